What follows belongs to an exercise in optimizing a design on an open flow for small area and a short achievable clock period; a production flow would make more cautious choices. At most, simulation tests tie the RTL to the original design; equivalence was not proved. The runs stand in the order in which they began. Some may have run side by side, so a run need not build on the results above it, and the first need not be the original design. Some runs may be left out. An edit can pass the tests and still lose a function that they never use. For runs 2 to 9, 13 to 15, 19, 21 to 25, 28, 31, 32, 35 and 38, only the layout was checked, not whether the RTL still works. No activity file was given, so power comes from the tool's default toggle rates.

===== flow/design.v =====
module matmul(A,B,y,clk);    
    input logic [31:0] A;
    input logic [31:0] B;
    output logic [31:0] y;
	 input logic clk;
    logic [7:0] A1 [0:1][0:1];
    logic [7:0] B1 [0:1][0:1];
    logic [7:0] y1 [0:1][0:1]; 
    integer i,j,k;
    always @(posedge clk)  
    begin
        {A1[0][0],A1[0][1],A1[1][0],A1[1][1]} = A;
        {B1[0][0],B1[0][1],B1[1][0],B1[1][1]} = B;
        i = 0;
        j = 0;
        k = 0;
        {y1[0][0],y1[0][1],y1[1][0],y1[1][1]} = 32'd0; 
        for(i=0;i < 2;i=i+1)
            for(j=0;j < 2;j=j+1)
                for(k=0;k < 2;k=k+1)
                    y1[i][j] = y1[i][j] + (A1[i][k] * B1[k][j]);
        y = {y1[0][0],y1[0][1],y1[1][0],y1[1][1]};            
    end 
endmodule

===== flow/config.mk =====
export PLATFORM = sky130hd
export DESIGN_NAME = matmul
export DESIGN_NICKNAME = matmul
export VERILOG_FILES = /design/flow/design.v
export SDC_FILE = /design/flow/constraint.sdc
export NUM_CORES = 4
export LEC_CHECK = 0
export CAP_MARGIN = 20
export CORE_MARGIN = 2
export CORE_UTILIZATION = 40
export SLEW_MARGIN = 20

===== flow/run.sh =====
#!/bin/bash
# synth_recipe.tcl (not shown) runs the flow's synth.tcl, then flattens the netlist and writes it again
# the make line also repeats each setting of config.mk as NAME=value (left out here)
make -C /OpenROAD-flow-scripts/flow DESIGN_CONFIG=/design/flow/config.mk WORK_HOME=/design/flow/orfs CLKGATE_MAP_FILE= SYNTH_SCRIPT=/design/flow/synth_recipe.tcl finish

===== flow/constraint.sdc =====
create_clock -name core_clock -period 10.0 [get_ports {clk}]
set_input_delay 2.0000 -clock core_clock [delete_from_list [all_inputs] [get_ports {clk}]]
set_output_delay 2.0000 -clock core_clock [all_outputs]
set_load 0.01 [all_outputs]

==> results of run 1 <==
==> cell type report <==
type / count / area [sq um]
tap: 275 / 344
clock buffer: 7 / 153
sequential: 32 / 641
inverter: 180 / 676
fill: 2118 / 11100
timing repair buffer: 97 / 968
multi-input combinational: 696 / 7060
==> metal layers <==
layer | routed length, um | up-vias | part of all wire
li1 | - | 2930 | -
met3 | 1170 | 18 | 0.055
met1 | 9420 | 3082 | 0.44
met5 | 13 | - | 0.00061
met2 | 10400 | 136 | 0.49
met4 | 292 | 2 | 0.014
==> tightest hold or removal path: stages <==
cell and delay (ns):
sky130_fd_sc_hd__clkdlybuf4s50_1 0.46, sky130_fd_sc_hd__buf_4 0.24, sky130_fd_sc_hd__and2_1 0.16, sky130_fd_sc_hd__ha_1 0.11
==> cell families (layout without fill, tap and decap cells) <==
family,Yosys count,after routing,synth area share
AOI/OAI and AO/OA,20,20,0.0141
xor gates and xnor gates,116,116,0.145
adders and majority gates,264,264,0.497
buffers and inverters,214,284,0.0948
DFF,32,32,0.0753
and+or+nand+nor,296,296,0.173
==> cells in the mapped netlist <==
library cell,n
sky130_fd_sc_hd__nand2_1,143
sky130_fd_sc_hd__a21oi_1,12
sky130_fd_sc_hd__o21bai_1,4
sky130_fd_sc_hd__and2_1,145
sky130_fd_sc_hd__xor2_1,21
sky130_fd_sc_hd__inv_1,180
sky130_fd_sc_hd__nor2_1,8
sky130_fd_sc_hd__clkbuf_1,31
sky130_fd_sc_hd__fa_1,124
sky130_fd_sc_hd__clkbuf_2,2
sky130_fd_sc_hd__xnor2_1,79
sky130_fd_sc_hd__dfxtp_1,32
sky130_fd_sc_hd__a21o_1,4
sky130_fd_sc_hd__xnor3_1,16
sky130_fd_sc_hd__ha_1,140
sky130_fd_sc_hd__buf_2,1
==> how the worst min path moves through the flow <==
stage | endpoint | slack, ns | depth (start not counted)
floorplan | y[16] | 2.23 | 2
global placement | y[8] | 2.74 | 1
detailed placement | y[9] | 2.74 | 1
CTS | y[16] | 2.69 | 4
global route | y[16] | 2.71 | 4
finish | y[16] | 2.71 | 4
==> power by group <==
part / total (mW) / internal [mW] / switching [mW]
Sequential: 0.221 / 0.205 / 0.0159
Clock: 0.168 / 0.105 / 0.0633
Combinational: 1.54 / 0.847 / 0.697
Total: 1.93 / 1.16 / 0.776
==> run summary, run 1 <==
Worst Min Path Start=B[16]; Initial Utilization=0.406; final antenna-violating net count=0; post-detailed-placement half-perimeter wirelength=17,600 um; initial detailed-routing violation count=approximately 350; placement-stage worst setup slack=roughly 2.7 ns; fin. max-slew vios=0; final standard cell area without fillers=9850 sq um; GR Util All Layers=0.204; Worst Max-Slew Pin Slew=about 0.73 ns; detailed-router iteration count before antenna repair=4; quantity of I/O buffers inserted on ports=96; CTS clk-pin slew, worst paths=around 0.060 ns; nature of the critical path endpoint=register; Crit. path cell count=15; endpoint of the most critical setup path=y[15]; Finished Core Util=0.470; die area=around 22,000 sq um; Yosys warning count=4; Distinct cells, synth=16; slowest cell on the critical path=sky130_fd_sc_hd__clkdlybuf4s50_1; shortest clock period the worst path allows after layout=about 7.0 ns; DRC viols=0; global-route met1 utilization=0.276; maximum number of pins on one net before global-route repair=17; Yosys reg bits=32; Top delay family on crit path=adder cells; clock tree buffer depth=2; final weighted congestion in routability-driven placement=a little over 0.8; number of vias per cell after detailed routing=approximately 4.8; Maximum Capacitance Violations=0; Worst EP required=just over 10 ns; Post-CTS Setup Inserts=0; maximum frequency from static timing analysis=144 MHz; TritonCTS clock tree=yes; antenna diode count=0; Cell Count Post-Placement=approximately 1,300; cells taking the most area after synthesis=sky130_fd_sc_hd__fa_1, sky130_fd_sc_hd__ha_1, sky130_fd_sc_hd__and2_1; number of gates given a new drive strength after cts=0; net total in the final layout=roughly 1,300; maximum ir drop on the vdd rail=~95 uV; worst min-delay path class=in -> reg; width of the die=around 150 um; fraction of the yosys area taken by sequential cells=0.0753; met2 usage=0.348; via count of the first global-routing pass=about 6,500; minimum setup slack in the final design=3.04 ns; Leak=approximately 4.8 nW; setup total negative slack=0 ns; layout cells sized above 1=0.00791; std cell rows=53; CORE AREA=approximately 21,000 sq um; CTS Buf Count=5; cell type with the highest occurrence count on the critical path=sky130_fd_sc_hd__fa_1; cell area reported after detailed placement=about 9700 sq um; element type at the critical path start=input port; met3 track demand over resource=0.0259; most frequent cells in the layout=sky130_fd_sc_hd__inv_1, sky130_fd_sc_hd__and2_1, sky130_fd_sc_hd__nand2_1; number of antenna violations at the first check in global routing=1; Final Non-Filler Cells=about 1,300; wire length of the first global-routing pass=approximately 35,000 um; Top Ports=97; Hold-fix buffers, CTS=0; area growth from synthesis to layout=15.7%; Hold Worst Slack=2.71 ns; routed wire length per instance=approximately 17 um; cell at the root of the clock tree=sky130_fd_sc_hd__clkbuf_16; overall power after layout=1.93 mW; tightest slew margin relative to the limit=0.511; Post-Synthesis Cell Area=~8500 sq um; RSZ-0062 raised after global routing=no; Most Crowded Layer GR=met2; Die Y=between 100 and 150 um; synthesized area divided by synthesized cell count=around 9 sq um; type of the worst setup path=in -> reg; timing startpoint of the critical path=B[25]; CP cell instances=clkdlybuf4s50_1 -> nand2_1 -> fa_1 -> fa_1 -> fa_1 -> inv_1 -> fa_1 -> fa_1 -> inv_1 -> fa_1 -> xor2_1 -> xnor2_1 -> xnor2_1 -> xnor3_1 -> xnor3_1; crit-path max FO=14; number of setup violations in the final report=0; area fraction of the dominant cell type after synthesis=0.292; number of flip-flops in the largest register=32; final number of hold-violating endpoints=0; GR Overflow Total=0; cell accounting for the most synthesized area=sky130_fd_sc_hd__fa_1; final worst-path cycle share=0.696; Post-Route WL=approximately 21,000 um; Synth Net Count=1,271; power per unit of standard cell area=around 200 nW/um^2; Critical Path Max Stage Delay=between 0.8 and 0.9 ns; Via Count=roughly 6,200; result of the run=complete, no violations; htree depth=2; Buf/Inv on CP=3; Critical Path AT=between 7 and 8 ns; total number of clock tree sinks=32; post-synthesis cell count=around 940; most common cell after layout, fill and taps aside=sky130_fd_sc_hd__inv_1
==> inputs of run 2 (changes only) <==
==> flow/design.v (replaced) <==
module matmul_fa (input logic a, input logic b, input logic c, output logic s, output logic co);
  assign s = a ^ b ^ c;
  assign co = (a & b) | (a & c) | (b & c);
endmodule
module matmul_ha (input logic a, input logic b, output logic s, output logic co);
  assign s = a ^ b;
  assign co = a & b;
endmodule
module matmul_dot2 (input logic [7:0] a0, input logic [7:0] b0,
                    input logic [7:0] a1, input logic [7:0] b1,
                    output logic [7:0] y);
  wire n1 = ~(a0[0] & b0[0]);
  wire n2 = ~(a0[0] & b0[1]);
  wire n3 = ~(a0[0] & b0[2]);
  wire n4 = ~(a0[0] & b0[3]);
  wire n5 = ~(a0[0] & b0[4]);
  wire n6 = ~(a0[0] & b0[5]);
  wire n7 = ~(a0[0] & b0[6]);
  wire n8 = a0[0] & b0[7];
  wire n9 = ~(a0[1] & b0[0]);
  wire n10 = ~(a0[1] & b0[1]);
  wire n11 = ~(a0[1] & b0[2]);
  wire n12 = ~(a0[1] & b0[3]);
  wire n13 = ~(a0[1] & b0[4]);
  wire n14 = ~(a0[1] & b0[5]);
  wire n15 = a0[1] & b0[6];
  wire n16 = ~(a0[2] & b0[0]);
  wire n17 = ~(a0[2] & b0[1]);
  wire n18 = ~(a0[2] & b0[2]);
  wire n19 = ~(a0[2] & b0[3]);
  wire n20 = ~(a0[2] & b0[4]);
  wire n21 = a0[2] & b0[5];
  wire n22 = ~(a0[3] & b0[0]);
  wire n23 = ~(a0[3] & b0[1]);
  wire n24 = ~(a0[3] & b0[2]);
  wire n25 = ~(a0[3] & b0[3]);
  wire n26 = a0[3] & b0[4];
  wire n27 = ~(a0[4] & b0[0]);
  wire n28 = ~(a0[4] & b0[1]);
  wire n29 = ~(a0[4] & b0[2]);
  wire n30 = a0[4] & b0[3];
  wire n31 = ~(a0[5] & b0[0]);
  wire n32 = ~(a0[5] & b0[1]);
  wire n33 = a0[5] & b0[2];
  wire n34 = ~(a0[6] & b0[0]);
  wire n35 = a0[6] & b0[1];
  wire n36 = a0[7] & b0[0];
  wire n37 = ~(a1[0] & b1[0]);
  wire n38 = ~(a1[0] & b1[1]);
  wire n39 = ~(a1[0] & b1[2]);
  wire n40 = ~(a1[0] & b1[3]);
  wire n41 = ~(a1[0] & b1[4]);
  wire n42 = ~(a1[0] & b1[5]);
  wire n43 = ~(a1[0] & b1[6]);
  wire n44 = a1[0] & b1[7];
  wire n45 = ~(a1[1] & b1[0]);
  wire n46 = ~(a1[1] & b1[1]);
  wire n47 = ~(a1[1] & b1[2]);
  wire n48 = ~(a1[1] & b1[3]);
  wire n49 = ~(a1[1] & b1[4]);
  wire n50 = ~(a1[1] & b1[5]);
  wire n51 = a1[1] & b1[6];
  wire n52 = ~(a1[2] & b1[0]);
  wire n53 = ~(a1[2] & b1[1]);
  wire n54 = ~(a1[2] & b1[2]);
  wire n55 = ~(a1[2] & b1[3]);
  wire n56 = ~(a1[2] & b1[4]);
  wire n57 = a1[2] & b1[5];
  wire n58 = ~(a1[3] & b1[0]);
  wire n59 = ~(a1[3] & b1[1]);
  wire n60 = ~(a1[3] & b1[2]);
  wire n61 = ~(a1[3] & b1[3]);
  wire n62 = a1[3] & b1[4];
  wire n63 = ~(a1[4] & b1[0]);
  wire n64 = ~(a1[4] & b1[1]);
  wire n65 = ~(a1[4] & b1[2]);
  wire n66 = a1[4] & b1[3];
  wire n67 = ~(a1[5] & b1[0]);
  wire n68 = ~(a1[5] & b1[1]);
  wire n69 = a1[5] & b1[2];
  wire n70 = ~(a1[6] & b1[0]);
  wire n71 = a1[6] & b1[1];
  wire n72 = a1[7] & b1[0];
  wire n73 = n1 ^ n37;
  wire n74 = n1 | n37;
  wire n75, n76;
  matmul_fa fn75 (.a(n2), .b(n9), .c(n38), .s(n75), .co(n76));
  wire n77, n78;
  matmul_fa fn77 (.a(n45), .b(n74), .c(n75), .s(n77), .co(n78));
  wire n79, n80;
  matmul_fa fn79 (.a(n3), .b(n10), .c(n16), .s(n79), .co(n80));
  wire n81, n82;
  matmul_fa fn81 (.a(n39), .b(n46), .c(n52), .s(n81), .co(n82));
  wire n83, n84;
  matmul_fa fn83 (.a(n76), .b(n79), .c(n81), .s(n83), .co(n84));
  wire n85 = n78 ^ n83;
  wire n86 = n78 | n83;
  wire n87, n88;
  matmul_fa fn87 (.a(n4), .b(n11), .c(n17), .s(n87), .co(n88));
  wire n89, n90;
  matmul_fa fn89 (.a(n22), .b(n40), .c(n47), .s(n89), .co(n90));
  wire n91, n92;
  matmul_fa fn91 (.a(n53), .b(n58), .c(n80), .s(n91), .co(n92));
  wire n93, n94;
  matmul_fa fn93 (.a(n82), .b(n87), .c(n89), .s(n93), .co(n94));
  wire n95, n96;
  matmul_fa fn95 (.a(n84), .b(n91), .c(n93), .s(n95), .co(n96));
  wire n97 = n86 ^ n95;
  wire n98 = n86 | n95;
  wire n99, n100;
  matmul_fa fn99 (.a(n5), .b(n12), .c(n18), .s(n99), .co(n100));
  wire n101, n102;
  matmul_fa fn101 (.a(n23), .b(n27), .c(n41), .s(n101), .co(n102));
  wire n103, n104;
  matmul_fa fn103 (.a(n48), .b(n54), .c(n59), .s(n103), .co(n104));
  wire n105, n106;
  matmul_fa fn105 (.a(n63), .b(n88), .c(n90), .s(n105), .co(n106));
  wire n107, n108;
  matmul_fa fn107 (.a(n99), .b(n101), .c(n103), .s(n107), .co(n108));
  wire n109, n110;
  matmul_fa fn109 (.a(n92), .b(n94), .c(n105), .s(n109), .co(n110));
  wire n111, n112;
  matmul_fa fn111 (.a(n107), .b(n96), .c(n109), .s(n111), .co(n112));
  wire n113 = n98 ^ n111;
  wire n114 = n98 | n111;
  wire n115, n116;
  matmul_fa fn115 (.a(n6), .b(n13), .c(n19), .s(n115), .co(n116));
  wire n117, n118;
  matmul_fa fn117 (.a(n24), .b(n28), .c(n31), .s(n117), .co(n118));
  wire n119, n120;
  matmul_fa fn119 (.a(n42), .b(n49), .c(n55), .s(n119), .co(n120));
  wire n121, n122;
  matmul_fa fn121 (.a(n60), .b(n64), .c(n67), .s(n121), .co(n122));
  wire n123, n124;
  matmul_fa fn123 (.a(n100), .b(n102), .c(n104), .s(n123), .co(n124));
  wire n125, n126;
  matmul_fa fn125 (.a(n115), .b(n117), .c(n119), .s(n125), .co(n126));
  wire n127, n128;
  matmul_fa fn127 (.a(n121), .b(n106), .c(n108), .s(n127), .co(n128));
  wire n129, n130;
  matmul_fa fn129 (.a(n123), .b(n125), .c(n110), .s(n129), .co(n130));
  wire n131, n132;
  matmul_fa fn131 (.a(n127), .b(n112), .c(n129), .s(n131), .co(n132));
  wire n133 = n114 ^ n131;
  wire n134 = n114 | n131;
  wire n135, n136;
  matmul_fa fn135 (.a(n7), .b(n14), .c(n20), .s(n135), .co(n136));
  wire n137, n138;
  matmul_fa fn137 (.a(n25), .b(n29), .c(n32), .s(n137), .co(n138));
  wire n139, n140;
  matmul_fa fn139 (.a(n34), .b(n43), .c(n50), .s(n139), .co(n140));
  wire n141, n142;
  matmul_fa fn141 (.a(n56), .b(n61), .c(n65), .s(n141), .co(n142));
  wire n143, n144;
  matmul_fa fn143 (.a(n68), .b(n70), .c(n116), .s(n143), .co(n144));
  wire n145, n146;
  matmul_fa fn145 (.a(n118), .b(n120), .c(n122), .s(n145), .co(n146));
  wire n147, n148;
  matmul_fa fn147 (.a(n135), .b(n137), .c(n139), .s(n147), .co(n148));
  wire n149, n150;
  matmul_fa fn149 (.a(n141), .b(n124), .c(n126), .s(n149), .co(n150));
  wire n151, n152;
  matmul_fa fn151 (.a(n143), .b(n145), .c(n147), .s(n151), .co(n152));
  wire n153, n154;
  matmul_fa fn153 (.a(n128), .b(n149), .c(n151), .s(n153), .co(n154));
  wire n155, n156;
  matmul_fa fn155 (.a(n130), .b(n153), .c(n132), .s(n155), .co(n156));
  wire n157 = n134 ^ n155;
  wire n158 = n134 | n155;
  wire n159 = n8 ^ n15;
  wire n160 = n21 ^ n26;
  wire n161 = n30 ^ n33;
  wire n162 = n35 ^ n36;
  wire n163 = n44 ^ n51;
  wire n164 = n57 ^ n62;
  wire n165 = n66 ^ n69;
  wire n166 = n71 ^ n72;
  wire n167 = n159 ^ n160;
  wire n168 = n161 ^ n162;
  wire n169 = n163 ^ n164;
  wire n170 = n165 ^ n166;
  wire n171 = n136 ^ n138;
  wire n172 = n140 ^ n142;
  wire n173 = n167 ^ n168;
  wire n174 = n169 ^ n170;
  wire n175 = n171 ^ n172;
  wire n176 = n173 ^ n174;
  wire n177 = n144 ^ n146;
  wire n178 = n148 ^ n175;
  wire n179 = n176 ^ n177;
  wire n180 = n178 ^ n150;
  wire n181 = n179 ^ n152;
  wire n182 = n180 ^ n181;
  wire n183 = n154 ^ n182;
  wire n184 = n183 ^ n156;
  wire n185 = n184 ^ n158;
  assign y = {n185, n157, n133, n113, n97, n85, ~n77, n73};
endmodule
module matmul(A,B,y,clk);
    input logic [31:0] A;
    input logic [31:0] B;
    output logic [31:0] y;
    input logic clk;
    logic [7:0] y00, y01, y10, y11;
    matmul_dot2 u00 (.a0(A[31:24]), .b0(B[31:24]), .a1(A[23:16]), .b1(B[15:8]), .y(y00));
    matmul_dot2 u01 (.a0(A[31:24]), .b0(B[23:16]), .a1(A[23:16]), .b1(B[7:0]),  .y(y01));
    matmul_dot2 u10 (.a0(A[15:8]),  .b0(B[31:24]), .a1(A[7:0]),   .b1(B[15:8]), .y(y10));
    matmul_dot2 u11 (.a0(A[15:8]),  .b0(B[23:16]), .a1(A[7:0]),   .b1(B[7:0]),  .y(y11));
    always_ff @(posedge clk)
        y <= {y00, y01, y10, y11};
endmodule
--- a/flow/config.mk
+++ b/flow/config.mk
@@ -11 +11,3 @@
 export SLEW_MARGIN = 20
+export SYNTH_HIERARCHICAL = 1
+export SYNTH_MINIMUM_KEEP_SIZE = 0
==> run 2 against run 1 <==
- routed wire length down 18%
- clock power down 9.5%
- first-iteration DRC count up 2.6%
- via count down 22%
- critical path type unchanged
- core utilization up 1.0 points
- critical endpoint unchanged
- final cell count down 26%
- final area down 23%
- worst hold slack worse by 0.027 ns
==> run summary, run 2 <==
RSZ-0062 raised after global routing=no; Synth Net Count=893; met3 track demand over resource=0.0357; number of flip-flops in the largest register=32; number of vias per cell after detailed routing=5.05; wire length of the first global-routing pass=between 20,000 and 30,000 um; area fraction of the dominant cell type after synthesis=0.465; Post-CTS Setup Inserts=0; area growth from synthesis to layout=18.3%; maximum frequency from static timing analysis=around 140 MHz; CTS Buf Count=5; Hold-fix buffers, CTS=0; Distinct cells, synth=13; crit-path max FO=16; Top Ports=97; fraction of the yosys area taken by sequential cells=0.100; Via Count=between 4,000 and 5,000; met2 usage=0.381; via count of the first global-routing pass=~5,300; post-detailed-placement half-perimeter wirelength=13,400 um; die area=~17,000 sq um; total number of clock tree sinks=32; Post-Synthesis Cell Area=between 6000 and 7000 sq um; nature of the critical path endpoint=register; net total in the final layout=a little under 1,000; GR Overflow Total=0; number of antenna violations at the first check in global routing=0; Initial Utilization=0.406; final antenna-violating net count=0; GR Util All Layers=0.221; dominant synthesized flop cell=sky130_fd_sc_hd__dfxtp_1; antenna diode count=0; detailed-router iteration count before antenna repair=5; htree depth=2; power per unit of standard cell area=194 nW/um^2; most instantiated library cell after synthesis=sky130_fd_sc_hd__nand2_1; Finished Core Util=0.480; Leak=2.89 nW; initial detailed-routing violation count=roughly 360; CORE AREA=between 15,000 and 20,000 sq um; post-synthesis cell count=between 600 and 700; final number of hold-violating endpoints=0; TritonCTS clock tree=yes; final weighted congestion in routability-driven placement=around 0.87; clock tree buffer depth=2; number of gates given a new drive strength after cts=0; number of enable-type register cells in the synthesized netlist=0; most frequent cells in the layout=sky130_fd_sc_hd__nand2_1, sky130_fd_sc_hd__fa_1, sky130_fd_sc_hd__clkdlybuf4s50_1; Most Crowded Layer GR=met2; shortest clock period the worst path allows after layout=just over 7 ns; Worst Max-Slew Pin Slew=about 0.74 ns; Yosys warning count=7; Post-Route WL=approximately 17,000 um; cells taking the most area after synthesis=sky130_fd_sc_hd__fa_1, sky130_fd_sc_hd__nand2_1, sky130_fd_sc_hd__dfxtp_1; most common cell after layout, fill and taps aside=sky130_fd_sc_hd__nand2_1; CTS clk-pin slew, worst paths=around 0.060 ns; tightest slew margin relative to the limit=0.503; quantity of I/O buffers inserted on ports=96; fin. max-slew vios=0; global-route met1 utilization=0.292; synthesized area divided by synthesized cell count=slightly below 10 sq um; layout cells sized above 1=0.0327; Critical Path AT=between 7 and 8 ns; Die Y=between 100 and 150 um; std cell rows=46; DRC viols=0; cell at the root of the clock tree=sky130_fd_sc_hd__clkbuf_16; element type at the critical path start=input port; width of the die=roughly 130 um; number of fill cells in the layout=about 1,500; number of setup violations in the final report=0; cell accounting for the most synthesized area=sky130_fd_sc_hd__fa_1; Maximum Capacitance Violations=0; Worst EP required=~10 ns; worst min-delay path class=in -> reg; maximum number of pins on one net before global-route repair=17; final worst-path cycle share=0.708; proportion of synthesized flip-flops having asynchronous set or reset=0; leading post-synthesis cells by instance count=sky130_fd_sc_hd__nand2_1, sky130_fd_sc_hd__fa_1, sky130_fd_sc_hd__xnor2_1; routed wire length per instance=between 15 and 20 um; type of the worst setup path=in -> reg; maximum ir drop on the vdd rail=roughly 89 uV; result of the run=complete, no violations; Yosys reg bits=32; setup total negative slack=0 ns
==> run 2: area by class of cell <==
| type | count | area (sq um) | share of cell area |
|---|---|---|---|
| well taps | 216 | 270 | 0.0358 |
| clock inverters | 1 | 5.00 | 0.000663 |
| inverters | 32 | 120 | 0.0159 |
| flip-flops and latches | 32 | 641 | 0.0849 |
| clock buffers | 6 | 129 | 0.0171 |
| multi-input cells | 564 | 5410 | 0.716 |
| repair buffers | 98 | 976 | 0.129 |
==> run 2: cells by family after synthesis <==
| logic type | synth area share |
|---|---|
| AND/OR/NAND/NOR | 0.175 |
| XOR/XNOR | 0.161 |
| adder cells (fa/ha/maj) | 0.512 |
| flip-flops | 0.100 |
| buffers and inverters | 0.0518 |
==> run 2: path summary, 6_finish.rpt <==
kind / startpoint / to / cells after the start
setup / recovery: B[24] / y[15] / 15
hold / removal: B[8] / y[9] / 5
==> run 2: Yosys stat by module (local to each module, per instance) <==
module	cell area (sq um)	cells
matmul_dot2	693	119
matmul	641	32
matmul_fa	20.0	1
==> run 2: metal layers <==
layer / wire (um) / part of all wire / vias up
met5: 0 / 0 / -
met4: 262 / 0.015 / 0
met3: 1540 / 0.088 / 22
met2: 8870 / 0.51 / 226
met1: 6820 / 0.39 / 2459
li1: - / - / 2089
==> run 2: power breakdown <==
part           switching [mW]  internal (mW)  leakage (nW)  total (mW)
registers              0.0141          0.199         0.270       0.213
logic                   0.490          0.611          2.56        1.10
clock network          0.0617         0.0906        0.0667       0.152
==> run 2: metrics by stage <==
stage	power [mW]	std cells	setup WS [ns]	hold slack, ns	cell area, sq um
after floorplan	1.25	656	3.82	2.30	6380
after global placement	1.30	942	2.72	2.74	7410
after detailed placement	1.33	942	2.64	2.73	7410
after CTS	1.49	949	2.94	2.67	7550
after global routing	1.62	949	2.70	2.72	7550
final	1.47	949	2.92	2.68	7550
==> run 2: critical path: stages <==
cell and delay [ns]:
sky130_fd_sc_hd__clkdlybuf4s50_1 0.95, sky130_fd_sc_hd__nand2_1 0.19, sky130_fd_sc_hd__fa_1 0.61, sky130_fd_sc_hd__fa_1 0.44, sky130_fd_sc_hd__fa_1 0.41, sky130_fd_sc_hd__fa_1 0.44
sky130_fd_sc_hd__fa_1 0.42, sky130_fd_sc_hd__fa_1 0.49, sky130_fd_sc_hd__inv_1 0.05, sky130_fd_sc_hd__ha_1 0.21, sky130_fd_sc_hd__xnor2_1 0.14, sky130_fd_sc_hd__xnor2_1 0.19
sky130_fd_sc_hd__xnor2_1 0.15, sky130_fd_sc_hd__xnor2_1 0.14, sky130_fd_sc_hd__xnor3_1 0.40
==> inputs of run 3 (changes only) <==
==> flow/flow/run.sh (new file) <==
#!/bin/bash
set -e
cp standard.sh standard.sh.txt 2>/dev/null || true
export BUFFER_PORTS_ARGS="-buffer_cell sky130_fd_sc_hd__buf_1"
bash standard.sh > standard.log 2>&1
==> flow/standard.sh (new file) <==
#!/bin/bash
# synth_recipe.tcl (not shown) runs the flow's synth.tcl, then flattens the netlist and writes it again
# the make line also repeats each setting of config.mk as NAME=value (left out here)
make -C /OpenROAD-flow-scripts/flow DESIGN_CONFIG=/design/flow/config.mk WORK_HOME=/design/flow/orfs CLKGATE_MAP_FILE= SYNTH_SCRIPT=/design/flow/synth_recipe.tcl "${@:-finish}"
removed: flow/run.sh
==> run 3 against run 2 <==
- still clean
- synthesized area did not move
- power decreased by 5.8%
- die area did not move
- critical path depth stayed put
- first-iteration DRC count grew 19%
- clock-buffer cell count rose by 1
- flip-flop and latch count did not move
- routed wire length is 4.2% lower
- sequential power is essentially flat
- critical path type unchanged
- critical endpoint is now y[31]
- largest cell class unchanged
- largest power group unchanged
- highest routed layer unchanged
==> run summary, run 3 <==
slowest cell on the critical path=sky130_fd_sc_hd__buf_1; detailed-router iteration count before antenna repair=5; area fraction of the dominant cell type after synthesis=0.465; Worst Max-Slew Pin Slew=~0.89 ns; final worst-path cycle share=0.671; number of vias per cell after detailed routing=between 5 and 6; maximum frequency from static timing analysis=between 100 and 150 MHz; cell at the root of the clock tree=sky130_fd_sc_hd__clkbuf_16; via count of the first global-routing pass=around 4,900; Post-Synthesis Cell Area=6380 sq um; cells taking the most area after synthesis=sky130_fd_sc_hd__fa_1, sky130_fd_sc_hd__nand2_1, sky130_fd_sc_hd__dfxtp_1; fraction of power consumed by sequential logic=0.154; switching part of the total=0.403; number of antenna violations at the first check in global routing=0; shortest clock period the worst path allows after layout=between 6 and 7 ns; setup total negative slack=0 ns; net total in the final layout=between 900 and 1,000; final number of hold-violating endpoints=0; final weighted congestion in routability-driven placement=approximately 0.83; dominant synthesized flop cell=sky130_fd_sc_hd__dfxtp_1; most instantiated library cell after synthesis=sky130_fd_sc_hd__nand2_1; Hold-fix buffers, CTS=0; Combinational Power Share=0.726; synthesized area divided by synthesized cell count=roughly 9.7 sq um; Post-CTS Setup Inserts=0; Leak=2.66 nW; leading post-synthesis cells by instance count=sky130_fd_sc_hd__nand2_1, sky130_fd_sc_hd__fa_1, sky130_fd_sc_hd__xnor2_1; post-synthesis cell count=656; Clk pwr share=0.121; number of cells on the worst hold path=4; Critical Path AT=between 6 and 7 ns; cell internal power dissipation=between 800 and 900 uW; RSZ-0062 raised after global routing=no; switching power=between 500 and 600 uW; number of gates given a new drive strength after cts=0; tightest slew margin relative to the limit=0.405; htree depth=2; most frequent cells in the layout=sky130_fd_sc_hd__nand2_1, sky130_fd_sc_hd__fa_1, sky130_fd_sc_hd__buf_1; cell type with the highest occurrence count on the critical path=sky130_fd_sc_hd__fa_1; Via Count=about 4,800; power per unit of standard cell area=between 150 and 200 nW/um^2; antenna diode count=0; Synth Net Count=roughly 890; number of flip-flops in the largest register=32; proportion of synthesized flip-flops having asynchronous set or reset=0; result of the run=complete, no violations; CTS Buf Count=5; cell accounting for the most synthesized area=sky130_fd_sc_hd__fa_1; Die Y=130 um; CORE AREA=15,700 sq um; std cell rows=46; initial detailed-routing violation count=423; Distinct cells, synth=13; area growth from synthesis to layout=9.69%; Initial Utilization=0.406; CTS clk-pin slew, worst paths=approximately 0.050 ns; Worst EP required=10.17 ns; maximum ir drop on the vdd rail=about 96 uV; element type at the critical path start=input port; worst min-delay path class=in -> reg; wire length of the first global-routing pass=26,500 um; DRC viols=0; Cell Count Post-Placement=946; number of enable-type register cells in the synthesized netlist=0; post-detailed-placement half-perimeter wirelength=13,000 um; die area=~17,000 sq um; layout cells sized above 1=0.0393; Top Ports=just under 100; Maximum Capacitance Violations=0; GR Util All Layers=0.209; nature of the critical path endpoint=register; Critical Path Max Stage Delay=approximately 0.6 ns; clock tree buffer depth=2; CP cell instances=buf_1 -> nand2_1 -> fa_1 -> fa_1 -> fa_1 -> fa_1 -> fa_1 -> fa_1 -> inv_1 -> ha_1 -> xnor2_1 -> xnor2_1 -> xnor2_1 -> xnor2_1 -> xnor3_1; total number of clock tree sinks=32; number of setup violations in the final report=0; quantity of I/O buffers inserted on ports=96; Post-Route WL=16,800 um; routed wire length per instance=roughly 18 um; fin. max-slew vios=0; most common cell after layout, fill and taps aside=sky130_fd_sc_hd__nand2_1; type of the worst setup path=in -> reg; final antenna-violating net count=0; TritonCTS clock tree=yes; crit-path max FO=16; fraction of the yosys area taken by sequential cells=0.100; Yosys warning count=7; Final Non-Filler Cells=between 900 and 1,000; width of the die=130 um; maximum number of pins on one net before global-route repair=17; GR Overflow Total=0; Yosys reg bits=32
[run 3: cell counts after synthesis]
Identical to the previous run, type by type.
[run 3: cell families (layout without fill, tap and decap cells)]
kind of cell | count (synthesis) | after routing | share of synthesized area
XOR/XNOR | 104 | 104 | 0.161
adder cells (fa/ha/maj) | 172 | 172 | 0.512
buffers and inverters | 60 | 141 | 0.0518
flip-flops | 32 | 32 | 0.100
AND/OR/NAND/NOR | 288 | 288 | 0.175
[run 3: power groups by stage]
stage	clock, mW	combinational (mW)	sequential [mW]
2_1_floorplan	0	1.00	0.246
3_3_place_gp	0	1.00	0.216
3_5_place_dp	0	1.02	0.215
4_1_cts	0.173	1.03	0.213
5_1_grt	0.176	1.15	0.218
6_report	0.167	1.00	0.212
[run 3: modules after synthesis, one instance, submodules excluded]
module | flip-flops and latches | copies in the design
matmul_dot2 | 0 | 4
matmul | 32 | 1
matmul_fa | 0 | 148
[run 3: layer usage]
metal	track usage	routed length (um)	up-vias
li1	-	-	2099
met1	0.294	7110	2443
met2	0.343	8170	216
met3	0.0324	1250	14
met4	0.0512	224	0
met5	0	0	-
[run 3: final timing paths]
check     to   from  slack, ns
max    y[31]  A[24]       3.29
min    y[16]   B[0]       2.31
[run 3: layout make-up]
type,instances,area (sq um)
sequential,32,641
tap,216,270
fill,1570,8720
inverter,32,120
timing repair buffer,102,405
clock buffer,7,153
multi-input combinational,564,5410
[run 3: metrics by stage]
step	hold slack [ns]	util	total power, mW	cell area [sq um]	setup WS [ns]
finish	2.31	0.445	1.38	6990	3.29
global route	2.33	0.445	1.54	6990	3.02
CTS	2.31	0.445	1.41	6990	3.31
detailed placement	2.38	0.435	1.24	6840	3.01
global placement	2.39	0.435	1.22	6840	3.01
floorplan	2.30	-	1.25	6380	3.82
[run 3: critical path, delay by kind of cell]
family	cells	cell delay, ns
buffers and inverters	2	0.65
xor gates and xnor gates	5	1.03
adders and majority gates	7	2.98
and+or+nand+nor	1	0.20
==> inputs of run 4 (changes only) <==
==> flow/flow/run.sh (replaced) <==
#!/bin/bash
# The standard layout (standard.sh), except that buffer_ports uses
# sky130_fd_sc_hd__buf_1 for the port buffers instead of the delay-buffer cell it picks by default.
set -e
export BUFFER_PORTS_ARGS="-buffer_cell sky130_fd_sc_hd__buf_1"
bash standard.sh > standard.log 2>&1
--- a/flow/config.mk
+++ b/flow/config.mk
@@ -10,2 +10,3 @@
 export CORE_UTILIZATION = 40
+export SETUP_SLACK_MARGIN = 1.5
 export SLEW_MARGIN = 20
==> run 4 against run 3 <==
- largest power group unchanged
- via count stayed put
- synthesized area did not move
- sequential share of layout area is the same
- clock power barely moved
- power is the same
- synthesized cell count stayed put
- final cell count stayed put
==> run summary, run 4 <==
result of the run=complete, no violations; net total in the final layout=974; clock tree buffer depth=2; element type at the critical path start=input port; Distinct cells, synth=13; number of vias per cell after detailed routing=about 5.0; Critical Path Max Stage Delay=about 0.61 ns; maximum number of pins on one net before global-route repair=17; most common cell after layout, fill and taps aside=sky130_fd_sc_hd__nand2_1; leading post-synthesis cells by instance count=sky130_fd_sc_hd__nand2_1, sky130_fd_sc_hd__fa_1, sky130_fd_sc_hd__xnor2_1; post-synthesis cell count=roughly 660; detailed-router iteration count before antenna repair=5; cell at the root of the clock tree=sky130_fd_sc_hd__clkbuf_16; area growth from synthesis to layout=9.69%; Finished Core Util=0.445; final weighted congestion in routability-driven placement=0.834; CTS Buf Count=5; met2 wire len=around 8200 um; GR Util All Layers=0.209; number of gates given a new drive strength after cts=0; initial detailed-routing violation count=roughly 420; CTS clk-pin slew, worst paths=~0.050 ns; number of flip-flops in the largest register=32; RSZ-0062 raised after global routing=no; routed wire length per instance=~18 um; Yosys reg bits=32; Leak=around 2.7 nW; Post-CTS Setup Inserts=0; tightest slew margin relative to the limit=0.405; setup total negative slack=0 ns; cells taking the most area after synthesis=sky130_fd_sc_hd__fa_1, sky130_fd_sc_hd__nand2_1, sky130_fd_sc_hd__dfxtp_1; quantity of I/O buffers inserted on ports=96; Yosys warning count=7; crit-path max FO=16; proportion of synthesized flip-flops having asynchronous set or reset=0; power per unit of standard cell area=~200 nW/um^2; maximum ir drop on the vdd rail=roughly 96 uV; total number of clock tree sinks=32; CORE AREA=roughly 16,000 sq um; fin. max-slew vios=0; Maximum Capacitance Violations=0; Synth Net Count=about 890; via count of the first global-routing pass=~4,900; TritonCTS clock tree=yes; number of antenna violations at the first check in global routing=0; dominant synthesized flop cell=sky130_fd_sc_hd__dfxtp_1; most instantiated library cell after synthesis=sky130_fd_sc_hd__nand2_1; final number of hold-violating endpoints=0; number of cells on the worst hold path=4; Post-Route WL=16,800 um; Post-Synthesis Cell Area=6380 sq um; Critical Path AT=a little under 7 ns; number of setup violations in the final report=0; uppermost layer routed=met4; htree depth=2; nature of the critical path endpoint=register; slowest cell on the critical path=sky130_fd_sc_hd__buf_1; antenna diode count=0; Via Count=about 4,800; number of enable-type register cells in the synthesized netlist=0; Top Ports=97; die area=approximately 17,000 sq um; synthesized area divided by synthesized cell count=roughly 9.7 sq um; worst min-delay path class=in -> reg; Die Y=approximately 130 um; type of the worst setup path=in -> reg; Initial Utilization=0.406; post-detailed-placement half-perimeter wirelength=about 13,000 um; endpoint with the worst hold slack=y[16]; maximum frequency from static timing analysis=149 MHz; fraction of the yosys area taken by sequential cells=0.100; layout cells sized above 1=0.0393; width of the die=about 130 um; DRC viols=0; final antenna-violating net count=0; shortest clock period the worst path allows after layout=around 6.7 ns; cell accounting for the most synthesized area=sky130_fd_sc_hd__fa_1; CP cell instances=buf_1 -> nand2_1 -> fa_1 -> fa_1 -> fa_1 -> fa_1 -> fa_1 -> fa_1 -> inv_1 -> ha_1 -> xnor2_1 -> xnor2_1 -> xnor2_1 -> xnor2_1 -> xnor3_1; total length of routed met3 wires=~1300 um; area fraction of the dominant cell type after synthesis=0.465; std cell rows=46; Hold-fix buffers, CTS=0; wire length of the first global-routing pass=between 20,000 and 30,000 um; final worst-path cycle share=0.671; timing startpoint of the critical path=A[24]; Worst Min Path Start=B[0]; Worst Max-Slew Pin Slew=approximately 0.9 ns; Worst EP required=10.17 ns; GR Overflow Total=0; most frequent cells in the layout=sky130_fd_sc_hd__nand2_1, sky130_fd_sc_hd__fa_1, sky130_fd_sc_hd__buf_1; cell type with the highest occurrence count on the critical path=sky130_fd_sc_hd__fa_1; DRT met1 WL=~7100 um
## run 4: cell counts after synthesis
Identical to the previous run, type by type.
## run 4: cell families (layout without fill, tap and decap cells)
group / count (synthesis) / in the layout / share of synthesized area
flip-flops: 32 / 32 / 0.100
AND/OR/NAND/NOR: 288 / 288 / 0.175
adder cells (fa/ha/maj): 172 / 172 / 0.512
buffers and inverters: 60 / 141 / 0.0518
XOR/XNOR: 104 / 104 / 0.161
## run 4: critical path: cells and delay by family
kind / cells / cell delay [ns]
xor gates and xnor gates: 5 / 1.03
adders and majority gates: 7 / 2.98
buffers and inverters: 2 / 0.65
and+or+nand+nor: 1 / 0.20
## run 4: Yosys stat by module (local to each module, per instance)
| module | flops+latches | cell area [sq um] |
|---|---|---|
| matmul_dot2 | 0 | 693 |
| matmul | 32 | 641 |
| matmul_fa | 0 | 20.0 |
## run 4: stage by stage
step           hold WS [ns]  instances  power, mW  instance area, sq um  setup WS, ns
6_report               2.31        953       1.38                  6990          3.29
5_1_grt                2.33        953       1.54                  6990          3.02
4_1_cts                2.31        953       1.41                  6990          3.31
3_5_place_dp           2.38        946       1.24                  6840          3.01
3_3_place_gp           2.39        946       1.22                  6840          3.01
2_1_floorplan          2.30        656       1.25                  6380          3.82
## run 4: worst max path at each step
stage,to,slack [ns]
floorplan,y[15],3.82
global placement,y[23],3.01
detailed placement,y[23],3.01
CTS,y[31],3.31
global route,y[7],3.02
finish,y[31],3.29
## run 4: layout make-up
class	instances	area [sq um]
clock buffer	7	153
multi-input combinational	564	5410
fill	1570	8720
tap	216	270
timing repair buffer	102	405
inverter	32	120
sequential	32	641
## run 4: routing by layer
metal / track usage / up-vias
met2: 0.343 / 216
li1: - / 2099
met1: 0.294 / 2443
met3: 0.0324 / 14
met5: 0 / -
met4: 0.0512 / 0
## run 4: power by group
group          leakage [nW]  total (mW)  internal, mW  switching, mW
logic                  2.31        1.00         0.521          0.481
clock network        0.0760       0.167         0.105         0.0624
registers             0.270       0.212         0.199         0.0134
==> inputs of run 5 (changes only) <==
--- a/flow/config.mk
+++ b/flow/config.mk
@@ -10,3 +10,3 @@
 export CORE_UTILIZATION = 40
-export SETUP_SLACK_MARGIN = 1.5
+export SETUP_SLACK_MARGIN = 3.5
 export SLEW_MARGIN = 20
==> run 5 against run 4 <==
- core utilization is 0.60 points higher
- synthesized cell count stayed put
- clock-buffer cell count stayed put
- setup slack better by 0.44 ns
- final area is 1.3% higher
- first-iteration DRC count is 6.1% higher
- combinational power hardly changed
- still clean
- largest power group unchanged
- global-route usage hardly changed
- synthesized area stayed put
- largest cell class unchanged
- routed wire length is 0.60% higher
- worst hold slack worse by 0.049 ns
==> run summary, run 5 <==
result of the run=complete, no violations; quantity of I/O buffers inserted on ports=between 90 and 100; Via Count=around 4,800; Cell Count Post-Placement=946; placement-stage worst setup slack=between 3 and 4 ns; shortest clock period the worst path allows after layout=6.27 ns; cells taking the most area after synthesis=sky130_fd_sc_hd__fa_1, sky130_fd_sc_hd__nand2_1, sky130_fd_sc_hd__dfxtp_1; Initial Utilization=0.406; most instantiated library cell after synthesis=sky130_fd_sc_hd__nand2_1; antenna diode count=0; global-route met1 utilization=0.294; die area=roughly 17,000 sq um; cell type with the highest occurrence count on the critical path=sky130_fd_sc_hd__fa_1; Post-Synthesis Cell Area=6380 sq um; maximum frequency from static timing analysis=159 MHz; Yosys reg bits=32; met2 usage=0.343; layout cells sized above 1=0.0757; number of flip-flops in the largest register=32; Post-Route WL=between 15,000 and 20,000 um; crit-path max FO=14; post-detailed-placement half-perimeter wirelength=13,000 um; final antenna-violating net count=0; fraction of power consumed by sequential logic=0.153; worst min-delay path class=in -> reg; cell at the root of the clock tree=sky130_fd_sc_hd__clkbuf_16; CTS Buf Count=5; type of the worst setup path=in -> reg; number of vias per cell after detailed routing=about 5.0; GR Overflow Total=0; minimum setup slack in the final design=~3.7 ns; clock tree buffer depth=2; proportion of synthesized flip-flops having asynchronous set or reset=0; element type at the critical path start=input port; most frequent cells in the layout=sky130_fd_sc_hd__nand2_1, sky130_fd_sc_hd__fa_1, sky130_fd_sc_hd__xnor2_1, sky130_fd_sc_hd__buf_1; CORE AREA=15,700 sq um; cell accounting for the most synthesized area=sky130_fd_sc_hd__fa_1; fraction of the yosys area taken by sequential cells=0.100; Leak=~2.8 nW; CTS clk-pin slew, worst paths=~0.060 ns; maximum number of pins on one net before global-route repair=17; routed wire length per instance=roughly 18 um; Most Crowded Layer GR=met2; area growth from synthesis to layout=11.2%; Top Ports=97; setup total negative slack=0 ns; Clk pwr share=0.120; DRC viols=0; cell internal power dissipation=about 830 uW; Distinct cells, synth=13; final number of hold-violating endpoints=0; Synth Net Count=893; leading post-synthesis cells by instance count=sky130_fd_sc_hd__nand2_1, sky130_fd_sc_hd__fa_1, sky130_fd_sc_hd__xnor2_1; Die Y=about 130 um; most common cell after layout, fill and taps aside=sky130_fd_sc_hd__nand2_1; RSZ-0062 raised after global routing=no; area fraction of the dominant cell type after synthesis=0.465; total number of clock tree sinks=32; initial detailed-routing violation count=449; maximum ir drop on the vdd rail=just under 100 uV; dominant synthesized flop cell=sky130_fd_sc_hd__dfxtp_1; synthesized area divided by synthesized cell count=between 9 and 10 sq um; tightest slew margin relative to the limit=0.579; Combinational Power Share=0.727; fin. max-slew vios=0; Hold-fix buffers, CTS=0; Critical Path Max Stage Delay=~0.52 ns; std cell rows=46; TritonCTS clock tree=yes; number of setup violations in the final report=0; Worst Max-Slew Pin Slew=0.631 ns; width of the die=~130 um; via count of the first global-routing pass=just under 5,000; final weighted congestion in routability-driven placement=roughly 0.83; CP cell instances=buf_2 -> nand2_1 -> fa_1 -> fa_1 -> fa_1 -> fa_1 -> fa_1 -> fa_1 -> inv_1 -> ha_1 -> xnor2_1 -> xnor2_1 -> xnor2_1 -> xnor2_1 -> xnor3_1; number of antenna violations at the first check in global routing=0; Final Non-Filler Cells=between 900 and 1,000; number of enable-type register cells in the synthesized netlist=0; met3 track demand over resource=0.0324; switching part of the total=0.403; Maximum Capacitance Violations=0; power per unit of standard cell area=approximately 200 nW/um^2; GR Util All Layers=0.209; final worst-path cycle share=0.627; Critical Path AT=about 6.5 ns; wire length of the first global-routing pass=between 20,000 and 30,000 um; detailed-router iteration count before antenna repair=5; nature of the critical path endpoint=register; overall power after layout=1.39 mW; post-synthesis cell count=between 600 and 700; htree depth=2; Yosys warning count=7; net total in the final layout=between 900 and 1,000; switching power=roughly 560 uW; slowest cell on the critical path=sky130_fd_sc_hd__fa_1; Worst EP required=10.18 ns
==> run 5: layer usage <==
layer	share of wire	up-vias
li1	-	2104
met1	0.41	2459
met2	0.49	215
met3	0.081	14
met4	0.013	0
met5	0	-
==> run 5: power by group through the flow <==
stage | sequential, mW | clock (mW) | combinational [mW]
after global placement | 0.216 | 0 | 1.00
after CTS | 0.213 | 0.173 | 1.03
after detailed placement | 0.215 | 0 | 1.02
final | 0.212 | 0.166 | 1.01
after floorplan | 0.246 | 0 | 1.00
after global routing | 0.218 | 0.176 | 1.15
==> run 5: critical path, delay by kind of cell <==
family	cells	cell delay, ns
fa+ha+maj	7	2.91
xor+xnor	5	1.04
buf+inv	2	0.34
simple gates	1	0.15
==> run 5: layout make-up <==
cell class                 instances  area (sq um)
sequential                        32           641
multi-input combinational        564          5410
clock buffer                       7           153
inverter                          32           120
timing repair buffer             105           499
tap                              216           270
fill                            1559          8620
==> run 5: modules after synthesis, one instance, submodules excluded <==
| module | cell area, sq um | cells inside | copies in the design |
|---|---|---|---|
| matmul_fa | 20.0 | 1 | 148 |
| matmul_dot2 | 693 | 119 | 4 |
| matmul | 641 | 32 | 1 |
==> run 5: timing repair <==
action | CTS | global route
buffers inserted | 0 | 3
gates resized for setup | 16 | 27
gates cloned | 0 | 0
endpoints found under the setup margin | 4 | 4
hold endpoints to repair | 0 | 0
==> run 5: kinds of logic after synthesis <==
logic type                 after synthesis  synth area share
and+or+nand+nor                        288             0.175
DFF                                     32             0.100
xor gates and xnor gates               104             0.161
adders and majority gates              172             0.512
buffers and inverters                   60            0.0518
==> run 5: per-stage QoR <==
| stage | hold WS, ns | util | cell area, sq um |
|---|---|---|---|
| floorplan | 2.30 | - | 6380 |
| global placement | 2.39 | 0.435 | 6840 |
| detailed placement | 2.38 | 0.435 | 6840 |
| CTS | 2.29 | 0.447 | 7020 |
| global route | 2.28 | 0.451 | 7090 |
| finish | 2.26 | 0.451 | 7090 |
==> run 5: final timing paths <==
path,to,cells after the start,start
setup / recovery,y[23],15,A[17]
hold / removal,y[8],3,A[0]
==> inputs of run 6 (changes only) <==
--- a/flow/config.mk
+++ b/flow/config.mk
@@ -10,3 +10,3 @@
 export CORE_UTILIZATION = 40
-export SETUP_SLACK_MARGIN = 3.5
+export SETUP_SLACK_MARGIN = 5
 export SLEW_MARGIN = 20
==> run 6 against run 5 <==
- largest power group unchanged
- setup slack improved by 0.48 ns
- synthesized area unchanged
- critical path depth is 1 higher
- global-route usage grew 1.6 points
- routed wire length up 6.5%
- final cell count down 0.21%
- flip-flop and latch count is the same
- synthesized cell count stayed put
- die area stayed put
- first-iteration DRC count is 22% lower
- sequential share of layout area down 0.68 points
- still clean on timing, DRC and antenna
==> run summary, run 6 <==
GR Util All Layers=0.225; layout cells sized above 1=0.199; tightest slew margin relative to the limit=0.727; post-synthesis cell count=656; Clk pwr share=0.116; number of antenna violations at the first check in global routing=1; cell area reported after detailed placement=7060 sq um; shortest clock period the worst path allows after layout=around 5.8 ns; Top Ports=just under 100; endpoint with the worst hold slack=y[16]; wire length of the first global-routing pass=between 20,000 and 30,000 um; number of fill cells in the layout=about 1,500; detailed-router iteration count before antenna repair=5; final worst-path cycle share=0.579; number of cells on the worst hold path=3; proportion of synthesized flip-flops having asynchronous set or reset=0; Post-Route WL=roughly 18,000 um; synthesized area divided by synthesized cell count=just under 10 sq um; Via Count=between 4,000 and 5,000; result of the run=complete, no violations; element type at the critical path start=input port; power per unit of standard cell area=185 nW/um^2; clock tree buffer depth=2; setup total negative slack=0 ns; maximum number of pins on one net before global-route repair=17; Worst Max-Slew Pin Slew=0.410 ns; most instantiated library cell after synthesis=sky130_fd_sc_hd__nand2_1; TritonCTS clock tree=yes; Distinct cells, synth=13; cell accounting for the most synthesized area=sky130_fd_sc_hd__fa_1; net total in the final layout=between 900 and 1,000; CORE AREA=between 15,000 and 20,000 sq um; die area=roughly 17,000 sq um; dominant synthesized flop cell=sky130_fd_sc_hd__dfxtp_1; switching part of the total=0.429; maximum frequency from static timing analysis=173 MHz; number of vias per cell after detailed routing=between 5 and 6; final number of hold-violating endpoints=0; Worst Min Path Start=A[16]; fraction of the yosys area taken by sequential cells=0.100; leading post-synthesis cells by instance count=sky130_fd_sc_hd__nand2_1, sky130_fd_sc_hd__fa_1, sky130_fd_sc_hd__xnor2_1; Critical Path Max Stage Delay=between 0.5 and 0.6 ns; Post-Synthesis Cell Area=approximately 6400 sq um; cells taking the most area after synthesis=sky130_fd_sc_hd__fa_1, sky130_fd_sc_hd__nand2_1, sky130_fd_sc_hd__dfxtp_1; routed wire length per instance=~19 um; quantity of I/O buffers inserted on ports=between 90 and 100; post-detailed-placement half-perimeter wirelength=around 14,000 um; Hold-fix buffers, CTS=0; Die Y=130 um; number of enable-type register cells in the synthesized netlist=0; most frequent cells in the layout=sky130_fd_sc_hd__nand2_1, sky130_fd_sc_hd__fa_1, sky130_fd_sc_hd__xnor2_1; fin. max-slew vios=0; htree depth=2; width of the die=about 130 um; initial detailed-routing violation count=349; type of the worst setup path=in -> reg; Combinational Power Share=0.733; fraction of power consumed by sequential logic=0.151; minimum setup slack in the final design=approximately 4.2 ns; final standard cell area without fillers=~7700 sq um; cell at the root of the clock tree=sky130_fd_sc_hd__clkbuf_16; Yosys reg bits=32; std cell rows=46; Worst EP required=about 10 ns; DRC viols=0; slowest cell on the critical path=sky130_fd_sc_hd__fa_1; area fraction of the dominant cell type after synthesis=0.465; via count of the first global-routing pass=~5,500; most common cell after layout, fill and taps aside=sky130_fd_sc_hd__nand2_1; Leak=~3 nW; Finished Core Util=0.488; Critical Path AT=between 5 and 6 ns; final weighted congestion in routability-driven placement=roughly 0.84; number of flip-flops in the largest register=32; switching power=just over 600 uW; crit-path max FO=7; maximum ir drop on the vdd rail=between 70 and 80 uV; total number of clock tree sinks=32; GR Overflow Total=0; Buf/Inv on CP=4; final antenna-violating net count=0; CTS Buf Count=5; Maximum Capacitance Violations=0; Initial Utilization=0.406; CP cell instances=buf_6 -> buf_12 -> buf_6 -> nand2_1 -> fa_1 -> fa_1 -> fa_1 -> fa_1 -> fa_1 -> inv_2 -> ha_4 -> xnor2_2 -> xnor2_1 -> xnor2_1 -> xnor2_1 -> xnor3_1; Yosys warning count=7; Synth Net Count=between 800 and 900; nature of the critical path endpoint=register; Top delay family on crit path=adder cells; worst min-delay path class=in -> reg; Hold Worst Slack=approximately 2.1 ns; placement-stage worst setup slack=between 3 and 4 ns; number of setup violations in the final report=0; area growth from synthesis to layout=20.3%; antenna diode count=0; CTS clk-pin slew, worst paths=~0.060 ns; RSZ-0062 raised after global routing=yes; cell internal power dissipation=between 800 and 900 uW; cell type with the highest occurrence count on the critical path=sky130_fd_sc_hd__fa_1
[run 6: cell count changes in the layout (fill, tap and decap cells not counted), moves of 12 or more]
cell,delta
sky130_fd_sc_hd__nand2_1,-16
sky130_fd_sc_hd__nand2_2,+12
sky130_fd_sc_hd__buf_12,+12
sky130_fd_sc_hd__fa_1,-40
sky130_fd_sc_hd__fa_2,+40
sky130_fd_sc_hd__buf_1,-26
[run 6: cell type report]
class	instances	area, sq um	area share
clock buffers	8	146	0.0191
flip-flops and latches	32	641	0.0835
inverters	32	120	0.0157
multi-input cells	564	5690	0.742
repair buffers	102	803	0.105
well taps	216	270	0.0352
[run 6: logic make-up after synthesis]
group                      count (synthesis)  synth area share
xor gates and xnor gates                 104             0.161
DFF                                       32             0.100
and+or+nand+nor                          288             0.175
adders and majority gates                172             0.512
buffers and inverters                     60            0.0518
[run 6: tightest hold or removal path, stage by stage]
cell and delay, ns:
sky130_fd_sc_hd__buf_12 0.13, sky130_fd_sc_hd__and2_1 0.14, sky130_fd_sc_hd__ha_1 0.13
[run 6: metrics by stage]
step                      cells  power, mW
after detailed placement    942       1.25
after floorplan             656       1.30
final                       954       1.42
after global routing        954       1.60
after CTS                   954       1.44
after global placement      942       1.23
[run 6: modules after synthesis, one instance, submodules excluded]
module / times used / flops+latches / cells / area (sq um)
matmul: 1 / 32 / 32 / 641
matmul_dot2: 4 / 0 / 119 / 693
matmul_fa: 148 / 0 / 1 / 20.0
[run 6: power groups by stage]
stage | clock network [mW] | registers [mW] | logic, mW
5_1_grt | 0.177 | 0.220 | 1.20
6_report | 0.165 | 0.214 | 1.04
3_3_place_gp | 0 | 0.217 | 1.01
4_1_cts | 0.171 | 0.215 | 1.06
3_5_place_dp | 0 | 0.217 | 1.03
2_1_floorplan | 0 | 0.246 | 1.05
[run 6: layer usage]
metal,part of all wire,up-vias,GRT usage
li1,-,2105,-
met1,0.42,2490,0.296
met2,0.50,199,0.386
met3,0.063,34,0.0349
met4,0.024,2,0.0702
met5,0.00072,-,0
[run 6: worst max path at each step]
stage | endpoint | start | slack, ns | cells past startpoint
3_5_place_dp | y[31] | A[17] | 3.18 | 15
6_report | y[7] | A[1] | 4.21 | 16
3_3_place_gp | y[23] | A[17] | 3.28 | 15
2_1_floorplan | y[15] | A[1] | 4.13 | 15
5_1_grt | y[15] | A[1] | 4.10 | 16
4_1_cts | y[31] | A[17] | 4.18 | 15
[run 6: what timing repair did]
| item | 4_1_cts | 5_1_grt |
|---|---|---|
| buffers inserted | 4 | 0 |
| resized for setup | 140 | 44 |
| endpoints found under the setup margin | 14 | 7 |
| pin swaps | 30 | 22 |
==> inputs of run 7 (changes only) <==
==> flow/design.v (replaced) <==
module matmul_fa (input logic a, input logic b, input logic c, output logic s, output logic co);
  assign s = a ^ b ^ c;
  assign co = (a & b) | (a & c) | (b & c);
endmodule
module matmul_dot2 (input logic [7:0] a0, input logic [7:0] b0,
                    input logic [7:0] a1, input logic [7:0] b1,
                    output logic [7:0] y);
  wire n1 = ~(a0[0] & b0[0]);
  wire n2 = ~(a1[0] & b1[0]);
  wire n3 = n1 ^ n2;
  wire n4 = ~(a0[0] & b0[0] & a1[0] & b1[0]);
  wire n5 = ~(a0[0] & b0[1]);
  wire n6 = ~(a0[1] & b0[0]);
  wire n7 = ~(a1[0] & b1[1]);
  wire n8 = ~(a1[1] & b1[0]);
  wire n9, n10;
  matmul_fa un9 (.a(n4), .b(n5), .c(n6), .s(n9), .co(n10));
  wire n11, n12;
  matmul_fa un11 (.a(n7), .b(n8), .c(n9), .s(n11), .co(n12));
  wire n13 = ~n11;
  wire n14 = ~(a0[0] & b0[2]);
  wire n15 = ~(a0[1] & b0[1]);
  wire n16 = ~(n14 ^ n15);
  wire n17 = ~(a0[0] & b0[2] & a0[1] & b0[1]);
  wire n18 = ~(a0[2] & b0[0]);
  wire n19 = ~(a1[0] & b1[2]);
  wire n20 = ~(a1[1] & b1[1]);
  wire n21 = ~(a1[2] & b1[0]);
  wire n22, n23;
  matmul_fa un22 (.a(n18), .b(n19), .c(n20), .s(n22), .co(n23));
  wire n24, n25;
  matmul_fa un24 (.a(n21), .b(n16), .c(n10), .s(n24), .co(n25));
  wire n26, n27;
  matmul_fa un26 (.a(n22), .b(n24), .c(n12), .s(n26), .co(n27));
  wire n28 = ~n26;
  wire n29 = ~(a0[0] & b0[3]);
  wire n30 = ~(a0[1] & b0[2]);
  wire n31 = ~(n29 ^ n30);
  wire n32 = ~(a0[0] & b0[3] & a0[1] & b0[2]);
  wire n33 = ~(a0[2] & b0[1]);
  wire n34 = ~(a0[3] & b0[0]);
  wire n35 = ~(a1[0] & b1[3]);
  wire n36 = ~(a1[1] & b1[2]);
  wire n37 = ~(a1[2] & b1[1]);
  wire n38 = ~(a1[3] & b1[0]);
  wire n39, n40;
  matmul_fa un39 (.a(n17), .b(n33), .c(n34), .s(n39), .co(n40));
  wire n41, n42;
  matmul_fa un41 (.a(n35), .b(n36), .c(n37), .s(n41), .co(n42));
  wire n43, n44;
  matmul_fa un43 (.a(n38), .b(n31), .c(n23), .s(n43), .co(n44));
  wire n45, n46;
  matmul_fa un45 (.a(n39), .b(n41), .c(n25), .s(n45), .co(n46));
  wire n47, n48;
  matmul_fa un47 (.a(n43), .b(n45), .c(n27), .s(n47), .co(n48));
  wire n49 = ~n47;
  wire n50 = ~(a0[0] & b0[4]);
  wire n51 = ~(a0[1] & b0[3]);
  wire n52 = ~(n50 ^ n51);
  wire n53 = ~(a0[0] & b0[4] & a0[1] & b0[3]);
  wire n54 = ~(a0[2] & b0[2]);
  wire n55 = ~(a0[3] & b0[1]);
  wire n56 = ~(a0[4] & b0[0]);
  wire n57 = ~(a1[0] & b1[4]);
  wire n58 = ~(a1[1] & b1[3]);
  wire n59 = ~(a1[2] & b1[2]);
  wire n60 = ~(a1[3] & b1[1]);
  wire n61 = ~(a1[4] & b1[0]);
  wire n62, n63;
  matmul_fa un62 (.a(n32), .b(n54), .c(n55), .s(n62), .co(n63));
  wire n64, n65;
  matmul_fa un64 (.a(n56), .b(n57), .c(n58), .s(n64), .co(n65));
  wire n66, n67;
  matmul_fa un66 (.a(n59), .b(n60), .c(n61), .s(n66), .co(n67));
  wire n68, n69;
  matmul_fa un68 (.a(n52), .b(n40), .c(n42), .s(n68), .co(n69));
  wire n70, n71;
  matmul_fa un70 (.a(n62), .b(n64), .c(n66), .s(n70), .co(n71));
  wire n72, n73;
  matmul_fa un72 (.a(n44), .b(n68), .c(n70), .s(n72), .co(n73));
  wire n74, n75;
  matmul_fa un74 (.a(n46), .b(n72), .c(n48), .s(n74), .co(n75));
  wire n76 = ~n74;
  wire n77 = ~(a0[0] & b0[5]);
  wire n78 = ~(a0[1] & b0[4]);
  wire n79 = ~(n77 ^ n78);
  wire n80 = ~(a0[0] & b0[5] & a0[1] & b0[4]);
  wire n81 = ~(a0[2] & b0[3]);
  wire n82 = ~(a0[3] & b0[2]);
  wire n83 = ~(a0[4] & b0[1]);
  wire n84 = ~(a0[5] & b0[0]);
  wire n85 = ~(a1[0] & b1[5]);
  wire n86 = ~(a1[1] & b1[4]);
  wire n87 = ~(a1[2] & b1[3]);
  wire n88 = ~(a1[3] & b1[2]);
  wire n89 = ~(a1[4] & b1[1]);
  wire n90 = ~(a1[5] & b1[0]);
  wire n91, n92;
  matmul_fa un91 (.a(n53), .b(n81), .c(n82), .s(n91), .co(n92));
  wire n93, n94;
  matmul_fa un93 (.a(n83), .b(n84), .c(n85), .s(n93), .co(n94));
  wire n95, n96;
  matmul_fa un95 (.a(n86), .b(n87), .c(n88), .s(n95), .co(n96));
  wire n97, n98;
  matmul_fa un97 (.a(n89), .b(n90), .c(n79), .s(n97), .co(n98));
  wire n99, n100;
  matmul_fa un99 (.a(n63), .b(n65), .c(n67), .s(n99), .co(n100));
  wire n101, n102;
  matmul_fa un101 (.a(n91), .b(n93), .c(n95), .s(n101), .co(n102));
  wire n103, n104;
  matmul_fa un103 (.a(n97), .b(n69), .c(n71), .s(n103), .co(n104));
  wire n105, n106;
  matmul_fa un105 (.a(n99), .b(n101), .c(n103), .s(n105), .co(n106));
  wire n107, n108;
  matmul_fa un107 (.a(n73), .b(n105), .c(n75), .s(n107), .co(n108));
  wire n109 = ~n107;
  wire n110 = ~(a0[0] & b0[6]);
  wire n111 = ~(a0[1] & b0[5]);
  wire n112 = ~(n110 ^ n111);
  wire n113 = ~(a0[0] & b0[6] & a0[1] & b0[5]);
  wire n114 = ~(a0[2] & b0[4]);
  wire n115 = ~(a0[3] & b0[3]);
  wire n116 = ~(a0[4] & b0[2]);
  wire n117 = ~(a0[5] & b0[1]);
  wire n118 = ~(a0[6] & b0[0]);
  wire n119 = ~(a1[0] & b1[6]);
  wire n120 = ~(a1[1] & b1[5]);
  wire n121 = ~(a1[2] & b1[4]);
  wire n122 = ~(a1[3] & b1[3]);
  wire n123 = ~(a1[4] & b1[2]);
  wire n124 = ~(a1[5] & b1[1]);
  wire n125 = ~(a1[6] & b1[0]);
  wire n126, n127;
  matmul_fa un126 (.a(n80), .b(n114), .c(n115), .s(n126), .co(n127));
  wire n128, n129;
  matmul_fa un128 (.a(n116), .b(n117), .c(n118), .s(n128), .co(n129));
  wire n130, n131;
  matmul_fa un130 (.a(n119), .b(n120), .c(n121), .s(n130), .co(n131));
  wire n132, n133;
  matmul_fa un132 (.a(n122), .b(n123), .c(n124), .s(n132), .co(n133));
  wire n134, n135;
  matmul_fa un134 (.a(n125), .b(n112), .c(n92), .s(n134), .co(n135));
  wire n136, n137;
  matmul_fa un136 (.a(n94), .b(n96), .c(n126), .s(n136), .co(n137));
  wire n138, n139;
  matmul_fa un138 (.a(n128), .b(n130), .c(n132), .s(n138), .co(n139));
  wire n140, n141;
  matmul_fa un140 (.a(n98), .b(n100), .c(n134), .s(n140), .co(n141));
  wire n142, n143;
  matmul_fa un142 (.a(n102), .b(n136), .c(n138), .s(n142), .co(n143));
  wire n144, n145;
  matmul_fa un144 (.a(n104), .b(n140), .c(n142), .s(n144), .co(n145));
  wire n146, n147;
  matmul_fa un146 (.a(n106), .b(n144), .c(n108), .s(n146), .co(n147));
  wire n148 = ~n146;
  wire n149 = a0[0] & b0[7];
  wire n150 = a0[1] & b0[6];
  wire n151 = a0[2] & b0[5];
  wire n152 = a0[3] & b0[4];
  wire n153 = a0[4] & b0[3];
  wire n154 = a0[5] & b0[2];
  wire n155 = a0[6] & b0[1];
  wire n156 = a0[7] & b0[0];
  wire n157 = a1[0] & b1[7];
  wire n158 = a1[1] & b1[6];
  wire n159 = a1[2] & b1[5];
  wire n160 = a1[3] & b1[4];
  wire n161 = a1[4] & b1[3];
  wire n162 = a1[5] & b1[2];
  wire n163 = a1[6] & b1[1];
  wire n164 = a1[7] & b1[0];
  wire n165 = n113 ^ n149;
  wire n166 = n150 ^ n151;
  wire n167 = n152 ^ n153;
  wire n168 = n154 ^ n155;
  wire n169 = n156 ^ n157;
  wire n170 = n158 ^ n159;
  wire n171 = n160 ^ n161;
  wire n172 = n162 ^ n163;
  wire n173 = n164 ^ n165;
  wire n174 = n166 ^ n167;
  wire n175 = n168 ^ n169;
  wire n176 = n170 ^ n171;
  wire n177 = n172 ^ n173;
  wire n178 = n174 ^ n175;
  wire n179 = n176 ^ n127;
  wire n180 = n129 ^ n131;
  wire n181 = n133 ^ n177;
  wire n182 = n178 ^ n179;
  wire n183 = n180 ^ n181;
  wire n184 = n182 ^ n135;
  wire n185 = n137 ^ n139;
  wire n186 = n183 ^ n184;
  wire n187 = n185 ^ n186;
  wire n188 = n141 ^ n187;
  wire n189 = n143 ^ n188;
  wire n190 = n189 ^ n145;
  wire n191 = n190 ^ n147;
  assign y = {n191, n148, n109, n76, n49, n28, n13, n3};
endmodule
module matmul(A,B,y,clk);
    input logic [31:0] A;
    input logic [31:0] B;
    output logic [31:0] y;
    input logic clk;
    logic [7:0] y00, y01, y10, y11;
    matmul_dot2 u00 (.a0(A[31:24]), .b0(B[31:24]), .a1(A[23:16]), .b1(B[15:8]), .y(y00));
    matmul_dot2 u01 (.a0(A[31:24]), .b0(B[23:16]), .a1(A[23:16]), .b1(B[7:0]),  .y(y01));
    matmul_dot2 u10 (.a0(A[15:8]),  .b0(B[31:24]), .a1(A[7:0]),   .b1(B[15:8]), .y(y10));
    matmul_dot2 u11 (.a0(A[15:8]),  .b0(B[23:16]), .a1(A[7:0]),   .b1(B[7:0]),  .y(y11));
    always_ff @(posedge clk)
        y <= {y00, y01, y10, y11};
endmodule
==> run 7 against run 6 <==
- core utilization grew 0.69 points
- flip-flop and latch count is the same
- critical path depth shrank 1
- highest routed layer is now met4
- largest power group unchanged
==> run summary, run 7 <==
die area=about 17,000 sq um; TritonCTS clock tree=yes; maximum ir drop on the vdd rail=between 100 and 150 uV; crit-path max FO=5; cell type with the highest occurrence count on the critical path=sky130_fd_sc_hd__fa_2; maximum frequency from static timing analysis=173 MHz; CORE AREA=15,900 sq um; overall power after layout=roughly 1.4 mW; quantity of I/O buffers inserted on ports=between 90 and 100; GR Util All Layers=0.240; Leak=between 2 and 3 nW; maximum number of pins on one net before global-route repair=19; Critical Path Max Stage Delay=0.60 ns; Yosys reg bits=32; cell at the root of the clock tree=sky130_fd_sc_hd__clkbuf_16; Cell Count Post-Placement=960; synthesized area divided by synthesized cell count=9.29 sq um; Hold-fix buffers, CTS=0; width of the die=131 um; post-synthesis cell count=700; element type at the critical path start=input port; Critical Path AT=around 5.9 ns; type of the worst setup path=in -> reg; dominant synthesized flop cell=sky130_fd_sc_hd__dfxtp_1; detailed-router iteration count before antenna repair=6; worst min-delay path class=in -> reg; Worst EP required=roughly 10 ns; CTS clk-pin slew, worst paths=0.05 ns; setup total negative slack=0 ns; via count of the first global-routing pass=between 5,000 and 6,000; layout cells sized above 1=0.196; Top delay family on crit path=adder cells; shortest clock period the worst path allows after layout=a little under 6 ns; Initial Utilization=0.409; antenna diode count=0; Synth Net Count=a little over 900; area fraction of the dominant cell type after synthesis=0.456; final number of hold-violating endpoints=0; Post-Route WL=19,800 um; met3 track demand over resource=0.0544; number of flip-flops in the largest register=32; proportion of synthesized flip-flops having asynchronous set or reset=0; Buf/Inv on CP=3; cell internal power dissipation=~850 uW; tightest slew margin relative to the limit=0.724; Yosys warning count=7; routed wire length per instance=about 20 um; Distinct cells, synth=13; cell accounting for the most synthesized area=sky130_fd_sc_hd__fa_1; leading post-synthesis cells by instance count=sky130_fd_sc_hd__nand2_1, sky130_fd_sc_hd__fa_1, sky130_fd_sc_hd__xnor2_1; CP cell instances=buf_1 -> buf_6 -> buf_4 -> nand2_1 -> fa_1 -> fa_2 -> fa_1 -> fa_2 -> fa_2 -> fa_2 -> xor2_1 -> xnor2_1 -> xnor2_2 -> xnor3_1 -> xnor3_1; result of the run=complete, no violations; GR Overflow Total=0; fin. max-slew vios=0; most common cell after layout, fill and taps aside=sky130_fd_sc_hd__nand2_1; htree depth=2; cells taking the most area after synthesis=sky130_fd_sc_hd__fa_1, sky130_fd_sc_hd__nand2_1, sky130_fd_sc_hd__xnor2_1; Maximum Capacitance Violations=0; switching power=590 uW; slowest cell on the critical path=sky130_fd_sc_hd__fa_2; Clk pwr share=0.113; DRC viols=0; most instantiated library cell after synthesis=sky130_fd_sc_hd__nand2_1; number of vias per cell after detailed routing=between 5 and 6; final worst-path cycle share=0.577; switching part of the total=0.410; Top Ports=between 90 and 100; most frequent cells in the layout=sky130_fd_sc_hd__nand2_1, sky130_fd_sc_hd__fa_1, sky130_fd_sc_hd__xnor2_1; final weighted congestion in routability-driven placement=0.837; clock tree buffer depth=2; Combinational Power Share=0.739; Worst Max-Slew Pin Slew=0.414 ns; number of antenna violations at the first check in global routing=0; power per unit of standard cell area=approximately 180 nW/um^2; area growth from synthesis to layout=20.9%; nature of the critical path endpoint=register; Most Crowded Layer GR=met2; wire length of the first global-routing pass=between 30,000 and 40,000 um; net total in the final layout=roughly 1,000; initial detailed-routing violation count=approximately 420; post-detailed-placement half-perimeter wirelength=approximately 13,000 um; total number of clock tree sinks=32; fraction of power consumed by sequential logic=0.148; global-route met1 utilization=0.321; Via Count=about 5,300; number of fill cells in the layout=between 1,500 and 2,000; std cell rows=46; Die Y=131 um; CTS Buf Count=5; RSZ-0062 raised after global routing=yes; Final Non-Filler Cells=around 1,000; final antenna-violating net count=0; number of enable-type register cells in the synthesized netlist=0; number of setup violations in the final report=0; fraction of the yosys area taken by sequential cells=0.0985; Post-Synthesis Cell Area=about 6500 sq um; met2 usage=0.388
==> run 7: cell count changes after synthesis, sizes merged <==
cell / delta
nand4: +20
xor2: +4
xnor3: +4
nand3: +4
nand2: +8
clkbuf: +20
ha: -24
xnor2: +12
inv: -8
and2: -8
buf: +12
==> run 7: logic make-up after synthesis <==
kind of cell / share of synthesized area
xor gates and xnor gates: 0.189
adders and majority gates: 0.456
buffers and inverters: 0.0685
DFF: 0.0985
and+or+nand+nor: 0.189
==> run 7: timing repair <==
| item | CTS | global route |
|---|---|---|
| setup buffers | 29 | 0 |
| cloned | 9 | 0 |
| gates resized for setup | 112 | 20 |
| endpoints found under the setup margin | 12 | 8 |
| pin swaps | 28 | 17 |
==> run 7: cell type report <==
class,instances,area (sq um),area share
multi-input combinational,584,5600,0.712
timing repair buffer,142,1120,0.142
sequential,32,641,0.0815
tap,216,270,0.0344
clock buffer,8,146,0.0186
inverter,24,90.1,0.0115
==> run 7: routing by layer <==
layer,routed length [um],vias up
li1,-,2247
met1,8080,2685
met2,9390,297
met3,1860,36
met4,465,0
met5,0,-
==> run 7: through the flow <==
stage               worst slack [ns]  hold slack (ns)  cell area (sq um)  utilization
finish                          4.23             2.05               7860        0.495
global route                    4.07             2.06               7860        0.495
CTS                             4.19             2.04               7790        0.491
detailed placement              3.23             2.39               6960        0.438
global placement                3.31             2.39               6960        0.438
floorplan                       4.00             2.28               6940            -
==> run 7: worst paths after layout <==
path | start | endpoint | slack, ns | cells after the start
setup / recovery | B[8] | y[15] | 4.23 | 15
hold / removal | A[16] | y[16] | 2.05 | 3
==> run 7: power groups by stage <==
stage / registers (mW) / logic (mW) / clock network (mW)
floorplan: 0.247 / 1.02 / 0
global placement: 0.218 / 1.00 / 0
detailed placement: 0.215 / 1.02 / 0
CTS: 0.213 / 1.07 / 0.172
global route: 0.217 / 1.19 / 0.175
finish: 0.212 / 1.06 / 0.162
==> run 7: per-module statistics from Yosys, one instance, submodules excluded <==
module / copies in the design / flops+latches
matmul: 1 / 32
matmul_fa: 148 / 0
matmul_dot2: 4 / 0
==> inputs of run 8 (changes only) <==
==> flow/design.v: back to that of run 2 <==
--- a/flow/config.mk
+++ b/flow/config.mk
@@ -9,4 +9,5 @@
 export CORE_MARGIN = 2
-export CORE_UTILIZATION = 40
-export SETUP_SLACK_MARGIN = 5
+export CORE_UTILIZATION = 70
+export PLACE_DENSITY = 0.8
+export SETUP_SLACK_MARGIN = 3.5
 export SLEW_MARGIN = 20
==> run 8 against run 7 <==
- final cell count is 16% lower
- sequential share of layout area up 1.2 points
- setup slack got worse by 0.60 ns
- power is 3.7% lower
- critical path depth is 1 higher
- fmax decreased by 9.5%
- largest cell class unchanged
- global-route usage increased by 12 points
- still clean
==> run summary, run 8 <==
result of the run=complete, no violations; element type at the critical path start=input port; number of enable-type register cells in the synthesized netlist=0; layout cells sized above 1=0.0759; initial detailed-routing violation count=around 450; synthesized area divided by synthesized cell count=slightly below 10 sq um; GR Overflow Total=0; maximum number of pins on one net before global-route repair=17; cell at the root of the clock tree=sky130_fd_sc_hd__clkbuf_8; endpoint with the worst hold slack=y[8]; Die Y=around 99 um; Post-Synthesis Cell Area=roughly 6400 sq um; Top Ports=slightly below 100; post-detailed-placement half-perimeter wirelength=between 10,000 and 15,000 um; most frequent cells in the layout=sky130_fd_sc_hd__nand2_1, sky130_fd_sc_hd__fa_1, sky130_fd_sc_hd__xnor2_1; TritonCTS clock tree=yes; Distinct cells, synth=13; area fraction of the dominant cell type after synthesis=0.465; met2 usage=0.574; Worst Min Path Start=A[0]; Combinational Power Share=0.762; Hold-fix buffers, CTS=0; global-route met1 utilization=0.480; cells taking the most area after synthesis=sky130_fd_sc_hd__fa_1, sky130_fd_sc_hd__nand2_1, sky130_fd_sc_hd__dfxtp_1; number of setup violations in the final report=0; htree depth=2; total number of clock tree sinks=32; final weighted congestion in routability-driven placement=roughly 0.95; number of cells on the worst hold path=3; most common cell after layout, fill and taps aside=sky130_fd_sc_hd__nand2_1; Synth Net Count=between 800 and 900; cell accounting for the most synthesized area=sky130_fd_sc_hd__fa_1; Most Crowded Layer GR=met2; cell internal power dissipation=795 uW; fraction of the yosys area taken by sequential cells=0.100; power per unit of standard cell area=approximately 200 nW/um^2; Critical Path AT=6.56 ns; quantity of I/O buffers inserted on ports=96; proportion of synthesized flip-flops having asynchronous set or reset=0; antenna diode count=0; overall power after layout=~1.4 mW; worst min-delay path class=in -> reg; Worst EP required=10.19 ns; final worst-path cycle share=0.637; area growth from synthesis to layout=7.95%; Clk pwr share=0.085; shortest clock period the worst path allows after layout=roughly 6.4 ns; final antenna-violating net count=0; number of vias per cell after detailed routing=between 5 and 6; CTS Buf Count=5; die area=around 9900 sq um; switching part of the total=0.426; Leak=2.72 nW; met3 track demand over resource=0.0949; fraction of power consumed by sequential logic=0.153; leading post-synthesis cells by instance count=sky130_fd_sc_hd__nand2_1, sky130_fd_sc_hd__fa_1, sky130_fd_sc_hd__xnor2_1; Post-Route WL=between 15,000 and 20,000 um; setup total negative slack=0 ns; routed wire length per instance=roughly 20 um; net total in the final layout=975; Worst Max-Slew Pin Slew=about 0.64 ns; CTS clk-pin slew, worst paths=0.09 ns; Hold Worst Slack=2.22 ns; tightest slew margin relative to the limit=0.572; Via Count=between 5,000 and 6,000; clock tree buffer depth=2; most instantiated library cell after synthesis=sky130_fd_sc_hd__nand2_1; Maximum Capacitance Violations=0; width of the die=roughly 99 um; post-synthesis cell count=656; Initial Utilization=0.728; GR Util All Layers=0.365; detailed-router iteration count before antenna repair=5; Yosys warning count=7; CORE AREA=between 8000 and 9000 sq um; maximum frequency from static timing analysis=around 160 MHz; DRC viols=0; nature of the critical path endpoint=register; via count of the first global-routing pass=around 5,700; wire length of the first global-routing pass=27,300 um; dominant synthesized flop cell=sky130_fd_sc_hd__dfxtp_1; final number of hold-violating endpoints=0; RSZ-0062 raised after global routing=yes; maximum ir drop on the vdd rail=roughly 210 uV; type of the worst setup path=in -> reg; crit-path max FO=16; fin. max-slew vios=0; number of antenna violations at the first check in global routing=0; Yosys reg bits=32; switching power=590 uW; number of flip-flops in the largest register=32; std cell rows=34
[run 8: cell types whose count changed in the layout (fill, tap and decap cells not counted), sizes merged]
cell    change
buf        -38
ha         +24
nand4      -20
xnor2      -12
and2        +8
inv         +8
nand2       -8
bufbuf      -4
nand3       -4
xnor3       -4
xor2        -4
clkbuf      +2
[run 8: logic make-up (layout without fill, tap and decap cells)]
family / after synthesis / count (layout) / share of synthesized area
AND/OR/NAND/NOR: 288 / 288 / 0.175
adder cells (fa/ha/maj): 172 / 172 / 0.512
XOR/XNOR: 104 / 104 / 0.161
flip-flops: 32 / 32 / 0.100
buffers and inverters: 60 / 142 / 0.0518
[run 8: critical path: stages]
cell	delay, ns
sky130_fd_sc_hd__buf_1	0.08
sky130_fd_sc_hd__buf_6	0.20
sky130_fd_sc_hd__nand2_1	0.11
sky130_fd_sc_hd__fa_1	0.51
sky130_fd_sc_hd__fa_1	0.44
sky130_fd_sc_hd__fa_1	0.44
sky130_fd_sc_hd__fa_1	0.49
sky130_fd_sc_hd__fa_1	0.39
sky130_fd_sc_hd__fa_1	0.50
sky130_fd_sc_hd__inv_1	0.05
sky130_fd_sc_hd__ha_1	0.24
sky130_fd_sc_hd__xnor2_1	0.19
sky130_fd_sc_hd__xnor2_1	0.17
sky130_fd_sc_hd__xnor2_1	0.18
sky130_fd_sc_hd__xnor2_1	0.16
sky130_fd_sc_hd__xnor3_1	0.40
[run 8: power by group through the flow]
stage / Combinational, mW / Sequential (mW) / Clock [mW]
after floorplan: 1.00 / 0.246 / 0
after global routing: 1.17 / 0.217 / 0.122
after CTS: 1.05 / 0.212 / 0.121
after detailed placement: 1.03 / 0.215 / 0
after global placement: 0.978 / 0.213 / 0
final: 1.06 / 0.212 / 0.118
[run 8: metal layers]
| metal | vias up | share of wire |
|---|---|---|
| met4 | 0 | 0.047 |
| met3 | 83 | 0.15 |
| met1 | 2422 | 0.35 |
| li1 | 2103 | - |
| met5 | - | 0 |
| met2 | 443 | 0.45 |
[run 8: per-stage QoR]
| stage | area (sq um) | std cells | setup WS [ns] | utilization |
|---|---|---|---|---|
| 6_report | 6880 | 846 | 3.63 | 0.785 |
| 3_3_place_gp | 6700 | 837 | 3.00 | 0.764 |
| 2_1_floorplan | 6380 | 656 | 3.82 | - |
| 3_5_place_dp | 6700 | 837 | 2.91 | 0.764 |
| 4_1_cts | 6830 | 844 | 3.48 | 0.780 |
| 5_1_grt | 6880 | 846 | 3.46 | 0.785 |
[run 8: modules after synthesis (local to each module, per instance)]
module | cell area [sq um] | flops+latches
matmul_dot2 | 693 | 0
matmul | 641 | 32
matmul_fa | 20.0 | 0
[run 8: layout make-up]
| cell class | count | area [sq um] |
|---|---|---|
| tap | 108 | 135 |
| clock buffer | 7 | 96.3 |
| inverter | 32 | 120 |
| fill | 592 | 1880 |
| multi-input combinational | 564 | 5410 |
| timing repair buffer | 103 | 485 |
| sequential | 32 | 641 |
[run 8: worst max path at each step]
stage | startpoint | endpoint | slack (ns) | depth (start not counted)
finish | A[8] | y[7] | 3.63 | 16
global route | A[8] | y[7] | 3.46 | 16
CTS | B[3] | y[7] | 3.48 | 15
detailed placement | B[16] | y[7] | 2.91 | 15
global placement | B[16] | y[7] | 3.00 | 15
floorplan | B[27] | y[15] | 3.82 | 15
[run 8: timing repair]
item / in CTS / in global routing
buffers inserted: 0 / 2
setup endpoints to repair: 4 / 4
pin swaps: 0 / 1
gates resized for setup: 25 / 21
==> inputs of run 9 (changes only) <==
==> flow/design.v: back to that of run 7 <==
--- a/flow/config.mk
+++ b/flow/config.mk
@@ -9,4 +9,3 @@
 export CORE_MARGIN = 2
-export CORE_UTILIZATION = 70
-export PLACE_DENSITY = 0.8
+export CORE_UTILIZATION = 40
 export SETUP_SLACK_MARGIN = 3.5
==> run 9 against run 8 <==
- clock-buffer cell count unchanged
- final cell count is 17% higher
- via count down 0.93%
- non-clock buffer count rose by 24
- clock power up about 70%
- die area is 75% higher
- flip-flop and latch count is the same
- critical endpoint unchanged
==> run summary, run 9 <==
endpoint with the worst hold slack=y[16]; synthesized area divided by synthesized cell count=~9.3 sq um; Worst EP required=between 10 and 15 ns; clock tree buffer depth=2; multiplexer share of the synthesized area=0; Maximum Capacitance Violations=0; Top Ports=97; wire length of the first global-routing pass=29,000 um; cell at the root of the clock tree=sky130_fd_sc_hd__clkbuf_16; post-synthesis cell count=700; Critical Path AT=approximately 6.5 ns; initial detailed-routing violation count=between 300 and 400; layout cells sized above 1=0.0955; final number of hold-violating endpoints=0; timing startpoint of the critical path=B[16]; maximum ir drop on the vdd rail=approximately 150 uV; final antenna-violating net count=0; result of the run=complete, no violations; Yosys reg bits=32; number of vias per cell after detailed routing=5.05; Cell Count Post-Placement=around 960; width of the die=around 130 um; most common cell after layout, fill and taps aside=sky130_fd_sc_hd__nand2_1; fraction of the yosys area taken by sequential cells=0.0985; shortest clock period the worst path allows after layout=~6.4 ns; Leak=2.74 nW; number of antenna violations at the first check in global routing=0; power per unit of standard cell area=~210 nW/um^2; xor-xnor portion of the synthesized cell area=0.189; fraction of power consumed by sequential logic=0.141; Die Y=about 130 um; Combinational Power Share=0.726; routed wire length per instance=about 18 um; Via Count=roughly 5,000; maximum frequency from static timing analysis=~160 MHz; area share of and/or/nand/nor cells after synthesis=0.189; Synth Net Count=~910; cell accounting for the most synthesized area=sky130_fd_sc_hd__fa_1; total number of clock tree sinks=32; CTS Buf Count=5; area fraction of the dominant cell type after synthesis=0.456; Initial Utilization=0.409; Worst Min Path Start=B[16]; DRC viols=0; std cell rows=46; Hold Worst Slack=between 2 and 2.5 ns; tightest slew margin relative to the limit=0.533; leading post-synthesis cells by instance count=sky130_fd_sc_hd__nand2_1, sky130_fd_sc_hd__fa_1, sky130_fd_sc_hd__xnor2_1; Final Non-Filler Cells=approximately 990; CORE AREA=15,900 sq um; TritonCTS clock tree=yes; area of the multi-input gates=about 5500 sq um; Critical Path Max Stage Delay=about 0.48 ns; detailed-router iteration count before antenna repair=5; combinational family with the most area after synthesis=adder cells; Yosys warning count=7; number of enable-type register cells in the synthesized netlist=0; setup total negative slack=0 ns; number of setup violations in the final report=0; overall power after layout=about 1.5 mW; RSZ-0062 raised after global routing=yes; area growth from synthesis to layout=13.2%; Clk pwr share=0.132; maximum number of pins on one net before global-route repair=27; cells taking the most area after synthesis=sky130_fd_sc_hd__fa_1, sky130_fd_sc_hd__nand2_1, sky130_fd_sc_hd__xnor2_1; CTS clk-pin slew, worst paths=0.06 ns; Worst Max-Slew Pin Slew=0.700 ns; type of the worst setup path=in -> reg; slowest cell on the critical path=sky130_fd_sc_hd__fa_1; number of flip-flops in the largest register=32; most instantiated library cell after synthesis=sky130_fd_sc_hd__nand2_1; nature of the critical path endpoint=register; quantity of I/O buffers inserted on ports=96; via count of the first global-routing pass=approximately 5,500; post-synthesis compound-gate area fraction=0; most frequent cells in the layout=sky130_fd_sc_hd__nand2_1, sky130_fd_sc_hd__fa_1, sky130_fd_sc_hd__xnor2_1; worst min-delay path class=in -> reg; Distinct cells, synth=13; switching part of the total=0.384; Post-Synthesis Cell Area=6500 sq um; crit-path max FO=11; number of cells on the worst hold path=3; GR Overflow Total=0; Finished Core Util=0.463; dominant synthesized flop cell=sky130_fd_sc_hd__dfxtp_1; die area=between 15,000 and 20,000 sq um; cell internal power dissipation=a little over 900 uW; number of fill cells in the layout=between 1,500 and 2,000; GR Util All Layers=0.215; antenna diode count=0; sequential cell area=around 640 sq um; CP cell instances=clkbuf_4 -> buf_8 -> nand4_1 -> fa_2 -> fa_1 -> fa_1 -> fa_1 -> fa_1 -> fa_1 -> fa_1 -> xor2_2 -> xnor2_2 -> xnor2_2 -> xnor3_1 -> xnor3_1; final worst-path cycle share=0.636; adder and majority gate portion of the synthesized area=0.456; switching power=about 600 uW; proportion of synthesized flip-flops having asynchronous set or reset=0; Hold-fix buffers, CTS=0; final weighted congestion in routability-driven placement=between 0.8 and 0.9; htree depth=2; net total in the final layout=approximately 990; post-detailed-placement half-perimeter wirelength=13,400 um; Post-Route WL=between 15,000 and 20,000 um; fin. max-slew vios=0; element type at the critical path start=input port; cell type with the highest occurrence count on the critical path=sky130_fd_sc_hd__fa_1
## run 9: changes by cell type after synthesis, sizes merged, moves of 12 or more
| cell | previous run | this run |
|---|---|---|
| buf | 28 | 40 |
| clkbuf | 0 | 20 |
| ha | 24 | 0 |
| nand4 | 0 | 20 |
| xnor2 | 80 | 92 |
## run 9: power by group through the flow
stage                     Clock, mW  Combinational [mW]  Sequential (mW)
after CTS                     0.206                1.09            0.216
after global placement            0                1.06            0.220
after floorplan                   0                1.08            0.247
after global routing          0.211                1.23            0.219
final                         0.201                1.10            0.215
after detailed placement          0                1.08            0.218
## run 9: logic make-up (layout without fill, tap and decap cells)
kind of cell | after synthesis | after routing
AND/OR/NAND/NOR | 312 | 312
flip-flops | 32 | 32
buffers and inverters | 84 | 159
adder cells (fa/ha/maj) | 148 | 148
XOR/XNOR | 124 | 124
## run 9: routing by layer
layer / GRT usage / share of wire
met5: 0 / 0
met4: 0.0652 / 0.017
met3: 0.0417 / 0.056
met2: 0.365 / 0.51
met1: 0.279 / 0.42
## run 9: stage by stage
stage                     setup WS, ns  cell area, sq um
after global routing              3.46              7360
after CTS                         3.51              7090
after floorplan                   3.51              6560
after global placement            2.93              6880
after detailed placement          2.86              6880
final                             3.64              7360
## run 9: critical path, delay by kind of cell
kind | cells | cell delay (ns)
xor gates and xnor gates | 5 | 1.15
adders and majority gates | 7 | 2.90
buffers and inverters | 2 | 0.34
and+or+nand+nor | 1 | 0.13
## run 9: per-module statistics from Yosys, one instance, submodules excluded
module,cells inside,flip-flops and latches
matmul_dot2,130,0
matmul,32,32
matmul_fa,1,0
## run 9: final cells by class
cell class,count,share of cell area
Multi-Input combinational cell,584,0.742
Timing Repair Buffer,127,0.0972
Sequential cell,32,0.0870
Inverter,24,0.0122
Clock buffer,7,0.0207
Tap cell,216,0.0367
Clock inverter,1,0.00408
## run 9: how the worst max path moves through the flow
| stage | endpoint | slack (ns) | cells past startpoint |
|---|---|---|---|
| floorplan | y[15] | 3.51 | 15 |
| global placement | y[7] | 2.93 | 14 |
| detailed placement | y[7] | 2.86 | 14 |
| CTS | y[23] | 3.51 | 15 |
| global route | y[15] | 3.46 | 15 |
| finish | y[7] | 3.64 | 15 |
## run 9: repair_timing
item | CTS | global route
pin swaps | 2 | 5
setup endpoints to repair | 4 | 4
buffers inserted | 0 | 18
cloned | 0 | 1
gates resized for setup | 25 | 26
==> inputs of run 10 (changes only) <==
--- a/flow/design.v
+++ b/flow/design.v
@@ -1 +1,4 @@
+module matmul_xor (input logic a, input logic b, output logic y);
+  assign y = a ^ b;
+endmodule
 module matmul_fa (input logic a, input logic b, input logic c, output logic s, output logic co);
@@ -155,45 +158,72 @@
   wire n148 = ~n146;
-  wire n149 = a0[0] & b0[7];
-  wire n150 = a0[1] & b0[6];
-  wire n151 = a0[2] & b0[5];
-  wire n152 = a0[3] & b0[4];
-  wire n153 = a0[4] & b0[3];
-  wire n154 = a0[5] & b0[2];
-  wire n155 = a0[6] & b0[1];
-  wire n156 = a0[7] & b0[0];
-  wire n157 = a1[0] & b1[7];
-  wire n158 = a1[1] & b1[6];
-  wire n159 = a1[2] & b1[5];
-  wire n160 = a1[3] & b1[4];
-  wire n161 = a1[4] & b1[3];
-  wire n162 = a1[5] & b1[2];
-  wire n163 = a1[6] & b1[1];
-  wire n164 = a1[7] & b1[0];
-  wire n165 = n113 ^ n149;
-  wire n166 = n150 ^ n151;
-  wire n167 = n152 ^ n153;
-  wire n168 = n154 ^ n155;
-  wire n169 = n156 ^ n157;
-  wire n170 = n158 ^ n159;
-  wire n171 = n160 ^ n161;
-  wire n172 = n162 ^ n163;
-  wire n173 = n164 ^ n165;
-  wire n174 = n166 ^ n167;
-  wire n175 = n168 ^ n169;
-  wire n176 = n170 ^ n171;
-  wire n177 = n172 ^ n173;
-  wire n178 = n174 ^ n175;
-  wire n179 = n176 ^ n127;
-  wire n180 = n129 ^ n131;
-  wire n181 = n133 ^ n177;
-  wire n182 = n178 ^ n179;
-  wire n183 = n180 ^ n181;
-  wire n184 = n182 ^ n135;
-  wire n185 = n137 ^ n139;
-  wire n186 = n183 ^ n184;
-  wire n187 = n185 ^ n186;
-  wire n188 = n141 ^ n187;
-  wire n189 = n143 ^ n188;
-  wire n190 = n189 ^ n145;
-  wire n191 = n190 ^ n147;
+  wire n149 = ~(a0[0] & b0[7]);
+  wire n150 = ~(a0[1] & b0[6]);
+  wire n151 = ~(a0[2] & b0[5]);
+  wire n152 = ~(a0[3] & b0[4]);
+  wire n153 = ~(a0[4] & b0[3]);
+  wire n154 = ~(a0[5] & b0[2]);
+  wire n155 = ~(a0[6] & b0[1]);
+  wire n156 = ~(a0[7] & b0[0]);
+  wire n157 = ~(a1[0] & b1[7]);
+  wire n158 = ~(a1[1] & b1[6]);
+  wire n159 = ~(a1[2] & b1[5]);
+  wire n160 = ~(a1[3] & b1[4]);
+  wire n161 = ~(a1[4] & b1[3]);
+  wire n162 = ~(a1[5] & b1[2]);
+  wire n163 = ~(a1[6] & b1[1]);
+  wire n164 = ~(a1[7] & b1[0]);
+  wire n165;
+  matmul_xor un165 (.a(n113), .b(n149), .y(n165));
+  wire n166;
+  matmul_xor un166 (.a(n150), .b(n151), .y(n166));
+  wire n167;
+  matmul_xor un167 (.a(n152), .b(n153), .y(n167));
+  wire n168;
+  matmul_xor un168 (.a(n154), .b(n155), .y(n168));
+  wire n169;
+  matmul_xor un169 (.a(n156), .b(n157), .y(n169));
+  wire n170;
+  matmul_xor un170 (.a(n158), .b(n159), .y(n170));
+  wire n171;
+  matmul_xor un171 (.a(n160), .b(n161), .y(n171));
+  wire n172;
+  matmul_xor un172 (.a(n162), .b(n163), .y(n172));
+  wire n173;
+  matmul_xor un173 (.a(n164), .b(n165), .y(n173));
+  wire n174;
+  matmul_xor un174 (.a(n166), .b(n167), .y(n174));
+  wire n175;
+  matmul_xor un175 (.a(n168), .b(n169), .y(n175));
+  wire n176;
+  matmul_xor un176 (.a(n170), .b(n171), .y(n176));
+  wire n177;
+  matmul_xor un177 (.a(n172), .b(n173), .y(n177));
+  wire n178;
+  matmul_xor un178 (.a(n174), .b(n175), .y(n178));
+  wire n179;
+  matmul_xor un179 (.a(n176), .b(n127), .y(n179));
+  wire n180;
+  matmul_xor un180 (.a(n129), .b(n131), .y(n180));
+  wire n181;
+  matmul_xor un181 (.a(n133), .b(n177), .y(n181));
+  wire n182;
+  matmul_xor un182 (.a(n178), .b(n179), .y(n182));
+  wire n183;
+  matmul_xor un183 (.a(n180), .b(n181), .y(n183));
+  wire n184;
+  matmul_xor un184 (.a(n182), .b(n135), .y(n184));
+  wire n185;
+  matmul_xor un185 (.a(n137), .b(n139), .y(n185));
+  wire n186;
+  matmul_xor un186 (.a(n183), .b(n184), .y(n186));
+  wire n187;
+  matmul_xor un187 (.a(n185), .b(n186), .y(n187));
+  wire n188;
+  matmul_xor un188 (.a(n141), .b(n187), .y(n188));
+  wire n189;
+  matmul_xor un189 (.a(n143), .b(n188), .y(n189));
+  wire n190;
+  matmul_xor un190 (.a(n189), .b(n145), .y(n190));
+  wire n191;
+  matmul_xor un191 (.a(n190), .b(n147), .y(n191));
   assign y = {n191, n148, n109, n76, n49, n28, n13, n3};
==> run 10 against run 9 <==
- synthesized area down 0.77%
- final area decreased by 6.6%
- first-iteration DRC count down 15%
- die area fell by 0.74%
- combinational power fell by 27%
- clock power fell by about 30%
- power decreased by 24%
- largest power group unchanged
==> run summary, run 10 <==
Top Ports=just under 100; maximum ir drop on the vdd rail=between 80 and 90 uV; GR Overflow Total=0; fraction of the yosys area taken by sequential cells=0.0993; wire length of the first global-routing pass=around 26,000 um; total number of clock tree sinks=32; dominant synthesized flop cell=sky130_fd_sc_hd__dfxtp_1; power per unit of standard cell area=between 150 and 200 nW/um^2; Post-CTS Setup Inserts=0; cells taking the most area after synthesis=sky130_fd_sc_hd__fa_1, sky130_fd_sc_hd__nand2_1, sky130_fd_sc_hd__xor2_1; nature of the critical path endpoint=register; most instantiated library cell after synthesis=sky130_fd_sc_hd__nand2_1; TritonCTS clock tree=yes; final antenna-violating net count=0; type of the worst setup path=in -> reg; cell type with the highest occurrence count on the critical path=sky130_fd_sc_hd__fa_1; fin. max-slew vios=0; Yosys warning count=7; via count of the first global-routing pass=around 5,100; Critical Path Max Stage Delay=roughly 0.70 ns; most common cell after layout, fill and taps aside=sky130_fd_sc_hd__nand2_1; std cell rows=46; CORE AREA=roughly 16,000 sq um; clock tree buffer depth=2; Synth Net Count=921; number of enable-type register cells in the synthesized netlist=0; final number of hold-violating endpoints=0; quantity of I/O buffers inserted on ports=96; synthesized area divided by synthesized cell count=between 9 and 10 sq um; Critical Path AT=6.11 ns; cell at the root of the clock tree=sky130_fd_sc_hd__clkbuf_16; number of flip-flops in the largest register=32; die area=between 15,000 and 20,000 sq um; area fraction of the dominant cell type after synthesis=0.459; GR Util All Layers=0.204; area growth from synthesis to layout=6.59%; number of vias per cell after detailed routing=about 5; placement-stage worst setup slack=3.77 ns; number of gates given a new drive strength after cts=0; slowest cell on the critical path=sky130_fd_sc_hd__buf_1; minimum setup slack in the final design=just over 4 ns; Post-Synthesis Cell Area=~6500 sq um; number of antenna violations at the first check in global routing=0; cell area reported after detailed placement=just under 7000 sq um; result of the run=complete, no violations; most frequent cells in the layout=sky130_fd_sc_hd__nand2_1, sky130_fd_sc_hd__fa_1, sky130_fd_sc_hd__xor2_1; leading post-synthesis cells by instance count=sky130_fd_sc_hd__nand2_1, sky130_fd_sc_hd__fa_1, sky130_fd_sc_hd__xor2_1; number of fill cells in the layout=roughly 1,600; post-detailed-placement half-perimeter wirelength=about 13,000 um; layout cells sized above 1=0.0172; antenna diode count=0; CP cell instances=buf_1 -> nand4_1 -> fa_1 -> fa_1 -> fa_1 -> fa_1 -> fa_1 -> fa_1 -> fa_1 -> xor2_1; Leak=about 2.5 nW; net total in the final layout=972; CTS Buf Count=5; Worst EP required=10.16 ns; Via Count=between 4,000 and 5,000; Distinct cells, synth=11; tightest slew margin relative to the limit=0.353; final standard cell area without fillers=around 6900 sq um; crit-path max FO=20; Worst Max-Slew Pin Slew=0.970 ns; RSZ-0062 raised after global routing=no; Die Y=131 um; Initial Utilization=0.408; met3 track demand over resource=0.0297; Hold-fix buffers, CTS=0; global-route met1 utilization=0.280; Cell Count Post-Placement=between 900 and 1,000; detailed-router iteration count before antenna repair=6; final worst-path cycle share=0.595; cell accounting for the most synthesized area=sky130_fd_sc_hd__fa_1; proportion of synthesized flip-flops having asynchronous set or reset=0; Buf/Inv on CP=1; setup total negative slack=0 ns; Maximum Capacitance Violations=0; Finished Core Util=0.434; final weighted congestion in routability-driven placement=around 0.82; number of setup violations in the final report=0; met2 usage=0.342; DRC viols=0; worst min-delay path class=in -> reg; htree depth=2; routed wire length per instance=16.6 um; post-synthesis cell count=708; element type at the critical path start=input port; Most Crowded Layer GR=met2; CTS clk-pin slew, worst paths=~0.050 ns; maximum frequency from static timing analysis=~170 MHz; Final Non-Filler Cells=between 900 and 1,000; width of the die=approximately 130 um; Top delay family on crit path=adder cells; Yosys reg bits=32; maximum number of pins on one net before global-route repair=21; initial detailed-routing violation count=a little under 300; shortest clock period the worst path allows after layout=5.95 ns; Post-Route WL=about 16,000 um
==> run 10: cell count changes after synthesis, moves of 8 or more <==
| cell | delta |
|---|---|
| sky130_fd_sc_hd__buf_2 | +16 |
| sky130_fd_sc_hd__clkbuf_1 | -20 |
| sky130_fd_sc_hd__nand3_1 | +16 |
| sky130_fd_sc_hd__nand4_1 | -16 |
| sky130_fd_sc_hd__xnor2_1 | -68 |
| sky130_fd_sc_hd__xnor3_1 | -8 |
| sky130_fd_sc_hd__xor2_1 | +88 |
==> run 10: final cells by class <==
cell class	instances	area, sq um	area share
Clock buffer	5	125	0.0182
Timing Repair Buffer	100	390	0.0568
Multi-Input combinational cell	596	5360	0.779
Tap cell	216	270	0.0393
Sequential cell	32	641	0.0932
Inverter	24	90.1	0.0131
==> run 10: path summary, 6_finish.rpt <==
path	start	end	slack (ns)	depth (start not counted)
worst min-delay path	A[24]	y[16]	2.19	4
worst max-delay path	A[8]	y[15]	4.05	10
==> run 10: report_power, final <==
| group | leakage (nW) | internal, mW | switching [mW] | total, mW |
|---|---|---|---|---|
| sequential | 0.270 | 0.200 | 0.0120 | 0.212 |
| combinational | 2.17 | 0.353 | 0.450 | 0.803 |
| clock | 0.0616 | 0.0877 | 0.0529 | 0.141 |
| total | 2.50 | 0.641 | 0.514 | 1.16 |
==> run 10: per-module statistics from Yosys (local to each module, per instance) <==
module       area (sq um)  flip-flops and latches  cells inside
matmul_dot2           475                       0           105
matmul_xor           8.76                       0             1
matmul_fa            20.0                       0             1
matmul                641                      32            32
==> run 10: through the flow <==
step | hold WS [ns] | total power [mW]
2_1_floorplan | 2.30 | 1.09
3_3_place_gp | 2.39 | 1.02
3_5_place_dp | 2.38 | 1.04
4_1_cts | 2.18 | 1.18
5_1_grt | 2.21 | 1.31
6_report | 2.19 | 1.16
==> run 10: layer usage <==
layer,part of all wire,routed length (um)
met2,0.50,8010
met1,0.42,6860
met4,0.013,214
met5,0,0
met3,0.066,1070
==> run 10: logic make-up (layout without fill, tap and decap cells) <==
kind of cell             after synthesis  count (layout)  share of synthesized area
buffers and inverters                 80             129                     0.0698
adder cells (fa/ha/maj)              148             148                      0.459
AND/OR/NAND/NOR                      316             316                      0.192
flip-flops                            32              32                     0.0993
XOR/XNOR                             132             132                      0.179
==> run 10: worst min-delay path, cell delays in order <==
cell,delay [ns]
sky130_fd_sc_hd__buf_1,0.07
sky130_fd_sc_hd__buf_4,0.20
sky130_fd_sc_hd__nand2_1,0.09
sky130_fd_sc_hd__xor2_1,0.06
==> inputs of run 11 (changes only) <==
--- a/flow/config.mk
+++ b/flow/config.mk
@@ -10,3 +10,3 @@
 export CORE_UTILIZATION = 40
-export SETUP_SLACK_MARGIN = 3.5
+export SETUP_SLACK_MARGIN = 5
 export SLEW_MARGIN = 20
==> run 11 against run 10 <==
- first-iteration DRC count down 14%
- via count up 2.3%
- sequential power barely moved
- synthesized area unchanged
- routed wire length rose by 7.7%
==> run summary, run 11 <==
Initial Utilization=0.408; Maximum Capacitance Violations=0; area growth from synthesis to layout=13.8%; final weighted congestion in routability-driven placement=0.812; CTS Buf Count=5; Worst EP required=approximately 10 ns; GR Overflow Total=0; CORE AREA=about 16,000 sq um; switching power=around 530 uW; quantity of I/O buffers inserted on ports=96; final worst-path cycle share=0.500; number of setup violations in the final report=0; number of vias per cell after detailed routing=between 4 and 5; nature of the critical path endpoint=register; switching part of the total=0.442; final number of hold-violating endpoints=0; Critical Path AT=between 5 and 6 ns; final antenna-violating net count=0; crit-path max FO=8; Synth Net Count=921; post-detailed-placement half-perimeter wirelength=between 10,000 and 15,000 um; Yosys reg bits=32; xor-xnor portion of the synthesized cell area=0.179; Post-Synthesis Cell Area=6450 sq um; post-synthesis compound-gate area fraction=0; DRC viols=0; proportion of synthesized flip-flops having asynchronous set or reset=0; most frequent cells in the layout=sky130_fd_sc_hd__nand2_1, sky130_fd_sc_hd__xor2_1, sky130_fd_sc_hd__fa_1; Top Ports=97; synthesized area divided by synthesized cell count=9.11 sq um; number of enable-type register cells in the synthesized netlist=0; GR Util All Layers=0.219; area fraction of the dominant cell type after synthesis=0.459; element type at the critical path start=input port; cell accounting for the most synthesized area=sky130_fd_sc_hd__fa_1; Worst Max-Slew Pin Slew=between 0.3 and 0.4 ns; number of antenna violations at the first check in global routing=0; TritonCTS clock tree=yes; Die Y=131 um; Post-Route WL=17,400 um; via count of the first global-routing pass=5,425; most instantiated library cell after synthesis=sky130_fd_sc_hd__nand2_1; total number of clock tree sinks=32; Yosys warning count=7; area share of and/or/nand/nor cells after synthesis=0.192; maximum number of pins on one net before global-route repair=21; Combinational Power Share=0.706; die area=approximately 17,000 sq um; power per unit of standard cell area=164 nW/um^2; cells taking the most area after synthesis=sky130_fd_sc_hd__fa_1, sky130_fd_sc_hd__nand2_1, sky130_fd_sc_hd__xor2_1; post-synthesis cell count=about 700; Distinct cells, synth=11; fraction of power consumed by sequential logic=0.177; combinational family with the most area after synthesis=adder cells; routed wire length per instance=between 15 and 20 um; type of the worst setup path=in -> reg; maximum ir drop on the vdd rail=around 87 uV; most common cell after layout, fill and taps aside=sky130_fd_sc_hd__nand2_1; layout cells sized above 1=0.157; shortest clock period the worst path allows after layout=~5.0 ns; Clk pwr share=0.117; final standard cell area without fillers=7340 sq um; std cell rows=46; initial detailed-routing violation count=between 200 and 250; fin. max-slew vios=0; fraction of the yosys area taken by sequential cells=0.0993; worst min-delay path class=in -> reg; number of fill cells in the layout=approximately 1,500; Leak=approximately 2.7 nW; width of the die=about 130 um; cell at the root of the clock tree=sky130_fd_sc_hd__clkbuf_16; cell area reported after detailed placement=a little under 7000 sq um; cell internal power dissipation=about 670 uW; Hold Worst Slack=~2.0 ns; htree depth=2; dominant synthesized flop cell=sky130_fd_sc_hd__dfxtp_1; detailed-router iteration count before antenna repair=5; Via Count=4,959; maximum frequency from static timing analysis=between 200 and 250 MHz; tightest slew margin relative to the limit=0.752; CTS clk-pin slew, worst paths=~0.05 ns; wire length of the first global-routing pass=28,400 um; adder and majority gate portion of the synthesized area=0.459; result of the run=complete, no violations; leading post-synthesis cells by instance count=sky130_fd_sc_hd__nand2_1, sky130_fd_sc_hd__fa_1, sky130_fd_sc_hd__xor2_1; multiplexer share of the synthesized area=0; RSZ-0062 raised after global routing=yes; number of flip-flops in the largest register=32; antenna diode count=0; net total in the final layout=993; clock tree buffer depth=2; setup total negative slack=0 ns
run 11: cell counts after synthesis:
Identical to the previous run, type by type.
run 11: logic make-up after synthesis:
group / Yosys count
DFF: 32
and+or+nand+nor: 316
buffers and inverters: 80
xor gates and xnor gates: 132
adders and majority gates: 148
run 11: worst paths after layout:
kind | startpoint | endpoint | slack, ns | depth (start not counted)
hold / removal | A[24] | y[24] | 2.04 | 3
setup / recovery | B[0] | y[7] | 5.00 | 11
run 11: timing repair:
item,in CTS,in global routing
hold buffers,0,0
pin swaps,1,5
gates cloned,2,0
setup endpoints to repair,12,8
buffers inserted,16,2
resized for setup,84,11
endpoints found under the hold margin,0,0
run 11: power groups by stage:
stage          Sequential [mW]  Combinational [mW]  Clock, mW
2_1_floorplan            0.247               0.870          0
3_3_place_gp             0.217               0.830          0
3_5_place_dp             0.217               0.851          0
4_1_cts                  0.214               0.869      0.147
5_1_grt                  0.220               0.982      0.152
6_report                 0.212               0.849      0.141
run 11: modules after synthesis (local to each module, per instance):
| module | flops+latches | times used | area [sq um] | cells inside |
|---|---|---|---|---|
| matmul | 32 | 1 | 641 | 32 |
| matmul_dot2 | 0 | 4 | 475 | 105 |
| matmul_xor | 0 | 108 | 8.76 | 1 |
| matmul_fa | 0 | 148 | 20.0 | 1 |
run 11: layout make-up:
class                      count  area (sq um)  area share
inverter                      24          90.1      0.0123
multi-input combinational    596          5490       0.749
tap                          216           270      0.0368
clock buffer                   5           125      0.0171
timing repair buffer         121           719      0.0980
sequential                    32           641      0.0873
run 11: through the flow:
step | instances | total power [mW] | utilization | setup slack (ns)
after floorplan | 708 | 1.12 | - | 4.81
after global placement | 969 | 1.05 | 0.435 | 4.09
after detailed placement | 969 | 1.07 | 0.435 | 4.03
after CTS | 992 | 1.23 | 0.460 | 4.98
after global routing | 994 | 1.35 | 0.464 | 4.89
final | 994 | 1.20 | 0.464 | 5.00
run 11: routing by layer:
layer	up-vias	global-route usage	wire length, um
li1	2217	-	-
met1	2529	0.285	7100
met2	196	0.383	8750
met3	17	0.0362	1300
met4	0	0.0513	239
met5	-	0	0
run 11: critical path: stages:
cell,delay [ns]
sky130_fd_sc_hd__buf_1,0.09
sky130_fd_sc_hd__buf_6,0.15
sky130_fd_sc_hd__nand4_1,0.12
sky130_fd_sc_hd__fa_2,0.37
sky130_fd_sc_hd__fa_2,0.35
sky130_fd_sc_hd__fa_1,0.47
sky130_fd_sc_hd__fa_2,0.36
sky130_fd_sc_hd__fa_2,0.37
sky130_fd_sc_hd__fa_2,0.34
sky130_fd_sc_hd__fa_1,0.38
sky130_fd_sc_hd__xor2_1,0.16
==> inputs of run 12 (changes only) <==
--- a/flow/flow/run.sh
+++ b/flow/flow/run.sh
@@ -5,2 +5,2 @@
 export BUFFER_PORTS_ARGS="-buffer_cell sky130_fd_sc_hd__buf_1"
-bash standard.sh > standard.log 2>&1
+bash standard.sh SETUP_SLACK_MARGIN=6.5 finish > standard.log 2>&1
--- a/flow/config.mk
+++ b/flow/config.mk
@@ -10,3 +10,2 @@
 export CORE_UTILIZATION = 40
-export SETUP_SLACK_MARGIN = 5
 export SLEW_MARGIN = 20
==> run 12 against run 11 <==
- flip-flop and latch count unchanged
- synthesized area unchanged
- setup slack got worse by 0.026 ns
- fmax decreased by 0.51%
- first-iteration DRC count increased by 43%
- still clean
- worst hold slack got worse by 0.0041 ns
- core utilization increased by 1.3 points
- sequential share of layout area decreased by 0.23 points
- die area unchanged
- routed wire length increased by 3.5%
- sequential power about the same
- highest routed layer unchanged
==> run summary, run 12 <==
Critical Path Max Stage Delay=approximately 0.53 ns; maximum number of pins on one net before global-route repair=21; initial detailed-routing violation count=356; net total in the final layout=about 1,000; post-detailed-placement half-perimeter wirelength=between 10,000 and 15,000 um; most instantiated library cell after synthesis=sky130_fd_sc_hd__nand2_1; Post-Route WL=18,000 um; antenna diode count=0; wire length of the first global-routing pass=approximately 28,000 um; maximum frequency from static timing analysis=around 200 MHz; fraction of power consumed by sequential logic=0.169; CORE AREA=15,800 sq um; post-synthesis cell count=between 700 and 800; Synth Net Count=roughly 920; Post-Synthesis Cell Area=about 6500 sq um; setup total negative slack=0 ns; clock tree buffer depth=2; switching power=around 550 uW; Yosys warning count=7; leading post-synthesis cells by instance count=sky130_fd_sc_hd__nand2_1, sky130_fd_sc_hd__fa_1, sky130_fd_sc_hd__xor2_1; Hold-fix buffers, CTS=0; GR Util All Layers=0.224; layout cells sized above 1=0.179; CP cell instances=buf_1 -> buf_6 -> nand4_1 -> fa_2 -> fa_2 -> fa_2 -> fa_2 -> fa_2 -> fa_2 -> fa_2 -> inv_1; Initial Utilization=0.408; power per unit of standard cell area=roughly 170 nW/um^2; synthesized area divided by synthesized cell count=approximately 9.1 sq um; CTS Buf Count=5; RSZ-0062 raised after global routing=yes; number of flip-flops in the largest register=32; std cell rows=between 40 and 50; Worst EP required=around 10 ns; cell internal power dissipation=between 700 and 800 uW; final number of hold-violating endpoints=0; Die Y=roughly 130 um; dominant synthesized flop cell=sky130_fd_sc_hd__dfxtp_1; number of vias per cell after detailed routing=approximately 5.0; number of enable-type register cells in the synthesized netlist=0; worst min-delay path class=in -> reg; most common cell after layout, fill and taps aside=sky130_fd_sc_hd__nand2_1; crit-path max FO=7; switching part of the total=0.440; Hold Worst Slack=2.03 ns; number of setup violations in the final report=0; final antenna-violating net count=0; fraction of the yosys area taken by sequential cells=0.0993; Clk pwr share=0.127; shortest clock period the worst path allows after layout=slightly above 5 ns; tightest slew margin relative to the limit=0.740; area growth from synthesis to layout=16.9%; detailed-router iteration count before antenna repair=7; TritonCTS clock tree=yes; Leak=2.84 nW; slowest cell on the critical path=sky130_fd_sc_hd__fa_2; routed wire length per instance=about 18 um; cell accounting for the most synthesized area=sky130_fd_sc_hd__fa_1; Distinct cells, synth=11; htree depth=2; width of the die=approximately 130 um; cell at the root of the clock tree=sky130_fd_sc_hd__clkbuf_16; fin. max-slew vios=0; type of the worst setup path=in -> reg; most frequent cells in the layout=sky130_fd_sc_hd__nand2_1, sky130_fd_sc_hd__xor2_1, sky130_fd_sc_hd__fa_1; via count of the first global-routing pass=5,312; number of cells on the worst hold path=3; total number of clock tree sinks=32; Combinational Power Share=0.705; die area=around 17,000 sq um; maximum ir drop on the vdd rail=slightly below 100 uV; Yosys reg bits=32; area fraction of the dominant cell type after synthesis=0.459; CTS clk-pin slew, worst paths=~0.050 ns; final worst-path cycle share=0.503; proportion of synthesized flip-flops having asynchronous set or reset=0; DRC viols=0; nature of the critical path endpoint=register; element type at the critical path start=input port; result of the run=complete, no violations; cells taking the most area after synthesis=sky130_fd_sc_hd__fa_1, sky130_fd_sc_hd__nand2_1, sky130_fd_sc_hd__xor2_1; quantity of I/O buffers inserted on ports=96; number of antenna violations at the first check in global routing=0; Critical Path AT=5.22 ns; cell type with the highest occurrence count on the critical path=sky130_fd_sc_hd__fa_2; Worst Max-Slew Pin Slew=roughly 0.4 ns; Top Ports=between 90 and 100; GR Overflow Total=0; Via Count=slightly above 5,000; final weighted congestion in routability-driven placement=0.810; Maximum Capacitance Violations=0
## run 12: layout make-up
cell class              instances  area, sq um
well taps                     216          270
inverters                      24         90.1
clock buffers                   8          146
repair buffers                128          881
multi-input cells             596         5510
fillers                      1561         8290
flip-flops and latches         32          641
## run 12: cell families after synthesis
family        share of synthesized area
xor+xnor                          0.179
fa+ha+maj                         0.459
buf+inv                          0.0698
flops                            0.0993
simple gates                      0.192
## run 12: stage by stage
step                      area (sq um)  worst slack, ns  utilization  total power, mW  std cells
after floorplan                   6750             4.82            -             1.12        708
after global placement            6890             4.07        0.435             1.05        968
after detailed placement          6890             4.01        0.435             1.07        968
after CTS                         7450             4.99        0.471             1.27        999
after global routing              7540             4.90        0.476             1.40       1004
final                             7540             4.97        0.476             1.25       1004
## run 12: critical path, delay by kind of cell
family | cells | cell delay [ns]
buffers and inverters | 3 | 0.27
AND/OR/NAND/NOR | 1 | 0.14
adder cells (fa/ha/maj) | 7 | 2.81
## run 12: power by group through the flow
stage / registers, mW / logic [mW] / clock network [mW]
floorplan: 0.247 / 0.871 / 0
global placement: 0.215 / 0.834 / 0
detailed placement: 0.215 / 0.856 / 0
CTS: 0.212 / 0.891 / 0.163
global route: 0.218 / 1.02 / 0.169
finish: 0.211 / 0.884 / 0.159
## run 12: per-layer routing
metal / vias to the layer above / GRT usage / part of all wire
met4: 0 / 0.0738 / 0.024
met5: - / 0 / 0
met2: 186 / 0.370 / 0.49
met1: 2598 / 0.295 / 0.42
met3: 29 / 0.0448 / 0.068
li1: 2233 / - / -
## run 12: worst paths after layout
kind	startpoint	to	slack (ns)
setup / recovery	B[0]	y[6]	4.97
hold / removal	A[24]	y[24]	2.03
## run 12: what timing repair did
action | in CTS | in global routing
pin swaps | 24 | 12
cloned | 2 | 1
buffers inserted | 21 | 4
endpoints found under the setup margin | 28 | 24
gates resized for setup | 124 | 8
## run 12: per-module statistics from Yosys, one instance, submodules excluded
module	flops+latches	cells inside	area (sq um)	copies in the design
matmul	32	32	641	1
matmul_dot2	0	105	475	4
matmul_fa	0	1	20.0	148
matmul_xor	0	1	8.76	108
==> inputs of run 13 (changes only) <==
==> flow/design.v (replaced) <==
module matmul_fa (input logic a, input logic b, input logic c, output logic s, output logic co);
  assign s = a ^ b ^ c;
  assign co = (a & b) | (a & c) | (b & c);
endmodule
module matmul_xor (input logic a, input logic b, output logic y);
  assign y = a ^ b;
endmodule
module matmul_xnor (input logic a, input logic b, output logic y);
  assign y = ~(a ^ b);
endmodule
module matmul_or (input logic a, input logic b, output logic y);
  assign y = a | b;
endmodule
module matmul_and (input logic a, input logic b, output logic y);
  assign y = a & b;
endmodule
module matmul_nand (input logic a, input logic b, output logic y);
  assign y = ~(a & b);
endmodule
module matmul_nor (input logic a, input logic b, output logic y);
  assign y = ~(a | b);
endmodule
module matmul_aoi (input logic a1, input logic a2, input logic b1, output logic y);
  assign y = ~((a1 & a2) | b1);
endmodule
module matmul_oai (input logic a1, input logic a2, input logic b1, output logic y);
  assign y = ~((a1 | a2) & b1);
endmodule
module matmul_dot2 (input logic [7:0] a0, input logic [7:0] b0,
                    input logic [7:0] a1, input logic [7:0] b1,
                    output logic [7:0] y);
  wire n1 = ~(a0[0] & b0[0]);
  wire n2 = ~(a1[0] & b1[0]);
  wire n3 = ~(a0[0] & b0[1]);
  wire n4 = ~(a0[1] & b0[0]);
  wire n5 = ~(a1[0] & b1[1]);
  wire n6 = ~(a1[1] & b1[0]);
  wire n7, n8;
  matmul_fa un7 (.a(n3), .b(n4), .c(n5), .s(n7), .co(n8));
  wire n9 = ~(a0[0] & b0[2]);
  wire n10 = ~(a0[1] & b0[1]);
  wire n11 = ~(a0[2] & b0[0]);
  wire n12 = ~(a1[0] & b1[2]);
  wire n13 = ~(a1[1] & b1[1]);
  wire n14 = ~(a1[2] & b1[0]);
  wire n15, n16;
  matmul_fa un15 (.a(n9), .b(n10), .c(n11), .s(n15), .co(n16));
  wire n17, n18;
  matmul_fa un17 (.a(n12), .b(n13), .c(n14), .s(n17), .co(n18));
  wire n19;
  matmul_xnor un19 (.a(n8), .b(n15), .y(n19));
  wire n20;
  matmul_or un20 (.a(n8), .b(n15), .y(n20));
  wire n21 = ~(a0[0] & b0[3]);
  wire n22 = ~(a0[1] & b0[2]);
  wire n23 = ~(a0[2] & b0[1]);
  wire n24 = ~(a0[3] & b0[0]);
  wire n25 = ~(a1[0] & b1[3]);
  wire n26 = ~(a1[1] & b1[2]);
  wire n27 = ~(a1[2] & b1[1]);
  wire n28 = ~(a1[3] & b1[0]);
  wire n29, n30;
  matmul_fa un29 (.a(n21), .b(n22), .c(n23), .s(n29), .co(n30));
  wire n31, n32;
  matmul_fa un31 (.a(n24), .b(n25), .c(n26), .s(n31), .co(n32));
  wire n33, n34;
  matmul_fa un33 (.a(n27), .b(n28), .c(n16), .s(n33), .co(n34));
  wire n35, n36;
  matmul_fa un35 (.a(n18), .b(n29), .c(n31), .s(n35), .co(n36));
  wire n37;
  matmul_xnor un37 (.a(n20), .b(n33), .y(n37));
  wire n38;
  matmul_or un38 (.a(n20), .b(n33), .y(n38));
  wire n39 = ~(a0[0] & b0[4]);
  wire n40 = ~(a0[1] & b0[3]);
  wire n41 = ~(a0[2] & b0[2]);
  wire n42 = ~(a0[3] & b0[1]);
  wire n43 = ~(a0[4] & b0[0]);
  wire n44 = ~(a1[0] & b1[4]);
  wire n45 = ~(a1[1] & b1[3]);
  wire n46 = ~(a1[2] & b1[2]);
  wire n47 = ~(a1[3] & b1[1]);
  wire n48 = ~(a1[4] & b1[0]);
  wire n49, n50;
  matmul_fa un49 (.a(n39), .b(n40), .c(n41), .s(n49), .co(n50));
  wire n51, n52;
  matmul_fa un51 (.a(n42), .b(n43), .c(n44), .s(n51), .co(n52));
  wire n53, n54;
  matmul_fa un53 (.a(n45), .b(n46), .c(n47), .s(n53), .co(n54));
  wire n55, n56;
  matmul_fa un55 (.a(n48), .b(n30), .c(n32), .s(n55), .co(n56));
  wire n57, n58;
  matmul_fa un57 (.a(n49), .b(n51), .c(n53), .s(n57), .co(n58));
  wire n59, n60;
  matmul_fa un59 (.a(n34), .b(n55), .c(n36), .s(n59), .co(n60));
  wire n61;
  matmul_xnor un61 (.a(n57), .b(n38), .y(n61));
  wire n62;
  matmul_or un62 (.a(n57), .b(n38), .y(n62));
  wire n63 = ~(a0[0] & b0[5]);
  wire n64 = ~(a0[1] & b0[4]);
  wire n65 = ~(a0[2] & b0[3]);
  wire n66 = ~(a0[3] & b0[2]);
  wire n67 = ~(a0[4] & b0[1]);
  wire n68 = ~(a0[5] & b0[0]);
  wire n69 = ~(a1[0] & b1[5]);
  wire n70 = ~(a1[1] & b1[4]);
  wire n71 = ~(a1[2] & b1[3]);
  wire n72 = ~(a1[3] & b1[2]);
  wire n73 = ~(a1[4] & b1[1]);
  wire n74 = ~(a1[5] & b1[0]);
  wire n75, n76;
  matmul_fa un75 (.a(n63), .b(n64), .c(n65), .s(n75), .co(n76));
  wire n77, n78;
  matmul_fa un77 (.a(n66), .b(n67), .c(n68), .s(n77), .co(n78));
  wire n79, n80;
  matmul_fa un79 (.a(n69), .b(n70), .c(n71), .s(n79), .co(n80));
  wire n81, n82;
  matmul_fa un81 (.a(n72), .b(n73), .c(n74), .s(n81), .co(n82));
  wire n83, n84;
  matmul_fa un83 (.a(n50), .b(n52), .c(n54), .s(n83), .co(n84));
  wire n85, n86;
  matmul_fa un85 (.a(n75), .b(n77), .c(n79), .s(n85), .co(n86));
  wire n87, n88;
  matmul_fa un87 (.a(n81), .b(n56), .c(n58), .s(n87), .co(n88));
  wire n89, n90;
  matmul_fa un89 (.a(n83), .b(n85), .c(n60), .s(n89), .co(n90));
  wire n91;
  matmul_xnor un91 (.a(n62), .b(n87), .y(n91));
  wire n92;
  matmul_or un92 (.a(n62), .b(n87), .y(n92));
  wire n93 = ~(a0[0] & b0[6]);
  wire n94 = ~(a0[1] & b0[5]);
  wire n95 = ~(a0[2] & b0[4]);
  wire n96 = ~(a0[3] & b0[3]);
  wire n97 = ~(a0[4] & b0[2]);
  wire n98 = ~(a0[5] & b0[1]);
  wire n99 = ~(a0[6] & b0[0]);
  wire n100 = ~(a1[0] & b1[6]);
  wire n101 = ~(a1[1] & b1[5]);
  wire n102 = ~(a1[2] & b1[4]);
  wire n103 = ~(a1[3] & b1[3]);
  wire n104 = ~(a1[4] & b1[2]);
  wire n105 = ~(a1[5] & b1[1]);
  wire n106 = ~(a1[6] & b1[0]);
  wire n107, n108;
  matmul_fa un107 (.a(n93), .b(n94), .c(n95), .s(n107), .co(n108));
  wire n109, n110;
  matmul_fa un109 (.a(n96), .b(n97), .c(n98), .s(n109), .co(n110));
  wire n111, n112;
  matmul_fa un111 (.a(n99), .b(n100), .c(n101), .s(n111), .co(n112));
  wire n113, n114;
  matmul_fa un113 (.a(n102), .b(n103), .c(n104), .s(n113), .co(n114));
  wire n115, n116;
  matmul_fa un115 (.a(n105), .b(n106), .c(n76), .s(n115), .co(n116));
  wire n117, n118;
  matmul_fa un117 (.a(n78), .b(n80), .c(n82), .s(n117), .co(n118));
  wire n119, n120;
  matmul_fa un119 (.a(n107), .b(n109), .c(n111), .s(n119), .co(n120));
  wire n121, n122;
  matmul_fa un121 (.a(n113), .b(n84), .c(n115), .s(n121), .co(n122));
  wire n123, n124;
  matmul_fa un123 (.a(n86), .b(n117), .c(n119), .s(n123), .co(n124));
  wire n125, n126;
  matmul_fa un125 (.a(n88), .b(n121), .c(n123), .s(n125), .co(n126));
  wire n127;
  matmul_xnor un127 (.a(n92), .b(n90), .y(n127));
  wire n128;
  matmul_or un128 (.a(n92), .b(n90), .y(n128));
  wire n129 = ~(a0[0] & b0[7]);
  wire n130 = ~(a0[1] & b0[6]);
  wire n131 = ~(a0[2] & b0[5]);
  wire n132 = ~(a0[3] & b0[4]);
  wire n133 = ~(a0[4] & b0[3]);
  wire n134 = ~(a0[5] & b0[2]);
  wire n135 = ~(a0[6] & b0[1]);
  wire n136 = ~(a0[7] & b0[0]);
  wire n137 = ~(a1[0] & b1[7]);
  wire n138 = ~(a1[1] & b1[6]);
  wire n139 = ~(a1[2] & b1[5]);
  wire n140 = ~(a1[3] & b1[4]);
  wire n141 = ~(a1[4] & b1[3]);
  wire n142 = ~(a1[5] & b1[2]);
  wire n143 = ~(a1[6] & b1[1]);
  wire n144 = ~(a1[7] & b1[0]);
  wire n145;
  matmul_xor un145 (.a(n129), .b(n130), .y(n145));
  wire n146;
  matmul_xor un146 (.a(n131), .b(n132), .y(n146));
  wire n147;
  matmul_xor un147 (.a(n133), .b(n134), .y(n147));
  wire n148;
  matmul_xor un148 (.a(n135), .b(n136), .y(n148));
  wire n149;
  matmul_xor un149 (.a(n137), .b(n138), .y(n149));
  wire n150;
  matmul_xor un150 (.a(n139), .b(n140), .y(n150));
  wire n151;
  matmul_xor un151 (.a(n141), .b(n142), .y(n151));
  wire n152;
  matmul_xor un152 (.a(n143), .b(n144), .y(n152));
  wire n153;
  matmul_xor un153 (.a(n145), .b(n146), .y(n153));
  wire n154;
  matmul_xor un154 (.a(n147), .b(n148), .y(n154));
  wire n155;
  matmul_xor un155 (.a(n149), .b(n150), .y(n155));
  wire n156;
  matmul_xor un156 (.a(n151), .b(n152), .y(n156));
  wire n157;
  matmul_xor un157 (.a(n153), .b(n154), .y(n157));
  wire n158;
  matmul_xor un158 (.a(n155), .b(n156), .y(n158));
  wire n159;
  matmul_xor un159 (.a(n108), .b(n110), .y(n159));
  wire n160;
  matmul_xor un160 (.a(n112), .b(n114), .y(n160));
  wire n161;
  matmul_xor un161 (.a(n157), .b(n158), .y(n161));
  wire n162;
  matmul_xor un162 (.a(n159), .b(n160), .y(n162));
  wire n163;
  matmul_xor un163 (.a(n161), .b(n162), .y(n163));
  wire n164;
  matmul_xor un164 (.a(n116), .b(n118), .y(n164));
  wire n165;
  matmul_xor un165 (.a(n120), .b(n163), .y(n165));
  wire n166;
  matmul_xor un166 (.a(n164), .b(n165), .y(n166));
  wire n167;
  matmul_xor un167 (.a(n122), .b(n166), .y(n167));
  wire n168;
  matmul_xor un168 (.a(n124), .b(n167), .y(n168));
  wire n169;
  matmul_xor un169 (.a(n168), .b(n126), .y(n169));
  wire n170;
  matmul_xor un170 (.a(n128), .b(n169), .y(n170));
  wire n171;
  matmul_xor un171 (.a(n1), .b(n2), .y(n171));
  wire n172;
  matmul_or un172 (.a(n1), .b(n2), .y(n172));
  wire n173, n174;
  matmul_fa un173 (.a(n6), .b(n7), .c(n172), .s(n173), .co(n174));
  wire n175 = ~n173;
  wire n176, n177;
  matmul_fa un176 (.a(n17), .b(n19), .c(n174), .s(n176), .co(n177));
  wire n178 = ~n176;
  wire n179, n180;
  matmul_fa un179 (.a(n35), .b(n37), .c(n177), .s(n179), .co(n180));
  wire n181 = ~n179;
  wire n182;
  matmul_xor un182 (.a(n61), .b(n59), .y(n182));
  wire n183;
  matmul_and un183 (.a(n61), .b(n59), .y(n183));
  wire n184;
  matmul_or un184 (.a(n61), .b(n59), .y(n184));
  wire n185;
  matmul_oai un185 (.a1(n183), .a2(n180), .b1(n184), .y(n185));
  wire n186;
  matmul_xor un186 (.a(n182), .b(n180), .y(n186));
  wire n187 = ~n186;
  wire n188;
  matmul_xor un188 (.a(n91), .b(n89), .y(n188));
  wire n189;
  matmul_nand un189 (.a(n91), .b(n89), .y(n189));
  wire n190;
  matmul_nor un190 (.a(n91), .b(n89), .y(n190));
  wire n191;
  matmul_aoi un191 (.a1(n189), .a2(n185), .b1(n190), .y(n191));
  wire n192;
  matmul_xor un192 (.a(n188), .b(n185), .y(n192));
  wire n193;
  matmul_xor un193 (.a(n127), .b(n125), .y(n193));
  wire n194;
  matmul_and un194 (.a(n127), .b(n125), .y(n194));
  wire n195;
  matmul_or un195 (.a(n127), .b(n125), .y(n195));
  wire n196;
  matmul_oai un196 (.a1(n194), .a2(n191), .b1(n195), .y(n196));
  wire n197;
  matmul_xor un197 (.a(n193), .b(n191), .y(n197));
  wire n198 = ~n197;
  wire n199;
  matmul_xor un199 (.a(n170), .b(n196), .y(n199));
  wire n200 = ~n199;
  assign y = {n200, n198, n192, n187, n181, n178, n175, n171};
endmodule
module matmul(A,B,y,clk);
    input logic [31:0] A;
    input logic [31:0] B;
    output logic [31:0] y;
    input logic clk;
    logic [7:0] y00, y01, y10, y11;
    matmul_dot2 u00 (.a0(A[31:24]), .b0(B[31:24]), .a1(A[23:16]), .b1(B[15:8]), .y(y00));
    matmul_dot2 u01 (.a0(A[31:24]), .b0(B[23:16]), .a1(A[23:16]), .b1(B[7:0]),  .y(y01));
    matmul_dot2 u10 (.a0(A[15:8]),  .b0(B[31:24]), .a1(A[7:0]),   .b1(B[15:8]), .y(y10));
    matmul_dot2 u11 (.a0(A[15:8]),  .b0(B[23:16]), .a1(A[7:0]),   .b1(B[7:0]),  .y(y11));
    always_ff @(posedge clk)
        y <= {y00, y01, y10, y11};
endmodule
--- a/flow/flow/run.sh
+++ b/flow/flow/run.sh
@@ -5,2 +5,2 @@
 export BUFFER_PORTS_ARGS="-buffer_cell sky130_fd_sc_hd__buf_1"
-bash standard.sh SETUP_SLACK_MARGIN=6.5 finish > standard.log 2>&1
+bash standard.sh  finish > standard.log 2>&1
--- a/flow/config.mk
+++ b/flow/config.mk
@@ -10,2 +10,3 @@
 export CORE_UTILIZATION = 40
+export SETUP_SLACK_MARGIN = 5
 export SLEW_MARGIN = 20
==> run 13 against run 12 <==
- critical path depth down 1
- clock power down 3%
- worst hold slack better by 0.14 ns
- still clean on timing, DRC and antenna
- power up 8.9%
- critical endpoint is now y[31]
- clock-buffer cell count down 3
- sequential power up 3%
- combinational power up 12%
- routed wire length down 4.3%
- sequential share of layout area up 0.54 points
- core utilization down 3.3 points
- setup slack better by 0.19 ns
- largest cell class unchanged
==> run summary, run 13 <==
proportion of synthesized flip-flops having asynchronous set or reset=0; Initial Utilization=0.411; layout cells sized above 1=0.0625; DRC viols=0; clock tree buffer depth=2; Worst Max-Slew Pin Slew=0.466 ns; Yosys reg bits=32; placement-stage worst setup slack=4.47 ns; CP cell instances=clkdlybuf4s15_2 -> nand2_1 -> fa_1 -> fa_1 -> fa_1 -> fa_1 -> or2_1 -> o21ai_1 -> xor2_1 -> inv_1; Crit. path cell count=10; crit-path max FO=16; leading post-synthesis cells by instance count=sky130_fd_sc_hd__nand2_1, sky130_fd_sc_hd__fa_1, sky130_fd_sc_hd__xor2_1; Cell Count Post-Placement=1,008; combinational family with the most area after synthesis=adder cells; Critical Path AT=5.03 ns; die area=~17,000 sq um; fin. max-slew vios=0; Via Count=roughly 5,000; adder and majority gate portion of the synthesized area=0.414; net total in the final layout=~1,000; number of antenna violations at the first check in global routing=0; number of enable-type register cells in the synthesized netlist=0; final weighted congestion in routability-driven placement=0.854; area fraction of the dominant cell type after synthesis=0.414; Leak=2.71 nW; initial detailed-routing violation count=around 260; Final Non-Filler Cells=between 1,000 and 1,500; htree depth=2; post-synthesis compound-gate area fraction=0.0114; synthesized area divided by synthesized cell count=8.84 sq um; final antenna-violating net count=0; detailed-router iteration count before antenna repair=4; xor-xnor portion of the synthesized cell area=0.208; area share of and/or/nand/nor cells after synthesis=0.207; maximum ir drop on the vdd rail=~87 uV; element type at the critical path start=input port; Buf/Inv on CP=2; via count of the first global-routing pass=roughly 5,300; cell at the root of the clock tree=sky130_fd_sc_hd__clkbuf_16; wire length of the first global-routing pass=roughly 28,000 um; nature of the critical path endpoint=register; Yosys warning count=7; GR Overflow Total=0; number of flip-flops in the largest register=32; Die Y=roughly 130 um; multiplexer share of the synthesized area=0; setup total negative slack=0 ns; fraction of the yosys area taken by sequential cells=0.0974; result of the run=complete, no violations; Maximum Capacitance Violations=0; post-synthesis cell count=~740; final number of hold-violating endpoints=0; Hold-fix buffers, CTS=0; number of setup violations in the final report=0; final worst-path cycle share=0.484; number of vias per cell after detailed routing=between 4 and 5; Synth Net Count=around 950; total number of clock tree sinks=32; maximum frequency from static timing analysis=207 MHz; cell type with the highest occurrence count on the critical path=sky130_fd_sc_hd__fa_1; Post-CTS Setup Inserts=0; Critical Path Max Stage Delay=between 0.5 and 0.6 ns; routed wire length per instance=16.9 um; number of cells on the worst hold path=3; slowest cell on the critical path=sky130_fd_sc_hd__fa_1; TritonCTS clock tree=yes; Finished Core Util=0.443; worst min-delay path class=in -> reg; minimum setup slack in the final design=around 5.2 ns; area growth from synthesis to layout=7.76%; post-detailed-placement half-perimeter wirelength=between 10,000 and 15,000 um; tightest slew margin relative to the limit=0.689; antenna diode count=0; width of the die=between 100 and 150 um; Top delay family on crit path=adder cells; Post-Synthesis Cell Area=roughly 6600 sq um; most common cell after layout, fill and taps aside=sky130_fd_sc_hd__nand2_1; number of fill cells in the layout=roughly 1,700; quantity of I/O buffers inserted on ports=96; Distinct cells, synth=13; cells taking the most area after synthesis=sky130_fd_sc_hd__fa_1, sky130_fd_sc_hd__xor2_1, sky130_fd_sc_hd__nand2_1; Worst EP required=between 10 and 15 ns; overall power after layout=1.37 mW; GR Util All Layers=0.206; cell accounting for the most synthesized area=sky130_fd_sc_hd__fa_1; CORE AREA=approximately 16,000 sq um; CTS Buf Count=5; RSZ-0062 raised after global routing=no; Top Ports=97; type of the worst setup path=in -> reg; power per unit of standard cell area=~190 nW/um^2; shortest clock period the worst path allows after layout=between 4 and 5 ns; most instantiated library cell after synthesis=sky130_fd_sc_hd__nand2_1; CTS clk-pin slew, worst paths=0.06 ns; most frequent cells in the layout=sky130_fd_sc_hd__nand2_1, sky130_fd_sc_hd__fa_1, sky130_fd_sc_hd__xor2_1; Post-Route WL=between 15,000 and 20,000 um; dominant synthesized flop cell=sky130_fd_sc_hd__dfxtp_1; std cell rows=46; maximum number of pins on one net before global-route repair=17
## run 13: routing by layer
layer,GRT usage,wire [um],vias to the layer above
met5,0,0,-
met4,0.0675,375,0
met3,0.0281,924,27
met2,0.346,8550,182
met1,0.276,7370,2541
li1,-,-,2288
## run 13: layout make-up
| type | instances | area, sq um | share of cell area |
|---|---|---|---|
| Clock buffer | 5 | 125 | 0.0177 |
| Clock inverter | 3 | 18.8 | 0.00265 |
| Inverter | 24 | 90.1 | 0.0127 |
| Multi-Input combinational cell | 640 | 5530 | 0.780 |
| Sequential cell | 32 | 641 | 0.0904 |
| Tap cell | 216 | 270 | 0.0381 |
| Timing Repair Buffer | 96 | 417 | 0.0588 |
## run 13: final timing paths
path                 to  start  slack, ns
hold / removal    y[16]  A[24]       2.17
setup / recovery  y[31]   B[8]       5.16
## run 13: cells by family (layout without fill, tap and decap cells)
family          count (synthesis)  count (layout)
compound gates                 12              12
fa+ha+maj                     136             136
buf+inv                        72             128
simple gates                  336             336
xor+xnor                      156             156
flops                          32              32
## run 13: metrics by stage
step           area, sq um  hold slack (ns)
3_3_place_gp          6890             2.39
5_1_grt               7090             2.20
2_1_floorplan         6580             2.30
4_1_cts               7080             2.16
3_5_place_dp          6890             2.38
6_report              7090             2.17
## run 13: where the power goes
part	internal (mW)	total [mW]	switching [mW]
combinational	0.438	0.993	0.555
clock	0.0917	0.155	0.0629
sequential	0.200	0.218	0.0181
## run 13: worst min-delay path, cell delays in order
cell and delay, ns:
sky130_fd_sc_hd__buf_2 0.21, sky130_fd_sc_hd__nand2_1 0.13, sky130_fd_sc_hd__xor2_1 0.07
## run 13: modules after synthesis (local to each module, per instance), excerpt
module	cell area (sq um)	flip-flops and latches	cells
matmul_oai	5.00	0	1
matmul_nor	3.75	0	1
matmul_or	6.26	0	1
matmul_dot2	373	0	90
matmul_xor	8.76	0	1
matmul_and	6.26	0	1
matmul_xnor	8.76	0	1
## run 13: timing repair
| item | 4_1_cts | 5_1_grt |
|---|---|---|
| gates resized for setup | 24 | 25 |
| gates cloned | 0 | 0 |
| endpoints found under the setup margin | 9 | 8 |
==> inputs of run 14 (changes only) <==
--- a/flow/design.v
+++ b/flow/design.v
@@ -247,41 +247,47 @@
   wire n178 = ~n176;
-  wire n179, n180;
-  matmul_fa un179 (.a(n35), .b(n37), .c(n177), .s(n179), .co(n180));
-  wire n181 = ~n179;
+  wire n179;
+  matmul_xor un179 (.a(n35), .b(n37), .y(n179));
+  wire n180;
+  matmul_and un180 (.a(n35), .b(n37), .y(n180));
+  wire n181;
+  matmul_or un181 (.a(n35), .b(n37), .y(n181));
   wire n182;
-  matmul_xor un182 (.a(n61), .b(n59), .y(n182));
+  matmul_oai un182 (.a1(n180), .a2(n177), .b1(n181), .y(n182));
   wire n183;
-  matmul_and un183 (.a(n61), .b(n59), .y(n183));
-  wire n184;
-  matmul_or un184 (.a(n61), .b(n59), .y(n184));
+  matmul_xor un183 (.a(n179), .b(n177), .y(n183));
+  wire n184 = ~n183;
   wire n185;
-  matmul_oai un185 (.a1(n183), .a2(n180), .b1(n184), .y(n185));
+  matmul_xor un185 (.a(n61), .b(n59), .y(n185));
   wire n186;
-  matmul_xor un186 (.a(n182), .b(n180), .y(n186));
-  wire n187 = ~n186;
+  matmul_nand un186 (.a(n61), .b(n59), .y(n186));
+  wire n187;
+  matmul_nor un187 (.a(n61), .b(n59), .y(n187));
   wire n188;
-  matmul_xor un188 (.a(n91), .b(n89), .y(n188));
+  matmul_aoi un188 (.a1(n186), .a2(n182), .b1(n187), .y(n188));
   wire n189;
-  matmul_nand un189 (.a(n91), .b(n89), .y(n189));
+  matmul_xor un189 (.a(n185), .b(n182), .y(n189));
   wire n190;
-  matmul_nor un190 (.a(n91), .b(n89), .y(n190));
+  matmul_xor un190 (.a(n91), .b(n89), .y(n190));
   wire n191;
-  matmul_aoi un191 (.a1(n189), .a2(n185), .b1(n190), .y(n191));
+  matmul_and un191 (.a(n91), .b(n89), .y(n191));
   wire n192;
-  matmul_xor un192 (.a(n188), .b(n185), .y(n192));
+  matmul_or un192 (.a(n91), .b(n89), .y(n192));
   wire n193;
-  matmul_xor un193 (.a(n127), .b(n125), .y(n193));
+  matmul_oai un193 (.a1(n191), .a2(n188), .b1(n192), .y(n193));
   wire n194;
-  matmul_and un194 (.a(n127), .b(n125), .y(n194));
-  wire n195;
-  matmul_or un195 (.a(n127), .b(n125), .y(n195));
+  matmul_xor un194 (.a(n190), .b(n188), .y(n194));
+  wire n195 = ~n194;
   wire n196;
-  matmul_oai un196 (.a1(n194), .a2(n191), .b1(n195), .y(n196));
+  matmul_xor un196 (.a(n127), .b(n125), .y(n196));
   wire n197;
-  matmul_xor un197 (.a(n193), .b(n191), .y(n197));
-  wire n198 = ~n197;
+  matmul_nand un197 (.a(n127), .b(n125), .y(n197));
+  wire n198;
+  matmul_nor un198 (.a(n127), .b(n125), .y(n198));
   wire n199;
-  matmul_xor un199 (.a(n170), .b(n196), .y(n199));
-  wire n200 = ~n199;
-  assign y = {n200, n198, n192, n187, n181, n178, n175, n171};
+  matmul_aoi un199 (.a1(n197), .a2(n193), .b1(n198), .y(n199));
+  wire n200;
+  matmul_xor un200 (.a(n196), .b(n193), .y(n200));
+  wire n201;
+  matmul_xor un201 (.a(n170), .b(n199), .y(n201));
+  assign y = {n201, n200, n195, n189, n184, n178, n175, n171};
 endmodule
==> run 14 against run 13 <==
- final area is 0.65% higher
- sequential share of layout area is 0.059 points lower
- core utilization is 0.29 points higher
- power is 1.7% higher
- still clean
- worst hold slack better by 0.0061 ns
- routed wire length is 2.7% lower
- highest routed layer unchanged
- synthesized area is 0.38% higher
- non-clock buffer count stayed put
- combinational power is 0.8% lower
- clock-buffer cell count is 2 higher
==> run summary, run 14 <==
result of the run=complete, no violations; htree depth=2; Via Count=about 4,900; crit-path max FO=8; global-route met1 utilization=0.271; Post-CTS Setup Inserts=0; CORE AREA=~16,000 sq um; Distinct cells, synth=13; met3 track demand over resource=0.0234; Leak=2.69 nW; Post-Synthesis Cell Area=~6600 sq um; routed wire length per instance=16.4 um; antenna diode count=0; fin. max-slew vios=0; area growth from synthesis to layout=8.06%; post-synthesis cell count=752; cell area reported after detailed placement=just under 7000 sq um; via count of the first global-routing pass=around 5,000; type of the worst setup path=in -> reg; number of antenna violations at the first check in global routing=0; final standard cell area without fillers=approximately 7100 sq um; final weighted congestion in routability-driven placement=around 0.8; number of flip-flops in the largest register=32; cell at the root of the clock tree=sky130_fd_sc_hd__clkbuf_16; number of cells on the worst hold path=3; maximum frequency from static timing analysis=approximately 210 MHz; fraction of the yosys area taken by sequential cells=0.0970; Synth Net Count=949; final number of hold-violating endpoints=0; overall power after layout=around 1.4 mW; synthesized area divided by synthesized cell count=~9 sq um; net total in the final layout=1,004; worst min-delay path class=in -> reg; Worst Min Path Start=A[0]; dominant synthesized flop cell=sky130_fd_sc_hd__dfxtp_1; Worst Max-Slew Pin Slew=0.560 ns; proportion of synthesized flip-flops having asynchronous set or reset=0; wire length of the first global-routing pass=approximately 27,000 um; Top Ports=between 90 and 100; met2 usage=0.333; Post-Route WL=approximately 17,000 um; cells taking the most area after synthesis=sky130_fd_sc_hd__fa_1, sky130_fd_sc_hd__xor2_1, sky130_fd_sc_hd__nand2_1; CTS Buf Count=5; clock tree buffer depth=2; Most Crowded Layer GR=met2; element type at the critical path start=input port; tightest slew margin relative to the limit=0.627; most common cell after layout, fill and taps aside=sky130_fd_sc_hd__nand2_1; layout cells sized above 1=0.0582; leading post-synthesis cells by instance count=sky130_fd_sc_hd__nand2_1, sky130_fd_sc_hd__xor2_1, sky130_fd_sc_hd__fa_1; endpoint with the worst hold slack=y[8]; cell accounting for the most synthesized area=sky130_fd_sc_hd__fa_1; setup total negative slack=0 ns; std cell rows=46; CTS clk-pin slew, worst paths=0.06 ns; quantity of I/O buffers inserted on ports=96; post-detailed-placement half-perimeter wirelength=approximately 13,000 um; TritonCTS clock tree=yes; DRC viols=0; final worst-path cycle share=0.483; initial detailed-routing violation count=about 340; maximum number of pins on one net before global-route repair=17; final antenna-violating net count=0; nature of the critical path endpoint=register; GR Util All Layers=0.197; total number of clock tree sinks=32; Critical Path AT=about 5.0 ns; number of setup violations in the final report=0; GR Overflow Total=0; Initial Utilization=0.413; maximum ir drop on the vdd rail=89.9 uV; die area=17,500 sq um; Maximum Capacitance Violations=0; Yosys reg bits=32; Die Y=between 100 and 150 um; width of the die=between 100 and 150 um; most frequent cells in the layout=sky130_fd_sc_hd__nand2_1, sky130_fd_sc_hd__xor2_1, sky130_fd_sc_hd__fa_1; detailed-router iteration count before antenna repair=4; RSZ-0062 raised after global routing=no; shortest clock period the worst path allows after layout=~4.8 ns; Worst EP required=between 10 and 15 ns; area fraction of the dominant cell type after synthesis=0.400; number of enable-type register cells in the synthesized netlist=0; power per unit of standard cell area=around 190 nW/um^2; number of vias per cell after detailed routing=between 4 and 5; most instantiated library cell after synthesis=sky130_fd_sc_hd__nand2_1; Yosys warning count=7
==> run 14: cell types whose count changed after synthesis <==
cell / change
sky130_fd_sc_hd__nand2_1: +4
sky130_fd_sc_hd__fa_1: -4
sky130_fd_sc_hd__inv_1: -8
sky130_fd_sc_hd__xor2_1: +8
sky130_fd_sc_hd__nor2_1: +4
sky130_fd_sc_hd__a21oi_2: +4
==> run 14: power by group <==
group          internal [mW]  switching [mW]  total, mW
logic                  0.432           0.553      0.985
clock network          0.131          0.0581      0.189
registers              0.199          0.0151      0.214
total                  0.762           0.626       1.39
==> run 14: through the flow <==
stage | util | instances | setup slack, ns | hold slack, ns
global placement | 0.432 | 1016 | 4.54 | 2.39
detailed placement | 0.432 | 1016 | 4.48 | 2.39
global route | 0.446 | 1024 | 5.01 | 2.22
CTS | 0.446 | 1024 | 4.99 | 2.17
floorplan | - | 752 | 5.15 | 2.30
finish | 0.446 | 1024 | 5.17 | 2.18
==> run 14: critical path: stages <==
cell,delay [ns]
sky130_fd_sc_hd__buf_1,0.40
sky130_fd_sc_hd__nand2_1,0.15
sky130_fd_sc_hd__fa_1,0.52
sky130_fd_sc_hd__fa_1,0.56
sky130_fd_sc_hd__fa_1,0.44
sky130_fd_sc_hd__fa_1,0.56
sky130_fd_sc_hd__nand2_1,0.10
sky130_fd_sc_hd__a21oi_2,0.17
sky130_fd_sc_hd__xor2_1,0.14
==> run 14: per-layer routing <==
metal	up-vias	wire (um)
met5	-	0
met4	0	184
met3	14	825
met2	150	8360
met1	2461	7390
li1	2321	-
==> run 14: worst max-delay path by stage <==
stage | slack, ns | start | cells past startpoint | to
6_report | 5.17 | A[12] | 9 | y[7]
5_1_grt | 5.01 | A[3] | 13 | y[15]
4_1_cts | 4.99 | B[9] | 10 | y[31]
3_5_place_dp | 4.48 | B[24] | 10 | y[31]
3_3_place_gp | 4.54 | A[8] | 10 | y[7]
2_1_floorplan | 5.15 | A[8] | 11 | y[15]
==> run 14: logic make-up (layout without fill, tap and decap cells) <==
group,Yosys count,count (layout),synth area share
and+or+nand+nor,344,344,0.211
DFF,32,32,0.0970
AOI/OAI and AO/OA,16,16,0.0167
xor gates and xnor gates,164,164,0.218
adders and majority gates,132,132,0.400
buffers and inverters,64,120,0.0576
==> run 14: modules after synthesis, one instance, submodules excluded <==
module	area (sq um)	times used
matmul_or	6.26	32
matmul	641	1
matmul_nand	3.75	8
matmul_aoi	8.76	8
matmul_dot2	365	4
matmul_xor	8.76	144
matmul_oai	5.00	8
matmul_and	6.26	8
matmul_nor	3.75	8
matmul_xnor	8.76	20
matmul_fa	20.0	132
==> run 14: final cells by class <==
cell class              instances  area, sq um
clock inverters                 1         30.0
clock buffers                   7          153
inverters                      16         60.1
well taps                     216          270
flip-flops and latches         32          641
multi-input cells             656         5580
fillers                      1688         8870
repair buffers                 96          399
==> run 14: timing repair <==
action / CTS / global route
gates resized for setup: 20 / 17
setup endpoints to repair: 9 / 9
gates cloned: 0 / 0
hold buffers: 0 / 0
==> inputs of run 15 (changes only) <==
==> flow/design.v: back to that of run 13 <==
--- a/flow/flow/run.sh
+++ b/flow/flow/run.sh
@@ -5,2 +5,2 @@
 export BUFFER_PORTS_ARGS="-buffer_cell sky130_fd_sc_hd__buf_1"
-bash standard.sh  finish > standard.log 2>&1
+bash standard.sh SETUP_SLACK_MARGIN=6.5 finish > standard.log 2>&1
--- a/flow/config.mk
+++ b/flow/config.mk
@@ -10,3 +10,2 @@
 export CORE_UTILIZATION = 40
-export SETUP_SLACK_MARGIN = 5
 export SLEW_MARGIN = 20
==> run 15 against run 14 <==
- via count increased by 5.7%
- critical path type unchanged
- fmax increased by 1.4%
- still clean on timing, DRC and antenna
- critical endpoint is now y[23]
- flip-flop and latch count stayed put
==> run summary, run 15 <==
adder and majority gate portion of the synthesized area=0.414; overall power after layout=1.55 mW; combinational family with the most area after synthesis=adder cells; xor-xnor portion of the synthesized cell area=0.208; worst min-delay path class=in -> reg; Initial Utilization=0.411; Die Y=~130 um; GR Overflow Total=0; Synth Net Count=945; Critical Path AT=4.93 ns; Leak=3.40 nW; RSZ-0062 raised after global routing=yes; initial detailed-routing violation count=approximately 320; number of flip-flops in the largest register=32; slowest cell on the critical path=sky130_fd_sc_hd__fa_1; DRC viols=0; dominant synthesized flop cell=sky130_fd_sc_hd__dfxtp_1; minimum setup slack in the final design=around 5.2 ns; power per unit of standard cell area=~180 nW/um^2; number of antenna violations at the first check in global routing=0; post-detailed-placement half-perimeter wirelength=13,300 um; number of enable-type register cells in the synthesized netlist=0; sequential cell area=about 640 sq um; number of setup violations in the final report=0; cell accounting for the most synthesized area=sky130_fd_sc_hd__fa_1; most frequent cells in the layout=sky130_fd_sc_hd__nand2_1, sky130_fd_sc_hd__xor2_1, sky130_fd_sc_hd__fa_1; fin. max-slew vios=0; die area=17,500 sq um; via count of the first global-routing pass=around 6,000; Critical Path Max Stage Delay=~0.44 ns; net total in the final layout=about 1,100; crit-path max FO=8; Hold-fix buffers, CTS=0; most common cell after layout, fill and taps aside=sky130_fd_sc_hd__nand2_1; Yosys warning count=7; synthesized area divided by synthesized cell count=about 9 sq um; Final Non-Filler Cells=~1,100; layout cells sized above 1=0.285; most instantiated library cell after synthesis=sky130_fd_sc_hd__nand2_1; Top delay family on crit path=adder cells; setup total negative slack=0 ns; total number of clock tree sinks=32; clock tree buffer depth=2; Top Ports=between 90 and 100; number of fill cells in the layout=about 1,500; cell type with the highest occurrence count on the critical path=sky130_fd_sc_hd__fa_2; Buf/Inv on CP=5; post-synthesis cell count=about 740; area growth from synthesis to layout=32.1%; area fraction of the dominant cell type after synthesis=0.414; Distinct cells, synth=13; placement-stage worst setup slack=4.33 ns; std cell rows=46; Cell Count Post-Placement=about 1,000; antenna diode count=0; Worst EP required=a little over 10 ns; number of vias per cell after detailed routing=roughly 4.9; maximum ir drop on the vdd rail=124 uV; nature of the critical path endpoint=register; cells taking the most area after synthesis=sky130_fd_sc_hd__fa_1, sky130_fd_sc_hd__xor2_1, sky130_fd_sc_hd__nand2_1; routed wire length per instance=between 15 and 20 um; wire length of the first global-routing pass=31,200 um; GR Util All Layers=0.227; leading post-synthesis cells by instance count=sky130_fd_sc_hd__nand2_1, sky130_fd_sc_hd__fa_1, sky130_fd_sc_hd__xor2_1; multiplexer share of the synthesized area=0; post-synthesis compound-gate area fraction=0.0114; width of the die=around 130 um; Finished Core Util=0.543; Yosys reg bits=32; detailed-router iteration count before antenna repair=5; Via Count=about 5,200; proportion of synthesized flip-flops having asynchronous set or reset=0; TritonCTS clock tree=yes; CTS clk-pin slew, worst paths=about 0.050 ns; area share of and/or/nand/nor cells after synthesis=0.207; final antenna-violating net count=0; cell at the root of the clock tree=sky130_fd_sc_hd__clkbuf_16; Worst Max-Slew Pin Slew=approximately 0.40 ns; element type at the critical path start=input port; Post-Synthesis Cell Area=between 6000 and 7000 sq um; Post-Route WL=just under 20,000 um; fraction of the yosys area taken by sequential cells=0.0974; final worst-path cycle share=0.476; result of the run=complete, no violations; CP cell instances=buf_6 -> buf_8 -> buf_4 -> buf_4 -> nand2_2 -> fa_2 -> fa_2 -> fa_2 -> fa_1 -> xnor2_1 -> and2_1 -> o21ai_1 -> xor2_1 -> inv_1; maximum number of pins on one net before global-route repair=17; shortest clock period the worst path allows after layout=about 4.8 ns; type of the worst setup path=in -> reg; final number of hold-violating endpoints=0; CTS Buf Count=5; maximum frequency from static timing analysis=210 MHz; area of the multi-input gates=roughly 6000 sq um; htree depth=2; CORE AREA=about 16,000 sq um; quantity of I/O buffers inserted on ports=96; Maximum Capacitance Violations=0; final weighted congestion in routability-driven placement=a little over 0.8; tightest slew margin relative to the limit=0.733
-- run 15: final timing paths --
path	from	end	slack, ns	cells past startpoint
worst max-delay path	B[0]	y[23]	5.24	14
worst min-delay path	A[16]	y[16]	2.04	3
-- run 15: logic make-up (layout without fill, tap and decap cells) --
logic type / Yosys count / after routing
xor gates and xnor gates: 156 / 156
DFF: 32 / 32
and+or+nand+nor: 336 / 336
adders and majority gates: 136 / 136
buffers and inverters: 72 / 180
AOI/OAI and AO/OA: 12 / 12
-- run 15: metal layers --
metal / share of wire / wire length, um / track usage / up-vias
li1: - / - / - / 2392
met4: 0.020 / 385 / 0.0597 / 0
met3: 0.065 / 1250 / 0.0319 / 25
met1: 0.42 / 8180 / 0.303 / 2613
met2: 0.49 / 9440 / 0.390 / 199
met5: 0 / 0 / 0 / -
-- run 15: worst min-delay path: cells and delay by family --
family                 cells  cell delay [ns]
buffers and inverters      1             0.12
XOR/XNOR                   1             0.07
AND/OR/NAND/NOR            1             0.08
-- run 15: Yosys stat by module, one instance, submodules excluded --
module / cells / copies in the design / area [sq um]
matmul_xnor: 1 / 20 / 8.76
matmul_nor: 1 / 4 / 3.75
matmul_or: 1 / 32 / 6.26
matmul_nand: 1 / 4 / 3.75
matmul_dot2: 90 / 4 / 373
matmul_xor: 1 / 136 / 8.76
matmul_aoi: 1 / 4 / 8.76
matmul_oai: 1 / 8 / 5.00
matmul_fa: 1 / 136 / 20.0
matmul: 32 / 1 / 641
matmul_and: 1 / 8 / 6.26
-- run 15: through the flow --
stage               hold slack (ns)  area, sq um
finish                         2.04         8690
global route                   2.04         8690
CTS                            2.03         8300
detailed placement             2.39         7010
global placement               2.39         7010
floorplan                      2.30         6790
-- run 15: power by group --
part	leakage (nW)	internal, mW	switching (mW)
registers	0.270	0.199	0.0154
clock network	0.0736	0.0916	0.0585
logic	3.05	0.553	0.634
total	3.40	0.844	0.708
-- run 15: area by class of cell --
cell class	count	share of cell area
clock buffers	5	0.0144
clock inverters	3	0.00216
inverters	24	0.0104
multi-input cells	640	0.687
flip-flops and latches	32	0.0737
well taps	216	0.0311
repair buffers	148	0.181
-- run 15: repair_timing --
action | 4_1_cts | 5_1_grt
setup endpoints to repair | 28 | 24
pin swaps | 89 | 79
resized for setup | 268 | 72
gates cloned | 4 | 0
buffers inserted | 32 | 14
==> inputs of run 16 (changes only) <==
--- a/flow/design.v
+++ b/flow/design.v
@@ -259,29 +259,26 @@
   wire n186;
-  matmul_xor un186 (.a(n182), .b(n180), .y(n186));
-  wire n187 = ~n186;
+  matmul_xnor un186 (.a(n182), .b(n180), .y(n186));
+  wire n187;
+  matmul_xor un187 (.a(n91), .b(n89), .y(n187));
   wire n188;
-  matmul_xor un188 (.a(n91), .b(n89), .y(n188));
+  matmul_nand un188 (.a(n91), .b(n89), .y(n188));
   wire n189;
-  matmul_nand un189 (.a(n91), .b(n89), .y(n189));
+  matmul_nor un189 (.a(n91), .b(n89), .y(n189));
   wire n190;
-  matmul_nor un190 (.a(n91), .b(n89), .y(n190));
+  matmul_aoi un190 (.a1(n188), .a2(n185), .b1(n189), .y(n190));
   wire n191;
-  matmul_aoi un191 (.a1(n189), .a2(n185), .b1(n190), .y(n191));
+  matmul_xor un191 (.a(n187), .b(n185), .y(n191));
   wire n192;
-  matmul_xor un192 (.a(n188), .b(n185), .y(n192));
+  matmul_xor un192 (.a(n127), .b(n125), .y(n192));
   wire n193;
-  matmul_xor un193 (.a(n127), .b(n125), .y(n193));
+  matmul_and un193 (.a(n127), .b(n125), .y(n193));
   wire n194;
-  matmul_and un194 (.a(n127), .b(n125), .y(n194));
+  matmul_or un194 (.a(n127), .b(n125), .y(n194));
   wire n195;
-  matmul_or un195 (.a(n127), .b(n125), .y(n195));
+  matmul_oai un195 (.a1(n193), .a2(n190), .b1(n194), .y(n195));
   wire n196;
-  matmul_oai un196 (.a1(n194), .a2(n191), .b1(n195), .y(n196));
+  matmul_xnor un196 (.a(n192), .b(n190), .y(n196));
   wire n197;
-  matmul_xor un197 (.a(n193), .b(n191), .y(n197));
-  wire n198 = ~n197;
-  wire n199;
-  matmul_xor un199 (.a(n170), .b(n196), .y(n199));
-  wire n200 = ~n199;
-  assign y = {n200, n198, n192, n187, n181, n178, n175, n171};
+  matmul_xnor un197 (.a(n170), .b(n195), .y(n197));
+  assign y = {n197, n196, n191, n186, n181, n178, n175, n171};
 endmodule
--- a/flow/flow/run.sh
+++ b/flow/flow/run.sh
@@ -5,2 +5,2 @@
 export BUFFER_PORTS_ARGS="-buffer_cell sky130_fd_sc_hd__buf_1"
-bash standard.sh SETUP_SLACK_MARGIN=6.5 finish > standard.log 2>&1
+bash standard.sh  finish > standard.log 2>&1
--- a/flow/config.mk
+++ b/flow/config.mk
@@ -10,2 +10,3 @@
 export CORE_UTILIZATION = 40
+export SETUP_SLACK_MARGIN = 4.5
 export SLEW_MARGIN = 20
==> run 16 against run 15 <==
- worst hold slack improved by 0.36 ns
- synthesized area fell by 0.68%
- clock-buffer cell count rose by 2
- combinational power fell by 18%
==> run summary, run 16 <==
leading post-synthesis cells by instance count=sky130_fd_sc_hd__nand2_1, sky130_fd_sc_hd__fa_1, sky130_fd_sc_hd__xor2_1; fin. max-slew vios=0; final weighted congestion in routability-driven placement=~0.8; die area=17,400 sq um; htree depth=2; GR Overflow Total=0; DRC viols=0; Post-Route WL=16,900 um; nature of the critical path endpoint=register; Die Y=approximately 130 um; Top Ports=between 90 and 100; detailed-router iteration count before antenna repair=4; Hold-fix buffers, CTS=0; maximum number of pins on one net before global-route repair=17; Yosys warning count=7; number of cells on the worst hold path=3; number of vias per cell after detailed routing=about 4.9; timing startpoint of the critical path=A[8]; proportion of synthesized flip-flops having asynchronous set or reset=0; wire length of the first global-routing pass=between 20,000 and 30,000 um; initial detailed-routing violation count=between 200 and 300; TritonCTS clock tree=yes; width of the die=around 130 um; Post-Synthesis Cell Area=6530 sq um; via count of the first global-routing pass=~5,200; cell accounting for the most synthesized area=sky130_fd_sc_hd__fa_1; most frequent cells in the layout=sky130_fd_sc_hd__nand2_1, sky130_fd_sc_hd__fa_1, sky130_fd_sc_hd__xor2_1; most common cell after layout, fill and taps aside=sky130_fd_sc_hd__nand2_1; std cell rows=46; area of the multi-input gates=approximately 5500 sq um; area growth from synthesis to layout=7.55%; most instantiated library cell after synthesis=sky130_fd_sc_hd__nand2_1; number of enable-type register cells in the synthesized netlist=0; CORE AREA=approximately 16,000 sq um; worst min-delay path class=in -> reg; number of setup violations in the final report=0; shortest clock period the worst path allows after layout=5.17 ns; number of fill cells in the layout=between 1,500 and 2,000; setup total negative slack=0 ns; maximum ir drop on the vdd rail=about 85 uV; Yosys reg bits=32; area fraction of the dominant cell type after synthesis=0.417; Worst Max-Slew Pin Slew=about 0.9 ns; fraction of the yosys area taken by sequential cells=0.0981; post-synthesis cell count=732; crit-path max FO=16; Combinational Power Share=0.706; Finished Core Util=0.441; Clk pwr share=0.139; CTS clk-pin slew, worst paths=approximately 0.050 ns; final worst-path cycle share=0.517; endpoint of the most critical setup path=y[7]; clock tree buffer depth=2; Worst EP required=between 10 and 15 ns; quantity of I/O buffers inserted on ports=96; switching power=between 600 and 700 uW; cell at the root of the clock tree=sky130_fd_sc_hd__clkbuf_16; number of flip-flops in the largest register=32; Post-CTS Setup Inserts=0; net total in the final layout=988; Via Count=about 5,000; tightest slew margin relative to the limit=0.395; switching part of the total=0.435; final number of hold-violating endpoints=0; number of gates given a new drive strength after cts=0; sequential cell area=roughly 640 sq um; number of antenna violations at the first check in global routing=0; Initial Utilization=0.410; result of the run=complete, no violations; cells taking the most area after synthesis=sky130_fd_sc_hd__fa_1, sky130_fd_sc_hd__nand2_1, sky130_fd_sc_hd__xor2_1; Leak=between 2 and 3 nW; Critical Path AT=5.39 ns; fraction of power consumed by sequential logic=0.155; layout cells sized above 1=0.0152; Maximum Capacitance Violations=0; GR Util All Layers=0.206; type of the worst setup path=in -> reg; power per unit of standard cell area=197 nW/um^2; Worst Min Path Start=B[16]; final antenna-violating net count=0; maximum frequency from static timing analysis=just under 200 MHz; cell internal power dissipation=approximately 780 uW; Synth Net Count=slightly above 900; element type at the critical path start=input port; antenna diode count=0; Distinct cells, synth=13; RSZ-0062 raised after global routing=no; synthesized area divided by synthesized cell count=approximately 8.9 sq um; dominant synthesized flop cell=sky130_fd_sc_hd__dfxtp_1; total number of clock tree sinks=32; post-detailed-placement half-perimeter wirelength=13,300 um; routed wire length per instance=approximately 17 um; CTS Buf Count=5
## run 16: metrics by stage
stage               power, mW  cells  cell area (sq um)  hold slack (ns)  worst slack, ns
floorplan                1.25    732               6530             2.30             5.20
global placement         1.19    996               6840             2.39             4.54
detailed placement       1.20    996               6840             2.39             4.53
CTS                      1.40   1004               7020             2.38             4.83
global route             1.53   1004               7020             2.45             4.66
finish                   1.38   1004               7020             2.40             4.83
## run 16: worst min path at each step
| stage | endpoint | slack (ns) |
|---|---|---|
| 2_1_floorplan | y[0] | 2.30 |
| 3_3_place_gp | y[9] | 2.39 |
| 3_5_place_dp | y[18] | 2.39 |
| 4_1_cts | y[8] | 2.38 |
| 5_1_grt | y[16] | 2.45 |
| 6_report | y[0] | 2.40 |
## run 16: cell type report
class / count / area share
Multi-Input combinational cell: 640 / 0.787
Sequential cell: 32 / 0.0912
Timing Repair Buffer: 96 / 0.0513
Tap cell: 216 / 0.0385
Clock buffer: 7 / 0.0217
Inverter: 12 / 0.00641
Clock inverter: 1 / 0.00428
## run 16: critical path: stages
cell and delay [ns]:
sky130_fd_sc_hd__buf_1 0.65, sky130_fd_sc_hd__nand2_1 0.20, sky130_fd_sc_hd__fa_1 0.57, sky130_fd_sc_hd__fa_1 0.48, sky130_fd_sc_hd__fa_1 0.57, sky130_fd_sc_hd__fa_1 0.45
sky130_fd_sc_hd__or2_1 0.24, sky130_fd_sc_hd__o21ai_1 0.09, sky130_fd_sc_hd__xnor2_1 0.13
## run 16: power by group through the flow
stage                     registers, mW  logic [mW]  clock network (mW)
final                             0.215       0.977               0.193
after CTS                         0.215       0.988               0.199
after global placement            0.218       0.973                   0
after detailed placement          0.218       0.985                   0
after floorplan                   0.246        1.00                   0
after global routing              0.220        1.10               0.204
## run 16: kinds of logic (layout without fill, tap and decap cells)
kind of cell	Yosys count	count (layout)	share of synthesized area
buf+inv	60	116	0.0559
simple gates	336	336	0.208
fa+ha+maj	136	136	0.417
xor+xnor	156	156	0.209
flops	32	32	0.0981
compound gates	12	12	0.0115
## run 16: Yosys stat by module (local to each module, per instance), a selection
module | flops+latches | cells | copies in the design | cell area [sq um]
matmul_and | 0 | 1 | 8 | 6.26
matmul_aoi | 0 | 1 | 4 | 8.76
matmul_dot2 | 0 | 87 | 4 | 362
matmul_fa | 0 | 1 | 136 | 20.0
matmul_nand | 0 | 1 | 4 | 3.75
matmul_nor | 0 | 1 | 4 | 3.75
matmul_oai | 0 | 1 | 8 | 5.00
matmul_xnor | 0 | 1 | 32 | 8.76
matmul_xor | 0 | 1 | 124 | 8.76
## run 16: per-layer routing
layer  wire length, um  track usage  vias to the layer above
met5                 0            0                        -
met4               284       0.0628                        0
met3              1010       0.0373                       18
met2              8360        0.350                      182
met1              7250        0.267                     2496
li1                  -            -                     2264
==> inputs of run 17 (changes only) <==
--- a/flow/config.mk
+++ b/flow/config.mk
@@ -10,3 +10,3 @@
 export CORE_UTILIZATION = 40
-export SETUP_SLACK_MARGIN = 4.5
+export SETUP_SLACK_MARGIN = 5
 export SLEW_MARGIN = 20
==> run 17 against run 16 <==
- fmax grew 6.9%
- critical path depth is the same
- largest cell class unchanged
- global-route usage is essentially flat
- power is essentially flat
- via count grew 0.99%
- flip-flop and latch count is the same
==> run summary, run 17 <==
shortest clock period the worst path allows after layout=~4.8 ns; cell area reported after detailed placement=6840 sq um; most frequent cells in the layout=sky130_fd_sc_hd__nand2_1, sky130_fd_sc_hd__fa_1, sky130_fd_sc_hd__xor2_1; most instantiated library cell after synthesis=sky130_fd_sc_hd__nand2_1; tightest slew margin relative to the limit=0.574; nature of the critical path endpoint=register; quantity of I/O buffers inserted on ports=between 90 and 100; setup total negative slack=0 ns; crit-path max FO=16; most common cell after layout, fill and taps aside=sky130_fd_sc_hd__nand2_1; Critical Path AT=about 5.0 ns; htree depth=2; number of fill cells in the layout=approximately 1,600; fraction of the yosys area taken by sequential cells=0.0981; number of enable-type register cells in the synthesized netlist=0; overall power after layout=1.39 mW; fin. max-slew vios=0; Synth Net Count=933; worst min-delay path class=in -> reg; antenna diode count=0; wire length of the first global-routing pass=between 20,000 and 30,000 um; Die Y=132 um; final number of hold-violating endpoints=0; Leak=~2.6 nW; placement-stage worst setup slack=approximately 4.5 ns; element type at the critical path start=input port; Buf/Inv on CP=1; Hold Worst Slack=2.18 ns; number of antenna violations at the first check in global routing=0; std cell rows=46; via count of the first global-routing pass=around 5,300; cell type with the highest occurrence count on the critical path=sky130_fd_sc_hd__fa_1; cell accounting for the most synthesized area=sky130_fd_sc_hd__fa_1; area growth from synthesis to layout=8.31%; Post-Synthesis Cell Area=around 6500 sq um; Initial Utilization=0.410; Worst Min Path Start=A[8]; layout cells sized above 1=0.0533; Maximum Capacitance Violations=0; final worst-path cycle share=0.484; Worst Max-Slew Pin Slew=between 0.6 and 0.7 ns; DRC viols=0; CTS clk-pin slew, worst paths=~0.05 ns; dominant synthesized flop cell=sky130_fd_sc_hd__dfxtp_1; RSZ-0062 raised after global routing=yes; CP cell instances=clkdlybuf4s15_2 -> nand2_1 -> fa_1 -> fa_1 -> fa_1 -> fa_1 -> or2_1 -> o21ai_1 -> xnor2_1; area fraction of the dominant cell type after synthesis=0.417; clock tree buffer depth=2; Distinct cells, synth=13; type of the worst setup path=in -> reg; endpoint with the worst hold slack=y[8]; GR Util All Layers=0.206; number of flip-flops in the largest register=32; Worst EP required=10.18 ns; net total in the final layout=between 900 and 1,000; maximum number of pins on one net before global-route repair=17; result of the run=complete, no violations; maximum ir drop on the vdd rail=84.6 uV; total number of clock tree sinks=32; Yosys reg bits=32; final standard cell area without fillers=7070 sq um; CORE AREA=15,900 sq um; minimum setup slack in the final design=about 5.2 ns; detailed-router iteration count before antenna repair=4; leading post-synthesis cells by instance count=sky130_fd_sc_hd__nand2_1, sky130_fd_sc_hd__fa_1, sky130_fd_sc_hd__xor2_1; number of vias per cell after detailed routing=4.99; width of the die=between 100 and 150 um; post-synthesis cell count=732; Post-Route WL=17,000 um; CTS Buf Count=5; Yosys warning count=7; power per unit of standard cell area=between 150 and 200 nW/um^2; number of cells on the worst hold path=3; Top delay family on crit path=adder cells; cells taking the most area after synthesis=sky130_fd_sc_hd__fa_1, sky130_fd_sc_hd__nand2_1, sky130_fd_sc_hd__xor2_1; final weighted congestion in routability-driven placement=~0.82; Top Ports=between 90 and 100; Cell Count Post-Placement=~1,000; initial detailed-routing violation count=approximately 290; post-detailed-placement half-perimeter wirelength=about 13,000 um; Critical Path Max Stage Delay=0.57 ns; synthesized area divided by synthesized cell count=just under 9 sq um; cell at the root of the clock tree=sky130_fd_sc_hd__clkbuf_16; Finished Core Util=0.444; slowest cell on the critical path=sky130_fd_sc_hd__fa_1; Hold-fix buffers, CTS=0; TritonCTS clock tree=yes; Via Count=5,009; routed wire length per instance=16.9 um; maximum frequency from static timing analysis=about 210 MHz; proportion of synthesized flip-flops having asynchronous set or reset=0; Final Non-Filler Cells=between 1,000 and 1,500; Post-CTS Setup Inserts=0; GR Overflow Total=0; number of setup violations in the final report=0; die area=17,400 sq um; final antenna-violating net count=0
[run 17: cell type report]
class	count	area [sq um]	share of cell area
clock buffer	7	153	0.0216
clock inverter	1	30.0	0.00424
inverter	12	45.0	0.00637
multi-input combinational	640	5530	0.781
sequential	32	641	0.0906
tap	216	270	0.0382
timing repair buffer	96	410	0.0580
[run 17: logic make-up after synthesis]
kind of cell	Yosys count	synth area share
flip-flops	32	0.0981
AO/OA/AOI/OAI	12	0.0115
XOR/XNOR	156	0.209
AND/OR/NAND/NOR	336	0.208
buffers and inverters	60	0.0559
adder cells (fa/ha/maj)	136	0.417
[run 17: timing repair]
| action | 4_1_cts | 5_1_grt |
|---|---|---|
| pin swaps | 0 | 0 |
| resized for setup | 11 | 30 |
| setup endpoints to repair | 8 | 8 |
[run 17: worst max path at each step]
stage / from / endpoint / slack, ns / depth (start not counted)
2_1_floorplan: A[8] / y[15] / 5.20 / 10
5_1_grt: A[24] / y[23] / 4.99 / 10
4_1_cts: B[1] / y[23] / 5.01 / 9
6_report: A[24] / y[23] / 5.16 / 9
3_5_place_dp: A[8] / y[7] / 4.53 / 9
3_3_place_gp: A[8] / y[7] / 4.54 / 9
[run 17: power breakdown]
part / internal, mW / total (mW) / switching (mW)
sequential: 0.199 / 0.214 / 0.0153
clock: 0.131 / 0.192 / 0.0613
combinational: 0.454 / 0.978 / 0.525
[run 17: per-module statistics from Yosys (local to each module, per instance)]
module	cells inside	flops+latches
matmul_dot2	87	0
matmul_oai	1	0
matmul_aoi	1	0
matmul_xor	1	0
matmul_xnor	1	0
matmul	32	32
matmul_and	1	0
matmul_or	1	0
matmul_fa	1	0
matmul_nor	1	0
matmul_nand	1	0
[run 17: worst min-delay path: cells and delay by family]
kind / cells / cell delay, ns
buffers and inverters: 1 / 0.22
and+or+nand+nor: 1 / 0.13
xor gates and xnor gates: 1 / 0.06
[run 17: layer usage]
metal,vias to the layer above,GRT usage,part of all wire
li1,2265,-,-
met1,2547,0.267,0.42
met2,177,0.352,0.50
met3,20,0.0373,0.063
met4,0,0.0628,0.017
met5,-,0,0
==> inputs of run 18 (changes only) <==
--- a/flow/flow/run.sh
+++ b/flow/flow/run.sh
@@ -5,2 +5,2 @@
 export BUFFER_PORTS_ARGS="-buffer_cell sky130_fd_sc_hd__buf_1"
-bash standard.sh  finish > standard.log 2>&1
+bash standard.sh SETUP_SLACK_MARGIN=5.5 finish > standard.log 2>&1
--- a/flow/config.mk
+++ b/flow/config.mk
@@ -10,3 +10,2 @@
 export CORE_UTILIZATION = 40
-export SETUP_SLACK_MARGIN = 5
 export SLEW_MARGIN = 20
==> run 18 against run 17 <==
- clock-buffer cell count shrank 1
- core utilization rose by 6.6 points
- power rose by 4.8%
- sequential share of layout area decreased by 1.2 points
- die area unchanged
- routed wire length increased by 9.8%
- non-clock buffer count up 20
- synthesized cell count unchanged
- first-iteration DRC count rose by 34%
- final cell count grew 2.0%
- combinational power increased by 9%
- sequential power fell by 2%
- largest power group unchanged
==> run summary, run 18 <==
result of the run=complete, no violations; timing startpoint of the critical path=A[10]; number of setup violations in the final report=0; Combinational Power Share=0.734; antenna diode count=0; proportion of synthesized flip-flops having asynchronous set or reset=0; Leak=roughly 3 nW; maximum frequency from static timing analysis=about 220 MHz; minimum setup slack in the final design=5.40 ns; post-synthesis cell count=~730; DRC viols=0; number of antenna violations at the first check in global routing=0; dominant synthesized flop cell=sky130_fd_sc_hd__dfxtp_1; Worst Max-Slew Pin Slew=0.314 ns; area fraction of the dominant cell type after synthesis=0.417; slowest cell on the critical path=sky130_fd_sc_hd__fa_1; Final Non-Filler Cells=~1,000; cell type with the highest occurrence count on the critical path=sky130_fd_sc_hd__fa_1; Top Ports=97; final standard cell area without fillers=~8100 sq um; layout cells sized above 1=0.199; Post-Synthesis Cell Area=between 6000 and 7000 sq um; final antenna-violating net count=0; setup total negative slack=0 ns; fraction of power consumed by sequential logic=0.145; fin. max-slew vios=0; maximum number of pins on one net before global-route repair=17; net total in the final layout=1,008; cell area reported after detailed placement=between 6000 and 7000 sq um; number of enable-type register cells in the synthesized netlist=0; die area=17,400 sq um; final number of hold-violating endpoints=0; RSZ-0062 raised after global routing=yes; Yosys reg bits=32; switching power=624 uW; CTS Buf Count=5; power per unit of standard cell area=179 nW/um^2; post-detailed-placement half-perimeter wirelength=roughly 13,000 um; wire length of the first global-routing pass=~29,000 um; Worst Min Path Start=A[16]; Die Y=132 um; fraction of the yosys area taken by sequential cells=0.0981; Via Count=approximately 5,200; number of vias per cell after detailed routing=roughly 5.1; Critical Path AT=about 4.8 ns; final worst-path cycle share=0.460; maximum ir drop on the vdd rail=roughly 120 uV; placement-stage worst setup slack=between 4 and 5 ns; shortest clock period the worst path allows after layout=approximately 4.6 ns; worst min-delay path class=in -> reg; Crit. path cell count=11; area growth from synthesis to layout=24.5%; Finished Core Util=0.510; clock tree buffer depth=2; GR Overflow Total=0; Worst EP required=~10 ns; number of flip-flops in the largest register=32; Clk pwr share=0.121; switching part of the total=0.430; TritonCTS clock tree=yes; cell internal power dissipation=~830 uW; type of the worst setup path=in -> reg; Post-Route WL=approximately 19,000 um; tightest slew margin relative to the limit=0.789; via count of the first global-routing pass=around 5,600; Hold Worst Slack=approximately 2.1 ns; CORE AREA=15,900 sq um; Critical Path Max Stage Delay=between 0.5 and 0.6 ns; quantity of I/O buffers inserted on ports=96; std cell rows=46; cell at the root of the clock tree=sky130_fd_sc_hd__clkbuf_16; cells taking the most area after synthesis=sky130_fd_sc_hd__fa_1, sky130_fd_sc_hd__nand2_1, sky130_fd_sc_hd__xor2_1; Top delay family on crit path=adder cells; CP cell instances=buf_1 -> buf_6 -> buf_4 -> nand2_1 -> fa_1 -> fa_1 -> fa_1 -> fa_2 -> or2_1 -> o21ai_1 -> xnor2_1; Synth Net Count=around 930; detailed-router iteration count before antenna repair=4; most instantiated library cell after synthesis=sky130_fd_sc_hd__nand2_1; synthesized area divided by synthesized cell count=about 9 sq um; overall power after layout=between 1 and 1.5 mW; width of the die=132 um; Buf/Inv on CP=3; Distinct cells, synth=13; Cell Count Post-Placement=997; Initial Utilization=0.410; nature of the critical path endpoint=register; htree depth=2; Maximum Capacitance Violations=0; most common cell after layout, fill and taps aside=sky130_fd_sc_hd__nand2_1; cell accounting for the most synthesized area=sky130_fd_sc_hd__fa_1; CTS clk-pin slew, worst paths=about 0.05 ns; number of cells on the worst hold path=3; leading post-synthesis cells by instance count=sky130_fd_sc_hd__nand2_1, sky130_fd_sc_hd__fa_1, sky130_fd_sc_hd__xor2_1; initial detailed-routing violation count=around 390; routed wire length per instance=about 18 um; Hold-fix buffers, CTS=0; final weighted congestion in routability-driven placement=0.839; element type at the critical path start=input port; total number of clock tree sinks=32; most frequent cells in the layout=sky130_fd_sc_hd__nand2_1, sky130_fd_sc_hd__xor2_1, sky130_fd_sc_hd__fa_1; crit-path max FO=6; Yosys warning count=7; GR Util All Layers=0.211
## run 18: cells by family after synthesis
group | share of synthesized area
and+or+nand+nor | 0.208
xor gates and xnor gates | 0.209
adders and majority gates | 0.417
buffers and inverters | 0.0559
DFF | 0.0981
AOI/OAI and AO/OA | 0.0115
## run 18: worst paths after layout
check / endpoint / slack (ns)
worst max-delay path: y[15] / 5.40
worst min-delay path: y[16] / 2.06
## run 18: layout make-up
cell class | count | area [sq um]
Clock inverter | 2 | 35.0
Clock buffer | 6 | 129
Multi-Input combinational cell | 640 | 5830
Tap cell | 216 | 270
Fill cell | 1518 | 7810
Inverter | 12 | 45.0
Sequential cell | 32 | 641
Timing Repair Buffer | 116 | 1180
## run 18: timing repair
item,4_1_cts,5_1_grt
resized for setup,156,131
buffers inserted,3,10
setup endpoints to repair,20,9
pin swaps,28,85
gates cloned,0,6
## run 18: power groups by stage
| stage | registers [mW] | logic (mW) | clock network (mW) |
|---|---|---|---|
| 4_1_cts | 0.211 | 1.02 | 0.181 |
| 3_3_place_gp | 0.214 | 0.976 | 0 |
| 3_5_place_dp | 0.214 | 0.995 | 0 |
| 6_report | 0.210 | 1.07 | 0.176 |
| 2_1_floorplan | 0.246 | 1.01 | 0 |
| 5_1_grt | 0.216 | 1.19 | 0.189 |
## run 18: layer usage
layer	vias up	share of wire	track usage	routed length (um)
li1	2305	-	-	-
met1	2632	0.40	0.265	7460
met2	206	0.51	0.367	9600
met3	32	0.059	0.0319	1100
met4	0	0.027	0.0797	505
met5	-	0	0	0
## run 18: Yosys stat by module, one instance, submodules excluded
module       area, sq um  cells inside  flops+latches
matmul_aoi          8.76             1              0
matmul_or           6.26             1              0
matmul_and          6.26             1              0
matmul_xnor         8.76             1              0
matmul_nand         3.75             1              0
matmul               641            32             32
matmul_dot2          362            87              0
matmul_fa           20.0             1              0
matmul_nor          3.75             1              0
matmul_oai          5.00             1              0
matmul_xor          8.76             1              0
## Run 19: large edit since run 18, in outline
flow/design.v: 297 -> 324 lines; modules unchanged: 10
  matmul_maj: new, 3 lines
  matmul_dot2: edited, 256 -> 280 lines, not shown
==> module matmul_maj as of run 19 <==
module matmul_maj (input logic a, input logic b, input logic c, output logic y);
  assign y = (a & b) | (a & c) | (b & c);
endmodule
--- a/flow/flow/run.sh
+++ b/flow/flow/run.sh
@@ -5,2 +5,2 @@
 export BUFFER_PORTS_ARGS="-buffer_cell sky130_fd_sc_hd__buf_1"
-bash standard.sh SETUP_SLACK_MARGIN=5.5 finish > standard.log 2>&1
+bash standard.sh  finish > standard.log 2>&1
--- a/flow/config.mk
+++ b/flow/config.mk
@@ -10,2 +10,3 @@
 export CORE_UTILIZATION = 40
+export SETUP_SLACK_MARGIN = 5
 export SLEW_MARGIN = 20
==> run 19 against run 18 <==
- still clean on timing, DRC and antenna
- synthesized area rose by 3.2%
- global-route usage down 1.1 points
- combinational power hardly changed
- flip-flop and latch count is the same
==> run summary, run 19 <==
result of the run=complete, no violations; DRC viols=0; endpoint of the most critical setup path=y[23]; element type at the critical path start=input port; number of setup violations in the final report=0; crit-path max FO=16; total number of clock tree sinks=32; Crit. path cell count=13; number of antenna violations at the first check in global routing=0; width of the die=~130 um; most common cell after layout, fill and taps aside=sky130_fd_sc_hd__nand2_1; die area=around 18,000 sq um; Hold-fix buffers, CTS=0; fraction of power consumed by sequential logic=0.149; cell area reported after detailed placement=7060 sq um; Worst EP required=10.21 ns; Critical Path Max Stage Delay=about 0.46 ns; power per unit of standard cell area=approximately 200 nW/um^2; switching part of the total=0.452; Yosys reg bits=32; post-synthesis cell count=780; final standard cell area without fillers=just over 7000 sq um; most frequent cells in the layout=sky130_fd_sc_hd__nand2_1, sky130_fd_sc_hd__xor2_1, sky130_fd_sc_hd__fa_1; fraction of the yosys area taken by sequential cells=0.0950; Clk pwr share=0.104; via count of the first global-routing pass=5,310; Maximum Capacitance Violations=0; std cell rows=47; tightest slew margin relative to the limit=0.584; synthesized area divided by synthesized cell count=just under 9 sq um; Leak=2.70 nW; setup total negative slack=0 ns; net total in the final layout=just over 1,000; Top delay family on crit path=XOR/XNOR gates; sequential cell area=approximately 640 sq um; Worst Max-Slew Pin Slew=0.624 ns; number of vias per cell after detailed routing=between 4 and 5; most instantiated library cell after synthesis=sky130_fd_sc_hd__nand2_1; maximum ir drop on the vdd rail=approximately 94 uV; layout cells sized above 1=0.0789; area of the multi-input gates=roughly 5700 sq um; switching power=between 600 and 700 uW; Yosys warning count=7; Distinct cells, synth=14; Critical Path AT=~5 ns; wire length of the first global-routing pass=roughly 28,000 um; number of flip-flops in the largest register=32; leading post-synthesis cells by instance count=sky130_fd_sc_hd__nand2_1, sky130_fd_sc_hd__xor2_1, sky130_fd_sc_hd__fa_1; GR Util All Layers=0.199; Synth Net Count=around 960; area fraction of the dominant cell type after synthesis=0.333; maximum number of pins on one net before global-route repair=17; detailed-router iteration count before antenna repair=5; area growth from synthesis to layout=7.89%; cell accounting for the most synthesized area=sky130_fd_sc_hd__fa_1; RSZ-0062 raised after global routing=yes; dominant synthesized flop cell=sky130_fd_sc_hd__dfxtp_1; Buf/Inv on CP=1; GR Overflow Total=0; clock tree buffer depth=2; Finished Core Util=0.440; CP cell instances=clkdlybuf4s18_2 -> nand2_1 -> fa_1 -> xor2_1 -> xor2_1 -> xor2_1 -> xor2_1 -> xor2_1 -> xor2_1 -> xor2_1 -> xor2_1 -> xor2_1 -> xnor2_1; post-detailed-placement half-perimeter wirelength=roughly 13,000 um; Via Count=approximately 5,200; cell at the root of the clock tree=sky130_fd_sc_hd__clkbuf_16; Post-Synthesis Cell Area=6740 sq um; number of fill cells in the layout=1,657; shortest clock period the worst path allows after layout=4.87 ns; TritonCTS clock tree=yes; final antenna-violating net count=0; cell internal power dissipation=784 uW; quantity of I/O buffers inserted on ports=96; final number of hold-violating endpoints=0; antenna diode count=0; maximum frequency from static timing analysis=around 210 MHz; CORE AREA=between 15,000 and 20,000 sq um; cells taking the most area after synthesis=sky130_fd_sc_hd__fa_1, sky130_fd_sc_hd__xor2_1, sky130_fd_sc_hd__nand2_1; proportion of synthesized flip-flops having asynchronous set or reset=0; number of enable-type register cells in the synthesized netlist=0; timing startpoint of the critical path=B[16]; worst min-delay path class=in -> reg; initial detailed-routing violation count=375; Post-Route WL=between 15,000 and 20,000 um; CTS Buf Count=5; Die Y=roughly 130 um; type of the worst setup path=in -> reg; cell type with the highest occurrence count on the critical path=sky130_fd_sc_hd__xor2_1; final worst-path cycle share=0.487; final weighted congestion in routability-driven placement=approximately 0.9; slowest cell on the critical path=sky130_fd_sc_hd__clkdlybuf4s18_2; fin. max-slew vios=0; htree depth=2; CTS clk-pin slew, worst paths=around 0.050 ns; routed wire length per instance=approximately 17 um; Initial Utilization=0.408; nature of the critical path endpoint=register; Top Ports=between 90 and 100; Combinational Power Share=0.747
-- run 19: how the worst min path moves through the flow --
| stage | cells past startpoint | slack [ns] | endpoint | startpoint |
|---|---|---|---|---|
| 6_report | 3 | 2.24 | y[24] | B[24] |
| 5_1_grt | 4 | 2.25 | y[0] | B[0] |
| 3_5_place_dp | 1 | 2.39 | y[6] | y[6] |
| 3_3_place_gp | 1 | 2.39 | y[5] | y[5] |
| 2_1_floorplan | 0 | 2.30 | y[0] | y[0] |
| 4_1_cts | 4 | 2.23 | y[16] | B[0] |
-- run 19: kinds of logic after synthesis --
logic type | after synthesis | share of synthesized area
flops | 32 | 0.0950
xor+xnor | 204 | 0.265
buf+inv | 60 | 0.0542
simple gates | 336 | 0.202
compound gates | 12 | 0.0111
fa+ha+maj | 136 | 0.373
-- run 19: cell type report --
type	instances	share of cell area
multi-input combinational	688	0.789
timing repair buffer	97	0.0592
clock buffer	8	0.0201
inverter	12	0.00619
sequential	32	0.0881
tap	220	0.0378
-- run 19: routing by layer --
metal,up-vias,wire [um],track usage
li1,2439,-,-
met2,236,7940,0.313
met5,-,0,0
met3,19,1490,0.0291
met1,2534,7980,0.290
met4,0,210,0.0532
-- run 19: power by group through the flow --
stage	Clock, mW	Combinational, mW	Sequential, mW
2_1_floorplan	0	1.08	0.247
3_3_place_gp	0	1.06	0.217
3_5_place_dp	0	1.07	0.217
4_1_cts	0.154	1.08	0.215
5_1_grt	0.159	1.19	0.218
6_report	0.149	1.07	0.213
-- run 19: modules after synthesis (local to each module, per instance), a selection --
module       flops+latches  cells inside  cell area, sq um
matmul                  32            32               641
matmul_dot2              0            87               362
matmul_maj               0             1              11.3
matmul_xnor              0             1              8.76
matmul_aoi               0             1              8.76
matmul_nand              0             1              3.75
-- run 19: through the flow --
| step | setup WS, ns | hold WS (ns) | instances | power, mW |
|---|---|---|---|---|
| global route | 4.96 | 2.25 | 1057 | 1.57 |
| detailed placement | 4.57 | 2.39 | 1049 | 1.29 |
| CTS | 4.99 | 2.23 | 1057 | 1.45 |
| finish | 5.13 | 2.24 | 1057 | 1.43 |
| floorplan | 5.36 | 2.30 | 780 | 1.33 |
| global placement | 4.56 | 2.39 | 1049 | 1.27 |
-- run 19: timing repair --
item | in CTS | in global routing
setup endpoints to repair | 5 | 8
cloned | 0 | 0
setup buffers | 0 | 0
gates resized for setup | 13 | 33
==> inputs of run 20 (changes only) <==
==> flow/design.v: back to that of run 16 <==
--- a/flow/config.mk
+++ b/flow/config.mk
@@ -10,2 +10,3 @@
 export CORE_UTILIZATION = 40
+export CTS_BUF_LIST = sky130_fd_sc_hd__clkbuf_8
 export SETUP_SLACK_MARGIN = 5
==> run 20 against run 19 <==
- still clean on timing, DRC and antenna
- core utilization about the same
- worst hold slack got worse by 0.060 ns
- critical path depth down 4
- via count shrank 3.8%
- routed wire length shrank 4.0%
- highest routed layer unchanged
- setup slack worse by 0.0049 ns
- final cell count fell by 5.0%
- fmax about the same
- clock-buffer cell count down 1
- die area down 3.0%
- non-clock buffer count fell by 1
==> run summary, run 20 <==
most instantiated library cell after synthesis=sky130_fd_sc_hd__nand2_1; area fraction of the dominant cell type after synthesis=0.417; maximum frequency from static timing analysis=between 200 and 250 MHz; nature of the critical path endpoint=register; Maximum Capacitance Violations=0; power per unit of standard cell area=190 nW/um^2; number of cells on the worst hold path=3; CTS Buf Count=5; area growth from synthesis to layout=7.47%; Worst EP required=10.24 ns; Distinct cells, synth=13; width of the die=132 um; maximum number of pins on one net before global-route repair=17; Top Ports=97; number of enable-type register cells in the synthesized netlist=0; slowest cell on the critical path=sky130_fd_sc_hd__fa_1; setup total negative slack=0 ns; quantity of I/O buffers inserted on ports=96; CORE AREA=15,900 sq um; DRC viols=0; number of flip-flops in the largest register=32; Hold Worst Slack=roughly 2.2 ns; layout cells sized above 1=0.0482; worst min-delay path class=in -> reg; number of vias per cell after detailed routing=about 5; GR Util All Layers=0.206; final number of hold-violating endpoints=0; Yosys warning count=7; most common cell after layout, fill and taps aside=sky130_fd_sc_hd__nand2_1; most frequent cells in the layout=sky130_fd_sc_hd__nand2_1, sky130_fd_sc_hd__fa_1, sky130_fd_sc_hd__xor2_1; std cell rows=between 40 and 50; Worst Max-Slew Pin Slew=about 0.63 ns; number of setup violations in the final report=0; leading post-synthesis cells by instance count=sky130_fd_sc_hd__nand2_1, sky130_fd_sc_hd__fa_1, sky130_fd_sc_hd__xor2_1; result of the run=complete, no violations; htree depth=2; Yosys reg bits=32; post-synthesis cell count=between 700 and 800; tightest slew margin relative to the limit=0.582; placement-stage worst setup slack=around 4.5 ns; Post-Route WL=approximately 17,000 um; Synth Net Count=933; Crit. path cell count=9; dominant synthesized flop cell=sky130_fd_sc_hd__dfxtp_1; net total in the final layout=988; Hold-fix buffers, CTS=0; cell type with the highest occurrence count on the critical path=sky130_fd_sc_hd__fa_1; cell accounting for the most synthesized area=sky130_fd_sc_hd__fa_1; die area=around 17,000 sq um; Via Count=slightly above 5,000; routed wire length per instance=about 17 um; fraction of the yosys area taken by sequential cells=0.0981; via count of the first global-routing pass=around 5,300; Top delay family on crit path=adder cells; total number of clock tree sinks=32; proportion of synthesized flip-flops having asynchronous set or reset=0; CP cell instances=clkdlybuf4s15_2 -> nand2_1 -> fa_1 -> fa_1 -> fa_1 -> fa_1 -> or2_1 -> o21ai_1 -> xnor2_1; synthesized area divided by synthesized cell count=~8.9 sq um; CTS clk-pin slew, worst paths=roughly 0.07 ns; initial detailed-routing violation count=~260; fin. max-slew vios=0; detailed-router iteration count before antenna repair=5; element type at the critical path start=input port; cells taking the most area after synthesis=sky130_fd_sc_hd__fa_1, sky130_fd_sc_hd__nand2_1, sky130_fd_sc_hd__xor2_1; final worst-path cycle share=0.488; Critical Path Max Stage Delay=approximately 0.56 ns; Die Y=132 um; antenna diode count=0; clock tree buffer depth=2; Initial Utilization=0.410; maximum ir drop on the vdd rail=~81 uV; TritonCTS clock tree=yes; shortest clock period the worst path allows after layout=between 4 and 5 ns; cell at the root of the clock tree=sky130_fd_sc_hd__clkbuf_8; number of antenna violations at the first check in global routing=0; Leak=approximately 2.6 nW; type of the worst setup path=in -> reg; final antenna-violating net count=0; post-detailed-placement half-perimeter wirelength=approximately 13,000 um; RSZ-0062 raised after global routing=yes; Buf/Inv on CP=1; final weighted congestion in routability-driven placement=0.819; wire length of the first global-routing pass=~28,000 um; GR Overflow Total=0; number of fill cells in the layout=roughly 1,600; crit-path max FO=16; Post-Synthesis Cell Area=around 6500 sq um; Critical Path AT=just over 5 ns; minimum setup slack in the final design=roughly 5.1 ns
==> run 20: cell types whose count changed in the layout (fill, tap and decap cells not counted), sizes merged <==
cell | previous run | this run
buf | 69 | 72
bufinv | 0 | 1
clkbuf | 32 | 28
clkdlybuf4s18 | 1 | 0
fa | 112 | 136
maj3 | 24 | 0
xor2 | 172 | 124
==> run 20: power breakdown <==
part	switching, mW	internal, mW
combinational	0.524	0.453
clock	0.0570	0.0880
sequential	0.0154	0.199
total	0.597	0.740
==> run 20: kinds of logic after synthesis <==
group                      share of synthesized area
buffers and inverters                         0.0559
xor gates and xnor gates                       0.209
AOI/OAI and AO/OA                             0.0115
and+or+nand+nor                                0.208
DFF                                           0.0981
adders and majority gates                      0.417
==> run 20: per-module statistics from Yosys, one instance, submodules excluded, a selection <==
module / cell area, sq um / flip-flops and latches / copies in the design / cells
matmul_nor: 3.75 / 0 / 4 / 1
matmul_xor: 8.76 / 0 / 124 / 1
matmul_and: 6.26 / 0 / 8 / 1
matmul_aoi: 8.76 / 0 / 4 / 1
matmul_or: 6.26 / 0 / 32 / 1
matmul_oai: 5.00 / 0 / 8 / 1
==> run 20: repair_timing <==
action,CTS,global route
resized for setup,8,28
setup buffers,0,0
setup endpoints to repair,5,10
==> run 20: through the flow <==
stage	cells	power, mW	instance area (sq um)	utilization
3_5_place_dp	996	1.20	6840	0.429
4_1_cts	1004	1.35	6990	0.439
5_1_grt	1004	1.48	7020	0.440
6_report	1004	1.34	7020	0.440
3_3_place_gp	996	1.19	6840	0.429
2_1_floorplan	732	1.25	6530	-
==> run 20: path summary, 6_finish.rpt <==
path / startpoint / end / slack (ns)
setup / recovery: A[8] / y[7] / 5.12
hold / removal: B[16] / y[0] / 2.18
==> run 20: metal layers <==
layer  routed length [um]  GRT usage
met5                    0          0
met2                 8350      0.349
met4                  353     0.0676
met1                 7150      0.269
met3                 1070     0.0350
==> run 20: final cells by class <==
type,count,area [sq um],share of cell area
Clock buffer,7,96.3,0.0137
Sequential cell,32,641,0.0913
Clock inverter,1,30.0,0.00428
Tap cell,216,270,0.0385
Timing Repair Buffer,96,412,0.0586
Multi-Input combinational cell,640,5530,0.787
Inverter,12,45.0,0.00642
==> run 20: tightest hold or removal path, delay by kind of cell <==
family        cells  cell delay, ns
buf+inv           1            0.22
simple gates      1            0.14
xor+xnor          1            0.07
==> inputs of run 21 (changes only) <==
==> flow/design.v: back to that of run 19 <==
--- a/flow/flow/run.sh
+++ b/flow/flow/run.sh
@@ -5,2 +5,2 @@
 export BUFFER_PORTS_ARGS="-buffer_cell sky130_fd_sc_hd__buf_1"
-bash standard.sh  finish > standard.log 2>&1
+bash standard.sh SETUP_SLACK_MARGIN=5.4 finish > standard.log 2>&1
--- a/flow/config.mk
+++ b/flow/config.mk
@@ -10,4 +10,2 @@
 export CORE_UTILIZATION = 40
-export CTS_BUF_LIST = sky130_fd_sc_hd__clkbuf_8
-export SETUP_SLACK_MARGIN = 5
 export SLEW_MARGIN = 20
==> run 21 against run 20 <==
- highest routed layer unchanged
- power up 9.6%
- synthesized area increased by 3.2%
- still clean
- clock-buffer cell count fell by 1
==> run summary, run 21 <==
result of the run=complete, no violations; worst min-delay path class=in -> reg; Initial Utilization=0.408; Yosys warning count=7; final antenna-violating net count=0; number of flip-flops in the largest register=32; type of the worst setup path=in -> reg; GR Overflow Total=0; Hold-fix buffers, CTS=0; number of vias per cell after detailed routing=about 5; htree depth=2; synthesized area divided by synthesized cell count=between 8 and 9 sq um; CTS Buf Count=5; met3 track demand over resource=0.0299; cell accounting for the most synthesized area=sky130_fd_sc_hd__fa_1; post-synthesis cell count=between 700 and 800; tightest slew margin relative to the limit=0.778; fin. max-slew vios=0; initial detailed-routing violation count=about 260; die area=~18,000 sq um; std cell rows=47; proportion of synthesized flip-flops having asynchronous set or reset=0; nature of the critical path endpoint=register; clock tree buffer depth=2; sequential cell area=roughly 640 sq um; shortest clock period the worst path allows after layout=4.48 ns; crit-path max FO=14; element type at the critical path start=input port; maximum number of pins on one net before global-route repair=17; placement-stage worst setup slack=around 4.7 ns; width of the die=~130 um; TritonCTS clock tree=yes; most instantiated library cell after synthesis=sky130_fd_sc_hd__nand2_1; met2 usage=0.357; most frequent cells in the layout=sky130_fd_sc_hd__nand2_1, sky130_fd_sc_hd__xor2_1, sky130_fd_sc_hd__fa_1; detailed-router iteration count before antenna repair=5; final worst-path cycle share=0.448; Post-Route WL=18,100 um; post-detailed-placement half-perimeter wirelength=~14,000 um; total number of clock tree sinks=32; CTS clk-pin slew, worst paths=about 0.06 ns; final weighted congestion in routability-driven placement=~0.86; leading post-synthesis cells by instance count=sky130_fd_sc_hd__nand2_1, sky130_fd_sc_hd__xor2_1, sky130_fd_sc_hd__fa_1; fraction of the yosys area taken by sequential cells=0.0950; layout cells sized above 1=0.139; Maximum Capacitance Violations=0; maximum frequency from static timing analysis=about 220 MHz; area fraction of the dominant cell type after synthesis=0.333; Post-Synthesis Cell Area=6740 sq um; most common cell after layout, fill and taps aside=sky130_fd_sc_hd__nand2_1; setup total negative slack=0 ns; net total in the final layout=a little over 1,000; Worst Max-Slew Pin Slew=around 0.33 ns; via count of the first global-routing pass=around 5,400; number of enable-type register cells in the synthesized netlist=0; Critical Path AT=4.67 ns; number of setup violations in the final report=0; routed wire length per instance=between 15 and 20 um; Yosys reg bits=32; power per unit of standard cell area=between 150 and 200 nW/um^2; CORE AREA=about 17,000 sq um; Worst EP required=around 10 ns; Most Crowded Layer GR=met2; number of fill cells in the layout=around 1,700; cell at the root of the clock tree=sky130_fd_sc_hd__clkbuf_16; wire length of the first global-routing pass=between 20,000 and 30,000 um; RSZ-0062 raised after global routing=yes; Via Count=about 5,300; Die Y=~130 um; Top Ports=a little under 100; final number of hold-violating endpoints=0; area of the multi-input gates=just under 6000 sq um; number of antenna violations at the first check in global routing=0; Synth Net Count=between 900 and 1,000; minimum setup slack in the final design=5.52 ns; DRC viols=0; Hold Worst Slack=around 2.1 ns; cells taking the most area after synthesis=sky130_fd_sc_hd__fa_1, sky130_fd_sc_hd__xor2_1, sky130_fd_sc_hd__nand2_1; dominant synthesized flop cell=sky130_fd_sc_hd__dfxtp_1; maximum ir drop on the vdd rail=about 80 uV; global-route met1 utilization=0.267; GR Util All Layers=0.205; Distinct cells, synth=14; antenna diode count=0; area growth from synthesis to layout=12.4%; Leak=~2.9 nW; quantity of I/O buffers inserted on ports=96
[run 21: final cells by class]
cell class,count,area share
Clock inverter,2,0.00132
Timing Repair Buffer,104,0.0845
Inverter,12,0.00594
Multi-Input combinational cell,688,0.769
Sequential cell,32,0.0845
Tap cell,220,0.0363
Clock buffer,6,0.0183
[run 21: worst paths after layout]
path / start / end / depth (start not counted)
worst max-delay path: B[17] / y[23] / 10
worst min-delay path: A[0] / y[8] / 3
[run 21: kinds of logic (layout without fill, tap and decap cells)]
logic type / count (synthesis) / after routing / synth area share
simple gates: 336 / 336 / 0.202
xor+xnor: 204 / 204 / 0.265
fa+ha+maj: 136 / 136 / 0.373
buf+inv: 60 / 124 / 0.0542
flops: 32 / 32 / 0.0950
compound gates: 12 / 12 / 0.0111
[run 21: per-stage QoR]
stage	total power, mW	area, sq um	util	cells
CTS	1.46	7320	0.443	1058
detailed placement	1.30	7130	0.431	1050
finish	1.47	7580	0.459	1064
global placement	1.28	7130	0.431	1050
global route	1.60	7580	0.459	1064
floorplan	1.34	6800	-	780
[run 21: Yosys stat by module (local to each module, per instance)]
module	area (sq um)	flip-flops and latches	copies in the design	cells inside
matmul_xnor	8.76	0	32	1
matmul_xor	8.76	0	172	1
matmul_dot2	362	0	4	87
matmul_and	6.26	0	8	1
matmul_maj	11.3	0	24	1
matmul_nand	3.75	0	4	1
matmul_oai	5.00	0	8	1
matmul_nor	3.75	0	4	1
matmul_or	6.26	0	32	1
matmul	641	32	1	32
matmul_fa	20.0	0	112	1
matmul_aoi	8.76	0	4	1
[run 21: repair_timing]
| action | 4_1_cts | 5_1_grt |
|---|---|---|
| buffers inserted | 0 | 5 |
| pin swaps | 0 | 38 |
| gates cloned | 0 | 1 |
| endpoints found under the setup margin | 12 | 8 |
| resized for setup | 52 | 106 |
[run 21: routing by layer]
metal / wire length [um] / up-vias / part of all wire
met1: 7620 / 2679 / 0.42
met3: 1060 / 16 / 0.059
met2: 9140 / 187 / 0.51
met4: 235 / 0 / 0.013
met5: 0 / - / 0
li1: - / 2452 / -
[run 21: worst max-delay path: stages]
cell	delay, ns
sky130_fd_sc_hd__clkbuf_4	0.24
sky130_fd_sc_hd__nand2_1	0.11
sky130_fd_sc_hd__fa_1	0.51
sky130_fd_sc_hd__fa_1	0.42
sky130_fd_sc_hd__fa_1	0.43
sky130_fd_sc_hd__maj3_2	0.36
sky130_fd_sc_hd__o21ai_2	0.20
sky130_fd_sc_hd__a21oi_2	0.10
sky130_fd_sc_hd__o21ai_1	0.20
sky130_fd_sc_hd__xnor2_1	0.09
[run 21: power by group]
group	total [mW]	internal, mW	leakage [nW]	switching, mW
combinational	1.09	0.507	2.53	0.582
clock	0.160	0.0982	0.0766	0.0620
sequential	0.216	0.199	0.270	0.0170
total	1.47	0.805	2.88	0.661
==> inputs of run 22 (changes only) <==
==> flow/flow/run.sh (replaced) <==
#!/bin/bash
# The standard layout (standard.sh), except that buffer_ports uses
# sky130_fd_sc_hd__buf_2 for the port buffers instead of the delay-buffer cell it picks by default.
set -e
export BUFFER_PORTS_ARGS="-buffer_cell sky130_fd_sc_hd__buf_2"
bash standard.sh  finish > standard.log 2>&1
==> run 22 against run 21 <==
- final area down 3.3%
- non-clock buffer count down 8
- final cell count down 0.85%
- critical endpoint is now y[15]
- highest routed layer unchanged
==> run summary, run 22 <==
width of the die=134 um; initial detailed-routing violation count=358; leading post-synthesis cells by instance count=sky130_fd_sc_hd__nand2_1, sky130_fd_sc_hd__xor2_1, sky130_fd_sc_hd__fa_1; Maximum Capacitance Violations=0; area fraction of the dominant cell type after synthesis=0.333; die area=17,900 sq um; most instantiated library cell after synthesis=sky130_fd_sc_hd__nand2_1; RSZ-0062 raised after global routing=no; Post-Synthesis Cell Area=slightly below 7000 sq um; Via Count=5,171; Cell Count Post-Placement=between 1,000 and 1,500; power per unit of standard cell area=between 150 and 200 nW/um^2; quantity of I/O buffers inserted on ports=96; total number of clock tree sinks=32; detailed-router iteration count before antenna repair=5; number of setup violations in the final report=0; Hold-fix buffers, CTS=0; CORE AREA=approximately 17,000 sq um; Finished Core Util=0.444; CTS clk-pin slew, worst paths=roughly 0.050 ns; fin. max-slew vios=0; cell at the root of the clock tree=sky130_fd_sc_hd__clkbuf_16; maximum ir drop on the vdd rail=91.7 uV; GR Overflow Total=0; Post-CTS Setup Inserts=0; Synth Net Count=957; std cell rows=47; type of the worst setup path=in -> reg; TritonCTS clock tree=yes; routed wire length per instance=between 15 and 20 um; result of the run=complete, no violations; number of enable-type register cells in the synthesized netlist=0; htree depth=2; net total in the final layout=1,012; final antenna-violating net count=0; dominant synthesized flop cell=sky130_fd_sc_hd__dfxtp_1; Leak=2.87 nW; maximum frequency from static timing analysis=around 210 MHz; Worst EP required=between 10 and 15 ns; setup total negative slack=0 ns; maximum number of pins on one net before global-route repair=17; Post-Route WL=roughly 17,000 um; final worst-path cycle share=0.471; Final Non-Filler Cells=1,055; most common cell after layout, fill and taps aside=sky130_fd_sc_hd__nand2_1; element type at the critical path start=input port; Yosys reg bits=32; via count of the first global-routing pass=~5,300; cell accounting for the most synthesized area=sky130_fd_sc_hd__fa_1; nature of the critical path endpoint=register; number of vias per cell after detailed routing=4.90; number of antenna violations at the first check in global routing=0; area growth from synthesis to layout=8.72%; post-synthesis cell count=between 700 and 800; crit-path max FO=16; synthesized area divided by synthesized cell count=between 8 and 9 sq um; wire length of the first global-routing pass=between 20,000 and 30,000 um; Yosys warning count=7; DRC viols=0; Critical Path AT=4.87 ns; fraction of the yosys area taken by sequential cells=0.0950; shortest clock period the worst path allows after layout=4.71 ns; most frequent cells in the layout=sky130_fd_sc_hd__nand2_1, sky130_fd_sc_hd__xor2_1, sky130_fd_sc_hd__fa_1; Distinct cells, synth=14; GR Util All Layers=0.201; antenna diode count=0; Die Y=roughly 130 um; final weighted congestion in routability-driven placement=0.874; worst min-delay path class=in -> reg; Top Ports=a little under 100; post-detailed-placement half-perimeter wirelength=roughly 13,000 um; layout cells sized above 1=0.157; proportion of synthesized flip-flops having asynchronous set or reset=0; CTS Buf Count=5; number of flip-flops in the largest register=32; final number of hold-violating endpoints=0; number of gates given a new drive strength after cts=0; Worst Max-Slew Pin Slew=roughly 0.40 ns; cells taking the most area after synthesis=sky130_fd_sc_hd__fa_1, sky130_fd_sc_hd__xor2_1, sky130_fd_sc_hd__nand2_1; tightest slew margin relative to the limit=0.730; clock tree buffer depth=2; Initial Utilization=0.408
run 22: final cells by class:
type	count	area [sq um]
timing repair buffer	96	480
multi-input combinational	688	5740
inverter	12	45.0
tap	220	275
clock buffer	7	153
sequential	32	641
fill	1672	9200
run 22: per-module statistics from Yosys (local to each module, per instance):
module	flops+latches	cells	copies in the design	area, sq um
matmul_nor	0	1	4	3.75
matmul_xnor	0	1	32	8.76
matmul_and	0	1	8	6.26
matmul_oai	0	1	8	5.00
matmul_fa	0	1	112	20.0
matmul_dot2	0	87	4	362
matmul_maj	0	1	24	11.3
matmul	32	32	1	641
matmul_aoi	0	1	4	8.76
matmul_xor	0	1	172	8.76
matmul_nand	0	1	4	3.75
matmul_or	0	1	32	6.26
run 22: path summary, 6_finish.rpt:
| check | startpoint | end | slack [ns] | cells past startpoint |
|---|---|---|---|---|
| max | A[8] | y[15] | 5.29 | 10 |
| min | A[0] | y[0] | 2.20 | 3 |
run 22: logic make-up after synthesis:
kind of cell             after synthesis  synth area share
AO/OA/AOI/OAI                         12            0.0111
AND/OR/NAND/NOR                      336             0.202
flip-flops                            32            0.0950
adder cells (fa/ha/maj)              136             0.373
XOR/XNOR                             204             0.265
buffers and inverters                 60            0.0542
run 22: metrics by stage:
| step | cell area, sq um | total power, mW | setup slack (ns) | hold slack [ns] |
|---|---|---|---|---|
| 2_1_floorplan | 6740 | 1.33 | 5.36 | 2.30 |
| 3_3_place_gp | 7180 | 1.29 | 5.08 | 2.39 |
| 3_5_place_dp | 7180 | 1.31 | 5.04 | 2.39 |
| 4_1_cts | 7330 | 1.46 | 5.33 | 2.19 |
| 5_1_grt | 7330 | 1.59 | 5.10 | 2.22 |
| 6_report | 7330 | 1.45 | 5.29 | 2.20 |
run 22: per-layer routing:
metal  GRT usage  vias to the layer above  wire length (um)
met3      0.0238                       16              1230
li1            -                     2434                 -
met2       0.306                      201              7700
met5           0                        -                 0
met4      0.0443                        0               198
met1       0.308                     2520              8330
run 22: power breakdown:
part / switching, mW / total (mW) / internal (mW)
clock network: 0.0518 / 0.156 / 0.104
logic: 0.579 / 1.08 / 0.501
registers: 0.0126 / 0.212 / 0.199
run 22: critical path, stage by stage:
cell and delay [ns]:
sky130_fd_sc_hd__buf_2 0.33, sky130_fd_sc_hd__nand2_1 0.16, sky130_fd_sc_hd__fa_1 0.52, sky130_fd_sc_hd__fa_1 0.42
sky130_fd_sc_hd__fa_1 0.42, sky130_fd_sc_hd__maj3_2 0.34, sky130_fd_sc_hd__o21ai_1 0.25, sky130_fd_sc_hd__a21oi_2 0.11
sky130_fd_sc_hd__o21ai_1 0.21, sky130_fd_sc_hd__xnor2_1 0.10
==> inputs of run 23 (changes only) <==
==> flow/flow/run.sh (replaced) <==
#!/bin/bash
# The standard layout (standard.sh) with two changes to the port buffers:
# buffer_ports uses sky130_fd_sc_hd__buf_4 for them instead of the delay-buffer cell it picks by
# default, and after global placement flow/outbuf.tcl sets the output ports'
# buffers to buf_1 (they only drive the pin load).
set -e
export BUFFER_PORTS_ARGS="-buffer_cell sky130_fd_sc_hd__buf_4"
export POST_GLOBAL_PLACE_TCL="$(pwd)/flow/outbuf.tcl"
bash standard.sh  finish > standard.log 2>&1
==> flow/flow/outbuf.tcl (new file) <==
# Output ports only drive their pin load: their port buffers get the smallest
# buffer cell (the input ports keep the cell buffer_ports used).
set outbuf sky130_fd_sc_hd__buf_1
set n 0
foreach port [all_outputs] {
  set net [get_nets [get_full_name $port]]
  foreach pin [get_pins -of_objects $net -filter "direction == output"] {
    set inst [get_cells -of_objects $pin]
    set cell [get_property [get_property $inst liberty_cell] name]
    if {[string match "sky130_fd_sc_hd__buf_*" $cell] && $cell ne $outbuf} {
      replace_cell $inst $outbuf
      incr n
    }
  }
}
puts "outbuf.tcl: $n output port buffers set to $outbuf"
==> run 23 against run 22 <==
- sequential power about the same
- clock power barely moved
- synthesized cell count stayed put
- via count grew 0.58%
- critical endpoint is now y[23]
- final area increased by 1.6%
- sequential share of layout area down 0.14 points
- die area is the same
- clock-buffer cell count unchanged
- worst hold slack got worse by 0.066 ns
- global-route usage shrank 0.13 points
==> run summary, run 23 <==
result of the run=complete, no violations; post-synthesis cell count=780; post-detailed-placement half-perimeter wirelength=~13,000 um; Top delay family on crit path=simple AND/OR/NAND/NOR gates; tightest slew margin relative to the limit=0.790; cell type with the highest occurrence count on the critical path=sky130_fd_sc_hd__or2_1; leading post-synthesis cells by instance count=sky130_fd_sc_hd__nand2_1, sky130_fd_sc_hd__xor2_1, sky130_fd_sc_hd__fa_1; Finished Core Util=0.451; setup total negative slack=0 ns; cells taking the most area after synthesis=sky130_fd_sc_hd__fa_1, sky130_fd_sc_hd__xor2_1, sky130_fd_sc_hd__nand2_1; antenna diode count=0; Crit. path cell count=11; Critical Path AT=roughly 4.7 ns; most common cell after layout, fill and taps aside=sky130_fd_sc_hd__nand2_1; Critical Path Max Stage Delay=0.48 ns; global-route met1 utilization=0.302; Buf/Inv on CP=1; Leak=about 2.8 nW; CP cell instances=buf_4 -> nand2_1 -> fa_1 -> fa_1 -> or2_1 -> or2_1 -> or2_1 -> xnor2_1 -> and2_1 -> o21ai_1 -> xnor2_1; final antenna-violating net count=0; area growth from synthesis to layout=10.5%; Post-Synthesis Cell Area=about 6700 sq um; Worst EP required=10.17 ns; initial detailed-routing violation count=300; Most Crowded Layer GR=met2; Via Count=between 5,000 and 6,000; most frequent cells in the layout=sky130_fd_sc_hd__nand2_1, sky130_fd_sc_hd__xor2_1, sky130_fd_sc_hd__fa_1; die area=around 18,000 sq um; final number of hold-violating endpoints=0; cell accounting for the most synthesized area=sky130_fd_sc_hd__fa_1; via count of the first global-routing pass=approximately 5,200; TritonCTS clock tree=yes; Post-Route WL=about 18,000 um; clock tree buffer depth=2; final worst-path cycle share=0.452; Initial Utilization=0.408; maximum frequency from static timing analysis=between 200 and 250 MHz; GR Overflow Total=0; most instantiated library cell after synthesis=sky130_fd_sc_hd__nand2_1; Hold-fix buffers, CTS=0; Hold Worst Slack=2.13 ns; Post-CTS Setup Inserts=0; routed wire length per instance=between 15 and 20 um; CTS clk-pin slew, worst paths=0.06 ns; cell area reported after detailed placement=approximately 7300 sq um; area fraction of the dominant cell type after synthesis=0.333; Synth Net Count=~960; maximum ir drop on the vdd rail=76.7 uV; std cell rows=between 40 and 50; net total in the final layout=1,012; total number of clock tree sinks=32; wire length of the first global-routing pass=28,100 um; final standard cell area without fillers=around 7400 sq um; type of the worst setup path=in -> reg; Yosys reg bits=32; Die Y=134 um; number of vias per cell after detailed routing=4.93; number of enable-type register cells in the synthesized netlist=0; Worst Max-Slew Pin Slew=about 0.31 ns; slowest cell on the critical path=sky130_fd_sc_hd__fa_1; CORE AREA=roughly 17,000 sq um; width of the die=134 um; cell at the root of the clock tree=sky130_fd_sc_hd__clkbuf_16; synthesized area divided by synthesized cell count=8.64 sq um; Top Ports=97; number of gates given a new drive strength after cts=0; number of fill cells in the layout=1,663; element type at the critical path start=input port; timing startpoint of the critical path=A[24]; layout cells sized above 1=0.119; nature of the critical path endpoint=register; endpoint of the most critical setup path=y[23]; met2 usage=0.307; Distinct cells, synth=14; number of antenna violations at the first check in global routing=0; number of flip-flops in the largest register=32; quantity of I/O buffers inserted on ports=96; worst min-delay path class=in -> reg; Maximum Capacitance Violations=0; Yosys warning count=7; detailed-router iteration count before antenna repair=5; fin. max-slew vios=0; CTS Buf Count=5; shortest clock period the worst path allows after layout=4.52 ns; htree depth=2; met3 track demand over resource=0.0291; Final Non-Filler Cells=1,055; RSZ-0062 raised after global routing=no; crit-path max FO=16; Cell Count Post-Placement=1,048; DRC viols=0; proportion of synthesized flip-flops having asynchronous set or reset=0; maximum number of pins on one net before global-route repair=17; fraction of the yosys area taken by sequential cells=0.0950; number of setup violations in the final report=0; dominant synthesized flop cell=sky130_fd_sc_hd__dfxtp_1; power per unit of standard cell area=roughly 190 nW/um^2; GR Util All Layers=0.200
[run 23: worst min-delay path by stage]
stage / start / to / slack [ns] / cells past startpoint
2_1_floorplan: y[0] / y[0] / 2.30 / 0
3_5_place_dp: y[30] / y[30] / 2.39 / 1
5_1_grt: A[0] / y[0] / 2.14 / 3
6_report: A[0] / y[0] / 2.13 / 3
3_3_place_gp: y[30] / y[30] / 2.39 / 1
4_1_cts: A[0] / y[0] / 2.12 / 3
[run 23: tightest hold or removal path: stages]
cell and delay [ns]:
sky130_fd_sc_hd__buf_4 0.19, sky130_fd_sc_hd__nand2_1 0.11, sky130_fd_sc_hd__xor2_1 0.07
[run 23: metrics by stage]
stage | setup WS (ns) | power (mW)
6_report | 5.48 | 1.44
5_1_grt | 5.28 | 1.59
4_1_cts | 5.49 | 1.46
3_5_place_dp | 5.20 | 1.30
3_3_place_gp | 5.20 | 1.33
2_1_floorplan | 5.36 | 1.33
[run 23: area by class of cell]
class / count / area (sq um) / area share
multi-input cells: 688 / 5740 / 0.770
flip-flops and latches: 32 / 641 / 0.0860
repair buffers: 96 / 601 / 0.0806
well taps: 220 / 275 / 0.0369
clock buffers: 7 / 153 / 0.0205
inverters: 12 / 45.0 / 0.00605
[run 23: routing by layer]
layer / share of wire / up-vias / wire [um]
met5: 0 / - / 0
met4: 0.0091 / 0 / 160
met3: 0.072 / 17 / 1260
met2: 0.44 / 210 / 7820
met1: 0.48 / 2540 / 8410
li1: - / 2434 / -
[run 23: per-module statistics from Yosys, one instance, submodules excluded]
| module | area, sq um | times used | cells inside |
|---|---|---|---|
| matmul_fa | 20.0 | 112 | 1 |
| matmul_or | 6.26 | 32 | 1 |
| matmul_nand | 3.75 | 4 | 1 |
| matmul_nor | 3.75 | 4 | 1 |
| matmul_aoi | 8.76 | 4 | 1 |
| matmul_oai | 5.00 | 8 | 1 |
| matmul | 641 | 1 | 32 |
| matmul_maj | 11.3 | 24 | 1 |
| matmul_dot2 | 362 | 4 | 87 |
| matmul_xor | 8.76 | 172 | 1 |
| matmul_and | 6.26 | 8 | 1 |
| matmul_xnor | 8.76 | 32 | 1 |
[run 23: cell families after synthesis]
kind of cell / share of synthesized area
simple gates: 0.202
xor+xnor: 0.265
fa+ha+maj: 0.373
buf+inv: 0.0542
flops: 0.0950
compound gates: 0.0111
[run 23: where the power goes]
group          switching [mW]  total (mW)  internal, mW
Sequential             0.0148       0.214         0.199
Combinational           0.578        1.07         0.495
Clock                  0.0518       0.156         0.104
==> inputs of run 24 (changes only) <==
==> flow/flow/run.sh (replaced) <==
#!/bin/bash
# The standard layout (standard.sh) with two changes to the port buffers:
# buffer_ports uses sky130_fd_sc_hd__buf_2 for them instead of the delay-buffer cell it picks by
# default, and after global placement flow/outbuf.tcl sets the output ports'
# buffers to buf_1 (they only drive the pin load).
set -e
export BUFFER_PORTS_ARGS="-buffer_cell sky130_fd_sc_hd__buf_2"
export POST_GLOBAL_PLACE_TCL="$(pwd)/flow/outbuf.tcl"
bash standard.sh  finish > standard.log 2>&1
==> run 24 against run 23 <==
- setup slack lost 0.18 ns
- non-clock buffer count is the same
- combinational power is essentially flat
- synthesized area is the same
- largest power group unchanged
==> run summary, run 24 <==
routed wire length per instance=roughly 17 um; total number of clock tree sinks=32; Leak=roughly 2.8 nW; Initial Utilization=0.408; wire length of the first global-routing pass=around 29,000 um; detailed-router iteration count before antenna repair=5; Post-CTS Setup Inserts=0; uppermost layer routed=met4; Buf/Inv on CP=1; Via Count=between 5,000 and 6,000; element type at the critical path start=input port; layout cells sized above 1=0.119; Die Y=134 um; minimum setup slack in the final design=5.30 ns; leading post-synthesis cells by instance count=sky130_fd_sc_hd__nand2_1, sky130_fd_sc_hd__xor2_1, sky130_fd_sc_hd__fa_1; net total in the final layout=just over 1,000; cells taking the most area after synthesis=sky130_fd_sc_hd__fa_1, sky130_fd_sc_hd__xor2_1, sky130_fd_sc_hd__nand2_1; cell type with the highest occurrence count on the critical path=sky130_fd_sc_hd__or2_1; proportion of synthesized flip-flops having asynchronous set or reset=0; initial detailed-routing violation count=301; area growth from synthesis to layout=8.13%; Critical Path Max Stage Delay=0.48 ns; number of vias per cell after detailed routing=~4.9; Top delay family on crit path=simple AND/OR/NAND/NOR gates; Final Non-Filler Cells=about 1,100; area fraction of the dominant cell type after synthesis=0.333; CORE AREA=16,500 sq um; GR Overflow Total=0; synthesized area divided by synthesized cell count=approximately 8.6 sq um; cell accounting for the most synthesized area=sky130_fd_sc_hd__fa_1; antenna diode count=0; placement-stage worst setup slack=about 5 ns; number of gates given a new drive strength after cts=0; power per unit of standard cell area=around 200 nW/um^2; Distinct cells, synth=14; most common cell after layout, fill and taps aside=sky130_fd_sc_hd__nand2_1; final standard cell area without fillers=roughly 7300 sq um; Cell Count Post-Placement=around 1,000; TritonCTS clock tree=yes; final worst-path cycle share=0.470; final number of hold-violating endpoints=0; number of flip-flops in the largest register=32; Worst Max-Slew Pin Slew=between 0.4 and 0.5 ns; Yosys reg bits=32; DRT met1 WL=8360 um; std cell rows=47; CP cell instances=buf_2 -> nand2_1 -> fa_1 -> fa_1 -> or2_1 -> or2_1 -> or2_1 -> xnor2_1 -> and2_1 -> o21ai_1 -> xnor2_1; most frequent cells in the layout=sky130_fd_sc_hd__nand2_1, sky130_fd_sc_hd__xor2_1, sky130_fd_sc_hd__fa_1; Maximum Capacitance Violations=0; met2 wire len=7670 um; RSZ-0062 raised after global routing=no; Critical Path AT=~5 ns; type of the worst setup path=in -> reg; post-detailed-placement half-perimeter wirelength=about 13,000 um; total length of routed met3 wires=between 1000 and 1500 um; fraction of the yosys area taken by sequential cells=0.0950; die area=approximately 18,000 sq um; dominant synthesized flop cell=sky130_fd_sc_hd__dfxtp_1; number of setup violations in the final report=0; worst min-delay path class=in -> reg; CTS clk-pin slew, worst paths=0.05 ns; number of enable-type register cells in the synthesized netlist=0; Yosys warning count=7; Top Ports=97; maximum ir drop on the vdd rail=94.9 uV; shortest clock period the worst path allows after layout=between 4 and 5 ns; overall power after layout=approximately 1.4 mW; final antenna-violating net count=0; post-synthesis cell count=approximately 800; Post-Synthesis Cell Area=around 6700 sq um; most instantiated library cell after synthesis=sky130_fd_sc_hd__nand2_1; tightest slew margin relative to the limit=0.733; maximum number of pins on one net before global-route repair=17; cell area reported after detailed placement=a little over 7000 sq um; Finished Core Util=0.441; number of antenna violations at the first check in global routing=0; result of the run=complete, no violations; GR Util All Layers=0.202; width of the die=134 um; Synth Net Count=~960; quantity of I/O buffers inserted on ports=96; fin. max-slew vios=0; cell at the root of the clock tree=sky130_fd_sc_hd__clkbuf_16; clock tree buffer depth=2; setup total negative slack=0 ns; crit-path max FO=16; Hold-fix buffers, CTS=0; Post-Route WL=17,500 um; CTS Buf Count=5; nature of the critical path endpoint=register; htree depth=2; via count of the first global-routing pass=roughly 5,300; Hold Worst Slack=approximately 2.2 ns; slowest cell on the critical path=sky130_fd_sc_hd__fa_1; Worst EP required=around 10 ns; maximum frequency from static timing analysis=~210 MHz; DRC viols=0
[run 24: cell counts after synthesis]
Identical to the previous run, type by type.
[run 24: worst paths after layout]
path	from	slack, ns	end	cells after the start
max	A[24]	5.30	y[23]	11
min	A[16]	2.20	y[24]	3
[run 24: worst min-delay path: stages]
cell                      delay (ns)
sky130_fd_sc_hd__buf_2          0.22
sky130_fd_sc_hd__nand2_1        0.13
sky130_fd_sc_hd__xor2_1         0.07
[run 24: layout make-up]
type | instances | area, sq um
multi-input cells | 688 | 5740
clock buffers | 7 | 153
flip-flops and latches | 32 | 641
well taps | 220 | 275
inverters | 12 | 45.0
fillers | 1672 | 9240
repair buffers | 96 | 440
[run 24: cell families (layout without fill, tap and decap cells)]
| logic type | Yosys count | in the layout | share of synthesized area |
|---|---|---|---|
| AOI/OAI and AO/OA | 12 | 12 | 0.0111 |
| and+or+nand+nor | 336 | 336 | 0.202 |
| DFF | 32 | 32 | 0.0950 |
| xor gates and xnor gates | 204 | 204 | 0.265 |
| buffers and inverters | 60 | 115 | 0.0542 |
| adders and majority gates | 136 | 136 | 0.373 |
[run 24: report_power, final]
group	switching (mW)	internal, mW	leakage (nW)
sequential	0.0142	0.199	0.270
combinational	0.583	0.487	2.43
clock	0.0520	0.104	0.0760
[run 24: modules after synthesis (local to each module, per instance), a selection]
| module | cells inside | cell area [sq um] |
|---|---|---|
| matmul_maj | 1 | 11.3 |
| matmul | 32 | 641 |
| matmul_aoi | 1 | 8.76 |
| matmul_dot2 | 87 | 362 |
| matmul_oai | 1 | 5.00 |
| matmul_xnor | 1 | 8.76 |
| matmul_nand | 1 | 3.75 |
| matmul_nor | 1 | 3.75 |
| matmul_or | 1 | 6.26 |
| matmul_fa | 1 | 20.0 |
| matmul_and | 1 | 6.26 |
[run 24: metal layers]
| layer | global-route usage | vias to the layer above |
|---|---|---|
| met2 | 0.306 | 210 |
| li1 | - | 2432 |
| met3 | 0.0197 | 15 |
| met4 | 0.0479 | 0 |
| met5 | 0 | - |
| met1 | 0.311 | 2538 |
## Run 25: large edit since run 24, in outline
flow/design.v: 324 -> 337 lines; modules unchanged: 11
  matmul_nand4: new, 3 lines
  matmul_dot2: edited, 280 -> 290 lines, not shown
==> module matmul_nand4 as of run 25 <==
module matmul_nand4 (input logic a, input logic b, input logic c, input logic d, output logic y);
  assign y = ~(a & b & c & d);
endmodule
==> flow/flow/run.sh (replaced) <==
#!/bin/bash
# The standard layout (standard.sh) with two changes to the port buffers:
# buffer_ports uses sky130_fd_sc_hd__buf_4 for them instead of the delay-buffer cell it picks by
# default, and after global placement flow/outbuf.tcl sets the output ports'
# buffers to buf_1 (they only drive the pin load).
set -e
export BUFFER_PORTS_ARGS="-buffer_cell sky130_fd_sc_hd__buf_4"
export POST_GLOBAL_PLACE_TCL="$(pwd)/flow/outbuf.tcl"
bash standard.sh  finish > standard.log 2>&1
==> run 25 against run 24 <==
- setup slack better by 0.27 ns
- first-iteration DRC count down 8.6%
- routed wire length down 0.45%
- critical endpoint is now y[15]
- highest routed layer unchanged
==> run summary, run 25 <==
Worst EP required=between 10 and 15 ns; fraction of the yosys area taken by sequential cells=0.0942; Die Y=134 um; most frequent cells in the layout=sky130_fd_sc_hd__nand2_1, sky130_fd_sc_hd__xor2_1, sky130_fd_sc_hd__fa_1; nature of the critical path endpoint=register; fin. max-slew vios=0; post-synthesis cell count=roughly 800; GR Util All Layers=0.200; maximum number of pins on one net before global-route repair=25; power per unit of standard cell area=190 nW/um^2; clock tree buffer depth=2; switching power=645 uW; Top Ports=97; dominant synthesized flop cell=sky130_fd_sc_hd__dfxtp_1; cell at the root of the clock tree=sky130_fd_sc_hd__clkbuf_16; die area=around 18,000 sq um; TritonCTS clock tree=yes; Yosys warning count=7; Post-CTS Setup Inserts=0; maximum frequency from static timing analysis=approximately 230 MHz; number of antenna violations at the first check in global routing=0; initial detailed-routing violation count=roughly 280; number of gates given a new drive strength after cts=0; tightest slew margin relative to the limit=0.737; most common cell after layout, fill and taps aside=sky130_fd_sc_hd__nand2_1; via count of the first global-routing pass=between 5,000 and 6,000; Leak=between 2 and 3 nW; std cell rows=47; setup total negative slack=0 ns; number of setup violations in the final report=0; post-detailed-placement half-perimeter wirelength=about 14,000 um; Yosys reg bits=32; total number of clock tree sinks=32; CP cell instances=buf_4 -> nand2_1 -> fa_1 -> fa_1 -> xor2_1 -> or2_1 -> o21ai_1 -> a21oi_2 -> o21ai_1 -> a21oi_2 -> xor2_1; crit-path max FO=24; GR Overflow Total=0; maximum ir drop on the vdd rail=between 70 and 80 uV; placement-stage worst setup slack=around 5.3 ns; Distinct cells, synth=15; Via Count=5,338; layout cells sized above 1=0.127; number of fill cells in the layout=~1,700; final worst-path cycle share=0.443; area fraction of the dominant cell type after synthesis=0.306; htree depth=2; CTS clk-pin slew, worst paths=around 0.060 ns; number of vias per cell after detailed routing=approximately 5.0; cell accounting for the most synthesized area=sky130_fd_sc_hd__fa_1; DRC viols=0; net total in the final layout=roughly 1,000; cells taking the most area after synthesis=sky130_fd_sc_hd__fa_1, sky130_fd_sc_hd__xor2_1, sky130_fd_sc_hd__nand2_1; type of the worst setup path=in -> reg; number of enable-type register cells in the synthesized netlist=0; final antenna-violating net count=0; Post-Synthesis Cell Area=6800 sq um; Combinational Power Share=0.717; Worst Max-Slew Pin Slew=~0.39 ns; worst min-delay path class=in -> reg; width of the die=between 100 and 150 um; Critical Path AT=between 4 and 5 ns; synthesized area divided by synthesized cell count=~8.5 sq um; proportion of synthesized flip-flops having asynchronous set or reset=0; minimum setup slack in the final design=between 5 and 6 ns; slowest cell on the critical path=sky130_fd_sc_hd__fa_1; most instantiated library cell after synthesis=sky130_fd_sc_hd__nand2_1; quantity of I/O buffers inserted on ports=between 90 and 100; result of the run=complete, no violations; Initial Utilization=0.410; number of cells on the worst hold path=3; Clk pwr share=0.133; cell internal power dissipation=786 uW; area growth from synthesis to layout=10.9%; Maximum Capacitance Violations=0; Post-Route WL=between 15,000 and 20,000 um; antenna diode count=0; CTS Buf Count=5; endpoint with the worst hold slack=y[0]; Critical Path Max Stage Delay=0.52 ns; detailed-router iteration count before antenna repair=5; number of flip-flops in the largest register=32; fraction of power consumed by sequential logic=0.150; Hold-fix buffers, CTS=0; Worst Min Path Start=A[0]; leading post-synthesis cells by instance count=sky130_fd_sc_hd__nand2_1, sky130_fd_sc_hd__xor2_1, sky130_fd_sc_hd__fa_1; Synth Net Count=between 900 and 1,000; RSZ-0062 raised after global routing=no; wire length of the first global-routing pass=about 28,000 um; CORE AREA=approximately 17,000 sq um; switching part of the total=0.451; shortest clock period the worst path allows after layout=~4.4 ns; routed wire length per instance=between 15 and 20 um; final number of hold-violating endpoints=0; element type at the critical path start=input port
-- run 25: cell types whose count changed after synthesis --
cell,change
sky130_fd_sc_hd__a21oi_2,+4
sky130_fd_sc_hd__fa_1,-8
sky130_fd_sc_hd__inv_1,-8
sky130_fd_sc_hd__maj3_2,+4
sky130_fd_sc_hd__nand2_1,+4
sky130_fd_sc_hd__nand4_1,+16
sky130_fd_sc_hd__nor2_1,+4
sky130_fd_sc_hd__or2_1,-16
sky130_fd_sc_hd__xnor2_1,-8
sky130_fd_sc_hd__xor2_1,+24
-- run 25: cells by family (layout without fill, tap and decap cells) --
kind of cell / after synthesis / in the layout / share of synthesized area
AOI/OAI and AO/OA: 16 / 16 / 0.0162
adders and majority gates: 132 / 132 / 0.352
and+or+nand+nor: 344 / 344 / 0.205
DFF: 32 / 32 / 0.0942
buffers and inverters: 52 / 108 / 0.0493
xor gates and xnor gates: 220 / 220 / 0.283
-- run 25: per-module statistics from Yosys, one instance, submodules excluded --
module,flip-flops and latches,cells inside
matmul,32,32
matmul_dot2,0,85
matmul_fa,0,1
matmul_maj,0,1
matmul_aoi,0,1
matmul_xnor,0,1
matmul_xor,0,1
matmul_and,0,1
matmul_nand4,0,1
matmul_or,0,1
matmul_oai,0,1
matmul_nand,0,1
matmul_nor,0,1
-- run 25: power groups by stage --
stage          clock (mW)  sequential [mW]  combinational, mW
6_report            0.190            0.215               1.03
5_1_grt             0.201            0.218               1.15
4_1_cts             0.197            0.216               1.04
3_5_place_dp            0            0.218               1.04
3_3_place_gp            0            0.219               1.06
2_1_floorplan           0            0.247               1.04
-- run 25: per-layer routing --
layer / vias up / wire [um] / global-route usage
met2: 173 / 8450 / 0.340
met1: 2616 / 7750 / 0.266
li1: 2534 / - / -
met4: 0 / 224 / 0.0515
met3: 15 / 980 / 0.0302
met5: - / 0 / 0
-- run 25: area by class of cell --
cell class / count / area [sq um] / area share
clock buffers: 7 / 153 / 0.0202
repair buffers: 96 / 601 / 0.0797
well taps: 220 / 275 / 0.0365
clock inverters: 1 / 30.0 / 0.00398
flip-flops and latches: 32 / 641 / 0.0850
multi-input cells: 712 / 5830 / 0.773
inverters: 4 / 15.0 / 0.00199
-- run 25: worst max-delay path by stage --
stage                     cells after the start     to  start  slack [ns]
final                                        11  y[15]   A[8]        5.57
after global routing                         11  y[23]  A[24]        5.37
after CTS                                    11  y[15]   A[8]        5.58
after detailed placement                     11  y[15]   A[8]        5.26
after global placement                       11  y[15]   A[8]        5.28
after floorplan                              12  y[15]   A[8]        5.52
-- run 25: through the flow --
stage / util / cells / hold slack, ns / power, mW / instance area (sq um)
final: 0.455 / 1072 / 2.12 / 1.43 / 7540
after global routing: 0.455 / 1072 / 2.14 / 1.57 / 7540
after CTS: 0.455 / 1072 / 2.11 / 1.45 / 7540
after detailed placement: 0.444 / 1064 / 2.39 / 1.26 / 7360
after global placement: 0.451 / 1064 / 2.39 / 1.28 / 7480
after floorplan: - / 796 / 2.30 / 1.29 / 6800
-- run 25: critical path, delay by kind of cell --
family | cells | cell delay (ns)
AO/OA/AOI/OAI | 4 | 0.63
AND/OR/NAND/NOR | 2 | 0.35
adder cells (fa/ha/maj) | 2 | 0.99
XOR/XNOR | 2 | 0.38
buffers and inverters | 1 | 0.24
==> inputs of run 26 (changes only) <==
==> flow/design.v (replaced) <==
module matmul_fa (input logic a, input logic b, input logic c, output logic s, output logic co);
  assign s = a ^ b ^ c;
  assign co = (a & b) | (a & c) | (b & c);
endmodule
module matmul_and (input logic a, input logic b, output logic y);
  assign y = a & b;
endmodule
module matmul_aoi (input logic a1, input logic a2, input logic b1, output logic y);
  assign y = ~((a1 & a2) | b1);
endmodule
module matmul_maj (input logic a, input logic b, input logic c, output logic y);
  assign y = (a & b) | (a & c) | (b & c);
endmodule
module matmul_nand (input logic a, input logic b, output logic y);
  assign y = ~(a & b);
endmodule
module matmul_nor (input logic a, input logic b, output logic y);
  assign y = ~(a | b);
endmodule
module matmul_oai (input logic a1, input logic a2, input logic b1, output logic y);
  assign y = ~((a1 | a2) & b1);
endmodule
module matmul_or (input logic a, input logic b, output logic y);
  assign y = a | b;
endmodule
module matmul_xnor (input logic a, input logic b, output logic y);
  assign y = ~(a ^ b);
endmodule
module matmul_xor (input logic a, input logic b, output logic y);
  assign y = a ^ b;
endmodule
module matmul_dot2 (input logic [7:0] a0, input logic [7:0] b0,
                    input logic [7:0] a1, input logic [7:0] b1,
                    output logic [7:0] y);
  wire n1 = ~(a0[0] & b0[0]);
  wire n2 = ~(a1[0] & b1[0]);
  wire n3 = ~(a0[0] & b0[1]);
  wire n4 = ~(a0[1] & b0[0]);
  wire n5 = ~(a1[0] & b1[1]);
  wire n6 = ~(a1[1] & b1[0]);
  wire n7, n8;
  matmul_fa un7 (.a(n3), .b(n4), .c(n5), .s(n7), .co(n8));
  wire n9 = ~(a0[0] & b0[2]);
  wire n10 = ~(a0[1] & b0[1]);
  wire n11 = ~(a0[2] & b0[0]);
  wire n12 = ~(a1[0] & b1[2]);
  wire n13 = ~(a1[1] & b1[1]);
  wire n14 = ~(a1[2] & b1[0]);
  wire n15, n16;
  matmul_fa un15 (.a(n9), .b(n10), .c(n11), .s(n15), .co(n16));
  wire n17, n18;
  matmul_fa un17 (.a(n12), .b(n13), .c(n14), .s(n17), .co(n18));
  wire n19;
  matmul_xnor un19 (.a(n8), .b(n15), .y(n19));
  wire n20;
  matmul_or un20 (.a(n8), .b(n15), .y(n20));
  wire n21 = ~(a0[0] & b0[3]);
  wire n22 = ~(a0[1] & b0[2]);
  wire n23 = ~(a0[2] & b0[1]);
  wire n24 = ~(a0[3] & b0[0]);
  wire n25 = ~(a1[0] & b1[3]);
  wire n26 = ~(a1[1] & b1[2]);
  wire n27 = ~(a1[2] & b1[1]);
  wire n28 = ~(a1[3] & b1[0]);
  wire n29, n30;
  matmul_fa un29 (.a(n21), .b(n22), .c(n23), .s(n29), .co(n30));
  wire n31, n32;
  matmul_fa un31 (.a(n24), .b(n25), .c(n26), .s(n31), .co(n32));
  wire n33, n34;
  matmul_fa un33 (.a(n27), .b(n28), .c(n16), .s(n33), .co(n34));
  wire n35, n36;
  matmul_fa un35 (.a(n18), .b(n29), .c(n31), .s(n35), .co(n36));
  wire n37;
  matmul_xnor un37 (.a(n20), .b(n33), .y(n37));
  wire n38;
  matmul_or un38 (.a(n20), .b(n33), .y(n38));
  wire n39 = ~(a0[0] & b0[4]);
  wire n40 = ~(a0[1] & b0[3]);
  wire n41 = ~(a0[2] & b0[2]);
  wire n42 = ~(a0[3] & b0[1]);
  wire n43 = ~(a0[4] & b0[0]);
  wire n44 = ~(a1[0] & b1[4]);
  wire n45 = ~(a1[1] & b1[3]);
  wire n46 = ~(a1[2] & b1[2]);
  wire n47 = ~(a1[3] & b1[1]);
  wire n48 = ~(a1[4] & b1[0]);
  wire n49, n50;
  matmul_fa un49 (.a(n39), .b(n40), .c(n41), .s(n49), .co(n50));
  wire n51, n52;
  matmul_fa un51 (.a(n42), .b(n43), .c(n44), .s(n51), .co(n52));
  wire n53, n54;
  matmul_fa un53 (.a(n45), .b(n46), .c(n47), .s(n53), .co(n54));
  wire n55, n56;
  matmul_fa un55 (.a(n48), .b(n30), .c(n32), .s(n55), .co(n56));
  wire n57, n58;
  matmul_fa un57 (.a(n49), .b(n51), .c(n53), .s(n57), .co(n58));
  wire n59, n60;
  matmul_fa un59 (.a(n34), .b(n55), .c(n36), .s(n59), .co(n60));
  wire n61;
  matmul_xnor un61 (.a(n57), .b(n38), .y(n61));
  wire n62;
  matmul_or un62 (.a(n57), .b(n38), .y(n62));
  wire n63 = ~(a0[0] & b0[5]);
  wire n64 = ~(a0[1] & b0[4]);
  wire n65 = ~(a0[2] & b0[3]);
  wire n66 = ~(a0[3] & b0[2]);
  wire n67 = ~(a0[4] & b0[1]);
  wire n68 = ~(a0[5] & b0[0]);
  wire n69 = ~(a1[0] & b1[5]);
  wire n70 = ~(a1[1] & b1[4]);
  wire n71 = ~(a1[2] & b1[3]);
  wire n72 = ~(a1[3] & b1[2]);
  wire n73 = ~(a1[4] & b1[1]);
  wire n74 = ~(a1[5] & b1[0]);
  wire n75, n76;
  matmul_fa un75 (.a(n63), .b(n64), .c(n65), .s(n75), .co(n76));
  wire n77, n78;
  matmul_fa un77 (.a(n66), .b(n67), .c(n68), .s(n77), .co(n78));
  wire n79, n80;
  matmul_fa un79 (.a(n69), .b(n70), .c(n71), .s(n79), .co(n80));
  wire n81, n82;
  matmul_fa un81 (.a(n72), .b(n73), .c(n74), .s(n81), .co(n82));
  wire n83, n84;
  matmul_fa un83 (.a(n50), .b(n52), .c(n54), .s(n83), .co(n84));
  wire n85, n86;
  matmul_fa un85 (.a(n75), .b(n77), .c(n79), .s(n85), .co(n86));
  wire n87, n88;
  matmul_fa un87 (.a(n81), .b(n56), .c(n58), .s(n87), .co(n88));
  wire n89;
  matmul_xor un89 (.a(n83), .b(n85), .y(n89));
  wire n90;
  matmul_xor un90 (.a(n89), .b(n60), .y(n90));
  wire n91;
  matmul_maj un91 (.a(n83), .b(n85), .c(n60), .y(n91));
  wire n92;
  matmul_xnor un92 (.a(n62), .b(n87), .y(n92));
  wire n93;
  matmul_or un93 (.a(n62), .b(n87), .y(n93));
  wire n94 = ~(a0[0] & b0[6]);
  wire n95 = ~(a0[1] & b0[5]);
  wire n96 = ~(a0[2] & b0[4]);
  wire n97 = ~(a0[3] & b0[3]);
  wire n98 = ~(a0[4] & b0[2]);
  wire n99 = ~(a0[5] & b0[1]);
  wire n100 = ~(a0[6] & b0[0]);
  wire n101 = ~(a1[0] & b1[6]);
  wire n102 = ~(a1[1] & b1[5]);
  wire n103 = ~(a1[2] & b1[4]);
  wire n104 = ~(a1[3] & b1[3]);
  wire n105 = ~(a1[4] & b1[2]);
  wire n106 = ~(a1[5] & b1[1]);
  wire n107 = ~(a1[6] & b1[0]);
  wire n108, n109;
  matmul_fa un108 (.a(n94), .b(n95), .c(n96), .s(n108), .co(n109));
  wire n110, n111;
  matmul_fa un110 (.a(n97), .b(n98), .c(n99), .s(n110), .co(n111));
  wire n112, n113;
  matmul_fa un112 (.a(n100), .b(n101), .c(n102), .s(n112), .co(n113));
  wire n114, n115;
  matmul_fa un114 (.a(n103), .b(n104), .c(n105), .s(n114), .co(n115));
  wire n116, n117;
  matmul_fa un116 (.a(n106), .b(n107), .c(n76), .s(n116), .co(n117));
  wire n118, n119;
  matmul_fa un118 (.a(n78), .b(n80), .c(n82), .s(n118), .co(n119));
  wire n120, n121;
  matmul_fa un120 (.a(n108), .b(n110), .c(n112), .s(n120), .co(n121));
  wire n122, n123;
  matmul_fa un122 (.a(n114), .b(n84), .c(n116), .s(n122), .co(n123));
  wire n124;
  matmul_xor un124 (.a(n86), .b(n118), .y(n124));
  wire n125;
  matmul_xor un125 (.a(n124), .b(n120), .y(n125));
  wire n126;
  matmul_maj un126 (.a(n86), .b(n118), .c(n120), .y(n126));
  wire n127;
  matmul_xor un127 (.a(n125), .b(n88), .y(n127));
  wire n128;
  matmul_xor un128 (.a(n127), .b(n122), .y(n128));
  wire n129;
  matmul_maj un129 (.a(n125), .b(n88), .c(n122), .y(n129));
  wire n130;
  matmul_xnor un130 (.a(n93), .b(n91), .y(n130));
  wire n131;
  matmul_or un131 (.a(n93), .b(n91), .y(n131));
  wire n132 = ~(a0[0] & b0[7]);
  wire n133 = ~(a0[1] & b0[6]);
  wire n134 = ~(a0[2] & b0[5]);
  wire n135 = ~(a0[3] & b0[4]);
  wire n136 = ~(a0[4] & b0[3]);
  wire n137 = ~(a0[5] & b0[2]);
  wire n138 = ~(a0[6] & b0[1]);
  wire n139 = ~(a0[7] & b0[0]);
  wire n140 = ~(a1[0] & b1[7]);
  wire n141 = ~(a1[1] & b1[6]);
  wire n142 = ~(a1[2] & b1[5]);
  wire n143 = ~(a1[3] & b1[4]);
  wire n144 = ~(a1[4] & b1[3]);
  wire n145 = ~(a1[5] & b1[2]);
  wire n146 = ~(a1[6] & b1[1]);
  wire n147 = ~(a1[7] & b1[0]);
  wire n148;
  matmul_xor un148 (.a(n132), .b(n133), .y(n148));
  wire n149;
  matmul_xor un149 (.a(n134), .b(n135), .y(n149));
  wire n150;
  matmul_xor un150 (.a(n136), .b(n137), .y(n150));
  wire n151;
  matmul_xor un151 (.a(n138), .b(n139), .y(n151));
  wire n152;
  matmul_xor un152 (.a(n140), .b(n141), .y(n152));
  wire n153;
  matmul_xor un153 (.a(n142), .b(n143), .y(n153));
  wire n154;
  matmul_xor un154 (.a(n144), .b(n145), .y(n154));
  wire n155;
  matmul_xor un155 (.a(n146), .b(n147), .y(n155));
  wire n156;
  matmul_xor un156 (.a(n148), .b(n149), .y(n156));
  wire n157;
  matmul_xor un157 (.a(n150), .b(n151), .y(n157));
  wire n158;
  matmul_xor un158 (.a(n152), .b(n153), .y(n158));
  wire n159;
  matmul_xor un159 (.a(n154), .b(n155), .y(n159));
  wire n160;
  matmul_xor un160 (.a(n156), .b(n157), .y(n160));
  wire n161;
  matmul_xor un161 (.a(n158), .b(n159), .y(n161));
  wire n162;
  matmul_xor un162 (.a(n109), .b(n111), .y(n162));
  wire n163;
  matmul_xor un163 (.a(n113), .b(n115), .y(n163));
  wire n164;
  matmul_xor un164 (.a(n160), .b(n161), .y(n164));
  wire n165;
  matmul_xor un165 (.a(n162), .b(n163), .y(n165));
  wire n166;
  matmul_xor un166 (.a(n164), .b(n165), .y(n166));
  wire n167;
  matmul_xor un167 (.a(n117), .b(n119), .y(n167));
  wire n168;
  matmul_xor un168 (.a(n121), .b(n166), .y(n168));
  wire n169;
  matmul_xor un169 (.a(n167), .b(n168), .y(n169));
  wire n170;
  matmul_xor un170 (.a(n123), .b(n126), .y(n170));
  wire n171;
  matmul_xor un171 (.a(n169), .b(n170), .y(n171));
  wire n172;
  matmul_xor un172 (.a(n129), .b(n171), .y(n172));
  wire n173;
  matmul_xor un173 (.a(n131), .b(n172), .y(n173));
  wire n174;
  matmul_xor un174 (.a(n1), .b(n2), .y(n174));
  wire n175;
  matmul_or un175 (.a(n1), .b(n2), .y(n175));
  wire n176, n177;
  matmul_fa un176 (.a(n6), .b(n7), .c(n175), .s(n176), .co(n177));
  wire n178 = ~n176;
  wire n179, n180;
  matmul_fa un179 (.a(n17), .b(n19), .c(n177), .s(n179), .co(n180));
  wire n181 = ~n179;
  wire n182;
  matmul_xor un182 (.a(n35), .b(n37), .y(n182));
  wire n183;
  matmul_xor un183 (.a(n182), .b(n180), .y(n183));
  wire n184;
  matmul_maj un184 (.a(n35), .b(n37), .c(n180), .y(n184));
  wire n185 = ~n183;
  wire n186;
  matmul_xor un186 (.a(n61), .b(n59), .y(n186));
  wire n187;
  matmul_and un187 (.a(n61), .b(n59), .y(n187));
  wire n188;
  matmul_or un188 (.a(n61), .b(n59), .y(n188));
  wire n189;
  matmul_xnor un189 (.a(n186), .b(n184), .y(n189));
  wire n190;
  matmul_oai un190 (.a1(n187), .a2(n184), .b1(n188), .y(n190));
  wire n191;
  matmul_xor un191 (.a(n90), .b(n92), .y(n191));
  wire n192;
  matmul_nand un192 (.a(n90), .b(n92), .y(n192));
  wire n193;
  matmul_nor un193 (.a(n90), .b(n92), .y(n193));
  wire n194;
  matmul_xor un194 (.a(n191), .b(n190), .y(n194));
  wire n195;
  matmul_aoi un195 (.a1(n192), .a2(n190), .b1(n193), .y(n195));
  wire n196;
  matmul_xor un196 (.a(n128), .b(n130), .y(n196));
  wire n197;
  matmul_and un197 (.a(n128), .b(n130), .y(n197));
  wire n198;
  matmul_or un198 (.a(n128), .b(n130), .y(n198));
  wire n199;
  matmul_xnor un199 (.a(n196), .b(n195), .y(n199));
  wire n200;
  matmul_oai un200 (.a1(n197), .a2(n195), .b1(n198), .y(n200));
  wire n201;
  matmul_xnor un201 (.a(n173), .b(n200), .y(n201));
  assign y = {n201, n199, n194, n189, n185, n181, n178, n174};
endmodule
module matmul(A,B,y,clk);
    input logic [31:0] A;
    input logic [31:0] B;
    output logic [31:0] y;
    input logic clk;
    logic [7:0] y00, y01, y10, y11;
    matmul_dot2 u00 (.a0(A[31:24]), .b0(B[31:24]), .a1(A[23:16]), .b1(B[15:8]), .y(y00));
    matmul_dot2 u01 (.a0(A[31:24]), .b0(B[23:16]), .a1(A[23:16]), .b1(B[7:0]),  .y(y01));
    matmul_dot2 u10 (.a0(A[15:8]),  .b0(B[31:24]), .a1(A[7:0]),   .b1(B[15:8]), .y(y10));
    matmul_dot2 u11 (.a0(A[15:8]),  .b0(B[23:16]), .a1(A[7:0]),   .b1(B[7:0]),  .y(y11));
    always_ff @(posedge clk)
        y <= {y00, y01, y10, y11};
endmodule
==> run 26 against run 25 <==
- worst hold slack worse by 0.018 ns
- power fell by 4.4%
- synthesized cell count shrank 4.0%
- highest routed layer unchanged
- sequential power down 2%
- clock-buffer cell count decreased by 2
- final cell count decreased by 3.3%
- fmax is 1.7% lower
==> run summary, run 26 <==
result of the run=complete, no violations; Via Count=slightly above 5,000; Maximum Capacitance Violations=0; number of fill cells in the layout=1,694; cells taking the most area after synthesis=sky130_fd_sc_hd__fa_1, sky130_fd_sc_hd__xor2_1, sky130_fd_sc_hd__nand2_1; number of gates given a new drive strength after cts=0; final antenna-violating net count=0; endpoint with the worst hold slack=y[0]; most instantiated library cell after synthesis=sky130_fd_sc_hd__nand2_1; Worst Min Path Start=A[8]; element type at the critical path start=input port; Synth Net Count=~950; setup total negative slack=0 ns; proportion of synthesized flip-flops having asynchronous set or reset=0; multiplexer share of the synthesized area=0; DRC viols=0; post-detailed-placement half-perimeter wirelength=around 13,000 um; die area=between 15,000 and 20,000 sq um; adder and majority gate portion of the synthesized area=0.387; fin. max-slew vios=0; nature of the critical path endpoint=register; leading post-synthesis cells by instance count=sky130_fd_sc_hd__nand2_1, sky130_fd_sc_hd__xor2_1, sky130_fd_sc_hd__fa_1; Post-Route WL=between 15,000 and 20,000 um; shortest clock period the worst path allows after layout=roughly 4.5 ns; number of antenna violations at the first check in global routing=0; dominant synthesized flop cell=sky130_fd_sc_hd__dfxtp_1; total number of clock tree sinks=32; number of enable-type register cells in the synthesized netlist=0; area growth from synthesis to layout=10.2%; Critical Path AT=about 4.7 ns; number of cells on the worst hold path=3; maximum ir drop on the vdd rail=85.1 uV; type of the worst setup path=in -> reg; CTS clk-pin slew, worst paths=about 0.04 ns; GR Util All Layers=0.198; area fraction of the dominant cell type after synthesis=0.360; TritonCTS clock tree=yes; most common cell after layout, fill and taps aside=sky130_fd_sc_hd__nand2_1; final standard cell area without fillers=between 7000 and 8000 sq um; net total in the final layout=1,004; detailed-router iteration count before antenna repair=4; maximum number of pins on one net before global-route repair=17; antenna diode count=0; std cell rows=47; minimum setup slack in the final design=approximately 5.5 ns; initial detailed-routing violation count=between 300 and 400; post-synthesis cell count=between 700 and 800; post-synthesis compound-gate area fraction=0.0113; quantity of I/O buffers inserted on ports=96; worst min-delay path class=in -> reg; number of setup violations in the final report=0; number of vias per cell after detailed routing=4.85; Distinct cells, synth=14; clock tree buffer depth=2; crit-path max FO=16; synthesized area divided by synthesized cell count=8.73 sq um; CORE AREA=between 15,000 and 20,000 sq um; Yosys reg bits=32; width of the die=133 um; fraction of the yosys area taken by sequential cells=0.0960; xor-xnor portion of the synthesized cell area=0.247; maximum frequency from static timing analysis=222 MHz; Leak=~2.8 nW; Yosys warning count=7; overall power after layout=approximately 1.4 mW; number of flip-flops in the largest register=32; Post-CTS Setup Inserts=0; power per unit of standard cell area=186 nW/um^2; tightest slew margin relative to the limit=0.807; wire length of the first global-routing pass=27,300 um; Worst Max-Slew Pin Slew=between 0.2 and 0.3 ns; Worst EP required=about 10 ns; cell at the root of the clock tree=sky130_fd_sc_hd__clkbuf_16; via count of the first global-routing pass=around 5,200; Hold-fix buffers, CTS=0; Initial Utilization=0.405; RSZ-0062 raised after global routing=no; layout cells sized above 1=0.109; combinational family with the most area after synthesis=adder cells; cell area reported after detailed placement=between 7000 and 8000 sq um; cell accounting for the most synthesized area=sky130_fd_sc_hd__fa_1; Die Y=about 130 um; routed wire length per instance=16.0 um; GR Overflow Total=0; CTS Buf Count=5; final number of hold-violating endpoints=0; placement-stage worst setup slack=5.20 ns; most frequent cells in the layout=sky130_fd_sc_hd__nand2_1, sky130_fd_sc_hd__xor2_1, sky130_fd_sc_hd__fa_1; final worst-path cycle share=0.451; Top Ports=between 90 and 100; area share of and/or/nand/nor cells after synthesis=0.204; Post-Synthesis Cell Area=6670 sq um; timing startpoint of the critical path=B[24]; htree depth=2
==> run 26: changes by cell type after synthesis, moves of 8 or more <==
cell / before / now
sky130_fd_sc_hd__or2_1: 16 / 32
sky130_fd_sc_hd__maj3_2: 28 / 16
sky130_fd_sc_hd__xor2_1: 196 / 156
sky130_fd_sc_hd__fa_1: 104 / 120
sky130_fd_sc_hd__inv_1: 4 / 12
sky130_fd_sc_hd__nand4_1: 16 / 0
sky130_fd_sc_hd__xnor2_1: 24 / 32
==> run 26: stage by stage <==
stage | util | hold slack [ns] | std cells
final | 0.447 | 2.10 | 1037
after global routing | 0.447 | 2.11 | 1037
after CTS | 0.447 | 2.09 | 1037
after detailed placement | 0.439 | 2.39 | 1032
after global placement | 0.446 | 2.39 | 1032
after floorplan | - | 2.30 | 764
==> run 26: where the power goes <==
group / switching [mW] / internal [mW]
logic: 0.544 / 0.477
clock network: 0.0500 / 0.0873
registers: 0.0116 / 0.199
total: 0.605 / 0.764
==> run 26: logic make-up after synthesis <==
group	Yosys count
and+or+nand+nor	336
xor gates and xnor gates	188
adders and majority gates	136
buffers and inverters	60
DFF	32
AOI/OAI and AO/OA	12
==> run 26: worst max path at each step <==
stage                       end  slack, ns  cells after the start
final                     y[15]       5.49                     10
after global placement    y[31]       5.24                     10
after floorplan           y[15]       5.30                     11
after global routing      y[15]       5.31                     10
after detailed placement  y[23]       5.20                     10
after CTS                 y[23]       5.50                     10
==> run 26: critical path, stage by stage <==
cell and delay (ns):
sky130_fd_sc_hd__buf_4 0.21, sky130_fd_sc_hd__nand2_1 0.12, sky130_fd_sc_hd__fa_1 0.45, sky130_fd_sc_hd__fa_1 0.48, sky130_fd_sc_hd__fa_1 0.45, sky130_fd_sc_hd__maj3_2 0.34
sky130_fd_sc_hd__xnor2_1 0.25, sky130_fd_sc_hd__and2_1 0.17, sky130_fd_sc_hd__o21ai_1 0.07, sky130_fd_sc_hd__xnor2_1 0.12
==> run 26: area by class of cell <==
cell class / count / area (sq um) / area share
multi-input cells: 672 / 5670 / 0.771
repair buffers: 96 / 601 / 0.0817
well taps: 220 / 275 / 0.0374
flip-flops and latches: 32 / 641 / 0.0871
inverters: 12 / 45.0 / 0.00613
clock buffers: 5 / 125 / 0.0170
==> run 26: per-module statistics from Yosys (local to each module, per instance) <==
module	cells	copies in the design	area, sq um
matmul_nor	1	4	3.75
matmul_xor	1	156	8.76
matmul_xnor	1	32	8.76
matmul	32	1	641
matmul_nand	1	4	3.75
matmul_fa	1	120	20.0
matmul_and	1	8	6.26
matmul_maj	1	16	11.3
matmul_aoi	1	4	8.76
matmul_dot2	87	4	362
matmul_oai	1	8	5.00
matmul_or	1	32	6.26
==> run 26: routing by layer <==
| metal | up-vias | track usage | wire [um] |
|---|---|---|---|
| met5 | - | 0 | 0 |
| met4 | 0 | 0.0626 | 368 |
| met3 | 28 | 0.0346 | 1260 |
| met2 | 178 | 0.321 | 7870 |
| met1 | 2455 | 0.272 | 7100 |
| li1 | 2371 | - | - |
==> inputs of run 27 (changes only) <==
==> flow/flow/run.sh (replaced) <==
#!/bin/bash
# The standard layout (standard.sh) with two changes:
# - buffer_ports gives every port a sky130_fd_sc_hd__buf_6 buffer instead of the delay-buffer
#   cell it picks by default;
# - after global placement, flow/size2.tcl sets each cell that is not near-critical to the smallest drive strength
#   of its family that keeps the worst setup slack, and
#   gives the output ports buf_1 buffers.
# Each tool's full output is in the ORFS logs under orfs/logs; make's output
# is in standard.log.
set -e
export BUFFER_PORTS_ARGS="-buffer_cell sky130_fd_sc_hd__buf_6"
export POST_GLOBAL_PLACE_TCL="$(pwd)/flow/size2.tcl"
bash standard.sh  finish > standard.log 2>&1
==> flow/flow/size2.tcl (new file) <==
set outbuf sky130_fd_sc_hd__buf_1
set n 0
foreach port [all_outputs] {
  set net [get_nets [get_full_name $port]]
  foreach pin [get_pins -of_objects $net -filter "direction == output"] {
    set inst [get_cells -of_objects $pin]
    set cell [get_property [get_property $inst liberty_cell] name]
    if {[string match "sky130_fd_sc_hd__buf_*" $cell] && $cell ne $outbuf} {
      replace_cell $inst $outbuf
      incr n
    }
  }
}
puts "size2.tcl: $n output port buffers set to $outbuf"
estimate_parasitics -placement

proc total_area {} {
  set a 0.0
  foreach i [[ord::get_db_block] getInsts] {
    set m [$i getMaster]
    if {[$m getType] eq "CORE"} { set a [expr {$a + [$m getWidth] * [$m getHeight] / 1e6}] }
  }
  return $a
}
puts [format "size2.tcl: start area %.1f wns %.3f" [total_area] [worst_slack -max]]
if {[info exists ::env(SIZE_MARGIN)] && $::env(SIZE_MARGIN) ne ""} {
  repair_timing -setup -setup_margin $::env(SIZE_MARGIN) -skip_last_gasp -verbose
  estimate_parasitics -placement
  puts [format "size2.tcl: after repair_timing area %.1f wns %.3f" [total_area] [worst_slack -max]]
}

set dont_use [expr {[info exists ::env(DONT_USE_CELLS)] ? $::env(DONT_USE_CELLS) : {}}]
array set fam {}
array set carea {}
foreach lc [get_lib_cells sky130_fd_sc_hd__*] {
  set name [get_name $lc]
  if {[lsearch -exact $dont_use $name] >= 0} continue
  if {![regexp {^(sky130_fd_sc_hd__[a-z0-9]+)_([0-9]+)$} $name -> base size]} continue
  set m [[ord::get_db] findMaster $name]
  if {$m eq "NULL"} continue
  set carea($name) [expr {[$m getWidth] * [$m getHeight] / 1e6}]
  lappend fam($base) $name
}
set skip_re {^sky130_fd_sc_hd__(dfxtp|dfxbp|dfrtp|tapvpwrvgnd|fill|decap|conb)}
set W [worst_slack -max]
set changed 0
foreach inst [get_cells *] {
  set lc [get_property $inst liberty_cell]
  if {$lc eq "" || $lc eq "NULL"} continue
  set cell [get_name $lc]
  if {[regexp $skip_re $cell]} continue
  if {![regexp {^(sky130_fd_sc_hd__[a-z0-9]+)_([0-9]+)$} $cell -> base size]} continue
  if {![info exists fam($base)]} continue
  set smaller {}
  foreach alt $fam($base) {
    if {$carea($alt) < $carea($cell) - 1e-6} { lappend smaller [list $carea($alt) $alt] }
  }
  if {![llength $smaller]} continue
  set s 1e9
  foreach pin [get_pins -of_objects $inst -filter "direction == output"] {
    set ps [get_property $pin slack_max]
    if {$ps ne "" && $ps < $s} { set s $ps }
  }
  if {$s < $W + 0.02} continue
  foreach pair [lsort -real -index 0 $smaller] {
    set alt [lindex $pair 1]
    replace_cell $inst $alt
    estimate_parasitics -placement
    if {[worst_slack -max] >= $W - 0.0005} { incr changed; set cell {}; break }
  }
  if {$cell ne {}} {
    replace_cell $inst $cell
    estimate_parasitics -placement
  }
}
puts [format "size2.tcl: downsized %d cells, area %.1f wns %.3f" $changed [total_area] [worst_slack -max]]
removed: flow/flow/outbuf.tcl
==> run 27 against run 26 <==
- synthesized cell count unchanged
- via count is 1.3% lower
- still clean on timing, DRC and antenna
- critical path depth unchanged
- combinational power hardly changed
- critical endpoint is now y[7]
==> run summary, run 27 <==
number of enable-type register cells in the synthesized netlist=0; tightest slew margin relative to the limit=0.803; maximum ir drop on the vdd rail=approximately 65 uV; Via Count=roughly 5,000; std cell rows=47; clock tree buffer depth=2; Yosys reg bits=32; Synth Net Count=949; detailed-router iteration count before antenna repair=4; Finished Core Util=0.443; Hold-fix buffers, CTS=0; power per unit of standard cell area=186 nW/um^2; shortest clock period the worst path allows after layout=between 4 and 5 ns; RSZ-0062 raised after global routing=no; Most Crowded Layer GR=met2; Distinct cells, synth=14; post-detailed-placement half-perimeter wirelength=about 13,000 um; width of the die=133 um; cell accounting for the most synthesized area=sky130_fd_sc_hd__fa_1; area of the multi-input gates=approximately 5700 sq um; fin. max-slew vios=0; nature of the critical path endpoint=register; post-synthesis cell count=764; Worst EP required=10.17 ns; most common cell after layout, fill and taps aside=sky130_fd_sc_hd__nand2_1; type of the worst setup path=in -> reg; Initial Utilization=0.405; htree depth=2; total number of clock tree sinks=32; result of the run=complete, no violations; final number of hold-violating endpoints=0; element type at the critical path start=input port; number of vias per cell after detailed routing=4.78; area fraction of the dominant cell type after synthesis=0.360; Post-Synthesis Cell Area=around 6700 sq um; quantity of I/O buffers inserted on ports=96; Post-CTS Setup Inserts=0; DRC viols=0; final worst-path cycle share=0.447; die area=17,700 sq um; layout cells sized above 1=0.0845; sequential cell area=641 sq um; met3 track demand over resource=0.0312; Hold Worst Slack=between 2 and 2.5 ns; Leak=~2.7 nW; number of setup violations in the final report=0; routed wire length per instance=roughly 16 um; overall power after layout=about 1.4 mW; leading post-synthesis cells by instance count=sky130_fd_sc_hd__nand2_1, sky130_fd_sc_hd__xor2_1, sky130_fd_sc_hd__fa_1; cell at the root of the clock tree=sky130_fd_sc_hd__clkbuf_16; area growth from synthesis to layout=9.36%; via count of the first global-routing pass=5,141; cells taking the most area after synthesis=sky130_fd_sc_hd__fa_1, sky130_fd_sc_hd__xor2_1, sky130_fd_sc_hd__nand2_1; synthesized area divided by synthesized cell count=8.73 sq um; setup total negative slack=0 ns; GR Overflow Total=0; Yosys warning count=7; number of gates given a new drive strength after cts=0; CTS clk-pin slew, worst paths=~0.040 ns; fraction of the yosys area taken by sequential cells=0.0960; crit-path max FO=14; most frequent cells in the layout=sky130_fd_sc_hd__nand2_1, sky130_fd_sc_hd__xor2_1, sky130_fd_sc_hd__fa_1; initial detailed-routing violation count=232; Worst Max-Slew Pin Slew=roughly 0.29 ns; Top Ports=97; TritonCTS clock tree=yes; global-route met1 utilization=0.275; GR Util All Layers=0.196; worst min-delay path class=in -> reg; CTS Buf Count=5; number of fill cells in the layout=between 1,500 and 2,000; maximum number of pins on one net before global-route repair=17; Post-Route WL=16,600 um; proportion of synthesized flip-flops having asynchronous set or reset=0; number of antenna violations at the first check in global routing=0; final antenna-violating net count=0; number of flip-flops in the largest register=32; Die Y=133 um; CORE AREA=16,500 sq um; maximum frequency from static timing analysis=around 220 MHz; Critical Path AT=approximately 4.6 ns; most instantiated library cell after synthesis=sky130_fd_sc_hd__nand2_1; net total in the final layout=around 1,000; met2 usage=0.325; Maximum Capacitance Violations=0; dominant synthesized flop cell=sky130_fd_sc_hd__dfxtp_1; wire length of the first global-routing pass=about 27,000 um
-- run 27: cell type report --
class / instances / share of cell area
inverter: 12 / 0.00617
tap: 220 / 0.0377
timing repair buffer: 96 / 0.0758
clock buffer: 5 / 0.0171
sequential: 32 / 0.0878
multi-input combinational: 672 / 0.775
antenna: 1 / 0.000343
-- run 27: through the flow --
| stage | cells | setup slack [ns] | instance area (sq um) |
|---|---|---|---|
| 2_1_floorplan | 764 | 5.30 | 6670 |
| 3_3_place_gp | 1032 | 5.30 | 7710 |
| 3_5_place_dp | 1032 | 5.24 | 7170 |
| 4_1_cts | 1037 | 5.54 | 7290 |
| 5_1_grt | 1037 | 5.34 | 7290 |
| 6_report | 1038 | 5.53 | 7300 |
-- run 27: logic make-up after synthesis --
logic type                 count (synthesis)  synth area share
buffers and inverters                     60            0.0548
DFF                                       32            0.0960
adders and majority gates                136             0.387
AOI/OAI and AO/OA                         12            0.0113
and+or+nand+nor                          336             0.204
xor gates and xnor gates                 188             0.247
-- run 27: layer usage --
layer | wire length, um | vias to the layer above
li1 | - | 2371
met1 | 7470 | 2430
met2 | 7840 | 155
met3 | 1150 | 10
met4 | 146 | 0
met5 | 0 | -
-- run 27: per-module statistics from Yosys, one instance, submodules excluded, excerpt --
module | cells inside | area [sq um]
matmul_maj | 1 | 11.3
matmul | 32 | 641
matmul_nand | 1 | 3.75
matmul_fa | 1 | 20.0
matmul_oai | 1 | 5.00
matmul_or | 1 | 6.26
matmul_nor | 1 | 3.75
-- run 27: where the power goes --
group | internal, mW | total [mW] | switching (mW)
logic | 0.470 | 1.01 | 0.542
clock network | 0.0874 | 0.137 | 0.0499
registers | 0.199 | 0.211 | 0.0122
total | 0.756 | 1.36 | 0.604
-- run 27: final timing paths --
kind | from | end | cells past startpoint
max | A[9] | y[7] | 10
min | A[8] | y[8] | 3
-- run 27: worst max-delay path, cell delays in order --
cell and delay (ns):
sky130_fd_sc_hd__buf_4 0.20, sky130_fd_sc_hd__nand2_1 0.11, sky130_fd_sc_hd__fa_1 0.44, sky130_fd_sc_hd__fa_1 0.49, sky130_fd_sc_hd__fa_1 0.46, sky130_fd_sc_hd__maj3_2 0.34
sky130_fd_sc_hd__xnor2_1 0.24, sky130_fd_sc_hd__and2_1 0.16, sky130_fd_sc_hd__o21ai_1 0.06, sky130_fd_sc_hd__xnor2_1 0.12
==> inputs of run 28 (changes only) <==
==> flow/design.v: back to that of run 25 <==
==> run 28 against run 27 <==
- fmax increased by 0.46%
- global-route usage grew 0.51 points
- final area up 0.48%
- critical path depth unchanged
- combinational power is essentially flat
- synthesized area grew 2.0%
- synthesized cell count increased by 4.2%
- clock-buffer cell count is the same
- sequential share of layout area about the same
- flip-flop and latch count did not move
- via count increased by 7.0%
- highest routed layer unchanged
==> run summary, run 28 <==
Top delay family on crit path=adder cells; dominant synthesized flop cell=sky130_fd_sc_hd__dfxtp_1; type of the worst setup path=in -> reg; CORE AREA=around 17,000 sq um; cell accounting for the most synthesized area=sky130_fd_sc_hd__fa_1; leading post-synthesis cells by instance count=sky130_fd_sc_hd__nand2_1, sky130_fd_sc_hd__xor2_1, sky130_fd_sc_hd__fa_1; Cell Count Post-Placement=about 1,100; cells taking the most area after synthesis=sky130_fd_sc_hd__fa_1, sky130_fd_sc_hd__xor2_1, sky130_fd_sc_hd__nand2_1; number of flip-flops in the largest register=32; overall power after layout=roughly 1.4 mW; Synth Net Count=965; Buf/Inv on CP=1; synthesized area divided by synthesized cell count=8.54 sq um; Hold-fix buffers, CTS=0; DRT met1 WL=between 7000 and 8000 um; routed wire length per instance=approximately 16 um; CP cell instances=buf_2 -> nand2_1 -> fa_1 -> fa_1 -> xor2_1 -> xor2_1 -> and2_1 -> o21ai_1 -> a21oi_2 -> xor2_1; Worst Max-Slew Pin Slew=between 0.5 and 0.6 ns; antenna diode count=0; Post-CTS Setup Inserts=0; nature of the critical path endpoint=register; total length of routed met3 wires=roughly 980 um; number of setup violations in the final report=0; wire length of the first global-routing pass=roughly 28,000 um; Post-Route WL=approximately 17,000 um; Initial Utilization=0.410; std cell rows=47; number of gates given a new drive strength after cts=0; fraction of the yosys area taken by sequential cells=0.0942; final antenna-violating net count=0; clock tree buffer depth=2; met2 wire len=8220 um; detailed-router iteration count before antenna repair=5; area growth from synthesis to layout=7.78%; cell at the root of the clock tree=sky130_fd_sc_hd__clkbuf_16; GR Overflow Total=0; number of vias per cell after detailed routing=4.96; result of the run=complete, no violations; number of enable-type register cells in the synthesized netlist=0; Worst Min Path Start=A[24]; Worst EP required=between 10 and 15 ns; net total in the final layout=1,020; total number of clock tree sinks=32; shortest clock period the worst path allows after layout=about 4.4 ns; CTS clk-pin slew, worst paths=0.06 ns; Top Ports=97; element type at the critical path start=input port; Leak=2.72 nW; Distinct cells, synth=15; Final Non-Filler Cells=1,072; most common cell after layout, fill and taps aside=sky130_fd_sc_hd__nand2_1; CTS Buf Count=5; endpoint with the worst hold slack=y[16]; GR Util All Layers=0.201; Post-Synthesis Cell Area=approximately 7000 sq um; area fraction of the dominant cell type after synthesis=0.306; post-synthesis cell count=796; Via Count=roughly 5,300; via count of the first global-routing pass=~5,400; fin. max-slew vios=0; post-detailed-placement half-perimeter wirelength=between 10,000 and 15,000 um; width of the die=~130 um; Critical Path Max Stage Delay=0.60 ns; final number of hold-violating endpoints=0; Yosys warning count=7; tightest slew margin relative to the limit=0.654; cell type with the highest occurrence count on the critical path=sky130_fd_sc_hd__xor2_1; most instantiated library cell after synthesis=sky130_fd_sc_hd__nand2_1; Critical Path AT=~4.7 ns; crit-path max FO=14; most frequent cells in the layout=sky130_fd_sc_hd__nand2_1, sky130_fd_sc_hd__xor2_1, sky130_fd_sc_hd__fa_1; final worst-path cycle share=0.445; RSZ-0062 raised after global routing=no; maximum frequency from static timing analysis=approximately 220 MHz; htree depth=2; TritonCTS clock tree=yes; Maximum Capacitance Violations=0; layout cells sized above 1=0.0669; Yosys reg bits=32; Hold Worst Slack=between 2 and 2.5 ns; slowest cell on the critical path=sky130_fd_sc_hd__fa_1; initial detailed-routing violation count=302; worst min-delay path class=in -> reg; number of antenna violations at the first check in global routing=0; number of cells on the worst hold path=3; maximum ir drop on the vdd rail=78.1 uV; Die Y=134 um; DRC viols=0; proportion of synthesized flip-flops having asynchronous set or reset=0; power per unit of standard cell area=187 nW/um^2; maximum number of pins on one net before global-route repair=25; uppermost layer routed=met4; setup total negative slack=0 ns; die area=around 18,000 sq um; quantity of I/O buffers inserted on ports=96
[run 28: changes by cell type after synthesis, sizes merged, moves of 12 or more]
cell   delta
maj3     +12
xor2     +40
or2      -16
nand4    +16
fa       -16
[run 28: layer usage]
layer / vias to the layer above / global-route usage
met5: - / 0
met4: 0 / 0.0497
met3: 23 / 0.0295
met2: 189 / 0.336
met1: 2570 / 0.275
li1: 2531 / -
[run 28: where the power goes]
part	total [mW]	internal (mW)	switching, mW
registers	0.214	0.200	0.0148
clock network	0.153	0.0917	0.0613
logic	1.01	0.437	0.569
[run 28: worst max-delay path by stage]
| stage | from | to | slack (ns) | depth (start not counted) |
|---|---|---|---|---|
| after floorplan | A[8] | y[15] | 5.52 | 12 |
| after CTS | B[13] | y[15] | 5.58 | 9 |
| after global placement | A[8] | y[15] | 5.32 | 11 |
| after detailed placement | B[27] | y[15] | 5.28 | 10 |
| after global routing | B[27] | y[15] | 5.32 | 11 |
| final | B[27] | y[15] | 5.55 | 10 |
[run 28: modules after synthesis (local to each module, per instance), a selection]
module,cells inside,cell area (sq um)
matmul_oai,1,5.00
matmul_and,1,6.26
matmul_nand,1,3.75
matmul,32,641
matmul_xor,1,8.76
matmul_nor,1,3.75
matmul_nand4,1,6.26
matmul_xnor,1,8.76
matmul_maj,1,11.3
matmul_aoi,1,8.76
matmul_or,1,6.26
[run 28: logic make-up (layout without fill, tap and decap cells)]
kind of cell	count (synthesis)	in the layout	share of synthesized area
AND/OR/NAND/NOR	344	344	0.205
XOR/XNOR	220	220	0.283
adder cells (fa/ha/maj)	132	132	0.352
buffers and inverters	52	108	0.0493
flip-flops	32	32	0.0942
AO/OA/AOI/OAI	16	16	0.0162
[run 28: through the flow]
stage | setup WS (ns) | utilization | instance area, sq um
2_1_floorplan | 5.52 | - | 6800
3_3_place_gp | 5.32 | 0.473 | 7840
3_5_place_dp | 5.28 | 0.433 | 7190
4_1_cts | 5.58 | 0.442 | 7330
5_1_grt | 5.32 | 0.442 | 7330
6_report | 5.55 | 0.442 | 7330
[run 28: worst min-delay path, stage by stage]
cell	delay [ns]
sky130_fd_sc_hd__buf_6	0.15
sky130_fd_sc_hd__nand2_1	0.10
sky130_fd_sc_hd__xor2_1	0.06
[run 28: cell type report]
class,instances,area (sq um)
clock buffers,5,125
well taps,220,275
inverters,4,15.0
multi-input cells,712,5780
fillers,1698,9250
flip-flops and latches,32,641
repair buffers,96,477
clock inverters,3,18.8
==> inputs of run 29 (changes only) <==
--- a/flow/design.v
+++ b/flow/design.v
@@ -16,5 +16,2 @@
 endmodule
-module matmul_nand4 (input logic a, input logic b, input logic c, input logic d, output logic y);
-  assign y = ~(a & b & c & d);
-endmodule
 module matmul_nor (input logic a, input logic b, output logic y);
@@ -62,3 +59,3 @@
   wire n24;
-  matmul_nand4 un24 (.a(a0[0]), .b(b0[3]), .c(a0[1]), .d(b0[2]), .y(n24));
+  matmul_or un24 (.a(n21), .b(n22), .y(n24));
   wire n25 = ~(a0[2] & b0[1]);
@@ -86,3 +83,3 @@
   wire n43;
-  matmul_nand4 un43 (.a(a0[0]), .b(b0[4]), .c(a0[1]), .d(b0[3]), .y(n43));
+  matmul_or un43 (.a(n40), .b(n41), .y(n43));
   wire n44 = ~(a0[2] & b0[2]);
@@ -100,5 +97,5 @@
   wire n56, n57;
-  matmul_fa un56 (.a(n50), .b(n51), .c(n24), .s(n56), .co(n57));
+  matmul_fa un56 (.a(n50), .b(n51), .c(n42), .s(n56), .co(n57));
   wire n58, n59;
-  matmul_fa un58 (.a(n42), .b(n32), .c(n34), .s(n58), .co(n59));
+  matmul_fa un58 (.a(n24), .b(n32), .c(n34), .s(n58), .co(n59));
   wire n60, n61;
@@ -116,3 +113,3 @@
   wire n68;
-  matmul_nand4 un68 (.a(a0[0]), .b(b0[5]), .c(a0[1]), .d(b0[4]), .y(n68));
+  matmul_or un68 (.a(n65), .b(n66), .y(n68));
   wire n69 = ~(a0[2] & b0[3]);
@@ -134,7 +131,7 @@
   wire n85, n86;
-  matmul_fa un85 (.a(n78), .b(n43), .c(n67), .s(n85), .co(n86));
+  matmul_fa un85 (.a(n78), .b(n67), .c(n43), .s(n85), .co(n86));
   wire n87, n88;
-  matmul_fa un87 (.a(n53), .b(n55), .c(n57), .s(n87), .co(n88));
+  matmul_fa un87 (.a(n53), .b(n55), .c(n79), .s(n87), .co(n88));
   wire n89, n90;
-  matmul_fa un89 (.a(n79), .b(n81), .c(n83), .s(n89), .co(n90));
+  matmul_fa un89 (.a(n81), .b(n83), .c(n57), .s(n89), .co(n90));
   wire n91;
@@ -142,7 +139,7 @@
   wire n92;
-  matmul_xor un92 (.a(n91), .b(n61), .y(n92));
+  matmul_xor un92 (.a(n91), .b(n87), .y(n92));
   wire n93;
-  matmul_maj un93 (.a(n85), .b(n59), .c(n61), .y(n93));
+  matmul_maj un93 (.a(n85), .b(n59), .c(n87), .y(n93));
   wire n94;
-  matmul_xor un94 (.a(n87), .b(n89), .y(n94));
+  matmul_xor un94 (.a(n61), .b(n89), .y(n94));
   wire n95;
@@ -150,3 +147,3 @@
   wire n96;
-  matmul_maj un96 (.a(n87), .b(n89), .c(n92), .y(n96));
+  matmul_maj un96 (.a(n61), .b(n89), .c(n92), .y(n96));
   wire n97 = ~(a0[0] & b0[6]);
@@ -156,3 +153,3 @@
   wire n100;
-  matmul_nand4 un100 (.a(a0[0]), .b(b0[6]), .c(a0[1]), .d(b0[5]), .y(n100));
+  matmul_or un100 (.a(n97), .b(n98), .y(n100));
   wire n101 = ~(a0[2] & b0[4]);
@@ -178,3 +175,3 @@
   wire n121, n122;
-  matmul_fa un121 (.a(n68), .b(n99), .c(n80), .s(n121), .co(n122));
+  matmul_fa un121 (.a(n99), .b(n68), .c(n80), .s(n121), .co(n122));
   wire n123, n124;
@@ -184,9 +181,9 @@
   wire n127;
-  matmul_xor un127 (.a(n86), .b(n88), .y(n127));
+  matmul_xor un127 (.a(n86), .b(n121), .y(n127));
   wire n128;
-  matmul_xor un128 (.a(n127), .b(n121), .y(n128));
+  matmul_xor un128 (.a(n127), .b(n88), .y(n128));
   wire n129;
-  matmul_maj un129 (.a(n86), .b(n88), .c(n121), .y(n129));
+  matmul_maj un129 (.a(n86), .b(n121), .c(n88), .y(n129));
   wire n130;
-  matmul_xor un130 (.a(n90), .b(n123), .y(n130));
+  matmul_xor un130 (.a(n123), .b(n90), .y(n130));
   wire n131;
@@ -194,3 +191,3 @@
   wire n132;
-  matmul_maj un132 (.a(n90), .b(n123), .c(n125), .y(n132));
+  matmul_maj un132 (.a(n123), .b(n90), .c(n125), .y(n132));
   wire n133;
@@ -234,11 +231,11 @@
   wire n160;
-  matmul_xor un160 (.a(n100), .b(n152), .y(n160));
+  matmul_xor un160 (.a(n152), .b(n153), .y(n160));
   wire n161;
-  matmul_xor un161 (.a(n153), .b(n154), .y(n161));
+  matmul_xor un161 (.a(n154), .b(n155), .y(n161));
   wire n162;
-  matmul_xor un162 (.a(n155), .b(n156), .y(n162));
+  matmul_xor un162 (.a(n156), .b(n157), .y(n162));
   wire n163;
-  matmul_xor un163 (.a(n157), .b(n158), .y(n163));
+  matmul_xor un163 (.a(n158), .b(n159), .y(n163));
   wire n164;
-  matmul_xor un164 (.a(n159), .b(n160), .y(n164));
+  matmul_xor un164 (.a(n100), .b(n160), .y(n164));
   wire n165;
@@ -301,7 +298,7 @@
   wire n195;
-  matmul_xor un195 (.a(n64), .b(n95), .y(n195));
+  matmul_xor un195 (.a(n95), .b(n64), .y(n195));
   wire n196;
-  matmul_and un196 (.a(n64), .b(n95), .y(n196));
+  matmul_and un196 (.a(n95), .b(n64), .y(n196));
   wire n197;
-  matmul_or un197 (.a(n64), .b(n95), .y(n197));
+  matmul_or un197 (.a(n95), .b(n64), .y(n197));
   wire n198;
==> run 29 against run 28 <==
- still clean on timing, DRC and antenna
- fmax up 2.3%
- sequential power about the same
- core utilization up 0.54 points
- final cell count about the same
- setup slack better by 0.099 ns
- flip-flop and latch count unchanged
- via count down 0.70%
- global-route usage down 0.36 points
- critical endpoint is now y[23]
- largest cell class unchanged
==> run summary, run 29 <==
element type at the critical path start=input port; maximum ir drop on the vdd rail=82.8 uV; CP cell instances=buf_2 -> nand2_1 -> xnor2_1 -> fa_1 -> fa_1 -> maj3_2 -> or2_1 -> o21ai_1 -> a21oi_2 -> xor2_1; Synth Net Count=965; Cell Count Post-Placement=1,064; placement-stage worst setup slack=5.39 ns; number of flip-flops in the largest register=32; Top Ports=between 90 and 100; leading post-synthesis cells by instance count=sky130_fd_sc_hd__nand2_1, sky130_fd_sc_hd__xor2_1, sky130_fd_sc_hd__fa_1; Critical Path Max Stage Delay=roughly 0.5 ns; nature of the critical path endpoint=register; net total in the final layout=between 1,000 and 1,500; minimum setup slack in the final design=5.65 ns; tightest slew margin relative to the limit=0.795; crit-path max FO=8; maximum frequency from static timing analysis=230 MHz; Post-CTS Setup Inserts=0; Final Non-Filler Cells=~1,100; std cell rows=47; fin. max-slew vios=0; Via Count=~5,300; via count of the first global-routing pass=about 5,500; number of vias per cell after detailed routing=~4.9; TritonCTS clock tree=yes; Yosys warning count=7; number of enable-type register cells in the synthesized netlist=0; routed wire length per instance=15.9 um; area growth from synthesis to layout=9.11%; Hold-fix buffers, CTS=0; dominant synthesized flop cell=sky130_fd_sc_hd__dfxtp_1; antenna diode count=0; RSZ-0062 raised after global routing=no; most common cell after layout, fill and taps aside=sky130_fd_sc_hd__nand2_1; Die Y=approximately 130 um; htree depth=2; type of the worst setup path=in -> reg; DRC viols=0; Maximum Capacitance Violations=0; Post-Synthesis Cell Area=6800 sq um; most instantiated library cell after synthesis=sky130_fd_sc_hd__nand2_1; wire length of the first global-routing pass=roughly 28,000 um; detailed-router iteration count before antenna repair=5; GR Util All Layers=0.197; slowest cell on the critical path=sky130_fd_sc_hd__fa_1; Leak=between 2 and 3 nW; setup total negative slack=0 ns; Worst Max-Slew Pin Slew=0.307 ns; number of setup violations in the final report=0; cells taking the most area after synthesis=sky130_fd_sc_hd__fa_1, sky130_fd_sc_hd__xor2_1, sky130_fd_sc_hd__nand2_1; result of the run=complete, no violations; number of gates given a new drive strength after cts=0; Critical Path AT=approximately 4.5 ns; synthesized area divided by synthesized cell count=8.54 sq um; CTS Buf Count=5; Worst Min Path Start=A[8]; post-detailed-placement half-perimeter wirelength=~13,000 um; sequential cell area=around 640 sq um; initial detailed-routing violation count=319; worst min-delay path class=in -> reg; width of the die=approximately 130 um; Buf/Inv on CP=1; number of fill cells in the layout=1,730; number of antenna violations at the first check in global routing=0; Initial Utilization=0.410; final worst-path cycle share=0.435; Post-Route WL=~17,000 um; total number of clock tree sinks=32; quantity of I/O buffers inserted on ports=96; CTS clk-pin slew, worst paths=0.06 ns; Distinct cells, synth=14; Yosys reg bits=32; cell at the root of the clock tree=sky130_fd_sc_hd__clkbuf_16; GR Overflow Total=0; area fraction of the dominant cell type after synthesis=0.306; layout cells sized above 1=0.0764; post-synthesis cell count=approximately 800; maximum number of pins on one net before global-route repair=17; die area=about 18,000 sq um; cell type with the highest occurrence count on the critical path=sky130_fd_sc_hd__fa_1; Worst EP required=between 10 and 15 ns; area of the multi-input gates=5790 sq um; power per unit of standard cell area=184 nW/um^2; CORE AREA=16,600 sq um; most frequent cells in the layout=sky130_fd_sc_hd__nand2_1, sky130_fd_sc_hd__xor2_1, sky130_fd_sc_hd__fa_1; cell accounting for the most synthesized area=sky130_fd_sc_hd__fa_1; proportion of synthesized flip-flops having asynchronous set or reset=0; Top delay family on crit path=adder cells; shortest clock period the worst path allows after layout=approximately 4.3 ns; final number of hold-violating endpoints=0; timing startpoint of the critical path=B[20]; fraction of the yosys area taken by sequential cells=0.0942; final antenna-violating net count=0; clock tree buffer depth=2
==> run 29: final cells by class <==
cell class                      count  share of cell area
Clock buffer                        6              0.0174
Clock inverter                      1            0.000674
Inverter                            4             0.00202
Multi-Input combinational cell    712               0.780
Sequential cell                    32              0.0863
Tap cell                          220              0.0371
Timing Repair Buffer               96              0.0762
==> run 29: path summary, 6_finish.rpt <==
kind / endpoint / slack (ns) / cells after the start
worst max-delay path: y[23] / 5.65 / 10
worst min-delay path: y[8] / 2.05 / 3
==> run 29: Yosys stat by module, one instance, submodules excluded, excerpt <==
module       times used  flops+latches  cells
matmul                1             32     32
matmul_dot2           4              0     85
matmul_fa           104              0      1
matmul_maj           28              0      1
matmul_xnor          24              0      1
matmul_xor          196              0      1
matmul_or            32              0      1
matmul_oai            8              0      1
matmul_nor            8              0      1
==> run 29: stage by stage <==
stage                     hold slack [ns]  total power [mW]  utilization  area [sq um]
after floorplan                      2.30              1.30            -          6800
after global placement               2.35              1.33        0.473          7840
after detailed placement             2.35              1.24        0.439          7290
after CTS                            2.04              1.39        0.447          7420
after global routing                 2.06              1.51        0.447          7420
final                                2.05              1.37        0.447          7420
==> run 29: where the power goes <==
group / total (mW) / switching (mW) / internal (mW)
Combinational: 1.00 / 0.558 / 0.446
Sequential: 0.213 / 0.0128 / 0.200
Clock: 0.150 / 0.0591 / 0.0905
Total: 1.37 / 0.630 / 0.736
==> run 29: logic make-up after synthesis <==
| family | share of synthesized area |
|---|---|
| adder cells (fa/ha/maj) | 0.352 |
| AO/OA/AOI/OAI | 0.0162 |
| AND/OR/NAND/NOR | 0.205 |
| XOR/XNOR | 0.283 |
| buffers and inverters | 0.0493 |
| flip-flops | 0.0942 |
==> run 29: per-layer routing <==
layer / wire length, um / track usage
met5: 0 / 0
met4: 280 / 0.0538
met3: 1070 / 0.0299
met2: 8120 / 0.331
met1: 7620 / 0.266
==> inputs of run 30 (changes only) <==
--- a/flow/config.mk
+++ b/flow/config.mk
@@ -9,3 +9,4 @@
 export CORE_MARGIN = 2
-export CORE_UTILIZATION = 40
+export CORE_UTILIZATION = 60
+export PLACE_DENSITY = 0.75
 export SLEW_MARGIN = 20
==> run 30 against run 29 <==
- flip-flop and latch count is the same
- worst hold slack gained 0.024 ns
- routed wire length grew 2.4%
- die area shrank 32%
- final area shrank 1.1%
- non-clock buffer count is the same
- core utilization grew 22 points
- largest cell class unchanged
==> run summary, run 30 <==
result of the run=complete, no violations; type of the worst setup path=in -> reg; Critical Path AT=approximately 4.6 ns; fraction of the yosys area taken by sequential cells=0.0942; initial detailed-routing violation count=385; most instantiated library cell after synthesis=sky130_fd_sc_hd__nand2_1; Buf/Inv on CP=1; leading post-synthesis cells by instance count=sky130_fd_sc_hd__nand2_1, sky130_fd_sc_hd__xor2_1, sky130_fd_sc_hd__fa_1; clock tree buffer depth=2; Most Crowded Layer GR=met2; total number of clock tree sinks=32; detailed-router iteration count before antenna repair=5; slowest cell on the critical path=sky130_fd_sc_hd__fa_1; quantity of I/O buffers inserted on ports=between 90 and 100; setup total negative slack=0 ns; Worst Max-Slew Pin Slew=0.397 ns; overall power after layout=~1.4 mW; met3 track demand over resource=0.0456; Yosys warning count=7; Post-Synthesis Cell Area=about 6800 sq um; CP cell instances=buf_6 -> nand2_1 -> xnor2_1 -> fa_1 -> fa_1 -> xor2_1 -> nand2_1 -> a21oi_2 -> o21ai_1 -> a21oi_2 -> xor2_1; antenna diode count=0; area fraction of the dominant cell type after synthesis=0.306; shortest clock period the worst path allows after layout=4.38 ns; CTS clk-pin slew, worst paths=roughly 0.06 ns; cell accounting for the most synthesized area=sky130_fd_sc_hd__fa_1; most frequent cells in the layout=sky130_fd_sc_hd__nand2_1, sky130_fd_sc_hd__xor2_1, sky130_fd_sc_hd__fa_1; power per unit of standard cell area=around 190 nW/um^2; Maximum Capacitance Violations=0; number of setup violations in the final report=0; Leak=~2.8 nW; endpoint with the worst hold slack=y[24]; Die Y=roughly 110 um; Yosys reg bits=32; Critical Path Max Stage Delay=0.55 ns; GR Util All Layers=0.290; number of flip-flops in the largest register=32; maximum frequency from static timing analysis=~230 MHz; cells taking the most area after synthesis=sky130_fd_sc_hd__fa_1, sky130_fd_sc_hd__xor2_1, sky130_fd_sc_hd__nand2_1; most common cell after layout, fill and taps aside=sky130_fd_sc_hd__nand2_1; final number of hold-violating endpoints=0; element type at the critical path start=input port; htree depth=2; Post-CTS Setup Inserts=0; Hold-fix buffers, CTS=0; cell at the root of the clock tree=sky130_fd_sc_hd__clkbuf_16; die area=12,200 sq um; final worst-path cycle share=0.438; Top delay family on crit path=adder cells; Top Ports=97; proportion of synthesized flip-flops having asynchronous set or reset=0; Distinct cells, synth=14; maximum number of pins on one net before global-route repair=17; routed wire length per instance=roughly 18 um; Synth Net Count=between 900 and 1,000; Worst EP required=slightly above 10 ns; number of antenna violations at the first check in global routing=0; number of gates given a new drive strength after cts=0; wire length of the first global-routing pass=roughly 28,000 um; GR Overflow Total=0; synthesized area divided by synthesized cell count=8.54 sq um; Finished Core Util=0.671; number of enable-type register cells in the synthesized netlist=0; Initial Utilization=0.622; Post-Route WL=approximately 17,000 um; net total in the final layout=1,020; number of cells on the worst hold path=3; worst min-delay path class=in -> reg; layout cells sized above 1=0.0776; Via Count=between 5,000 and 6,000; post-synthesis cell count=796; nature of the critical path endpoint=register; DRC viols=0; global-route met1 utilization=0.401; area growth from synthesis to layout=7.95%; tightest slew margin relative to the limit=0.735; maximum ir drop on the vdd rail=160 uV; post-detailed-placement half-perimeter wirelength=between 10,000 and 15,000 um; crit-path max FO=14; TritonCTS clock tree=yes; dominant synthesized flop cell=sky130_fd_sc_hd__dfxtp_1; via count of the first global-routing pass=between 5,000 and 6,000; CTS Buf Count=5; fin. max-slew vios=0; final antenna-violating net count=0; RSZ-0062 raised after global routing=no; width of the die=110 um; placement-stage worst setup slack=about 5.4 ns; number of vias per cell after detailed routing=approximately 5.6; minimum setup slack in the final design=approximately 5.6 ns; std cell rows=38; CORE AREA=roughly 11,000 sq um; met2 usage=0.474; Worst Min Path Start=A[16]
-- run 30: cell counts after synthesis --
Identical to the previous run, type by type.
-- run 30: modules after synthesis (local to each module, per instance) --
| module | copies in the design | area (sq um) |
|---|---|---|
| matmul | 1 | 641 |
| matmul_and | 8 | 6.26 |
| matmul_aoi | 8 | 8.76 |
| matmul_dot2 | 4 | 354 |
| matmul_fa | 104 | 20.0 |
| matmul_maj | 28 | 11.3 |
| matmul_nand | 8 | 3.75 |
| matmul_nor | 8 | 3.75 |
| matmul_oai | 8 | 5.00 |
| matmul_or | 32 | 6.26 |
| matmul_xnor | 24 | 8.76 |
| matmul_xor | 196 | 8.76 |
-- run 30: layer usage --
layer / vias to the layer above / routed length [um] / share of wire
met4: 0 / 414 / 0.024
met5: - / 0 / 0
met2: 322 / 8220 / 0.47
met1: 2680 / 7120 / 0.41
li1: 2502 / - / -
met3: 33 / 1750 / 0.10
-- run 30: layout make-up --
class	count	area (sq um)
multi-input combinational	712	5800
fill	951	3590
sequential	32	641
timing repair buffer	96	563
tap	140	175
clock buffer	7	153
inverter	4	15.0
-- run 30: through the flow --
stage,cell area (sq um),hold WS (ns),cells
floorplan,6800,2.30,796
global placement,7740,2.35,984
CTS,7340,2.07,991
detailed placement,7190,2.36,984
finish,7340,2.08,991
global route,7340,2.10,991
-- run 30: cell families (layout without fill, tap and decap cells) --
| group | count (synthesis) | after routing | share of synthesized area |
|---|---|---|---|
| buffers and inverters | 52 | 107 | 0.0493 |
| and+or+nand+nor | 344 | 344 | 0.205 |
| AOI/OAI and AO/OA | 16 | 16 | 0.0162 |
| adders and majority gates | 132 | 132 | 0.352 |
| xor gates and xnor gates | 220 | 220 | 0.283 |
| DFF | 32 | 32 | 0.0942 |
-- run 30: how the worst max path moves through the flow --
stage | from | endpoint | cells after the start
CTS | B[24] | y[31] | 11
floorplan | A[8] | y[15] | 12
global placement | A[25] | y[23] | 11
global route | B[29] | y[31] | 11
finish | A[25] | y[23] | 11
detailed placement | B[29] | y[31] | 11
-- run 30: power breakdown --
part | internal, mW | leakage [nW] | switching, mW
Combinational | 0.447 | 2.42 | 0.571
Clock | 0.104 | 0.0760 | 0.0542
Sequential | 0.200 | 0.270 | 0.0128
Total | 0.751 | 2.77 | 0.638
## Run 31: large edit since run 30, in outline
flow/design.v: 334 -> 370 lines; modules unchanged: 11
  matmul_dot2: edited, 290 -> 326 lines, not shown
--- a/flow/config.mk
+++ b/flow/config.mk
@@ -9,4 +9,3 @@
 export CORE_MARGIN = 2
-export CORE_UTILIZATION = 60
-export PLACE_DENSITY = 0.75
+export CORE_UTILIZATION = 40
 export SLEW_MARGIN = 20
==> run 31 against run 30 <==
- largest power group unchanged
- largest cell class unchanged
- synthesized cell count is 9.0% higher
- clock-buffer cell count stayed put
- fmax is 2.1% higher
- via count is 0.18% lower
- critical path depth stayed put
- power is 3.4% higher
- critical path type unchanged
- setup slack better by 0.092 ns
- die area is 55% higher
- sequential power hardly changed
- first-iteration DRC count is 11% lower
==> run summary, run 31 <==
area fraction of the dominant cell type after synthesis=0.330; routed wire length per instance=15.9 um; quantity of I/O buffers inserted on ports=96; CTS Buf Count=5; area of the multi-input gates=a little over 6000 sq um; slowest cell on the critical path=sky130_fd_sc_hd__fa_1; Critical Path AT=4.46 ns; via count of the first global-routing pass=~5,300; post-synthesis cell count=between 800 and 900; fraction of the yosys area taken by sequential cells=0.0900; shortest clock period the worst path allows after layout=about 4.3 ns; nature of the critical path endpoint=register; die area=around 19,000 sq um; cell area reported after detailed placement=7550 sq um; RSZ-0062 raised after global routing=no; power per unit of standard cell area=186 nW/um^2; sequential cell area=641 sq um; worst min-delay path class=in -> reg; most common cell after layout, fill and taps aside=sky130_fd_sc_hd__nand2_1; number of fill cells in the layout=approximately 1,800; cell accounting for the most synthesized area=sky130_fd_sc_hd__xor2_1; Via Count=5,527; maximum frequency from static timing analysis=around 230 MHz; final number of hold-violating endpoints=0; Leak=2.87 nW; Distinct cells, synth=14; endpoint of the most critical setup path=y[15]; leading post-synthesis cells by instance count=sky130_fd_sc_hd__nand2_1, sky130_fd_sc_hd__xor2_1, sky130_fd_sc_hd__fa_1; maximum ir drop on the vdd rail=~87 uV; final worst-path cycle share=0.429; cell at the root of the clock tree=sky130_fd_sc_hd__clkbuf_16; Worst Max-Slew Pin Slew=~0.35 ns; number of flip-flops in the largest register=32; wire length of the first global-routing pass=approximately 29,000 um; Hold-fix buffers, CTS=0; Post-Synthesis Cell Area=7120 sq um; antenna diode count=0; final antenna-violating net count=0; dominant synthesized flop cell=sky130_fd_sc_hd__dfxtp_1; Critical Path Max Stage Delay=0.50 ns; width of the die=around 140 um; Yosys reg bits=32; Top Ports=97; Crit. path cell count=11; GR Util All Layers=0.201; number of vias per cell after detailed routing=between 4 and 5; cell type with the highest occurrence count on the critical path=sky130_fd_sc_hd__xor2_1; Die Y=roughly 140 um; Post-Route WL=18,300 um; Initial Utilization=0.410; layout cells sized above 1=0.0649; type of the worst setup path=in -> reg; number of setup violations in the final report=0; number of enable-type register cells in the synthesized netlist=0; element type at the critical path start=input port; Post-CTS Setup Inserts=0; final standard cell area without fillers=between 7000 and 8000 sq um; Worst EP required=10.17 ns; detailed-router iteration count before antenna repair=5; cells taking the most area after synthesis=sky130_fd_sc_hd__xor2_1, sky130_fd_sc_hd__fa_1, sky130_fd_sc_hd__nand2_1; std cell rows=48; net total in the final layout=1,056; post-detailed-placement half-perimeter wirelength=between 10,000 and 15,000 um; Synth Net Count=1,001; Final Non-Filler Cells=about 1,100; fin. max-slew vios=0; CTS clk-pin slew, worst paths=approximately 0.06 ns; maximum number of pins on one net before global-route repair=17; total number of clock tree sinks=32; initial detailed-routing violation count=344; Top delay family on crit path=adder cells; result of the run=complete, no violations; Maximum Capacitance Violations=0; number of antenna violations at the first check in global routing=0; setup total negative slack=0 ns; CP cell instances=buf_6 -> nand2_1 -> xnor2_1 -> fa_1 -> maj3_1 -> xor2_1 -> xor2_1 -> or2_1 -> o21ai_1 -> a21oi_1 -> xor2_1; tightest slew margin relative to the limit=0.763; clock tree buffer depth=2; CORE AREA=17,400 sq um; Cell Count Post-Placement=approximately 1,100; Yosys warning count=7; TritonCTS clock tree=yes; proportion of synthesized flip-flops having asynchronous set or reset=0; area growth from synthesis to layout=8.70%; number of gates given a new drive strength after cts=0; most frequent cells in the layout=sky130_fd_sc_hd__nand2_1, sky130_fd_sc_hd__xor2_1, sky130_fd_sc_hd__fa_1; Buf/Inv on CP=1; GR Overflow Total=0; DRC viols=0; timing startpoint of the critical path=A[9]; synthesized area divided by synthesized cell count=slightly above 8 sq um; htree depth=2; most instantiated library cell after synthesis=sky130_fd_sc_hd__nand2_1; overall power after layout=roughly 1.4 mW; crit-path max FO=14
run 31: changes by cell type after synthesis:
| cell | previous run | this run |
|---|---|---|
| sky130_fd_sc_hd__maj3_2 | 28 | 64 |
| sky130_fd_sc_hd__xor2_1 | 196 | 268 |
| sky130_fd_sc_hd__fa_1 | 104 | 68 |
run 31: worst min-delay path by stage:
stage / start / to / slack, ns / depth (start not counted)
floorplan: y[0] / y[0] / 2.30 / 0
global placement: A[16] / y[24] / 2.37 / 3
detailed placement: A[16] / y[24] / 2.37 / 3
CTS: A[16] / y[16] / 2.07 / 3
global route: B[8] / y[24] / 2.09 / 3
finish: A[16] / y[16] / 2.08 / 3
run 31: metal layers:
metal	global-route usage	vias to the layer above	part of all wire
met1	0.290	2619	0.48
met3	0.0177	12	0.047
li1	-	2759	-
met2	0.327	137	0.46
met5	0	-	0
met4	0.0395	0	0.011
run 31: where the power goes:
part           leakage [nW]  internal, mW  switching, mW  total [mW]
registers             0.270         0.200         0.0128       0.212
logic                  2.51         0.447          0.588        1.03
clock network        0.0901         0.131         0.0578       0.189
total                  2.87         0.778          0.658        1.44
run 31: tightest hold or removal path: cells and delay by family:
kind | cells | cell delay (ns)
xor+xnor | 1 | 0.06
buf+inv | 1 | 0.14
simple gates | 1 | 0.10
run 31: through the flow:
| stage | utilization | worst slack, ns | hold WS [ns] |
|---|---|---|---|
| 2_1_floorplan | - | 5.62 | 2.30 |
| 3_3_place_gp | 0.470 | 5.49 | 2.37 |
| 3_5_place_dp | 0.435 | 5.45 | 2.37 |
| 4_1_cts | 0.446 | 5.74 | 2.07 |
| 5_1_grt | 0.446 | 5.35 | 2.09 |
| 6_report | 0.446 | 5.71 | 2.08 |
run 31: cell families after synthesis:
kind of cell / synth area share
AND/OR/NAND/NOR: 0.196
XOR/XNOR: 0.359
adder cells (fa/ha/maj): 0.293
buffers and inverters: 0.0471
flip-flops: 0.0900
AO/OA/AOI/OAI: 0.0155
run 31: final cells by class:
cell class                 count  share of cell area
inverter                       4             0.00194
timing repair buffer          96              0.0738
clock inverter                 1             0.00388
multi-input combinational    784               0.781
clock buffer                   7              0.0197
sequential                    32              0.0828
tap                          225              0.0364
run 31: Yosys stat by module, one instance, submodules excluded:
module	cells	flip-flops and latches
matmul_dot2	85	0
matmul_nand	1	0
matmul_maj	1	0
matmul_and	1	0
matmul_xnor	1	0
matmul_aoi	1	0
matmul_or	1	0
matmul_oai	1	0
matmul_fa	1	0
matmul_nor	1	0
matmul_xor	1	0
matmul	32	32
==> inputs of run 32 (changes only) <==
==> flow/design.v (replaced) <==
module matmul_fa (input logic a, input logic b, input logic c, output logic s, output logic co);
  assign s = a ^ b ^ c;
  assign co = (a & b) | (a & c) | (b & c);
endmodule
module matmul_and (input logic a, input logic b, output logic y);
  assign y = a & b;
endmodule
module matmul_aoi (input logic a1, input logic a2, input logic b1, output logic y);
  assign y = ~((a1 & a2) | b1);
endmodule
module matmul_nand (input logic a, input logic b, output logic y);
  assign y = ~(a & b);
endmodule
module matmul_nor (input logic a, input logic b, output logic y);
  assign y = ~(a | b);
endmodule
module matmul_oai (input logic a1, input logic a2, input logic b1, output logic y);
  assign y = ~((a1 | a2) & b1);
endmodule
module matmul_or (input logic a, input logic b, output logic y);
  assign y = a | b;
endmodule
module matmul_xnor (input logic a, input logic b, output logic y);
  assign y = ~(a ^ b);
endmodule
module matmul_xor (input logic a, input logic b, output logic y);
  assign y = a ^ b;
endmodule
module matmul_dot2 (input logic [7:0] a0, input logic [7:0] b0,
                    input logic [7:0] a1, input logic [7:0] b1,
                    output logic [7:0] y);
  wire n1 = ~(a0[0] & b0[0]);
  wire n2 = ~(a1[0] & b1[0]);
  wire n3 = ~(a0[0] & b0[1]);
  wire n4 = ~(a0[1] & b0[0]);
  wire n5 = ~(a1[0] & b1[1]);
  wire n6 = ~(a1[1] & b1[0]);
  wire n7, n8;
  matmul_fa un7 (.a(n3), .b(n4), .c(n5), .s(n7), .co(n8));
  wire n9 = ~(a0[0] & b0[2]);
  wire n10 = ~(a0[1] & b0[1]);
  wire n11 = ~(a0[2] & b0[0]);
  wire n12 = ~(a1[0] & b1[2]);
  wire n13 = ~(a1[1] & b1[1]);
  wire n14 = ~(a1[2] & b1[0]);
  wire n15, n16;
  matmul_fa un15 (.a(n9), .b(n10), .c(n11), .s(n15), .co(n16));
  wire n17, n18;
  matmul_fa un17 (.a(n12), .b(n13), .c(n14), .s(n17), .co(n18));
  wire n19, n20;
  matmul_fa un19 (.a(n8), .b(n15), .c(n17), .s(n19), .co(n20));
  wire n21 = ~(a0[0] & b0[3]);
  wire n22 = ~(a0[1] & b0[2]);
  wire n23;
  matmul_xnor un23 (.a(n21), .b(n22), .y(n23));
  wire n24;
  matmul_or un24 (.a(n21), .b(n22), .y(n24));
  wire n25 = ~(a0[2] & b0[1]);
  wire n26 = ~(a0[3] & b0[0]);
  wire n27 = ~(a1[0] & b1[3]);
  wire n28 = ~(a1[1] & b1[2]);
  wire n29 = ~(a1[2] & b1[1]);
  wire n30 = ~(a1[3] & b1[0]);
  wire n31, n32;
  matmul_fa un31 (.a(n25), .b(n26), .c(n27), .s(n31), .co(n32));
  wire n33, n34;
  matmul_fa un33 (.a(n28), .b(n29), .c(n30), .s(n33), .co(n34));
  wire n35, n36;
  matmul_fa un35 (.a(n23), .b(n16), .c(n18), .s(n35), .co(n36));
  wire n37, n38;
  matmul_fa un37 (.a(n31), .b(n33), .c(n35), .s(n37), .co(n38));
  wire n39 = ~(a0[0] & b0[4]);
  wire n40 = ~(a0[1] & b0[3]);
  wire n41;
  matmul_xnor un41 (.a(n39), .b(n40), .y(n41));
  wire n42;
  matmul_or un42 (.a(n39), .b(n40), .y(n42));
  wire n43 = ~(a0[2] & b0[2]);
  wire n44 = ~(a0[3] & b0[1]);
  wire n45 = ~(a0[4] & b0[0]);
  wire n46 = ~(a1[0] & b1[4]);
  wire n47 = ~(a1[1] & b1[3]);
  wire n48 = ~(a1[2] & b1[2]);
  wire n49 = ~(a1[3] & b1[1]);
  wire n50 = ~(a1[4] & b1[0]);
  wire n51, n52;
  matmul_fa un51 (.a(n43), .b(n44), .c(n45), .s(n51), .co(n52));
  wire n53, n54;
  matmul_fa un53 (.a(n46), .b(n47), .c(n48), .s(n53), .co(n54));
  wire n55, n56;
  matmul_fa un55 (.a(n49), .b(n50), .c(n41), .s(n55), .co(n56));
  wire n57, n58;
  matmul_fa un57 (.a(n24), .b(n32), .c(n34), .s(n57), .co(n58));
  wire n59, n60;
  matmul_fa un59 (.a(n51), .b(n53), .c(n55), .s(n59), .co(n60));
  wire n61, n62;
  matmul_fa un61 (.a(n36), .b(n57), .c(n59), .s(n61), .co(n62));
  wire n63 = ~(a0[0] & b0[5]);
  wire n64 = ~(a0[1] & b0[4]);
  wire n65;
  matmul_xnor un65 (.a(n63), .b(n64), .y(n65));
  wire n66;
  matmul_or un66 (.a(n63), .b(n64), .y(n66));
  wire n67 = ~(a0[2] & b0[3]);
  wire n68 = ~(a0[3] & b0[2]);
  wire n69 = ~(a0[4] & b0[1]);
  wire n70 = ~(a0[5] & b0[0]);
  wire n71 = ~(a1[0] & b1[5]);
  wire n72 = ~(a1[1] & b1[4]);
  wire n73 = ~(a1[2] & b1[3]);
  wire n74 = ~(a1[3] & b1[2]);
  wire n75 = ~(a1[4] & b1[1]);
  wire n76 = ~(a1[5] & b1[0]);
  wire n77, n78;
  matmul_fa un77 (.a(n67), .b(n68), .c(n69), .s(n77), .co(n78));
  wire n79, n80;
  matmul_fa un79 (.a(n70), .b(n71), .c(n72), .s(n79), .co(n80));
  wire n81, n82;
  matmul_fa un81 (.a(n73), .b(n74), .c(n75), .s(n81), .co(n82));
  wire n83, n84;
  matmul_fa un83 (.a(n76), .b(n65), .c(n42), .s(n83), .co(n84));
  wire n85, n86;
  matmul_fa un85 (.a(n52), .b(n54), .c(n77), .s(n85), .co(n86));
  wire n87, n88;
  matmul_fa un87 (.a(n79), .b(n81), .c(n56), .s(n87), .co(n88));
  wire n89, n90;
  matmul_fa un89 (.a(n83), .b(n58), .c(n85), .s(n89), .co(n90));
  wire n91, n92;
  matmul_fa un91 (.a(n60), .b(n87), .c(n89), .s(n91), .co(n92));
  wire n93 = ~(a0[0] & b0[6]);
  wire n94 = ~(a0[1] & b0[5]);
  wire n95;
  matmul_xnor un95 (.a(n93), .b(n94), .y(n95));
  wire n96;
  matmul_or un96 (.a(n93), .b(n94), .y(n96));
  wire n97 = ~(a0[2] & b0[4]);
  wire n98 = ~(a0[3] & b0[3]);
  wire n99 = ~(a0[4] & b0[2]);
  wire n100 = ~(a0[5] & b0[1]);
  wire n101 = ~(a0[6] & b0[0]);
  wire n102 = ~(a1[0] & b1[6]);
  wire n103 = ~(a1[1] & b1[5]);
  wire n104 = ~(a1[2] & b1[4]);
  wire n105 = ~(a1[3] & b1[3]);
  wire n106 = ~(a1[4] & b1[2]);
  wire n107 = ~(a1[5] & b1[1]);
  wire n108 = ~(a1[6] & b1[0]);
  wire n109, n110;
  matmul_fa un109 (.a(n97), .b(n98), .c(n99), .s(n109), .co(n110));
  wire n111, n112;
  matmul_fa un111 (.a(n100), .b(n101), .c(n102), .s(n111), .co(n112));
  wire n113, n114;
  matmul_fa un113 (.a(n103), .b(n104), .c(n105), .s(n113), .co(n114));
  wire n115, n116;
  matmul_fa un115 (.a(n106), .b(n107), .c(n108), .s(n115), .co(n116));
  wire n117, n118;
  matmul_fa un117 (.a(n95), .b(n66), .c(n78), .s(n117), .co(n118));
  wire n119, n120;
  matmul_fa un119 (.a(n80), .b(n82), .c(n109), .s(n119), .co(n120));
  wire n121, n122;
  matmul_fa un121 (.a(n111), .b(n113), .c(n115), .s(n121), .co(n122));
  wire n123, n124;
  matmul_fa un123 (.a(n84), .b(n117), .c(n86), .s(n123), .co(n124));
  wire n125, n126;
  matmul_fa un125 (.a(n119), .b(n88), .c(n121), .s(n125), .co(n126));
  wire n127, n128;
  matmul_fa un127 (.a(n90), .b(n123), .c(n125), .s(n127), .co(n128));
  wire n129 = ~(a0[0] & b0[7]);
  wire n130 = ~(a0[1] & b0[6]);
  wire n131 = ~(a0[2] & b0[5]);
  wire n132 = ~(a0[3] & b0[4]);
  wire n133 = ~(a0[4] & b0[3]);
  wire n134 = ~(a0[5] & b0[2]);
  wire n135 = ~(a0[6] & b0[1]);
  wire n136 = ~(a0[7] & b0[0]);
  wire n137 = ~(a1[0] & b1[7]);
  wire n138 = ~(a1[1] & b1[6]);
  wire n139 = ~(a1[2] & b1[5]);
  wire n140 = ~(a1[3] & b1[4]);
  wire n141 = ~(a1[4] & b1[3]);
  wire n142 = ~(a1[5] & b1[2]);
  wire n143 = ~(a1[6] & b1[1]);
  wire n144 = ~(a1[7] & b1[0]);
  wire n145;
  matmul_xor un145 (.a(n129), .b(n130), .y(n145));
  wire n146;
  matmul_xor un146 (.a(n131), .b(n132), .y(n146));
  wire n147;
  matmul_xor un147 (.a(n133), .b(n134), .y(n147));
  wire n148;
  matmul_xor un148 (.a(n135), .b(n136), .y(n148));
  wire n149;
  matmul_xor un149 (.a(n137), .b(n138), .y(n149));
  wire n150;
  matmul_xor un150 (.a(n139), .b(n140), .y(n150));
  wire n151;
  matmul_xor un151 (.a(n141), .b(n142), .y(n151));
  wire n152;
  matmul_xor un152 (.a(n143), .b(n144), .y(n152));
  wire n153;
  matmul_xor un153 (.a(n145), .b(n146), .y(n153));
  wire n154;
  matmul_xor un154 (.a(n147), .b(n148), .y(n154));
  wire n155;
  matmul_xor un155 (.a(n149), .b(n150), .y(n155));
  wire n156;
  matmul_xor un156 (.a(n151), .b(n152), .y(n156));
  wire n157;
  matmul_xor un157 (.a(n96), .b(n153), .y(n157));
  wire n158;
  matmul_xor un158 (.a(n154), .b(n155), .y(n158));
  wire n159;
  matmul_xor un159 (.a(n156), .b(n110), .y(n159));
  wire n160;
  matmul_xor un160 (.a(n112), .b(n114), .y(n160));
  wire n161;
  matmul_xor un161 (.a(n116), .b(n157), .y(n161));
  wire n162;
  matmul_xor un162 (.a(n158), .b(n159), .y(n162));
  wire n163;
  matmul_xor un163 (.a(n160), .b(n161), .y(n163));
  wire n164;
  matmul_xor un164 (.a(n162), .b(n118), .y(n164));
  wire n165;
  matmul_xor un165 (.a(n120), .b(n122), .y(n165));
  wire n166;
  matmul_xor un166 (.a(n163), .b(n164), .y(n166));
  wire n167;
  matmul_xor un167 (.a(n165), .b(n166), .y(n167));
  wire n168;
  matmul_xor un168 (.a(n124), .b(n167), .y(n168));
  wire n169;
  matmul_xor un169 (.a(n126), .b(n168), .y(n169));
  wire n170;
  matmul_xor un170 (.a(n169), .b(n128), .y(n170));
  wire n171;
  matmul_xor un171 (.a(n1), .b(n2), .y(n171));
  wire n172;
  matmul_or un172 (.a(n1), .b(n2), .y(n172));
  wire n173, n174;
  matmul_fa un173 (.a(n6), .b(n7), .c(n172), .s(n173), .co(n174));
  wire n175 = ~n173;
  wire n176;
  matmul_xor un176 (.a(n19), .b(n174), .y(n176));
  wire n177;
  matmul_or un177 (.a(n19), .b(n174), .y(n177));
  wire n178;
  matmul_xor un178 (.a(n20), .b(n37), .y(n178));
  wire n179;
  matmul_and un179 (.a(n20), .b(n37), .y(n179));
  wire n180;
  matmul_or un180 (.a(n20), .b(n37), .y(n180));
  wire n181;
  matmul_xnor un181 (.a(n178), .b(n177), .y(n181));
  wire n182;
  matmul_oai un182 (.a1(n179), .a2(n177), .b1(n180), .y(n182));
  wire n183;
  matmul_xor un183 (.a(n38), .b(n61), .y(n183));
  wire n184;
  matmul_nand un184 (.a(n38), .b(n61), .y(n184));
  wire n185;
  matmul_nor un185 (.a(n38), .b(n61), .y(n185));
  wire n186;
  matmul_xor un186 (.a(n183), .b(n182), .y(n186));
  wire n187;
  matmul_aoi un187 (.a1(n184), .a2(n182), .b1(n185), .y(n187));
  wire n188;
  matmul_xor un188 (.a(n62), .b(n91), .y(n188));
  wire n189;
  matmul_and un189 (.a(n62), .b(n91), .y(n189));
  wire n190;
  matmul_or un190 (.a(n62), .b(n91), .y(n190));
  wire n191;
  matmul_xnor un191 (.a(n188), .b(n187), .y(n191));
  wire n192;
  matmul_oai un192 (.a1(n189), .a2(n187), .b1(n190), .y(n192));
  wire n193;
  matmul_xor un193 (.a(n92), .b(n127), .y(n193));
  wire n194;
  matmul_nand un194 (.a(n92), .b(n127), .y(n194));
  wire n195;
  matmul_nor un195 (.a(n92), .b(n127), .y(n195));
  wire n196;
  matmul_xor un196 (.a(n193), .b(n192), .y(n196));
  wire n197;
  matmul_aoi un197 (.a1(n194), .a2(n192), .b1(n195), .y(n197));
  wire n198;
  matmul_xor un198 (.a(n170), .b(n197), .y(n198));
  assign y = {n198, n196, n191, n186, n181, n176, n175, n171};
endmodule
module matmul(A,B,y,clk);
    input logic [31:0] A;
    input logic [31:0] B;
    output logic [31:0] y;
    input logic clk;
    logic [7:0] y00, y01, y10, y11;
    matmul_dot2 u00 (.a0(A[31:24]), .b0(B[31:24]), .a1(A[23:16]), .b1(B[15:8]), .y(y00));
    matmul_dot2 u01 (.a0(A[31:24]), .b0(B[23:16]), .a1(A[23:16]), .b1(B[7:0]),  .y(y01));
    matmul_dot2 u10 (.a0(A[15:8]),  .b0(B[31:24]), .a1(A[7:0]),   .b1(B[15:8]), .y(y10));
    matmul_dot2 u11 (.a0(A[15:8]),  .b0(B[23:16]), .a1(A[7:0]),   .b1(B[7:0]),  .y(y11));
    always_ff @(posedge clk)
        y <= {y00, y01, y10, y11};
endmodule
==> run 32 against run 31 <==
- final cell count down 12%
- non-clock buffer count unchanged
- fmax down 9.0%
- setup slack worse by 0.43 ns
- synthesized cell count down 15%
- power down 6.1%
- clock-buffer cell count down 2
- final area down 7.5%
- worst hold slack worse by 0.0043 ns
- core utilization up 0.32 points
- critical path type unchanged
- critical endpoint unchanged
- largest cell class unchanged
- largest power group unchanged
- highest routed layer unchanged
==> run summary, run 32 <==
maximum number of pins on one net before global-route repair=17; number of setup violations in the final report=0; layout cells sized above 1=0.0653; cell type with the highest occurrence count on the critical path=sky130_fd_sc_hd__fa_1; type of the worst setup path=in -> reg; number of antenna violations at the first check in global routing=0; cells taking the most area after synthesis=sky130_fd_sc_hd__fa_1, sky130_fd_sc_hd__xor2_1, sky130_fd_sc_hd__nand2_1; Critical Path AT=roughly 5 ns; Worst EP required=slightly above 10 ns; CP cell instances=buf_4 -> nand2_1 -> fa_1 -> fa_1 -> fa_1 -> fa_1 -> or2_1 -> o21ai_1 -> a21oi_2 -> xor2_1; Post-CTS Setup Inserts=0; minimum setup slack in the final design=about 5.3 ns; die area=17,400 sq um; tightest slew margin relative to the limit=0.737; wire length of the first global-routing pass=27,600 um; Die Y=roughly 130 um; endpoint of the most critical setup path=y[15]; Top delay family on crit path=adder cells; RSZ-0062 raised after global routing=no; fraction of the yosys area taken by sequential cells=0.0977; timing startpoint of the critical path=A[1]; width of the die=between 100 and 150 um; total number of clock tree sinks=32; Yosys warning count=7; proportion of synthesized flip-flops having asynchronous set or reset=0; most common cell after layout, fill and taps aside=sky130_fd_sc_hd__nand2_1; maximum frequency from static timing analysis=approximately 210 MHz; placement-stage worst setup slack=5.00 ns; power per unit of standard cell area=~190 nW/um^2; synthesized area divided by synthesized cell count=8.86 sq um; Via Count=~5,000; fin. max-slew vios=0; final worst-path cycle share=0.472; slowest cell on the critical path=sky130_fd_sc_hd__fa_1; dominant synthesized flop cell=sky130_fd_sc_hd__dfxtp_1; setup total negative slack=0 ns; post-detailed-placement half-perimeter wirelength=between 10,000 and 15,000 um; most frequent cells in the layout=sky130_fd_sc_hd__nand2_1, sky130_fd_sc_hd__xor2_1, sky130_fd_sc_hd__fa_1; Yosys reg bits=32; final number of hold-violating endpoints=0; Synth Net Count=about 940; number of gates given a new drive strength after cts=0; clock tree buffer depth=2; via count of the first global-routing pass=roughly 5,400; Maximum Capacitance Violations=0; nature of the critical path endpoint=register; number of vias per cell after detailed routing=4.95; GR Util All Layers=0.200; Crit. path cell count=10; area fraction of the dominant cell type after synthesis=0.403; initial detailed-routing violation count=~290; crit-path max FO=14; Top Ports=97; leading post-synthesis cells by instance count=sky130_fd_sc_hd__nand2_1, sky130_fd_sc_hd__xor2_1, sky130_fd_sc_hd__fa_1; net total in the final layout=slightly below 1,000; Worst Max-Slew Pin Slew=around 0.4 ns; Leak=about 2.7 nW; Initial Utilization=0.411; CORE AREA=15,900 sq um; CTS Buf Count=5; post-synthesis cell count=740; std cell rows=46; Hold Worst Slack=just over 2 ns; DRC viols=0; Critical Path Max Stage Delay=0.56 ns; shortest clock period the worst path allows after layout=~4.7 ns; antenna diode count=0; detailed-router iteration count before antenna repair=4; CTS clk-pin slew, worst paths=~0.060 ns; Post-Synthesis Cell Area=approximately 6600 sq um; element type at the critical path start=input port; area growth from synthesis to layout=9.16%; htree depth=2; Post-Route WL=about 17,000 um; routed wire length per instance=between 15 and 20 um; number of enable-type register cells in the synthesized netlist=0; GR Overflow Total=0; number of flip-flops in the largest register=32; Hold-fix buffers, CTS=0; cell accounting for the most synthesized area=sky130_fd_sc_hd__fa_1; result of the run=complete, no violations; maximum ir drop on the vdd rail=between 80 and 90 uV; most instantiated library cell after synthesis=sky130_fd_sc_hd__nand2_1; worst min-delay path class=in -> reg; Distinct cells, synth=13; Buf/Inv on CP=1; quantity of I/O buffers inserted on ports=96; cell at the root of the clock tree=sky130_fd_sc_hd__clkbuf_16; final antenna-violating net count=0; TritonCTS clock tree=yes
run 32: per-layer routing:
layer | GRT usage | vias to the layer above | routed length, um
li1 | - | 2299 | -
met1 | 0.251 | 2502 | 6840
met2 | 0.357 | 195 | 8630
met3 | 0.0369 | 18 | 1210
met4 | 0.0489 | 0 | 311
met5 | 0 | - | 0
run 32: where the power goes:
group | switching [mW] | internal, mW | leakage, nW
Combinational | 0.541 | 0.440 | 2.31
Clock | 0.0608 | 0.0917 | 0.0736
Sequential | 0.0151 | 0.200 | 0.270
Total | 0.617 | 0.732 | 2.66
run 32: worst min path at each step:
stage / start / end / depth (start not counted)
2_1_floorplan: y[0] / y[0] / 0
3_3_place_gp: A[0] / y[8] / 3
3_5_place_dp: B[24] / y[24] / 3
4_1_cts: B[24] / y[24] / 3
5_1_grt: B[24] / y[24] / 3
6_report: B[24] / y[24] / 3
run 32: area by class of cell:
| class | count | area, sq um |
|---|---|---|
| timing repair buffer | 96 | 522 |
| multi-input combinational | 656 | 5570 |
| tap | 216 | 270 |
| clock buffer | 5 | 125 |
| sequential | 32 | 641 |
| inverter | 4 | 15.0 |
| clock inverter | 3 | 18.8 |
| fill | 1601 | 8790 |
run 32: stage by stage:
step                cells  instance area, sq um   util  power [mW]
finish               1012                  7160  0.449        1.35
global route         1012                  7160  0.449        1.49
CTS                  1012                  7160  0.449        1.37
detailed placement   1004                  7010  0.440        1.21
global placement     1004                  7590  0.476        1.30
floorplan             740                  6560      -        1.25
run 32: modules after synthesis, one instance, submodules excluded:
module	cells	flip-flops and latches	cell area [sq um]	times used
matmul_aoi	1	0	8.76	8
matmul_nor	1	0	3.75	8
matmul_nand	1	0	3.75	8
matmul_oai	1	0	5.00	8
matmul_fa	1	0	20.0	132
matmul_and	1	0	6.26	8
matmul	32	32	641	1
matmul_xor	1	0	8.76	140
matmul_or	1	0	6.26	32
matmul_xnor	1	0	8.76	24
matmul_dot2	85	0	354	4
run 32: cells by family (layout without fill, tap and decap cells):
group,after synthesis,after routing,synth area share
buffers and inverters,52,108,0.0511
AOI/OAI and AO/OA,16,16,0.0168
DFF,32,32,0.0977
adders and majority gates,132,132,0.403
and+or+nand+nor,344,344,0.212
xor gates and xnor gates,164,164,0.219
run 32: tightest hold or removal path: cells and delay by family:
kind,cells,cell delay [ns]
buffers and inverters,1,0.14
xor gates and xnor gates,1,0.07
and+or+nand+nor,1,0.09
==> inputs of run 33 (changes only) <==
==> flow/design.v: back to that of run 29 <==
--- a/flow/config.mk
+++ b/flow/config.mk
@@ -10,2 +10,3 @@
 export CORE_UTILIZATION = 40
+export CTS_BUF_LIST = sky130_fd_sc_hd__clkbuf_4 sky130_fd_sc_hd__clkbuf_8
 export SLEW_MARGIN = 20
==> run 33 against run 32 <==
- critical path depth unchanged
- routed wire length about the same
- sequential power about the same
- final cell count increased by 5.8%
- synthesized area increased by 3.7%
- sequential share of layout area fell by 0.26 points
- die area grew 3.6%
- non-clock buffer count unchanged
- largest power group unchanged
==> run summary, run 33 <==
GR Util All Layers=0.197; final antenna-violating net count=0; initial detailed-routing violation count=about 320; post-detailed-placement half-perimeter wirelength=~13,000 um; crit-path max FO=8; dominant synthesized flop cell=sky130_fd_sc_hd__dfxtp_1; Worst Max-Slew Pin Slew=0.300 ns; leading post-synthesis cells by instance count=sky130_fd_sc_hd__nand2_1, sky130_fd_sc_hd__xor2_1, sky130_fd_sc_hd__fa_1; tightest slew margin relative to the limit=0.799; sequential cell area=about 640 sq um; synthesized area divided by synthesized cell count=between 8 and 9 sq um; most instantiated library cell after synthesis=sky130_fd_sc_hd__nand2_1; number of vias per cell after detailed routing=a little under 5; area fraction of the dominant cell type after synthesis=0.306; Top Ports=between 90 and 100; total number of clock tree sinks=32; Die Y=134 um; via count of the first global-routing pass=between 5,000 and 6,000; Distinct cells, synth=14; slowest cell on the critical path=sky130_fd_sc_hd__fa_1; Hold-fix buffers, CTS=0; number of antenna violations at the first check in global routing=0; Leak=2.74 nW; final number of hold-violating endpoints=0; shortest clock period the worst path allows after layout=4.31 ns; number of flip-flops in the largest register=32; fin. max-slew vios=0; Top delay family on crit path=adder cells; number of setup violations in the final report=0; Critical Path Max Stage Delay=approximately 0.5 ns; routed wire length per instance=15.9 um; most common cell after layout, fill and taps aside=sky130_fd_sc_hd__nand2_1; maximum ir drop on the vdd rail=just over 80 uV; final worst-path cycle share=0.431; CP cell instances=buf_2 -> nand2_1 -> xnor2_1 -> fa_1 -> fa_1 -> maj3_2 -> or2_1 -> o21ai_1 -> a21oi_2 -> xor2_1; wire length of the first global-routing pass=approximately 28,000 um; cell type with the highest occurrence count on the critical path=sky130_fd_sc_hd__fa_1; htree depth=2; proportion of synthesized flip-flops having asynchronous set or reset=0; CTS clk-pin slew, worst paths=approximately 0.08 ns; type of the worst setup path=in -> reg; overall power after layout=1.32 mW; number of enable-type register cells in the synthesized netlist=0; RSZ-0062 raised after global routing=no; Critical Path AT=4.51 ns; antenna diode count=0; width of the die=around 130 um; setup total negative slack=0 ns; cells taking the most area after synthesis=sky130_fd_sc_hd__fa_1, sky130_fd_sc_hd__xor2_1, sky130_fd_sc_hd__nand2_1; net total in the final layout=1,020; quantity of I/O buffers inserted on ports=96; post-synthesis cell count=796; DRC viols=0; Yosys warning count=7; Post-Route WL=approximately 17,000 um; cell accounting for the most synthesized area=sky130_fd_sc_hd__fa_1; Synth Net Count=slightly below 1,000; Worst Min Path Start=A[8]; Via Count=5,280; worst min-delay path class=in -> reg; Maximum Capacitance Violations=0; Post-Synthesis Cell Area=just under 7000 sq um; power per unit of standard cell area=roughly 180 nW/um^2; maximum number of pins on one net before global-route repair=17; clock tree buffer depth=2; element type at the critical path start=input port; maximum frequency from static timing analysis=between 200 and 250 MHz; Post-CTS Setup Inserts=0; Buf/Inv on CP=1; most frequent cells in the layout=sky130_fd_sc_hd__nand2_1, sky130_fd_sc_hd__xor2_1, sky130_fd_sc_hd__fa_1; Initial Utilization=0.410; Finished Core Util=0.444; area growth from synthesis to layout=8.33%; timing startpoint of the critical path=B[20]; Worst EP required=10.20 ns; fraction of the yosys area taken by sequential cells=0.0942; nature of the critical path endpoint=register; area of the multi-input gates=approximately 5800 sq um; detailed-router iteration count before antenna repair=5; result of the run=complete, no violations; CORE AREA=approximately 17,000 sq um; CTS Buf Count=5; Yosys reg bits=32; GR Overflow Total=0; die area=18,100 sq um; TritonCTS clock tree=yes; number of gates given a new drive strength after cts=0; number of fill cells in the layout=1,736; std cell rows=between 40 and 50; cell at the root of the clock tree=sky130_fd_sc_hd__clkbuf_8; layout cells sized above 1=0.0776
run 33: where the power goes:
group / total, mW / leakage [nW] / switching, mW / internal, mW
combinational: 1.00 / 2.42 / 0.557 / 0.445
clock: 0.104 / 0.0445 / 0.0540 / 0.0501
sequential: 0.212 / 0.270 / 0.0128 / 0.199
run 33: per-layer routing:
layer,track usage,vias to the layer above,share of wire
met5,0,-,0
met4,0.0480,0,0.014
met3,0.0280,15,0.058
met2,0.333,153,0.48
met1,0.267,2615,0.45
li1,-,2497,-
run 33: final cells by class:
class / count / share of cell area
well taps: 220 / 0.0374
flip-flops and latches: 32 / 0.0869
clock buffers: 6 / 0.0104
clock inverters: 1 / 0.000679
inverters: 4 / 0.00204
multi-input cells: 712 / 0.786
repair buffers: 96 / 0.0768
run 33: modules after synthesis (local to each module, per instance), excerpt:
module / area (sq um) / flops+latches
matmul: 641 / 32
matmul_and: 6.26 / 0
matmul_fa: 20.0 / 0
matmul_maj: 11.3 / 0
matmul_nand: 3.75 / 0
matmul_xnor: 8.76 / 0
matmul_xor: 8.76 / 0
run 33: tightest hold or removal path: cells and delay by family:
family / cells / cell delay [ns]
buffers and inverters: 1 / 0.14
xor gates and xnor gates: 1 / 0.06
and+or+nand+nor: 1 / 0.09
run 33: logic make-up (layout without fill, tap and decap cells):
kind of cell,after synthesis,count (layout),synth area share
compound gates,16,16,0.0162
xor+xnor,220,220,0.283
fa+ha+maj,132,132,0.352
buf+inv,52,107,0.0493
flops,32,32,0.0942
simple gates,344,344,0.205
run 33: metrics by stage:
step           hold slack (ns)  setup slack, ns  std cells  instance area (sq um)
2_1_floorplan             2.30             5.52        796                   6800
6_report                  2.03             5.69       1071                   7370
3_5_place_dp              2.35             5.39       1064                   7290
4_1_cts                   2.01             5.72       1071                   7370
5_1_grt                   2.03             5.47       1071                   7370
3_3_place_gp              2.35             5.43       1064                   7840
run 33: worst paths after layout:
check	endpoint	depth (start not counted)
worst max-delay path	y[23]	10
worst min-delay path	y[8]	3
==> inputs of run 34 (changes only) <==
--- a/flow/config.mk
+++ b/flow/config.mk
@@ -10,3 +10,3 @@
 export CORE_UTILIZATION = 40
-export CTS_BUF_LIST = sky130_fd_sc_hd__clkbuf_4 sky130_fd_sc_hd__clkbuf_8
+export CTS_BUF_LIST = sky130_fd_sc_hd__clkbuf_8
 export SLEW_MARGIN = 20
==> run 34 against run 33 <==
- still clean
- flip-flop and latch count is the same
- combinational power about the same
- power fell by 0.26%
- final area about the same
- final cell count unchanged
- first-iteration DRC count unchanged
- clock power shrank 4%
- fmax is 0.13% higher
- synthesized area unchanged
- sequential power hardly changed
- sequential share of layout area about the same
- core utilization about the same
- critical path type unchanged
- critical endpoint is now y[31]
- largest cell class unchanged
==> run summary, run 34 <==
via count of the first global-routing pass=approximately 5,500; Post-Synthesis Cell Area=6800 sq um; fraction of the yosys area taken by sequential cells=0.0942; final number of hold-violating endpoints=0; Initial Utilization=0.410; die area=between 15,000 and 20,000 sq um; dominant synthesized flop cell=sky130_fd_sc_hd__dfxtp_1; clock tree buffer depth=2; wire length of the first global-routing pass=27,700 um; cells taking the most area after synthesis=sky130_fd_sc_hd__fa_1, sky130_fd_sc_hd__xor2_1, sky130_fd_sc_hd__nand2_1; xor-xnor portion of the synthesized cell area=0.283; Critical Path Max Stage Delay=slightly below 0.5 ns; number of fill cells in the layout=1,736; Yosys reg bits=32; final worst-path cycle share=0.431; width of the die=~130 um; net total in the final layout=between 1,000 and 1,500; CP cell instances=buf_2 -> nand2_1 -> xnor2_1 -> fa_1 -> fa_1 -> maj3_1 -> or2_1 -> o21ai_1 -> a21oi_1 -> xor2_1; std cell rows=47; endpoint with the worst hold slack=y[8]; maximum frequency from static timing analysis=232 MHz; total number of clock tree sinks=32; number of antenna violations at the first check in global routing=0; overall power after layout=around 1.3 mW; Finished Core Util=0.444; number of flip-flops in the largest register=32; Yosys warning count=7; Top Ports=slightly below 100; power per unit of standard cell area=179 nW/um^2; most instantiated library cell after synthesis=sky130_fd_sc_hd__nand2_1; Crit. path cell count=10; slowest cell on the critical path=sky130_fd_sc_hd__fa_1; antenna diode count=0; routed wire length per instance=around 16 um; worst min-delay path class=in -> reg; Maximum Capacitance Violations=0; multiplexer share of the synthesized area=0; initial detailed-routing violation count=around 320; nature of the critical path endpoint=register; Synth Net Count=~970; htree depth=2; leading post-synthesis cells by instance count=sky130_fd_sc_hd__nand2_1, sky130_fd_sc_hd__xor2_1, sky130_fd_sc_hd__fa_1; Worst EP required=between 10 and 15 ns; Buf/Inv on CP=1; area share of and/or/nand/nor cells after synthesis=0.205; layout cells sized above 1=0.0764; quantity of I/O buffers inserted on ports=96; Distinct cells, synth=14; combinational family with the most area after synthesis=adder cells; crit-path max FO=8; minimum setup slack in the final design=around 5.7 ns; Worst Min Path Start=A[8]; Leak=~2.7 nW; proportion of synthesized flip-flops having asynchronous set or reset=0; setup total negative slack=0 ns; tightest slew margin relative to the limit=0.796; number of setup violations in the final report=0; RSZ-0062 raised after global routing=no; area growth from synthesis to layout=8.28%; post-synthesis cell count=approximately 800; final standard cell area without fillers=between 7000 and 8000 sq um; most frequent cells in the layout=sky130_fd_sc_hd__nand2_1, sky130_fd_sc_hd__xor2_1, sky130_fd_sc_hd__fa_1; DRC viols=0; CTS clk-pin slew, worst paths=around 0.08 ns; Hold Worst Slack=between 2 and 2.5 ns; Via Count=roughly 5,300; Worst Max-Slew Pin Slew=a little over 0.3 ns; Die Y=approximately 130 um; CTS Buf Count=5; shortest clock period the worst path allows after layout=4.31 ns; number of vias per cell after detailed routing=4.93; final antenna-violating net count=0; TritonCTS clock tree=yes; placement-stage worst setup slack=around 5.4 ns; Final Non-Filler Cells=approximately 1,100; number of cells on the worst hold path=3; Critical Path AT=~4.5 ns; Top delay family on crit path=adder cells; CORE AREA=about 17,000 sq um; most common cell after layout, fill and taps aside=sky130_fd_sc_hd__nand2_1; GR Overflow Total=0; fin. max-slew vios=0; area fraction of the dominant cell type after synthesis=0.306; post-synthesis compound-gate area fraction=0.0162; cell type with the highest occurrence count on the critical path=sky130_fd_sc_hd__fa_1; type of the worst setup path=in -> reg; cell at the root of the clock tree=sky130_fd_sc_hd__clkbuf_8; GR Util All Layers=0.197; maximum ir drop on the vdd rail=just over 80 uV; Post-CTS Setup Inserts=0; Cell Count Post-Placement=~1,100; adder and majority gate portion of the synthesized area=0.352; result of the run=complete, no violations; number of enable-type register cells in the synthesized netlist=0; Hold-fix buffers, CTS=0; maximum number of pins on one net before global-route repair=17; number of gates given a new drive strength after cts=0; synthesized area divided by synthesized cell count=between 8 and 9 sq um; element type at the critical path start=input port; cell accounting for the most synthesized area=sky130_fd_sc_hd__fa_1; post-detailed-placement half-perimeter wirelength=about 13,000 um; detailed-router iteration count before antenna repair=5; cell area reported after detailed placement=7290 sq um; Post-Route WL=around 17,000 um
[run 34: cell counts after synthesis]
No cell type changed its count.
[run 34: where the power goes]
part	switching [mW]	internal, mW	leakage (nW)
registers	0.0128	0.199	0.270
logic	0.557	0.445	2.42
clock network	0.0542	0.0463	0.0452
total	0.624	0.691	2.74
[run 34: cell families (layout without fill, tap and decap cells)]
| logic type | count (synthesis) | in the layout |
|---|---|---|
| DFF | 32 | 32 |
| xor gates and xnor gates | 220 | 220 |
| buffers and inverters | 52 | 107 |
| AOI/OAI and AO/OA | 16 | 16 |
| and+or+nand+nor | 344 | 344 |
| adders and majority gates | 132 | 132 |
[run 34: worst max path at each step]
stage	start	endpoint	slack, ns
2_1_floorplan	A[8]	y[15]	5.52
3_3_place_gp	A[8]	y[15]	5.43
3_5_place_dp	B[27]	y[31]	5.39
4_1_cts	B[27]	y[31]	5.72
5_1_grt	A[26]	y[23]	5.47
6_report	B[28]	y[31]	5.69
[run 34: worst min-delay path, stage by stage]
cell and delay [ns]:
sky130_fd_sc_hd__buf_6 0.14, sky130_fd_sc_hd__nand2_1 0.09, sky130_fd_sc_hd__xor2_1 0.06
[run 34: modules after synthesis, one instance, submodules excluded]
module       flops+latches  times used  area (sq um)
matmul_xor               0         196          8.76
matmul_xnor              0          24          8.76
matmul_oai               0           8          5.00
matmul_aoi               0           8          8.76
matmul_fa                0         104          20.0
matmul_or                0          32          6.26
matmul_and               0           8          6.26
matmul                  32           1           641
matmul_dot2              0           4           354
matmul_maj               0          28          11.3
matmul_nand              0           8          3.75
matmul_nor               0           8          3.75
[run 34: layer usage]
metal | track usage | part of all wire
met5 | 0 | 0
met4 | 0.0480 | 0.015
met3 | 0.0280 | 0.057
met2 | 0.333 | 0.48
met1 | 0.267 | 0.45
[run 34: final cells by class]
| type | count | area (sq um) | area share |
|---|---|---|---|
| clock buffer | 5 | 68.8 | 0.00934 |
| clock inverter | 2 | 8.76 | 0.00119 |
| inverter | 4 | 15.0 | 0.00204 |
| multi-input combinational | 712 | 5790 | 0.786 |
| sequential | 32 | 641 | 0.0870 |
| tap | 220 | 275 | 0.0374 |
| timing repair buffer | 96 | 566 | 0.0768 |
==> run 35: too many edits to list; what changed since run 34 <==
flow/design.v: 334 -> 342 lines; modules unchanged: 11
  matmul_dot2: edited, 290 -> 298 lines, not shown
==> run 35 against run 34 <==
- still clean on timing, DRC and antenna
- die area up 1.0%
- setup slack worse by 0.033 ns
- combinational power about the same
- final cell count up 1.6%
- core utilization down 0.20 points
- synthesized area up 1.0%
- critical path depth up 1
- flip-flop and latch count unchanged
- global-route usage up 1.1 points
- critical endpoint is now y[23]
- largest power group unchanged
- highest routed layer unchanged
==> run summary, run 35 <==
shortest clock period the worst path allows after layout=around 4.3 ns; die area=~18,000 sq um; Final Non-Filler Cells=1,088; fin. max-slew vios=0; final worst-path cycle share=0.434; number of vias per cell after detailed routing=just under 5; leading post-synthesis cells by instance count=sky130_fd_sc_hd__nand2_1, sky130_fd_sc_hd__xor2_1, sky130_fd_sc_hd__fa_1; wire length of the first global-routing pass=29,100 um; initial detailed-routing violation count=~290; layout cells sized above 1=0.0680; maximum frequency from static timing analysis=about 230 MHz; dominant synthesized flop cell=sky130_fd_sc_hd__dfxtp_1; Post-CTS Setup Inserts=0; GR Util All Layers=0.208; Distinct cells, synth=14; synthesized area divided by synthesized cell count=8.46 sq um; GR Overflow Total=0; width of the die=approximately 140 um; number of fill cells in the layout=1,772; std cell rows=47; most instantiated library cell after synthesis=sky130_fd_sc_hd__nand2_1; final number of hold-violating endpoints=0; Cell Count Post-Placement=roughly 1,100; Synth Net Count=973; Combinational Power Share=0.761; maximum number of pins on one net before global-route repair=17; cell internal power dissipation=701 uW; clock tree buffer depth=2; area fraction of the dominant cell type after synthesis=0.280; power per unit of standard cell area=184 nW/um^2; RSZ-0062 raised after global routing=no; via count of the first global-routing pass=5,446; Worst EP required=between 10 and 15 ns; DRC viols=0; final antenna-violating net count=0; fraction of power consumed by sequential logic=0.158; Clk pwr share=0.081; element type at the critical path start=input port; fraction of the yosys area taken by sequential cells=0.0932; number of enable-type register cells in the synthesized netlist=0; Leak=around 2.8 nW; number of flip-flops in the largest register=32; Via Count=approximately 5,300; area growth from synthesis to layout=7.45%; type of the worst setup path=in -> reg; Worst Max-Slew Pin Slew=about 0.38 ns; CORE AREA=approximately 17,000 sq um; Post-Route WL=~18,000 um; cell accounting for the most synthesized area=sky130_fd_sc_hd__fa_1; setup total negative slack=0 ns; worst min-delay path class=in -> reg; post-synthesis cell count=a little over 800; placement-stage worst setup slack=approximately 5.3 ns; overall power after layout=1.36 mW; Yosys reg bits=32; detailed-router iteration count before antenna repair=4; Maximum Capacitance Violations=0; total number of clock tree sinks=32; nature of the critical path endpoint=register; proportion of synthesized flip-flops having asynchronous set or reset=0; most common cell after layout, fill and taps aside=sky130_fd_sc_hd__nand2_1; CTS Buf Count=5; number of gates given a new drive strength after cts=0; number of setup violations in the final report=0; net total in the final layout=between 1,000 and 1,500; routed wire length per instance=between 15 and 20 um; crit-path max FO=16; antenna diode count=0; quantity of I/O buffers inserted on ports=96; Initial Utilization=0.411; Post-Synthesis Cell Area=6870 sq um; Die Y=~140 um; TritonCTS clock tree=yes; post-detailed-placement half-perimeter wirelength=~14,000 um; Critical Path AT=4.53 ns; cell at the root of the clock tree=sky130_fd_sc_hd__clkbuf_8; Top Ports=97; tightest slew margin relative to the limit=0.750; maximum ir drop on the vdd rail=about 100 uV; switching power=655 uW; Finished Core Util=0.442; Hold-fix buffers, CTS=0; CTS clk-pin slew, worst paths=0.07 ns; minimum setup slack in the final design=5.66 ns; most frequent cells in the layout=sky130_fd_sc_hd__nand2_1, sky130_fd_sc_hd__xor2_1, sky130_fd_sc_hd__fa_1; cells taking the most area after synthesis=sky130_fd_sc_hd__fa_1, sky130_fd_sc_hd__xor2_1, sky130_fd_sc_hd__nand2_1; Yosys warning count=7; result of the run=complete, no violations; number of antenna violations at the first check in global routing=0; htree depth=2; switching part of the total=0.483
[run 35: cell types whose count changed after synthesis]
cell,change
sky130_fd_sc_hd__xor2_1,+16
sky130_fd_sc_hd__fa_1,-8
sky130_fd_sc_hd__maj3_2,+8
[run 35: final timing paths]
| check | startpoint | to | slack (ns) | cells past startpoint |
|---|---|---|---|---|
| setup / recovery | A[24] | y[23] | 5.66 | 11 |
| hold / removal | A[8] | y[0] | 2.06 | 3 |
[run 35: power by group through the flow]
stage / clock [mW] / sequential [mW] / combinational [mW]
floorplan: 0 / 0.248 / 1.07
global placement: 0 / 0.231 / 1.14
finish: 0.110 / 0.214 / 1.03
CTS: 0.116 / 0.215 / 1.04
detailed placement: 0 / 0.218 / 1.04
global route: 0.121 / 0.220 / 1.16
[run 35: logic make-up (layout without fill, tap and decap cells)]
kind of cell,after synthesis,count (layout),synth area share
flip-flops,32,32,0.0932
AND/OR/NAND/NOR,344,344,0.202
buffers and inverters,52,108,0.0488
XOR/XNOR,236,236,0.301
AO/OA/AOI/OAI,16,16,0.0160
adder cells (fa/ha/maj),132,132,0.339
[run 35: area by class of cell]
cell class | instances | area [sq um] | area share
sequential | 32 | 641 | 0.0868
clock buffer | 6 | 82.6 | 0.0112
inverter | 4 | 15.0 | 0.00203
timing repair buffer | 96 | 522 | 0.0707
clock inverter | 2 | 11.3 | 0.00153
tap | 220 | 275 | 0.0373
multi-input combinational | 728 | 5840 | 0.791
[run 35: per-layer routing]
metal | vias up | share of wire | GRT usage
met2 | 134 | 0.49 | 0.361
met1 | 2625 | 0.46 | 0.279
li1 | 2555 | - | -
met5 | - | 0 | 0
met3 | 15 | 0.042 | 0.0225
met4 | 0 | 0.013 | 0.0503
[run 35: stage by stage]
step,cell area [sq um],hold WS (ns)
5_1_grt,7380,2.06
4_1_cts,7380,2.04
3_5_place_dp,7290,2.38
3_3_place_gp,7910,2.36
6_report,7380,2.06
2_1_floorplan,6870,2.30
[run 35: worst max-delay path: stages]
cell                      delay, ns
sky130_fd_sc_hd__buf_4         0.22
sky130_fd_sc_hd__nand2_1       0.13
sky130_fd_sc_hd__fa_1          0.47
sky130_fd_sc_hd__fa_1          0.52
sky130_fd_sc_hd__xor2_1        0.20
sky130_fd_sc_hd__or2_1         0.23
sky130_fd_sc_hd__o21ai_1       0.12
sky130_fd_sc_hd__a21oi_1       0.13
sky130_fd_sc_hd__o21ai_1       0.25
sky130_fd_sc_hd__a21oi_2       0.09
sky130_fd_sc_hd__xor2_1        0.16
[run 35: modules after synthesis (local to each module, per instance)]
module,copies in the design,cells,cell area (sq um),flops+latches
matmul_dot2,4,85,354,0
matmul_xor,212,1,8.76,0
matmul_nor,8,1,3.75,0
matmul_fa,96,1,20.0,0
matmul_maj,36,1,11.3,0
matmul_xnor,24,1,8.76,0
matmul_aoi,8,1,8.76,0
matmul_nand,8,1,3.75,0
matmul_oai,8,1,5.00,0
matmul,1,32,641,32
matmul_or,32,1,6.26,0
matmul_and,8,1,6.26,0
==> inputs of run 36 (changes only) <==
==> flow/design.v: back to that of run 29 <==
--- a/flow/config.mk
+++ b/flow/config.mk
@@ -11,2 +11,4 @@
 export CTS_BUF_LIST = sky130_fd_sc_hd__clkbuf_8
+export CTS_CLUSTER_DIAMETER = 200
+export CTS_CLUSTER_SIZE = 32
 export SLEW_MARGIN = 20
==> run 36 against run 35 <==
- final area fell by 0.25%
- largest cell class unchanged
- synthesized area is 1.0% lower
- first-iteration DRC count grew 12%
==> run summary, run 36 <==
fraction of the yosys area taken by sequential cells=0.0942; final worst-path cycle share=0.431; result of the run=complete, no violations; Finished Core Util=0.444; detailed-router iteration count before antenna repair=5; DRC viols=0; CTS Buf Count=5; net total in the final layout=between 1,000 and 1,500; crit-path max FO=8; overall power after layout=1.32 mW; width of the die=about 130 um; final number of hold-violating endpoints=0; cell accounting for the most synthesized area=sky130_fd_sc_hd__fa_1; proportion of synthesized flip-flops having asynchronous set or reset=0; number of setup violations in the final report=0; Die Y=approximately 130 um; CTS clk-pin slew, worst paths=0.08 ns; Post-Synthesis Cell Area=just under 7000 sq um; Worst Min Path Start=A[8]; element type at the critical path start=input port; RSZ-0062 raised after global routing=no; total number of clock tree sinks=32; std cell rows=47; GR Util All Layers=0.197; setup total negative slack=0 ns; Hold-fix buffers, CTS=0; fin. max-slew vios=0; via count of the first global-routing pass=5,494; Synth Net Count=roughly 970; Distinct cells, synth=14; Critical Path Max Stage Delay=0.49 ns; most frequent cells in the layout=sky130_fd_sc_hd__nand2_1, sky130_fd_sc_hd__xor2_1, sky130_fd_sc_hd__fa_1; wire length of the first global-routing pass=between 20,000 and 30,000 um; synthesized area divided by synthesized cell count=between 8 and 9 sq um; initial detailed-routing violation count=between 300 and 400; Top Ports=between 90 and 100; routed wire length per instance=~16 um; power per unit of standard cell area=around 180 nW/um^2; timing startpoint of the critical path=B[28]; layout cells sized above 1=0.0764; type of the worst setup path=in -> reg; slowest cell on the critical path=sky130_fd_sc_hd__fa_1; dominant synthesized flop cell=sky130_fd_sc_hd__dfxtp_1; CP cell instances=buf_2 -> nand2_1 -> xnor2_1 -> fa_1 -> fa_1 -> maj3_1 -> or2_1 -> o21ai_1 -> a21oi_1 -> xor2_1; Crit. path cell count=10; most common cell after layout, fill and taps aside=sky130_fd_sc_hd__nand2_1; Via Count=roughly 5,300; Top delay family on crit path=adder cells; number of flip-flops in the largest register=32; tightest slew margin relative to the limit=0.796; area growth from synthesis to layout=8.28%; htree depth=2; Critical Path AT=between 4 and 5 ns; Worst Max-Slew Pin Slew=between 0.3 and 0.4 ns; Maximum Capacitance Violations=0; Yosys reg bits=32; post-synthesis cell count=slightly below 800; Initial Utilization=0.410; GR Overflow Total=0; shortest clock period the worst path allows after layout=approximately 4.3 ns; maximum number of pins on one net before global-route repair=17; cell type with the highest occurrence count on the critical path=sky130_fd_sc_hd__fa_1; post-detailed-placement half-perimeter wirelength=around 13,000 um; maximum frequency from static timing analysis=232 MHz; Post-Route WL=approximately 17,000 um; final antenna-violating net count=0; Yosys warning count=7; number of vias per cell after detailed routing=about 5; leading post-synthesis cells by instance count=sky130_fd_sc_hd__nand2_1, sky130_fd_sc_hd__xor2_1, sky130_fd_sc_hd__fa_1; Buf/Inv on CP=1; Worst EP required=10.19 ns; CORE AREA=approximately 17,000 sq um; maximum ir drop on the vdd rail=around 83 uV; cell at the root of the clock tree=sky130_fd_sc_hd__clkbuf_8; number of cells on the worst hold path=3; most instantiated library cell after synthesis=sky130_fd_sc_hd__nand2_1; Leak=between 2 and 3 nW; area fraction of the dominant cell type after synthesis=0.306; number of enable-type register cells in the synthesized netlist=0; number of antenna violations at the first check in global routing=0; Post-CTS Setup Inserts=0; quantity of I/O buffers inserted on ports=between 90 and 100; cells taking the most area after synthesis=sky130_fd_sc_hd__fa_1, sky130_fd_sc_hd__xor2_1, sky130_fd_sc_hd__nand2_1; number of gates given a new drive strength after cts=0; die area=about 18,000 sq um; nature of the critical path endpoint=register; clock tree buffer depth=2; worst min-delay path class=in -> reg; TritonCTS clock tree=yes; antenna diode count=0
run 36: cell count changes after synthesis, sizes merged:
| cell | delta |
|---|---|
| fa | +8 |
| xor2 | -16 |
| maj3 | -8 |
run 36: layer usage:
layer  up-vias  global-route usage  share of wire
li1       2497                   -              -
met1      2601               0.267           0.45
met2       159               0.333           0.48
met3        19              0.0280          0.057
met4         0              0.0480          0.015
met5         -                   0              0
run 36: final timing paths:
kind	end
worst max-delay path	y[31]
worst min-delay path	y[8]
run 36: area by class of cell:
| type | instances | area [sq um] |
|---|---|---|
| fillers | 1736 | 9220 |
| clock buffers | 5 | 68.8 |
| well taps | 220 | 275 |
| flip-flops and latches | 32 | 641 |
| multi-input cells | 712 | 5790 |
| inverters | 4 | 15.0 |
| clock inverters | 2 | 8.76 |
| repair buffers | 96 | 566 |
run 36: power by group:
group	total, mW	internal, mW	switching (mW)
sequential	0.212	0.199	0.0128
clock	0.100	0.0463	0.0542
combinational	1.00	0.445	0.557
total	1.32	0.691	0.624
run 36: logic make-up (layout without fill, tap and decap cells):
logic type / after synthesis / after routing / share of synthesized area
buffers and inverters: 52 / 107 / 0.0493
and+or+nand+nor: 344 / 344 / 0.205
adders and majority gates: 132 / 132 / 0.352
DFF: 32 / 32 / 0.0942
AOI/OAI and AO/OA: 16 / 16 / 0.0162
xor gates and xnor gates: 220 / 220 / 0.283
run 36: per-stage QoR:
stage	setup slack [ns]	hold slack, ns	instance area (sq um)	instances
finish	5.69	2.03	7360	1071
global route	5.47	2.03	7360	1071
CTS	5.72	2.01	7360	1071
detailed placement	5.39	2.35	7290	1064
global placement	5.43	2.35	7840	1064
floorplan	5.52	2.30	6800	796
run 36: modules after synthesis, one instance, submodules excluded, a selection:
module	cells	copies in the design
matmul_and	1	8
matmul_or	1	32
matmul_fa	1	104
matmul_xor	1	196
matmul_nand	1	8
matmul_dot2	85	4
matmul	32	1
matmul_nor	1	8
matmul_maj	1	28
==> inputs of run 37 (changes only) <==
--- a/flow/config.mk
+++ b/flow/config.mk
@@ -11,4 +11,3 @@
 export CTS_BUF_LIST = sky130_fd_sc_hd__clkbuf_8
-export CTS_CLUSTER_DIAMETER = 200
-export CTS_CLUSTER_SIZE = 32
+export PLACE_DENSITY = 0.75
 export SLEW_MARGIN = 20
==> run 37 against run 36 <==
- still clean
- flip-flop and latch count did not move
- fmax fell by 0.78%
- sequential power barely moved
- routed wire length fell by 2.1%
- via count rose by 2.3%
- clock power barely moved
- largest cell class unchanged
- highest routed layer unchanged
==> run summary, run 37 <==
result of the run=complete, no violations; post-synthesis compound-gate area fraction=0.0162; number of setup violations in the final report=0; fin. max-slew vios=0; shortest clock period the worst path allows after layout=around 4.3 ns; layout cells sized above 1=0.0763; timing startpoint of the critical path=A[28]; combinational family with the most area after synthesis=adder cells; detailed-router iteration count before antenna repair=5; CTS clk-pin slew, worst paths=about 0.070 ns; final standard cell area without fillers=roughly 7400 sq um; number of gates given a new drive strength after cts=0; area growth from synthesis to layout=8.11%; area fraction of the dominant cell type after synthesis=0.306; power per unit of standard cell area=180 nW/um^2; fraction of power consumed by sequential logic=0.161; cell accounting for the most synthesized area=sky130_fd_sc_hd__fa_1; Yosys reg bits=32; leading post-synthesis cells by instance count=sky130_fd_sc_hd__nand2_1, sky130_fd_sc_hd__xor2_1, sky130_fd_sc_hd__fa_1; crit-path max FO=8; Final Non-Filler Cells=roughly 1,100; Cell Count Post-Placement=1,064; final number of hold-violating endpoints=0; met2 wire len=between 7000 and 8000 um; most common cell after layout, fill and taps aside=sky130_fd_sc_hd__nand2_1; synthesized area divided by synthesized cell count=8.54 sq um; maximum number of pins on one net before global-route repair=17; endpoint of the most critical setup path=y[31]; Worst Min Path Start=A[24]; switching power=around 620 uW; multiplexer share of the synthesized area=0; sequential cell area=641 sq um; post-synthesis cell count=between 700 and 800; number of enable-type register cells in the synthesized netlist=0; final antenna-violating net count=0; maximum frequency from static timing analysis=230 MHz; final worst-path cycle share=0.434; number of fill cells in the layout=roughly 1,700; Critical Path AT=4.57 ns; Hold-fix buffers, CTS=0; net total in the final layout=about 1,000; antenna diode count=0; Maximum Capacitance Violations=0; Clk pwr share=0.077; xor-xnor portion of the synthesized cell area=0.283; clock tree buffer depth=2; DRC viols=0; quantity of I/O buffers inserted on ports=96; placement-stage worst setup slack=5.35 ns; DRT met1 WL=about 6900 um; initial detailed-routing violation count=between 400 and 500; Yosys warning count=7; die area=around 18,000 sq um; total length of routed met3 wires=between 1000 and 1500 um; cell at the root of the clock tree=sky130_fd_sc_hd__clkbuf_8; type of the worst setup path=in -> reg; width of the die=approximately 130 um; area share of and/or/nand/nor cells after synthesis=0.205; Initial Utilization=0.410; htree depth=2; GR Overflow Total=0; Worst Max-Slew Pin Slew=approximately 0.29 ns; most frequent cells in the layout=sky130_fd_sc_hd__nand2_1, sky130_fd_sc_hd__xor2_1, sky130_fd_sc_hd__fa_1; fraction of the yosys area taken by sequential cells=0.0942; nature of the critical path endpoint=register; adder and majority gate portion of the synthesized area=0.352; CTS Buf Count=5; number of antenna violations at the first check in global routing=0; proportion of synthesized flip-flops having asynchronous set or reset=0; Post-Synthesis Cell Area=about 6800 sq um; number of vias per cell after detailed routing=between 5 and 6; Post-CTS Setup Inserts=0; tightest slew margin relative to the limit=0.804; Combinational Power Share=0.762; setup total negative slack=0 ns; routed wire length per instance=between 15 and 20 um; maximum ir drop on the vdd rail=76.3 uV; CORE AREA=16,600 sq um; Distinct cells, synth=14; cell internal power dissipation=699 uW; cell area reported after detailed placement=about 7300 sq um; Top Ports=slightly below 100; switching part of the total=0.472; Worst EP required=roughly 10 ns; Synth Net Count=around 970; worst min-delay path class=in -> reg; Leak=roughly 2.7 nW; TritonCTS clock tree=yes; via count of the first global-routing pass=~5,500; wire length of the first global-routing pass=~27,000 um; post-detailed-placement half-perimeter wirelength=roughly 13,000 um; most instantiated library cell after synthesis=sky130_fd_sc_hd__nand2_1; RSZ-0062 raised after global routing=no; Post-Route WL=16,600 um; dominant synthesized flop cell=sky130_fd_sc_hd__dfxtp_1; number of flip-flops in the largest register=32; uppermost layer routed=met4; std cell rows=47; Die Y=134 um; minimum setup slack in the final design=between 5 and 6 ns; area of the multi-input gates=slightly below 6000 sq um; Via Count=about 5,400; cells taking the most area after synthesis=sky130_fd_sc_hd__fa_1, sky130_fd_sc_hd__xor2_1, sky130_fd_sc_hd__nand2_1; GR Util All Layers=0.190; total number of clock tree sinks=32; element type at the critical path start=input port
-- run 37: cell counts after synthesis --
No cell type changed its count.
-- run 37: logic make-up (layout without fill, tap and decap cells) --
kind of cell / count (synthesis) / count (layout)
and+or+nand+nor: 344 / 344
xor gates and xnor gates: 220 / 220
adders and majority gates: 132 / 132
buffers and inverters: 52 / 108
DFF: 32 / 32
AOI/OAI and AO/OA: 16 / 16
-- run 37: critical path, cell delays in order --
cell                      delay, ns
sky130_fd_sc_hd__buf_2         0.21
sky130_fd_sc_hd__nand2_1       0.11
sky130_fd_sc_hd__fa_1          0.38
sky130_fd_sc_hd__fa_1          0.56
sky130_fd_sc_hd__xor2_1        0.19
sky130_fd_sc_hd__xor2_1        0.24
sky130_fd_sc_hd__xor2_1        0.19
sky130_fd_sc_hd__xor2_1        0.29
sky130_fd_sc_hd__nand2_1       0.11
sky130_fd_sc_hd__a21oi_2       0.15
sky130_fd_sc_hd__xor2_1        0.13
-- run 37: per-layer routing --
metal / vias up / GRT usage
met3: 16 / 0.0351
li1: 2504 / -
met4: 0 / 0.0392
met1: 2635 / 0.255
met2: 243 / 0.320
met5: - / 0
-- run 37: per-stage QoR --
stage | power (mW) | hold slack, ns | utilization
after CTS | 1.34 | 2.03 | 0.443
after floorplan | 1.30 | 2.30 | -
final | 1.32 | 2.04 | 0.443
after global routing | 1.46 | 2.04 | 0.443
after detailed placement | 1.24 | 2.35 | 0.438
after global placement | 1.33 | 2.34 | 0.473
-- run 37: worst min path at each step --
stage	end	slack, ns	depth (start not counted)
floorplan	y[0]	2.30	0
global placement	y[8]	2.34	3
detailed placement	y[24]	2.35	3
CTS	y[24]	2.03	3
global route	y[24]	2.04	3
finish	y[24]	2.04	3
-- run 37: layout make-up --
cell class	count	area share
Tap cell	220	0.0374
Sequential cell	32	0.0871
Multi-Input combinational cell	712	0.788
Clock buffer	6	0.0112
Inverter	4	0.00204
Timing Repair Buffer	96	0.0735
Clock inverter	2	0.00102
-- run 37: power by group through the flow --
stage / Combinational (mW) / Clock (mW) / Sequential [mW]
after floorplan: 1.05 / 0 / 0.247
after global placement: 1.10 / 0 / 0.230
after detailed placement: 1.02 / 0 / 0.218
after CTS: 1.02 / 0.107 / 0.215
after global routing: 1.13 / 0.112 / 0.219
final: 1.01 / 0.102 / 0.213
-- run 37: Yosys stat by module, one instance, submodules excluded --
module / cell area (sq um) / cells / times used / flops+latches
matmul_maj: 11.3 / 1 / 28 / 0
matmul_oai: 5.00 / 1 / 8 / 0
matmul_dot2: 354 / 85 / 4 / 0
matmul_fa: 20.0 / 1 / 104 / 0
matmul: 641 / 32 / 1 / 32
matmul_xor: 8.76 / 1 / 196 / 0
matmul_aoi: 8.76 / 1 / 8 / 0
matmul_nand: 3.75 / 1 / 8 / 0
matmul_xnor: 8.76 / 1 / 24 / 0
matmul_or: 6.26 / 1 / 32 / 0
matmul_nor: 3.75 / 1 / 8 / 0
matmul_and: 6.26 / 1 / 8 / 0
==> inputs of run 38 (changes only) <==
==> flow/design.v (replaced) <==
module matmul_fa (input logic a, input logic b, input logic c, output logic s, output logic co);
  assign s = a ^ b ^ c;
  assign co = (a & b) | (a & c) | (b & c);
endmodule
module matmul_aoi (input logic a1, input logic a2, input logic b1, output logic y);
  assign y = ~((a1 & a2) | b1);
endmodule
module matmul_maj (input logic a, input logic b, input logic c, output logic y);
  assign y = (a & b) | (a & c) | (b & c);
endmodule
module matmul_nand (input logic a, input logic b, output logic y);
  assign y = ~(a & b);
endmodule
module matmul_nor (input logic a, input logic b, output logic y);
  assign y = ~(a | b);
endmodule
module matmul_or (input logic a, input logic b, output logic y);
  assign y = a | b;
endmodule
module matmul_xnor (input logic a, input logic b, output logic y);
  assign y = ~(a ^ b);
endmodule
module matmul_xor (input logic a, input logic b, output logic y);
  assign y = a ^ b;
endmodule
module matmul_dot2 (input logic [7:0] a0, input logic [7:0] b0,
                    input logic [7:0] a1, input logic [7:0] b1,
                    output logic [7:0] y);
  wire n1 = ~(a0[0] & b0[0]);
  wire n2 = ~(a1[0] & b1[0]);
  wire n3 = ~(a0[0] & b0[1]);
  wire n4 = ~(a0[1] & b0[0]);
  wire n5 = ~(a1[0] & b1[1]);
  wire n6 = ~(a1[1] & b1[0]);
  wire n7, n8;
  matmul_fa un7 (.a(n3), .b(n4), .c(n5), .s(n7), .co(n8));
  wire n9 = ~(a0[0] & b0[2]);
  wire n10 = ~(a0[1] & b0[1]);
  wire n11;
  matmul_xnor un11 (.a(n9), .b(n10), .y(n11));
  wire n12;
  matmul_or un12 (.a(n9), .b(n10), .y(n12));
  wire n13 = ~(a0[2] & b0[0]);
  wire n14 = ~(a1[0] & b1[2]);
  wire n15 = ~(a1[1] & b1[1]);
  wire n16 = ~(a1[2] & b1[0]);
  wire n17, n18;
  matmul_fa un17 (.a(n13), .b(n14), .c(n15), .s(n17), .co(n18));
  wire n19, n20;
  matmul_fa un19 (.a(n16), .b(n11), .c(n8), .s(n19), .co(n20));
  wire n21 = ~(a0[0] & b0[3]);
  wire n22 = ~(a0[1] & b0[2]);
  wire n23 = ~(a0[2] & b0[1]);
  wire n24 = ~(a0[3] & b0[0]);
  wire n25 = ~(a1[0] & b1[3]);
  wire n26 = ~(a1[1] & b1[2]);
  wire n27 = ~(a1[2] & b1[1]);
  wire n28 = ~(a1[3] & b1[0]);
  wire n29, n30;
  matmul_fa un29 (.a(n21), .b(n22), .c(n23), .s(n29), .co(n30));
  wire n31, n32;
  matmul_fa un31 (.a(n24), .b(n25), .c(n26), .s(n31), .co(n32));
  wire n33, n34;
  matmul_fa un33 (.a(n27), .b(n28), .c(n12), .s(n33), .co(n34));
  wire n35, n36;
  matmul_fa un35 (.a(n18), .b(n29), .c(n31), .s(n35), .co(n36));
  wire n37;
  matmul_xor un37 (.a(n33), .b(n20), .y(n37));
  wire n38;
  matmul_xor un38 (.a(n37), .b(n35), .y(n38));
  wire n39;
  matmul_maj un39 (.a(n33), .b(n20), .c(n35), .y(n39));
  wire n40 = ~(a0[0] & b0[4]);
  wire n41 = ~(a0[1] & b0[3]);
  wire n42;
  matmul_xnor un42 (.a(n40), .b(n41), .y(n42));
  wire n43;
  matmul_or un43 (.a(n40), .b(n41), .y(n43));
  wire n44 = ~(a0[2] & b0[2]);
  wire n45 = ~(a0[3] & b0[1]);
  wire n46 = ~(a0[4] & b0[0]);
  wire n47 = ~(a1[0] & b1[4]);
  wire n48 = ~(a1[1] & b1[3]);
  wire n49 = ~(a1[2] & b1[2]);
  wire n50 = ~(a1[3] & b1[1]);
  wire n51 = ~(a1[4] & b1[0]);
  wire n52, n53;
  matmul_fa un52 (.a(n44), .b(n45), .c(n46), .s(n52), .co(n53));
  wire n54, n55;
  matmul_fa un54 (.a(n47), .b(n48), .c(n49), .s(n54), .co(n55));
  wire n56, n57;
  matmul_fa un56 (.a(n50), .b(n51), .c(n42), .s(n56), .co(n57));
  wire n58, n59;
  matmul_fa un58 (.a(n30), .b(n32), .c(n52), .s(n58), .co(n59));
  wire n60, n61;
  matmul_fa un60 (.a(n54), .b(n34), .c(n56), .s(n60), .co(n61));
  wire n62;
  matmul_xor un62 (.a(n36), .b(n58), .y(n62));
  wire n63;
  matmul_xor un63 (.a(n62), .b(n60), .y(n63));
  wire n64;
  matmul_maj un64 (.a(n36), .b(n58), .c(n60), .y(n64));
  wire n65 = ~(a0[0] & b0[5]);
  wire n66 = ~(a0[1] & b0[4]);
  wire n67 = ~(a0[2] & b0[3]);
  wire n68 = ~(a0[3] & b0[2]);
  wire n69 = ~(a0[4] & b0[1]);
  wire n70 = ~(a0[5] & b0[0]);
  wire n71 = ~(a1[0] & b1[5]);
  wire n72 = ~(a1[1] & b1[4]);
  wire n73 = ~(a1[2] & b1[3]);
  wire n74 = ~(a1[3] & b1[2]);
  wire n75 = ~(a1[4] & b1[1]);
  wire n76 = ~(a1[5] & b1[0]);
  wire n77, n78;
  matmul_fa un77 (.a(n65), .b(n66), .c(n67), .s(n77), .co(n78));
  wire n79, n80;
  matmul_fa un79 (.a(n68), .b(n69), .c(n70), .s(n79), .co(n80));
  wire n81, n82;
  matmul_fa un81 (.a(n71), .b(n72), .c(n73), .s(n81), .co(n82));
  wire n83, n84;
  matmul_fa un83 (.a(n74), .b(n75), .c(n76), .s(n83), .co(n84));
  wire n85, n86;
  matmul_fa un85 (.a(n43), .b(n53), .c(n55), .s(n85), .co(n86));
  wire n87, n88;
  matmul_fa un87 (.a(n77), .b(n79), .c(n81), .s(n87), .co(n88));
  wire n89, n90;
  matmul_fa un89 (.a(n83), .b(n57), .c(n85), .s(n89), .co(n90));
  wire n91;
  matmul_xor un91 (.a(n59), .b(n87), .y(n91));
  wire n92;
  matmul_xor un92 (.a(n91), .b(n61), .y(n92));
  wire n93;
  matmul_maj un93 (.a(n59), .b(n87), .c(n61), .y(n93));
  wire n94;
  matmul_xor un94 (.a(n89), .b(n92), .y(n94));
  wire n95;
  matmul_xor un95 (.a(n94), .b(n64), .y(n95));
  wire n96;
  matmul_maj un96 (.a(n89), .b(n92), .c(n64), .y(n96));
  wire n97 = ~(a0[0] & b0[6]);
  wire n98 = ~(a0[1] & b0[5]);
  wire n99;
  matmul_xnor un99 (.a(n97), .b(n98), .y(n99));
  wire n100;
  matmul_or un100 (.a(n97), .b(n98), .y(n100));
  wire n101 = ~(a0[2] & b0[4]);
  wire n102 = ~(a0[3] & b0[3]);
  wire n103 = ~(a0[4] & b0[2]);
  wire n104 = ~(a0[5] & b0[1]);
  wire n105 = ~(a0[6] & b0[0]);
  wire n106 = ~(a1[0] & b1[6]);
  wire n107 = ~(a1[1] & b1[5]);
  wire n108 = ~(a1[2] & b1[4]);
  wire n109 = ~(a1[3] & b1[3]);
  wire n110 = ~(a1[4] & b1[2]);
  wire n111 = ~(a1[5] & b1[1]);
  wire n112 = ~(a1[6] & b1[0]);
  wire n113, n114;
  matmul_fa un113 (.a(n101), .b(n102), .c(n103), .s(n113), .co(n114));
  wire n115, n116;
  matmul_fa un115 (.a(n104), .b(n105), .c(n106), .s(n115), .co(n116));
  wire n117, n118;
  matmul_fa un117 (.a(n107), .b(n108), .c(n109), .s(n117), .co(n118));
  wire n119, n120;
  matmul_fa un119 (.a(n110), .b(n111), .c(n112), .s(n119), .co(n120));
  wire n121, n122;
  matmul_fa un121 (.a(n99), .b(n78), .c(n80), .s(n121), .co(n122));
  wire n123, n124;
  matmul_fa un123 (.a(n82), .b(n84), .c(n113), .s(n123), .co(n124));
  wire n125, n126;
  matmul_fa un125 (.a(n115), .b(n117), .c(n119), .s(n125), .co(n126));
  wire n127, n128;
  matmul_fa un127 (.a(n86), .b(n121), .c(n88), .s(n127), .co(n128));
  wire n129;
  matmul_xor un129 (.a(n123), .b(n125), .y(n129));
  wire n130;
  matmul_xor un130 (.a(n129), .b(n90), .y(n130));
  wire n131;
  matmul_maj un131 (.a(n123), .b(n125), .c(n90), .y(n131));
  wire n132;
  matmul_xor un132 (.a(n127), .b(n93), .y(n132));
  wire n133;
  matmul_xor un133 (.a(n132), .b(n130), .y(n133));
  wire n134;
  matmul_maj un134 (.a(n127), .b(n93), .c(n130), .y(n134));
  wire n135 = ~(a0[0] & b0[7]);
  wire n136 = ~(a0[1] & b0[6]);
  wire n137 = ~(a0[2] & b0[5]);
  wire n138 = ~(a0[3] & b0[4]);
  wire n139 = ~(a0[4] & b0[3]);
  wire n140 = ~(a0[5] & b0[2]);
  wire n141 = ~(a0[6] & b0[1]);
  wire n142 = ~(a0[7] & b0[0]);
  wire n143 = ~(a1[0] & b1[7]);
  wire n144 = ~(a1[1] & b1[6]);
  wire n145 = ~(a1[2] & b1[5]);
  wire n146 = ~(a1[3] & b1[4]);
  wire n147 = ~(a1[4] & b1[3]);
  wire n148 = ~(a1[5] & b1[2]);
  wire n149 = ~(a1[6] & b1[1]);
  wire n150 = ~(a1[7] & b1[0]);
  wire n151;
  matmul_xor un151 (.a(n135), .b(n136), .y(n151));
  wire n152;
  matmul_xor un152 (.a(n137), .b(n138), .y(n152));
  wire n153;
  matmul_xor un153 (.a(n139), .b(n140), .y(n153));
  wire n154;
  matmul_xor un154 (.a(n141), .b(n142), .y(n154));
  wire n155;
  matmul_xor un155 (.a(n143), .b(n144), .y(n155));
  wire n156;
  matmul_xor un156 (.a(n145), .b(n146), .y(n156));
  wire n157;
  matmul_xor un157 (.a(n147), .b(n148), .y(n157));
  wire n158;
  matmul_xor un158 (.a(n149), .b(n150), .y(n158));
  wire n159;
  matmul_xor un159 (.a(n151), .b(n152), .y(n159));
  wire n160;
  matmul_xor un160 (.a(n153), .b(n154), .y(n160));
  wire n161;
  matmul_xor un161 (.a(n155), .b(n156), .y(n161));
  wire n162;
  matmul_xor un162 (.a(n157), .b(n158), .y(n162));
  wire n163;
  matmul_xor un163 (.a(n100), .b(n159), .y(n163));
  wire n164;
  matmul_xor un164 (.a(n160), .b(n161), .y(n164));
  wire n165;
  matmul_xor un165 (.a(n162), .b(n114), .y(n165));
  wire n166;
  matmul_xor un166 (.a(n116), .b(n118), .y(n166));
  wire n167;
  matmul_xor un167 (.a(n120), .b(n163), .y(n167));
  wire n168;
  matmul_xor un168 (.a(n164), .b(n165), .y(n168));
  wire n169;
  matmul_xor un169 (.a(n166), .b(n167), .y(n169));
  wire n170;
  matmul_xor un170 (.a(n168), .b(n122), .y(n170));
  wire n171;
  matmul_xor un171 (.a(n124), .b(n126), .y(n171));
  wire n172;
  matmul_xor un172 (.a(n169), .b(n170), .y(n172));
  wire n173;
  matmul_xor un173 (.a(n171), .b(n172), .y(n173));
  wire n174;
  matmul_xor un174 (.a(n128), .b(n173), .y(n174));
  wire n175;
  matmul_xor un175 (.a(n174), .b(n131), .y(n175));
  wire n176;
  matmul_xor un176 (.a(n134), .b(n175), .y(n176));
  wire n177;
  matmul_xor un177 (.a(n1), .b(n2), .y(n177));
  wire n178;
  matmul_or un178 (.a(n1), .b(n2), .y(n178));
  wire n179, n180;
  matmul_fa un179 (.a(n6), .b(n7), .c(n178), .s(n179), .co(n180));
  wire n181 = ~n179;
  wire n182, n183;
  matmul_fa un182 (.a(n17), .b(n19), .c(n180), .s(n182), .co(n183));
  wire n184 = ~n182;
  wire n185;
  matmul_xor un185 (.a(n38), .b(n183), .y(n185));
  wire n186;
  matmul_nor un186 (.a(n38), .b(n183), .y(n186));
  wire n187;
  matmul_xor un187 (.a(n39), .b(n63), .y(n187));
  wire n188;
  matmul_nand un188 (.a(n39), .b(n63), .y(n188));
  wire n189;
  matmul_nor un189 (.a(n39), .b(n63), .y(n189));
  wire n190;
  matmul_xor un190 (.a(n187), .b(n186), .y(n190));
  wire n191;
  matmul_aoi un191 (.a1(n188), .a2(n186), .b1(n189), .y(n191));
  wire n192;
  matmul_xor un192 (.a(n95), .b(n191), .y(n192));
  wire n193;
  matmul_nor un193 (.a(n95), .b(n191), .y(n193));
  wire n194;
  matmul_xor un194 (.a(n133), .b(n96), .y(n194));
  wire n195;
  matmul_nand un195 (.a(n133), .b(n96), .y(n195));
  wire n196;
  matmul_nor un196 (.a(n133), .b(n96), .y(n196));
  wire n197;
  matmul_xor un197 (.a(n194), .b(n193), .y(n197));
  wire n198;
  matmul_aoi un198 (.a1(n195), .a2(n193), .b1(n196), .y(n198));
  wire n199;
  matmul_xor un199 (.a(n176), .b(n198), .y(n199));
  assign y = {n199, n197, n192, n190, n185, n184, n181, n177};
endmodule
module matmul(A,B,y,clk);
    input logic [31:0] A;
    input logic [31:0] B;
    output logic [31:0] y;
    input logic clk;
    logic [7:0] y00, y01, y10, y11;
    matmul_dot2 u00 (.a0(A[31:24]), .b0(B[31:24]), .a1(A[23:16]), .b1(B[15:8]), .y(y00));
    matmul_dot2 u01 (.a0(A[31:24]), .b0(B[23:16]), .a1(A[23:16]), .b1(B[7:0]),  .y(y01));
    matmul_dot2 u10 (.a0(A[15:8]),  .b0(B[31:24]), .a1(A[7:0]),   .b1(B[15:8]), .y(y10));
    matmul_dot2 u11 (.a0(A[15:8]),  .b0(B[23:16]), .a1(A[7:0]),   .b1(B[7:0]),  .y(y11));
    always_ff @(posedge clk)
        y <= {y00, y01, y10, y11};
endmodule
--- a/flow/config.mk
+++ b/flow/config.mk
@@ -11,3 +11,2 @@
 export CTS_BUF_LIST = sky130_fd_sc_hd__clkbuf_8
-export PLACE_DENSITY = 0.75
 export SLEW_MARGIN = 20
==> run 38 against run 37 <==
- non-clock buffer count unchanged
- setup slack got worse by 0.082 ns
- sequential power about the same
- combinational power about the same
- critical path type unchanged
- core utilization decreased by 0.66 points
- synthesized area decreased by 2.4%
- final area decreased by 2.5%
- via count decreased by 8.2%
- clock power increased by 9.8%
- first-iteration DRC count decreased by 55%
- synthesized cell count decreased by 4.5%
==> run summary, run 38 <==
RSZ-0062 raised after global routing=no; width of the die=about 130 um; post-synthesis cell count=760; wire length of the first global-routing pass=approximately 26,000 um; number of flip-flops in the largest register=32; CTS Buf Count=5; Post-Route WL=around 16,000 um; synthesized area divided by synthesized cell count=around 9 sq um; type of the worst setup path=in -> reg; proportion of synthesized flip-flops having asynchronous set or reset=0; net total in the final layout=roughly 1,000; setup total negative slack=0 ns; Clk pwr share=0.084; Synth Net Count=~940; number of vias per cell after detailed routing=about 4.8; std cell rows=between 40 and 50; Worst Max-Slew Pin Slew=between 0.3 and 0.4 ns; area fraction of the dominant cell type after synthesis=0.350; detailed-router iteration count before antenna repair=4; layout cells sized above 1=0.0798; number of gates given a new drive strength after cts=0; cells taking the most area after synthesis=sky130_fd_sc_hd__fa_1, sky130_fd_sc_hd__xor2_1, sky130_fd_sc_hd__nand2_1; maximum frequency from static timing analysis=226 MHz; Hold Worst Slack=around 2.0 ns; Post-Synthesis Cell Area=roughly 6600 sq um; maximum number of pins on one net before global-route repair=17; Leak=roughly 2.7 nW; Top Ports=97; area growth from synthesis to layout=7.91%; switching part of the total=0.472; Initial Utilization=0.405; TritonCTS clock tree=yes; cell at the root of the clock tree=sky130_fd_sc_hd__clkbuf_8; shortest clock period the worst path allows after layout=4.42 ns; total number of clock tree sinks=32; Post-CTS Setup Inserts=0; most frequent cells in the layout=sky130_fd_sc_hd__nand2_1, sky130_fd_sc_hd__xor2_1, sky130_fd_sc_hd__fa_1; Distinct cells, synth=12; clock tree buffer depth=2; fraction of the yosys area taken by sequential cells=0.0965; crit-path max FO=14; most common cell after layout, fill and taps aside=sky130_fd_sc_hd__nand2_1; final number of hold-violating endpoints=0; Maximum Capacitance Violations=0; Critical Path AT=~4.6 ns; maximum ir drop on the vdd rail=approximately 70 uV; post-detailed-placement half-perimeter wirelength=about 13,000 um; cell accounting for the most synthesized area=sky130_fd_sc_hd__fa_1; Die Y=133 um; GR Util All Layers=0.187; Hold-fix buffers, CTS=0; DRC viols=0; final worst-path cycle share=0.442; fin. max-slew vios=0; CTS clk-pin slew, worst paths=roughly 0.07 ns; worst min-delay path class=in -> reg; element type at the critical path start=input port; fraction of power consumed by sequential logic=0.160; nature of the critical path endpoint=register; cell internal power dissipation=about 700 uW; leading post-synthesis cells by instance count=sky130_fd_sc_hd__nand2_1, sky130_fd_sc_hd__xor2_1, sky130_fd_sc_hd__fa_1; Worst EP required=a little over 10 ns; Finished Core Util=0.437; tightest slew margin relative to the limit=0.750; Combinational Power Share=0.756; routed wire length per instance=15.3 um; number of enable-type register cells in the synthesized netlist=0; via count of the first global-routing pass=5,109; initial detailed-routing violation count=around 210; overall power after layout=~1.3 mW; quantity of I/O buffers inserted on ports=96; Yosys reg bits=32; htree depth=2; number of antenna violations at the first check in global routing=0; Via Count=between 4,000 and 5,000; most instantiated library cell after synthesis=sky130_fd_sc_hd__nand2_1; result of the run=complete, no violations; antenna diode count=0; GR Overflow Total=0; die area=17,700 sq um; dominant synthesized flop cell=sky130_fd_sc_hd__dfxtp_1; power per unit of standard cell area=~190 nW/um^2; CORE AREA=approximately 16,000 sq um; switching power=about 630 uW; Yosys warning count=7; number of setup violations in the final report=0; final antenna-violating net count=0
-- run 38: cell count changes after synthesis, sizes merged --
cell,change
xnor2,-12
fa,+12
xor2,-12
or2,-16
inv,+4
maj3,-4
o21ai,-8
and2,-8
nor2,+8
-- run 38: path summary, 6_finish.rpt --
path | from | to | cells past startpoint
max | B[1] | y[7] | 10
min | A[8] | y[0] | 3
-- run 38: cell families (layout without fill, tap and decap cells) --
logic type	after synthesis	in the layout	synth area share
AOI/OAI and AO/OA	8	8	0.0106
xor gates and xnor gates	196	196	0.258
adders and majority gates	140	140	0.390
buffers and inverters	56	111	0.0528
DFF	32	32	0.0965
and+or+nand+nor	328	328	0.191
-- run 38: cell type report --
class / instances / area, sq um
fill: 1655 / 9240
multi-input combinational: 672 / 5610
sequential: 32 / 641
timing repair buffer: 96 / 512
tap: 220 / 275
clock buffer: 7 / 96.3
inverter: 8 / 30.0
-- run 38: power by group through the flow --
stage / Combinational (mW) / Sequential (mW) / Clock, mW
floorplan: 1.07 / 0.248 / 0
global placement: 1.11 / 0.228 / 0
detailed placement: 1.02 / 0.217 / 0
CTS: 1.02 / 0.214 / 0.117
global route: 1.13 / 0.216 / 0.121
finish: 1.00 / 0.212 / 0.112
-- run 38: worst max-delay path, cell delays in order --
cell                      delay (ns)
sky130_fd_sc_hd__buf_2          0.31
sky130_fd_sc_hd__nand2_1        0.15
sky130_fd_sc_hd__fa_1           0.50
sky130_fd_sc_hd__fa_1           0.54
sky130_fd_sc_hd__xor2_1         0.18
sky130_fd_sc_hd__xor2_1         0.25
sky130_fd_sc_hd__xor2_1         0.29
sky130_fd_sc_hd__nand2_1        0.11
sky130_fd_sc_hd__a21oi_2        0.15
sky130_fd_sc_hd__xor2_1         0.15
-- run 38: per-stage QoR --
stage	instances	worst slack, ns	area (sq um)
2_1_floorplan	760	5.35	6640
3_3_place_gp	1028	5.33	7680
3_5_place_dp	1028	5.26	7070
4_1_cts	1035	5.58	7170
5_1_grt	1035	5.34	7170
6_report	1035	5.58	7170
-- run 38: modules after synthesis (local to each module, per instance), a selection --
module / cells / flops+latches / copies in the design
matmul_nor: 1 / 0 / 16
matmul_aoi: 1 / 0 / 8
matmul_dot2: 86 / 0 / 4
matmul_maj: 1 / 0 / 24
matmul_or: 1 / 0 / 16
matmul_fa: 1 / 0 / 116
matmul_nand: 1 / 0 / 8
-- run 38: per-layer routing --
metal  GRT usage  wire length [um]  vias up
li1            -                 -     2370
met1       0.254              6890     2413
met2       0.314              7660      156
met3      0.0284              1080       17
met4      0.0472               238        0
met5           0                 0        -
==> inputs of run 39 (changes only) <==
--- a/flow/design.v
+++ b/flow/design.v
@@ -4,2 +4,5 @@
 endmodule
+module matmul_and (input logic a, input logic b, output logic y);
+  assign y = a & b;
+endmodule
 module matmul_aoi (input logic a1, input logic a2, input logic b1, output logic y);
@@ -16,2 +19,5 @@
 endmodule
+module matmul_oai (input logic a1, input logic a2, input logic b1, output logic y);
+  assign y = ~((a1 | a2) & b1);
+endmodule
 module matmul_or (input logic a, input logic b, output logic y);
@@ -104,38 +110,40 @@
   wire n66 = ~(a0[1] & b0[4]);
-  wire n67 = ~(a0[2] & b0[3]);
-  wire n68 = ~(a0[3] & b0[2]);
-  wire n69 = ~(a0[4] & b0[1]);
-  wire n70 = ~(a0[5] & b0[0]);
-  wire n71 = ~(a1[0] & b1[5]);
-  wire n72 = ~(a1[1] & b1[4]);
-  wire n73 = ~(a1[2] & b1[3]);
-  wire n74 = ~(a1[3] & b1[2]);
-  wire n75 = ~(a1[4] & b1[1]);
-  wire n76 = ~(a1[5] & b1[0]);
-  wire n77, n78;
-  matmul_fa un77 (.a(n65), .b(n66), .c(n67), .s(n77), .co(n78));
+  wire n67;
+  matmul_xnor un67 (.a(n65), .b(n66), .y(n67));
+  wire n68;
+  matmul_or un68 (.a(n65), .b(n66), .y(n68));
+  wire n69 = ~(a0[2] & b0[3]);
+  wire n70 = ~(a0[3] & b0[2]);
+  wire n71 = ~(a0[4] & b0[1]);
+  wire n72 = ~(a0[5] & b0[0]);
+  wire n73 = ~(a1[0] & b1[5]);
+  wire n74 = ~(a1[1] & b1[4]);
+  wire n75 = ~(a1[2] & b1[3]);
+  wire n76 = ~(a1[3] & b1[2]);
+  wire n77 = ~(a1[4] & b1[1]);
+  wire n78 = ~(a1[5] & b1[0]);
   wire n79, n80;
-  matmul_fa un79 (.a(n68), .b(n69), .c(n70), .s(n79), .co(n80));
+  matmul_fa un79 (.a(n69), .b(n70), .c(n71), .s(n79), .co(n80));
   wire n81, n82;
-  matmul_fa un81 (.a(n71), .b(n72), .c(n73), .s(n81), .co(n82));
+  matmul_fa un81 (.a(n72), .b(n73), .c(n74), .s(n81), .co(n82));
   wire n83, n84;
-  matmul_fa un83 (.a(n74), .b(n75), .c(n76), .s(n83), .co(n84));
+  matmul_fa un83 (.a(n75), .b(n76), .c(n77), .s(n83), .co(n84));
   wire n85, n86;
-  matmul_fa un85 (.a(n43), .b(n53), .c(n55), .s(n85), .co(n86));
+  matmul_fa un85 (.a(n78), .b(n67), .c(n43), .s(n85), .co(n86));
   wire n87, n88;
-  matmul_fa un87 (.a(n77), .b(n79), .c(n81), .s(n87), .co(n88));
+  matmul_fa un87 (.a(n53), .b(n55), .c(n79), .s(n87), .co(n88));
   wire n89, n90;
-  matmul_fa un89 (.a(n83), .b(n57), .c(n85), .s(n89), .co(n90));
+  matmul_fa un89 (.a(n81), .b(n83), .c(n57), .s(n89), .co(n90));
   wire n91;
-  matmul_xor un91 (.a(n59), .b(n87), .y(n91));
+  matmul_xor un91 (.a(n85), .b(n59), .y(n91));
   wire n92;
-  matmul_xor un92 (.a(n91), .b(n61), .y(n92));
+  matmul_xor un92 (.a(n91), .b(n87), .y(n92));
   wire n93;
-  matmul_maj un93 (.a(n59), .b(n87), .c(n61), .y(n93));
+  matmul_maj un93 (.a(n85), .b(n59), .c(n87), .y(n93));
   wire n94;
-  matmul_xor un94 (.a(n89), .b(n92), .y(n94));
+  matmul_xor un94 (.a(n61), .b(n89), .y(n94));
   wire n95;
-  matmul_xor un95 (.a(n94), .b(n64), .y(n95));
+  matmul_xor un95 (.a(n94), .b(n92), .y(n95));
   wire n96;
-  matmul_maj un96 (.a(n89), .b(n92), .c(n64), .y(n96));
+  matmul_maj un96 (.a(n61), .b(n89), .c(n92), .y(n96));
   wire n97 = ~(a0[0] & b0[6]);
@@ -167,3 +175,3 @@
   wire n121, n122;
-  matmul_fa un121 (.a(n99), .b(n78), .c(n80), .s(n121), .co(n122));
+  matmul_fa un121 (.a(n99), .b(n68), .c(n80), .s(n121), .co(n122));
   wire n123, n124;
@@ -172,125 +180,139 @@
   matmul_fa un125 (.a(n115), .b(n117), .c(n119), .s(n125), .co(n126));
-  wire n127, n128;
-  matmul_fa un127 (.a(n86), .b(n121), .c(n88), .s(n127), .co(n128));
+  wire n127;
+  matmul_xor un127 (.a(n86), .b(n121), .y(n127));
+  wire n128;
+  matmul_xor un128 (.a(n127), .b(n88), .y(n128));
   wire n129;
-  matmul_xor un129 (.a(n123), .b(n125), .y(n129));
+  matmul_maj un129 (.a(n86), .b(n121), .c(n88), .y(n129));
   wire n130;
-  matmul_xor un130 (.a(n129), .b(n90), .y(n130));
+  matmul_xor un130 (.a(n123), .b(n90), .y(n130));
   wire n131;
-  matmul_maj un131 (.a(n123), .b(n125), .c(n90), .y(n131));
+  matmul_xor un131 (.a(n130), .b(n125), .y(n131));
   wire n132;
-  matmul_xor un132 (.a(n127), .b(n93), .y(n132));
+  matmul_maj un132 (.a(n123), .b(n90), .c(n125), .y(n132));
   wire n133;
-  matmul_xor un133 (.a(n132), .b(n130), .y(n133));
+  matmul_xor un133 (.a(n128), .b(n93), .y(n133));
   wire n134;
-  matmul_maj un134 (.a(n127), .b(n93), .c(n130), .y(n134));
-  wire n135 = ~(a0[0] & b0[7]);
-  wire n136 = ~(a0[1] & b0[6]);
-  wire n137 = ~(a0[2] & b0[5]);
-  wire n138 = ~(a0[3] & b0[4]);
-  wire n139 = ~(a0[4] & b0[3]);
-  wire n140 = ~(a0[5] & b0[2]);
-  wire n141 = ~(a0[6] & b0[1]);
-  wire n142 = ~(a0[7] & b0[0]);
-  wire n143 = ~(a1[0] & b1[7]);
-  wire n144 = ~(a1[1] & b1[6]);
-  wire n145 = ~(a1[2] & b1[5]);
-  wire n146 = ~(a1[3] & b1[4]);
-  wire n147 = ~(a1[4] & b1[3]);
-  wire n148 = ~(a1[5] & b1[2]);
-  wire n149 = ~(a1[6] & b1[1]);
-  wire n150 = ~(a1[7] & b1[0]);
-  wire n151;
-  matmul_xor un151 (.a(n135), .b(n136), .y(n151));
+  matmul_xor un134 (.a(n133), .b(n131), .y(n134));
+  wire n135;
+  matmul_maj un135 (.a(n128), .b(n93), .c(n131), .y(n135));
+  wire n136 = ~(a0[0] & b0[7]);
+  wire n137 = ~(a0[1] & b0[6]);
+  wire n138 = ~(a0[2] & b0[5]);
+  wire n139 = ~(a0[3] & b0[4]);
+  wire n140 = ~(a0[4] & b0[3]);
+  wire n141 = ~(a0[5] & b0[2]);
+  wire n142 = ~(a0[6] & b0[1]);
+  wire n143 = ~(a0[7] & b0[0]);
+  wire n144 = ~(a1[0] & b1[7]);
+  wire n145 = ~(a1[1] & b1[6]);
+  wire n146 = ~(a1[2] & b1[5]);
+  wire n147 = ~(a1[3] & b1[4]);
+  wire n148 = ~(a1[4] & b1[3]);
+  wire n149 = ~(a1[5] & b1[2]);
+  wire n150 = ~(a1[6] & b1[1]);
+  wire n151 = ~(a1[7] & b1[0]);
   wire n152;
-  matmul_xor un152 (.a(n137), .b(n138), .y(n152));
+  matmul_xor un152 (.a(n136), .b(n137), .y(n152));
   wire n153;
-  matmul_xor un153 (.a(n139), .b(n140), .y(n153));
+  matmul_xor un153 (.a(n138), .b(n139), .y(n153));
   wire n154;
-  matmul_xor un154 (.a(n141), .b(n142), .y(n154));
+  matmul_xor un154 (.a(n140), .b(n141), .y(n154));
   wire n155;
-  matmul_xor un155 (.a(n143), .b(n144), .y(n155));
+  matmul_xor un155 (.a(n142), .b(n143), .y(n155));
   wire n156;
-  matmul_xor un156 (.a(n145), .b(n146), .y(n156));
+  matmul_xor un156 (.a(n144), .b(n145), .y(n156));
   wire n157;
-  matmul_xor un157 (.a(n147), .b(n148), .y(n157));
+  matmul_xor un157 (.a(n146), .b(n147), .y(n157));
   wire n158;
-  matmul_xor un158 (.a(n149), .b(n150), .y(n158));
+  matmul_xor un158 (.a(n148), .b(n149), .y(n158));
   wire n159;
-  matmul_xor un159 (.a(n151), .b(n152), .y(n159));
+  matmul_xor un159 (.a(n150), .b(n151), .y(n159));
   wire n160;
-  matmul_xor un160 (.a(n153), .b(n154), .y(n160));
+  matmul_xor un160 (.a(n152), .b(n153), .y(n160));
   wire n161;
-  matmul_xor un161 (.a(n155), .b(n156), .y(n161));
+  matmul_xor un161 (.a(n154), .b(n155), .y(n161));
   wire n162;
-  matmul_xor un162 (.a(n157), .b(n158), .y(n162));
+  matmul_xor un162 (.a(n156), .b(n157), .y(n162));
   wire n163;
-  matmul_xor un163 (.a(n100), .b(n159), .y(n163));
+  matmul_xor un163 (.a(n158), .b(n159), .y(n163));
   wire n164;
-  matmul_xor un164 (.a(n160), .b(n161), .y(n164));
+  matmul_xor un164 (.a(n100), .b(n160), .y(n164));
   wire n165;
-  matmul_xor un165 (.a(n162), .b(n114), .y(n165));
+  matmul_xor un165 (.a(n161), .b(n162), .y(n165));
   wire n166;
-  matmul_xor un166 (.a(n116), .b(n118), .y(n166));
+  matmul_xor un166 (.a(n163), .b(n114), .y(n166));
   wire n167;
-  matmul_xor un167 (.a(n120), .b(n163), .y(n167));
+  matmul_xor un167 (.a(n116), .b(n118), .y(n167));
   wire n168;
-  matmul_xor un168 (.a(n164), .b(n165), .y(n168));
+  matmul_xor un168 (.a(n120), .b(n164), .y(n168));
   wire n169;
-  matmul_xor un169 (.a(n166), .b(n167), .y(n169));
+  matmul_xor un169 (.a(n165), .b(n166), .y(n169));
   wire n170;
-  matmul_xor un170 (.a(n168), .b(n122), .y(n170));
+  matmul_xor un170 (.a(n167), .b(n168), .y(n170));
   wire n171;
-  matmul_xor un171 (.a(n124), .b(n126), .y(n171));
+  matmul_xor un171 (.a(n169), .b(n122), .y(n171));
   wire n172;
-  matmul_xor un172 (.a(n169), .b(n170), .y(n172));
+  matmul_xor un172 (.a(n124), .b(n126), .y(n172));
   wire n173;
-  matmul_xor un173 (.a(n171), .b(n172), .y(n173));
+  matmul_xor un173 (.a(n170), .b(n171), .y(n173));
   wire n174;
-  matmul_xor un174 (.a(n128), .b(n173), .y(n174));
+  matmul_xor un174 (.a(n172), .b(n173), .y(n174));
   wire n175;
-  matmul_xor un175 (.a(n174), .b(n131), .y(n175));
+  matmul_xor un175 (.a(n129), .b(n132), .y(n175));
   wire n176;
-  matmul_xor un176 (.a(n134), .b(n175), .y(n176));
+  matmul_xor un176 (.a(n174), .b(n175), .y(n176));
   wire n177;
-  matmul_xor un177 (.a(n1), .b(n2), .y(n177));
+  matmul_xor un177 (.a(n135), .b(n176), .y(n177));
   wire n178;
-  matmul_or un178 (.a(n1), .b(n2), .y(n178));
-  wire n179, n180;
-  matmul_fa un179 (.a(n6), .b(n7), .c(n178), .s(n179), .co(n180));
-  wire n181 = ~n179;
-  wire n182, n183;
-  matmul_fa un182 (.a(n17), .b(n19), .c(n180), .s(n182), .co(n183));
-  wire n184 = ~n182;
+  matmul_xor un178 (.a(n1), .b(n2), .y(n178));
+  wire n179;
+  matmul_or un179 (.a(n1), .b(n2), .y(n179));
+  wire n180, n181;
+  matmul_fa un180 (.a(n6), .b(n7), .c(n179), .s(n180), .co(n181));
+  wire n182 = ~n180;
+  wire n183;
+  matmul_xor un183 (.a(n17), .b(n19), .y(n183));
+  wire n184;
+  matmul_xor un184 (.a(n183), .b(n181), .y(n184));
   wire n185;
-  matmul_xor un185 (.a(n38), .b(n183), .y(n185));
-  wire n186;
-  matmul_nor un186 (.a(n38), .b(n183), .y(n186));
+  matmul_maj un185 (.a(n17), .b(n19), .c(n181), .y(n185));
+  wire n186 = ~n184;
   wire n187;
-  matmul_xor un187 (.a(n39), .b(n63), .y(n187));
+  matmul_xor un187 (.a(n38), .b(n185), .y(n187));
   wire n188;
-  matmul_nand un188 (.a(n39), .b(n63), .y(n188));
+  matmul_nor un188 (.a(n38), .b(n185), .y(n188));
   wire n189;
-  matmul_nor un189 (.a(n39), .b(n63), .y(n189));
+  matmul_xor un189 (.a(n39), .b(n63), .y(n189));
   wire n190;
-  matmul_xor un190 (.a(n187), .b(n186), .y(n190));
+  matmul_nand un190 (.a(n39), .b(n63), .y(n190));
   wire n191;
-  matmul_aoi un191 (.a1(n188), .a2(n186), .b1(n189), .y(n191));
+  matmul_nor un191 (.a(n39), .b(n63), .y(n191));
   wire n192;
-  matmul_xor un192 (.a(n95), .b(n191), .y(n192));
+  matmul_xor un192 (.a(n189), .b(n188), .y(n192));
   wire n193;
-  matmul_nor un193 (.a(n95), .b(n191), .y(n193));
+  matmul_aoi un193 (.a1(n190), .a2(n188), .b1(n191), .y(n193));
   wire n194;
-  matmul_xor un194 (.a(n133), .b(n96), .y(n194));
+  matmul_xor un194 (.a(n64), .b(n95), .y(n194));
   wire n195;
-  matmul_nand un195 (.a(n133), .b(n96), .y(n195));
+  matmul_and un195 (.a(n64), .b(n95), .y(n195));
   wire n196;
-  matmul_nor un196 (.a(n133), .b(n96), .y(n196));
+  matmul_or un196 (.a(n64), .b(n95), .y(n196));
   wire n197;
-  matmul_xor un197 (.a(n194), .b(n193), .y(n197));
+  matmul_xnor un197 (.a(n194), .b(n193), .y(n197));
   wire n198;
-  matmul_aoi un198 (.a1(n195), .a2(n193), .b1(n196), .y(n198));
+  matmul_oai un198 (.a1(n195), .a2(n193), .b1(n196), .y(n198));
   wire n199;
-  matmul_xor un199 (.a(n176), .b(n198), .y(n199));
-  assign y = {n199, n197, n192, n190, n185, n184, n181, n177};
+  matmul_xor un199 (.a(n96), .b(n134), .y(n199));
+  wire n200;
+  matmul_nand un200 (.a(n96), .b(n134), .y(n200));
+  wire n201;
+  matmul_nor un201 (.a(n96), .b(n134), .y(n201));
+  wire n202;
+  matmul_xor un202 (.a(n199), .b(n198), .y(n202));
+  wire n203;
+  matmul_aoi un203 (.a1(n200), .a2(n198), .b1(n201), .y(n203));
+  wire n204;
+  matmul_xor un204 (.a(n177), .b(n203), .y(n204));
+  assign y = {n204, n202, n197, n192, n187, n186, n182, n178};
 endmodule
==> run 39 against run 38 <==
- critical path depth rose by 1
- synthesized area increased by 2.1%
- combinational power about the same
- non-clock buffer count unchanged
- flip-flop and latch count unchanged
- critical path type unchanged
- largest power group unchanged
==> run summary, run 39 <==
Post-CTS Setup Inserts=0; net total in the final layout=a little over 1,000; result of the run=complete, no violations; cell at the root of the clock tree=sky130_fd_sc_hd__clkbuf_8; worst min-delay path class=in -> reg; initial detailed-routing violation count=320; via count of the first global-routing pass=about 5,300; shortest clock period the worst path allows after layout=around 4.3 ns; Post-Route WL=16,300 um; dominant synthesized flop cell=sky130_fd_sc_hd__dfxtp_1; area growth from synthesis to layout=8.39%; Initial Utilization=0.409; Leak=around 2.8 nW; number of vias per cell after detailed routing=4.88; GR Overflow Total=0; final antenna-violating net count=0; fin. max-slew vios=0; htree depth=2; detailed-router iteration count before antenna repair=5; quantity of I/O buffers inserted on ports=96; antenna diode count=0; CP cell instances=buf_6 -> nand2_1 -> fa_1 -> fa_1 -> xor2_1 -> xor2_1 -> nand2_1 -> a21oi_2 -> o21ai_1 -> a21oi_2 -> xor2_1; most instantiated library cell after synthesis=sky130_fd_sc_hd__nand2_1; maximum number of pins on one net before global-route repair=17; clock tree buffer depth=2; placement-stage worst setup slack=roughly 5.4 ns; Post-Synthesis Cell Area=between 6000 and 7000 sq um; Yosys warning count=7; DRC viols=0; number of flip-flops in the largest register=32; minimum setup slack in the final design=5.69 ns; overall power after layout=1.32 mW; proportion of synthesized flip-flops having asynchronous set or reset=0; Worst EP required=a little over 10 ns; leading post-synthesis cells by instance count=sky130_fd_sc_hd__nand2_1, sky130_fd_sc_hd__xor2_1, sky130_fd_sc_hd__fa_1; area fraction of the dominant cell type after synthesis=0.307; Hold-fix buffers, CTS=0; cell type with the highest occurrence count on the critical path=sky130_fd_sc_hd__xor2_1; final worst-path cycle share=0.431; tightest slew margin relative to the limit=0.806; power per unit of standard cell area=179 nW/um^2; width of the die=134 um; cells taking the most area after synthesis=sky130_fd_sc_hd__fa_1, sky130_fd_sc_hd__xor2_1, sky130_fd_sc_hd__nand2_1; cell accounting for the most synthesized area=sky130_fd_sc_hd__fa_1; final number of hold-violating endpoints=0; Maximum Capacitance Violations=0; Critical Path Max Stage Delay=about 0.61 ns; most frequent cells in the layout=sky130_fd_sc_hd__nand2_1, sky130_fd_sc_hd__xor2_1, sky130_fd_sc_hd__fa_1; CTS clk-pin slew, worst paths=0.06 ns; element type at the critical path start=input port; maximum ir drop on the vdd rail=69.8 uV; RSZ-0062 raised after global routing=no; GR Util All Layers=0.188; routed wire length per instance=15.3 um; Yosys reg bits=32; slowest cell on the critical path=sky130_fd_sc_hd__fa_1; Synth Net Count=approximately 960; layout cells sized above 1=0.0852; Critical Path AT=~4.5 ns; Worst Max-Slew Pin Slew=0.290 ns; crit-path max FO=16; post-synthesis cell count=just under 800; std cell rows=47; number of setup violations in the final report=0; Via Count=about 5,200; number of gates given a new drive strength after cts=0; total number of clock tree sinks=32; Die Y=~130 um; setup total negative slack=0 ns; TritonCTS clock tree=yes; CTS Buf Count=5; synthesized area divided by synthesized cell count=8.56 sq um; number of enable-type register cells in the synthesized netlist=0; post-detailed-placement half-perimeter wirelength=between 10,000 and 15,000 um; wire length of the first global-routing pass=26,800 um; maximum frequency from static timing analysis=roughly 230 MHz; fraction of the yosys area taken by sequential cells=0.0945; type of the worst setup path=in -> reg; Top Ports=97; die area=roughly 18,000 sq um; Distinct cells, synth=14; nature of the critical path endpoint=register; number of antenna violations at the first check in global routing=0; CORE AREA=16,600 sq um; most common cell after layout, fill and taps aside=sky130_fd_sc_hd__nand2_1
-- run 39: changes by cell type after synthesis --
cell                      delta
sky130_fd_sc_hd__and2_1      +4
sky130_fd_sc_hd__xnor2_1     +8
sky130_fd_sc_hd__maj3_2      +8
sky130_fd_sc_hd__or2_1       +8
sky130_fd_sc_hd__nor2_1      -4
sky130_fd_sc_hd__xor2_1     +16
sky130_fd_sc_hd__fa_1       -12
sky130_fd_sc_hd__o21ai_1     +4
-- run 39: path summary, 6_finish.rpt --
path              slack, ns     to  startpoint  cells after the start
setup / recovery       5.69  y[15]        A[8]                     11
hold / removal         2.05  y[16]       A[24]                      3
-- run 39: logic make-up after synthesis --
family / Yosys count / synth area share
AND/OR/NAND/NOR: 336 / 0.196
AO/OA/AOI/OAI: 12 / 0.0133
buffers and inverters: 56 / 0.0517
flip-flops: 32 / 0.0945
adder cells (fa/ha/maj): 136 / 0.360
XOR/XNOR: 220 / 0.284
-- run 39: metal layers --
| layer | up-vias | GRT usage | share of wire |
|---|---|---|---|
| met3 | 14 | 0.0265 | 0.069 |
| met4 | 0 | 0.0345 | 0.010 |
| met2 | 181 | 0.320 | 0.48 |
| met5 | - | 0 | 0 |
| li1 | 2479 | - | - |
| met1 | 2519 | 0.257 | 0.44 |
-- run 39: cell type report --
cell class / instances / area, sq um
inverter: 8 / 30.0
clock buffer: 5 / 68.8
sequential: 32 / 641
fill: 1732 / 9230
tap: 220 / 275
timing repair buffer: 96 / 576
multi-input combinational: 704 / 5760
-- run 39: critical path: cells and delay by family --
kind            cells  cell delay [ns]
fa+ha+maj           2             1.06
simple gates        2             0.20
buf+inv             1             0.15
compound gates      3             0.46
xor+xnor            3             0.62
-- run 39: per-module statistics from Yosys, one instance, submodules excluded --
module	area, sq um	cells	flip-flops and latches	copies in the design
matmul_xnor	8.76	1	0	20
matmul_oai	5.00	1	0	4
matmul_xor	8.76	1	0	200
matmul_or	6.26	1	0	24
matmul_and	6.26	1	0	4
matmul	641	32	32	1
matmul_fa	20.0	1	0	104
matmul_aoi	8.76	1	0	8
matmul_maj	11.3	1	0	32
matmul_dot2	358	86	0	4
matmul_nor	3.75	1	0	12
matmul_nand	3.75	1	0	8
-- run 39: power breakdown --
group          internal [mW]  leakage (nW)  switching (mW)
Sequential             0.200         0.270          0.0113
Clock                 0.0449        0.0359          0.0479
Combinational          0.450          2.46           0.564
-- run 39: through the flow --
step,utilization,hold slack (ns),instances,cell area (sq um)
global placement,0.471,2.35,1060,7820
detailed placement,0.439,2.35,1060,7280
CTS,0.443,2.04,1065,7350
global route,0.443,2.07,1065,7350
finish,0.443,2.05,1065,7350
floorplan,-,2.30,792,6780
==> inputs of run 40 (changes only) <==
--- a/flow/flow/run.sh
+++ b/flow/flow/run.sh
@@ -2,3 +2,3 @@
 # The standard layout (standard.sh) with two changes:
-# - buffer_ports gives every port a sky130_fd_sc_hd__buf_6 buffer instead of the delay-buffer
+# - buffer_ports gives every port a sky130_fd_sc_hd__buf_8 buffer instead of the delay-buffer
 #   cell it picks by default;
@@ -10,3 +10,3 @@
 set -e
-export BUFFER_PORTS_ARGS="-buffer_cell sky130_fd_sc_hd__buf_6"
+export BUFFER_PORTS_ARGS="-buffer_cell sky130_fd_sc_hd__buf_8"
 export POST_GLOBAL_PLACE_TCL="$(pwd)/flow/size2.tcl"
==> run 40 against run 39 <==
- critical path type unchanged
- clock-buffer cell count unchanged
- power up 0.45%
- non-clock buffer count unchanged
- flip-flop and latch count unchanged
- final cell count unchanged
- highest routed layer unchanged
- still clean on timing, DRC and antenna
- first-iteration DRC count down 11%
- core utilization up 0.17 points
- global-route usage up 0.22 points
==> run summary, run 40 <==
result of the run=complete, no violations; crit-path max FO=8; quantity of I/O buffers inserted on ports=96; wire length of the first global-routing pass=27,100 um; timing startpoint of the critical path=B[20]; Yosys warning count=7; layout cells sized above 1=0.0864; Via Count=~5,300; die area=about 18,000 sq um; most common cell after layout, fill and taps aside=sky130_fd_sc_hd__nand2_1; final antenna-violating net count=0; shortest clock period the worst path allows after layout=roughly 4.3 ns; fraction of the yosys area taken by sequential cells=0.0945; CP cell instances=buf_2 -> nand2_1 -> xnor2_1 -> fa_1 -> fa_1 -> xor2_1 -> nand2_1 -> a21oi_2 -> o21ai_1 -> a21oi_2 -> xor2_1; synthesized area divided by synthesized cell count=~8.6 sq um; most instantiated library cell after synthesis=sky130_fd_sc_hd__nand2_1; initial detailed-routing violation count=285; TritonCTS clock tree=yes; Synth Net Count=961; Top delay family on crit path=adder cells; area fraction of the dominant cell type after synthesis=0.307; Top Ports=just under 100; Critical Path Max Stage Delay=around 0.54 ns; dominant synthesized flop cell=sky130_fd_sc_hd__dfxtp_1; RSZ-0062 raised after global routing=no; tightest slew margin relative to the limit=0.797; cell at the root of the clock tree=sky130_fd_sc_hd__clkbuf_8; via count of the first global-routing pass=5,592; power per unit of standard cell area=179 nW/um^2; routed wire length per instance=~16 um; Buf/Inv on CP=1; element type at the critical path start=input port; setup total negative slack=0 ns; Critical Path AT=about 4.5 ns; cells taking the most area after synthesis=sky130_fd_sc_hd__fa_1, sky130_fd_sc_hd__xor2_1, sky130_fd_sc_hd__nand2_1; width of the die=around 130 um; maximum frequency from static timing analysis=approximately 230 MHz; number of vias per cell after detailed routing=~5.0; worst min-delay path class=in -> reg; Leak=about 2.8 nW; number of gates given a new drive strength after cts=0; number of cells on the worst hold path=3; number of flip-flops in the largest register=32; CORE AREA=around 17,000 sq um; number of setup violations in the final report=0; Initial Utilization=0.409; maximum number of pins on one net before global-route repair=17; area growth from synthesis to layout=8.80%; Crit. path cell count=11; number of fill cells in the layout=around 1,700; GR Overflow Total=0; final worst-path cycle share=0.431; Yosys reg bits=32; total number of clock tree sinks=32; GR Util All Layers=0.190; Post-Synthesis Cell Area=6780 sq um; net total in the final layout=roughly 1,000; final number of hold-violating endpoints=0; Worst Min Path Start=A[24]; maximum ir drop on the vdd rail=76.2 uV; DRC viols=0; Worst Max-Slew Pin Slew=approximately 0.30 ns; type of the worst setup path=in -> reg; std cell rows=47; clock tree buffer depth=2; Post-Route WL=16,800 um; Hold-fix buffers, CTS=0; slowest cell on the critical path=sky130_fd_sc_hd__fa_1; Maximum Capacitance Violations=0; Die Y=~130 um; Post-CTS Setup Inserts=0; CTS Buf Count=5; fin. max-slew vios=0; overall power after layout=1.32 mW; post-detailed-placement half-perimeter wirelength=approximately 13,000 um; number of enable-type register cells in the synthesized netlist=0; detailed-router iteration count before antenna repair=6; CTS clk-pin slew, worst paths=around 0.060 ns; cell accounting for the most synthesized area=sky130_fd_sc_hd__fa_1; number of antenna violations at the first check in global routing=0; leading post-synthesis cells by instance count=sky130_fd_sc_hd__nand2_1, sky130_fd_sc_hd__xor2_1, sky130_fd_sc_hd__fa_1; antenna diode count=0; most frequent cells in the layout=sky130_fd_sc_hd__nand2_1, sky130_fd_sc_hd__xor2_1, sky130_fd_sc_hd__fa_1; Worst EP required=approximately 10 ns; post-synthesis cell count=792; htree depth=2; endpoint with the worst hold slack=y[16]; proportion of synthesized flip-flops having asynchronous set or reset=0; nature of the critical path endpoint=register; Distinct cells, synth=14
==> run 40: changes by cell type in the layout (fill, tap and decap cells not counted) <==
cell / before / now
sky130_fd_sc_hd__a21oi_1: 2 / 1
sky130_fd_sc_hd__a21oi_2: 6 / 7
sky130_fd_sc_hd__buf_1: 49 / 47
sky130_fd_sc_hd__buf_2: 10 / 13
sky130_fd_sc_hd__buf_4: 20 / 17
sky130_fd_sc_hd__buf_6: 17 / 14
sky130_fd_sc_hd__buf_8: 0 / 5
sky130_fd_sc_hd__maj3_1: 18 / 20
sky130_fd_sc_hd__maj3_2: 14 / 12
==> run 40: power by group <==
group / total (mW) / internal (mW) / switching (mW)
clock: 0.0916 / 0.0448 / 0.0468
sequential: 0.212 / 0.200 / 0.0117
combinational: 1.02 / 0.451 / 0.570
==> run 40: modules after synthesis (local to each module, per instance) <==
module,flip-flops and latches,cell area [sq um],times used
matmul,32,641,1
matmul_dot2,0,358,4
matmul_fa,0,20.0,104
matmul_maj,0,11.3,32
matmul_aoi,0,8.76,8
matmul_xnor,0,8.76,20
matmul_xor,0,8.76,200
matmul_and,0,6.26,4
matmul_or,0,6.26,24
matmul_oai,0,5.00,4
matmul_nand,0,3.75,8
matmul_nor,0,3.75,12
==> run 40: layer usage <==
metal,global-route usage,wire [um],vias to the layer above
met5,0,0,-
met4,0.0667,442,0
met3,0.0280,1020,34
met2,0.323,8060,193
met1,0.246,7260,2613
li1,-,-,2484
==> run 40: stage by stage <==
step                      cell area, sq um  cells  hold WS [ns]  utilization  setup slack [ns]
after global routing                  7380   1065          2.07        0.445              5.50
after floorplan                       6780    792          2.30            -              5.51
after detailed placement              7310   1060          2.36        0.441              5.39
after global placement                8180   1060          2.34        0.493              5.46
after CTS                             7380   1065          2.05        0.445              5.70
final                                 7380   1065          2.06        0.445              5.69
==> run 40: area by class of cell <==
type | count | area, sq um | share of cell area
well taps | 220 | 275 | 0.0373
repair buffers | 96 | 602 | 0.0816
inverters | 8 | 30.0 | 0.00407
multi-input cells | 704 | 5760 | 0.781
clock buffers | 5 | 68.8 | 0.00933
flip-flops and latches | 32 | 641 | 0.0868
==> run 40: logic make-up after synthesis <==
family,count (synthesis),synth area share
buffers and inverters,56,0.0517
adder cells (fa/ha/maj),136,0.360
AO/OA/AOI/OAI,12,0.0133
flip-flops,32,0.0945
XOR/XNOR,220,0.284
AND/OR/NAND/NOR,336,0.196
==> run 40: worst min-delay path: cells and delay by family <==
family	cells	cell delay (ns)
xor+xnor	1	0.07
buf+inv	1	0.13
simple gates	1	0.09
==> run 40: worst max path at each step <==
stage	slack [ns]	end
5_1_grt	5.50	y[15]
6_report	5.69	y[23]
4_1_cts	5.70	y[23]
3_5_place_dp	5.39	y[23]
2_1_floorplan	5.51	y[15]
3_3_place_gp	5.46	y[23]
==> inputs of run 41 (changes only) <==
--- a/flow/flow/run.sh
+++ b/flow/flow/run.sh
@@ -2,3 +2,3 @@
 # The standard layout (standard.sh) with two changes:
-# - buffer_ports gives every port a sky130_fd_sc_hd__buf_8 buffer instead of the delay-buffer
+# - buffer_ports gives every port a sky130_fd_sc_hd__buf_6 buffer instead of the delay-buffer
 #   cell it picks by default;
@@ -10,3 +10,3 @@
 set -e
-export BUFFER_PORTS_ARGS="-buffer_cell sky130_fd_sc_hd__buf_8"
+export BUFFER_PORTS_ARGS="-buffer_cell sky130_fd_sc_hd__buf_6"
 export POST_GLOBAL_PLACE_TCL="$(pwd)/flow/size2.tcl"
--- a/flow/config.mk
+++ b/flow/config.mk
@@ -11,2 +11,3 @@
 export CTS_BUF_LIST = sky130_fd_sc_hd__clkbuf_8
+export GPL_ROUTABILITY_DRIVEN = 0
 export SLEW_MARGIN = 20
==> run 41 against run 40 <==
- still clean
- clock power rose by 1%
- flip-flop and latch count unchanged
- synthesized area did not move
- clock-buffer cell count is the same
- combinational power hardly changed
- die area unchanged
- first-iteration DRC count increased by 12%
- largest power group unchanged
==> run summary, run 41 <==
Worst EP required=between 10 and 15 ns; Yosys reg bits=32; Leak=2.76 nW; GR Util All Layers=0.188; TritonCTS clock tree=yes; wire length of the first global-routing pass=26,800 um; layout cells sized above 1=0.0852; initial detailed-routing violation count=320; std cell rows=47; final antenna-violating net count=0; Post-Route WL=~16,000 um; Post-CTS Setup Inserts=0; clock tree buffer depth=2; area fraction of the dominant cell type after synthesis=0.307; Maximum Capacitance Violations=0; power per unit of standard cell area=approximately 180 nW/um^2; cell internal power dissipation=roughly 700 uW; fraction of the yosys area taken by sequential cells=0.0945; antenna diode count=0; Distinct cells, synth=14; CTS clk-pin slew, worst paths=around 0.06 ns; leading post-synthesis cells by instance count=sky130_fd_sc_hd__nand2_1, sky130_fd_sc_hd__xor2_1, sky130_fd_sc_hd__fa_1; crit-path max FO=16; routed wire length per instance=about 15 um; Via Count=5,193; Yosys warning count=7; Initial Utilization=0.409; result of the run=complete, no violations; timing startpoint of the critical path=A[8]; DRC viols=0; dominant synthesized flop cell=sky130_fd_sc_hd__dfxtp_1; final number of hold-violating endpoints=0; fraction of power consumed by sequential logic=0.160; fin. max-slew vios=0; Top delay family on crit path=adder cells; maximum ir drop on the vdd rail=about 70 uV; global-route met1 utilization=0.257; via count of the first global-routing pass=between 5,000 and 6,000; total number of clock tree sinks=32; quantity of I/O buffers inserted on ports=96; post-synthesis cell count=just under 800; Combinational Power Share=0.769; maximum number of pins on one net before global-route repair=17; net total in the final layout=1,016; slowest cell on the critical path=sky130_fd_sc_hd__fa_1; element type at the critical path start=input port; setup total negative slack=0 ns; switching power=approximately 620 uW; most common cell after layout, fill and taps aside=sky130_fd_sc_hd__nand2_1; post-detailed-placement half-perimeter wirelength=between 10,000 and 15,000 um; number of gates given a new drive strength after cts=0; type of the worst setup path=in -> reg; CORE AREA=~17,000 sq um; final worst-path cycle share=0.431; tightest slew margin relative to the limit=0.806; Die Y=134 um; number of setup violations in the final report=0; synthesized area divided by synthesized cell count=~8.6 sq um; die area=around 18,000 sq um; CP cell instances=buf_6 -> nand2_1 -> fa_1 -> fa_1 -> xor2_1 -> xor2_1 -> nand2_1 -> a21oi_2 -> o21ai_1 -> a21oi_2 -> xor2_1; shortest clock period the worst path allows after layout=~4.3 ns; Worst Max-Slew Pin Slew=a little under 0.3 ns; cell at the root of the clock tree=sky130_fd_sc_hd__clkbuf_8; Post-Synthesis Cell Area=6780 sq um; Hold-fix buffers, CTS=0; final standard cell area without fillers=about 7400 sq um; endpoint of the most critical setup path=y[15]; Most Crowded Layer GR=met2; number of antenna violations at the first check in global routing=0; cell type with the highest occurrence count on the critical path=sky130_fd_sc_hd__xor2_1; proportion of synthesized flip-flops having asynchronous set or reset=0; most instantiated library cell after synthesis=sky130_fd_sc_hd__nand2_1; Buf/Inv on CP=1; Clk pwr share=0.070; nature of the critical path endpoint=register; number of fill cells in the layout=between 1,500 and 2,000; width of the die=~130 um; Critical Path Max Stage Delay=0.61 ns; GR Overflow Total=0; maximum frequency from static timing analysis=around 230 MHz; cells taking the most area after synthesis=sky130_fd_sc_hd__fa_1, sky130_fd_sc_hd__xor2_1, sky130_fd_sc_hd__nand2_1; cell area reported after detailed placement=7280 sq um; met2 usage=0.320; number of vias per cell after detailed routing=roughly 5; Synth Net Count=a little under 1,000; most frequent cells in the layout=sky130_fd_sc_hd__nand2_1, sky130_fd_sc_hd__xor2_1, sky130_fd_sc_hd__fa_1; Top Ports=97; Crit. path cell count=11; switching part of the total=0.473; CTS Buf Count=5; overall power after layout=approximately 1.3 mW; cell accounting for the most synthesized area=sky130_fd_sc_hd__fa_1; number of enable-type register cells in the synthesized netlist=0; Critical Path AT=4.52 ns; detailed-router iteration count before antenna repair=5; worst min-delay path class=in -> reg; RSZ-0062 raised after global routing=no; htree depth=2; met3 track demand over resource=0.0265; area growth from synthesis to layout=8.39%; number of flip-flops in the largest register=32
==> run 41: worst min-delay path by stage <==
| stage | cells after the start | end | slack, ns | from |
|---|---|---|---|---|
| 2_1_floorplan | 0 | y[0] | 2.30 | y[0] |
| 5_1_grt | 3 | y[24] | 2.07 | A[16] |
| 3_3_place_gp | 3 | y[16] | 2.35 | A[24] |
| 4_1_cts | 3 | y[16] | 2.04 | A[24] |
| 3_5_place_dp | 3 | y[16] | 2.35 | A[24] |
| 6_report | 3 | y[16] | 2.05 | A[24] |
==> run 41: through the flow <==
stage / hold WS [ns] / setup slack [ns] / util / std cells
3_3_place_gp: 2.35 / 5.46 / 0.471 / 1060
2_1_floorplan: 2.30 / 5.51 / - / 792
6_report: 2.05 / 5.69 / 0.443 / 1065
4_1_cts: 2.04 / 5.70 / 0.443 / 1065
5_1_grt: 2.07 / 5.45 / 0.443 / 1065
3_5_place_dp: 2.35 / 5.39 / 0.439 / 1060
==> run 41: power by group through the flow <==
stage                     sequential, mW  combinational, mW  clock (mW)
after floorplan                    0.248               1.07           0
after global placement             0.227               1.11           0
after detailed placement           0.215               1.03           0
after CTS                          0.212               1.03      0.0974
after global routing               0.216               1.14       0.102
final                              0.211               1.01      0.0928
==> run 41: layer usage <==
metal / part of all wire / routed length [um]
met2: 0.48 / 7830
met3: 0.069 / 1130
met1: 0.44 / 7190
met5: 0 / 0
met4: 0.010 / 168
==> run 41: logic make-up (layout without fill, tap and decap cells) <==
group,Yosys count,count (layout),synth area share
xor+xnor,220,220,0.284
buf+inv,56,109,0.0517
flops,32,32,0.0945
simple gates,336,336,0.196
compound gates,12,12,0.0133
fa+ha+maj,136,136,0.360
==> run 41: tightest hold or removal path, delay by kind of cell <==
family                 cells  cell delay, ns
AND/OR/NAND/NOR            1            0.09
XOR/XNOR                   1            0.06
buffers and inverters      1            0.14
==> run 41: final cells by class <==
class                           instances  area [sq um]  share of cell area
Inverter                                8          30.0             0.00409
Clock buffer                            5          68.8             0.00936
Tap cell                              220           275              0.0374
Multi-Input combinational cell        704          5760               0.784
Sequential cell                        32           641              0.0871
Timing Repair Buffer                   96           576              0.0783
==> run 41: modules after synthesis (local to each module, per instance), a selection <==
module	flops+latches	area [sq um]	copies in the design
matmul	32	641	1
matmul_dot2	0	358	4
matmul_aoi	0	8.76	8
matmul_xor	0	8.76	200
matmul_nor	0	3.75	12
matmul_oai	0	5.00	4
matmul_nand	0	3.75	8
matmul_fa	0	20.0	104
matmul_xnor	0	8.76	20
matmul_or	0	6.26	24
==> inputs of run 42 (changes only) <==
--- a/flow/config.mk
+++ b/flow/config.mk
@@ -11,3 +11,3 @@
 export CTS_BUF_LIST = sky130_fd_sc_hd__clkbuf_8
-export GPL_ROUTABILITY_DRIVEN = 0
+export GPL_TIMING_DRIVEN = 0
 export SLEW_MARGIN = 20
==> run 42 against run 41 <==
- first-iteration DRC count is 2.2% lower
- routed wire length fell by 0.81%
- critical endpoint unchanged
- largest power group unchanged
- final area grew 0.44%
- power up 9.5%
==> run summary, run 42 <==
result of the run=complete, no violations; die area=between 15,000 and 20,000 sq um; cell accounting for the most synthesized area=sky130_fd_sc_hd__fa_1; Post-CTS Setup Inserts=0; most frequent cells in the layout=sky130_fd_sc_hd__nand2_1, sky130_fd_sc_hd__xor2_1, sky130_fd_sc_hd__fa_1; Worst Min Path Start=A[8]; maximum frequency from static timing analysis=222 MHz; area growth from synthesis to layout=8.87%; number of gates given a new drive strength after cts=0; Post-Route WL=~16,000 um; width of the die=approximately 130 um; minimum setup slack in the final design=5.50 ns; clock tree buffer depth=2; number of vias per cell after detailed routing=4.82; Via Count=between 5,000 and 6,000; Top Ports=between 90 and 100; number of flip-flops in the largest register=32; Yosys reg bits=32; cell at the root of the clock tree=sky130_fd_sc_hd__clkbuf_8; final antenna-violating net count=0; power per unit of standard cell area=195 nW/um^2; DRC viols=0; Critical Path AT=between 4 and 5 ns; total number of clock tree sinks=32; synthesized area divided by synthesized cell count=about 8.6 sq um; type of the worst setup path=in -> reg; GR Overflow Total=0; endpoint with the worst hold slack=y[0]; final number of hold-violating endpoints=0; Worst Max-Slew Pin Slew=about 0.43 ns; number of antenna violations at the first check in global routing=0; number of cells on the worst hold path=4; maximum number of pins on one net before global-route repair=15; GR Util All Layers=0.188; Die Y=134 um; htree depth=2; std cell rows=47; proportion of synthesized flip-flops having asynchronous set or reset=0; most instantiated library cell after synthesis=sky130_fd_sc_hd__nand2_1; number of setup violations in the final report=0; quantity of I/O buffers inserted on ports=just under 90; Post-Synthesis Cell Area=~6800 sq um; placement-stage worst setup slack=a little over 5 ns; post-synthesis cell count=around 800; layout cells sized above 1=0.0712; Initial Utilization=0.409; Hold-fix buffers, CTS=0; cells taking the most area after synthesis=sky130_fd_sc_hd__fa_1, sky130_fd_sc_hd__xor2_1, sky130_fd_sc_hd__nand2_1; CTS clk-pin slew, worst paths=0.06 ns; wire length of the first global-routing pass=26,700 um; tightest slew margin relative to the limit=0.716; area fraction of the dominant cell type after synthesis=0.307; shortest clock period the worst path allows after layout=between 4 and 5 ns; initial detailed-routing violation count=~310; setup total negative slack=0 ns; number of enable-type register cells in the synthesized netlist=0; TritonCTS clock tree=yes; Synth Net Count=about 960; dominant synthesized flop cell=sky130_fd_sc_hd__dfxtp_1; net total in the final layout=roughly 1,100; number of fill cells in the layout=~1,700; CTS Buf Count=5; antenna diode count=0; final worst-path cycle share=0.450; maximum ir drop on the vdd rail=about 110 uV; Worst EP required=approximately 10 ns; element type at the critical path start=input port; Distinct cells, synth=14; nature of the critical path endpoint=register; post-detailed-placement half-perimeter wirelength=13,200 um; via count of the first global-routing pass=roughly 5,300; fin. max-slew vios=0; detailed-router iteration count before antenna repair=5; worst min-delay path class=in -> reg; most common cell after layout, fill and taps aside=sky130_fd_sc_hd__nand2_1; Leak=2.77 nW; CORE AREA=about 17,000 sq um; leading post-synthesis cells by instance count=sky130_fd_sc_hd__nand2_1, sky130_fd_sc_hd__xor2_1, sky130_fd_sc_hd__fa_1; fraction of the yosys area taken by sequential cells=0.0945; routed wire length per instance=roughly 15 um; Yosys warning count=7; RSZ-0062 raised after global routing=no; crit-path max FO=14; Maximum Capacitance Violations=0
-- run 42: cell families (layout without fill, tap and decap cells) --
logic type | Yosys count | count (layout) | synth area share
fa+ha+maj | 136 | 136 | 0.360
buf+inv | 56 | 149 | 0.0517
xor+xnor | 220 | 220 | 0.284
compound gates | 12 | 12 | 0.0133
flops | 32 | 32 | 0.0945
simple gates | 336 | 336 | 0.196
-- run 42: area by class of cell --
cell class              instances  area, sq um  share of cell area
clock buffers                   5         68.8             0.00932
repair buffers                 88          425              0.0576
flip-flops and latches         32          641              0.0868
multi-input cells             704         5740               0.777
plain buffers                  48          203              0.0275
well taps                     220          275              0.0373
inverters                       8         30.0             0.00407
-- run 42: power breakdown --
| part | total [mW] | internal (mW) | leakage (nW) | switching [mW] |
|---|---|---|---|---|
| clock | 0.0917 | 0.0448 | 0.0359 | 0.0470 |
| sequential | 0.212 | 0.201 | 0.270 | 0.0114 |
| combinational | 1.14 | 0.542 | 2.47 | 0.598 |
| total | 1.44 | 0.787 | 2.77 | 0.656 |
-- run 42: metal layers --
layer / vias to the layer above / wire [um] / GRT usage
met3: 8 / 940 / 0.0287
met4: 0 / 150 / 0.0404
met1: 2625 / 7490 / 0.260
met2: 137 / 7600 / 0.312
met5: - / 0 / 0
li1: 2554 / - / -
-- run 42: worst max path at each step --
stage,startpoint,to,slack [ns]
after floorplan,A[8],y[15],5.51
after global placement,A[24],y[31],5.26
after detailed placement,B[25],y[15],5.19
after CTS,B[25],y[15],5.51
after global routing,B[27],y[31],5.28
final,B[25],y[15],5.50
-- run 42: through the flow --
stage / std cells / hold slack [ns] / total power [mW] / util / area, sq um
floorplan: 792 / 2.30 / 1.32 / - / 6780
global placement: 1100 / 2.39 / 1.61 / 0.485 / 8050
detailed placement: 1100 / 2.39 / 1.37 / 0.441 / 7310
CTS: 1105 / 2.11 / 1.47 / 0.445 / 7380
global route: 1105 / 2.15 / 1.60 / 0.445 / 7380
finish: 1105 / 2.13 / 1.44 / 0.445 / 7380
-- run 42: Yosys stat by module, one instance, submodules excluded --
| module | flops+latches | area (sq um) | copies in the design | cells inside |
|---|---|---|---|---|
| matmul_maj | 0 | 11.3 | 32 | 1 |
| matmul_xor | 0 | 8.76 | 200 | 1 |
| matmul | 32 | 641 | 1 | 32 |
| matmul_nand | 0 | 3.75 | 8 | 1 |
| matmul_aoi | 0 | 8.76 | 8 | 1 |
| matmul_dot2 | 0 | 358 | 4 | 86 |
| matmul_nor | 0 | 3.75 | 12 | 1 |
| matmul_xnor | 0 | 8.76 | 20 | 1 |
| matmul_fa | 0 | 20.0 | 104 | 1 |
| matmul_or | 0 | 6.26 | 24 | 1 |
| matmul_oai | 0 | 5.00 | 4 | 1 |
| matmul_and | 0 | 6.26 | 4 | 1 |
-- run 42: worst max-delay path, cell delays in order --
cell and delay, ns:
sky130_fd_sc_hd__buf_4 0.21, sky130_fd_sc_hd__nand2_1 0.11, sky130_fd_sc_hd__fa_1 0.51, sky130_fd_sc_hd__fa_1 0.45, sky130_fd_sc_hd__maj3_1 0.40, sky130_fd_sc_hd__nor2_1 0.25, sky130_fd_sc_hd__a21oi_2 0.11, sky130_fd_sc_hd__o21ai_1 0.26
sky130_fd_sc_hd__a21oi_2 0.09, sky130_fd_sc_hd__xor2_1 0.16, sky130_fd_sc_hd__buf_4 0.13
==> inputs of run 43 (changes only) <==
--- a/flow/config.mk
+++ b/flow/config.mk
@@ -9,5 +9,4 @@
 export CORE_MARGIN = 2
-export CORE_UTILIZATION = 40
+export CORE_UTILIZATION = 50
 export CTS_BUF_LIST = sky130_fd_sc_hd__clkbuf_8
-export GPL_TIMING_DRIVEN = 0
 export SLEW_MARGIN = 20
==> run 43 against run 42 <==
- synthesized cell count stayed put
- non-clock buffer count is 40 lower
- final cell count is 7.3% lower
- critical path depth stayed put
- clock-buffer cell count stayed put
==> run summary, run 43 <==
Die Y=between 100 and 150 um; fraction of the yosys area taken by sequential cells=0.0945; final number of hold-violating endpoints=0; Final Non-Filler Cells=slightly above 1,000; total number of clock tree sinks=32; CTS Buf Count=5; Post-Route WL=17,700 um; GR Util All Layers=0.251; Cell Count Post-Placement=about 1,000; element type at the critical path start=input port; result of the run=complete, no violations; placement-stage worst setup slack=5.30 ns; maximum frequency from static timing analysis=between 200 and 250 MHz; clock tree buffer depth=2; worst min-delay path class=in -> reg; number of setup violations in the final report=0; multiplexer share of the synthesized area=0; most instantiated library cell after synthesis=sky130_fd_sc_hd__nand2_1; Post-CTS Setup Inserts=0; proportion of synthesized flip-flops having asynchronous set or reset=0; initial detailed-routing violation count=between 200 and 300; CTS clk-pin slew, worst paths=roughly 0.090 ns; TritonCTS clock tree=yes; quantity of I/O buffers inserted on ports=96; xor-xnor portion of the synthesized cell area=0.284; routed wire length per instance=between 15 and 20 um; layout cells sized above 1=0.0802; tightest slew margin relative to the limit=0.733; RSZ-0062 raised after global routing=no; Critical Path AT=roughly 4.6 ns; adder and majority gate portion of the synthesized area=0.360; Yosys reg bits=32; Worst EP required=approximately 10 ns; antenna diode count=0; fin. max-slew vios=0; sequential cell area=641 sq um; CORE AREA=about 13,000 sq um; post-synthesis compound-gate area fraction=0.0133; timing startpoint of the critical path=A[8]; Maximum Capacitance Violations=0; nature of the critical path endpoint=register; Synth Net Count=around 960; Worst Max-Slew Pin Slew=roughly 0.40 ns; area fraction of the dominant cell type after synthesis=0.307; GR Overflow Total=0; width of the die=120 um; net total in the final layout=a little over 1,000; leading post-synthesis cells by instance count=sky130_fd_sc_hd__nand2_1, sky130_fd_sc_hd__xor2_1, sky130_fd_sc_hd__fa_1; cell at the root of the clock tree=sky130_fd_sc_hd__clkbuf_8; minimum setup slack in the final design=approximately 5.6 ns; dominant synthesized flop cell=sky130_fd_sc_hd__dfxtp_1; synthesized area divided by synthesized cell count=approximately 8.6 sq um; number of flip-flops in the largest register=32; endpoint of the most critical setup path=y[7]; number of enable-type register cells in the synthesized netlist=0; cell accounting for the most synthesized area=sky130_fd_sc_hd__fa_1; htree depth=2; Distinct cells, synth=14; area growth from synthesis to layout=7.64%; cells taking the most area after synthesis=sky130_fd_sc_hd__fa_1, sky130_fd_sc_hd__xor2_1, sky130_fd_sc_hd__nand2_1; most common cell after layout, fill and taps aside=sky130_fd_sc_hd__nand2_1; number of vias per cell after detailed routing=between 5 and 6; Hold-fix buffers, CTS=0; Initial Utilization=0.512; type of the worst setup path=in -> reg; final worst-path cycle share=0.438; final antenna-violating net count=0; maximum ir drop on the vdd rail=115 uV; number of antenna violations at the first check in global routing=0; Yosys warning count=7; maximum number of pins on one net before global-route repair=17; Top Ports=97; die area=14,500 sq um; number of fill cells in the layout=about 1,300; area of the multi-input gates=around 5800 sq um; combinational family with the most area after synthesis=adder cells; via count of the first global-routing pass=about 5,600; Post-Synthesis Cell Area=6780 sq um; std cell rows=42; Leak=around 2.8 nW; post-synthesis cell count=792; wire length of the first global-routing pass=between 20,000 and 30,000 um; most frequent cells in the layout=sky130_fd_sc_hd__nand2_1, sky130_fd_sc_hd__xor2_1, sky130_fd_sc_hd__fa_1; setup total negative slack=0 ns; shortest clock period the worst path allows after layout=roughly 4.4 ns; crit-path max FO=16; area share of and/or/nand/nor cells after synthesis=0.196; number of gates given a new drive strength after cts=0; post-detailed-placement half-perimeter wirelength=13,500 um; DRC viols=0; power per unit of standard cell area=between 150 and 200 nW/um^2; detailed-router iteration count before antenna repair=5; Hold Worst Slack=a little over 2 ns; Via Count=5,392
-- run 43: logic make-up after synthesis --
| group | after synthesis |
|---|---|
| simple gates | 336 |
| buf+inv | 56 |
| flops | 32 |
| xor+xnor | 220 |
| compound gates | 12 |
| fa+ha+maj | 136 |
-- run 43: stage by stage --
step / instance area [sq um] / power [mW] / util
after floorplan: 6780 / 1.32 / -
after global placement: 7760 / 1.34 / 0.586
after detailed placement: 7190 / 1.24 / 0.543
after CTS: 7300 / 1.39 / 0.551
after global routing: 7300 / 1.51 / 0.551
final: 7300 / 1.37 / 0.551
-- run 43: critical path: stages --
cell	delay, ns
sky130_fd_sc_hd__buf_4	0.20
sky130_fd_sc_hd__nand2_1	0.11
sky130_fd_sc_hd__fa_1	0.46
sky130_fd_sc_hd__fa_1	0.61
sky130_fd_sc_hd__xor2_1	0.21
sky130_fd_sc_hd__xor2_1	0.30
sky130_fd_sc_hd__nand2_1	0.11
sky130_fd_sc_hd__a21oi_2	0.19
sky130_fd_sc_hd__o21ai_1	0.13
sky130_fd_sc_hd__a21oi_2	0.14
sky130_fd_sc_hd__xor2_1	0.13
-- run 43: area by class of cell --
type,count,area share
Clock buffer,5,0.00943
Timing Repair Buffer,96,0.0740
Inverter,8,0.00411
Tap cell,176,0.0302
Multi-Input combinational cell,704,0.789
Sequential cell,32,0.0878
Clock inverter,3,0.00531
-- run 43: power breakdown --
group | total, mW | leakage (nW) | switching, mW | internal [mW]
clock | 0.133 | 0.0593 | 0.0602 | 0.0731
sequential | 0.213 | 0.270 | 0.0130 | 0.200
combinational | 1.03 | 2.43 | 0.577 | 0.450
-- run 43: routing by layer --
metal	track usage	share of wire	vias to the layer above	wire, um
li1	-	-	2487	-
met1	0.316	0.42	2683	7350
met2	0.436	0.50	199	8920
met3	0.0528	0.064	23	1140
met4	0.0727	0.016	0	290
met5	0	0	-	0
-- run 43: how the worst min path moves through the flow --
stage                     start  endpoint  cells after the start
after floorplan            y[0]      y[0]                      0
after global placement    A[24]     y[24]                      3
after detailed placement  A[24]     y[24]                      3
after CTS                 A[24]     y[24]                      3
after global routing      A[24]     y[16]                      3
final                     A[24]     y[16]                      3
-- run 43: Yosys stat by module, one instance, submodules excluded --
module | cells | flip-flops and latches | area (sq um) | copies in the design
matmul_nand | 1 | 0 | 3.75 | 8
matmul | 32 | 32 | 641 | 1
matmul_and | 1 | 0 | 6.26 | 4
matmul_or | 1 | 0 | 6.26 | 24
matmul_maj | 1 | 0 | 11.3 | 32
matmul_xnor | 1 | 0 | 8.76 | 20
matmul_dot2 | 86 | 0 | 358 | 4
matmul_xor | 1 | 0 | 8.76 | 200
matmul_aoi | 1 | 0 | 8.76 | 8
matmul_fa | 1 | 0 | 20.0 | 104
matmul_nor | 1 | 0 | 3.75 | 12
matmul_oai | 1 | 0 | 5.00 | 4
==> inputs of run 44 (changes only) <==
--- a/flow/config.mk
+++ b/flow/config.mk
@@ -9,3 +9,3 @@
 export CORE_MARGIN = 2
-export CORE_UTILIZATION = 50
+export CORE_UTILIZATION = 33
 export CTS_BUF_LIST = sky130_fd_sc_hd__clkbuf_8
==> run 44 against run 43 <==
- still clean on timing, DRC and antenna
- first-iteration DRC count rose by 10%
- via count fell by 2.2%
- critical path depth fell by 1
- largest cell class unchanged
- highest routed layer unchanged
==> run summary, run 44 <==
tightest slew margin relative to the limit=0.773; Top Ports=just under 100; final antenna-violating net count=0; cell at the root of the clock tree=sky130_fd_sc_hd__clkbuf_8; element type at the critical path start=input port; result of the run=complete, no violations; Hold-fix buffers, CTS=0; wire length of the first global-routing pass=~29,000 um; std cell rows=52; final worst-path cycle share=0.432; DRC viols=0; Die Y=roughly 150 um; Yosys reg bits=32; most frequent cells in the layout=sky130_fd_sc_hd__nand2_1, sky130_fd_sc_hd__xor2_1, sky130_fd_sc_hd__fa_1; CORE AREA=a little over 20,000 sq um; synthesized area divided by synthesized cell count=around 8.6 sq um; maximum frequency from static timing analysis=232 MHz; TritonCTS clock tree=yes; minimum setup slack in the final design=between 5 and 6 ns; overall power after layout=approximately 1.4 mW; shortest clock period the worst path allows after layout=roughly 4.3 ns; antenna diode count=0; cells taking the most area after synthesis=sky130_fd_sc_hd__fa_1, sky130_fd_sc_hd__xor2_1, sky130_fd_sc_hd__nand2_1; placement-stage worst setup slack=5.37 ns; Post-Route WL=approximately 18,000 um; most instantiated library cell after synthesis=sky130_fd_sc_hd__nand2_1; Via Count=5,273; Leak=between 2 and 3 nW; fraction of the yosys area taken by sequential cells=0.0945; Top delay family on crit path=adder cells; initial detailed-routing violation count=a little over 300; number of vias per cell after detailed routing=4.72; Yosys warning count=7; Hold Worst Slack=2.03 ns; Worst EP required=10.24 ns; most common cell after layout, fill and taps aside=sky130_fd_sc_hd__nand2_1; GR Util All Layers=0.171; proportion of synthesized flip-flops having asynchronous set or reset=0; quantity of I/O buffers inserted on ports=96; Worst Min Path Start=A[24]; number of setup violations in the final report=0; leading post-synthesis cells by instance count=sky130_fd_sc_hd__nand2_1, sky130_fd_sc_hd__xor2_1, sky130_fd_sc_hd__fa_1; area fraction of the dominant cell type after synthesis=0.307; worst min-delay path class=in -> reg; maximum number of pins on one net before global-route repair=17; Post-Synthesis Cell Area=~6800 sq um; slowest cell on the critical path=sky130_fd_sc_hd__fa_1; maximum ir drop on the vdd rail=a little over 60 uV; crit-path max FO=10; Synth Net Count=961; CTS Buf Count=5; via count of the first global-routing pass=5,567; Post-CTS Setup Inserts=0; post-synthesis cell count=792; Buf/Inv on CP=1; nature of the critical path endpoint=register; htree depth=2; GR Overflow Total=0; power per unit of standard cell area=roughly 180 nW/um^2; number of gates given a new drive strength after cts=0; cell type with the highest occurrence count on the critical path=sky130_fd_sc_hd__xor2_1; Finished Core Util=0.369; number of flip-flops in the largest register=32; post-detailed-placement half-perimeter wirelength=about 14,000 um; fin. max-slew vios=0; dominant synthesized flop cell=sky130_fd_sc_hd__dfxtp_1; clock tree buffer depth=2; cell accounting for the most synthesized area=sky130_fd_sc_hd__fa_1; Maximum Capacitance Violations=0; routed wire length per instance=16.1 um; final number of hold-violating endpoints=0; Initial Utilization=0.336; die area=roughly 22,000 sq um; net total in the final layout=1,016; number of fill cells in the layout=approximately 2,100; number of enable-type register cells in the synthesized netlist=0; CP cell instances=buf_4 -> nand2_1 -> fa_1 -> fa_1 -> maj3_1 -> xor2_1 -> xor2_1 -> nand2_1 -> a21oi_2 -> xor2_1; Distinct cells, synth=14; area growth from synthesis to layout=9.65%; width of the die=roughly 150 um; CTS clk-pin slew, worst paths=approximately 0.07 ns; number of cells on the worst hold path=3; Critical Path Max Stage Delay=roughly 0.54 ns; Worst Max-Slew Pin Slew=between 0.3 and 0.4 ns; total number of clock tree sinks=32; setup total negative slack=0 ns; RSZ-0062 raised after global routing=no; layout cells sized above 1=0.0814; Critical Path AT=roughly 4.6 ns; endpoint with the worst hold slack=y[16]; number of antenna violations at the first check in global routing=0; type of the worst setup path=in -> reg; detailed-router iteration count before antenna repair=4
run 44: where the power goes:
| part | switching (mW) | internal [mW] |
|---|---|---|
| registers | 0.0136 | 0.200 |
| clock network | 0.0557 | 0.0729 |
| logic | 0.569 | 0.447 |
run 44: worst max-delay path by stage:
stage / from / end / slack, ns / cells after the start
2_1_floorplan: A[8] / y[15] / 5.51 / 12
4_1_cts: A[26] / y[23] / 5.70 / 10
3_3_place_gp: A[26] / y[31] / 5.43 / 11
6_report: A[27] / y[23] / 5.68 / 10
5_1_grt: A[26] / y[23] / 5.51 / 10
3_5_place_dp: A[26] / y[23] / 5.37 / 10
run 44: cell families after synthesis:
family                   after synthesis  synth area share
AND/OR/NAND/NOR                      336             0.196
XOR/XNOR                             220             0.284
adder cells (fa/ha/maj)              136             0.360
buffers and inverters                 56            0.0517
flip-flops                            32            0.0945
AO/OA/AOI/OAI                         12            0.0133
run 44: layout make-up:
cell class	instances	area [sq um]	share of cell area
multi-input combinational	704	5750	0.773
timing repair buffer	96	569	0.0766
tap	270	338	0.0454
inverter	8	30.0	0.00404
clock buffer	5	68.8	0.00925
clock inverter	3	38.8	0.00522
sequential	32	641	0.0862
run 44: routing by layer:
| layer | global-route usage | routed length [um] | part of all wire | up-vias |
|---|---|---|---|---|
| met2 | 0.299 | 8880 | 0.49 | 159 |
| li1 | - | - | - | 2483 |
| met4 | 0.0317 | 173 | 0.0096 | 0 |
| met3 | 0.0264 | 973 | 0.054 | 13 |
| met1 | 0.226 | 8000 | 0.44 | 2618 |
| met5 | 0 | 0 | 0 | - |
run 44: worst min-delay path, cell delays in order:
cell                      delay (ns)
sky130_fd_sc_hd__buf_6          0.14
sky130_fd_sc_hd__nand2_1        0.09
sky130_fd_sc_hd__xor2_1         0.06
run 44: metrics by stage:
step | instances | cell area (sq um)
2_1_floorplan | 792 | 6780
3_3_place_gp | 1110 | 7880
3_5_place_dp | 1110 | 7330
4_1_cts | 1118 | 7440
5_1_grt | 1118 | 7440
6_report | 1118 | 7440
run 44: per-module statistics from Yosys, one instance, submodules excluded, a selection:
module	copies in the design	cells inside
matmul_or	24	1
matmul_maj	32	1
matmul_nand	8	1
matmul_dot2	4	86
matmul	1	32
matmul_oai	4	1
matmul_aoi	8	1
matmul_nor	12	1
matmul_xor	200	1
matmul_fa	104	1
matmul_and	4	1

-- static timing again, ports no longer ideal --
The results above use ideal ports. As a check the final layouts listed here were re-extracted and re-timed, cells and wires unchanged. Step 1: set_driving_cell puts a clkbuf_16 on clk and a buf_2 on each other input, an assumption about the parent block. Step 2 adds t to the input delays and takes it off the output delays; t is the mean of the earliest and latest rising clock arrival at the registers after step 1. Input paths then give back, and output paths get back, about the clock's delay inside the block. a / b / c = no drivers / after step 1 / after step 2; a / b = the first two.
| run | t, ns | slack for setup (ns) | latest minus earliest clock arrival (ns) | slew at the worst register clock pin (ns) |
|---|---|---|---|---|
| run 1 | 0.340 | 3.041 / 3.061 / 2.721 | 0.007 / 0.007 | 0.06 / 0.06 |
| run 2 | 0.330 | 2.922 / 2.933 / 2.603 | 0.014 / 0.014 | 0.06 / 0.06 |
| run 3 | 0.332 | 3.286 / 3.292 / 2.960 | 0.010 / 0.010 | 0.06 / 0.06 |
| run 4 | 0.332 | 3.286 / 3.292 / 2.960 | 0.010 / 0.010 | 0.06 / 0.06 |
| run 5 | 0.331 | 3.729 / 3.746 / 3.415 | 0.010 / 0.010 | 0.06 / 0.06 |
| run 6 | 0.330 | 4.213 / 4.214 / 3.884 | 0.011 / 0.010 | 0.06 / 0.06 |
| run 7 | 0.337 | 4.230 / 4.243 / 3.906 | 0.007 / 0.006 | 0.06 / 0.06 |
| run 8 | 0.318 | 3.627 / 3.635 / 3.317 | 0.023 / 0.022 | 0.09 / 0.09 |
| run 9 | 0.335 | 3.639 / 3.656 / 3.322 | 0.013 / 0.013 | 0.07 / 0.07 |
| run 10 | 0.326 | 4.052 / 4.067 / 3.741 | 0.004 / 0.005 | 0.05 / 0.05 |
| run 11 | 0.328 | 5.000 / 5.003 / 4.675 | 0.004 / 0.003 | 0.05 / 0.05 |
| run 12 | 0.332 | 4.975 / 4.937 / 4.605 | 0.005 / 0.006 | 0.05 / 0.05 |
| run 13 | 0.334 | 5.161 / 5.179 / 4.845 | 0.012 / 0.012 | 0.06 / 0.06 |
| run 14 | 0.327 | 5.172 / 5.187 / 4.860 | 0.009 / 0.009 | 0.06 / 0.06 |
| run 15 | 0.318 | 5.239 / 5.134 / 4.816 | 0.010 / 0.010 | 0.06 / 0.06 |
| run 16 | 0.333 | 4.828 / 4.841 / 4.509 | 0.014 / 0.013 | 0.06 / 0.06 |
| run 17 | 0.333 | 5.162 / 5.171 / 4.839 | 0.014 / 0.013 | 0.06 / 0.06 |
| run 18 | 0.320 | 5.401 / 5.408 / 5.088 | 0.009 / 0.009 | 0.06 / 0.06 |
| run 19 | 0.308 | 5.125 / 5.127 / 4.818 | 0.007 / 0.007 | 0.05 / 0.05 |
| run 20 | 0.352 | 5.120 / 5.125 / 4.773 | 0.021 / 0.022 | 0.09 / 0.09 |
| run 21 | 0.331 | 5.521 / 5.537 / 5.206 | 0.013 / 0.013 | 0.06 / 0.06 |
| run 22 | 0.310 | 5.294 / 5.307 / 4.997 | 0.008 / 0.008 | 0.05 / 0.05 |
| run 23 | 0.310 | 5.481 / 5.492 / 5.181 | 0.011 / 0.011 | 0.06 / 0.06 |
| run 24 | 0.309 | 5.301 / 5.318 / 5.009 | 0.010 / 0.010 | 0.05 / 0.05 |
| run 25 | 0.324 | 5.571 / 5.582 / 5.258 | 0.007 / 0.007 | 0.06 / 0.06 |
| run 26 | 0.327 | 5.495 / 5.514 / 5.188 | 0.003 / 0.003 | 0.05 / 0.05 |
| run 27 | 0.326 | 5.532 / 5.542 / 5.216 | 0.002 / 0.002 | 0.05 / 0.05 |
| run 28 | 0.329 | 5.553 / 5.572 / 5.244 | 0.011 / 0.011 | 0.06 / 0.06 |
| run 29 | 0.332 | 5.652 / 5.663 / 5.331 | 0.007 / 0.007 | 0.06 / 0.06 |
| run 30 | 0.312 | 5.618 / 5.615 / 5.302 | 0.009 / 0.009 | 0.06 / 0.06 |
| run 31 | 0.319 | 5.710 / 5.711 / 5.392 | 0.010 / 0.010 | 0.06 / 0.06 |
| run 32 | 0.320 | 5.284 / 5.292 / 4.972 | 0.012 / 0.012 | 0.06 / 0.06 |
| run 33 | 0.345 | 5.689 / 5.695 / 5.351 | 0.012 / 0.013 | 0.08 / 0.08 |
| run 34 | 0.345 | 5.694 / 5.707 / 5.363 | 0.013 / 0.013 | 0.08 / 0.08 |
| run 35 | 0.347 | 5.661 / 5.675 / 5.328 | 0.011 / 0.011 | 0.08 / 0.08 |
| run 36 | 0.345 | 5.694 / 5.707 / 5.363 | 0.013 / 0.013 | 0.08 / 0.08 |
| run 37 | 0.329 | 5.661 / 5.659 / 5.330 | 0.008 / 0.007 | 0.07 / 0.07 |
| run 38 | 0.327 | 5.579 / 5.575 / 5.248 | 0.008 / 0.008 | 0.07 / 0.07 |
| run 39 | 0.322 | 5.694 / 5.673 / 5.351 | 0.003 / 0.003 | 0.07 / 0.07 |
| run 40 | 0.319 | 5.689 / 5.656 / 5.337 | 0.006 / 0.006 | 0.07 / 0.07 |
| run 41 | 0.322 | 5.694 / 5.673 / 5.351 | 0.003 / 0.003 | 0.07 / 0.07 |
| run 42 | 0.333 | 5.501 / 5.468 / 5.135 | 0.005 / 0.005 | 0.06 / 0.06 |
| run 43 | 0.346 | 5.621 / 5.611 / 5.265 | 0.019 / 0.019 | 0.09 / 0.09 |
| run 44 | 0.347 | 5.684 / 5.680 / 5.334 | 0.010 / 0.011 | 0.08 / 0.08 |
After both steps every run listed still meets setup and hold. The setup slack of run 15, which loses most, moves by -0.105 ns with the drivers and by -0.423 ns with both steps.
